What follows belongs to an exercise in optimizing a design on an open flow for small area, a short achievable clock period and few clock cycles; a production flow would make more cautious choices. The RTL was checked by simulation tests, not by an equivalence proof against the original design. Order is by start time. A run may have started before the one above it ended, and the first run may already hold edits. Not every run is shown, and edits may drop behaviour that the tests do not exercise. Power and IR drop assume default switching activity.

$ cat config.mk
export PLATFORM = sky130hd
export DESIGN_NAME = MAU
export DESIGN_NICKNAME = MAU
export VERILOG_FILES = /design/flow/design.v
export SDC_FILE = /design/flow/constraint.sdc
export NUM_CORES = 4
export LEC_CHECK = 0
export CAP_MARGIN = 20
export CORE_MARGIN = 2
export CORE_UTILIZATION = 40
export SLEW_MARGIN = 20
$ cat constraint.sdc
create_clock -name core_clock -period 10.0 [get_ports {clk}]
set_input_delay 2.0000 -clock core_clock [delete_from_list [all_inputs] [get_ports {clk}]]
set_output_delay 2.0000 -clock core_clock [all_outputs]
set_load 0.01 [all_outputs]
$ cat design.v
module FP_Input_Pipe (output logic [17:0] mantissa,
					output logic [4:0] exponent,
					output logic sign,
					input logic [15:0] FP16);
	always_comb
	begin
		mantissa = {(|FP16[14:10]), FP16[9:0], 7'd0};
		exponent = FP16[14:10];
		sign = FP16[15];
	end
endmodule
module FP_Output_Pipe (output logic [15:0] FP16,
					input logic [17:0] mantissa,
					input logic [4:0] exponent,
					input logic sign);
	logic [10:0] rounded_mantissa;
	logic round_up, overflow;
	always_comb
	begin
		round_up = mantissa[6];  
		rounded_mantissa = mantissa[16:7] + (round_up ? 10'd1 : '0);
		overflow = rounded_mantissa[10];
		FP16[15] = sign;
		FP16[14:10] = exponent + ((overflow && ~&exponent) ? 5'd1 : '0);
		FP16[9:0] = rounded_mantissa[9:0];
	end
endmodule
module IM_Log18 (output logic [4:0] log,
				input logic [17:0] number);
	logic [17:0] streched_number;
	always_comb
	begin
		streched_number[17] = number[17];
		streched_number[16] = |number[17:16];
		streched_number[15] = |number[17:15];
		streched_number[14] = |number[17:14];
		streched_number[13] = |number[17:13];
		streched_number[12] = |number[17:12];
		streched_number[11] = |number[17:11];
		streched_number[10] = |number[17:10];
		streched_number[9] = |number[17:9];
		streched_number[8] = |number[17:8];
		streched_number[7] = |number[17:7];
		streched_number[6] = |number[17:6];
		streched_number[5] = |number[17:5];
		streched_number[4] = |number[17:4];
		streched_number[3] = |number[17:3];
		streched_number[2] = |number[17:2];
		streched_number[1] = |number[17:1];
		streched_number[0] = |number[17:0];
		log[4] = streched_number[15];
		log[3] = ^{streched_number[15],
				   streched_number[7]};
		log[2] = ^{streched_number[15], 
				   streched_number[11], 
				   streched_number[7], 
				   streched_number[3]};
		log[1] = ^{streched_number[17], 
				   streched_number[15], 
				   streched_number[13], 
				   streched_number[11], 
		           streched_number[9], 
				   streched_number[7], 
				   streched_number[5], 
				   streched_number[3], 
				   streched_number[1]};
		log[0] = ^streched_number;
	end
endmodule
module MULT18 (dout, a, b);
	output [35:0] dout;
	input [17:0] a;
	input [17:0] b;
	assign dout = a * b;
endmodule
module MAU_Multiplier (output logic [17:0] c_mantissa,
					output logic [4:0] c_exponent,
					output logic c_sign,
					input logic [17:0] a_mantissa, b_mantissa,
					input logic [4:0] a_exponent, b_exponent,
					input logic a_sign, b_sign);
	logic [35:0] mult_output;
	logic [5:0] reduced_exp, initial_exp;
	logic very_small;
	MULT18 mult0 (
        .dout(mult_output),  
        .a(a_mantissa),  
        .b(b_mantissa)  
    );
	always_comb
	begin
		initial_exp = a_exponent + b_exponent;
		very_small = (initial_exp < 5'd14);
		reduced_exp = initial_exp - 5'd14;
		c_mantissa = mult_output[35:18];
		c_exponent = (reduced_exp[5] || very_small) ? (very_small ? '0 : '1) : reduced_exp[4:0];
		c_sign = a_sign ^ b_sign;
	end
endmodule
module MAU_Adder (output logic [17:0] c_mantissa,
				output logic [4:0] c_exponent,
				output logic c_sign,
				input logic [17:0] a_mantissa, b_mantissa,
				input logic [4:0] a_exponent, b_exponent,
				input logic a_sign, b_sign, clk, reset, start);
	logic [35:0] mult_output;
	logic [17:0] large_m, value, shift, adder_output;
	logic [4:0] large_e, log_output, adjusted_log, shift_value;
	logic large_s, small_s, adder_output_sign, adder_overflow, full_shift;
	enum {load, preshift, add, postshift} state;
	MULT18 mult0 (
        .dout(mult_output),  
        .a(value),  
        .b(shift)  
    );
	MAU_Mantissa_Adder add0 (
		.sum(adder_output),
		.sum_sign(adder_output_sign),
		.overflow(adder_overflow),
		.a(large_m),
		.a_sign(large_s),
		.b(value),
		.b_sign(small_s)
	);
	IM_Log18 log0 (
		.log(log_output),
		.number(adder_output)
	);
	MAU_Shift shift0 (
		.shift(shift),
		.number(shift_value)
	);
	assign adjusted_log = 5'd18 - log_output;
	assign full_shift = (large_e > adjusted_log);
	always_ff @ (posedge clk, posedge reset)
	begin
		if (reset)
		begin
			state <= load;
			large_m <= '0;
			large_e	<= '0;
			large_s <= '0;
			small_s <= '0;
			value <= '0;
			shift_value <= '0;
			c_mantissa <= '0;
			c_exponent <= '0;
			c_sign <= '0;
		end
		else
		begin
			case (state)
				load : begin
					if (start) begin
						state <= preshift;
						if (a_exponent > b_exponent) begin
							large_m <= a_mantissa;
							large_e <= a_exponent;
							large_s <= a_sign;
							small_s <= b_sign;
							shift_value <= (a_exponent - b_exponent);
							value <= b_mantissa;
						end else begin
							large_m <= b_mantissa;
							large_e <= b_exponent;
							large_s <= b_sign;
							small_s <= a_sign;
							shift_value <= (b_exponent - a_exponent);
							value <= a_mantissa;
						end
					end
				end
				preshift : begin
					state <= add;
					value <= mult_output[34:17];
				end
				add : begin
					state <= postshift;
					value <= adder_output;
					c_sign <= adder_output_sign;
					c_exponent <= adder_overflow ? (large_e + 5'd1) : (full_shift ? (large_e - adjusted_log) : '0);
					shift_value <= 5'd17 - (adder_overflow ? '0 : (full_shift ? adjusted_log : large_e));
				end
				postshift : begin
					state <= load;
					c_mantissa <= mult_output[17:0];
				end
			endcase
		end
	end
endmodule
module MAU_Mantissa_Adder (output logic [17:0] sum,
						output logic sum_sign, overflow,
						input logic [17:0] a, b,
						input logic a_sign, b_sign);
	logic [18:0] sum_internal;
	always_comb
	begin
		if (a_sign ^ b_sign)
			if (a > b) 
			begin 
				sum_internal = a - b;
				sum_sign = a_sign;
			end
			else
			begin 
				sum_internal = b - a;
				sum_sign = b_sign;
			end
		else
		begin 
			sum_internal = a + b;
			sum_sign = a_sign;
		end
		overflow = sum_internal[18];
		sum = overflow ? sum_internal[18:1] : sum_internal[17:0];
	end
endmodule
module MAU_Shift (output logic [17:0] shift,
				input logic [4:0] number);
	always_comb
	begin
		shift = (number < 18'd18) ? (18'b100000000000000000 >> number) : '0;
	end
endmodule
module MAU (output logic busy,
			output logic [15:0] dbs_output, dbi_output,
			input logic [15:0] data_bus_supr, data_bus_infr,
			input logic [15:0] matRAM,
			input logic start, mode, clk, reset, add_mode);
	logic [17:0] mult_a_m, mult_b_m, mult_out_m, buffer_m[2], add_out_m, add_in_m;
	logic [15:0] db_input_buffer[2], db_input;
	logic [4:0] mult_a_e, mult_b_e, mult_out_e, buffer_e[2], add_out_e, add_in_e;
	logic [3:0] time_waited;
	logic mult_a_s, mult_b_s, mult_out_s, buffer_s[2], add_out_s, add_in_s;
	logic start_add;
	enum {idle, mult1, mult2, add1, mult3, mult4, add2, add2_result, add3, add3_result, waiting} state;
	FP_Input_Pipe in0 (
		.mantissa(mult_a_m),
		.exponent(mult_a_e),
		.sign(mult_a_s),
		.FP16(db_input)
	);
	FP_Input_Pipe in1 (
		.mantissa(mult_b_m),
		.exponent(mult_b_e),
		.sign(mult_b_s),
		.FP16(matRAM)
	);
	MAU_Multiplier m_mult0 (
		.c_mantissa(mult_out_m),
		.c_exponent(mult_out_e),
		.c_sign(mult_out_s),
		.a_mantissa(mult_a_m),
		.b_mantissa(mult_b_m),
		.a_exponent(mult_a_e),
		.b_exponent(mult_b_e),
		.a_sign(mult_a_s),
		.b_sign(mult_b_s)
	);
	MAU_Adder m_add0 (
		.c_mantissa(add_out_m),
		.c_exponent(add_out_e),
		.c_sign(add_out_s),
		.a_mantissa(buffer_m[0]),
		.b_mantissa(add_in_m),
		.a_exponent(buffer_e[0]),
		.b_exponent(add_in_e),
		.a_sign(buffer_s[0]),
		.b_sign(add_in_s),
		.clk(clk), 
		.reset(reset), 
		.start(start_add)
	);
	FP_Output_Pipe out0 (
		.FP16(dbs_output),
		.mantissa(buffer_m[0]),
		.exponent(buffer_e[0]),
		.sign(buffer_s[0])
	);
	FP_Output_Pipe out1 (
		.FP16(dbi_output),
		.mantissa(buffer_m[1]),
		.exponent(buffer_e[1]),
		.sign(buffer_s[1])
	);
	always_ff @ (posedge clk, posedge reset)
	begin
		if (reset) 
		begin
			state <= idle;
			db_input_buffer[0] <= '0;
			db_input_buffer[1] <= '0;
			time_waited <= '0;
			buffer_m[0] <= '0;
			buffer_e[0] <= '0;
			buffer_s[0] <= '0;
			buffer_m[1] <= '0;
			buffer_e[1] <= '0;
			buffer_s[1] <= '0;
		end
		else
			case (state)
				idle : begin
					if (start) state <= mult1;
					time_waited <= '0;
				end
				mult1 : begin
					state <= mult2;
					db_input_buffer[0] <= data_bus_supr;
					db_input_buffer[1] <= data_bus_infr;
					buffer_m[0] <= mult_out_m;
					buffer_e[0] <= mult_out_e;
					buffer_s[0] <= mult_out_s;
				end
				mult2 : begin
					state <= add1;
					buffer_m[1] <= mult_out_m;
					buffer_e[1] <= mult_out_e;
					buffer_s[1] <= mult_out_s;
				end
				add1 : begin
					state <= mult3;
				end
				mult3 : begin
					state <= mult4;
					if (~mode || add_mode) db_input_buffer[1] <= data_bus_infr;
					buffer_m[0] <= mult_out_m;
					buffer_e[0] <= mult_out_e;
					buffer_s[0] <= mult_out_s;
				end
				mult4 : begin
					state <= waiting;
					buffer_m[1] <= mult_out_m;
					buffer_e[1] <= mult_out_e;
					buffer_s[1] <= mult_out_s;
				end
				add2 : begin
					state <= waiting;
					buffer_m[0] <= add_out_m;  
					buffer_e[0] <= add_out_e;
					buffer_s[0] <= add_out_s;
				end
				add2_result : begin
					state <= idle;
					buffer_m[1] <= add_out_m;  
					buffer_e[1] <= add_out_e;
					buffer_s[1] <= add_out_s;
				end
				add3 : begin
					state <= waiting;
				end
				add3_result : begin
					state <= idle;
					buffer_m[0] <= add_out_m;
					buffer_e[0] <= add_out_e;
					buffer_s[0] <= add_out_s;
				end
				waiting : begin
					time_waited <= time_waited + 4'd1;
					if (time_waited == 4'd0) state <= add2;
					if (time_waited == 4'd3) 
						if (mode) state <= add2_result; 
						else state <= add3;
					if (time_waited == 4'd6) state <= add3_result;
				end
			endcase
	end
	always_comb
	begin
		busy = '1;
		db_input = data_bus_supr;
		add_in_m = buffer_m[1];
		add_in_e = buffer_e[1];
		add_in_s = buffer_s[1];
		start_add = '0;
		case(state)
			idle : busy = '0;
			mult2 : begin
				db_input = db_input_buffer[1];
			end
			add1 : begin
				start_add = '1;
			end
			mult3 : begin
				if (mode && ~add_mode) db_input = db_input_buffer[0];
			end
			mult4 : begin
				db_input = db_input_buffer[1];
			end
			add2 : begin
				start_add = '1;
			end
			add3 : begin
				start_add = '1;
				add_in_m = add_out_m;
				add_in_e = add_out_e;
				add_in_s = add_out_s;
			end
		endcase
	end
endmodule
$ cat run.sh
#!/bin/bash
# synth_recipe.tcl (not shown) runs the flow's synth.tcl, then flattens the netlist and writes it again
# the make line also repeats each setting of config.mk as NAME=value (left out here)
make -C /OpenROAD-flow-scripts/flow DESIGN_CONFIG=/design/flow/config.mk WORK_HOME=/design/flow/orfs CLKGATE_MAP_FILE= SYNTH_SCRIPT=/design/flow/synth_recipe.tcl finish
==> notes.md, run 1 <==
- OpenSTA, run right after detailed placement, puts the worst setup slack at 0.797 ns.
- In this run the power density over the cells is 79.3 nW/um2.
- The cell depth of the worst flop-to-flop path is 30.
- In this run the vertical extent of the chip is 266 um.
- The startpoint identified for the worst register-to-register timing path is m_add0.shift_value[4]$_DFFE_PP0P_.
- TritonCTS built the clock tree.
- The endpoint identified for the worst register-to-register timing path is m_add0.value[17]$_DFFE_PP0P_.
- The number of cells produced by synthesis is 3,319.
- The final layout contains 3,967 nets.
- In the post-route analysis, the smallest setup slack over all paths is 1.16 ns.
- The critical path is of the register to register type.
- The largest incremental delay on the critical path is 0.74 ns.
- The port buffer count is 85.
- In the post-synthesis netlist, the biggest area contributors are sky130_fd_sc_hd__fa_1 (25%), sky130_fd_sc_hd__dfrtp_1 (15%), sky130_fd_sc_hd__ha_1 (12%).
- The clock arrives with 0.0151 ns of skew.
- The internal reg-to-reg setup slack is 1.16 ns.
- The die covers 70,700 um2.
- The maximum clock frequency is 113 MHz.
- STA classifies the critical path startpoint as a register.
- The average footprint of a synthesized cell is 8.27 um2.
- The post-CTS resize count is 0.
- After detailed routing, the average wire length per cell comes to 19.9 um.
- The top-level I/O count is 86.
- The number of max-cap violations is 0.
- The total CTS buffers is 17.
- The number of pins exceeding their max-slew limit in the final report came to 0.
- The layout overhead on the synthesized area is 8.90%.
- The arrival time of data at the critical path endpoint is 9.23 ns.
- The worst setup path is captured at a register.
- The ratio of cells with drive above 1 in the final layout is 6.10%.
- The count of buffers added by post-CTS timing repair for setup is 0.
- The first detailed-routing pass took 7 iterations.
- For this run, design rule violations remaining after detail routing come to 0.
- For this configuration, the core starts out at a cell density of 40.2%.
- The region available for standard cell placement spans 68,200 um2.
- The standard-cell row count is 96.
- In the synthesized netlist the dominant register cell turns out to be sky130_fd_sc_hd__dfrtp_1.
- At the pin with the least slew margin, the transition time is 1.03 ns.
- After the first detailed-routing iteration, the DRC count stood at 1,755.
- The final layout contains routed wiring with a total length of 83,700 um.
- Counting every net in the synthesized netlist gives 3,969.
- The die width is 266 um.
- The worst hold path passes through 2 cells.
- The end point of the most critical hold path is buffer_m[1][5]$_DFFE_PP0P_.
- Once detailed placement completed, the half-perimeter wirelength came to 67,100 um.
- Counting I/O delays and the setup requirement, the final critical path takes 8.84 ns.
- The share of synthesized area in the top cell type comes to 24.9%.
- The beginning of the worst hold path is buffer_m[1][5]$_DFFE_PP0P_.
- The first global-routing pass estimated 133,000 um of wire.
- The overall routing resource usage is 24.0%.
- The congestion estimate from routability-driven global placement came to 0.972.
- At the worst endpoint, the required time is 10.39 ns.
- Setup repair after global routing left no endpoint under its margin.
- The initial antenna violation count is 0.
- Summing over every cut layer, the via total after detailed routing is 23.4k.
- After global routing the overflow that remains totals 0.
- The largest individual stage delay along the critical path comes from the cell sky130_fd_sc_hd__nor3_1.
- Counting every sink on the clock net gives 162.
- The count of antenna-violating nets left after detailed routing is 0.
- The most frequently used cell type in the post-synthesis netlist is sky130_fd_sc_hd__inv_1.
- The H-tree generated during clock tree synthesis spans 4 levels.
- The via count of the first global-routing pass was 23.3k.
- The insertion delay of the later-clocked pin in the worst-skew pair is 0.44 ns.
- The sequential-to-total area share from yosys stat is 14.8%.
- The number of enable flip-flop cells after synthesis is 0.
- In the final timing run, aggregate negative setup slack is 0 ns.
- The total count of hold-check failures in the final report is 0.
- The maximum clock insertion buffer count is 2.
- Entering global routing, the biggest net connects 92 pins.
- The synthesis-stage register bit count is 162.
- Setup violations remaining at the end of the flow were counted as 0.
- The ratio of final minimum period to clock period is 88.4%.
- The peak supply drop is 160 uV.
- The cell taking the most area after synthesis is sky130_fd_sc_hd__fa_1.
- The fill cell total of the finished layout is 6,849.
- After detailed routing, the number of vias per cell comes to 5.56.
- The worst hold path belongs to the class register to register.
- The worst-path maximum fanout is 31.
- The buffer type at the clock tree root is sky130_fd_sc_hd__clkbuf_16.
- The run finished with no timing, DRC or antenna violations.
- The netlist area before placement is 27,400 um2.
- By count the netlist is led by sky130_fd_sc_hd__inv_1 (511), sky130_fd_sc_hd__nand2_1 (485), sky130_fd_sc_hd__fa_1 (342), sky130_fd_sc_hd__ha_1 (255), sky130_fd_sc_hd__o21ai_0 (176).
- The distinct cell type count after synthesis is 86.
- After clock tree synthesis, the clock-pin slew on the worst setup and hold paths is 0.08 ns.
- The reported leakage power is 14.3 nW.
- The hold-fix buffer count after cts is 0.
- The number of warning messages in the yosys log is 16.
- The share of synthesized flip-flops with an asynchronous set or reset is 100%.
- The tightest slew margin relative to the limit is 31.3%.
==> sequential cells by signal, summed over array words and instances (netlist names) <==
signal and flops:
buffer_m 36, db_input_buffer 32, m_add0.c_mantissa 18, m_add0.large_m 18, m_add0.value 18, buffer_e 10
m_add0.c_exponent 5, m_add0.large_e 5, m_add0.shift_value 5, state 4, time_waited 4, buffer_s 2
m_add0.state 2, m_add0.c_sign 1, m_add0.large_s 1, m_add0.small_s 1
==> metrics by stage <==
step	cells	hold slack, ns	util [%]	cell area (um2)	power (mW)
2_1_floorplan	3319	0.461	-	27400	1.49
3_3_place_gp	4180	0.480	43.0	29300	1.72
3_5_place_dp	4180	0.487	43.0	29300	1.72
4_1_cts	4212	0.506	43.8	29900	2.39
5_1_grt	4212	0.523	43.8	29900	2.58
6_report	4213	0.500	43.8	29900	2.37
==> worst max-delay path: cells and delay by family (launching register included) <==
family                   cells  cell delay (ns)
AO/OA/AOI/OAI               12             2.78
AND/OR/NAND/NOR              6             2.10
adder cells (fa/ha/maj)      7             3.11
flip-flops                   1             0.48
buffers and inverters        5             0.29
==> cell families after synthesis <==
logic type | count (synthesis) | synth area share, %
simple gates | 1052 | 17.7
buf+inv | 694 | 9.59
compound gates | 645 | 15.3
fa+ha+maj | 597 | 36.6
flops | 162 | 14.8
mux | 86 | 3.37
xor+xnor | 83 | 2.65
==> worst max path at each step <==
stage / startpoint / end / slack (ns)
floorplan: m_add0.shift_value[1]$_DFFE_PP0P_ / m_add0.value[17]$_DFFE_PP0P_ / 1.87
detailed placement: mode / buffer_m[0][17]$_DFFE_PP0P_ / 0.80
global route: mode / buffer_m[0][17]$_DFFE_PP0P_ / 0.56
finish: m_add0.shift_value[4]$_DFFE_PP0P_ / m_add0.value[17]$_DFFE_PP0P_ / 1.16
global placement: mode / buffer_m[0][17]$_DFFE_PP0P_ / 0.86
CTS: m_add0.shift_value[3]$_DFFE_PP0P_ / m_add0.value[17]$_DFFE_PP0P_ / 1.14
==> final cells by class <==
type                    count  area, um2  share of cell area [%]
well taps                 882       1100                    3.69
multi-input cells        2463      20800                    69.6
diodes                      1       2.50                 0.00837
clock buffers              17        425                    1.42
clock inverters            15        154                   0.515
inverters                 516       1940                    6.50
repair buffers            157       1390                    4.65
flip-flops and latches    162       4050                    13.6
==> power by group <==
| group | switching, mW | internal [mW] | total, mW |
|---|---|---|---|
| Sequential | 0 | 0.655 | 0.655 |
| Combinational | 0.614 | 0.446 | 1.06 |
| Clock | 0.322 | 0.334 | 0.656 |
| Total | 0.936 | 1.44 | 2.37 |
==> cells in the final DEF (no fill, tap or decap), types with 58 or more instances in the layout <==
master                            count
sky130_fd_sc_hd__xnor2_1             58
sky130_fd_sc_hd__inv_1              510
sky130_fd_sc_hd__dfrtp_1            162
sky130_fd_sc_hd__nand2_1            485
sky130_fd_sc_hd__fa_1               342
sky130_fd_sc_hd__ha_1               255
sky130_fd_sc_hd__o21ai_0            175
sky130_fd_sc_hd__a21oi_1            140
sky130_fd_sc_hd__nor3_1              93
sky130_fd_sc_hd__nor2_1             166
sky130_fd_sc_hd__clkdlybuf4s50_1     85
sky130_fd_sc_hd__buf_4               72
==> routing by layer <==
layer	track usage, %	wire (um)	up-vias
li1	-	-	11000
met1	33.3	37300	11500
met2	38.9	38400	789
met3	2.68	4800	142
met4	8.49	3130	0
met5	0	0	-
Testbench counts, summed over its fixed seeds: cycles 44,800.
==> run 2, diff against run 1 <==
==> design.v (replaced) <==
module FP_Input_Pipe (output logic [17:0] mantissa,
					output logic [4:0] exponent,
					output logic sign,
					input logic [15:0] FP16);
	always_comb
	begin
		mantissa = {(|FP16[14:10]), FP16[9:0], 7'd0};
		exponent = FP16[14:10];
		sign = FP16[15];
	end
endmodule
module FP_Output_Pipe (output logic [15:0] FP16,
					input logic [17:0] mantissa,
					input logic [4:0] exponent,
					input logic sign);
	logic [10:0] rounded_mantissa;
	logic round_up, overflow;
	always_comb
	begin
		round_up = mantissa[6];  
		rounded_mantissa = mantissa[16:7] + (round_up ? 10'd1 : '0);
		overflow = rounded_mantissa[10];
		FP16[15] = sign;
		FP16[14:10] = exponent + ((overflow && ~&exponent) ? 5'd1 : '0);
		FP16[9:0] = rounded_mantissa[9:0];
	end
endmodule
module IM_LZC18 (output logic [4:0] lz,
				input logic [17:0] number);
	always_comb
	begin
		lz = 5'd18;
		for (int i = 0; i < 18; i++)
			if (number[i]) lz = 5'(17 - i);
	end
endmodule
module MULT11 (dout, a, b);
	output [21:0] dout;
	input [10:0] a;
	input [10:0] b;
	assign dout = a * b;
endmodule
module MAU_Multiplier (output logic [17:0] c_mantissa,
					output logic [4:0] c_exponent,
					output logic c_sign,
					input logic [15:0] a, b);
	logic [21:0] mult_output;
	logic [5:0] initial_exp;
	MULT11 mult0 (
        .dout(mult_output),
        .a({(|a[14:10]), a[9:0]}),
        .b({(|b[14:10]), b[9:0]})
    );
	always_comb
	begin
		initial_exp = a[14:10] + b[14:10];
		c_mantissa = mult_output[21:4];
		c_exponent = (initial_exp < 6'd14) ? 5'd0 : ((initial_exp >= 6'd46) ? 5'd31 : 5'(initial_exp - 6'd14));
		c_sign = a[15] ^ b[15];
	end
endmodule
module MAU_Adder (output logic [17:0] c_mantissa,
				output logic [4:0] c_exponent,
				output logic c_sign,
				input logic [17:0] a_mantissa, b_mantissa,
				input logic [4:0] a_exponent, b_exponent,
				input logic a_sign, b_sign);
	logic a_large;
	logic [17:0] large_m, small_m, value, sum;
	logic [4:0] large_e, diff, lz, sh;
	logic large_s, small_s, ovf;
	logic [18:0] sum_internal;
	IM_LZC18 lzc0 (
		.lz(lz),
		.number(sum)
	);
	always_comb
	begin
		a_large = a_exponent > b_exponent;
		large_m = a_large ? a_mantissa : b_mantissa;
		small_m = a_large ? b_mantissa : a_mantissa;
		large_e = a_large ? a_exponent : b_exponent;
		large_s = a_large ? a_sign : b_sign;
		small_s = a_large ? b_sign : a_sign;
		diff = a_large ? (a_exponent - b_exponent) : (b_exponent - a_exponent);
		value = small_m >> diff;
		if (large_s ^ small_s)
			if (large_m > value)
			begin
				sum_internal = large_m - value;
				c_sign = large_s;
			end
			else
			begin
				sum_internal = value - large_m;
				c_sign = small_s;
			end
		else
		begin
			sum_internal = large_m + value;
			c_sign = large_s;
		end
		ovf = sum_internal[18];
		sum = ovf ? sum_internal[18:1] : sum_internal[17:0];
		sh = (large_e > lz) ? lz : large_e;
		c_mantissa = sum << sh;
		c_exponent = large_e - sh + {4'd0, ovf};
	end
endmodule
module MAU (output logic busy,
			output logic [15:0] dbs_output, dbi_output,
			input logic [15:0] data_bus_supr, data_bus_infr,
			input logic [15:0] matRAM,
			input logic start, mode, clk, reset, add_mode);
	logic [2:0] step;
	logic [15:0] hold_i, hold_s, mult_a;
	logic [17:0] p_m, q_m, r_m, mult_m, add_m, add_a_m;
	logic [4:0] p_e, q_e, r_e, mult_e, add_e, add_a_e;
	logic p_s, q_s, r_s, mult_s, add_s, add_a_s;
	logic reuse;
	assign reuse = mode && ~add_mode;
	always_comb
	begin
		mult_a = data_bus_supr;
		if (step == 3'd2 || step == 3'd5) mult_a = hold_i;
		else if (step == 3'd4 && reuse) mult_a = hold_s;
	end
	MAU_Multiplier m_mult0 (
		.c_mantissa(mult_m),
		.c_exponent(mult_e),
		.c_sign(mult_s),
		.a(mult_a),
		.b(matRAM)
	);
	assign add_a_m = (step == 3'd6) ? q_m : r_m;
	assign add_a_e = (step == 3'd6) ? q_e : r_e;
	assign add_a_s = (step == 3'd6) ? q_s : r_s;
	MAU_Adder m_add0 (
		.c_mantissa(add_m),
		.c_exponent(add_e),
		.c_sign(add_s),
		.a_mantissa(add_a_m),
		.b_mantissa(p_m),
		.a_exponent(add_a_e),
		.b_exponent(p_e),
		.a_sign(add_a_s),
		.b_sign(p_s)
	);
	FP_Output_Pipe out0 (
		.FP16(dbs_output),
		.mantissa(r_m),
		.exponent(r_e),
		.sign(r_s)
	);
	FP_Output_Pipe out1 (
		.FP16(dbi_output),
		.mantissa(q_m),
		.exponent(q_e),
		.sign(q_s)
	);
	assign busy = (step != 3'd0);
	always_ff @ (posedge clk, posedge reset)
	begin
		if (reset)
			step <= 3'd0;
		else if (step == 3'd0)
		begin
			if (start) step <= 3'd1;
		end
		else if ((step == 3'd6 && mode) || step == 3'd7)
			step <= 3'd0;
		else
			step <= step + 3'd1;
	end
	always_ff @ (posedge clk)
	begin
		case (step)
			3'd1 : begin
				hold_i <= data_bus_infr;
				hold_s <= data_bus_supr;
			end
			3'd4 : if (~reuse) hold_i <= data_bus_infr;
			default : ;
		endcase
		if (step == 3'd1 || step == 3'd2 || step == 3'd4 || step == 3'd5)
			{p_m, p_e, p_s} <= {mult_m, mult_e, mult_s};
		else if (step == 3'd6 && ~mode)
			{p_m, p_e, p_s} <= {add_m, add_e, add_s};
		if (step == 3'd2)
			{r_m, r_e, r_s} <= {p_m, p_e, p_s};
		else if (step == 3'd3 || step == 3'd7)
			{r_m, r_e, r_s} <= {add_m, add_e, add_s};
		if (step == 3'd5)
			{q_m, q_e, q_s} <= {p_m, p_e, p_s};
		else if (step == 3'd6 && mode)
			{q_m, q_e, q_s} <= {add_m, add_e, add_s};
	end
endmodule
==> notes.md, run 2 <==
- The most common cell after layout, fill and taps aside is sky130_fd_sc_hd__buf_4.
- The sink count of the clock tree is 107.
- The post-place instance area is 19,200 um2.
- The count of nets left with antenna violations once routing finished came out at 0.
- The floorplan step set the die height to 204 um.
- The post-route netlist has 21.5% of its cells at a drive strength greater than 1.
- For this design, the slowest cell found on the critical path is sky130_fd_sc_hd__or4b_4.
- The number of pins exceeding their max-slew limit in the final report is 0.
- Averaged over all synthesized cells, the footprint is 8.20 um2.
- The insertion delay of the later-clocked pin in the worst-skew pair is 0.38 ns.
- By area the synthesized netlist is led by sky130_fd_sc_hd__edfxtp_1 (20%), sky130_fd_sc_hd__ha_1 (12%), sky130_fd_sc_hd__fa_1 (11%).
- The total count of hold-check failures in the final report is 0.
- The core region is 39,500 um2.
- The overall routing resource usage is 26.1%.
- Entering global routing, the biggest net connects 40 pins.
- The initial antenna violation count is 1.
- The distinct cell type count after synthesis is 89.
- The flip-flop cell with the highest count after synthesis is sky130_fd_sc_hd__edfxtp_1.
- The worst setup path is of the register to register kind.
- The most common cell in the synthesized netlist is sky130_fd_sc_hd__nand2_1.
- The cell taking the most area after synthesis is sky130_fd_sc_hd__edfxtp_1.
- The number of levels in the clock H-tree is 3.
- The pre-antenna-repair detailed-routing pass consisted of 6 iterations.
- TritonCTS built the clock tree.
- For this run, the post-layout net count is 2,529.
- CTS placed an instance of sky130_fd_sc_hd__clkbuf_16 at the clock tree root.
- The routed via count divided by cell count is 5.67.
- For this configuration, the core starts out at a cell density of 40.4%.
- The maximum clock insertion buffer count is 2.
- STA classifies the critical path startpoint as a register.
- The wire length per cell after detailed routing is 19.9 um.
- The type of the tightest min-delay check is register to register.
- The number of nets handed over by synthesis was 2,239.
- Clock-pin slew was measured on the worst setup and hold paths at 0.08 ns.
- Along the worst path, the maximum fanout reaches 5.
- Measured against its own limit, the worst slew margin works out to 41.4%.
- The tool flagged a number of max-cap violations equal to 0.
- For this run, asynchronously set or reset flops after synthesis account for 2.80%.
- The flow ran to the end, but the layout failed its checks.
- The synthesized netlist occupies a cell area of 16,000 um2.
- The share of the synthesized area in the top cell type is 19.6%.
- After detailed routing, the total wire length is 55,100 um.
- The worst setup path is captured at a register.
- The wire length of the first global-routing pass is 84,700 um.
- The final critical path takes up 102% of the cycle.
- The total congestion overflow after global routing is 0.
- In this run, CTS created clock tree buffers numbering 9.
- The data required time at the worst endpoint is 10.22 ns.
- In the layout the commonest cells are sky130_fd_sc_hd__buf_4 (285), sky130_fd_sc_hd__nand2_1 (231), sky130_fd_sc_hd__inv_1 (172), sky130_fd_sc_hd__ha_1 (141), sky130_fd_sc_hd__nor2_1 (136).
- Detailed routing inserted a total of 15.7k vias.
- From left edge to right edge, the die measures 204 um.
- On the final layout, the worst clock skew is 0.0200 ns.
- In the routed design, unresolved DRC markers number 0.
- The standard-cell row count is 73.
- The area of the die is 41,500 um2.
- The worst path setup slack after routing is -0.162 ns.
- The post-route minimum period is 10.16 ns.
- The Yosys step of the flow raised 5 warnings.
- The layout has 3,698 filler cells.
- For the pin with the worst max-slew slack, the measured transition is 0.877 ns.
- Derived from the worst setup path, the maximum achievable clock frequency is 98.4 MHz.
- The commonest cells after synthesis are sky130_fd_sc_hd__nand2_1 (237), sky130_fd_sc_hd__inv_1 (181), sky130_fd_sc_hd__ha_1 (153), sky130_fd_sc_hd__nor2_1 (139), sky130_fd_sc_hd__a21oi_1 (133).
- The area growth from synthesis to layout is 28.7%.
- The first routing iteration left 1,057 violations.
- Detailed placement finished with a half-perimeter wire length of 44,300 um.
- The port buffer count is 85.
- For this run, the register share of the synthesized area comes to 20.0%.
- The number of cells produced by synthesis is 1,946.
- The summed negative setup slack over all endpoints is -1.67 ns.
- The number of enable flip-flop cells after synthesis is 104.
- Once layout is done, the placed cells without fillers occupy 20,500 um2.
- The setup violation total in the final timing report is 23.
- Setup repair after global routing could not meet its margin everywhere.
- The most repeated library cell on the critical path is sky130_fd_sc_hd__ha_4.
- The synthesis-stage register bit count is 107.
- The top-level I/O count is 86.
- The layout checks failed on negative setup slack.
- The routability-driven placement congestion ratio is 1.02.
- The via count of the first global-routing pass is 15.3k.
- The largest single stage delay on the critical path is 0.52 ns.
- At the worst endpoint, the arrival time is 10.38 ns.
## run 2: cell types whose count changed after synthesis, sizes merged, moves of 35 or more
cell / delta
inv: -332
dfrtp: -159
o21ai: -77
edfxtp: +104
clkbuf: -71
nor4: -35
mux2i: +71
ha: -102
mux2: -46
nor3: -56
nand2: -248
a22oi: -49
fa: -255
## run 2: per-layer routing
metal / routed length [um] / vias up / part of all wire [%] / global-route usage, %
met5: 0 / - / 0 / 0
li1: - / 7446 / - / -
met2: 25300 / 590 / 46 / 42.9
met1: 24100 / 7556 / 44 / 34.9
met4: 2310 / 0 / 4.2 / 9.93
met3: 3320 / 109 / 6.0 / 3.72
## run 2: layout make-up
class | count | area, um2 | share of cell area, %
antenna | 1 | 2.50 | 0.0122
sequential | 107 | 3200 | 15.6
clock buffer | 9 | 225 | 1.10
multi-input combinational | 1551 | 12500 | 60.8
inverter | 183 | 692 | 3.37
timing repair buffer | 384 | 3200 | 15.6
tap | 525 | 657 | 3.20
clock inverter | 7 | 88.8 | 0.433
## run 2: timing repair
action,CTS,global route
setup endpoints to repair,54,64
pin swaps,21,41
hold buffers,0,0
resized for setup,42,114
gates cloned,1,0
setup buffers,14,23
## run 2: cells by family (layout without fill, tap and decap cells)
kind of cell	count (synthesis)	in the layout	synth area share [%]
compound gates	482	482	19.9
xor+xnor	69	69	3.88
fa+ha+maj	241	241	23.0
buf+inv	288	583	7.06
flops	107	107	20.0
mux	111	111	7.01
other cells	0	1	0
simple gates	648	648	19.1
## run 2: final timing paths
| path | cells past startpoint | slack [ns] | from | end |
|---|---|---|---|---|
| max | 54 | -0.16 | step[1]$_DFFE_PP0P_ | p_e[4]$_DFFE_PP_ |
| min | 2 | 0.61 | step[0]$_DFFE_PP0P_ | step[0]$_DFFE_PP0P_ |
| max reg2reg | 54 | -0.16 | step[1]$_DFFE_PP0P_ | p_e[4]$_DFFE_PP_ |
| min reg2reg | 2 | 0.61 | step[0]$_DFFE_PP0P_ | step[0]$_DFFE_PP0P_ |
| max in group asynchronous | 2 | 8.07 | reset | step[1]$_DFFE_PP0P_ |
| min in group asynchronous | 2 | 1.80 | reset | step[2]$_DFFE_PP0P_ |
## run 2: metrics by stage
stage	setup WS [ns]	cells	hold slack [ns]	util (%)
2_1_floorplan	0.0191	1946	0.535	-
6_report	-0.162	2767	0.614	51.9
5_1_grt	-0.559	2766	0.644	51.9
4_1_cts	0.00253	2744	0.612	50.2
3_5_place_dp	-0.382	2713	0.600	48.6
3_3_place_gp	-0.218	2713	0.609	48.6
## run 2: critical path: cells and delay by family, from the launching register on
kind	cells	cell delay, ns
AO/OA/AOI/OAI	22	4.18
XOR/XNOR	2	0.37
adder cells (fa/ha/maj)	7	1.62
buffers and inverters	10	1.09
flip-flops	1	0.43
multiplexers	3	0.82
AND/OR/NAND/NOR	10	1.46
Testbench counts for the RTL of run 2, summed over its fixed seeds: cycles 24,000.
Power of run 2 is left out: the tool's default activity adds up to more than one toggle a clock period on the data nets, which glitch-free logic cannot reach.
==> run 3, diff against run 2 <==
==> design.v (replaced) <==
module FP_Input_Pipe (output logic [17:0] mantissa,
					output logic [4:0] exponent,
					output logic sign,
					input logic [15:0] FP16);
	always_comb
	begin
		mantissa = {(|FP16[14:10]), FP16[9:0], 7'd0};
		exponent = FP16[14:10];
		sign = FP16[15];
	end
endmodule
module FP_Output_Pipe (output logic [15:0] FP16,
					input logic [17:0] mantissa,
					input logic [4:0] exponent,
					input logic sign);
	logic [10:0] rounded_mantissa;
	logic round_up, overflow;
	always_comb
	begin
		round_up = mantissa[6];  
		rounded_mantissa = mantissa[16:7] + (round_up ? 10'd1 : '0);
		overflow = rounded_mantissa[10];
		FP16[15] = sign;
		FP16[14:10] = exponent + ((overflow && ~&exponent) ? 5'd1 : '0);
		FP16[9:0] = rounded_mantissa[9:0];
	end
endmodule
module IM_LZC18 (output logic [4:0] lz,
				input logic [17:0] number);
	always_comb
	begin
		lz = 5'd18;
		for (int i = 0; i < 18; i++)
			if (number[i]) lz = 5'(17 - i);
	end
endmodule
module MULT11 (dout, a, b);
	output [21:0] dout;
	input [10:0] a;
	input [10:0] b;
	assign dout = a * b;
endmodule
module MAU_Multiplier (output logic [17:0] c_mantissa,
					output logic [4:0] c_exponent,
					output logic c_sign,
					input logic [15:0] a, b);
	logic [21:0] mult_output;
	logic [5:0] initial_exp;
	MULT11 mult0 (
        .dout(mult_output),
        .a({(|a[14:10]), a[9:0]}),
        .b({(|b[14:10]), b[9:0]})
    );
	always_comb
	begin
		initial_exp = a[14:10] + b[14:10];
		c_mantissa = mult_output[21:4];
		c_exponent = (initial_exp < 6'd14) ? 5'd0 : ((initial_exp >= 6'd46) ? 5'd31 : 5'(initial_exp - 6'd14));
		c_sign = a[15] ^ b[15];
	end
endmodule
module MAU_Adder_Align (output logic [17:0] sum,
				output logic [4:0] large_e,
				output logic ovf, sign,
				input logic [17:0] q_mantissa, p_mantissa,
				input logic [4:0] q_exponent, p_exponent,
				input logic q_sign, p_sign,
				input logic q_large,
				input logic [4:0] diff);
	logic [17:0] large_m, small_m, value, addend;
	logic large_s, small_s, sub;
	logic [18:0] t;
	logic [17:0] u;
	always_comb
	begin
		large_m = q_large ? q_mantissa : p_mantissa;
		small_m = q_large ? p_mantissa : q_mantissa;
		large_e = q_large ? q_exponent : p_exponent;
		large_s = q_large ? q_sign : p_sign;
		small_s = q_large ? p_sign : q_sign;
		value = small_m >> diff;
		sub = large_s ^ small_s;
		addend = sub ? ~value : value;
		t = {1'b0, large_m} + {1'b0, addend};
		u = large_m + addend + 18'd1;
		ovf = ~sub & t[18];
		if (~sub)
		begin
			sum = t[18] ? t[18:1] : t[17:0];
			sign = large_s;
		end
		else if (t[18])
		begin
			sum = u;                  
			sign = large_s;
		end
		else
		begin
			sum = ~t[17:0];           
			sign = small_s;
		end
	end
endmodule
module MAU_Adder_Norm (output logic [17:0] c_mantissa,
				output logic [4:0] c_exponent,
				input logic [17:0] sum,
				input logic [4:0] large_e,
				input logic ovf);
	logic [17:0] limit;
	logic [4:0] sh;
	assign limit = sum | (18'h20000 >> large_e);
	IM_LZC18 lzc0 (
		.lz(sh),
		.number(limit)
	);
	always_comb
	begin
		c_mantissa = sum << sh;
		c_exponent = large_e - sh + {4'd0, ovf};
	end
endmodule
module MAU (output logic busy,
			output logic [15:0] dbs_output, dbi_output,
			input logic [15:0] data_bus_supr, data_bus_infr,
			input logic [15:0] matRAM,
			input logic start, mode, clk, reset, add_mode);
	logic [3:0] step;
	logic [15:0] hold_s, hold_i, mat;
	logic [17:0] p_m, q_m, sum1_m, mult_m, norm_m;
	logic [4:0] p_e, q_e, sum1_e, mult_e, norm_e;
	logic p_s, q_s, sum1_s, mult_s;
	logic q_large, next_q_large;
	logic [4:0] diff, next_diff;
	logic [17:0] x_sum, align_sum;
	logic [4:0] x_e, align_e;
	logic x_ovf, x_s, align_ovf, align_s;
	logic [15:0] rounded;
	MAU_Multiplier m_mult0 (
		.c_mantissa(mult_m),
		.c_exponent(mult_e),
		.c_sign(mult_s),
		.a((step == 4'd3 || step == 4'd6) ? hold_i : hold_s),
		.b(mat)
	);
	MAU_Adder_Align m_align0 (
		.sum(align_sum),
		.large_e(align_e),
		.ovf(align_ovf),
		.sign(align_s),
		.q_mantissa(q_m),
		.p_mantissa(p_m),
		.q_exponent(q_e),
		.p_exponent(p_e),
		.q_sign(q_s),
		.p_sign(p_s),
		.q_large(q_large),
		.diff(diff)
	);
	MAU_Adder_Norm m_norm0 (
		.c_mantissa(norm_m),
		.c_exponent(norm_e),
		.sum(x_sum),
		.large_e(x_e),
		.ovf(x_ovf)
	);
	FP_Output_Pipe out0 (
		.FP16(rounded),
		.mantissa(norm_m),
		.exponent(norm_e),
		.sign(x_s)
	);
	always_comb
	begin
		if (step == 4'd8)
		begin
			next_q_large = ~(sum1_e > norm_e);
			next_diff = (sum1_e > norm_e) ? (sum1_e - norm_e) : (norm_e - sum1_e);
		end
		else
		begin
			next_q_large = p_e > mult_e;
			next_diff = (p_e > mult_e) ? (p_e - mult_e) : (mult_e - p_e);
		end
	end
	assign busy = (step != 4'd0);
	always_ff @ (posedge clk, posedge reset)
	begin
		if (reset)
			step <= 4'd0;
		else if (step == 4'd0)
		begin
			if (start) step <= 4'd1;
		end
		else if ((step == 4'd8 && mode) || step == 4'd10)
			step <= 4'd0;
		else
			step <= step + 4'd1;
	end
	always_ff @ (posedge clk)
	begin
		mat <= matRAM;
		if (step == 4'd1 || (step == 4'd4 && ~(mode && ~add_mode)))
		begin
			hold_s <= data_bus_supr;
			hold_i <= data_bus_infr;
		end
		if (step == 4'd8)
			{p_m, p_e, p_s} <= {sum1_m, sum1_e, sum1_s};
		else
			{p_m, p_e, p_s} <= {mult_m, mult_e, mult_s};
		if (step == 4'd8)
			{q_m, q_e, q_s} <= {norm_m, norm_e, x_s};
		else
			{q_m, q_e, q_s} <= {p_m, p_e, p_s};
		q_large <= next_q_large;
		diff <= next_diff;
		{x_sum, x_e, x_ovf, x_s} <= {align_sum, align_e, align_ovf, align_s};
		if (step == 4'd5)
			{sum1_m, sum1_e, sum1_s} <= {norm_m, norm_e, x_s};
		if (step == 4'd5 || step == 4'd10)
			dbs_output <= rounded;
		if (step == 4'd8)
			dbi_output <= rounded;
	end
endmodule
==> notes.md, run 3 <==
- The total buffers and inverters traversed by the critical path is 3.
- The smallest clock period supported by the final layout is computed as 7.16 ns.
- The kind of cell with the highest combined delay on the critical path is adder cells.
- The largest net degree at the start of global routing is 70.
- Setup repair after global routing left no endpoint under its margin.
- The wire length per cell after detailed routing is 18.3 um.
- For this run, the detailed router's first-pass iteration total came to 7.
- Leaving out fill and tap cells, the most frequent cell in the layout is sky130_fd_sc_hd__nand2_1.
- During I/O placement, the number of pins put on the boundary was 86.
- The routability-driven placement congestion ratio is 0.902.
- For the final database, setup skew stands at 0.0120 ns.
- The tool flagged a number of max-cap violations equal to 0.
- The cell count after placement is 2,218.
- STA puts the critical path data required time at 10.31 ns.
- The buffer type at the clock tree root is sky130_fd_sc_hd__clkbuf_16.
- The cell taking the most area after synthesis is sky130_fd_sc_hd__edfxtp_1.
- The multi-input gate area in the final layout is 10,100 um2.
- The post-CTS resize count is 0.
- The setup violation total in the final timing report is 0.
- Setup slack on the worst reg-to-reg path comes out at 2.84 ns.
- Counting flops with an async set or reset pin after synthesis yields a share of 2.14%.
- The worst pin sits at a relative slew slack of 34.8%.
- 0 antenna diodes ended up in the layout.
- In the final layout, the share of cells above drive strength 1 is 8.77%.
- The detail route stage leaves a number of antenna-violating nets equal to 0.
- Counting instances in the post-synthesis netlist gives the leading cell types as sky130_fd_sc_hd__nand2_1 (221), sky130_fd_sc_hd__inv_1 (148), sky130_fd_sc_hd__a21oi_1 (128), sky130_fd_sc_hd__ha_1 (114), sky130_fd_sc_hd__nor2_1 (110).
- Wires add up to 41,300 um.
- In the final design database the tool counted 1,975 nets.
- TritonCTS built the clock tree.
- The worst slack after detailed placement is 2.87 ns.
- The summed negative setup slack over all endpoints is 0 ns.
- The die covers 40,800 um2.
- By area the synthesized netlist is led by sky130_fd_sc_hd__edfxtp_1 (17%), sky130_fd_sc_hd__dfxtp_1 (12%), sky130_fd_sc_hd__fa_1 (11%).
- The top cell types in the final layout, fill and taps aside, are sky130_fd_sc_hd__nand2_1 (221), sky130_fd_sc_hd__inv_1 (147), sky130_fd_sc_hd__a21oi_1 (127), sky130_fd_sc_hd__ha_1 (114), sky130_fd_sc_hd__nor2_1 (110).
- Clock-pin slew was measured on the worst setup and hold paths at 0.07 ns.
- The share of the synthesized area in the top cell type is 16.8%.
- The effective utilization at floorplan is 40.6%.
- The wire-length estimate of the detail-placed layout is 32,300 um.
- The number of enable flip-flop cells after synthesis is 88.
- The worst-path maximum fanout is 15.
- The number of pins exceeding their max-slew limit in the final report is 0.
- The critical path starts at step[0]$_DFFE_PP0P_.
- Excluding fillers, the count of instances in the completed layout stands at 2,251.
- The die width is 202 um.
- CTS saw 187 sinks.
- Dividing the detail-routed via count by the number of cells gives 5.35.
- In this run the number of cells on the critical path is 25.
- The distinct cell type count after synthesis is 89.
- The sequential cells in the finished layout cover a total of 4650 um2.
- The worst setup path is launched from a register.
- By instance count, the leading cell after synthesis is sky130_fd_sc_hd__nand2_1.
- The maximum clock insertion buffer count is 2.
- The initial antenna violation count was 1.
- The area of the core region is 38,600 um2.
- The H-tree was split into 4 levels.
- The maximum clock frequency is 140 MHz.
- The total count of hold-check failures in the final report is 0.
- The first routing iteration left 884 violations.
- The average footprint of a synthesized cell is 9.22 um2.
- The arrival time of data at the critical path endpoint is 7.47 ns.
- The critical path class is register to register.
- In this run, CTS created clock tree buffers numbering 17.
- The via count of the first global-routing pass is 12.1k.
- The first global-routing pass estimated 65,700 um of wire.
- The fill cell total of the finished layout is 3,711.
- The routed layout has 12.1k vias.
- For this run the aggregate overflow at the end of global routing stands at 0.
- The type of the tightest min-delay check is register to register.
- The startpoint identified for the worst register-to-register timing path is step[0]$_DFFE_PP0P_.
- In the synthesized netlist the dominant register cell turns out to be sky130_fd_sc_hd__dfxtp_1.
- The port buffer count is 85.
- For the pin with the worst max-slew slack, the measured transition is 0.962 ns.
- The standard-cell row count is 72.
- From bottom edge to top edge, the die measures 202 um.
- During synthesis, Yosys emitted a total of 6 warnings.
- Synthesis handed over a netlist of 1,702 instances.
- The worst setup path is captured at a register.
- The share of the Yosys chip area taken by registers is 29.6%.
- After detailed routing, the number of remaining DRC violations is 0.
- The netlist area before placement is 15,700 um2.
- The ratio of final minimum period to clock period is 71.6%.
- The count of buffers added by post-CTS timing repair for setup is 0.
- The most repeated library cell on the critical path is sky130_fd_sc_hd__fa_1.
- Measured in cells, the most critical reg-to-reg path has a length of 25.
- The flow ran to the end and the layout has no timing, DRC or antenna violations.
- On the worst path, the slowest cell contributes a delay of 0.53 ns.
- The critical path capture point is p_m[17]$_DFF_P_.
- The cell with the largest stage delay on the worst path is sky130_fd_sc_hd__fa_1.
- The layout overhead on the synthesized area is 11.5%.
- The hold-fix buffer count after cts is 0.
- The insertion delay of the later-clocked pin in the worst-skew pair is 0.45 ns.
- The number of nets in the synthesized netlist is 1,957.
- The endpoint identified for the worst register-to-register timing path is p_m[17]$_DFF_P_.
- After synthesis the netlist holds a flip-flop and latch count of 187.
- Setup slack on the critical path of the routed design comes to 2.84 ns.
- Global routing consumed, over all layers together, 20.4% of the routing resources.
run 3: changes by cell type in the layout (fill, tap and decap cells not counted), moves of 25 or more:
cell	before	now
sky130_fd_sc_hd__buf_4	285	13
sky130_fd_sc_hd__mux2_2	5	39
sky130_fd_sc_hd__mux2i_1	84	35
sky130_fd_sc_hd__xnor2_1	39	72
sky130_fd_sc_hd__ha_1	141	114
sky130_fd_sc_hd__inv_1	172	147
sky130_fd_sc_hd__dfxtp_1	0	94
sky130_fd_sc_hd__nor2_1	136	110
sky130_fd_sc_hd__nand3_1	54	18
run 3: worst min path at each step:
stage	to	cells past startpoint	start
2_1_floorplan	x_e[3]$_DFF_P_	2	q_e[3]$_DFF_P_
3_3_place_gp	x_e[3]$_DFF_P_	2	q_e[3]$_DFF_P_
3_5_place_dp	x_e[3]$_DFF_P_	2	q_e[3]$_DFF_P_
4_1_cts	p_s$_DFF_P_	2	sum1_s$_DFFE_PP_
5_1_grt	x_e[4]$_DFF_P_	1	q_e[4]$_DFF_P_
6_report	x_e[3]$_DFF_P_	2	q_e[3]$_DFF_P_
run 3: cell type report:
class | count | share of cell area (%)
clock inverter | 12 | 0.722
timing repair buffer | 99 | 5.53
tap | 518 | 3.70
clock buffer | 20 | 2.67
inverter | 153 | 3.28
multi-input combinational | 1262 | 57.5
sequential | 187 | 26.5
run 3: kinds of logic after synthesis:
group,after synthesis,share of synthesized area (%)
xor+xnor,104,5.81
compound gates,353,14.4
mux,95,7.99
simple gates,507,15.5
flops,187,29.6
fa+ha+maj,203,20.4
buf+inv,253,6.33
run 3: tightest hold or removal path, stage by stage, from the launching register on:
cell,delay (ns)
sky130_fd_sc_hd__dfxtp_1,0.31
sky130_fd_sc_hd__nand2_1,0.04
sky130_fd_sc_hd__o21ai_0,0.07
run 3: per-stage QoR:
step           utilization [%]  area (um2)  hold slack (ns)
3_3_place_gp              43.7       16900            0.413
3_5_place_dp              43.7       16900            0.434
2_1_floorplan                -       15700            0.401
6_report                  45.3       17500            0.448
5_1_grt                   45.3       17500            0.487
4_1_cts                   45.2       17500            0.452
run 3: layer usage:
layer	vias up	part of all wire [%]	GRT usage, %
met2	298	48	33.8
met1	5836	46	27.6
met3	45	4.0	2.95
met4	0	2.4	6.49
met5	-	0	0
li1	5871	-	-
Testbench counts for the RTL of run 3, summed over its fixed seeds: cycles 32,000.
Power of run 3 is left out for the same reason.
==> run 4, diff against run 3 <==
--- a/config.mk
+++ b/config.mk
@@ -10,2 +10,3 @@
 export CORE_UTILIZATION = 40
+export SETUP_SLACK_MARGIN = 5
 export SLEW_MARGIN = 20
==> notes.md, run 4 <==
- Measured in cells, the most critical reg-to-reg path has a length of 24.
- The worst hold margin is 0.432 ns.
- The later pin in the worst-skew pair is clocked with a latency of 0.46 ns.
- The kind of end point of the critical path is a register.
- The die covers 40,800 um2.
- The final wirelength is 44,600 um.
- In this run the deepest clock path goes through 2 buffers.
- TritonCTS built the clock tree.
- At the pin with the least slew margin, the transition time is 1.06 ns.
- Across the run, the number of max-cap violations was 0.
- The core region is 38,600 um2.
- The setup violation total in the final timing report is 0.
- The total overflow left after global routing is 0.
- The top cell types in the final layout, fill and taps aside, are sky130_fd_sc_hd__nand2_1 (206), sky130_fd_sc_hd__inv_1 (131), sky130_fd_sc_hd__a21oi_1 (109), sky130_fd_sc_hd__nor2_1 (105), sky130_fd_sc_hd__buf_4 (97).
- The area of all sequential standard cells is 4670 um2.
- The flow ran to the end and the layout has no timing, DRC or antenna violations.
- In this run the core area contains 72 standard-cell rows.
- The post-layout net count is 2,082.
- The overall routing resource usage is 21.2%.
- For this design the top-level I/O count stands at 86.
- Counting flops and latches in the post-synthesis netlist gives 187.
- In this run the worst setup path begins at step[0]$_DFFE_PP0P_.
- The port buffer count is 85.
- The distinct cell type count after synthesis is 89.
- The slowest stage of the critical path belongs to the cell sky130_fd_sc_hd__fa_1.
- The number of DRC violations after detailed-routing iteration 0 is 731.
- The number of pins exceeding their max-slew limit in the final report came to 0.
- The kind of cell with the highest combined delay on the critical path is adder cells.
- The ratio of cells with drive above 1 in the final layout is 22.9%.
- The number of nets in the synthesized netlist is 1,957.
- The fill cell total of the finished layout is 3,538.
- Entering global routing, the biggest net connects 70 pins.
- The flip-flop cell with the highest count after synthesis is sky130_fd_sc_hd__dfxtp_1.
- In this run the most critical hold path is launched from q_e[1]$_DFF_P_.
- The area of all placed cells without fillers is 19,400 um2.
- The routability-driven placement congestion ratio is 0.914.
- Sorting the synthesized cells by area gives the leading types as sky130_fd_sc_hd__edfxtp_1 (17%), sky130_fd_sc_hd__dfxtp_1 (12%), sky130_fd_sc_hd__fa_1 (11%).
- At the worst endpoint, the arrival time is 6.60 ns.
- Setup repair after global routing could not meet its margin everywhere.
- Once detailed placement completed, the half-perimeter wirelength came to 32,000 um.
- The most repeated library cell on the critical path is sky130_fd_sc_hd__fa_1.
- CTS built an H-tree with a depth of 4.
- The largest total area in the synthesized netlist belongs to sky130_fd_sc_hd__edfxtp_1.
- After routing, the total negative slack on setup checks comes to 0 ns.
- The share of the synthesized area in the top cell type is 16.8%.
- The die width is 202 um.
- Of all nets on the critical path, the largest fanout is 8.
- The via count of the first global-routing pass is 12.5k.
- The initial antenna violation count was 0.
- The detailed router placed 12.7k vias in this run.
- The die is 202 um tall.
- The Yosys step of the flow raised 6 warnings.
- The routed via count divided by cell count is 5.39.
- The category of the worst setup path launch point is a register.
- The number of cells produced by synthesis is 1,702.
- The maximum clock skew at final layout is 0.0174 ns.
- The diode insertion count for antenna repair is 0.
- The critical path class is register to register.
- Traced cell by cell, the critical path runs through inv_2 -> ha_4 -> mux2i_4 -> nor2_4 -> buf_12 -> mux2_4 -> buf_12 -> nand2_1 -> fa_1 -> fa_2 -> fa_1 -> inv_1 -> fa_1 -> fa_1 -> ha_4 -> nor2_4 -> a21oi_2 -> a221o_1 -> o311a_1 -> o21a_1 -> o21a_1 -> o41ai_2 -> xnor2_1 -> a21oi_1.
- The tightest slew margin relative to the limit is 28.3%.
- The multi-input combinational cells in the finished layout cover a total of 11,100 um2.
- Ranked by instance count, the synthesized netlist is headed by sky130_fd_sc_hd__nand2_1 (221), sky130_fd_sc_hd__inv_1 (148), sky130_fd_sc_hd__a21oi_1 (128), sky130_fd_sc_hd__ha_1 (114), sky130_fd_sc_hd__nor2_1 (110).
- For the finished layout, the period the worst path requires is 6.28 ns.
- After clock tree synthesis, the clock-pin slew on the worst setup and hold paths is 0.07 ns.
- In this run the critical register-to-register path is captured at p_m[17]$_DFF_P_.
- The data required time at the worst endpoint is 10.32 ns.
- Of all flip-flops after synthesis, the portion carrying an async set or reset was 2.14%.
- The maximum clock frequency is 159 MHz.
- From synthesis to final layout, the design area changed by 23.9%.
- The most common cell after layout, fill and taps aside is sky130_fd_sc_hd__nand2_1.
- The end point of the most critical hold path is x_e[1]$_DFF_P_.
- The netlist area before placement is 15,700 um2.
- The internal reg-to-reg setup slack is 3.72 ns.
- The type of the tightest min-delay check is register to register.
- The post-route core utilization is 50.3%.
- The count of antenna-violating nets left after detailed routing is 0.
- The average footprint of a synthesized cell is 9.22 um2.
- The detailed-router iteration count before antenna repair is 5.
- The total count of hold-check failures in the final report is 0.
- For this run, the slowest stage of the critical path takes 0.62 ns.
- The buffer type at the clock tree root is sky130_fd_sc_hd__clkbuf_16.
- The worst flop-to-flop path startpoint is step[0]$_DFFE_PP0P_.
- In this run, post-CTS hold repair placed 0 buffers.
- The tree built by TritonCTS fans out to 187 sinks.
- The share of the Yosys chip area taken by registers is 29.6%.
- The wire length of the first global-routing pass is 68,000 um.
- The most frequently used cell type in the post-synthesis netlist is sky130_fd_sc_hd__nand2_1.
- The post-route DRC violation count is 0.
- Yosys mapped a number of flops with a built-in enable equal to 88.
- The depth of the worst hold-timing path is 2.
- The post-place instance area is 17,100 um2.
- The total buffers and inverters traversed by the critical path is 4.
- The total CTS buffers is 17.
- Of the available clock period, the critical path in the final layout requires 62.8%.
- Dividing the detail-routed wire length by the instance count gives 18.9 um.
- The initial utilization of the core area, before any placement, comes to 40.6%.
-- run 4: cell count changes in the layout (fill, tap and decap cells not counted), sizes merged --
cell,previous run,this run
buf,14,116
clkbuf,20,22
mux2,39,41
clkinv,4,6
and2,47,48
inv,158,156
-- run 4: how the worst max path moves through the flow --
stage	end	slack [ns]	depth (start not counted)
after floorplan	p_m[17]$_DFF_P_	3.72	25
after global placement	p_m[17]$_DFF_P_	3.03	24
after detailed placement	p_m[17]$_DFF_P_	2.90	24
after CTS	p_m[17]$_DFF_P_	3.72	25
after global routing	p_m[17]$_DFF_P_	3.47	25
final	p_m[17]$_DFF_P_	3.72	24
-- run 4: kinds of logic (layout without fill, tap and decap cells) --
| logic type | count (synthesis) | after routing | synth area share [%] |
|---|---|---|---|
| buffers and inverters | 253 | 388 | 6.33 |
| XOR/XNOR | 104 | 104 | 5.81 |
| AND/OR/NAND/NOR | 507 | 508 | 15.5 |
| AO/OA/AOI/OAI | 353 | 353 | 14.4 |
| adder cells (fa/ha/maj) | 203 | 203 | 20.4 |
| flip-flops | 187 | 187 | 29.6 |
| multiplexers | 95 | 97 | 7.99 |
-- run 4: final cells by class --
cell class	count	share of cell area (%)
multi-input cells	1265	57.0
clock inverters	12	0.547
flip-flops and latches	187	24.0
clock buffers	20	2.25
inverters	153	3.12
repair buffers	203	9.72
well taps	518	3.34
-- run 4: through the flow --
step / setup WS, ns / instances
2_1_floorplan: 3.72 / 1702
3_3_place_gp: 3.03 / 2216
3_5_place_dp: 2.90 / 2216
4_1_cts: 3.72 / 2311
5_1_grt: 3.47 / 2358
6_report: 3.72 / 2358
-- run 4: what timing repair did --
| item | CTS | global route |
|---|---|---|
| hold endpoints to repair | 0 | 0 |
| buffers inserted | 61 | 42 |
| resized for setup | 100 | 124 |
| pin swaps | 38 | 58 |
| endpoints found under the setup margin | 61 | 46 |
| cloned | 2 | 5 |
-- run 4: routing by layer --
metal	GRT usage, %	vias up	share of wire, %
li1	-	6084	-
met1	28.3	6175	44
met2	34.9	394	49
met3	3.61	62	5.3
met4	6.75	0	2.4
met5	0	-	0
-- run 4: tightest hold or removal path, stage by stage (launching register included) --
cell,delay (ns)
sky130_fd_sc_hd__dfxtp_1,0.31
sky130_fd_sc_hd__nand2_1,0.04
sky130_fd_sc_hd__o21ai_0,0.05
Power of run 4 is left out for the same reason.
==> run 5, diff against run 4 <==
--- a/design.v
+++ b/design.v
@@ -141,3 +141,3 @@
 		.c_sign(mult_s),
-		.a((step == 4'd3 || step == 4'd6) ? hold_i : hold_s),
+		.a(hold_s),
 		.b(mat)
@@ -206,2 +206,7 @@
 		end
+		else if (step == 4'd2 || step == 4'd4 || step == 4'd5)
+		begin
+			hold_s <= hold_i;
+			hold_i <= hold_s;
+		end
 		if (step == 4'd8)
--- a/config.mk
+++ b/config.mk
@@ -10,3 +10,2 @@
 export CORE_UTILIZATION = 40
-export SETUP_SLACK_MARGIN = 5
 export SLEW_MARGIN = 20
==> notes.md, run 5 <==
- The worst-path maximum fanout is 26.
- The total count of hold-check failures in the final report was 0.
- For this run, the top clock speed supported by timing is 159 MHz.
- Once the clock tree was built, the resizer swapped 0 gates to a different size.
- Compared with the post-synthesis result, the final layout area differs by 11.5%.
- Synthesis handed over a netlist of 1,711 instances.
- The type of the tightest min-delay check is register to register.
- STA classifies the critical path startpoint as a register.
- The final route contains 12.4k vias.
- The most common cell after layout, fill and taps aside is sky130_fd_sc_hd__nand2_1.
- The slowest stage of the critical path belongs to the cell sky130_fd_sc_hd__dfxtp_1.
- The setup violation total in the final timing report is 0.
- The critical path class is register to register.
- The detailed placement HPWL is 31,300 um.
- For the pin with the worst max-slew slack, the measured transition is 1.01 ns.
- TritonCTS created 17 clock buffers.
- The count of antenna-violating nets left after detailed routing is 0.
- The cell depth of the worst flop-to-flop path is 18.
- The largest net degree at the start of global routing is 72.
- At the worst endpoint, the required time is 10.18 ns.
- After synthesis, flip-flops and latches occupy 29.3% of the total area.
- The diode insertion count for antenna repair is 0.
- Counting every net in the synthesized netlist gives 1,966.
- Averaged over all synthesized cells, the footprint is 9.25 um2.
- The clock tree from TritonCTS is built.
- The most numerous cell type found on the critical path is sky130_fd_sc_hd__ha_1.
- The run finished with no timing, DRC or antenna violations.
- The netlist area before placement is 15,800 um2.
- The effective utilization at floorplan is 40.8%.
- In the routed design, unresolved DRC markers number 0.
- The ratio of cells with drive above 1 in the final layout is 8.99%.
- The wire length per cell after detailed routing is 17.6 um.
- Walking the worst path, the cells encountered are nor4b_1 -> nor3_1 -> a21oi_1 -> a21boi_1 -> o21a_1 -> inv_1 -> ha_1 -> fa_1 -> a21o_1 -> a21oi_1 -> xnor2_1 -> xnor2_1 -> nor2_1 -> nor4_1 -> ha_1 -> ha_1 -> nand3_1 -> xor2_1.
- The insertion delay of the later-clocked pin in the worst-skew pair is 0.47 ns.
- The most used flip-flop cell after synthesis is sky130_fd_sc_hd__dfxtp_1.
- The most common cell in the synthesized netlist is sky130_fd_sc_hd__nand2_1.
- Sorting the synthesized cells by how often they occur yields sky130_fd_sc_hd__nand2_1 (210), sky130_fd_sc_hd__inv_1 (138), sky130_fd_sc_hd__nor2_1 (118), sky130_fd_sc_hd__a21oi_1 (114), sky130_fd_sc_hd__ha_1 (114).
- The clock-pin transition on the worst setup and hold timing paths is 0.08 ns.
- The synthesis-stage register bit count is 187.
- The number of DRC violations after detailed-routing iteration 0 is 608.
- The ratio of final minimum period to clock period is 62.9%.
- The library cells used most frequently in the layout, excluding fill and tap cells, are sky130_fd_sc_hd__nand2_1 (210), sky130_fd_sc_hd__inv_1 (138), sky130_fd_sc_hd__nor2_1 (117), sky130_fd_sc_hd__ha_1 (114), sky130_fd_sc_hd__a21oi_1 (113).
- For the final routed database, the setup TNS stands at 0 ns.
- The overall routing resource usage is 19.5%.
- The first global-routing pass estimated 64,100 um of wire.
- Yosys attributes the largest share of cell area to sky130_fd_sc_hd__edfxtp_1 (17%), sky130_fd_sc_hd__dfxtp_1 (12%), sky130_fd_sc_hd__fa_1 (11%).
- The number of enable flip-flop cells after synthesis is 88.
- The routed via count divided by cell count is 5.47.
- Across the run, the number of max-cap violations was 0.
- The number of warning messages in the yosys log is 6.
- The hold-fix buffer count after cts is 0.
- In this run the clock root is driven by a sky130_fd_sc_hd__clkbuf_16.
- The area of the die is 41,200 um2.
- The maximum clock skew at final layout is 0.0242 ns.
- The number of levels in the clock H-tree is 4.
- The kind of end point of the critical path is a register.
- The initialized floorplan defines 72 standard-cell rows.
- For this run, the number of standard cells in the final layout without fillers is 2,265.
- The cell taking the most area after synthesis is sky130_fd_sc_hd__edfxtp_1.
- Setup repair after global routing left no endpoint under its margin.
- The sink count of the clock tree is 187.
- The largest incremental delay on the critical path is 0.79 ns.
- The routability-driven placement congestion ratio is 0.914.
- In this run the count of I/O pins placed on the die edge is 86.
- The worst hold path was traced through 2 stages.
- The number of pins exceeding their max-slew limit in the final report came to 0.
- The first TritonRoute pass finished after 4 iterations.
- The post-route minimum period is 6.29 ns.
- The die is 203 um tall.
- At the end of the flow, the number of nets in the layout was 1,989.
- The die width is 203 um.
- The share of synthesized flip-flops with an asynchronous set or reset is 2.14%.
- The number of setup buffers added after CTS is 0.
- The arrival time of data at the critical path endpoint is 6.47 ns.
- The share of the synthesized area in the top cell type is 16.7%.
- The port buffer count is 85.
- The fill cell total of the finished layout is 3,784.
- The initial antenna violation count came to 0.
- After synthesis, the netlist uses 88 different library cells.
- For this block, the routed nets add up to 39,900 um of wire.
- In this run the tightest slew margin relative to its limit is 32.5%.
- No sink is reached through more buffers than the 2 on the longest clock path.
- The total congestion overflow after global routing is 0.
- Including well taps, the total number of placed cells is 2,233.
- The via count of the first global-routing pass was 12.0k.
- The area of the core region is 38,800 um2.
-- run 5: changes by cell type after synthesis, moves of 10 or more --
| cell | delta |
|---|---|
| sky130_fd_sc_hd__nand3_1 | +18 |
| sky130_fd_sc_hd__a21oi_1 | -14 |
| sky130_fd_sc_hd__mux2_2 | +24 |
| sky130_fd_sc_hd__inv_1 | -10 |
| sky130_fd_sc_hd__nand2_1 | -11 |
| sky130_fd_sc_hd__mux2i_1 | -15 |
-- run 5: metal layers --
metal	track usage [%]	wire length [um]
met5	0	0
met4	4.59	610
met3	2.73	1600
met2	32.4	18700
met1	26.9	19000
-- run 5: worst max-delay path, delay by kind of cell (launching register included) --
kind / cells / cell delay, ns
xor gates and xnor gates: 3 / 0.98
buffers and inverters: 1 / 0.68
adders and majority gates: 4 / 1.32
DFF: 1 / 0.79
and+or+nand+nor: 5 / 1.22
AOI/OAI and AO/OA: 5 / 1.01
-- run 5: worst paths after layout --
| kind | from | to | slack, ns |
|---|---|---|---|
| setup reg to reg | x_e[3]$_DFF_P_ | dbs_output[14]$_DFFE_PP_ | 3.71 |
| max in group asynchronous | reset | step[0]$_DFFE_PP0P_ | 8.14 |
| min in group asynchronous | reset | step[3]$_DFFE_PP0P_ | 1.70 |
| hold reg to reg | q_e[0]$_DFF_P_ | x_e[0]$_DFF_P_ | 0.46 |
| setup / recovery | x_e[3]$_DFF_P_ | dbs_output[14]$_DFFE_PP_ | 3.71 |
| hold / removal | q_e[0]$_DFF_P_ | x_e[0]$_DFF_P_ | 0.46 |
-- run 5: stage by stage --
| stage | worst slack [ns] | util (%) | hold slack (ns) | cell area (um2) |
|---|---|---|---|---|
| global placement | 4.13 | 43.9 | 0.433 | 17000 |
| detailed placement | 3.92 | 43.9 | 0.433 | 17000 |
| finish | 3.71 | 45.4 | 0.458 | 17600 |
| floorplan | 4.57 | - | 0.401 | 15800 |
| CTS | 3.89 | 45.4 | 0.457 | 17600 |
| global route | 3.17 | 45.4 | 0.481 | 17600 |
-- run 5: final cells by class --
cell class	count	area [um2]	share of cell area [%]
clock buffers	17	425	2.41
inverters	142	533	3.02
repair buffers	95	926	5.25
flip-flops and latches	187	4650	26.3
multi-input cells	1291	10300	58.3
clock inverters	15	180	1.02
well taps	518	648	3.67
-- run 5: cell families (layout without fill, tap and decap cells) --
family	after synthesis	in the layout	share of synthesized area [%]
AO/OA/AOI/OAI	358	358	14.9
XOR/XNOR	101	101	5.59
adder cells (fa/ha/maj)	203	203	20.2
buffers and inverters	233	269	5.82
flip-flops	187	187	29.3
multiplexers	101	101	8.31
AND/OR/NAND/NOR	528	528	15.8
Testbench counts for the RTL of run 5, summed over its fixed seeds: cycles 32,000.
Power of run 5 is left out for the same reason.
==> run 6, diff against run 5 <==
--- a/design.v
+++ b/design.v
@@ -36,9 +36,279 @@
 endmodule
-module MULT11 (dout, a, b);
-	output [21:0] dout;
-	input [10:0] a;
-	input [10:0] b;
-	assign dout = a * b;
+module MULT11_CS (r0, r1, a, b);
+	output [21:0] r0, r1;
+	input [10:0] a, b;
+	wire w1;
+	wire w2;
+	wire w3;
+	wire w4;
+	wire w5;
+	wire w6;
+	wire w7;
+	wire w8;
+	wire w9;
+	wire w10;
+	wire w11;
+	wire w12;
+	wire w13;
+	wire w14;
+	wire w15;
+	wire w16;
+	wire w17;
+	wire w18;
+	wire w19;
+	wire w20;
+	wire w21;
+	wire w22;
+	wire w23;
+	wire w24;
+	wire w25;
+	wire w26;
+	wire w27;
+	wire w28;
+	wire w29;
+	wire w30;
+	wire w31;
+	wire w32;
+	wire w33;
+	wire w34;
+	wire w35;
+	wire w36;
+	wire w37;
+	wire w38;
+	wire w39;
+	wire w40;
+	wire w41;
+	wire w42;
+	wire w43;
+	wire w44;
+	wire w45;
+	wire w46;
+	wire w47;
+	wire w48;
+	wire w49;
+	wire w50;
+	wire w51;
+	wire w52;
+	wire w53;
+	wire w54;
+	wire w55;
+	wire w56;
+	wire w57;
+	wire w58;
+	wire w59;
+	wire w60;
+	wire w61;
+	wire w62;
+	wire w63;
+	wire w64;
+	wire w65;
+	wire w66;
+	wire w67;
+	wire w68;
+	wire w69;
+	wire w70;
+	wire w71;
+	wire w72;
+	wire w73;
+	wire w74;
+	wire w75;
+	wire w76;
+	wire w77;
+	wire w78;
+	wire w79;
+	wire w80;
+	wire w81;
+	wire w82;
+	wire w83;
+	wire w84;
+	wire w85;
+	wire w86;
+	wire w87;
+	wire w88;
+	wire w89;
+	wire w90;
+	wire w91;
+	wire w92;
+	wire w93;
+	wire w94;
+	wire w95;
+	wire w96;
+	wire w97;
+	wire w98;
+	wire w99;
+	wire w100;
+	wire w101;
+	wire w102;
+	wire w103;
+	wire w104;
+	wire w105;
+	wire w106;
+	wire w107;
+	wire w108;
+	wire w109;
+	wire w110;
+	wire w111;
+	wire w112;
+	wire w113;
+	wire w114;
+	wire w115;
+	wire w116;
+	wire w117;
+	wire w118;
+	wire w119;
+	wire w120;
+	wire w121;
+	wire w122;
+	wire w123;
+	wire w124;
+	wire w125;
+	wire w126;
+	wire w127;
+	wire w128;
+	wire w129;
+	wire w130;
+	wire w131;
+	wire w132;
+	wire w133;
+	wire w134;
+	wire w135;
+	wire w136;
+	wire w137;
+	wire w138;
+	wire w139;
+	wire w140;
+	wire w141;
+	wire w142;
+	wire w143;
+	wire w144;
+	wire w145;
+	wire w146;
+	wire w147;
+	wire w148;
+	wire w149;
+	wire w150;
+	wire w151;
+	wire w152;
+	wire w153;
+	wire w154;
+	wire w155;
+	wire w156;
+	wire w157;
+	wire w158;
+	wire w159;
+	wire w160;
+	wire w161;
+	wire w162;
+	wire w163;
+	wire w164;
+	wire w165;
+	wire w166;
+	wire w167;
+	wire w168;
+	wire w169;
+	wire w170;
+	wire w171;
+	wire w172;
+	wire w173;
+	wire w174;
+	wire w175;
+	wire w176;
+	wire w177;
+	wire w178;
+	wire w179;
+	wire w180;
+	assign {w2, w1} = (a[0] & b[9]) + (a[1] & b[8]);
+	assign {w4, w3} = (a[0] & b[10]) + (a[1] & b[9]) + (a[2] & b[8]);
+	assign {w6, w5} = (a[3] & b[7]) + (a[4] & b[6]);
+	assign {w8, w7} = (a[1] & b[10]) + (a[2] & b[9]) + (a[3] & b[8]);
+	assign {w10, w9} = (a[4] & b[7]) + (a[5] & b[6]);
+	assign {w12, w11} = (a[2] & b[10]) + (a[3] & b[9]) + (a[4] & b[8]);
+	assign {w14, w13} = (a[0] & b[6]) + (a[1] & b[5]);
+	assign {w16, w15} = (a[0] & b[7]) + (a[1] & b[6]) + (a[2] & b[5]);
+	assign {w18, w17} = (a[3] & b[4]) + (a[4] & b[3]);
+	assign {w20, w19} = (a[0] & b[8]) + (a[1] & b[7]) + (a[2] & b[6]);
+	assign {w22, w21} = (a[3] & b[5]) + (a[4] & b[4]) + (a[5] & b[3]);
+	assign {w24, w23} = (a[6] & b[2]) + (a[7] & b[1]);
+	assign {w26, w25} = w1 + (a[2] & b[7]) + (a[3] & b[6]);
+	assign {w28, w27} = (a[4] & b[5]) + (a[5] & b[4]) + (a[6] & b[3]);
+	assign {w30, w29} = (a[7] & b[2]) + (a[8] & b[1]) + (a[9] & b[0]);
+	assign {w32, w31} = w2 + w3 + w5;
+	assign {w34, w33} = (a[5] & b[5]) + (a[6] & b[4]) + (a[7] & b[3]);
+	assign {w36, w35} = (a[8] & b[2]) + (a[9] & b[1]) + (a[10] & b[0]);
+	assign {w38, w37} = w4 + w6 + w7;
+	assign {w40, w39} = w9 + (a[6] & b[5]) + (a[7] & b[4]);
+	assign {w42, w41} = (a[8] & b[3]) + (a[9] & b[2]) + (a[10] & b[1]);
+	assign {w44, w43} = w8 + w10 + w11;
+	assign {w46, w45} = (a[5] & b[7]) + (a[6] & b[6]) + (a[7] & b[5]);
+	assign {w48, w47} = (a[8] & b[4]) + (a[9] & b[3]) + (a[10] & b[2]);
+	assign {w50, w49} = w12 + (a[3] & b[10]) + (a[4] & b[9]);
+	assign {w52, w51} = (a[5] & b[8]) + (a[6] & b[7]) + (a[7] & b[6]);
+	assign {w54, w53} = (a[8] & b[5]) + (a[9] & b[4]) + (a[10] & b[3]);
+	assign {w56, w55} = (a[4] & b[10]) + (a[5] & b[9]) + (a[6] & b[8]);
+	assign {w58, w57} = (a[7] & b[7]) + (a[8] & b[6]) + (a[9] & b[5]);
+	assign {w60, w59} = (a[5] & b[10]) + (a[6] & b[9]) + (a[7] & b[8]);
+	assign {w62, w61} = (a[0] & b[4]) + (a[1] & b[3]);
+	assign {w64, w63} = (a[0] & b[5]) + (a[1] & b[4]) + (a[2] & b[3]);
+	assign {w66, w65} = (a[3] & b[2]) + (a[4] & b[1]);
+	assign {w68, w67} = w13 + (a[2] & b[4]) + (a[3] & b[3]);
+	assign {w70, w69} = (a[4] & b[2]) + (a[5] & b[1]) + (a[6] & b[0]);
+	assign {w72, w71} = w14 + w15 + w17;
+	assign {w74, w73} = (a[5] & b[2]) + (a[6] & b[1]) + (a[7] & b[0]);
+	assign {w76, w75} = w16 + w18 + w19;
+	assign {w78, w77} = w21 + w23 + (a[8] & b[0]);
+	assign {w80, w79} = w20 + w22 + w24;
+	assign {w82, w81} = w25 + w27 + w29;
+	assign {w84, w83} = w26 + w28 + w30;
+	assign {w86, w85} = w31 + w33 + w35;
+	assign {w88, w87} = w32 + w34 + w36;
+	assign {w90, w89} = w37 + w39 + w41;
+	assign {w92, w91} = w38 + w40 + w42;
+	assign {w94, w93} = w43 + w45 + w47;
+	assign {w96, w95} = w44 + w46 + w48;
+	assign {w98, w97} = w49 + w51 + w53;
+	assign {w100, w99} = w50 + w52 + w54;
+	assign {w102, w101} = w55 + w57 + (a[10] & b[4]);
+	assign {w104, w103} = w56 + w58 + w59;
+	assign {w106, w105} = (a[8] & b[7]) + (a[9] & b[6]) + (a[10] & b[5]);
+	assign {w108, w107} = w60 + (a[6] & b[10]) + (a[7] & b[9]);
+	assign {w110, w109} = (a[8] & b[8]) + (a[9] & b[7]) + (a[10] & b[6]);
+	assign {w112, w111} = (a[7] & b[10]) + (a[8] & b[9]) + (a[9] & b[8]);
+	assign {w114, w113} = (a[0] & b[3]) + (a[1] & b[2]);
+	assign {w116, w115} = w61 + (a[2] & b[2]) + (a[3] & b[1]);
+	assign {w118, w117} = w62 + w63 + w65;
+	assign {w120, w119} = w64 + w66 + w67;
+	assign {w122, w121} = w68 + w70 + w71;
+	assign {w124, w123} = w72 + w74 + w75;
+	assign {w126, w125} = w76 + w78 + w79;
+	assign {w128, w127} = w80 + w82 + w83;
+	assign {w130, w129} = w84 + w86 + w87;
+	assign {w132, w131} = w88 + w90 + w91;
+	assign {w134, w133} = w92 + w94 + w95;
+	assign {w136, w135} = w96 + w98 + w99;
+	assign {w138, w137} = w100 + w102 + w103;
+	assign {w140, w139} = w104 + w106 + w107;
+	assign {w142, w141} = w108 + w110 + w111;
+	assign {w144, w143} = w112 + (a[8] & b[10]) + (a[9] & b[9]);
+	assign {w146, w145} = (a[0] & b[2]) + (a[1] & b[1]);
+	assign {w148, w147} = w113 + (a[2] & b[1]) + (a[3] & b[0]);
+	assign {w150, w149} = w114 + w115 + (a[4] & b[0]);
+	assign {w152, w151} = w116 + w117 + (a[5] & b[0]);
+	assign {w154, w153} = w118 + w119 + w69;
+	assign {w156, w155} = w120 + w121 + w73;
+	assign {w158, w157} = w122 + w123 + w77;
+	assign {w160, w159} = w124 + w125 + w81;
+	assign {w162, w161} = w126 + w127 + w85;
+	assign {w164, w163} = w128 + w129 + w89;
+	assign {w166, w165} = w130 + w131 + w93;
+	assign {w168, w167} = w132 + w133 + w97;
+	assign {w170, w169} = w134 + w135 + w101;
+	assign {w172, w171} = w136 + w137 + w105;
+	assign {w174, w173} = w138 + w139 + w109;
+	assign {w176, w175} = w140 + w141 + (a[10] & b[7]);
+	assign {w178, w177} = w142 + w143 + (a[10] & b[8]);
+	assign {w180, w179} = w144 + (a[9] & b[10]) + (a[10] & b[9]);
+	assign r0 = {1'b0, w180, w178, w176, w174, w172, w170, w168, w166, w164, w162, w160, w158, w156, w154, w152, w150, w148, w146, w145, (a[0] & b[1]), (a[0] & b[0])};
+	assign r1 = {1'b0, (a[10] & b[10]), w179, w177, w175, w173, w171, w169, w167, w165, w163, w161, w159, w157, w155, w153, w151, w149, w147, (a[2] & b[0]), (a[1] & b[0]), 1'b0};
 endmodule
-module MAU_Multiplier (output logic [17:0] c_mantissa,
+module MAU_Multiplier (output logic [21:0] c_r0, c_r1,
 					output logic [4:0] c_exponent,
@@ -46,9 +316,9 @@
 					input logic [15:0] a, b);
-	logic [21:0] mult_output;
 	logic [5:0] initial_exp;
-	MULT11 mult0 (
-        .dout(mult_output),
-        .a({(|a[14:10]), a[9:0]}),
-        .b({(|b[14:10]), b[9:0]})
-    );
+	MULT11_CS mult0 (
+		.r0(c_r0),
+		.r1(c_r1),
+		.a({(|a[14:10]), a[9:0]}),
+		.b({(|b[14:10]), b[9:0]})
+	);
 	always_comb
@@ -56,3 +326,2 @@
 		initial_exp = a[14:10] + b[14:10];
-		c_mantissa = mult_output[21:4];
 		c_exponent = (initial_exp < 6'd14) ? 5'd0 : ((initial_exp >= 6'd46) ? 5'd31 : 5'(initial_exp - 6'd14));
@@ -61,5 +330,14 @@
 endmodule
-module MAU_Adder_Align (output logic [17:0] sum,
+module MAU_Multiplier_Sum (output logic [17:0] c_mantissa,
+					input logic [21:0] r0, r1);
+	logic [21:0] product;
+	always_comb
+	begin
+		product = r0 + r1;
+		c_mantissa = product[21:4];
+	end
+endmodule
+module MAU_Adder_Align (output logic [17:0] large_m, addend,
 				output logic [4:0] large_e,
-				output logic ovf, sign,
+				output logic sub, large_s, small_s,
 				input logic [17:0] q_mantissa, p_mantissa,
@@ -69,6 +347,3 @@
 				input logic [4:0] diff);
-	logic [17:0] large_m, small_m, value, addend;
-	logic large_s, small_s, sub;
-	logic [18:0] t;
-	logic [17:0] u;
+	logic [17:0] small_m, value;
 	always_comb
@@ -83,2 +358,14 @@
 		addend = sub ? ~value : value;
+	end
+endmodule
+module MAU_Adder_Add (output logic [17:0] sum,
+				output logic [4:0] sh,
+				output logic ovf, sign,
+				input logic [17:0] large_m, addend,
+				input logic [4:0] large_e,
+				input logic sub, large_s, small_s);
+	logic [18:0] t;
+	logic [17:0] u, limit;
+	always_comb
+	begin
 		t = {1'b0, large_m} + {1'b0, addend};
@@ -102,10 +389,2 @@
 	end
-endmodule
-module MAU_Adder_Norm (output logic [17:0] c_mantissa,
-				output logic [4:0] c_exponent,
-				input logic [17:0] sum,
-				input logic [4:0] large_e,
-				input logic ovf);
-	logic [17:0] limit;
-	logic [4:0] sh;
 	assign limit = sum | (18'h20000 >> large_e);
@@ -115,2 +394,8 @@
 	);
+endmodule
+module MAU_Adder_Norm (output logic [17:0] c_mantissa,
+				output logic [4:0] c_exponent,
+				input logic [17:0] sum,
+				input logic [4:0] large_e, sh,
+				input logic ovf);
 	always_comb
@@ -128,13 +413,24 @@
 	logic [15:0] hold_s, hold_i, mat;
-	logic [17:0] p_m, q_m, sum1_m, mult_m, norm_m;
-	logic [4:0] p_e, q_e, sum1_e, mult_e, norm_e;
-	logic p_s, q_s, sum1_s, mult_s;
+	logic [21:0] mult_r0, mult_r1, m_r0, m_r1;
+	logic [4:0] mult_e, m_e;
+	logic mult_s, m_s;
+	logic [17:0] p_m, q_m, sum1_m, prod_m, norm_m;
+	logic [4:0] p_e, q_e, sum1_e, norm_e;
+	logic p_s, q_s, sum1_s;
 	logic q_large, next_q_large;
 	logic [4:0] diff, next_diff;
-	logic [17:0] x_sum, align_sum;
-	logic [4:0] x_e, align_e;
-	logic x_ovf, x_s, align_ovf, align_s;
+	logic [17:0] align_large_m, align_addend, x_large_m, x_addend;
+	logic [4:0] align_e, x_e;
+	logic align_sub, align_large_s, align_small_s, x_sub, x_large_s, x_small_s;
+	logic [17:0] add_sum, y_sum;
+	logic [4:0] add_sh, y_e, y_sh;
+	logic add_ovf, add_s, y_ovf, y_s;
 	logic [15:0] rounded;
+	logic [6:0] y_d, y_nd, y_d_ovf, d, nd;
+	logic d_pos;
+	logic [4:0] x_e_inc;
+	assign x_e_inc = x_e + 5'd1;
 	MAU_Multiplier m_mult0 (
-		.c_mantissa(mult_m),
+		.c_r0(mult_r0),
+		.c_r1(mult_r1),
 		.c_exponent(mult_e),
@@ -144,7 +440,14 @@
 	);
+	MAU_Multiplier_Sum m_mult1 (
+		.c_mantissa(prod_m),
+		.r0(m_r0),
+		.r1(m_r1)
+	);
 	MAU_Adder_Align m_align0 (
-		.sum(align_sum),
+		.large_m(align_large_m),
+		.addend(align_addend),
 		.large_e(align_e),
-		.ovf(align_ovf),
-		.sign(align_s),
+		.sub(align_sub),
+		.large_s(align_large_s),
+		.small_s(align_small_s),
 		.q_mantissa(q_m),
@@ -158,2 +461,14 @@
 	);
+	MAU_Adder_Add m_add0 (
+		.sum(add_sum),
+		.sh(add_sh),
+		.ovf(add_ovf),
+		.sign(add_s),
+		.large_m(x_large_m),
+		.addend(x_addend),
+		.large_e(x_e),
+		.sub(x_sub),
+		.large_s(x_large_s),
+		.small_s(x_small_s)
+	);
 	MAU_Adder_Norm m_norm0 (
@@ -161,5 +476,6 @@
 		.c_exponent(norm_e),
-		.sum(x_sum),
-		.large_e(x_e),
-		.ovf(x_ovf)
+		.sum(y_sum),
+		.large_e(y_e),
+		.sh(y_sh),
+		.ovf(y_ovf)
 	);
@@ -169,3 +485,3 @@
 		.exponent(norm_e),
-		.sign(x_s)
+		.sign(y_s)
 	);
@@ -173,6 +489,9 @@
 	begin
-		if (step == 4'd8)
+		d = y_ovf ? y_d_ovf : (y_d + {2'd0, y_sh});
+		nd = y_ovf ? -y_d_ovf : (y_nd - {2'd0, y_sh});
+		d_pos = ~d[6] && (d != 7'd0);
+		if (step == 4'd10)
 		begin
-			next_q_large = ~(sum1_e > norm_e);
-			next_diff = (sum1_e > norm_e) ? (sum1_e - norm_e) : (norm_e - sum1_e);
+			next_q_large = ~d_pos;
+			next_diff = d_pos ? d[4:0] : nd[4:0];
 		end
@@ -180,4 +499,4 @@
 		begin
-			next_q_large = p_e > mult_e;
-			next_diff = (p_e > mult_e) ? (p_e - mult_e) : (mult_e - p_e);
+			next_q_large = p_e > m_e;
+			next_diff = (p_e > m_e) ? (p_e - m_e) : (m_e - p_e);
 		end
@@ -193,3 +512,3 @@
 		end
-		else if ((step == 4'd8 && mode) || step == 4'd10)
+		else if ((step == 4'd10 && mode) || step == 4'd13)
 			step <= 4'd0;
@@ -211,8 +530,9 @@
 		end
-		if (step == 4'd8)
+		{m_r0, m_r1, m_e, m_s} <= {mult_r0, mult_r1, mult_e, mult_s};
+		if (step == 4'd10)
 			{p_m, p_e, p_s} <= {sum1_m, sum1_e, sum1_s};
 		else
-			{p_m, p_e, p_s} <= {mult_m, mult_e, mult_s};
-		if (step == 4'd8)
-			{q_m, q_e, q_s} <= {norm_m, norm_e, x_s};
+			{p_m, p_e, p_s} <= {prod_m, m_e, m_s};
+		if (step == 4'd10)
+			{q_m, q_e, q_s} <= {norm_m, norm_e, y_s};
 		else
@@ -221,8 +541,13 @@
 		diff <= next_diff;
-		{x_sum, x_e, x_ovf, x_s} <= {align_sum, align_e, align_ovf, align_s};
-		if (step == 4'd5)
-			{sum1_m, sum1_e, sum1_s} <= {norm_m, norm_e, x_s};
-		if (step == 4'd5 || step == 4'd10)
+		{x_large_m, x_addend, x_e, x_sub, x_large_s, x_small_s} <=
+			{align_large_m, align_addend, align_e, align_sub, align_large_s, align_small_s};
+		{y_sum, y_e, y_sh, y_ovf, y_s} <= {add_sum, x_e, add_sh, add_ovf, add_s};
+		y_d <= {2'd0, sum1_e} - {2'd0, x_e};
+		y_nd <= {2'd0, x_e} - {2'd0, sum1_e};
+		y_d_ovf <= {2'd0, sum1_e} - {2'd0, x_e_inc};
+		if (step == 4'd7)
+			{sum1_m, sum1_e, sum1_s} <= {norm_m, norm_e, y_s};
+		if (step == 4'd7 || step == 4'd13)
 			dbs_output <= rounded;
-		if (step == 4'd8)
+		if (step == 4'd10)
 			dbi_output <= rounded;
==> notes.md, run 6 <==
- The run finished with no timing, DRC or antenna violations.
- The count of buffers added by post-CTS timing repair for setup is 0.
- After synthesis, the share of flip-flops with an asynchronous set or reset is 1.34%.
- The total CTS buffers is 35.
- The tree is rooted in a sky130_fd_sc_hd__clkbuf_16.
- The number of DRC violations after detailed-routing iteration 0 is 699.
- The endpoint of the lowest-slack register-to-register path is dbi_output[14]$_DFFE_PP_.
- The maximum clock insertion buffer count is 3.
- At the later pin of the worst-skew pair, clock insertion delay measures 0.55 ns.
- The area fraction in compound gates after synthesis is 11.6%.
- The kind of end point of the critical path is a register.
- The ratio of final minimum period to clock period is 43.6%.
- The total count of hold-check failures in the final report was 0.
- The tightest slew margin relative to the limit is 27.3%.
- The maximum clock skew at final layout is 0.0309 ns.
- Yosys mapped a number of flops with a built-in enable equal to 88.
- The final wirelength is 45,000 um.
- At the end of routability-driven placement, the weighted congestion stood at 0.898.
- The number of vias in the routed layout is 13.2k.
- The wire length per cell after detailed routing is 17.9 um.
- The worst path setup slack after routing is 5.64 ns.
- Across every metal layer, demand over resource in global routing totals 18.9%.
- In the layout the commonest cells are sky130_fd_sc_hd__dfxtp_1 (205), sky130_fd_sc_hd__inv_1 (173), sky130_fd_sc_hd__nand2_1 (156), sky130_fd_sc_hd__ha_1 (109), sky130_fd_sc_hd__and2_1 (101).
- The initial antenna violation count is 0.
- The top-level I/O count is 86.
- CTS built an H-tree with a depth of 2.
- The most common cell after layout, fill and taps aside is sky130_fd_sc_hd__dfxtp_1.
- The post-route DRC violation count is 0.
- The depth of the worst hold-timing path is 1.
- The total overflow left after global routing is 0.
- The floorplan step defined a die boundary enclosing 48,000 um2.
- Buffers placed on the I/O ports in this run total 85.
- Summing the areas of all and, or, nand and nor instances in the mapped netlist gives 13.3% of the synthesized area.
- The worst-path maximum fanout is 24.
- By count the netlist is led by sky130_fd_sc_hd__dfxtp_1 (206), sky130_fd_sc_hd__inv_1 (174), sky130_fd_sc_hd__nand2_1 (156), sky130_fd_sc_hd__ha_1 (109), sky130_fd_sc_hd__and2_1 (101).
- Once the clock tree was built, the resizer swapped 0 gates to a different size.
- Summing the areas of all xor and xnor instances in the mapped netlist gives 5.30% of the synthesized area.
- The area share of fa/ha/maj cells after synthesis is 17.2%.
- Synthesis inferred 298 register bits.
- The effective utilization at floorplan is 40.7%.
- The pre-antenna-repair detailed-routing pass consisted of 5 iterations.
- The via count of the first global-routing pass came to 13.1k.
- The category of the worst setup path launch point is a register.
- The data required time at the worst endpoint is 10.27 ns.
- The number of warning messages in the yosys log is 8.
- The hold-fix buffer count after cts is 0.
- The combinational family with the most area after synthesis is adder cells.
- Setup violations remaining at the end of the flow were counted as 0.
- OpenSTA, run right after detailed placement, puts the worst setup slack at 5.70 ns.
- In the post-synthesis netlist, the biggest area contributors are sky130_fd_sc_hd__dfxtp_1 (22%), sky130_fd_sc_hd__edfxtp_1 (14%), sky130_fd_sc_hd__fa_1 (9.8%).
- The post-route minimum period is 4.36 ns.
- The critical path ends at dbi_output[14]$_DFFE_PP_.
- Setup repair after global routing left no endpoint under its margin.
- For this run, the leading register cell type out of synthesis is sky130_fd_sc_hd__dfxtp_1.
- The clock-pin transition on the worst setup and hold timing paths is 0.06 ns.
- The layout overhead on the synthesized area is 13.2%.
- The core region is 45,500 um2.
- Yosys mapped the design onto 85 distinct sky130hd cell types.
- The number of nets in the synthesized netlist is 2,099.
- The share of the synthesized area in the top cell type is 22.3%.
- The worst register-to-register path begins at y_sh[0]$_SDFF_PP0_.
- The detailed placement HPWL is 34,400 um.
- The wire length of the first global-routing pass is 71,300 um.
- The netlist area before placement is 18,500 um2.
- The floorplan has 78 rows.
- For this run, the register share of the synthesized area comes to 37.1%.
- The critical path class is register to register.
- The internal reg-to-reg setup slack is 5.64 ns.
- Using the TritonRoute via totals, the vias-per-cell ratio works out to 5.25.
- The average footprint of a synthesized cell is 10.0 um2.
- The cell depth of the worst flop-to-flop path is 14.
- After filler insertion, the fill cell instance count of the layout stands at 4,340.
- The arrival time of data at the critical path endpoint is 4.63 ns.
- The post-layout net count is 2,138.
- The maximum clock frequency is 230 MHz.
- 0 antenna diodes ended up in the layout.
- In the synthesized netlist, the number of instances is 1,846.
- The floorplan step set the die width to 219 um.
- The largest total area in the synthesized netlist belongs to sky130_fd_sc_hd__dfxtp_1.
- The worst hold path belongs to the class register to register.
- The largest net degree at the start of global routing is 72.
- In this run the vertical extent of the chip is 219 um.
- The detail route stage leaves a number of antenna-violating nets equal to 0.
- For the final routed database, the setup TNS stands at 0 ns.
- The sink count of the clock tree is 298.
- Max-cap violations in this run came to 0.
- The number of pins exceeding their max-slew limit in the final report is 0.
- The actual slew at the worst max-slew pin is 1.09 ns.
- TritonCTS built the clock tree.
- The ratio of cells with drive above 1 in the final layout is 10.0%.
- The critical path starts at y_sh[0]$_SDFF_PP0_.
- In the synthesized netlist, mux cells make up 9.57% of the area.
- sky130_fd_sc_hd__dfxtp_1 is the most common cell in the netlist.
[run 6: changes by cell type after synthesis, moves of 10 or more]
cell and change:
sky130_fd_sc_hd__a21oi_1 -17, sky130_fd_sc_hd__nor2_1 -21, sky130_fd_sc_hd__xor2_1 +10, sky130_fd_sc_hd__buf_2 +10, sky130_fd_sc_hd__mux2i_1 +25, sky130_fd_sc_hd__nand2_1 -54, sky130_fd_sc_hd__dfxtp_1 +111, sky130_fd_sc_hd__nand3_1 -14
sky130_fd_sc_hd__clkbuf_1 -13, sky130_fd_sc_hd__and2_1 +49, sky130_fd_sc_hd__nor2b_1 +23, sky130_fd_sc_hd__o21bai_1 -11, sky130_fd_sc_hd__inv_1 +36
[run 6: worst min-delay path by stage]
stage                          from        endpoint  slack [ns]
floorplan            x_e[4]$_DFF_P_  y_e[4]$_DFF_P_        0.33
detailed placement  mat[15]$_DFF_P_     m_s$_DFF_P_        0.42
CTS                 mat[15]$_DFF_P_     m_s$_DFF_P_        0.43
finish              mat[15]$_DFF_P_     m_s$_DFF_P_        0.42
global placement     q_e[1]$_DFF_P_  x_e[1]$_DFF_P_        0.42
global route         q_e[2]$_DFF_P_  x_e[2]$_DFF_P_        0.45
[run 6: area by class of cell]
class                           instances  area, um2  area share [%]
Clock inverter                         16        194           0.926
Timing Repair Buffer                   95        926            4.42
Multi-Input combinational cell       1275      10600            50.5
Clock buffer                           48        965            4.60
Tap cell                              600        751            3.58
Inverter                              180        676            3.22
Sequential cell                       298       6870            32.8
[run 6: cell families (layout without fill, tap and decap cells)]
logic type / Yosys count / in the layout
flip-flops: 298 / 298
adder cells (fa/ha/maj): 200 / 200
XOR/XNOR: 112 / 112
multiplexers: 138 / 138
buffers and inverters: 273 / 339
AND/OR/NAND/NOR: 498 / 498
AO/OA/AOI/OAI: 327 / 327
[run 6: layer usage]
metal  up-vias  wire length, um  GRT usage [%]
li1       6347                -              -
met1      6414            20800           26.1
met2       337            20500           30.2
met3        79             2380           3.09
met4         0             1260           6.15
met5         -                0              0
[run 6: critical path, stage by stage (launching register included)]
cell and delay, ns:
sky130_fd_sc_hd__dfxtp_1 0.98, sky130_fd_sc_hd__inv_1 0.31, sky130_fd_sc_hd__a21oi_1 0.29, sky130_fd_sc_hd__a21oi_1 0.16
sky130_fd_sc_hd__nor2_1 0.19, sky130_fd_sc_hd__ha_1 0.20, sky130_fd_sc_hd__ha_1 0.20, sky130_fd_sc_hd__nand3_1 0.11
sky130_fd_sc_hd__or3_1 0.46, sky130_fd_sc_hd__nor3_2 0.31, sky130_fd_sc_hd__o2111a_1 0.24, sky130_fd_sc_hd__ha_1 0.18
sky130_fd_sc_hd__ha_1 0.19, sky130_fd_sc_hd__nand3_1 0.09, sky130_fd_sc_hd__xnor2_1 0.17
[run 6: stage by stage]
stage / hold WS, ns / util, % / cells / instance area, um2
final: 0.423 / 46.1 / 2512 / 21000
after global routing: 0.449 / 46.1 / 2512 / 21000
after CTS: 0.426 / 46.1 / 2512 / 21000
after detailed placement: 0.417 / 43.5 / 2448 / 19800
after global placement: 0.416 / 43.5 / 2448 / 19800
after floorplan: 0.329 / - / 1846 / 18500
Testbench counts for the RTL of run 6, summed over its fixed seeds: cycles 40,000.
Power of run 6 is left out for the same reason.
==> run 7, diff against run 6 <==
==> design.v (replaced) <==
module FP_Input_Pipe (output logic [17:0] mantissa,
					output logic [4:0] exponent,
					output logic sign,
					input logic [15:0] FP16);
	always_comb
	begin
		mantissa = {(|FP16[14:10]), FP16[9:0], 7'd0};
		exponent = FP16[14:10];
		sign = FP16[15];
	end
endmodule
module FP_Output_Pipe (output logic [15:0] FP16,
					input logic [17:0] mantissa,
					input logic [4:0] exponent,
					input logic sign);
	logic [10:0] rounded_mantissa;
	logic round_up, overflow;
	always_comb
	begin
		round_up = mantissa[6];  
		rounded_mantissa = mantissa[16:7] + (round_up ? 10'd1 : '0);
		overflow = rounded_mantissa[10];
		FP16[15] = sign;
		FP16[14:10] = exponent + ((overflow && ~&exponent) ? 5'd1 : '0);
		FP16[9:0] = rounded_mantissa[9:0];
	end
endmodule
module IM_LZC18 (output logic [4:0] lz,
				input logic [17:0] number);
	always_comb
	begin
		lz = 5'd18;
		for (int i = 0; i < 18; i++)
			if (number[i]) lz = 5'(17 - i);
	end
endmodule
module MULT11 (dout, a, b);
	output [21:0] dout;
	input [10:0] a;
	input [10:0] b;
	assign dout = a * b;
endmodule
module MAU_Multiplier (output logic [17:0] c_mantissa,
					output logic [4:0] c_exponent,
					output logic c_sign,
					input logic [15:0] a, b);
	logic [21:0] mult_output;
	logic [5:0] initial_exp;
	MULT11 mult0 (
        .dout(mult_output),
        .a({(|a[14:10]), a[9:0]}),
        .b({(|b[14:10]), b[9:0]})
    );
	always_comb
	begin
		initial_exp = a[14:10] + b[14:10];
		c_mantissa = mult_output[21:4];
		c_exponent = (initial_exp < 6'd14) ? 5'd0 : ((initial_exp >= 6'd46) ? 5'd31 : 5'(initial_exp - 6'd14));
		c_sign = a[15] ^ b[15];
	end
endmodule
module MAU_Adder_Align (output logic [17:0] sum,
				output logic [4:0] large_e,
				output logic ovf, sign,
				input logic [17:0] q_mantissa, p_mantissa,
				input logic [4:0] q_exponent, p_exponent,
				input logic q_sign, p_sign,
				input logic q_large,
				input logic [4:0] diff);
	logic [17:0] large_m, small_m, value, addend;
	logic large_s, small_s, sub;
	logic [18:0] t;
	logic [17:0] u;
	always_comb
	begin
		large_m = q_large ? q_mantissa : p_mantissa;
		small_m = q_large ? p_mantissa : q_mantissa;
		large_e = q_large ? q_exponent : p_exponent;
		large_s = q_large ? q_sign : p_sign;
		small_s = q_large ? p_sign : q_sign;
		value = small_m >> diff;
		sub = large_s ^ small_s;
		addend = sub ? ~value : value;
		t = {1'b0, large_m} + {1'b0, addend};
		u = large_m + addend + 18'd1;
		ovf = ~sub & t[18];
		if (~sub)
		begin
			sum = t[18] ? t[18:1] : t[17:0];
			sign = large_s;
		end
		else if (t[18])
		begin
			sum = u;                  
			sign = large_s;
		end
		else
		begin
			sum = ~t[17:0];           
			sign = small_s;
		end
	end
endmodule
module MAU_Adder_Norm (output logic [17:0] c_mantissa,
				output logic [4:0] c_exponent, sh,
				input logic [17:0] sum,
				input logic [4:0] large_e,
				input logic ovf);
	logic [17:0] limit;
	assign limit = sum | (18'h20000 >> large_e);
	IM_LZC18 lzc0 (
		.lz(sh),
		.number(limit)
	);
	always_comb
	begin
		c_mantissa = sum << sh;
		c_exponent = large_e - sh + {4'd0, ovf};
	end
endmodule
module MAU (output logic busy,
			output logic [15:0] dbs_output, dbi_output,
			input logic [15:0] data_bus_supr, data_bus_infr,
			input logic [15:0] matRAM,
			input logic start, mode, clk, reset, add_mode);
	logic [3:0] step;
	logic [15:0] hold_s, hold_i, mat;
	logic [17:0] p_m, q_m, r_m, mult_m, norm_m;
	logic [4:0] p_e, q_e, r_e, mult_e, norm_e, norm_sh;
	logic p_s, q_s, r_s, mult_s;
	logic q_large, next_q_large;
	logic [4:0] diff, next_diff;
	logic [17:0] x_sum, align_sum;
	logic [4:0] x_e, align_e, align_e_inc;
	logic x_ovf, x_s, align_ovf, align_s;
	logic [6:0] x_d, x_nd, x_d_ovf, d, nd;
	logic d_pos;
	MAU_Multiplier m_mult0 (
		.c_mantissa(mult_m),
		.c_exponent(mult_e),
		.c_sign(mult_s),
		.a(hold_s),
		.b(mat)
	);
	MAU_Adder_Align m_align0 (
		.sum(align_sum),
		.large_e(align_e),
		.ovf(align_ovf),
		.sign(align_s),
		.q_mantissa(q_m),
		.p_mantissa(p_m),
		.q_exponent(q_e),
		.p_exponent(p_e),
		.q_sign(q_s),
		.p_sign(p_s),
		.q_large(q_large),
		.diff(diff)
	);
	MAU_Adder_Norm m_norm0 (
		.c_mantissa(norm_m),
		.c_exponent(norm_e),
		.sh(norm_sh),
		.sum(x_sum),
		.large_e(x_e),
		.ovf(x_ovf)
	);
	FP_Output_Pipe out0 (
		.FP16(dbs_output),
		.mantissa(r_m),
		.exponent(r_e),
		.sign(r_s)
	);
	FP_Output_Pipe out1 (
		.FP16(dbi_output),
		.mantissa(q_m),
		.exponent(q_e),
		.sign(q_s)
	);
	assign align_e_inc = align_e + 5'd1;
	always_comb
	begin
		d = x_ovf ? x_d_ovf : (x_d + {2'd0, norm_sh});
		nd = x_ovf ? -x_d_ovf : (x_nd - {2'd0, norm_sh});
		d_pos = ~d[6] && (d != 7'd0);
		if (step == 4'd8)
		begin
			next_q_large = ~d_pos;
			next_diff = d_pos ? d[4:0] : nd[4:0];
		end
		else
		begin
			next_q_large = p_e > mult_e;
			next_diff = (p_e > mult_e) ? (p_e - mult_e) : (mult_e - p_e);
		end
	end
	assign busy = (step != 4'd0);
	always_ff @ (posedge clk, posedge reset)
	begin
		if (reset)
			step <= 4'd0;
		else if (step == 4'd0)
		begin
			if (start) step <= 4'd1;
		end
		else if ((step == 4'd8 && mode) || step == 4'd10)
			step <= 4'd0;
		else
			step <= step + 4'd1;
	end
	always_ff @ (posedge clk)
	begin
		mat <= matRAM;
		if (step == 4'd1 || (step == 4'd4 && ~(mode && ~add_mode)))
		begin
			hold_s <= data_bus_supr;
			hold_i <= data_bus_infr;
		end
		else if (step == 4'd2 || step == 4'd4 || step == 4'd5)
		begin
			hold_s <= hold_i;
			hold_i <= hold_s;
		end
		if (step == 4'd8)
			{p_m, p_e, p_s} <= {r_m, r_e, r_s};
		else
			{p_m, p_e, p_s} <= {mult_m, mult_e, mult_s};
		if (step == 4'd8)
			{q_m, q_e, q_s} <= {norm_m, norm_e, x_s};
		else if (step == 4'd3 || step == 4'd6)
			{q_m, q_e, q_s} <= {p_m, p_e, p_s};
		q_large <= next_q_large;
		diff <= next_diff;
		{x_sum, x_e, x_ovf, x_s} <= {align_sum, align_e, align_ovf, align_s};
		x_d <= {2'd0, r_e} - {2'd0, align_e};
		x_nd <= {2'd0, align_e} - {2'd0, r_e};
		x_d_ovf <= {2'd0, r_e} - {2'd0, align_e_inc};
		if (step == 4'd5 || step == 4'd10)
			{r_m, r_e, r_s} <= {norm_m, norm_e, x_s};
	end
endmodule
==> notes.md, run 7 <==
- Cells fill 44.8% of the core in the end.
- The worst setup path is captured at a register.
- The detail route stage leaves a number of antenna-violating nets equal to 0.
- Across all register-to-register paths, the minimum setup slack is 3.87 ns.
- After Yosys synthesis, full adders, half adders and majority gates account for 21.5% of the synthesized area.
- The port buffer count is 85.
- The ratio of cells with drive above 1 in the final layout is 9.58%.
- The total congestion overflow after global routing is 0.
- The count of buffers added by post-CTS timing repair for setup is 0.
- The post-place instance area is 17,600 um2.
- The overall routing resource usage is 21.5%.
- In this run, synthesis inferred 80 flip-flops with an integrated enable.
- Setup repair after global routing left no endpoint under its margin.
- The ratio of final minimum period to clock period is 61.3%.
- For this run, the detailed router's first-pass iteration total came to 6.
- The top-level I/O count is 86.
- The library cell used most frequently in the layout, excluding fill and tap cells, is sky130_fd_sc_hd__nand2_1.
- The standard-cell row count is 74.
- The number of hold buffers added after CTS was 0.
- The area of all placed cells without fillers is 18,200 um2.
- The floorplan die height is 206 um.
- The post-layout net count is 2,062.
- The via count of the first global-routing pass was 12.9k.
- STA classifies the critical path startpoint as a register.
- For this run, design rule violations remaining after detail routing come to 0.
- Sequential cells were found to cover 25.9% of the synthesized design area.
- The initial antenna violation count is 0.
- The critical path class is register to register.
- The worst hold path passes through 2 cells.
- For the final routed database, the setup TNS stands at 0 ns.
- In the synthesized netlist, mux cells make up 10.8% of the area.
- The share of synthesized flip-flops with an asynchronous set or reset is 2.34%.
- Ranked by total cell area, the synthesized netlist is headed by sky130_fd_sc_hd__edfxtp_1 (15%), sky130_fd_sc_hd__fa_1 (11%), sky130_fd_sc_hd__dfxtp_1 (11%).
- Setup violations remaining at the end of the flow were counted as 0.
- For this run, the number of Yosys warnings is 6.
- The most frequently used cell type in the post-synthesis netlist is sky130_fd_sc_hd__nand2_1.
- Post-CTS repair changed the size of 0 cells.
- The average footprint of a synthesized cell is 9.28 um2.
- For the pin with the worst max-slew slack, the measured transition is 0.993 ns.
- The number of DRC violations after detailed-routing iteration 0 is 938.
- The flow ran to the end and the layout has no timing, DRC or antenna violations.
- The library cells used most frequently in the layout, excluding fill and tap cells, are sky130_fd_sc_hd__nand2_1 (172), sky130_fd_sc_hd__inv_1 (151), sky130_fd_sc_hd__ha_1 (136), sky130_fd_sc_hd__a21oi_1 (118), sky130_fd_sc_hd__nor2_1 (109).
- The die covers 42,500 um2.
- The die width is 206 um.
- The tightest slew margin relative to the limit is 33.6%.
- The clock-pin transition on the worst setup and hold timing paths is 0.07 ns.
- The number of cells on the worst reg-to-reg path is 19.
- The type of the tightest min-delay check is register to register.
- The distinct cell type count after synthesis is 96.
- In this run, placement finished with an instance count of 2,295.
- After synthesis, the largest family of logic cells by area is adder cells.
- The arrival time of data at the critical path endpoint is 6.46 ns.
- The share of the synthesized netlist area taken by xor and xnor gates is 7.28%.
- The routability-driven placement congestion ratio is 0.921.
- After the flow finishes, the layout carries non-filler instances totaling 2,327.
- The number of pins exceeding their max-slew limit in the final report is 0.
- In the routed layout, each cell is associated on average with a via count of 5.48.
- Static timing analysis puts the maximum clock frequency at 163 MHz.
- The worst flop-to-flop path startpoint is mat[11]$_DFF_P_.
- The detailed router placed 12.8k vias in this run.
- The most used flip-flop cell after synthesis is sky130_fd_sc_hd__dfxtp_1.
- The largest net degree at the start of global routing is 58.
- The number of max-cap violations is 0.
- The core region is 40,600 um2.
- The wire length per cell after detailed routing is 18.9 um.
- The total count of hold-check failures in the final report is 0.
- 0 antenna diodes ended up in the layout.
- The buffer type at the clock tree root is sky130_fd_sc_hd__clkbuf_16.
- The synthesis-stage register bit count is 171.
- By count the netlist is led by sky130_fd_sc_hd__nand2_1 (172), sky130_fd_sc_hd__inv_1 (151), sky130_fd_sc_hd__ha_1 (136), sky130_fd_sc_hd__a21oi_1 (119), sky130_fd_sc_hd__nor2_1 (110).
- Synthesis produced a netlist with a net count of 2,043.
- The number of levels in the clock H-tree is 4.
- For the worst-skew pair, the clock arrives at the later sink with an insertion delay of 0.48 ns.
- The wire length of the first global-routing pass is 70,900 um.
- The endpoint identified for the worst register-to-register timing path is p_m[16]$_DFF_P_.
- The share of the synthesized area in the top cell type is 14.7%.
- The HPWL after detailed placement is 35,200 um.
- The number of cells produced by synthesis is 1,763.
- The effective utilization at floorplan is 40.3%.
- Between clock sinks in the finished design, the worst skew comes to 0.0195 ns.
- In this run the deepest clock path goes through 2 buffers.
- The area fraction in and, or, nand and nor cells after synthesis is 14.0%.
- The clock tree from TritonCTS is built.
- The end point of the most critical hold path is p_m[17]$_DFF_P_.
- For this block, the routed nets add up to 43,900 um of wire.
- At the worst endpoint, the required time is 10.34 ns.
- Registers take 4250 um2.
- The beginning of the worst hold path is r_m[17]$_DFFE_PP_.
- The sink count of the clock tree is 171.
- The fill cell total of the finished layout is 3,920.
- The mapped netlist covers 16,400 um2.
- Buffers inserted during clock tree synthesis total 17.
- The worst-path maximum fanout is 11.
- The area growth from synthesis to layout is 11.2%.
- The smallest clock period supported by the final layout is computed as 6.13 ns.
- The biggest area contributor in the post-synthesis netlist is sky130_fd_sc_hd__edfxtp_1.
- The area fraction in compound gates after synthesis is 14.3%.
- The multi-input gate area in the final layout is 11,200 um2.
==> run 7: cell types whose count changed in the layout (fill, tap and decap cells not counted), moves of 8 or more <==
cell / delta
sky130_fd_sc_hd__o21ai_0: -10
sky130_fd_sc_hd__clkbuf_16: -18
sky130_fd_sc_hd__nor2_1: +13
sky130_fd_sc_hd__nand2_1: +16
sky130_fd_sc_hd__clkbuf_1: -9
sky130_fd_sc_hd__inv_1: -22
sky130_fd_sc_hd__ha_1: +27
sky130_fd_sc_hd__a21oi_1: +22
sky130_fd_sc_hd__nor2b_1: -21
sky130_fd_sc_hd__and2_1: -43
sky130_fd_sc_hd__edfxtp_1: -8
sky130_fd_sc_hd__xnor2_1: +18
sky130_fd_sc_hd__a21o_1: +9
sky130_fd_sc_hd__dfxtp_1: -119
==> run 7: critical path: stages, from the launching register on <==
cell and delay (ns):
sky130_fd_sc_hd__dfxtp_1 0.39, sky130_fd_sc_hd__nor3_1 0.08, sky130_fd_sc_hd__nand2_1 0.34, sky130_fd_sc_hd__nand2_1 0.15, sky130_fd_sc_hd__fa_1 0.54, sky130_fd_sc_hd__inv_1 0.05
sky130_fd_sc_hd__fa_1 0.50, sky130_fd_sc_hd__fa_1 0.52, sky130_fd_sc_hd__fa_1 0.51, sky130_fd_sc_hd__fa_1 0.50, sky130_fd_sc_hd__ha_1 0.36, sky130_fd_sc_hd__a21o_1 0.22
sky130_fd_sc_hd__a221o_1 0.35, sky130_fd_sc_hd__a21oi_1 0.20, sky130_fd_sc_hd__nor2b_1 0.08, sky130_fd_sc_hd__a2111oi_0 0.57, sky130_fd_sc_hd__o21ai_0 0.20, sky130_fd_sc_hd__a31oi_1 0.22
sky130_fd_sc_hd__xnor2_1 0.13, sky130_fd_sc_hd__o21ai_0 0.07
==> run 7: worst max-delay path by stage <==
stage	startpoint	to	slack (ns)	depth (start not counted)
4_1_cts	mat[11]$_DFF_P_	p_m[16]$_DFF_P_	3.86	19
2_1_floorplan	mat[11]$_DFF_P_	p_m[16]$_DFF_P_	4.36	20
6_report	mat[11]$_DFF_P_	p_m[16]$_DFF_P_	3.87	19
3_5_place_dp	mat[11]$_DFF_P_	p_m[16]$_DFF_P_	3.89	19
3_3_place_gp	mat[11]$_DFF_P_	p_m[16]$_DFF_P_	4.03	19
5_1_grt	mat[11]$_DFF_P_	p_m[16]$_DFF_P_	3.49	19
==> run 7: layout make-up <==
type | instances | share of cell area [%]
Multi-Input combinational cell | 1342 | 61.3
Sequential cell | 171 | 23.3
Timing Repair Buffer | 94 | 5.05
Tap cell | 532 | 3.66
Inverter | 156 | 3.22
Clock buffer | 17 | 2.34
Clock inverter | 15 | 1.06
==> run 7: cells by family (layout without fill, tap and decap cells) <==
kind of cell,after synthesis,count (layout)
adder cells (fa/ha/maj),227,227
AND/OR/NAND/NOR,477,477
XOR/XNOR,136,136
buffers and inverters,250,282
multiplexers,143,143
AO/OA/AOI/OAI,359,359
flip-flops,171,171
==> run 7: metal layers <==
| metal | GRT usage (%) | part of all wire [%] | routed length, um |
|---|---|---|---|
| met5 | 0 | 0 | 0 |
| met4 | 6.28 | 2.4 | 1030 |
| met3 | 3.71 | 5.4 | 2380 |
| met2 | 35.0 | 46 | 20300 |
| met1 | 29.3 | 46 | 20200 |
==> run 7: metrics by stage <==
step / worst slack, ns / hold slack, ns
after floorplan: 4.36 / 0.408
after global placement: 4.03 / 0.456
after detailed placement: 3.89 / 0.436
after CTS: 3.86 / 0.454
after global routing: 3.49 / 0.471
final: 3.87 / 0.453
Testbench counts for the RTL of run 7, summed over its fixed seeds: cycles 32,000.
Power of run 7 is left out for the same reason.
==> run 8, diff against run 7 <==
--- a/config.mk
+++ b/config.mk
@@ -9,3 +9,3 @@
 export CORE_MARGIN = 2
-export CORE_UTILIZATION = 40
+export CORE_UTILIZATION = 65
 export SLEW_MARGIN = 20
==> notes.md, run 8 <==
- The flow ran to the end and the layout has no timing, DRC or antenna violations.
- The summed negative setup slack over all endpoints is 0 ns.
- The average footprint of a synthesized cell is 9.28 um2.
- The tree is rooted in a sky130_fd_sc_hd__clkbuf_16.
- The initial utilization of the core area, before any placement, comes to 65.5%.
- The longest clock path from root to sink contains 2 buffers.
- The hold-fix buffer count after cts is 0.
- For the worst setup path, the data arrival time is 6.52 ns.
- The initial antenna violation count is 0.
- After layout, the worst setup slack is 3.78 ns.
- The floorplan die height is 163 um.
- The die width is 163 um.
- At the later pin of the worst-skew pair, clock insertion delay measures 0.44 ns.
- CTS saw 171 sinks.
- Using the TritonRoute via totals, the vias-per-cell ratio works out to 6.10.
- The critical path class is register to register.
- The clock tree from TritonCTS is built.
- The largest incremental delay on the critical path is 0.64 ns.
- In the layout the commonest cells are sky130_fd_sc_hd__nand2_1 (172), sky130_fd_sc_hd__inv_1 (151), sky130_fd_sc_hd__ha_1 (136), sky130_fd_sc_hd__a21oi_1 (118), sky130_fd_sc_hd__nor2_1 (109).
- In the final layout, the share of cells above drive strength 1 is 9.63%.
- CTS built an H-tree with a depth of 4.
- The count of buffers added on input and output ports is 85.
- The number of gates resized after CTS was 0.
- The detailed placement HPWL is 33,000 um.
- The post-route non-filler standard cell count is 2,127.
- The maximum clock skew at final layout is 0.0162 ns.
- The worst hold path belongs to the class register to register.
- The worst-path maximum fanout is 11.
- The number of pins exceeding their max-slew limit in the final report is 0.
- The netlist area before placement is 16,400 um2.
- The die covers 26,500 um2.
- Ranked by total cell area, the synthesized netlist is headed by sky130_fd_sc_hd__edfxtp_1 (15%), sky130_fd_sc_hd__fa_1 (11%), sky130_fd_sc_hd__dfxtp_1 (11%).
- The wire length of the first global-routing pass is 66,200 um.
- Global routing consumed, over all layers together, 32.1% of the routing resources.
- The maximum clock frequency is 161 MHz.
- Setup violations remaining at the end of the flow were counted as 0.
- The routability-driven placement congestion ratio is 0.955.
- The ratio of final minimum period to clock period is 62.2%.
- 0 antenna diodes ended up in the layout.
- After detailed routing, the number of remaining DRC violations is 0.
- The number of DRC violations after detailed-routing iteration 0 is 1,150.
- Summed over its instances, the top area cell type makes up 14.7% of the synthesized netlist area.
- Setup repair after global routing left no endpoint under its margin.
- The via count of the first global-routing pass is 12.8k.
- In this run, placement finished with an instance count of 2,095.
- The tightest slew margin relative to the limit is 40.5%.
- The multi-input gate area in the final layout is 11,100 um2.
- The total CTS buffers is 17.
- The share of synthesized flip-flops with an asynchronous set or reset is 2.34%.
- Global routing finished with a remaining overflow of 0.
- The number of setup buffers added after CTS is 0.
- The area of the core region is 25,000 um2.
- The largest individual stage delay along the critical path comes from the cell sky130_fd_sc_hd__a2111oi_0.
- The critical path goes through nor3_1 -> nand2_1 -> nand2_1 -> fa_1 -> inv_1 -> fa_1 -> fa_1 -> fa_1 -> fa_1 -> ha_1 -> a21o_1 -> a221o_1 -> a21oi_1 -> nor2b_1 -> a2111oi_0 -> o21ai_0 -> a31oi_1 -> xnor2_1 -> o21ai_0.
- The total count of hold-check failures in the final report is 0.
- The number of warning messages in the yosys log is 6.
- For this run, the leading register cell type out of synthesis is sky130_fd_sc_hd__dfxtp_1.
- The kind of cell with the highest combined delay along the critical path is adder cells.
- Leaving out fill and tap cells, the most frequent cell in the layout is sky130_fd_sc_hd__nand2_1.
- The worst slack after detailed placement is 3.85 ns.
- In this run the remaining antenna-violating nets after routing total 0.
- sky130_fd_sc_hd__edfxtp_1 takes more of the synthesized area than any other cell.
- The layout has 1,972 filler cells.
- The area of all sequential standard cells is 4250 um2.
- The commonest cells after synthesis are sky130_fd_sc_hd__nand2_1 (172), sky130_fd_sc_hd__inv_1 (151), sky130_fd_sc_hd__ha_1 (136), sky130_fd_sc_hd__a21oi_1 (119), sky130_fd_sc_hd__nor2_1 (110).
- The standard-cell row count is 58.
- The most common cell in the synthesized netlist is sky130_fd_sc_hd__nand2_1.
- Counting flops with a built-in enable in the synthesized netlist gives 80.
- The worst setup path is launched from a register.
- The most repeated library cell on the critical path is sky130_fd_sc_hd__fa_1.
- Together, buffers and inverters on the worst path number 1.
- The actual slew at the worst max-slew pin is 0.891 ns.
- The largest net degree at the start of global routing is 58.
- The post-route minimum period is 6.22 ns.
- The final wirelength is 41,800 um.
- When the netlist entered floorplanning its net count stood at 2,043.
- The post-route core utilization is 71.7%.
- The sequential-to-total area share from yosys stat is 25.9%.
- Synthesis produced 1,763 cells.
- The post-layout net count is 2,064.
- In the final routed layout, each cell accounts on average for 19.6 um.
- The layout overhead on the synthesized area is 9.45%.
- The kind of end point of the critical path is a register.
- 86 I/O pins were placed.
- The number of vias in the routed layout is 13.0k.
- The number of max-cap violations is 0.
- The data required time at the worst endpoint is 10.30 ns.
- The synthesis-stage register bit count is 171.
- Clock-pin slew was measured on the worst setup and hold paths at 0.07 ns.
- The detailed-router iteration count before antenna repair is 5.
- The distinct cell type count after synthesis is 96.
[run 8: cell type report]
cell class / instances / area share (%)
clock buffer: 18 / 2.40
clock inverter: 14 / 0.866
inverter: 156 / 3.27
multi-input combinational: 1342 / 62.2
sequential: 171 / 23.7
tap: 330 / 2.31
timing repair buffer: 96 / 5.21
[run 8: kinds of logic after synthesis]
logic type	share of synthesized area, %
AOI/OAI and AO/OA	14.3
xor gates and xnor gates	7.28
adders and majority gates	21.5
buffers and inverters	6.16
DFF	25.9
muxes	10.8
and+or+nand+nor	14.0
[run 8: path summary, 6_finish.rpt]
kind / cells past startpoint / end / start / slack (ns)
setup / recovery: 19 / p_m[16]$_DFF_P_ / mat[11]$_DFF_P_ / 3.78
hold / removal: 2 / p_m[17]$_DFF_P_ / r_m[17]$_DFFE_PP_ / 0.45
setup reg to reg: 19 / p_m[16]$_DFF_P_ / mat[11]$_DFF_P_ / 3.78
hold reg to reg: 2 / p_m[17]$_DFF_P_ / r_m[17]$_DFFE_PP_ / 0.45
max in group asynchronous: 2 / step[2]$_DFFE_PP0P_ / reset / 8.09
min in group asynchronous: 2 / step[0]$_DFFE_PP0P_ / reset / 1.74
[run 8: routing by layer]
| metal | global-route usage, % | up-vias | routed length (um) |
|---|---|---|---|
| met2 | 56.8 | 505 | 20600 |
| met1 | 40.4 | 6217 | 17400 |
| met4 | 11.6 | 0 | 1460 |
| met3 | 4.28 | 101 | 2330 |
| met5 | 0 | - | 0 |
| li1 | - | 6154 | - |
[run 8: worst reg2reg max path, cell delays in order, from the launching register on]
cell and delay, ns:
sky130_fd_sc_hd__dfxtp_1 0.39, sky130_fd_sc_hd__nor3_1 0.08, sky130_fd_sc_hd__nand2_1 0.28, sky130_fd_sc_hd__nand2_1 0.15
sky130_fd_sc_hd__fa_1 0.55, sky130_fd_sc_hd__inv_1 0.05, sky130_fd_sc_hd__fa_1 0.51, sky130_fd_sc_hd__fa_1 0.53
sky130_fd_sc_hd__fa_1 0.53, sky130_fd_sc_hd__fa_1 0.49, sky130_fd_sc_hd__ha_1 0.36, sky130_fd_sc_hd__a21o_1 0.21
sky130_fd_sc_hd__a221o_1 0.34, sky130_fd_sc_hd__a21oi_1 0.22, sky130_fd_sc_hd__nor2b_1 0.09, sky130_fd_sc_hd__a2111oi_0 0.64
sky130_fd_sc_hd__o21ai_0 0.21, sky130_fd_sc_hd__a31oi_1 0.23, sky130_fd_sc_hd__xnor2_1 0.14, sky130_fd_sc_hd__o21ai_0 0.08
[run 8: stage by stage]
stage	instance area, um2	hold WS [ns]
after floorplan	16400	0.408
after global placement	17300	0.434
after detailed placement	17300	0.429
after CTS	17900	0.461
after global routing	17900	0.477
final	17900	0.455
Power of run 8 is left out for the same reason.
==> run 9, diff against run 8 <==
--- a/design.v
+++ b/design.v
@@ -36,7 +36,201 @@
 endmodule
-module MULT11 (dout, a, b);
-	output [21:0] dout;
+module MULT11_Booth (r0, r1, a, neg, one, two);
+	output [21:0] r0, r1;
 	input [10:0] a;
+	input [5:0] neg, one, two;
+	wire w1;
+	wire w2;
+	wire w3;
+	wire w4;
+	wire w5;
+	wire w6;
+	wire w7;
+	wire w8;
+	wire w9;
+	wire w10;
+	wire w11;
+	wire w12;
+	wire w13;
+	wire w14;
+	wire w15;
+	wire w16;
+	wire w17;
+	wire w18;
+	wire w19;
+	wire w20;
+	wire w21;
+	wire w22;
+	wire w23;
+	wire w24;
+	wire w25;
+	wire w26;
+	wire w27;
+	wire w28;
+	wire w29;
+	wire w30;
+	wire w31;
+	wire w32;
+	wire w33;
+	wire w34;
+	wire w35;
+	wire w36;
+	wire w37;
+	wire w38;
+	wire w39;
+	wire w40;
+	wire w41;
+	wire w42;
+	wire w43;
+	wire w44;
+	wire w45;
+	wire w46;
+	wire w47;
+	wire w48;
+	wire w49;
+	wire w50;
+	wire w51;
+	wire w52;
+	wire w53;
+	wire w54;
+	wire w55;
+	wire w56;
+	wire w57;
+	wire w58;
+	wire w59;
+	wire w60;
+	wire w61;
+	wire w62;
+	wire w63;
+	wire w64;
+	wire w65;
+	wire w66;
+	wire w67;
+	wire w68;
+	wire w69;
+	wire w70;
+	wire w71;
+	wire w72;
+	wire w73;
+	wire w74;
+	wire w75;
+	wire w76;
+	wire w77;
+	wire w78;
+	wire w79;
+	wire w80;
+	wire w81;
+	wire w82;
+	wire w83;
+	wire w84;
+	wire w85;
+	wire w86;
+	wire w87;
+	wire w88;
+	wire w89;
+	wire w90;
+	wire w91;
+	wire w92;
+	wire w93;
+	wire w94;
+	wire w95;
+	wire w96;
+	wire w97;
+	wire w98;
+	wire w99;
+	wire w100;
+	wire w101;
+	wire w102;
+	wire w103;
+	wire w104;
+	wire w105;
+	wire w106;
+	wire w107;
+	wire w108;
+	wire w109;
+	wire w110;
+	wire w111;
+	wire w112;
+	wire w113;
+	wire w114;
+	wire w115;
+	wire w116;
+	wire w117;
+	wire w118;
+	wire w119;
+	wire w120;
+	assign {w2, w1} = (((a[10] & one[0]) | (a[9] & two[0])) ^ neg[0]) + (((a[8] & one[1]) | (a[7] & two[1])) ^ neg[1]);
+	assign {w4, w3} = (((a[10] & two[0])) ^ neg[0]) + (((a[9] & one[1]) | (a[8] & two[1])) ^ neg[1]);
+	assign {w6, w5} = (!neg[0]) + (((a[10] & one[1]) | (a[9] & two[1])) ^ neg[1]) + (((a[8] & one[2]) | (a[7] & two[2])) ^ neg[2]);
+	assign {w8, w7} = (((a[10] & two[1])) ^ neg[1]) + (((a[9] & one[2]) | (a[8] & two[2])) ^ neg[2]);
+	assign {w10, w9} = (((a[6] & one[0]) | (a[5] & two[0])) ^ neg[0]) + (((a[4] & one[1]) | (a[3] & two[1])) ^ neg[1]);
+	assign {w12, w11} = (((a[7] & one[0]) | (a[6] & two[0])) ^ neg[0]) + (((a[5] & one[1]) | (a[4] & two[1])) ^ neg[1]);
+	assign {w14, w13} = (((a[8] & one[0]) | (a[7] & two[0])) ^ neg[0]) + (((a[6] & one[1]) | (a[5] & two[1])) ^ neg[1]) + (((a[4] & one[2]) | (a[3] & two[2])) ^ neg[2]);
+	assign {w16, w15} = (((a[2] & one[3]) | (a[1] & two[3])) ^ neg[3]) + (((a[0] & one[4])) ^ neg[4]);
+	assign {w18, w17} = (((a[9] & one[0]) | (a[8] & two[0])) ^ neg[0]) + (((a[7] & one[1]) | (a[6] & two[1])) ^ neg[1]) + (((a[5] & one[2]) | (a[4] & two[2])) ^ neg[2]);
+	assign {w20, w19} = (((a[3] & one[3]) | (a[2] & two[3])) ^ neg[3]) + (((a[1] & one[4]) | (a[0] & two[4])) ^ neg[4]);
+	assign {w22, w21} = w1 + (((a[6] & one[2]) | (a[5] & two[2])) ^ neg[2]) + (((a[4] & one[3]) | (a[3] & two[3])) ^ neg[3]);
+	assign {w24, w23} = (((a[2] & one[4]) | (a[1] & two[4])) ^ neg[4]) + (((a[0] & one[5])) ^ neg[5]) + neg[5];
+	assign {w26, w25} = w2 + w3 + (((a[7] & one[2]) | (a[6] & two[2])) ^ neg[2]);
+	assign {w28, w27} = (((a[5] & one[3]) | (a[4] & two[3])) ^ neg[3]) + (((a[3] & one[4]) | (a[2] & two[4])) ^ neg[4]) + (((a[1] & one[5]) | (a[0] & two[5])) ^ neg[5]);
+	assign {w30, w29} = w4 + w5 + (((a[6] & one[3]) | (a[5] & two[3])) ^ neg[3]);
+	assign {w32, w31} = (((a[4] & one[4]) | (a[3] & two[4])) ^ neg[4]) + (((a[2] & one[5]) | (a[1] & two[5])) ^ neg[5]) + 1'b1;
+	assign {w34, w33} = w6 + w7 + (((a[7] & one[3]) | (a[6] & two[3])) ^ neg[3]);
+	assign {w36, w35} = (((a[5] & one[4]) | (a[4] & two[4])) ^ neg[4]) + (((a[3] & one[5]) | (a[2] & two[5])) ^ neg[5]) + 1'b1;
+	assign {w38, w37} = w8 + (!neg[1]) + (((a[10] & one[2]) | (a[9] & two[2])) ^ neg[2]);
+	assign {w40, w39} = (((a[8] & one[3]) | (a[7] & two[3])) ^ neg[3]) + (((a[6] & one[4]) | (a[5] & two[4])) ^ neg[4]) + (((a[4] & one[5]) | (a[3] & two[5])) ^ neg[5]);
+	assign {w42, w41} = (((a[10] & two[2])) ^ neg[2]) + (((a[9] & one[3]) | (a[8] & two[3])) ^ neg[3]) + (((a[7] & one[4]) | (a[6] & two[4])) ^ neg[4]);
+	assign {w44, w43} = (((a[5] & one[5]) | (a[4] & two[5])) ^ neg[5]) + 1'b1;
+	assign {w46, w45} = (!neg[2]) + (((a[10] & one[3]) | (a[9] & two[3])) ^ neg[3]) + (((a[8] & one[4]) | (a[7] & two[4])) ^ neg[4]);
+	assign {w48, w47} = (((a[10] & two[3])) ^ neg[3]) + (((a[9] & one[4]) | (a[8] & two[4])) ^ neg[4]);
+	assign {w50, w49} = (((a[4] & one[0]) | (a[3] & two[0])) ^ neg[0]) + (((a[2] & one[1]) | (a[1] & two[1])) ^ neg[1]);
+	assign {w52, w51} = (((a[5] & one[0]) | (a[4] & two[0])) ^ neg[0]) + (((a[3] & one[1]) | (a[2] & two[1])) ^ neg[1]);
+	assign {w54, w53} = w9 + (((a[2] & one[2]) | (a[1] & two[2])) ^ neg[2]) + (((a[0] & one[3])) ^ neg[3]);
+	assign {w56, w55} = w10 + w11 + (((a[3] & one[2]) | (a[2] & two[2])) ^ neg[2]);
+	assign {w58, w57} = w12 + w13 + w15;
+	assign {w60, w59} = w14 + w16 + w17;
+	assign {w62, w61} = w18 + w20 + w21;
+	assign {w64, w63} = w22 + w24 + w25;
+	assign {w66, w65} = w26 + w28 + w29;
+	assign {w68, w67} = w30 + w32 + w33;
+	assign {w70, w69} = w34 + w36 + w37;
+	assign {w72, w71} = w38 + w40 + w41;
+	assign {w74, w73} = w42 + w44 + w45;
+	assign {w76, w75} = w46 + w47 + (((a[7] & one[5]) | (a[6] & two[5])) ^ neg[5]);
+	assign {w78, w77} = w48 + (!neg[3]) + (((a[10] & one[4]) | (a[9] & two[4])) ^ neg[4]);
+	assign {w80, w79} = (((a[10] & two[4])) ^ neg[4]) + (((a[9] & one[5]) | (a[8] & two[5])) ^ neg[5]);
+	assign {w82, w81} = (((a[2] & one[0]) | (a[1] & two[0])) ^ neg[0]) + (((a[0] & one[1])) ^ neg[1]);
+	assign {w84, w83} = (((a[3] & one[0]) | (a[2] & two[0])) ^ neg[0]) + (((a[1] & one[1]) | (a[0] & two[1])) ^ neg[1]);
+	assign {w86, w85} = w49 + (((a[0] & one[2])) ^ neg[2]) + neg[2];
+	assign {w88, w87} = w50 + w51 + (((a[1] & one[2]) | (a[0] & two[2])) ^ neg[2]);
+	assign {w90, w89} = w52 + w53 + neg[3];
+	assign {w92, w91} = w54 + w55 + (((a[1] & one[3]) | (a[0] & two[3])) ^ neg[3]);
+	assign {w94, w93} = w56 + w57 + neg[4];
+	assign {w96, w95} = w58 + w59 + w19;
+	assign {w98, w97} = w60 + w61 + w23;
+	assign {w100, w99} = w62 + w63 + w27;
+	assign {w102, w101} = w64 + w65 + w31;
+	assign {w104, w103} = w66 + w67 + w35;
+	assign {w106, w105} = w68 + w69 + w39;
+	assign {w108, w107} = w70 + w71 + w43;
+	assign {w110, w109} = w72 + w73 + (((a[6] & one[5]) | (a[5] & two[5])) ^ neg[5]);
+	assign {w112, w111} = w74 + w75 + 1'b1;
+	assign {w114, w113} = w76 + w77 + (((a[8] & one[5]) | (a[7] & two[5])) ^ neg[5]);
+	assign {w116, w115} = w78 + w79 + 1'b1;
+	assign {w118, w117} = w80 + (!neg[4]) + (((a[10] & one[5]) | (a[9] & two[5])) ^ neg[5]);
+	assign {w120, w119} = (((a[10] & two[5])) ^ neg[5]) + 1'b1;
+	assign r0 = {w118, w116, w114, w112, w110, w108, w106, w104, w102, w100, w98, w96, w94, w92, w90, w88, w86, w84, w82, w81, (((a[1] & one[0]) | (a[0] & two[0])) ^ neg[0]), (((a[0] & one[0])) ^ neg[0])};
+	assign r1 = {w119, w117, w115, w113, w111, w109, w107, w105, w103, w101, w99, w97, w95, w93, w91, w89, w87, w85, w83, neg[1], 1'b0, neg[0]};
+endmodule
+module Booth_Encode11 (neg, one, two, b);
+	output [5:0] neg, one, two;
 	input [10:0] b;
-	assign dout = a * b;
+	wire [12:0] x = {1'b0, b, 1'b0};
+	genvar i;
+	generate
+		for (i = 0; i < 6; i = i + 1) begin : digit
+			assign neg[i] = x[2*i+2] & ~(x[2*i+1] & x[2*i]);
+			assign one[i] = x[2*i+1] ^ x[2*i];
+			assign two[i] = (x[2*i+2] & ~x[2*i+1] & ~x[2*i]) | (~x[2*i+2] & x[2*i+1] & x[2*i]);
+		end
+	endgenerate
 endmodule
@@ -45,16 +239,23 @@
 					output logic c_sign,
-					input logic [15:0] a, b);
-	logic [21:0] mult_output;
+					input logic [10:0] a_mantissa,
+					input logic [4:0] a_exponent, b_exponent,
+					input logic a_sign, b_sign,
+					input logic [5:0] b_neg, b_one, b_two);
+	logic [21:0] r0, r1, product;
 	logic [5:0] initial_exp;
-	MULT11 mult0 (
-        .dout(mult_output),
-        .a({(|a[14:10]), a[9:0]}),
-        .b({(|b[14:10]), b[9:0]})
-    );
+	MULT11_Booth mult0 (
+		.r0(r0),
+		.r1(r1),
+		.a(a_mantissa),
+		.neg(b_neg),
+		.one(b_one),
+		.two(b_two)
+	);
 	always_comb
 	begin
-		initial_exp = a[14:10] + b[14:10];
-		c_mantissa = mult_output[21:4];
+		product = r0 + r1;
+		initial_exp = a_exponent + b_exponent;
+		c_mantissa = product[21:4];
 		c_exponent = (initial_exp < 6'd14) ? 5'd0 : ((initial_exp >= 6'd46) ? 5'd31 : 5'(initial_exp - 6'd14));
-		c_sign = a[15] ^ b[15];
+		c_sign = a_sign ^ b_sign;
 	end
@@ -126,3 +327,6 @@
 	logic [3:0] step;
-	logic [15:0] hold_s, hold_i, mat;
+	logic [16:0] hold_s, hold_i;
+	logic [5:0] mat_neg, mat_one, mat_two, in_neg, in_one, in_two;
+	logic [4:0] mat_e;
+	logic mat_s;
 	logic [17:0] p_m, q_m, r_m, mult_m, norm_m;
@@ -137,2 +341,8 @@
 	logic d_pos;
+	Booth_Encode11 enc0 (
+		.neg(in_neg),
+		.one(in_one),
+		.two(in_two),
+		.b({(|matRAM[14:10]), matRAM[9:0]})
+	);
 	MAU_Multiplier m_mult0 (
@@ -141,4 +351,10 @@
 		.c_sign(mult_s),
-		.a(hold_s),
-		.b(mat)
+		.a_mantissa(hold_s[10:0]),
+		.a_exponent(hold_s[15:11]),
+		.a_sign(hold_s[16]),
+		.b_exponent(mat_e),
+		.b_sign(mat_s),
+		.b_neg(mat_neg),
+		.b_one(mat_one),
+		.b_two(mat_two)
 	);
@@ -211,7 +427,7 @@
 	begin
-		mat <= matRAM;
+		{mat_neg, mat_one, mat_two, mat_e, mat_s} <= {in_neg, in_one, in_two, matRAM[14:10], matRAM[15]};
 		if (step == 4'd1 || (step == 4'd4 && ~(mode && ~add_mode)))
 		begin
-			hold_s <= data_bus_supr;
-			hold_i <= data_bus_infr;
+			hold_s <= {data_bus_supr[15:10], (|data_bus_supr[14:10]), data_bus_supr[9:0]};
+			hold_i <= {data_bus_infr[15:10], (|data_bus_infr[14:10]), data_bus_infr[9:0]};
 		end
--- a/config.mk
+++ b/config.mk
@@ -9,3 +9,3 @@
 export CORE_MARGIN = 2
-export CORE_UTILIZATION = 65
+export CORE_UTILIZATION = 40
 export SLEW_MARGIN = 20
==> notes.md, run 9 <==
- STA classifies the critical path startpoint as a register.
- The detailed-router iteration count before antenna repair is 5.
- Entering global routing, the biggest net connects 55 pins.
- The post-route minimum period is 5.68 ns.
- After layout, the worst path uses 56.8% of the clock period.
- The net count of the finished layout is 1,985.
- The initialized floorplan defines 73 standard-cell rows.
- The arrival time of data at the critical path endpoint is 6.01 ns.
- The distinct cell type count after synthesis is 85.
- The floorplan die height is 203 um.
- The maximum clock frequency is 176 MHz.
- For the worst flop-to-flop path, the logic depth is 18.
- The die width is 203 um.
- In this run the critical register-to-register path is launched from q_large$_DFF_P_.
- The number of levels in the clock H-tree is 4.
- The area of the core region is 39,500 um2.
- Counting flops with a built-in enable in the synthesized netlist gives 82.
- The commonest cells after synthesis are sky130_fd_sc_hd__nand2_1 (148), sky130_fd_sc_hd__inv_1 (136), sky130_fd_sc_hd__xnor2_1 (133), sky130_fd_sc_hd__ha_1 (121), sky130_fd_sc_hd__nor2_1 (114).
- The maximum clock skew at final layout is 0.0168 ns.
- In the synthesized netlist the dominant register cell turns out to be sky130_fd_sc_hd__dfxtp_1.
- The total count of hold-check failures in the final report is 0.
- The end point of the most critical hold path is p_m[1]$_DFF_P_.
- The netlist area before placement is 15,900 um2.
- The layout overhead on the synthesized area is 11.4%.
- The setup violation total in the final timing report is 0.
- The clock passes through at most 2 buffers.
- In the global route stage, met1 resource usage came out at 27.4%.
- In the synthesized netlist the async set-or-reset flop fraction comes to 2.22%.
- After detailed routing, the number of vias per cell comes to 5.60.
- sky130_fd_sc_hd__edfxtp_1 takes more of the synthesized area than any other cell.
- The die covers 41,300 um2.
- The number of pins exceeding their max-slew limit in the final report is 0.
- The routed design has 42,600 um of wire.
- The number of warning messages in the yosys log is 6.
- The via count of the first global-routing pass is 12.5k.
- The first routing iteration left 1,128 violations.
- The depth of the worst hold-timing path is 2.
- The number of nets in the synthesized netlist is 1,970.
- The post-route DRC violation count is 0.
- The average footprint of a synthesized cell is 9.10 um2.
- The detail route stage leaves a number of antenna-violating nets equal to 0.
- In the final routed layout, each cell accounts on average for 18.5 um.
- The detailed placement HPWL is 33,400 um.
- The worst register-to-register path has a setup slack of 4.32 ns.
- The buffer type at the clock tree root is sky130_fd_sc_hd__clkbuf_16.
- The beginning of the worst hold path is r_m[1]$_DFFE_PP_.
- The worst setup path is captured at a register.
- The port buffer count is 85.
- Once placement finished, the instance area stood at 17,100 um2.
- By startpoint and endpoint, the worst setup path is classified as register to register.
- The first global-routing pass estimated 68,100 um of wire.
- The clock tree from TritonCTS is built.
- Measured against its own limit, the worst slew margin works out to 29.5%.
- The initial antenna violation count is 0.
- Setup repair after global routing left no endpoint under its margin.
- Max-cap violations in this run came to 0.
- During I/O placement, the number of pins put on the boundary was 86.
- The share of the synthesized area in the top cell type is 15.5%.
- The number of clock buffers added by TritonCTS is 17.
- The area of all sequential standard cells is 4450 um2.
- The routability-driven placement congestion ratio is 0.953.
- The layer carrying the most global-route usage is met2.
- The flow ran to the end and the layout has no timing, DRC or antenna violations.
- At the worst endpoint, the required time is 10.33 ns.
- The most frequently used cell type in the post-synthesis netlist is sky130_fd_sc_hd__nand2_1.
- In the layout the commonest cells are sky130_fd_sc_hd__nand2_1 (148), sky130_fd_sc_hd__inv_1 (136), sky130_fd_sc_hd__xnor2_1 (132), sky130_fd_sc_hd__ha_1 (121), sky130_fd_sc_hd__nor2_1 (113).
- After filler insertion, the fill cell instance count of the layout stands at 3,872.
- For met2 alone, demand over resource in global routing was 33.9%.
- The multi-input gate area in the final layout is 10,600 um2.
- The actual slew at the worst max-slew pin is 1.05 ns.
- The hold-fix buffer count after cts is 0.
- Global routing consumed, on the met3 layer, 3.93% of the routing resources.
- The post-CTS resize count is 0.
- Yosys attributes the largest share of cell area to sky130_fd_sc_hd__edfxtp_1 (15%), sky130_fd_sc_hd__dfxtp_1 (12%), sky130_fd_sc_hd__ha_1 (9.5%).
- For this configuration, the core starts out at a cell density of 40.3%.
- For this design, the sink count on the clock tree is 180.
- Leaving out fill and tap cells, the most frequent cell in the layout is sky130_fd_sc_hd__nand2_1.
- The endpoint of the lowest-slack register-to-register path is x_s$_DFF_P_.
- The number of cells produced by synthesis is 1,746.
- The synthesized design contains 180 register bits.
- The worst hold margin is 0.468 ns.
- The clock-pin transition on the worst setup and hold timing paths is 0.07 ns.
- The worst-path maximum fanout is 37.
- 0 antenna diodes ended up in the layout.
- In this run the worst hold path is classified as register to register.
- The finished cells cover 17,700 um2.
- Summed over all failing endpoints, the final setup total negative slack is 0 ns.
- The insertion delay of the later-clocked pin in the worst-skew pair is 0.45 ns.
- Detailed routing inserted a total of 12.9k vias.
- The total congestion overflow after global routing is 0.
- Global routing used 20.9% of the available tracks across all layers.
- The ratio of cells with drive above 1 in the final layout is 8.85%.
- The share of the Yosys chip area taken by registers is 28.0%.
- The count of buffers added by post-CTS timing repair for setup is 0.
-- run 9: changes by cell type after synthesis, moves of 10 or more --
cell and delta:
sky130_fd_sc_hd__a21oi_1 -10, sky130_fd_sc_hd__a22oi_1 +55, sky130_fd_sc_hd__a31oi_1 +14, sky130_fd_sc_hd__and2_1 -45, sky130_fd_sc_hd__fa_1 -41, sky130_fd_sc_hd__ha_1 -15
sky130_fd_sc_hd__inv_1 -15, sky130_fd_sc_hd__mux2i_1 -12, sky130_fd_sc_hd__nand2_1 -24, sky130_fd_sc_hd__nand3_1 +19, sky130_fd_sc_hd__xnor2_1 +41, sky130_fd_sc_hd__xor2_1 +14
-- run 9: area by class of cell --
type                    count  area share, %
multi-input cells        1328           59.7
flip-flops and latches    180           25.1
repair buffers             93           5.14
well taps                 525           3.71
inverters                 141           2.99
clock buffers              19           2.56
clock inverters            13          0.756
-- run 9: worst max path at each step --
stage	cells past startpoint	endpoint	startpoint
3_3_place_gp	19	x_sum[16]$_DFF_P_	q_large$_DFF_P_
6_report	18	x_s$_DFF_P_	q_large$_DFF_P_
2_1_floorplan	23	x_sum[16]$_DFF_P_	q_large$_DFF_P_
5_1_grt	18	x_s$_DFF_P_	q_large$_DFF_P_
4_1_cts	18	x_sum[16]$_DFF_P_	q_large$_DFF_P_
3_5_place_dp	18	x_sum[16]$_DFF_P_	q_large$_DFF_P_
-- run 9: logic make-up (layout without fill, tap and decap cells) --
| family | Yosys count | in the layout | share of synthesized area, % |
|---|---|---|---|
| compound gates | 426 | 426 | 17.8 |
| xor+xnor | 191 | 191 | 10.5 |
| fa+ha+maj | 171 | 171 | 15.8 |
| buf+inv | 238 | 266 | 5.84 |
| flops | 180 | 180 | 28.0 |
| mux | 125 | 125 | 9.90 |
| simple gates | 415 | 415 | 12.1 |
-- run 9: metrics by stage --
stage | cells | worst slack, ns | util (%)
final | 2299 | 4.32 | 44.9
after global routing | 2299 | 3.85 | 44.9
after CTS | 2299 | 4.15 | 44.9
after detailed placement | 2267 | 4.23 | 43.4
after global placement | 2267 | 4.41 | 43.4
after floorplan | 1746 | 5.08 | -
-- run 9: metal layers --
layer  vias to the layer above  routed length (um)
met5                         -                   0
met4                         0                1320
met3                        76                2650
met2                       458               19600
met1                      6116               19000
li1                       6227                   -
-- run 9: worst max-delay path, stage by stage, from the launching register on --
cell and delay [ns]:
sky130_fd_sc_hd__dfxtp_2 0.43, sky130_fd_sc_hd__buf_4 0.47, sky130_fd_sc_hd__mux4_2 0.60, sky130_fd_sc_hd__mux2i_1 0.20, sky130_fd_sc_hd__nand2_1 0.07, sky130_fd_sc_hd__o21ai_0 0.13
sky130_fd_sc_hd__or3_1 0.14, sky130_fd_sc_hd__o21ai_0 0.12, sky130_fd_sc_hd__xnor2_1 0.19, sky130_fd_sc_hd__ha_1 0.29, sky130_fd_sc_hd__fa_1 0.42, sky130_fd_sc_hd__a21o_1 0.18
sky130_fd_sc_hd__a21oi_1 0.25, sky130_fd_sc_hd__o21ai_0 0.22, sky130_fd_sc_hd__a311oi_1 0.50, sky130_fd_sc_hd__nor3_1 0.19, sky130_fd_sc_hd__o22a_1 0.50, sky130_fd_sc_hd__xnor2_1 0.29
sky130_fd_sc_hd__mux2_2 0.35
Testbench counts for the RTL of run 9, summed over its fixed seeds: cycles 32,000.
Power of run 9 is left out for the same reason.
==> run 10, diff against run 9 <==
--- a/design.v
+++ b/design.v
@@ -337,5 +337,6 @@
 	logic [17:0] x_sum, align_sum;
-	logic [4:0] x_e, align_e, align_e_inc;
+	logic [4:0] x_e, align_e;
 	logic x_ovf, x_s, align_ovf, align_s;
 	logic [6:0] x_d, x_nd, x_d_ovf, d, nd;
+	logic [4:0] x_e_inc;
 	logic d_pos;
@@ -394,3 +395,6 @@
 	);
-	assign align_e_inc = align_e + 5'd1;
+	assign x_e_inc = x_e + 5'd1;
+	assign x_d = {2'd0, r_e} - {2'd0, x_e};
+	assign x_nd = {2'd0, x_e} - {2'd0, r_e};
+	assign x_d_ovf = {2'd0, r_e} - {2'd0, x_e_inc};
 	always_comb
@@ -449,5 +453,2 @@
 		{x_sum, x_e, x_ovf, x_s} <= {align_sum, align_e, align_ovf, align_s};
-		x_d <= {2'd0, r_e} - {2'd0, align_e};
-		x_nd <= {2'd0, align_e} - {2'd0, r_e};
-		x_d_ovf <= {2'd0, r_e} - {2'd0, align_e_inc};
 		if (step == 4'd5 || step == 4'd10)
==> notes.md, run 10 <==
- The sink count of the clock tree is 164.
- Buffers added to address setup during post-CTS repair amount to 0.
- The floorplan step set the die height to 202 um.
- The layout overhead on the synthesized area is 11.5%.
- The later pin in the worst-skew pair is clocked with a latency of 0.47 ns.
- The synthesized design spends more area on one cell type than any other, namely sky130_fd_sc_hd__edfxtp_1.
- The number of pins exceeding their max-slew limit in the final report was 0.
- The repair_antennas step left the layout with diodes totalling 0.
- The critical path goes through inv_1 -> ha_1 -> nor2b_1 -> a21oi_1 -> o2111a_1 -> or2_1 -> clkinv_2 -> fa_1 -> nor2b_1 -> o21a_1 -> o21a_1 -> nor3_1 -> a2111oi_0 -> o211ai_1 -> nand2_1 -> mux4_2 -> a21oi_1.
- Timing would allow up to 159 MHz.
- In the finished design, the share of the clock period the worst path needs comes to 63.0%.
- The cell depth of the worst flop-to-flop path is 17.
- Across all register-to-register paths, the minimum setup slack is 3.70 ns.
- The clock passes through at most 2 buffers.
- The buffer type at the clock tree root is sky130_fd_sc_hd__clkbuf_16.
- The Yosys step of the flow raised 6 warnings.
- The tool flagged a number of max-cap violations equal to 0.
- The number of DRC violations after detailed-routing iteration 0 is 972.
- The tightest slew margin relative to the limit is 26.6%.
- The total CTS buffers is 17.
- At the pin with the least slew margin, the transition time is 1.10 ns.
- In the final routed layout, each cell accounts on average for 19.4 um.
- The worst register-to-register path ends at diff[1]$_DFF_P_.
- The fill cell total of the finished layout is 3,648.
- The setup path with the least slack is of type register to register.
- In this design, the stage delay of the slowest critical-path cell is 0.92 ns.
- Counting every instance in the synthesized netlist gives 1,722.
- The die width is 202 um.
- The worst hold path begins at r_m[2]$_DFFE_PP_.
- The number of enable flip-flop cells after synthesis is 82.
- Synthesis inferred 164 register bits.
- The end point of the most critical hold path is p_m[2]$_DFF_P_.
- The most frequently used cell type in the post-synthesis netlist is sky130_fd_sc_hd__nand2_1.
- Detailed routing inserted a total of 12.8k vias.
- The post-layout net count is 1,961.
- The type of the tightest min-delay check is register to register.
- Ranked by total cell area, the synthesized netlist is headed by sky130_fd_sc_hd__edfxtp_1 (16%), sky130_fd_sc_hd__dfxtp_1 (10%), sky130_fd_sc_hd__ha_1 (9.7%).
- The hold-fix buffer count after cts is 0.
- The setup violation total in the final timing report is 0.
- The library cell used most frequently in the layout, excluding fill and tap cells, is sky130_fd_sc_hd__nand2_1.
- In this run, distinct cell masters in the synthesized netlist total 86.
- Among all flip-flop cells after synthesis, the most frequent one is sky130_fd_sc_hd__edfxtp_1.
- The summed negative setup slack over all endpoints is 0 ns.
- Clock-pin slew was measured on the worst setup and hold paths at 0.07 ns.
- The H-tree was split into 4 levels.
- STA classifies the critical path endpoint as a register.
- For this block, wires on met1 add up to 20,100 um.
- The post-route minimum period is 6.30 ns.
- In this design, the largest share of critical-path delay is due to compound AO/OA/AOI/OAI gates.
- The worst flop-to-flop path startpoint is x_e[1]$_DFF_P_.
- Once the floorplan was initialized, standard cells occupied 40.6% of the core.
- After detailed routing, the number of remaining DRC violations is 0.
- The total buffers and inverters traversed by the critical path is 2.
- The final wirelength is 43,900 um.
- The total count of hold-check failures in the final report is 0.
- In the layout the commonest cells are sky130_fd_sc_hd__nand2_1 (143), sky130_fd_sc_hd__inv_1 (135), sky130_fd_sc_hd__xnor2_1 (130), sky130_fd_sc_hd__ha_1 (122).
- The initial antenna violation count is 0.
- Setup repair after global routing left no endpoint under its margin.
- The netlist area before placement is 15,700 um2.
- The ratio of cells with drive above 1 in the final layout is 9.44%.
- In this run, post-CTS repair resized a total of 0 instances.
- The overall routing resource usage is 21.6%.
- Clock skew on the completed layout was measured at 0.0145 ns.
- The detailed placement HPWL is 34,200 um.
- The number of nets in the synthesized netlist is 1,949.
- The run finished with no timing, DRC or antenna violations.
- The die covers 40,800 um2.
- After floorplanning, the core was divided into 72 placement rows.
- The count of buffers added on input and output ports is 85.
- The total congestion overflow after global routing is 0.
- Along the worst path, the maximum fanout reaches 27.
- The area of the core region is 38,600 um2.
- TritonCTS built the clock tree.
- Counting flops with an async set or reset pin after synthesis yields a share of 2.44%.
- The data required time at the worst endpoint is 10.40 ns.
- The via count of the first global-routing pass was 12.6k.
- For this run, the register share of the synthesized area comes to 26.3%.
- The post-route core utilization is 45.2%.
- Dividing the detail-routed via count by the number of cells gives 5.66.
- The wire length of the first global-routing pass is 69,400 um.
- The met3 wire length is 2520 um.
- At the end of routability-driven placement, the weighted congestion stood at 0.930.
- For this run, the detailed router's first-pass iteration total came to 5.
- Summed over all nets, wire length on met2 after detailed routing comes to 20,100 um.
- By count the netlist is led by sky130_fd_sc_hd__nand2_1 (143), sky130_fd_sc_hd__inv_1 (135), sky130_fd_sc_hd__xnor2_1 (131), sky130_fd_sc_hd__ha_1 (122), sky130_fd_sc_hd__nor2_1 (111).
- In this run the top signal layer used is met4.
- Counting instances, the worst hold path has a depth of 2.
- The slowest stage of the critical path is the sky130_fd_sc_hd__a21oi_1 cell.
- The count of antenna-violating nets left after detailed routing is 0.
- The arrival time of data at the critical path endpoint is 6.70 ns.
- The worst setup path is launched from a register.
- The share of the synthesized area in the top cell type is 15.7%.
- The largest net degree at the start of global routing is 55.
- The average footprint of a synthesized cell is 9.10 um2.
- 86 I/O pins were placed.
- The number of cells on the critical path is 17.
-- run 10: worst max path at each step --
| stage | slack, ns | from | to |
|---|---|---|---|
| global route | 3.23 | x_e[1]$_DFF_P_ | diff[1]$_DFF_P_ |
| global placement | 3.87 | x_e[1]$_DFF_P_ | diff[1]$_DFF_P_ |
| finish | 3.70 | x_e[1]$_DFF_P_ | diff[1]$_DFF_P_ |
| detailed placement | 3.58 | x_e[1]$_DFF_P_ | diff[1]$_DFF_P_ |
| floorplan | 4.97 | q_large$_DFF_P_ | x_sum[6]$_DFF_P_ |
| CTS | 3.57 | x_e[1]$_DFF_P_ | diff[1]$_DFF_P_ |
-- run 10: kinds of logic (layout without fill, tap and decap cells) --
kind of cell | Yosys count | count (layout) | synth area share, %
buf+inv | 244 | 269 | 6.12
xor+xnor | 187 | 187 | 10.5
mux | 124 | 124 | 10.5
flops | 164 | 164 | 26.3
compound gates | 437 | 437 | 18.6
simple gates | 392 | 392 | 11.7
fa+ha+maj | 174 | 174 | 16.4
-- run 10: per-stage QoR --
| stage | instances | area [um2] | setup WS, ns | hold WS [ns] |
|---|---|---|---|---|
| 6_report | 2265 | 17500 | 3.70 | 0.457 |
| 5_1_grt | 2265 | 17500 | 3.23 | 0.486 |
| 4_1_cts | 2264 | 17500 | 3.57 | 0.464 |
| 3_5_place_dp | 2232 | 16900 | 3.58 | 0.440 |
| 3_3_place_gp | 2232 | 16900 | 3.87 | 0.431 |
| 2_1_floorplan | 1722 | 15700 | 4.97 | 0.408 |
-- run 10: metal layers --
| layer | track usage, % | up-vias |
|---|---|---|
| li1 | - | 6159 |
| met2 | 34.5 | 360 |
| met5 | 0 | - |
| met1 | 29.6 | 6234 |
| met4 | 7.80 | 0 |
| met3 | 3.53 | 58 |
-- run 10: final cells by class --
type,instances,area (um2),area share [%]
flip-flops and latches,164,4130,23.6
well taps,518,648,3.71
multi-input cells,1314,10600,60.9
clock inverters,15,158,0.902
clock buffers,17,425,2.43
inverters,140,527,3.01
repair buffers,97,948,5.43
-- run 10: worst register-to-register path, stage by stage (launching register included) --
cell and delay [ns]:
sky130_fd_sc_hd__dfxtp_1 0.51, sky130_fd_sc_hd__inv_1 0.19, sky130_fd_sc_hd__ha_1 0.27, sky130_fd_sc_hd__nor2b_1 0.22
sky130_fd_sc_hd__a21oi_1 0.93, sky130_fd_sc_hd__o2111a_1 0.30, sky130_fd_sc_hd__or2_1 0.66, sky130_fd_sc_hd__clkinv_2 0.61
sky130_fd_sc_hd__fa_1 0.61, sky130_fd_sc_hd__nor2b_1 0.14, sky130_fd_sc_hd__o21a_1 0.14, sky130_fd_sc_hd__o21a_1 0.13
sky130_fd_sc_hd__nor3_1 0.07, sky130_fd_sc_hd__a2111oi_0 0.43, sky130_fd_sc_hd__o211ai_1 0.14, sky130_fd_sc_hd__nand2_1 0.22
sky130_fd_sc_hd__mux4_2 0.52, sky130_fd_sc_hd__a21oi_1 0.14
Testbench counts for the RTL of run 10, summed over its fixed seeds: cycles 32,000.
Power of run 10 is left out for the same reason.
==> run 11, diff against run 10 <==
--- a/design.v
+++ b/design.v
@@ -253,5 +253,14 @@
 	);
+	logic [21:0] product_inc;
+	logic carry, carry_inc;
+	Add_Compound #(.N(22)) add0 (
+		.s0(product),
+		.s1(product_inc),
+		.c0(carry),
+		.c1(carry_inc),
+		.a(r0),
+		.b(r1)
+	);
 	always_comb
 	begin
-		product = r0 + r1;
 		initial_exp = a_exponent + b_exponent;
@@ -274,2 +283,11 @@
 	logic [17:0] u;
+	logic cout_u;
+	Add_Compound #(.N(18)) add0 (
+		.s0(t[17:0]),
+		.s1(u),
+		.c0(t[18]),
+		.c1(cout_u),
+		.a(large_m),
+		.b(addend)
+	);
 	always_comb
@@ -284,4 +302,2 @@
 		addend = sub ? ~value : value;
-		t = {1'b0, large_m} + {1'b0, addend};
-		u = large_m + addend + 18'd1;
 		ovf = ~sub & t[18];
@@ -320,2 +336,26 @@
 	end
+endmodule
+module Add_Compound #(parameter int N = 18)
+				(output logic [N-1:0] s0, s1,
+				output logic c0, c1,
+				input logic [N-1:0] a, b);
+	logic [N-1:0] g, p, gg, pp;
+	always_comb
+	begin
+		g = a & b;
+		p = a ^ b;
+		gg = g;
+		pp = p;
+		for (int l = 0; l < 5; l++)
+			for (int i = N - 1; i >= 0; i--)
+				if (((i >> l) & 1) && ((1 << l) < N))
+				begin
+					gg[i] = gg[i] | (pp[i] & gg[((i >> l) << l) - 1]);
+					pp[i] = pp[i] & pp[((i >> l) << l) - 1];
+				end
+		s0 = p ^ {gg[N-2:0], 1'b0};
+		s1 = p ^ {gg[N-2:0] | pp[N-2:0], 1'b1};
+		c0 = gg[N-1];
+		c1 = gg[N-1] | pp[N-1];
+	end
 endmodule
==> notes.md, run 11 <==
- The flow ran to the end and the layout has no timing, DRC or antenna violations.
- The first detailed-routing pass ran for 8 iterations.
- The number of nets in the synthesized netlist is 1,882.
- Yosys attributes the largest share of cell area to sky130_fd_sc_hd__edfxtp_1 (16%), sky130_fd_sc_hd__dfxtp_1 (10%), sky130_fd_sc_hd__ha_1 (9.9%).
- The critical path is of the register to register type.
- Multiplexer cells account for 9.91% of the synthesized area.
- The worst slack after detailed placement is 4.12 ns.
- The layout overhead on the synthesized area is 11.9%.
- The total area inside the core boundary comes to 37,800 um2.
- The number of levels in the clock H-tree is 4.
- For the pin with the worst max-slew slack, the measured transition is 0.991 ns.
- The final wirelength is 41,600 um.
- Measured against its own limit, the worst slew margin works out to 33.8%.
- The maximum clock skew at final layout is 0.0105 ns.
- The average footprint of a synthesized cell is 9.36 um2.
- Clock tree synthesis found a total of 164 sinks.
- The number of enable flip-flop cells after synthesis is 82.
- The number of vias in the routed layout is 12.3k.
- After layout, the worst path uses 59.8% of the clock period.
- Leaving out fill and tap cells, the most frequent cell in the layout is sky130_fd_sc_hd__nand2_1.
- Summing the areas of all fa, ha and maj instances in the mapped netlist gives 17.4% of the synthesized area.
- The top-level I/O count is 86.
- The type of the tightest min-delay check is register to register.
- The cell with the largest stage delay on the worst path is sky130_fd_sc_hd__clkinv_1.
- The largest incremental delay on the critical path is 0.88 ns.
- Synthesis instantiated 90 different standard cells from the library.
- In the routed design, unresolved DRC markers number 0.
- Global routing used 20.7% of the available tracks across all layers.
- The area fraction in compound gates after synthesis is 17.5%.
- Of the synthesized area, sequential elements account for 26.7%.
- The insertion delay of the later-clocked pin in the worst-skew pair is 0.45 ns.
- At the end of routability-driven placement, the weighted congestion stood at 0.949.
- Data on the critical path is required at its endpoint by 10.38 ns.
- The initial antenna violation count is 1.
- The post-route minimum period is 5.98 ns.
- The fill cell total of the finished layout is 3,684.
- The kind of cell with the highest combined delay on the critical path is compound AO/OA/AOI/OAI gates.
- The worst hold path was traced through 2 stages.
- The number of DRC violations after detailed-routing iteration 0 is 746.
- The hold-fix buffer count after cts is 0.
- The critical path contains buffers and inverters numbering 2 combined.
- The summed negative setup slack over all endpoints is 0 ns.
- The maximum clock frequency is 167 MHz.
- The die is 200 um tall.
- After synthesis, the largest area contributor takes up 16.0% of total cell area.
- The number of pins exceeding their max-slew limit in the final report is 0.
- The worst setup path is captured at a register.
- For the worst setup path, the data arrival time is 6.36 ns.
- The signal on the critical path passes through inv_1 -> ha_1 -> nor2b_1 -> a2111oi_4 -> nor2b_1 -> a31o_1 -> clkinv_1 -> fa_1 -> nor2b_1 -> o21a_1 -> o21ai_0 -> a21oi_1 -> o211a_1 -> o31ai_1 -> o211ai_1 -> mux4_2 -> a21oi_1.
- In the final routed layout, each cell accounts on average for 18.9 um.
- The placed instances occupy a cell area of 16,600 um2.
- Of all cell types, the one taking the most synthesized area is sky130_fd_sc_hd__edfxtp_1.
- Setup repair after global routing left no endpoint under its margin.
- The total congestion overflow after global routing is 0.
- In the layout the commonest cells are sky130_fd_sc_hd__nand2_1 (130), sky130_fd_sc_hd__xnor2_1 (129), sky130_fd_sc_hd__ha_1 (122), sky130_fd_sc_hd__inv_1 (119), sky130_fd_sc_hd__nor2_1 (107).
- After Yosys synthesis, and, or, nand and nor cells account for 13.1% of the synthesized area.
- The post-route core utilization is 45.6%.
- The total count of hold-check failures in the final report came to 0.
- The setup violation total in the final timing report is 0.
- The total CTS buffers is 17.
- The maximum clock insertion buffer count is 2.
- The cell depth of the worst flop-to-flop path is 17.
- The post-CTS resize count is 0.
- Along the worst path, the maximum fanout reaches 25.
- From left edge to right edge, the die measures 200 um.
- The count of antenna-violating nets left after detailed routing is 0.
- The detailed placement HPWL is 32,500 um.
- Yosys printed 8 warnings.
- In the synthesized netlist the async set-or-reset flop fraction comes to 2.44%.
- Row generation in the floorplan step produced 71 rows.
- By area, the combinational part of the netlist is dominated by compound AO/OA/AOI/OAI gates.
- The effective utilization at floorplan is 40.8%.
- Max-cap violations in this run came to 0.
- The buffer type at the clock tree root is sky130_fd_sc_hd__clkbuf_16.
- The worst setup path is launched from a register.
- The ratio of cells with drive above 1 in the final layout is 10.1%.
- The post-layout net count is 1,906.
- The worst path setup slack after routing is 4.02 ns.
- Counting instances in the post-synthesis netlist gives the leading cell types as sky130_fd_sc_hd__nand2_1 (130), sky130_fd_sc_hd__xnor2_1 (130), sky130_fd_sc_hd__ha_1 (122), sky130_fd_sc_hd__inv_1 (119), sky130_fd_sc_hd__nor2_1 (108).
- The port buffer count is 85.
- The count of buffers added by post-CTS timing repair for setup is 0.
- The critical path runs through a total of 17 cells.
- Dividing the detail-routed via count by the number of cells gives 5.58.
- In the synthesized netlist the dominant register cell turns out to be sky130_fd_sc_hd__edfxtp_1.
- The die covers 40,200 um2.
- The via count of the first global-routing pass is 12.0k.
- In this design, the critical path's most frequently occurring cell is sky130_fd_sc_hd__nor2b_1.
- The area of all placed cells without fillers is 17,300 um2.
- Entering global routing, the biggest net connects 55 pins.
- The wire length of the first global-routing pass is 66,400 um.
- The synthesis-stage register bit count is 164.
- The clock-pin transition on the worst setup and hold timing paths is 0.08 ns.
- The mapped netlist covers 15,400 um2.
- Summing the areas of all xor and xnor instances in the mapped netlist gives 9.76% of the synthesized area.
- The cell count after synthesis came out at 1,649.
- The clock tree from TritonCTS is built.
==> run 11: cell types whose count changed after synthesis, moves of 6 or more <==
cell                       delta
sky130_fd_sc_hd__a21o_1       -8
sky130_fd_sc_hd__a21oi_1     -20
sky130_fd_sc_hd__clkbuf_1    -16
sky130_fd_sc_hd__fa_1         +6
sky130_fd_sc_hd__inv_1       -16
sky130_fd_sc_hd__mux2i_1      +9
sky130_fd_sc_hd__nand2_1     -13
sky130_fd_sc_hd__nand3_1      +9
sky130_fd_sc_hd__o211ai_1    -10
sky130_fd_sc_hd__o21ai_0     -11
sky130_fd_sc_hd__o21bai_1     -9
sky130_fd_sc_hd__xor2_1      -14
==> run 11: worst paths after layout <==
check / start / to / slack, ns
min in group asynchronous: reset / step[2]$_DFFE_PP0P_ / 1.75
worst min-delay path: r_m[2]$_DFFE_PP_ / p_m[2]$_DFF_P_ / 0.45
max in group asynchronous: reset / step[3]$_DFFE_PP0P_ / 8.09
worst max-delay path: x_e[1]$_DFF_P_ / diff[1]$_DFF_P_ / 4.02
worst max register to register: x_e[1]$_DFF_P_ / diff[1]$_DFF_P_ / 4.02
worst min register to register: r_m[2]$_DFFE_PP_ / p_m[2]$_DFF_P_ / 0.45
==> run 11: metrics by stage <==
stage,cells,hold slack [ns]
6_report,2198,0.449
4_1_cts,2196,0.453
5_1_grt,2197,0.472
2_1_floorplan,1649,0.408
3_5_place_dp,2164,0.421
3_3_place_gp,2164,0.422
==> run 11: cell families (layout without fill, tap and decap cells) <==
| family | count (synthesis) | in the layout |
|---|---|---|
| adders and majority gates | 180 | 180 |
| other | 0 | 1 |
| DFF | 164 | 164 |
| AOI/OAI and AO/OA | 387 | 387 |
| and+or+nand+nor | 411 | 411 |
| buffers and inverters | 214 | 251 |
| muxes | 121 | 121 |
| xor gates and xnor gates | 172 | 172 |
==> run 11: worst min-delay path: stages (launching register included) <==
cell,delay (ns)
sky130_fd_sc_hd__edfxtp_1,0.32
sky130_fd_sc_hd__nand2_1,0.04
sky130_fd_sc_hd__o21ai_0,0.06
==> run 11: layer usage <==
metal / global-route usage, % / wire length, um / vias up
li1: - / - / 5969
met1: 27.8 / 19000 / 5909
met2: 33.6 / 19200 / 345
met3: 4.22 / 2470 / 49
met4: 6.35 / 946 / 0
met5: 0 / 0 / -
==> run 11: layout make-up <==
type	count	area [um2]	share of cell area, %
Antenna cell	1	2.50	0.0145
Clock buffer	17	425	2.46
Clock inverter	15	179	1.04
Inverter	126	473	2.74
Multi-Input combinational cell	1271	10500	60.8
Sequential cell	164	4130	23.9
Tap cell	511	639	3.70
Timing Repair Buffer	93	931	5.39
Testbench counts for the RTL of run 11, summed over its fixed seeds: cycles 32,000.
Power of run 11 is left out for the same reason.
==> run 12, diff against run 11 <==
--- a/design.v
+++ b/design.v
@@ -379,4 +379,3 @@
 	logic x_ovf, x_s, align_ovf, align_s;
-	logic [6:0] x_d, x_nd, x_d_ovf, d, nd;
-	logic [4:0] x_e_inc;
+	logic [6:0] x_d, x_nd, k, d, nd;
 	logic d_pos;
@@ -435,10 +434,7 @@
 	);
-	assign x_e_inc = x_e + 5'd1;
-	assign x_d = {2'd0, r_e} - {2'd0, x_e};
-	assign x_nd = {2'd0, x_e} - {2'd0, r_e};
-	assign x_d_ovf = {2'd0, r_e} - {2'd0, x_e_inc};
 	always_comb
 	begin
-		d = x_ovf ? x_d_ovf : (x_d + {2'd0, norm_sh});
-		nd = x_ovf ? -x_d_ovf : (x_nd - {2'd0, norm_sh});
+		k = x_ovf ? ((&x_e) ? 7'd31 : 7'h7f) : {2'd0, norm_sh};
+		d = x_d + k;
+		nd = x_nd - k;
 		d_pos = ~d[6] && (d != 7'd0);
@@ -493,2 +489,4 @@
 		{x_sum, x_e, x_ovf, x_s} <= {align_sum, align_e, align_ovf, align_s};
+		x_d <= {2'd0, r_e} - {2'd0, align_e};
+		x_nd <= {2'd0, align_e} - {2'd0, r_e};
 		if (step == 4'd5 || step == 4'd10)
==> notes.md, run 12 <==
- The run finished with no timing, DRC or antenna violations.
- The die width is 200 um.
- The most critical setup path has its endpoint at x_sum[14]$_DFF_P_.
- Dividing the final minimum period by the clock period gives 59.1%.
- Setup repair after global routing left no endpoint under its margin.
- The post-route minimum period is 5.91 ns.
- The most frequently used cell type in the post-synthesis netlist is sky130_fd_sc_hd__nand2_1.
- The wire length per cell after detailed routing is 18.6 um.
- The worst setup path is captured at a register.
- The share of synthesized area in the top cell type comes to 16.0%.
- The final wirelength is 40,500 um.
- The total count of hold-check failures in the final report is 0.
- The arrival time of data at the critical path endpoint is 6.27 ns.
- The standard-cell row count is 71.
- The number of pins exceeding their max-slew limit in the final report is 0.
- The total congestion overflow after global routing is 0.
- The count of buffers added by post-CTS timing repair for setup is 0.
- The data required time at the worst endpoint is 10.35 ns.
- The via count of the first global-routing pass was 11.8k.
- The summed negative setup slack over all endpoints is 0 ns.
- In this run the mean area of a mapped cell was 9.45 um2.
- The layout has 3,603 filler cells.
- Setup violations remaining at the end of the flow were counted as 0.
- Yosys attributes the largest share of cell area to sky130_fd_sc_hd__edfxtp_1 (16%), sky130_fd_sc_hd__dfxtp_1 (11%), sky130_fd_sc_hd__ha_1 (9.4%).
- Clock-pin slew was measured on the worst setup and hold paths at 0.09 ns.
- After synthesis, the share of flip-flops with an asynchronous set or reset is 2.30%.
- Clock tree synthesis found a total of 174 sinks.
- The cell taking the most area after synthesis is sky130_fd_sc_hd__edfxtp_1.
- The number of DRC violations after detailed-routing iteration 0 is 770.
- The number of vias in the routed layout is 12.0k.
- The worst setup path is launched from a register.
- For the final database, setup skew stands at 0.0237 ns.
- The floorplan die height is 200 um.
- The detailed-router iteration count before antenna repair is 5.
- The number of nets in the synthesized netlist is 1,854.
- For this run, the register share of the synthesized area comes to 28.1%.
- The flip-flop cell with the highest count after synthesis is sky130_fd_sc_hd__dfxtp_1.
- The number of antenna diodes in the final layout is 0.
- The initial antenna violation count is 0.
- The first global-routing pass estimated 64,800 um of wire.
- The cell depth of the worst flop-to-flop path is 21.
- In the synthesized netlist, the cells that appear most often are sky130_fd_sc_hd__nand2_1 (136), sky130_fd_sc_hd__xnor2_1 (126), sky130_fd_sc_hd__inv_1 (122), sky130_fd_sc_hd__ha_1 (116), sky130_fd_sc_hd__nor2_1 (97).
- Synthesis inferred 174 register bits.
- Leaving out fill and tap cells, the most frequent cell in the layout is sky130_fd_sc_hd__nand2_1.
- TritonCTS built the clock tree.
- The setup path with the least slack is of type register to register.
- In this run, post-CTS hold repair placed 0 buffers.
- The tree is rooted in a sky130_fd_sc_hd__clkbuf_16.
- Synthesis instantiated 87 different standard cells from the library.
- The largest net degree at the start of global routing is 49.
- The worst register-to-register path begins at q_large$_DFF_P_.
- The type of the tightest min-delay check is register to register.
- The most critical setup path has its startpoint at q_large$_DFF_P_.
- In this run the tool buffered the top-level ports with 85 buffer cells.
- The worst register-to-register path has a setup slack of 4.09 ns.
- The actual slew at the worst max-slew pin is 1.00 ns.
- In this run the most critical hold path is launched from r_m[4]$_DFFE_PP_.
- The maximum clock insertion buffer count is 2.
- In this run the cell area of the synthesized design comes to 15,400 um2.
- The area of the core region is 37,800 um2.
- The Yosys step of the flow raised 8 warnings.
- 86 I/O pins were placed.
- The number of cells produced by synthesis is 1,630.
- The post-CTS resize count is 0.
- The library cells used most frequently in the layout, excluding fill and tap cells, are sky130_fd_sc_hd__nand2_1 (136), sky130_fd_sc_hd__xnor2_1 (125), sky130_fd_sc_hd__inv_1 (122), sky130_fd_sc_hd__ha_1 (116), sky130_fd_sc_hd__nor2_1 (96).
- The total CTS buffers is 17.
- The area of the die is 40,100 um2.
- The worst-path maximum fanout is 30.
- In the final layout, the share of cells above drive strength 1 is 10.1%.
- The tightest slew margin relative to the limit is 32.6%.
- The maximum clock frequency is 169 MHz.
- The effective utilization at floorplan is 40.8%.
- The count of antenna-violating nets left after detailed routing is 0.
- After detailed routing, the number of vias per cell comes to 5.49.
- In the routed design, unresolved DRC markers number 0.
- The insertion delay of the later-clocked pin in the worst-skew pair is 0.46 ns.
- The number of max-cap violations is 0.
- The clock tree synthesis step divided the H-tree into 4 levels.
- The layout overhead on the synthesized area is 11.9%.
- The routability-driven placement congestion ratio is 0.911.
- The endpoint of the lowest-slack register-to-register path is x_sum[14]$_DFF_P_.
- The number of enable flip-flop cells after synthesis is 82.
- The post-layout net count is 1,878.
- Summed over all nets, the half-perimeter wirelength after detailed placement is 31,700 um.
- For this run, the total global-route usage over all layers was measured as 20.1%.
## run 12: changes by cell type after synthesis, sizes merged, moves of 7 or more
| cell | delta |
|---|---|
| a211oi | -18 |
| buf | +7 |
| mux2i | +18 |
| nor3 | +12 |
| nor2 | -12 |
| nand3 | -9 |
| o21ai | -9 |
| nand2b | +8 |
| dfxtp | +10 |
| nor2b | -8 |
## run 12: how the worst min path moves through the flow
| stage | endpoint | slack, ns | depth (start not counted) |
|---|---|---|---|
| final | p_m[4]$_DFF_P_ | 0.46 | 2 |
| after global routing | p_m[4]$_DFF_P_ | 0.49 | 2 |
| after CTS | p_m[4]$_DFF_P_ | 0.46 | 2 |
| after detailed placement | p_m[4]$_DFF_P_ | 0.42 | 2 |
| after global placement | p_m[4]$_DFF_P_ | 0.42 | 2 |
| after floorplan | r_s$_DFFE_PP_ | 0.41 | 0 |
## run 12: final cells by class
cell class | instances | area, um2 | area share [%]
Multi-Input combinational cell | 1238 | 10200 | 59.3
Sequential cell | 174 | 4330 | 25.1
Timing Repair Buffer | 94 | 938 | 5.45
Tap cell | 511 | 639 | 3.71
Inverter | 129 | 484 | 2.81
Clock buffer | 17 | 425 | 2.47
Clock inverter | 15 | 195 | 1.13
## run 12: logic make-up after synthesis
kind of cell | Yosys count | synth area share (%)
AO/OA/AOI/OAI | 352 | 15.8
XOR/XNOR | 164 | 9.33
adder cells (fa/ha/maj) | 171 | 16.6
buffers and inverters | 218 | 5.81
flip-flops | 174 | 28.1
multiplexers | 145 | 11.6
AND/OR/NAND/NOR | 406 | 12.8
## run 12: routing by layer
metal	track usage (%)	part of all wire, %	vias to the layer above
met5	0	0	-
met4	5.33	2.2	0
met3	3.37	4.2	52
met2	33.9	48	261
met1	26.8	46	5798
li1	-	-	5842
## run 12: stage by stage
stage	hold WS, ns	utilization, %	instance area (um2)	instances	setup WS, ns
floorplan	0.408	-	15400	1630	5.07
global placement	0.422	43.9	16600	2145	4.21
detailed placement	0.424	43.9	16600	2145	4.11
CTS	0.456	45.6	17200	2177	4.10
global route	0.494	45.6	17200	2178	3.61
finish	0.456	45.6	17200	2178	4.09
## run 12: critical path, cell delays in order (launching register included)
cell and delay [ns]:
sky130_fd_sc_hd__dfxtp_2 0.58, sky130_fd_sc_hd__buf_4 0.48, sky130_fd_sc_hd__mux4_2 0.59, sky130_fd_sc_hd__mux2i_1 0.18, sky130_fd_sc_hd__nand2_1 0.07, sky130_fd_sc_hd__o21ai_0 0.15
sky130_fd_sc_hd__or3_1 0.14, sky130_fd_sc_hd__o21ai_0 0.09, sky130_fd_sc_hd__xnor2_1 0.23, sky130_fd_sc_hd__ha_1 0.17, sky130_fd_sc_hd__inv_1 0.05, sky130_fd_sc_hd__fa_1 0.40
sky130_fd_sc_hd__nor2b_1 0.15, sky130_fd_sc_hd__o31ai_1 0.10, sky130_fd_sc_hd__a211o_1 0.31, sky130_fd_sc_hd__o211a_1 0.30, sky130_fd_sc_hd__nor3_2 0.28, sky130_fd_sc_hd__o31a_1 0.56
sky130_fd_sc_hd__nor2_1 0.15, sky130_fd_sc_hd__buf_4 0.25, sky130_fd_sc_hd__mux2_2 0.29, sky130_fd_sc_hd__a211o_1 0.28
Testbench counts for the RTL of run 12, summed over its fixed seeds: cycles 32,000.
Power of run 12 is left out for the same reason.
==> run 13, diff against run 12 <==
--- a/design.v
+++ b/design.v
@@ -253,14 +253,5 @@
 	);
-	logic [21:0] product_inc;
-	logic carry, carry_inc;
-	Add_Compound #(.N(22)) add0 (
-		.s0(product),
-		.s1(product_inc),
-		.c0(carry),
-		.c1(carry_inc),
-		.a(r0),
-		.b(r1)
-	);
 	always_comb
 	begin
+		product = r0 + r1;
 		initial_exp = a_exponent + b_exponent;
@@ -283,11 +274,2 @@
 	logic [17:0] u;
-	logic cout_u;
-	Add_Compound #(.N(18)) add0 (
-		.s0(t[17:0]),
-		.s1(u),
-		.c0(t[18]),
-		.c1(cout_u),
-		.a(large_m),
-		.b(addend)
-	);
 	always_comb
@@ -302,2 +284,4 @@
 		addend = sub ? ~value : value;
+		t = {1'b0, large_m} + {1'b0, addend};
+		u = large_m + addend + 18'd1;
 		ovf = ~sub & t[18];
@@ -337,26 +321,2 @@
 endmodule
-module Add_Compound #(parameter int N = 18)
-				(output logic [N-1:0] s0, s1,
-				output logic c0, c1,
-				input logic [N-1:0] a, b);
-	logic [N-1:0] g, p, gg, pp;
-	always_comb
-	begin
-		g = a & b;
-		p = a ^ b;
-		gg = g;
-		pp = p;
-		for (int l = 0; l < 5; l++)
-			for (int i = N - 1; i >= 0; i--)
-				if (((i >> l) & 1) && ((1 << l) < N))
-				begin
-					gg[i] = gg[i] | (pp[i] & gg[((i >> l) << l) - 1]);
-					pp[i] = pp[i] & pp[((i >> l) << l) - 1];
-				end
-		s0 = p ^ {gg[N-2:0], 1'b0};
-		s1 = p ^ {gg[N-2:0] | pp[N-2:0], 1'b1};
-		c0 = gg[N-1];
-		c1 = gg[N-1] | pp[N-1];
-	end
-endmodule
 module MAU (output logic busy,
@@ -377,5 +337,5 @@
 	logic [17:0] x_sum, align_sum;
-	logic [4:0] x_e, align_e;
+	logic [4:0] x_e, align_e, align_e_inc;
 	logic x_ovf, x_s, align_ovf, align_s;
-	logic [6:0] x_d, x_nd, k, d, nd;
+	logic [6:0] x_d, x_nd, x_d_ovf, d, nd;
 	logic d_pos;
@@ -434,7 +394,7 @@
 	);
+	assign align_e_inc = align_e + 5'd1;
 	always_comb
 	begin
-		k = x_ovf ? ((&x_e) ? 7'd31 : 7'h7f) : {2'd0, norm_sh};
-		d = x_d + k;
-		nd = x_nd - k;
+		d = x_ovf ? x_d_ovf : (x_d + {2'd0, norm_sh});
+		nd = x_ovf ? -x_d_ovf : (x_nd - {2'd0, norm_sh});
 		d_pos = ~d[6] && (d != 7'd0);
@@ -491,2 +451,3 @@
 		x_nd <= {2'd0, align_e} - {2'd0, r_e};
+		x_d_ovf <= {2'd0, r_e} - {2'd0, align_e_inc};
 		if (step == 4'd5 || step == 4'd10)
--- a/config.mk
+++ b/config.mk
@@ -10,2 +10,3 @@
 export CORE_UTILIZATION = 40
+export SETUP_SLACK_MARGIN = 4.6
 export SLEW_MARGIN = 20
==> notes.md, run 13 <==
- The run finished with no timing, DRC or antenna violations.
- For the worst-skew pair, the clock arrives at the later sink with an insertion delay of 0.46 ns.
- The total congestion overflow after global routing is 0.
- The wire length of the first global-routing pass is 68,400 um.
- In this run the biggest area consumer among cell types represents 15.5% of the synthesized area.
- The ratio of cells with drive above 1 in the final layout is 10.7%.
- The synthesized netlist occupies a cell area of 15,900 um2.
- The area of the core region is 39,500 um2.
- The number of DRC violations after detailed-routing iteration 0 is 1,164.
- After detailed routing, the average wire length per cell comes to 18.6 um.
- The H-tree was split into 4 levels.
- The buffer type at the clock tree root is sky130_fd_sc_hd__clkbuf_16.
- Of all flip-flops after synthesis, the portion carrying an async set or reset was 2.22%.
- After clock tree synthesis, the clock-pin slew on the worst setup and hold paths is 0.07 ns.
- The effective utilization at floorplan is 40.3%.
- The post-layout net count is 2,007.
- The floorplan die height is 203 um.
- The largest net degree at the start of global routing is 55.
- Among all flip-flop cells after synthesis, the most frequent one is sky130_fd_sc_hd__dfxtp_1.
- The floorplan step defined a die boundary enclosing 41,300 um2.
- For this block, the routed nets add up to 43,100 um of wire.
- The area growth from synthesis to layout is 13.0%.
- The number of nets handed over by synthesis was 1,970.
- Ranked by total cell area, the synthesized netlist is headed by sky130_fd_sc_hd__edfxtp_1 (15%), sky130_fd_sc_hd__dfxtp_1 (12%), sky130_fd_sc_hd__ha_1 (9.5%).
- Measured against its own limit, the worst slew margin works out to 29.0%.
- The synthesized design contains 82 enable-type register cells.
- In this run, CTS created clock tree buffers numbering 17.
- The distinct cell type count after synthesis is 85.
- The number of vias in the routed layout is 13.0k.
- The count of antenna-violating nets left after detailed routing is 0.
- Each instance of the synthesized netlist takes up on average 9.10 um2.
- The floorplan has 73 rows.
- The type of the tightest min-delay check is register to register.
- After detailed routing, the number of remaining DRC violations is 0.
- The number of warning messages in the yosys log is 6.
- The worst path in the final design needs a cycle of 5.19 ns, including I/O delays and setup.
- On the final layout, the worst hold slack is 0.467 ns.
- No sink is reached through more buffers than the 2 on the longest clock path.
- After layout, the worst path uses 51.9% of the clock period.
- The clock net in this run drives a total of 180 sinks.
- STA classifies the critical path startpoint as a register.
- Sequential elements use 28.0% of the synthesized area.
- Setup repair after global routing could not meet its margin everywhere.
- The routability-driven placement congestion ratio is 0.953.
- Before antenna repair, the detailed router went through 7 iterations.
- In the synthesized netlist, the cells that appear most often are sky130_fd_sc_hd__nand2_1 (148), sky130_fd_sc_hd__inv_1 (136), sky130_fd_sc_hd__xnor2_1 (133), sky130_fd_sc_hd__ha_1 (121), sky130_fd_sc_hd__nor2_1 (114).
- The number of antenna diodes in the final layout is 0.
- The number of cells produced by synthesis is 1,746.
- Hold repair after CTS inserted 0 buffers.
- Summed over all nets, the half-perimeter wirelength after detailed placement is 33,400 um.
- The number of pins exceeding their max-slew limit in the final report is 0.
- Derived from the worst setup path, the maximum achievable clock frequency is 193 MHz.
- The via count of the first global-routing pass is 12.5k.
- Leaving out fill and tap cells, the most frequent cell in the layout is sky130_fd_sc_hd__nand2_1.
- The fill cell total of the finished layout is 3,851.
- The data required time at the worst endpoint is 8.00 ns.
- The library cells used most frequently in the layout, excluding fill and tap cells, are sky130_fd_sc_hd__nand2_1 (148), sky130_fd_sc_hd__inv_1 (136), sky130_fd_sc_hd__xnor2_1 (132), sky130_fd_sc_hd__ha_1 (121), sky130_fd_sc_hd__nor2_1 (111).
- Of all nets on the critical path, the largest fanout is 4.
- In this run the tool buffered the top-level ports with 85 buffer cells.
- The cell taking the most area after synthesis is sky130_fd_sc_hd__edfxtp_1.
- The setup path with the least slack is of type register to primary output.
- The kind of end point of the critical path is a primary output.
- The total count of hold-check failures in the final report is 0.
- Measured along the x axis, the die boundary spans 203 um.
- Setup violations remaining at the end of the flow were counted as 0.
- The summed negative setup slack over all endpoints is 0 ns.
- Between clock sinks in the finished design, the worst skew comes to 0.0169 ns.
- The overall routing resource usage is 20.9%.
- The synthesis-stage register bit count is 180.
- The number of max-cap violations is 0.
- The arrival time of data at the critical path endpoint is 3.19 ns.
- The top-level I/O count is 86.
- At the pin with the least slew margin, the transition time is 1.06 ns.
- The initial antenna violation count is 0.
- The most frequently used cell type in the post-synthesis netlist is sky130_fd_sc_hd__nand2_1.
- The routed via count divided by cell count is 5.58.
- TritonCTS built the clock tree.
## run 13: changes by cell type in the layout (fill, tap and decap cells not counted), moves of 15 or more
cell	previous run	this run
sky130_fd_sc_hd__a21oi_1	84	108
sky130_fd_sc_hd__buf_4	8	27
sky130_fd_sc_hd__xor2_1	38	57
sky130_fd_sc_hd__mux2i_1	55	39
sky130_fd_sc_hd__nor2_1	96	111
## run 13: cell type report
cell class              count  area (um2)  share of cell area [%]
clock buffers              19         454                    2.53
clock inverters            13         134                   0.745
inverters                 141         529                    2.95
multi-input cells        1329       10600                    59.2
flip-flops and latches    180        4450                    24.8
well taps                 525         657                    3.66
repair buffers            114        1090                    6.09
## run 13: what timing repair did
item                                   4_1_cts  5_1_grt
buffers inserted                             0       21
pin swaps                                    1        3
cloned                                       1        0
setup endpoints to repair                   20       23
endpoints found under the hold margin        0        0
gates resized for setup                      6       15
## run 13: path summary, 6_finish.rpt
kind                                startpoint             endpoint  slack [ns]  cells after the start
max                           q_m[6]$_DFFE_PP_       dbi_output[14]        4.81                     10
min                           r_m[1]$_DFFE_PP_       p_m[1]$_DFF_P_        0.47                      2
max reg2reg                hold_s[7]$_DFFE_PP_      p_m[17]$_DFF_P_        4.84                     20
min reg2reg                   r_m[1]$_DFFE_PP_       p_m[1]$_DFF_P_        0.47                      2
max in group asynchronous                reset  step[3]$_DFFE_PP0P_        8.13                      2
min in group asynchronous                reset  step[0]$_DFFE_PP0P_        1.72                      2
## run 13: per-stage QoR
step / setup slack, ns / cells / util (%) / instance area (um2)
2_1_floorplan: 5.08 / 1746 / - / 15900
3_3_place_gp: 4.41 / 2267 / 43.4 / 17100
3_5_place_dp: 4.23 / 2267 / 43.4 / 17100
4_1_cts: 4.67 / 2300 / 45.0 / 17700
5_1_grt: 4.55 / 2321 / 45.5 / 18000
6_report: 4.81 / 2321 / 45.5 / 18000
## run 13: metal layers
layer  part of all wire [%]  GRT usage [%]  up-vias
met5                      0              0        -
met4                    2.9           7.69        0
met3                    6.1           3.42       83
met2                     46           34.2      432
met1                     45           27.9     6176
li1                       -              -     6266
## run 13: cell families (layout without fill, tap and decap cells)
family          Yosys count  count (layout)  share of synthesized area [%]
compound gates          426             427                           17.8
simple gates            415             415                           12.1
buf+inv                 238             287                           5.84
xor+xnor                191             191                           10.5
flops                   180             180                           28.0
fa+ha+maj               171             171                           15.8
mux                     125             125                           9.90
## run 13: critical path, stage by stage (launching register included)
cell	delay, ns
sky130_fd_sc_hd__edfxtp_1	0.42
sky130_fd_sc_hd__ha_1	0.24
sky130_fd_sc_hd__ha_1	0.23
sky130_fd_sc_hd__nand2_1	0.11
sky130_fd_sc_hd__nor2_4	0.19
sky130_fd_sc_hd__o2111a_1	0.23
sky130_fd_sc_hd__ha_1	0.18
sky130_fd_sc_hd__ha_1	0.19
sky130_fd_sc_hd__nand3_1	0.11
sky130_fd_sc_hd__xnor2_1	0.24
sky130_fd_sc_hd__clkdlybuf4s50_1	0.59
Testbench counts for the RTL of run 13, summed over its fixed seeds: cycles 32,000.
Power of run 13 is left out for the same reason.
==> run 14, diff against run 13 <==
--- a/config.mk
+++ b/config.mk
@@ -10,3 +10,3 @@
 export CORE_UTILIZATION = 40
-export SETUP_SLACK_MARGIN = 4.6
+export SETUP_SLACK_MARGIN = 5.0
 export SLEW_MARGIN = 20
==> notes.md, run 14 <==
- The largest total area in the synthesized netlist belongs to sky130_fd_sc_hd__edfxtp_1.
- The tightest slew margin relative to the limit is 29.4%.
- The post-route DRC violation count is 0.
- The overall routing resource usage is 21.3%.
- The HPWL after detailed placement is 33,400 um.
- The top metal layer carrying routed signals is met4.
- Synthesis inferred 180 register bits.
- The flip-flop cell with the highest count after synthesis is sky130_fd_sc_hd__dfxtp_1.
- The number of max-cap violations is 0.
- In the layout the commonest cells are sky130_fd_sc_hd__nand2_1 (148), sky130_fd_sc_hd__inv_1 (132), sky130_fd_sc_hd__xnor2_1 (131), sky130_fd_sc_hd__ha_1 (118), sky130_fd_sc_hd__nor2_1 (111).
- For this run, the detailed router's first-pass iteration total came to 5.
- The number of pins exceeding their max-slew limit in the final report is 0.
- At the pin with the least slew margin, the transition time is 1.06 ns.
- The share of synthesized flip-flops with an asynchronous set or reset is 2.22%.
- The met2 wirelength from detailed routing is 20,500 um.
- The area of the die is 41,300 um2.
- Counting the buffers created by CTS gives 17.
- The sink count of the clock tree is 180.
- In this run the remaining antenna-violating nets after routing total 0.
- The kind of end point of the critical path is a primary output.
- In this run, the number of DRC markers left after iteration 0 of detailed routing was 1,078.
- Synthesis handed over a netlist of 1,746 instances.
- The initial antenna violation count is 0.
- In the final routing, the length of wire on met1 measures 19,500 um.
- In this run, synthesis inferred 82 flip-flops with an integrated enable.
- The most frequently used cell type in the post-synthesis netlist is sky130_fd_sc_hd__nand2_1.
- The ratio of cells with drive above 1 in the final layout is 12.9%.
- By area the synthesized netlist is led by sky130_fd_sc_hd__edfxtp_1 (15%), sky130_fd_sc_hd__dfxtp_1 (12%), sky130_fd_sc_hd__ha_1 (9.5%).
- The type of the tightest min-delay check is register to register.
- A synthesized cell averages 9.10 um2.
- The top cell type by area accounts for 15.5% of the synthesized area.
- The largest net degree at the start of global routing is 55.
- The buffer type at the clock tree root is sky130_fd_sc_hd__clkbuf_16.
- On the final layout, the worst clock skew is 0.0176 ns.
- The routed via count divided by cell count is 5.56.
- The first global-routing pass estimated 69,500 um of wire.
- The total congestion overflow after global routing is 0.
- The hold-fix buffer count after cts is 0.
- By count the netlist is led by sky130_fd_sc_hd__nand2_1 (148), sky130_fd_sc_hd__inv_1 (136), sky130_fd_sc_hd__xnor2_1 (133), sky130_fd_sc_hd__ha_1 (121), sky130_fd_sc_hd__nor2_1 (114).
- The total count of hold-check failures in the final report is 0.
- The floorplan die height is 203 um.
- After floorplanning, the core was divided into 73 placement rows.
- Yosys printed 6 warnings.
- The distinct cell type count after synthesis is 85.
- The worst setup path is of the register to primary output kind.
- The via count of the first global-routing pass is 12.6k.
- The ratio of final minimum period to clock period is 48.9%.
- In this run the number of H-tree levels came out at 4.
- The worst-path maximum fanout is 3.
- During I/O placement, the number of pins put on the boundary was 86.
- The maximum clock frequency is 205 MHz.
- The sequential-to-total area share from yosys stat is 28.0%.
- The layout overhead on the synthesized area is 14.4%.
- The effective utilization at floorplan is 40.3%.
- After detailed routing, the total wire length is 43,800 um.
- 0 antenna diodes ended up in the layout.
- The post-layout net count is 2,016.
- In this run the horizontal extent of the chip is 203 um.
- The most common cell after layout, fill and taps aside is sky130_fd_sc_hd__nand2_1.
- In the final routed layout, each cell accounts on average for 18.8 um.
- The fill cell total of the finished layout is 3,839.
- Port buffering added 85 buffers.
- The maximum clock insertion buffer count is 2.
- Setup repair after global routing could not meet its margin everywhere.
- TritonCTS built the clock tree.
- At the later pin of the worst-skew pair, clock insertion delay measures 0.46 ns.
- The number of nets in the synthesized netlist is 1,970.
- The run finished with no timing, DRC or antenna violations.
- The arrival time of data at the critical path endpoint is 2.89 ns.
- In the final timing run, aggregate negative setup slack is 0 ns.
- Summed over all nets, wire length on met3 after detailed routing comes to 2470 um.
- The core region is 39,500 um2.
- STA classifies the critical path startpoint as a register.
- The data required time at the worst endpoint is 8.00 ns.
- The clock-pin transition on the worst setup and hold timing paths is 0.07 ns.
- The worst path in the final design needs a cycle of 4.89 ns, including I/O delays and setup.
- Setup violations remaining at the end of the flow were counted as 0.
- The congestion estimate from routability-driven global placement came to 0.953.
- The netlist area before placement is 15,900 um2.
- The number of vias in the routed layout is 13.0k.
==> run 14: through the flow <==
step / hold WS, ns / setup slack [ns] / util (%) / cell area [um2] / std cells
after floorplan: 0.408 / 5.08 / - / 15900 / 1746
after global placement: 0.429 / 4.41 / 43.4 / 17100 / 2267
after detailed placement: 0.458 / 4.23 / 43.4 / 17100 / 2267
after CTS: 0.479 / 4.95 / 45.4 / 17900 / 2311
after global routing: 0.533 / 4.92 / 46.1 / 18200 / 2330
final: 0.467 / 5.11 / 46.1 / 18200 / 2330
==> run 14: layer usage <==
metal	global-route usage (%)	up-vias
li1	-	6290
met1	28.2	6156
met2	34.8	425
met3	3.48	84
met4	8.55	0
met5	0	-
==> run 14: final cells by class <==
class	instances	area [um2]	share of cell area [%]
Clock buffer	19	454	2.50
Clock inverter	13	134	0.736
Inverter	141	529	2.91
Multi-Input combinational cell	1329	10700	59.1
Sequential cell	180	4470	24.6
Tap cell	525	657	3.61
Timing Repair Buffer	123	1190	6.55
==> run 14: path summary, 6_finish.rpt <==
path | from | end | slack, ns | depth (start not counted)
max | q_m[7]$_DFFE_PP_ | dbi_output[13] | 5.11 | 9
min | r_m[1]$_DFFE_PP_ | p_m[1]$_DFF_P_ | 0.47 | 2
max reg2reg | hold_s[9]$_DFFE_PP_ | p_m[17]$_DFF_P_ | 5.16 | 21
min reg2reg | r_m[1]$_DFFE_PP_ | p_m[1]$_DFF_P_ | 0.47 | 2
max in group asynchronous | reset | step[3]$_DFFE_PP0P_ | 8.13 | 2
min in group asynchronous | reset | step[0]$_DFFE_PP0P_ | 1.72 | 2
==> run 14: critical path: stages, from the launching register on <==
cell and delay, ns:
sky130_fd_sc_hd__edfxtp_1 0.39, sky130_fd_sc_hd__ha_2 0.22, sky130_fd_sc_hd__ha_2 0.21, sky130_fd_sc_hd__nand2_1 0.09
sky130_fd_sc_hd__nor2_4 0.17, sky130_fd_sc_hd__o2111a_1 0.22, sky130_fd_sc_hd__ha_1 0.18, sky130_fd_sc_hd__nand3_1 0.10
sky130_fd_sc_hd__xnor2_1 0.26, sky130_fd_sc_hd__clkdlybuf4s50_1 0.59
==> run 14: kinds of logic (layout without fill, tap and decap cells) <==
group / after synthesis / count (layout) / share of synthesized area [%]
flip-flops: 180 / 180 / 28.0
adder cells (fa/ha/maj): 171 / 171 / 15.8
buffers and inverters: 238 / 296 / 5.84
XOR/XNOR: 191 / 191 / 10.5
multiplexers: 125 / 125 / 9.90
AO/OA/AOI/OAI: 426 / 427 / 17.8
AND/OR/NAND/NOR: 415 / 415 / 12.1
==> run 14: what timing repair did <==
item	4_1_cts	5_1_grt
cloned	2	0
pin swaps	4	16
setup endpoints to repair	34	33
resized for setup	30	33
buffers inserted	10	19
Power of run 14 is left out for the same reason.
==> run 15, diff against run 14 <==
--- a/design.v
+++ b/design.v
@@ -1,11 +1,255 @@
-module FP_Input_Pipe (output logic [17:0] mantissa,
-					output logic [4:0] exponent,
-					output logic sign,
-					input logic [15:0] FP16);
-	always_comb
-	begin
-		mantissa = {(|FP16[14:10]), FP16[9:0], 7'd0};
-		exponent = FP16[14:10];
-		sign = FP16[15];
-	end
+module Add_Compound18 (s0, s1, c0, c1, a, b);
+	output [17:0] s0, s1;
+	output c0, c1;
+	input [17:0] a, b;
+	wire g0_0;
+	wire p0_0;
+	wire g0_1;
+	wire p0_1;
+	wire g0_2;
+	wire p0_2;
+	wire g0_3;
+	wire p0_3;
+	wire g0_4;
+	wire p0_4;
+	wire g0_5;
+	wire p0_5;
+	wire g0_6;
+	wire p0_6;
+	wire g0_7;
+	wire p0_7;
+	wire g0_8;
+	wire p0_8;
+	wire g0_9;
+	wire p0_9;
+	wire g0_10;
+	wire p0_10;
+	wire g0_11;
+	wire p0_11;
+	wire g0_12;
+	wire p0_12;
+	wire g0_13;
+	wire p0_13;
+	wire g0_14;
+	wire p0_14;
+	wire g0_15;
+	wire p0_15;
+	wire g0_16;
+	wire p0_16;
+	wire g0_17;
+	wire p0_17;
+	wire g1_1;
+	wire p1_1;
+	wire g1_3;
+	wire p1_3;
+	wire g1_5;
+	wire p1_5;
+	wire g1_7;
+	wire p1_7;
+	wire g1_9;
+	wire p1_9;
+	wire g1_11;
+	wire p1_11;
+	wire g1_13;
+	wire p1_13;
+	wire g1_15;
+	wire p1_15;
+	wire g1_17;
+	wire p1_17;
+	wire g2_2;
+	wire p2_2;
+	wire g2_3;
+	wire p2_3;
+	wire g2_6;
+	wire p2_6;
+	wire g2_7;
+	wire p2_7;
+	wire g2_10;
+	wire p2_10;
+	wire g2_11;
+	wire p2_11;
+	wire g2_14;
+	wire p2_14;
+	wire g2_15;
+	wire p2_15;
+	wire g3_4;
+	wire p3_4;
+	wire g3_5;
+	wire p3_5;
+	wire g3_6;
+	wire p3_6;
+	wire g3_7;
+	wire p3_7;
+	wire g3_12;
+	wire p3_12;
+	wire g3_13;
+	wire p3_13;
+	wire g3_14;
+	wire p3_14;
+	wire g3_15;
+	wire p3_15;
+	wire g4_8;
+	wire p4_8;
+	wire g4_9;
+	wire p4_9;
+	wire g4_10;
+	wire p4_10;
+	wire g4_11;
+	wire p4_11;
+	wire g4_12;
+	wire p4_12;
+	wire g4_13;
+	wire p4_13;
+	wire g4_14;
+	wire p4_14;
+	wire g4_15;
+	wire p4_15;
+	wire g5_16;
+	wire p5_16;
+	wire g5_17;
+	wire p5_17;
+	assign g0_0 = a[0] & b[0];
+	assign p0_0 = a[0] ^ b[0];
+	assign g0_1 = a[1] & b[1];
+	assign p0_1 = a[1] ^ b[1];
+	assign g0_2 = a[2] & b[2];
+	assign p0_2 = a[2] ^ b[2];
+	assign g0_3 = a[3] & b[3];
+	assign p0_3 = a[3] ^ b[3];
+	assign g0_4 = a[4] & b[4];
+	assign p0_4 = a[4] ^ b[4];
+	assign g0_5 = a[5] & b[5];
+	assign p0_5 = a[5] ^ b[5];
+	assign g0_6 = a[6] & b[6];
+	assign p0_6 = a[6] ^ b[6];
+	assign g0_7 = a[7] & b[7];
+	assign p0_7 = a[7] ^ b[7];
+	assign g0_8 = a[8] & b[8];
+	assign p0_8 = a[8] ^ b[8];
+	assign g0_9 = a[9] & b[9];
+	assign p0_9 = a[9] ^ b[9];
+	assign g0_10 = a[10] & b[10];
+	assign p0_10 = a[10] ^ b[10];
+	assign g0_11 = a[11] & b[11];
+	assign p0_11 = a[11] ^ b[11];
+	assign g0_12 = a[12] & b[12];
+	assign p0_12 = a[12] ^ b[12];
+	assign g0_13 = a[13] & b[13];
+	assign p0_13 = a[13] ^ b[13];
+	assign g0_14 = a[14] & b[14];
+	assign p0_14 = a[14] ^ b[14];
+	assign g0_15 = a[15] & b[15];
+	assign p0_15 = a[15] ^ b[15];
+	assign g0_16 = a[16] & b[16];
+	assign p0_16 = a[16] ^ b[16];
+	assign g0_17 = a[17] & b[17];
+	assign p0_17 = a[17] ^ b[17];
+	assign g1_1 = g0_1 | (p0_1 & g0_0);
+	assign p1_1 = p0_1 & p0_0;
+	assign g1_3 = g0_3 | (p0_3 & g0_2);
+	assign p1_3 = p0_3 & p0_2;
+	assign g1_5 = g0_5 | (p0_5 & g0_4);
+	assign p1_5 = p0_5 & p0_4;
+	assign g1_7 = g0_7 | (p0_7 & g0_6);
+	assign p1_7 = p0_7 & p0_6;
+	assign g1_9 = g0_9 | (p0_9 & g0_8);
+	assign p1_9 = p0_9 & p0_8;
+	assign g1_11 = g0_11 | (p0_11 & g0_10);
+	assign p1_11 = p0_11 & p0_10;
+	assign g1_13 = g0_13 | (p0_13 & g0_12);
+	assign p1_13 = p0_13 & p0_12;
+	assign g1_15 = g0_15 | (p0_15 & g0_14);
+	assign p1_15 = p0_15 & p0_14;
+	assign g1_17 = g0_17 | (p0_17 & g0_16);
+	assign p1_17 = p0_17 & p0_16;
+	assign g2_2 = g0_2 | (p0_2 & g1_1);
+	assign p2_2 = p0_2 & p1_1;
+	assign g2_3 = g1_3 | (p1_3 & g1_1);
+	assign p2_3 = p1_3 & p1_1;
+	assign g2_6 = g0_6 | (p0_6 & g1_5);
+	assign p2_6 = p0_6 & p1_5;
+	assign g2_7 = g1_7 | (p1_7 & g1_5);
+	assign p2_7 = p1_7 & p1_5;
+	assign g2_10 = g0_10 | (p0_10 & g1_9);
+	assign p2_10 = p0_10 & p1_9;
+	assign g2_11 = g1_11 | (p1_11 & g1_9);
+	assign p2_11 = p1_11 & p1_9;
+	assign g2_14 = g0_14 | (p0_14 & g1_13);
+	assign p2_14 = p0_14 & p1_13;
+	assign g2_15 = g1_15 | (p1_15 & g1_13);
+	assign p2_15 = p1_15 & p1_13;
+	assign g3_4 = g0_4 | (p0_4 & g2_3);
+	assign p3_4 = p0_4 & p2_3;
+	assign g3_5 = g1_5 | (p1_5 & g2_3);
+	assign p3_5 = p1_5 & p2_3;
+	assign g3_6 = g2_6 | (p2_6 & g2_3);
+	assign p3_6 = p2_6 & p2_3;
+	assign g3_7 = g2_7 | (p2_7 & g2_3);
+	assign p3_7 = p2_7 & p2_3;
+	assign g3_12 = g0_12 | (p0_12 & g2_11);
+	assign p3_12 = p0_12 & p2_11;
+	assign g3_13 = g1_13 | (p1_13 & g2_11);
+	assign p3_13 = p1_13 & p2_11;
+	assign g3_14 = g2_14 | (p2_14 & g2_11);
+	assign p3_14 = p2_14 & p2_11;
+	assign g3_15 = g2_15 | (p2_15 & g2_11);
+	assign p3_15 = p2_15 & p2_11;
+	assign g4_8 = g0_8 | (p0_8 & g3_7);
+	assign p4_8 = p0_8 & p3_7;
+	assign g4_9 = g1_9 | (p1_9 & g3_7);
+	assign p4_9 = p1_9 & p3_7;
+	assign g4_10 = g2_10 | (p2_10 & g3_7);
+	assign p4_10 = p2_10 & p3_7;
+	assign g4_11 = g2_11 | (p2_11 & g3_7);
+	assign p4_11 = p2_11 & p3_7;
+	assign g4_12 = g3_12 | (p3_12 & g3_7);
+	assign p4_12 = p3_12 & p3_7;
+	assign g4_13 = g3_13 | (p3_13 & g3_7);
+	assign p4_13 = p3_13 & p3_7;
+	assign g4_14 = g3_14 | (p3_14 & g3_7);
+	assign p4_14 = p3_14 & p3_7;
+	assign g4_15 = g3_15 | (p3_15 & g3_7);
+	assign p4_15 = p3_15 & p3_7;
+	assign g5_16 = g0_16 | (p0_16 & g4_15);
+	assign p5_16 = p0_16 & p4_15;
+	assign g5_17 = g1_17 | (p1_17 & g4_15);
+	assign p5_17 = p1_17 & p4_15;
+	assign s0[0] = p0_0 ^ 1'b0;
+	assign s1[0] = p0_0 ^ 1'b1;
+	assign s0[1] = p0_1 ^ g0_0;
+	assign s1[1] = p0_1 ^ (g0_0 | p0_0);
+	assign s0[2] = p0_2 ^ g1_1;
+	assign s1[2] = p0_2 ^ (g1_1 | p1_1);
+	assign s0[3] = p0_3 ^ g2_2;
+	assign s1[3] = p0_3 ^ (g2_2 | p2_2);
+	assign s0[4] = p0_4 ^ g2_3;
+	assign s1[4] = p0_4 ^ (g2_3 | p2_3);
+	assign s0[5] = p0_5 ^ g3_4;
+	assign s1[5] = p0_5 ^ (g3_4 | p3_4);
+	assign s0[6] = p0_6 ^ g3_5;
+	assign s1[6] = p0_6 ^ (g3_5 | p3_5);
+	assign s0[7] = p0_7 ^ g3_6;
+	assign s1[7] = p0_7 ^ (g3_6 | p3_6);
+	assign s0[8] = p0_8 ^ g3_7;
+	assign s1[8] = p0_8 ^ (g3_7 | p3_7);
+	assign s0[9] = p0_9 ^ g4_8;
+	assign s1[9] = p0_9 ^ (g4_8 | p4_8);
+	assign s0[10] = p0_10 ^ g4_9;
+	assign s1[10] = p0_10 ^ (g4_9 | p4_9);
+	assign s0[11] = p0_11 ^ g4_10;
+	assign s1[11] = p0_11 ^ (g4_10 | p4_10);
+	assign s0[12] = p0_12 ^ g4_11;
+	assign s1[12] = p0_12 ^ (g4_11 | p4_11);
+	assign s0[13] = p0_13 ^ g4_12;
+	assign s1[13] = p0_13 ^ (g4_12 | p4_12);
+	assign s0[14] = p0_14 ^ g4_13;
+	assign s1[14] = p0_14 ^ (g4_13 | p4_13);
+	assign s0[15] = p0_15 ^ g4_14;
+	assign s1[15] = p0_15 ^ (g4_14 | p4_14);
+	assign s0[16] = p0_16 ^ g4_15;
+	assign s1[16] = p0_16 ^ (g4_15 | p4_15);
+	assign s0[17] = p0_17 ^ g5_16;
+	assign s1[17] = p0_17 ^ (g5_16 | p5_16);
+	assign c0 = g5_17;
+	assign c1 = g5_17 | p5_17;
 endmodule
@@ -274,2 +518,11 @@
 	logic [17:0] u;
+	logic cout_u;
+	Add_Compound18 add0 (
+		.s0(t[17:0]),
+		.s1(u),
+		.c0(t[18]),
+		.c1(cout_u),
+		.a(large_m),
+		.b(addend)
+	);
 	always_comb
@@ -284,4 +537,2 @@
 		addend = sub ? ~value : value;
-		t = {1'b0, large_m} + {1'b0, addend};
-		u = large_m + addend + 18'd1;
 		ovf = ~sub & t[18];
@@ -337,5 +588,5 @@
 	logic [17:0] x_sum, align_sum;
-	logic [4:0] x_e, align_e, align_e_inc;
+	logic [4:0] x_e, align_e;
 	logic x_ovf, x_s, align_ovf, align_s;
-	logic [6:0] x_d, x_nd, x_d_ovf, d, nd;
+	logic [6:0] x_d, x_nd, k, d, nd;
 	logic d_pos;
@@ -394,7 +645,7 @@
 	);
-	assign align_e_inc = align_e + 5'd1;
 	always_comb
 	begin
-		d = x_ovf ? x_d_ovf : (x_d + {2'd0, norm_sh});
-		nd = x_ovf ? -x_d_ovf : (x_nd - {2'd0, norm_sh});
+		k = x_ovf ? ((&x_e) ? 7'd31 : 7'h7f) : {2'd0, norm_sh};
+		d = x_d + k;
+		nd = x_nd - k;
 		d_pos = ~d[6] && (d != 7'd0);
@@ -451,3 +702,2 @@
 		x_nd <= {2'd0, align_e} - {2'd0, r_e};
-		x_d_ovf <= {2'd0, r_e} - {2'd0, align_e_inc};
 		if (step == 4'd5 || step == 4'd10)
--- a/config.mk
+++ b/config.mk
@@ -10,3 +10,3 @@
 export CORE_UTILIZATION = 40
-export SETUP_SLACK_MARGIN = 5.0
+export SETUP_SLACK_MARGIN = 4.6
 export SLEW_MARGIN = 20
==> notes.md, run 15 <==
- The setup violation total in the final timing report is 0.
- In the post-synthesis netlist, the biggest area contributors are sky130_fd_sc_hd__edfxtp_1 (16%), sky130_fd_sc_hd__dfxtp_1 (11%), sky130_fd_sc_hd__ha_1 (9.2%).
- The clock period could shrink to 5.08 ns.
- The maximum clock frequency is 197 MHz.
- STA classifies the critical path startpoint as a register.
- The synthesis-stage register bit count is 174.
- The sequential-to-total area share from yosys stat is 27.5%.
- Summed over its instances, the top area cell type makes up 15.7% of the synthesized netlist area.
- By instance count, the leading cell after synthesis is sky130_fd_sc_hd__nand2_1.
- The kind of cell with the highest combined delay on the critical path is adder cells.
- The netlist area before placement is 15,700 um2.
- At the pin with the least slew margin, the transition time is 0.986 ns.
- The insertion delay of the later-clocked pin in the worst-skew pair is 0.46 ns.
- After legalization and detailed placement, the total HPWL measured 31,900 um.
- The number of levels in the clock H-tree is 4.
- The library cells used most frequently in the layout, excluding fill and tap cells, are sky130_fd_sc_hd__nand2_1 (143), sky130_fd_sc_hd__inv_1 (129), sky130_fd_sc_hd__xnor2_1 (121), sky130_fd_sc_hd__ha_1 (116), sky130_fd_sc_hd__nor2_1 (114).
- After synthesis, the mean cell area works out to 9.15 um2.
- The most common cell after layout, fill and taps aside is sky130_fd_sc_hd__nand2_1.
- The critical path is of the register to register type.
- The number of vias in the routed layout is 12.7k.
- The number of nets in the synthesized netlist is 1,939.
- The internal reg-to-reg setup slack is 4.92 ns.
- The worst path setup slack after routing is 4.92 ns.
- In this run the worst hold path is classified as register to register.
- The arrival time of data at the critical path endpoint is 5.39 ns.
- For this run, the number of Yosys warnings is 6.
- Synthesis produced 1,718 cells.
- The sink count of the clock tree is 174.
- The flow ran to the end and the layout has no timing, DRC or antenna violations.
- The effective utilization at floorplan is 40.6%.
- The top-level I/O count is 86.
- The port buffer count is 85.
- The area growth from synthesis to layout is 12.5%.
- The initial antenna violation count is 0.
- Setup repair after global routing left no endpoint under its margin.
- The floorplan die height is 202 um.
- The total buffers and inverters traversed by the critical path is 4.
- The ratio of cells with drive above 1 in the final layout is 11.0%.
- The wire length per cell after detailed routing is 18.5 um.
- The distinct cell type count after synthesis is 93.
- Buffers inserted during clock tree synthesis total 17.
- The maximum clock insertion buffer count is 2.
- The critical path goes through a22oi_1 -> xnor2_1 -> ha_1 -> inv_1 -> fa_1 -> inv_1 -> fa_1 -> inv_1 -> fa_1 -> inv_1 -> ha_1 -> a21o_1 -> a221oi_1 -> o21ai_0 -> o211ai_1 -> o21ai_0 -> o31ai_1 -> xor2_1 -> a21oi_1.
- The total count of hold-check failures in the final report is 0.
- The number of enable flip-flop cells after synthesis is 82.
- The ratio of final minimum period to clock period is 50.8%.
- Wires add up to 42,100 um.
- The standard-cell row count is 72.
- The routed via count divided by cell count is 5.57.
- The detailed-router iteration count before antenna repair is 6.
- The kind of end point of the critical path is a register.
- The fill cell total of the finished layout is 3,796.
- Before CTS, the worst setup slack after placement is 4.43 ns.
- The worst-path maximum fanout is 10.
- Global routing used 3.43% of the available met3 tracks.
- In the final layout, flip-flops and latches occupy 4340 um2.
- The cell with the largest stage delay on the worst path is sky130_fd_sc_hd__edfxtp_1.
- TritonCTS built the clock tree.
- The post-layout net count is 1,969.
- The number of pins exceeding their max-slew limit in the final report is 0.
- Cells fill 45.7% of the core in the end.
- The clock-pin transition on the worst setup and hold timing paths is 0.08 ns.
- After synthesis, the most frequently instantiated cells are sky130_fd_sc_hd__nand2_1 (143), sky130_fd_sc_hd__inv_1 (129), sky130_fd_sc_hd__xnor2_1 (122), sky130_fd_sc_hd__ha_1 (116), sky130_fd_sc_hd__nor2_1 (115).
- The tightest slew margin relative to the limit is 34.1%.
- Summed over all layers, the global routing overflow is 0.
- The wire length of the first global-routing pass is 67,200 um.
- In the final layout, the multi-input gates occupy 10,500 um2.
- The met2 routing resource usage after global routing is 33.6%.
- After detailed routing, the number of remaining DRC violations is 0.
- The maximum clock skew at final layout is 0.0122 ns.
- The share of synthesized flip-flops with an asynchronous set or reset is 2.30%.
- The cell taking the most area after synthesis is sky130_fd_sc_hd__edfxtp_1.
- Buffers inserted to repair hold after CTS numbered 0.
- Among all flip-flop cells after synthesis, the most frequent one is sky130_fd_sc_hd__dfxtp_1.
- Global routing used 28.0% of the available met1 tracks.
- STA puts the critical path data required time at 10.30 ns.
- The die covers 40,900 um2.
- The first routing iteration left 968 violations.
- The congestion estimate from routability-driven global placement came to 0.905.
- The layer carrying the most global-route usage is met2.
- The die width is 202 um.
- The count of antenna-violating nets left after detailed routing is 0.
- The largest net degree at the start of global routing is 59.
- 0 antenna diodes ended up in the layout.
- Across the run, the number of max-cap violations was 0.
- The buffer type at the clock tree root is sky130_fd_sc_hd__clkbuf_16.
- The summed negative setup slack over all endpoints is 0 ns.
- The core region is 38,700 um2.
- The largest single stage delay on the critical path is 0.55 ns.
- The cell that appears most often on the critical path is sky130_fd_sc_hd__inv_1.
- The via count of the first global-routing pass is 12.2k.
- Across every metal layer, demand over resource in global routing totals 20.5%.
[run 15: cell types whose count changed in the layout (fill, tap and decap cells not counted), sizes merged, moves of 8 or more]
| cell | delta |
|---|---|
| o211ai | -8 |
| a31oi | -9 |
| xnor2 | -11 |
| buf | -10 |
| inv | -10 |
| or3 | +8 |
| a21oi | -11 |
[run 15: cell families (layout without fill, tap and decap cells)]
| family | after synthesis | after routing | synth area share (%) |
|---|---|---|---|
| simple gates | 453 | 453 | 14.1 |
| xor+xnor | 173 | 173 | 9.64 |
| buf+inv | 233 | 276 | 5.90 |
| compound gates | 392 | 392 | 17.0 |
| mux | 125 | 125 | 9.97 |
| flops | 174 | 174 | 27.5 |
| fa+ha+maj | 168 | 168 | 15.8 |
[run 15: layout make-up]
type                       instances  area share, %
multi-input combinational       1311           59.6
sequential                       174           24.5
timing repair buffer             112           6.18
tap                              518           3.66
inverter                         132           2.80
clock buffer                      20           2.47
clock inverter                    12          0.722
[run 15: final timing paths]
kind,startpoint,end,cells past startpoint
min in group asynchronous,reset,step[1]$_DFFE_PP0P_,2
hold reg to reg,r_m[1]$_DFFE_PP_,p_m[1]$_DFF_P_,2
setup / recovery,hold_s[9]$_DFFE_PP_,p_m[15]$_DFF_P_,19
hold / removal,r_m[1]$_DFFE_PP_,p_m[1]$_DFF_P_,2
setup reg to reg,hold_s[9]$_DFFE_PP_,p_m[15]$_DFF_P_,19
max in group asynchronous,reset,step[2]$_DFFE_PP0P_,2
[run 15: worst reg2reg max path: cells and delay by family (launching register included)]
| family | cells | cell delay (ns) |
|---|---|---|
| DFF | 1 | 0.55 |
| adders and majority gates | 5 | 2.10 |
| AOI/OAI and AO/OA | 8 | 1.83 |
| xor gates and xnor gates | 2 | 0.28 |
| buffers and inverters | 4 | 0.19 |
[run 15: repair_timing]
action	4_1_cts	5_1_grt
endpoints found under the setup margin	9	26
gates resized for setup	2	10
setup buffers	0	17
pin swaps	0	0
[run 15: through the flow]
step           hold WS [ns]  area, um2  instances
2_1_floorplan         0.408      15700       1718
3_3_place_gp          0.416      16900       2229
3_5_place_dp          0.422      16900       2229
4_1_cts               0.427      17500       2261
5_1_grt               0.448      17700       2279
6_report              0.420      17700       2279
[run 15: per-layer routing]
metal	vias up	part of all wire, %
li1	6180	-
met1	6081	45
met2	391	47
met3	49	5.9
met4	0	1.8
met5	-	0
Testbench counts for the RTL of run 15, summed over its fixed seeds: cycles 32,000.
Power of run 15 is left out for the same reason.
==> run 16, diff against run 15 <==
--- a/config.mk
+++ b/config.mk
@@ -10,3 +10,3 @@
 export CORE_UTILIZATION = 40
-export SETUP_SLACK_MARGIN = 4.6
+export SETUP_SLACK_MARGIN = 5.0
 export SLEW_MARGIN = 20
==> notes.md, run 16 <==
- The run finished with no timing, DRC or antenna violations.
- The number of vias in the routed layout is 12.7k.
- After synthesis, the netlist uses 93 different library cells.
- The effective utilization at floorplan is 40.6%.
- The number of DRC violations after detailed-routing iteration 0 is 926.
- The post-layout net count is 1,976.
- At the pin with the least slew margin, the transition time is 0.974 ns.
- The repair_antennas step left the layout with diodes totalling 0.
- The most common cell after layout, fill and taps aside is sky130_fd_sc_hd__nand2_1.
- The post-route minimum period is 4.87 ns.
- Setup repair after global routing could not meet its margin everywhere.
- The critical path class is register to primary output.
- In the synthesized netlist the async set-or-reset flop fraction comes to 2.30%.
- The via count of the first global-routing pass is 12.4k.
- The number of cells produced by synthesis is 1,718.
- The clock net in this run drives a total of 174 sinks.
- By count the netlist is led by sky130_fd_sc_hd__nand2_1 (143), sky130_fd_sc_hd__inv_1 (129), sky130_fd_sc_hd__xnor2_1 (122), sky130_fd_sc_hd__ha_1 (116), sky130_fd_sc_hd__nor2_1 (115).
- In the post-synthesis netlist, the biggest area contributors are sky130_fd_sc_hd__edfxtp_1 (16%), sky130_fd_sc_hd__dfxtp_1 (11%), sky130_fd_sc_hd__ha_1 (9.2%).
- The sequential-to-total area share from yosys stat is 27.5%.
- STA classifies the critical path startpoint as a register.
- Summed over all layers, the global routing overflow is 0.
- The total CTS buffers is 17.
- Dividing the detail-routed via count by the number of cells gives 5.57.
- The wire length per cell after detailed routing is 18.5 um.
- The buffer type at the clock tree root is sky130_fd_sc_hd__clkbuf_16.
- Compared with the post-synthesis result, the final layout area differs by 13.8%.
- For this run, design rule violations remaining after detail routing come to 0.
- The port buffer count is 85.
- The share of the synthesized area in the top cell type is 15.7%.
- Data arrives at the worst endpoint at 2.87 ns.
- The number of pins exceeding their max-slew limit in the final report is 0.
- Across the run, the number of max-cap violations was 0.
- For this run, the leading register cell type out of synthesis is sky130_fd_sc_hd__dfxtp_1.
- Wires add up to 42,300 um.
- Setup violations remaining at the end of the flow were counted as 0.
- The detailed placement HPWL is 31,900 um.
- At the worst endpoint, the required time is 8.00 ns.
- The count of antenna-violating nets left after detailed routing is 0.
- The number of enable flip-flop cells after synthesis is 82.
- The average footprint of a synthesized cell is 9.15 um2.
- Entering global routing, the biggest net connects 59 pins.
- In this run the horizontal extent of the chip is 202 um.
- The total count of hold-check failures in the final report came to 0.
- The routability-driven placement congestion ratio is 0.905.
- Cells with a size suffix above 1 make up 12.6% of the layout.
- The maximum clock frequency is 205 MHz.
- The initial antenna violation count is 0.
- The cell area that synthesis handed to floorplanning was 15,700 um2.
- The later pin in the worst-skew pair is clocked with a latency of 0.46 ns.
- The path class of the tightest hold or removal check is register to register.
- The worst-path maximum fanout is 3.
- The first global-routing pass estimated 68,100 um of wire.
- In the final timing run, aggregate negative setup slack is 0 ns.
- The die is 202 um tall.
- The clock tree synthesis step divided the H-tree into 4 levels.
- The cell count after placement is 2,229.
- The die covers 40,900 um2.
- The worst path uses 48.7% of the clock period.
- The standard-cell row count is 72.
- The tightest slew margin relative to the limit is 35.0%.
- The most frequently used cell type in the post-synthesis netlist is sky130_fd_sc_hd__nand2_1.
- In this run, synthesis produced a sequential element count of 174.
- The post-route core utilization is 46.2%.
- The library cells used most frequently in the layout, excluding fill and tap cells, are sky130_fd_sc_hd__nand2_1 (143), sky130_fd_sc_hd__inv_1 (129), sky130_fd_sc_hd__xnor2_1 (120), sky130_fd_sc_hd__nor2_1 (113), sky130_fd_sc_hd__ha_1 (112).
- Yosys printed 6 warnings.
- The clock passes through at most 2 buffers.
- Clock-pin slew was measured on the worst setup and hold paths at 0.08 ns.
- When the netlist entered floorplanning its net count stood at 1,939.
- The post-route non-filler standard cell count is 2,286.
- The overall routing resource usage is 20.8%.
- The detailed-router iteration count before antenna repair is 7.
- The clock tree from TritonCTS is built.
- In this run the standard cell core region covers 38,700 um2.
- The kind of end point of the critical path is a primary output.
- Across the routed clock network, the largest skew measured is 0.0151 ns.
- The cell taking the most area after synthesis is sky130_fd_sc_hd__edfxtp_1.
- The top-level I/O count is 86.
-- run 16: per-stage QoR --
stage / hold slack [ns] / cell area, um2 / setup slack, ns
after floorplan: 0.408 / 15700 / 5.01
after global placement: 0.416 / 16900 / 4.52
after detailed placement: 0.422 / 16900 / 4.43
after CTS: 0.427 / 17700 / 4.99
after global routing: 0.448 / 17900 / 4.98
final: 0.423 / 17900 / 5.13
-- run 16: final timing paths --
check,startpoint,to,slack [ns],depth (start not counted)
worst max register to register,q_m[15]$_DFFE_PP_,x_sum[17]$_DFF_P_,5.23,20
min in group asynchronous,reset,step[1]$_DFFE_PP0P_,1.72,2
max in group asynchronous,reset,step[2]$_DFFE_PP0P_,8.13,2
worst min-delay path,r_m[1]$_DFFE_PP_,p_m[1]$_DFF_P_,0.42,2
worst max-delay path,q_m[7]$_DFFE_PP_,dbi_output[12],5.13,8
worst min register to register,r_m[1]$_DFFE_PP_,p_m[1]$_DFF_P_,0.42,2
-- run 16: worst max-delay path, stage by stage (launching register included) --
cell                              delay, ns
sky130_fd_sc_hd__edfxtp_1              0.40
sky130_fd_sc_hd__ha_1                  0.25
sky130_fd_sc_hd__ha_1                  0.23
sky130_fd_sc_hd__and3_2                0.26
sky130_fd_sc_hd__o2111a_1              0.19
sky130_fd_sc_hd__ha_1                  0.21
sky130_fd_sc_hd__ha_1                  0.20
sky130_fd_sc_hd__xor2_1                0.13
sky130_fd_sc_hd__clkdlybuf4s50_1       0.55
-- run 16: cell families after synthesis --
| group | share of synthesized area [%] |
|---|---|
| compound gates | 17.0 |
| fa+ha+maj | 15.8 |
| simple gates | 14.1 |
| buf+inv | 5.90 |
| xor+xnor | 9.64 |
| flops | 27.5 |
| mux | 9.97 |
-- run 16: layer usage --
layer | global-route usage (%) | vias up | wire length [um]
met1 | 28.1 | 6087 | 19100
met2 | 34.0 | 399 | 19800
met3 | 3.32 | 62 | 2350
met4 | 6.62 | 0 | 1030
met5 | 0 | - | 0
li1 | - | 6176 | -
-- run 16: layout make-up --
cell class,count,area (um2)
Clock buffer,20,437
Sequential cell,174,4360
Multi-Input combinational cell,1311,10700
Fill cell,3772,20800
Inverter,132,495
Clock inverter,12,128
Tap cell,518,648
Timing Repair Buffer,119,1180
-- run 16: timing repair --
item                                    CTS  global route
cloned                                    0             0
buffers inserted                         12            12
endpoints found under the setup margin   35            27
hold buffers                              0             0
gates resized for setup                  20            28
pin swaps                                 0             6
Power of run 16 is left out for the same reason.
==> run 17, diff against run 16 <==
--- a/config.mk
+++ b/config.mk
@@ -7,2 +7,3 @@
 export LEC_CHECK = 0
+export ABC_AREA = 1
 export CAP_MARGIN = 20
==> notes.md, run 17 <==
- The combinational family with the most area after synthesis is simple AND/OR/NAND/NOR gates.
- The area fraction in and, or, nand and nor cells after synthesis is 21.7%.
- Walking the worst path, the cells encountered are ha_2 -> ha_2 -> nand3_2 -> nor3_4 -> nand3_2 -> nor4_4 -> ha_2 -> ha_1 -> clkdlybuf4s50_1.
- The worst flop-to-flop path startpoint is hold_s[8]$_DFFE_PP_.
- In this run the most critical hold path is launched from r_m[3]$_DFFE_PP_.
- The most used flip-flop cell after synthesis is sky130_fd_sc_hd__dfxtp_1.
- The detailed placement HPWL is 35,600 um.
- The number of max-cap violations is 0.
- Summing over every cut layer, the via total after detailed routing is 14.0k.
- The number of antenna diodes in the final layout is 0.
- For this run, design rule violations remaining after detail routing come to 0.
- The netlist area before placement is 15,400 um2.
- In this run, post-CTS hold repair placed 0 buffers.
- The overall routing resource usage is 22.0%.
- Of the cells placed in the final design, the portion with a size suffix greater than 1 is 10.6%.
- The maximum clock frequency is 207 MHz.
- The area of the core region is 37,800 um2.
- The depth of the worst hold-timing path is 2.
- The final wirelength is 45,400 um.
- The tightest slew margin relative to the limit is 44.9%.
- The initial antenna violation count is 0.
- Clock-pin slew was measured on the worst setup and hold paths at 0.07 ns.
- The number of DRC violations after detailed-routing iteration 0 is 1,101.
- In this run the critical register-to-register path is captured at p_m[17]$_DFF_P_.
- The clock tree from TritonCTS is built.
- The final layout contains 2,376 nets.
- Leaving out fill and tap cells, the most frequent cell in the layout is sky130_fd_sc_hd__nand2_1.
- The critical path class is register to primary output.
- For the worst flop-to-flop path, the logic depth is 18.
- The arrival time of data at the critical path endpoint is 2.83 ns.
- The post-route minimum period is 4.83 ns.
- The number of warning messages in the yosys log is 6.
- The number of nets in the synthesized netlist is 2,281.
- The most frequently used cell type in the post-synthesis netlist is sky130_fd_sc_hd__nand2_1.
- The commonest cells after synthesis are sky130_fd_sc_hd__nand2_1 (465), sky130_fd_sc_hd__inv_1 (292), sky130_fd_sc_hd__o21ai_0 (149), sky130_fd_sc_hd__nand3_1 (129), sky130_fd_sc_hd__xor2_1 (125).
- The routed via count divided by cell count is 5.23.
- The routability-driven placement congestion ratio is 0.945.
- The via count of the first global-routing pass is 13.1k.
- In this run the worst hold path is classified as register to register.
- The port buffer count is 85.
- The clock drives 174 sinks.
- The end point of the most critical hold path is p_m[3]$_DFF_P_.
- The effective utilization at floorplan is 40.8%.
- In the finished design, the share of the clock period the worst path needs comes to 48.3%.
- The synthesized design contains 82 enable-type register cells.
- The library cells used most frequently in the layout, excluding fill and tap cells, are sky130_fd_sc_hd__nand2_1 (462), sky130_fd_sc_hd__inv_1 (281), sky130_fd_sc_hd__o21ai_0 (126), sky130_fd_sc_hd__nand3_1 (126), sky130_fd_sc_hd__xor2_1 (125).
- The insertion delay of the later-clocked pin in the worst-skew pair is 0.45 ns.
- The top-level I/O count is 86.
- The category of the worst setup path launch point is a register.
- The area of the die is 40,100 um2.
- The layout overhead on the synthesized area is 16.9%.
- The synthesized design spends more area on one cell type than any other, namely sky130_fd_sc_hd__edfxtp_1.
- Synthesis inferred 174 register bits.
- The share of the synthesized area in the top cell type is 16.0%.
- The floorplan has 71 rows.
- The share of the synthesized netlist area taken by xor and xnor gates is 8.82%.
- By area the synthesized netlist is led by sky130_fd_sc_hd__edfxtp_1 (16%), sky130_fd_sc_hd__dfxtp_1 (11%), sky130_fd_sc_hd__nand2_1 (11%).
- The area fraction in compound gates after synthesis is 14.2%.
- The post-synthesis mux area share is 0.910%.
- The number of pins exceeding their max-slew limit in the final report came to 0.
- The first global-routing pass estimated 70,100 um of wire.
- The most repeated library cell on the critical path is sky130_fd_sc_hd__ha_2.
- The worst-path maximum fanout is 2.
- The kind of end point of the critical path is a primary output.
- The count of nets left with antenna violations once routing finished came out at 0.
- The internal reg-to-reg setup slack is 5.22 ns.
- For the final database, setup skew stands at 0.0131 ns.
- The average footprint of a synthesized cell is 7.48 um2.
- The summed negative setup slack over all endpoints is 0 ns.
- The total congestion overflow after global routing is 0.
- The share of synthesized flip-flops with an asynchronous set or reset is 2.30%.
- The total count of hold-check failures in the final report is 0.
- The largest net degree at the start of global routing is 72.
- The fill cell total of the finished layout is 3,696.
- Setup repair after global routing could not meet its margin everywhere.
- The number of cells produced by synthesis is 2,060.
- The area share of fa/ha/maj cells after synthesis is 16.2%.
- The actual slew at the worst max-slew pin is 0.825 ns.
- The flow ran to the end and the layout has no timing, DRC or antenna violations.
- The slowest stage of the critical path is the sky130_fd_sc_hd__clkdlybuf4s50_1 cell.
- Broken down by cell family, the worst path's largest delay share belongs to adder cells.
- The setup violation total in the final timing report is 0.
- The total buffers and inverters traversed by the critical path is 1.
- No sink is reached through more buffers than the 2 on the longest clock path.
- The number of clock buffers added by TritonCTS is 17.
- The detailed-router iteration count before antenna repair is 5.
- After detailed routing, the average wire length per cell comes to 16.9 um.
- The buffer type at the clock tree root is sky130_fd_sc_hd__clkbuf_16.
- The floorplan die height is 200 um.
- The data required time at the worst endpoint is 8.00 ns.
- The H-tree generated during clock tree synthesis spans 4 levels.
- The distinct cell type count after synthesis is 59.
- The largest incremental delay on the critical path is 0.47 ns.
- The sequential-to-total area share from yosys stat is 28.1%.
- The floorplan step set the die width to 200 um.
run 17: kinds of logic (layout without fill, tap and decap cells):
family | Yosys count | count (layout)
muxes | 14 | 14
buffers and inverters | 388 | 495
adders and majority gates | 168 | 168
and+or+nand+nor | 775 | 776
AOI/OAI and AO/OA | 386 | 386
DFF | 174 | 174
xor gates and xnor gates | 155 | 155
run 17: area by class of cell:
cell class	instances	area (um2)	share of cell area, %
well taps	511	639	3.55
multi-input cells	1499	9800	54.4
clock buffers	17	425	2.36
repair buffers	147	1400	7.78
repair inverters	2	10.0	0.0556
inverters	314	1240	6.88
clock inverters	15	148	0.820
flip-flops and latches	174	4340	24.1
run 17: per-stage QoR:
step | hold slack [ns] | utilization, % | area (um2) | cells | worst slack [ns]
after floorplan | 0.409 | - | 15400 | 2060 | 5.20
after global placement | 0.434 | 44.0 | 16600 | 2592 | 4.65
after detailed placement | 0.432 | 44.0 | 16600 | 2592 | 4.41
after CTS | 0.450 | 46.1 | 17400 | 2633 | 5.00
after global routing | 0.476 | 47.7 | 18000 | 2679 | 4.91
final | 0.448 | 47.7 | 18000 | 2679 | 5.17
run 17: how the worst max path moves through the flow:
stage / from / depth (start not counted) / endpoint / slack, ns
2_1_floorplan: mat_neg[1]$_DFF_P_ / 18 / p_m[17]$_DFF_P_ / 5.20
3_3_place_gp: q_large$_DFF_P_ / 44 / x_sum[10]$_DFF_P_ / 4.65
3_5_place_dp: q_large$_DFF_P_ / 44 / x_sum[2]$_DFF_P_ / 4.41
4_1_cts: r_m[6]$_DFFE_PP_ / 9 / dbs_output[11] / 5.00
5_1_grt: q_large$_DFF_P_ / 42 / x_sum[16]$_DFF_P_ / 4.91
6_report: r_m[6]$_DFFE_PP_ / 9 / dbs_output[11] / 5.17
run 17: worst min-delay path, cell delays in order (launching register included):
cell,delay [ns]
sky130_fd_sc_hd__edfxtp_1,0.32
sky130_fd_sc_hd__nand2_1,0.05
sky130_fd_sc_hd__nand2_1,0.05
run 17: layer usage:
layer	part of all wire, %	routed length, um	vias to the layer above	global-route usage (%)
li1	-	-	6943	-
met1	44	20000	6585	28.9
met2	48	21700	407	37.2
met3	5.1	2310	63	3.04
met4	3.0	1360	0	7.25
met5	0	0	-	0
run 17: repair_timing:
item                       CTS  global route
resized for setup           42            78
setup buffers                7            42
pin swaps                    7            17
setup endpoints to repair   32            33
gates cloned                 2             4
Power of run 17 is left out for the same reason.
==> run 18, diff against run 17 <==
--- a/config.mk
+++ b/config.mk
@@ -7,6 +7,5 @@
 export LEC_CHECK = 0
-export ABC_AREA = 1
 export CAP_MARGIN = 20
 export CORE_MARGIN = 2
-export CORE_UTILIZATION = 40
+export CORE_UTILIZATION = 55
 export SETUP_SLACK_MARGIN = 5.0
==> notes.md, run 18 <==
- The run finished with no timing, DRC or antenna violations.
- The sequential-to-total area share from yosys stat is 27.5%.
- The detailed placement HPWL is 31,600 um.
- The worst flop-to-flop path startpoint is hold_s[8]$_DFFE_PP_.
- The distinct cell type count after synthesis is 93.
- The hold-fix buffer count after cts is 0.
- The actual slew at the worst max-slew pin is 1.04 ns.
- After the first detailed-routing iteration, the DRC count stood at 1,015.
- The number of pins exceeding their max-slew limit in the final report is 0.
- The library cells used most frequently in the layout, excluding fill and tap cells, are sky130_fd_sc_hd__nand2_1 (143), sky130_fd_sc_hd__inv_1 (128), sky130_fd_sc_hd__xnor2_1 (119), sky130_fd_sc_hd__ha_1 (114), sky130_fd_sc_hd__nor2_1 (113).
- Summed over all layers, the routed wires come to 42,400 um.
- After synthesis, the largest family of logic cells by area is compound AO/OA/AOI/OAI gates.
- The total count of hold-check failures in the final report is 0.
- In this run, synthesis inferred 82 flip-flops with an integrated enable.
- The number of cells on the worst reg-to-reg path is 18.
- The port buffer count is 85.
- STA classifies the critical path endpoint as a register.
- The largest incremental delay on the critical path is 0.51 ns.
- The clock-pin transition on the worst setup and hold timing paths is 0.07 ns.
- Summed over all failing endpoints, the final setup total negative slack is 0 ns.
- In this run the tightest slew margin relative to its limit is 30.3%.
- In the final routed layout, each cell accounts on average for 19.7 um.
- The routed via count divided by cell count is 5.95.
- The endpoint of the lowest-slack register-to-register path is p_m[15]$_DFF_P_.
- The clock tree from TritonCTS is built.
- The share of synthesized flip-flops with an asynchronous set or reset is 2.30%.
- Traced cell by cell, the critical path runs through buf_4 -> a22oi_2 -> xnor2_1 -> ha_1 -> fa_1 -> fa_1 -> inv_1 -> fa_1 -> inv_1 -> ha_1 -> and3_4 -> a221oi_2 -> o21ai_1 -> o211ai_1 -> o21ai_1 -> o31ai_1 -> xor2_1 -> a21oi_1.
- The buffer type at the clock tree root is sky130_fd_sc_hd__clkbuf_16.
- When the netlist entered floorplanning its net count stood at 1,939.
- The number of cells produced by synthesis is 1,718.
- The total congestion overflow after global routing is 0.
- After synthesis the cells add up to 15,700 um2.
- The worst-path maximum fanout is 3.
- The routed layout has 12.8k vias.
- The number of max-cap violations is 0.
- The insertion delay of the later-clocked pin in the worst-skew pair is 0.46 ns.
- Summing the areas of all compound-gate instances in the mapped netlist gives 17.0% of the synthesized area.
- Based on the critical path, the design can be clocked at up to 207 MHz.
- The routability-driven placement congestion ratio is 0.930.
- By count the netlist is led by sky130_fd_sc_hd__nand2_1 (143), sky130_fd_sc_hd__inv_1 (129), sky130_fd_sc_hd__xnor2_1 (122), sky130_fd_sc_hd__ha_1 (116), sky130_fd_sc_hd__nor2_1 (115).
- The internal reg-to-reg setup slack is 5.16 ns.
- The die width is 173 um.
- The cell taking the most area after synthesis is sky130_fd_sc_hd__edfxtp_1.
- The post-layout net count is 1,986.
- The area of all placed cells without fillers is 17,900 um2.
- Compared with the post-synthesis result, the final layout area differs by 14.0%.
- In this run the remaining antenna-violating nets after routing total 0.
- The initial antenna violation count is 0.
- Following the worst setup path forward leads to its endpoint at p_m[15]$_DFF_P_.
- Of the total synthesized cell area, the portion taken by full adders, half adders and majority gates is 15.8%.
- The core region is 27,900 um2.
- The ratio of final minimum period to clock period is 48.4%.
- Counting the buffers created by CTS gives 17.
- The sink count of the clock tree is 174.
- The share of synthesized area in the top cell type comes to 15.7%.
- The initial utilization of the core area, before any placement, comes to 56.3%.
- By area the synthesized netlist is led by sky130_fd_sc_hd__edfxtp_1 (16%), sky130_fd_sc_hd__dfxtp_1 (11%), sky130_fd_sc_hd__ha_1 (9.2%).
- Entering global routing, the biggest net connects 59 pins.
- STA puts the critical path data arrival time at 5.17 ns.
- The diode insertion count for antenna repair is 0.
- Setup violations remaining at the end of the flow were counted as 0.
- The data required time at the worst endpoint is 10.33 ns.
- The library cell used most frequently in the layout, excluding fill and tap cells, is sky130_fd_sc_hd__nand2_1.
- The critical path class is register to register.
- Final hold analysis gives a worst-case slack of 0.436 ns.
- In this run the count of I/O pins placed on the die edge is 86.
- Synthesis inferred 174 register bits.
- The kind of cell with the highest combined delay along the critical path is adder cells.
- The startpoint of the most critical setup path is hold_s[8]$_DFFE_PP_.
- The number of cells on the critical path is 18.
- The maximum clock insertion buffer count is 2.
- For this design, the slowest cell found on the critical path is sky130_fd_sc_hd__fa_1.
- A synthesized cell averages 9.15 um2.
- CTS built an H-tree with a depth of 4.
- Clock skew on the completed layout was measured at 0.0115 ns.
- In the synthesized netlist, mux cells make up 9.97% of the area.
- Setup repair after global routing could not meet its margin everywhere.
- In the final layout, the share of cells above drive strength 1 is 13.4%.
- The placed instances occupy a cell area of 16,800 um2.
- After detailed routing, the number of remaining DRC violations is 0.
- The most frequently used cell type in the post-synthesis netlist is sky130_fd_sc_hd__nand2_1.
- Summing the areas of all xor and xnor instances in the mapped netlist gives 9.64% of the synthesized area.
- The first detailed-routing pass ran for 6 iterations.
- Counting both buffers and inverters, the worst setup path holds a total of 3.
- The first global-routing pass estimated 66,400 um of wire.
- The type of the tightest min-delay check is register to register.
- The area fraction in and, or, nand and nor cells after synthesis is 14.1%.
- The via count of the first global-routing pass is 12.1k.
- The worst setup path is launched from a register.
- Row generation in the floorplan step produced 61 rows.
- Global routing consumed, over all layers together, 28.0% of the routing resources.
- The die is 173 um tall.
- The cell that appears most often on the critical path is sky130_fd_sc_hd__fa_1.
- The area of the die is 30,000 um2.
- The flip-flop cell with the highest count after synthesis is sky130_fd_sc_hd__dfxtp_1.
- The layout has 2,395 filler cells.
- Yosys printed 6 warnings.
- The worst path in the final design needs a cycle of 4.84 ns, including I/O delays and setup.
==> run 18: changes by cell type in the layout (fill, tap and decap cells not counted), sizes merged, moves of 27 or more <==
cell,previous run,this run
a21oi,72,99
xor2,125,51
xnor2,30,122
inv,300,139
o22ai,65,14
nand2,493,145
o21ai,201,62
a22oi,1,60
mux2,0,67
nand3,131,46
==> run 18: layout make-up <==
class                           count  area, um2  area share [%]
Tap cell                          378        473            2.64
Sequential cell                   174       4360            24.3
Clock inverter                     15        219            1.22
Timing Repair Buffer              128       1260            7.04
Clock buffer                       17        425            2.37
Inverter                          132        495            2.76
Multi-Input combinational cell   1312      10700            59.7
==> run 18: cells by family after synthesis <==
| kind of cell | Yosys count |
|---|---|
| compound gates | 392 |
| buf+inv | 233 |
| flops | 174 |
| fa+ha+maj | 168 |
| mux | 125 |
| xor+xnor | 173 |
| simple gates | 453 |
==> run 18: how the worst min path moves through the flow <==
stage | start | end | slack (ns) | cells past startpoint
after floorplan | x_s$_DFF_P_ | r_s$_DFFE_PP_ | 0.41 | 0
after global placement | r_m[1]$_DFFE_PP_ | p_m[1]$_DFF_P_ | 0.41 | 2
after detailed placement | r_m[0]$_DFFE_PP_ | p_m[0]$_DFF_P_ | 0.43 | 2
after CTS | r_m[0]$_DFFE_PP_ | p_m[0]$_DFF_P_ | 0.44 | 2
after global routing | r_m[0]$_DFFE_PP_ | p_m[0]$_DFF_P_ | 0.48 | 2
final | r_m[0]$_DFFE_PP_ | p_m[0]$_DFF_P_ | 0.44 | 2
==> run 18: worst reg2reg max path: stages (launching register included) <==
cell and delay (ns):
sky130_fd_sc_hd__edfxtp_1 0.41, sky130_fd_sc_hd__buf_4 0.18, sky130_fd_sc_hd__a22oi_2 0.18, sky130_fd_sc_hd__xnor2_1 0.14, sky130_fd_sc_hd__ha_1 0.26, sky130_fd_sc_hd__fa_1 0.48
sky130_fd_sc_hd__fa_1 0.52, sky130_fd_sc_hd__inv_1 0.05, sky130_fd_sc_hd__fa_1 0.47, sky130_fd_sc_hd__inv_1 0.04, sky130_fd_sc_hd__ha_1 0.35, sky130_fd_sc_hd__and3_4 0.21
sky130_fd_sc_hd__a221oi_2 0.28, sky130_fd_sc_hd__o21ai_1 0.11, sky130_fd_sc_hd__o211ai_1 0.30, sky130_fd_sc_hd__o21ai_1 0.15, sky130_fd_sc_hd__o31ai_1 0.30, sky130_fd_sc_hd__xor2_1 0.21
sky130_fd_sc_hd__a21oi_1 0.08
==> run 18: stage by stage <==
| stage | util [%] | setup WS [ns] | instances |
|---|---|---|---|
| finish | 64.2 | 5.16 | 2156 |
| floorplan | - | 5.01 | 1718 |
| detailed placement | 60.0 | 4.56 | 2090 |
| global route | 64.2 | 4.91 | 2156 |
| global placement | 60.0 | 4.63 | 2090 |
| CTS | 62.7 | 5.00 | 2132 |
==> run 18: routing by layer <==
layer	up-vias	GRT usage [%]	share of wire, %
met2	419	44.0	46
li1	6213	-	-
met3	79	4.46	5.0
met1	6125	38.1	45
met4	0	12.4	3.9
met5	-	0	0
==> run 18: timing repair <==
| item | 4_1_cts | 5_1_grt |
|---|---|---|
| endpoints found under the setup margin | 28 | 34 |
| gates resized for setup | 18 | 40 |
| gates cloned | 1 | 2 |
| hold endpoints to repair | 0 | 0 |
| pin swaps | 2 | 15 |
| setup buffers | 9 | 21 |
Power of run 18 is left out for the same reason.
==> run 19, diff against run 18 <==
--- a/design.v
+++ b/design.v
@@ -396,72 +396,60 @@
 	wire w112;
-	wire w113;
-	wire w114;
-	wire w115;
-	wire w116;
-	wire w117;
-	wire w118;
-	wire w119;
-	wire w120;
-	assign {w2, w1} = (((a[10] & one[0]) | (a[9] & two[0])) ^ neg[0]) + (((a[8] & one[1]) | (a[7] & two[1])) ^ neg[1]);
-	assign {w4, w3} = (((a[10] & two[0])) ^ neg[0]) + (((a[9] & one[1]) | (a[8] & two[1])) ^ neg[1]);
-	assign {w6, w5} = (!neg[0]) + (((a[10] & one[1]) | (a[9] & two[1])) ^ neg[1]) + (((a[8] & one[2]) | (a[7] & two[2])) ^ neg[2]);
-	assign {w8, w7} = (((a[10] & two[1])) ^ neg[1]) + (((a[9] & one[2]) | (a[8] & two[2])) ^ neg[2]);
-	assign {w10, w9} = (((a[6] & one[0]) | (a[5] & two[0])) ^ neg[0]) + (((a[4] & one[1]) | (a[3] & two[1])) ^ neg[1]);
-	assign {w12, w11} = (((a[7] & one[0]) | (a[6] & two[0])) ^ neg[0]) + (((a[5] & one[1]) | (a[4] & two[1])) ^ neg[1]);
-	assign {w14, w13} = (((a[8] & one[0]) | (a[7] & two[0])) ^ neg[0]) + (((a[6] & one[1]) | (a[5] & two[1])) ^ neg[1]) + (((a[4] & one[2]) | (a[3] & two[2])) ^ neg[2]);
-	assign {w16, w15} = (((a[2] & one[3]) | (a[1] & two[3])) ^ neg[3]) + (((a[0] & one[4])) ^ neg[4]);
-	assign {w18, w17} = (((a[9] & one[0]) | (a[8] & two[0])) ^ neg[0]) + (((a[7] & one[1]) | (a[6] & two[1])) ^ neg[1]) + (((a[5] & one[2]) | (a[4] & two[2])) ^ neg[2]);
-	assign {w20, w19} = (((a[3] & one[3]) | (a[2] & two[3])) ^ neg[3]) + (((a[1] & one[4]) | (a[0] & two[4])) ^ neg[4]);
-	assign {w22, w21} = w1 + (((a[6] & one[2]) | (a[5] & two[2])) ^ neg[2]) + (((a[4] & one[3]) | (a[3] & two[3])) ^ neg[3]);
-	assign {w24, w23} = (((a[2] & one[4]) | (a[1] & two[4])) ^ neg[4]) + (((a[0] & one[5])) ^ neg[5]) + neg[5];
-	assign {w26, w25} = w2 + w3 + (((a[7] & one[2]) | (a[6] & two[2])) ^ neg[2]);
-	assign {w28, w27} = (((a[5] & one[3]) | (a[4] & two[3])) ^ neg[3]) + (((a[3] & one[4]) | (a[2] & two[4])) ^ neg[4]) + (((a[1] & one[5]) | (a[0] & two[5])) ^ neg[5]);
-	assign {w30, w29} = w4 + w5 + (((a[6] & one[3]) | (a[5] & two[3])) ^ neg[3]);
-	assign {w32, w31} = (((a[4] & one[4]) | (a[3] & two[4])) ^ neg[4]) + (((a[2] & one[5]) | (a[1] & two[5])) ^ neg[5]) + 1'b1;
-	assign {w34, w33} = w6 + w7 + (((a[7] & one[3]) | (a[6] & two[3])) ^ neg[3]);
-	assign {w36, w35} = (((a[5] & one[4]) | (a[4] & two[4])) ^ neg[4]) + (((a[3] & one[5]) | (a[2] & two[5])) ^ neg[5]) + 1'b1;
-	assign {w38, w37} = w8 + (!neg[1]) + (((a[10] & one[2]) | (a[9] & two[2])) ^ neg[2]);
-	assign {w40, w39} = (((a[8] & one[3]) | (a[7] & two[3])) ^ neg[3]) + (((a[6] & one[4]) | (a[5] & two[4])) ^ neg[4]) + (((a[4] & one[5]) | (a[3] & two[5])) ^ neg[5]);
-	assign {w42, w41} = (((a[10] & two[2])) ^ neg[2]) + (((a[9] & one[3]) | (a[8] & two[3])) ^ neg[3]) + (((a[7] & one[4]) | (a[6] & two[4])) ^ neg[4]);
-	assign {w44, w43} = (((a[5] & one[5]) | (a[4] & two[5])) ^ neg[5]) + 1'b1;
-	assign {w46, w45} = (!neg[2]) + (((a[10] & one[3]) | (a[9] & two[3])) ^ neg[3]) + (((a[8] & one[4]) | (a[7] & two[4])) ^ neg[4]);
-	assign {w48, w47} = (((a[10] & two[3])) ^ neg[3]) + (((a[9] & one[4]) | (a[8] & two[4])) ^ neg[4]);
-	assign {w50, w49} = (((a[4] & one[0]) | (a[3] & two[0])) ^ neg[0]) + (((a[2] & one[1]) | (a[1] & two[1])) ^ neg[1]);
-	assign {w52, w51} = (((a[5] & one[0]) | (a[4] & two[0])) ^ neg[0]) + (((a[3] & one[1]) | (a[2] & two[1])) ^ neg[1]);
-	assign {w54, w53} = w9 + (((a[2] & one[2]) | (a[1] & two[2])) ^ neg[2]) + (((a[0] & one[3])) ^ neg[3]);
-	assign {w56, w55} = w10 + w11 + (((a[3] & one[2]) | (a[2] & two[2])) ^ neg[2]);
-	assign {w58, w57} = w12 + w13 + w15;
-	assign {w60, w59} = w14 + w16 + w17;
-	assign {w62, w61} = w18 + w20 + w21;
-	assign {w64, w63} = w22 + w24 + w25;
-	assign {w66, w65} = w26 + w28 + w29;
-	assign {w68, w67} = w30 + w32 + w33;
-	assign {w70, w69} = w34 + w36 + w37;
-	assign {w72, w71} = w38 + w40 + w41;
-	assign {w74, w73} = w42 + w44 + w45;
-	assign {w76, w75} = w46 + w47 + (((a[7] & one[5]) | (a[6] & two[5])) ^ neg[5]);
-	assign {w78, w77} = w48 + (!neg[3]) + (((a[10] & one[4]) | (a[9] & two[4])) ^ neg[4]);
-	assign {w80, w79} = (((a[10] & two[4])) ^ neg[4]) + (((a[9] & one[5]) | (a[8] & two[5])) ^ neg[5]);
-	assign {w82, w81} = (((a[2] & one[0]) | (a[1] & two[0])) ^ neg[0]) + (((a[0] & one[1])) ^ neg[1]);
-	assign {w84, w83} = (((a[3] & one[0]) | (a[2] & two[0])) ^ neg[0]) + (((a[1] & one[1]) | (a[0] & two[1])) ^ neg[1]);
-	assign {w86, w85} = w49 + (((a[0] & one[2])) ^ neg[2]) + neg[2];
-	assign {w88, w87} = w50 + w51 + (((a[1] & one[2]) | (a[0] & two[2])) ^ neg[2]);
-	assign {w90, w89} = w52 + w53 + neg[3];
-	assign {w92, w91} = w54 + w55 + (((a[1] & one[3]) | (a[0] & two[3])) ^ neg[3]);
-	assign {w94, w93} = w56 + w57 + neg[4];
-	assign {w96, w95} = w58 + w59 + w19;
-	assign {w98, w97} = w60 + w61 + w23;
-	assign {w100, w99} = w62 + w63 + w27;
-	assign {w102, w101} = w64 + w65 + w31;
-	assign {w104, w103} = w66 + w67 + w35;
-	assign {w106, w105} = w68 + w69 + w39;
-	assign {w108, w107} = w70 + w71 + w43;
-	assign {w110, w109} = w72 + w73 + (((a[6] & one[5]) | (a[5] & two[5])) ^ neg[5]);
-	assign {w112, w111} = w74 + w75 + 1'b1;
-	assign {w114, w113} = w76 + w77 + (((a[8] & one[5]) | (a[7] & two[5])) ^ neg[5]);
-	assign {w116, w115} = w78 + w79 + 1'b1;
-	assign {w118, w117} = w80 + (!neg[4]) + (((a[10] & one[5]) | (a[9] & two[5])) ^ neg[5]);
-	assign {w120, w119} = (((a[10] & two[5])) ^ neg[5]) + 1'b1;
-	assign r0 = {w118, w116, w114, w112, w110, w108, w106, w104, w102, w100, w98, w96, w94, w92, w90, w88, w86, w84, w82, w81, (((a[1] & one[0]) | (a[0] & two[0])) ^ neg[0]), (((a[0] & one[0])) ^ neg[0])};
-	assign r1 = {w119, w117, w115, w113, w111, w109, w107, w105, w103, w101, w99, w97, w95, w93, w91, w89, w87, w85, w83, neg[1], 1'b0, neg[0]};
+	assign {w2, w1} = (((a[6] & one[0]) | (a[5] & two[0])) ^ neg[0]) + (((a[4] & one[1]) | (a[3] & two[1])) ^ neg[1]);
+	assign {w4, w3} = (((a[7] & one[0]) | (a[6] & two[0])) ^ neg[0]) + (((a[5] & one[1]) | (a[4] & two[1])) ^ neg[1]);
+	assign {w6, w5} = (((a[8] & one[0]) | (a[7] & two[0])) ^ neg[0]) + (((a[6] & one[1]) | (a[5] & two[1])) ^ neg[1]) + (((a[4] & one[2]) | (a[3] & two[2])) ^ neg[2]);
+	assign {w8, w7} = (((a[2] & one[3]) | (a[1] & two[3])) ^ neg[3]) + (((a[0] & one[4])) ^ neg[4]);
+	assign {w10, w9} = (((a[9] & one[0]) | (a[8] & two[0])) ^ neg[0]) + (((a[7] & one[1]) | (a[6] & two[1])) ^ neg[1]) + (((a[5] & one[2]) | (a[4] & two[2])) ^ neg[2]);
+	assign {w12, w11} = (((a[3] & one[3]) | (a[2] & two[3])) ^ neg[3]) + (((a[1] & one[4]) | (a[0] & two[4])) ^ neg[4]);
+	assign {w14, w13} = (((a[10] & one[0]) | (a[9] & two[0])) ^ neg[0]) + (((a[8] & one[1]) | (a[7] & two[1])) ^ neg[1]) + (((a[6] & one[2]) | (a[5] & two[2])) ^ neg[2]);
+	assign {w16, w15} = (((a[4] & one[3]) | (a[3] & two[3])) ^ neg[3]) + (((a[2] & one[4]) | (a[1] & two[4])) ^ neg[4]) + ((a[0] & one[5]));
+	assign {w18, w17} = (((a[10] & two[0])) ^ neg[0]) + (((a[9] & one[1]) | (a[8] & two[1])) ^ neg[1]) + (((a[7] & one[2]) | (a[6] & two[2])) ^ neg[2]);
+	assign {w20, w19} = (((a[5] & one[3]) | (a[4] & two[3])) ^ neg[3]) + (((a[3] & one[4]) | (a[2] & two[4])) ^ neg[4]) + ((a[1] & one[5]) | (a[0] & two[5]));
+	assign {w22, w21} = (((a[10] & one[1]) | (a[9] & two[1])) ^ neg[1]) + (((a[8] & one[2]) | (a[7] & two[2])) ^ neg[2]) + (((a[6] & one[3]) | (a[5] & two[3])) ^ neg[3]);
+	assign {w24, w23} = (((a[4] & one[4]) | (a[3] & two[4])) ^ neg[4]) + ((a[2] & one[5]) | (a[1] & two[5])) + neg[0];
+	assign {w26, w25} = (((a[10] & two[1])) ^ neg[1]) + (((a[9] & one[2]) | (a[8] & two[2])) ^ neg[2]) + (((a[7] & one[3]) | (a[6] & two[3])) ^ neg[3]);
+	assign {w28, w27} = (((a[5] & one[4]) | (a[4] & two[4])) ^ neg[4]) + ((a[3] & one[5]) | (a[2] & two[5])) + neg[0];
+	assign {w30, w29} = (((a[10] & one[2]) | (a[9] & two[2])) ^ neg[2]) + (((a[8] & one[3]) | (a[7] & two[3])) ^ neg[3]) + (((a[6] & one[4]) | (a[5] & two[4])) ^ neg[4]);
+	assign {w32, w31} = ((a[4] & one[5]) | (a[3] & two[5])) + (!neg[0]) + (!neg[1]);
+	assign {w34, w33} = (((a[10] & two[2])) ^ neg[2]) + (((a[9] & one[3]) | (a[8] & two[3])) ^ neg[3]) + (((a[7] & one[4]) | (a[6] & two[4])) ^ neg[4]);
+	assign {w36, w35} = ((a[5] & one[5]) | (a[4] & two[5])) + 1'b1;
+	assign {w38, w37} = (((a[10] & one[3]) | (a[9] & two[3])) ^ neg[3]) + (((a[8] & one[4]) | (a[7] & two[4])) ^ neg[4]) + ((a[6] & one[5]) | (a[5] & two[5]));
+	assign {w40, w39} = (((a[10] & two[3])) ^ neg[3]) + (((a[9] & one[4]) | (a[8] & two[4])) ^ neg[4]);
+	assign {w42, w41} = (((a[4] & one[0]) | (a[3] & two[0])) ^ neg[0]) + (((a[2] & one[1]) | (a[1] & two[1])) ^ neg[1]);
+	assign {w44, w43} = (((a[5] & one[0]) | (a[4] & two[0])) ^ neg[0]) + (((a[3] & one[1]) | (a[2] & two[1])) ^ neg[1]);
+	assign {w46, w45} = w1 + (((a[2] & one[2]) | (a[1] & two[2])) ^ neg[2]) + (((a[0] & one[3])) ^ neg[3]);
+	assign {w48, w47} = w2 + w3 + (((a[3] & one[2]) | (a[2] & two[2])) ^ neg[2]);
+	assign {w50, w49} = w4 + w5 + w7;
+	assign {w52, w51} = w6 + w8 + w9;
+	assign {w54, w53} = w10 + w12 + w13;
+	assign {w56, w55} = w14 + w16 + w17;
+	assign {w58, w57} = w18 + w20 + w21;
+	assign {w60, w59} = w22 + w24 + w25;
+	assign {w62, w61} = w26 + w28 + w29;
+	assign {w64, w63} = w30 + w32 + w33;
+	assign {w66, w65} = w34 + w36 + w37;
+	assign {w68, w67} = w38 + w39 + ((a[7] & one[5]) | (a[6] & two[5]));
+	assign {w70, w69} = w40 + (((a[10] & one[4]) | (a[9] & two[4])) ^ neg[4]) + ((a[8] & one[5]) | (a[7] & two[5]));
+	assign {w72, w71} = (((a[10] & two[4])) ^ neg[4]) + ((a[9] & one[5]) | (a[8] & two[5]));
+	assign {w74, w73} = (((a[2] & one[0]) | (a[1] & two[0])) ^ neg[0]) + (((a[0] & one[1])) ^ neg[1]);
+	assign {w76, w75} = (((a[3] & one[0]) | (a[2] & two[0])) ^ neg[0]) + (((a[1] & one[1]) | (a[0] & two[1])) ^ neg[1]);
+	assign {w78, w77} = w41 + (((a[0] & one[2])) ^ neg[2]) + neg[2];
+	assign {w80, w79} = w42 + w43 + (((a[1] & one[2]) | (a[0] & two[2])) ^ neg[2]);
+	assign {w82, w81} = w44 + w45 + neg[3];
+	assign {w84, w83} = w46 + w47 + (((a[1] & one[3]) | (a[0] & two[3])) ^ neg[3]);
+	assign {w86, w85} = w48 + w49 + neg[4];
+	assign {w88, w87} = w50 + w51 + w11;
+	assign {w90, w89} = w52 + w53 + w15;
+	assign {w92, w91} = w54 + w55 + w19;
+	assign {w94, w93} = w56 + w57 + w23;
+	assign {w96, w95} = w58 + w59 + w27;
+	assign {w98, w97} = w60 + w61 + w31;
+	assign {w100, w99} = w62 + w63 + w35;
+	assign {w102, w101} = w64 + w65 + (!neg[2]);
+	assign {w104, w103} = w66 + w67 + 1'b1;
+	assign {w106, w105} = w68 + w69 + (!neg[3]);
+	assign {w108, w107} = w70 + w71 + 1'b1;
+	assign {w110, w109} = w72 + ((a[10] & one[5]) | (a[9] & two[5])) + (!neg[4]);
+	assign {w112, w111} = ((a[10] & two[5])) + 1'b1;
+	assign r0 = {w110, w108, w106, w104, w102, w100, w98, w96, w94, w92, w90, w88, w86, w84, w82, w80, w78, w76, w74, w73, (((a[1] & one[0]) | (a[0] & two[0])) ^ neg[0]), (((a[0] & one[0])) ^ neg[0])};
+	assign r1 = {w111, w109, w107, w105, w103, w101, w99, w97, w95, w93, w91, w89, w87, w85, w83, w81, w79, w77, w75, neg[1], 1'b0, neg[0]};
 endmodule
--- a/config.mk
+++ b/config.mk
@@ -9,3 +9,3 @@
 export CORE_MARGIN = 2
-export CORE_UTILIZATION = 55
+export CORE_UTILIZATION = 40
 export SETUP_SLACK_MARGIN = 5.0
==> notes.md, run 19 <==
- Counting I/O delays and the setup requirement, the final critical path takes 4.90 ns.
- The total congestion overflow after global routing is 0.
- The number of pins exceeding their max-slew limit in the final report came to 0.
- The summed negative setup slack over all endpoints is 0 ns.
- The count of antenna-violating nets left after detailed routing is 0.
- The insertion delay of the later-clocked pin in the worst-skew pair is 0.45 ns.
- 0 antenna diodes ended up in the layout.
- Data arrives at the worst endpoint at 5.24 ns.
- The cell sitting at the root of the clock tree is a sky130_fd_sc_hd__clkbuf_16.
- The number of cells produced by synthesis is 1,703.
- The via count of the first global-routing pass is 12.4k.
- The clock drives 174 sinks.
- The distinct cell type count after synthesis is 90.
- The tightest min-delay check is of the register to register type.
- In this run, the number of DRC markers left after iteration 0 of detailed routing was 1,152.
- Counting instances in the post-synthesis netlist gives the leading cell types as sky130_fd_sc_hd__nand2_1 (133), sky130_fd_sc_hd__xnor2_1 (133), sky130_fd_sc_hd__inv_1 (126), sky130_fd_sc_hd__nor2_1 (113), sky130_fd_sc_hd__ha_1 (111).
- The clock tree from TritonCTS is built.
- The Yosys step of the flow raised 6 warnings.
- Relative to the synthesized area, the layout overhead comes to 15.3%.
- Summing the areas of all fa, ha and maj instances in the mapped netlist gives 15.6% of the synthesized area.
- The data required time at the worst endpoint is 10.33 ns.
- Leaving out fill and tap cells, the most frequent cell in the layout is sky130_fd_sc_hd__nand2_1.
- Leaving out fill and tap cells, the most frequent cells in the layout are sky130_fd_sc_hd__nand2_1 (133), sky130_fd_sc_hd__xnor2_1 (129), sky130_fd_sc_hd__inv_1 (126), sky130_fd_sc_hd__nor2_1 (111), sky130_fd_sc_hd__ha_1 (106).
- The total count of hold-check failures in the final report came to 0.
- Headroom to the max-slew limit came out at 34.9%.
- The effective utilization at floorplan is 40.6%.
- Routability-driven placement finished with a final weighted congestion of 0.926.
- Dividing the detail-routed via count by the number of cells gives 5.64.
- The critical path in this run is classified as register to register.
- The portion of synthesized area spent on multiplexers is 10.7%.
- Counting flops and latches in the post-synthesis netlist gives 174.
- The hold-fix buffer count after cts is 0.
- The ratio of cells with drive above 1 in the final layout is 14.2%.
- The area fraction in and, or, nand and nor cells after synthesis is 13.1%.
- Averaged over all synthesized cells, the footprint is 9.21 um2.
- The total CTS buffers is 17.
- Entering global routing, the biggest net connects 48 pins.
- For this run, the post-layout net count is 1,973.
- The category of the worst setup path launch point is a register.
- The flip-flop cell with the highest count after synthesis is sky130_fd_sc_hd__dfxtp_1.
- At the pin with the least slew margin, the transition time is 0.973 ns.
- The overall routing resource usage is 21.0%.
- The detailed-router iteration count before antenna repair is 5.
- The wire length per cell after detailed routing is 19.3 um.
- The worst path uses 49.0% of the clock period.
- The clock passes through at most 2 buffers.
- Global routing consumed, on the met1 layer, 27.7% of the routing resources.
- The detailed placement HPWL is 32,800 um.
- The floorplan die height is 202 um.
- The die width is 202 um.
- The floorplan has 72 rows.
- The cell taking the most area after synthesis is sky130_fd_sc_hd__edfxtp_1.
- Counting flops with a built-in enable in the synthesized netlist gives 82.
- Along the worst path, the maximum fanout reaches 6.
- In the routed design, unresolved DRC markers number 0.
- For the final database, setup skew stands at 0.0149 ns.
- The number of nets in the synthesized netlist is 1,920.
- The first global-routing pass estimated 67,800 um of wire.
- The worst slack after detailed placement is 3.97 ns.
- The count of buffers added on input and output ports is 85.
- Setup repair after global routing could not meet its margin everywhere.
- The final route contains 12.9k vias.
- The H-tree was split into 4 levels.
- The initial antenna violation count is 0.
- Of the total synthesized cell area, the portion taken by XOR and XNOR cells is 9.54%.
- The kind of end point of the critical path is a register.
- The number of max-cap violations is 0.
- Summing the areas of all compound-gate instances in the mapped netlist gives 17.4% of the synthesized area.
- The area of the core region is 38,600 um2.
- Global routing consumed, on the met3 layer, 3.97% of the routing resources.
- After detailed placement, the total cell area comes to 16,900 um2.
- The routed design has 44,100 um of wire.
- After clock tree synthesis, the clock-pin slew on the worst setup and hold paths is 0.08 ns.
- Of the synthesized area, sequential elements account for 27.6%.
- The area of all placed cells without fillers is 18,100 um2.
- For this run, global-route usage on met2 was measured as 35.2%.
- The area of the die is 40,800 um2.
- The setup violation total in the final timing report is 0.
- The netlist area before placement is 15,700 um2.
- The layer carrying the most global-route usage is met2.
- The combinational family with the most area after synthesis is compound AO/OA/AOI/OAI gates.
- The run finished with no timing, DRC or antenna violations.
- Counting flops with an async set or reset pin after synthesis yields a share of 2.30%.
- 86 I/O pins were placed.
- Timing would allow up to 204 MHz.
- By area the synthesized netlist is led by sky130_fd_sc_hd__edfxtp_1 (16%), sky130_fd_sc_hd__dfxtp_1 (11%), sky130_fd_sc_hd__ha_1 (8.9%).
- Across all setup checks in the final design, the least slack found is 5.10 ns.
- The share of the synthesized area in the top cell type is 15.7%.
[run 19: cell count changes after synthesis, sizes merged, moves of 6 or more]
| cell | change |
|---|---|
| a211oi | +13 |
| a22o | +6 |
| mux2i | +10 |
| nand2 | -12 |
| nand3 | -11 |
| nand4 | -6 |
| nor4 | +6 |
| o221ai | +6 |
| o22ai | -10 |
| o31ai | -13 |
| xnor2 | +11 |
| xor2 | -13 |
[run 19: area by class of cell]
| class | instances | area [um2] |
|---|---|---|
| Fill cell | 3672 | 20600 |
| Tap cell | 518 | 648 |
| Clock inverter | 15 | 165 |
| Sequential cell | 174 | 4360 |
| Multi-Input combinational cell | 1294 | 10600 |
| Timing Repair Buffer | 135 | 1380 |
| Clock buffer | 17 | 425 |
| Inverter | 134 | 509 |
[run 19: critical path, cell delays in order (launching register included)]
cell,delay (ns)
sky130_fd_sc_hd__dfxtp_4,0.41
sky130_fd_sc_hd__buf_12,0.15
sky130_fd_sc_hd__mux4_2,0.52
sky130_fd_sc_hd__nand2_1,0.08
sky130_fd_sc_hd__a21oi_1,0.06
sky130_fd_sc_hd__a21oi_1,0.15
sky130_fd_sc_hd__nor2_1,0.05
sky130_fd_sc_hd__a21oi_1,0.14
sky130_fd_sc_hd__o21ai_1,0.09
sky130_fd_sc_hd__xnor2_1,0.28
sky130_fd_sc_hd__ha_2,0.22
sky130_fd_sc_hd__inv_1,0.06
sky130_fd_sc_hd__fa_2,0.40
sky130_fd_sc_hd__nor2b_4,0.18
sky130_fd_sc_hd__o2111ai_4,0.16
sky130_fd_sc_hd__a311oi_2,0.23
sky130_fd_sc_hd__buf_4,0.17
sky130_fd_sc_hd__o221a_4,0.20
sky130_fd_sc_hd__o22a_1,0.20
sky130_fd_sc_hd__a221o_2,0.28
sky130_fd_sc_hd__buf_12,0.15
sky130_fd_sc_hd__buf_4,0.10
sky130_fd_sc_hd__nor3_1,0.04
sky130_fd_sc_hd__or4_1,0.49
[run 19: per-layer routing]
metal | vias to the layer above | routed length (um)
met5 | - | 0
met1 | 6215 | 19300
met4 | 0 | 884
met3 | 57 | 2800
li1 | 6186 | -
met2 | 430 | 21100
[run 19: worst paths after layout]
| check | start | to | slack (ns) | cells after the start |
|---|---|---|---|---|
| setup / recovery | q_large$_DFF_P_ | x_sum[5]$_DFF_P_ | 5.10 | 23 |
| hold / removal | r_m[5]$_DFFE_PP_ | p_m[5]$_DFF_P_ | 0.45 | 2 |
| setup reg to reg | q_large$_DFF_P_ | x_sum[5]$_DFF_P_ | 5.10 | 23 |
| hold reg to reg | r_m[5]$_DFFE_PP_ | p_m[5]$_DFF_P_ | 0.45 | 2 |
| max in group asynchronous | reset | step[1]$_DFFE_PP0P_ | 8.07 | 2 |
| min in group asynchronous | reset | step[0]$_DFFE_PP0P_ | 1.76 | 2 |
[run 19: cells by family after synthesis]
family	after synthesis
buffers and inverters	235
muxes	137
DFF	174
AOI/OAI and AO/OA	396
and+or+nand+nor	426
xor gates and xnor gates	171
adders and majority gates	164
[run 19: stage by stage]
stage,cells,hold slack [ns],util [%]
after floorplan,1703,0.408,-
after global placement,2215,0.431,43.7
after detailed placement,2215,0.436,43.7
after CTS,2257,0.453,45.6
after global routing,2287,0.484,46.8
final,2287,0.451,46.8
[run 19: repair_timing]
| action | 4_1_cts | 5_1_grt |
|---|---|---|
| gates cloned | 0 | 5 |
| setup buffers | 10 | 24 |
| endpoints found under the setup margin | 32 | 30 |
| pin swaps | 3 | 11 |
| hold endpoints to repair | 0 | 0 |
| resized for setup | 24 | 44 |
Testbench counts for the RTL of run 19, summed over its fixed seeds: cycles 32,000.
Power of run 19 is left out for the same reason.
==> run 20, diff against run 19 <==
--- a/design.v
+++ b/design.v
@@ -258,13 +258,10 @@
 					input logic [4:0] exponent,
-					input logic sign);
-	logic [10:0] rounded_mantissa;
-	logic round_up, overflow;
+					input logic sign, all_ones);
+	logic overflow;
 	always_comb
 	begin
-		round_up = mantissa[6];  
-		rounded_mantissa = mantissa[16:7] + (round_up ? 10'd1 : '0);
-		overflow = rounded_mantissa[10];
+		overflow = mantissa[6] & all_ones;
 		FP16[15] = sign;
 		FP16[14:10] = exponent + ((overflow && ~&exponent) ? 5'd1 : '0);
-		FP16[9:0] = rounded_mantissa[9:0];
+		FP16[9:0] = mantissa[16:7] + {9'd0, mantissa[6]};
 	end
@@ -573,2 +570,3 @@
 	logic p_s, q_s, r_s, mult_s;
+	logic q_ao, r_ao;
 	logic q_large, next_q_large;
@@ -625,3 +623,4 @@
 		.exponent(r_e),
-		.sign(r_s)
+		.sign(r_s),
+		.all_ones(r_ao)
 	);
@@ -631,3 +630,4 @@
 		.exponent(q_e),
-		.sign(q_s)
+		.sign(q_s),
+		.all_ones(q_ao)
 	);
@@ -682,5 +682,5 @@
 		if (step == 4'd8)
-			{q_m, q_e, q_s} <= {norm_m, norm_e, x_s};
+			{q_m, q_e, q_s, q_ao} <= {norm_m, norm_e, x_s, (&norm_m[16:7])};
 		else if (step == 4'd3 || step == 4'd6)
-			{q_m, q_e, q_s} <= {p_m, p_e, p_s};
+			{q_m, q_e, q_s, q_ao} <= {p_m, p_e, p_s, (&p_m[16:7])};
 		q_large <= next_q_large;
@@ -691,3 +691,3 @@
 		if (step == 4'd5 || step == 4'd10)
-			{r_m, r_e, r_s} <= {norm_m, norm_e, x_s};
+			{r_m, r_e, r_s, r_ao} <= {norm_m, norm_e, x_s, (&norm_m[16:7])};
 	end
==> notes.md, run 20 <==
- The diode insertion count for antenna repair is 0.
- The commonest cells after synthesis are sky130_fd_sc_hd__nand2_1 (153), sky130_fd_sc_hd__nor2_1 (136), sky130_fd_sc_hd__xnor2_1 (133), sky130_fd_sc_hd__inv_1 (120), sky130_fd_sc_hd__a21oi_1 (116).
- In this run the most used layer during global routing was met2.
- The critical path crosses 21 cells after its start point.
- Once layout is complete, the utilization of the core stands at 46.6%.
- The detailed placement HPWL is 32,700 um.
- The post-route non-filler standard cell count is 2,310.
- In the finished design, the share of the clock period the worst path needs comes to 48.1%.
- The count of antenna-violating nets left after detailed routing is 0.
- The arrival time of data at the critical path endpoint is 5.16 ns.
- The layout overhead on the synthesized area is 15.4%.
- Of all nets on the critical path, the largest fanout is 15.
- The number of max-cap violations is 0.
- The H-tree was split into 4 levels.
- In the final layout, the multi-input gates occupy 10,500 um2.
- The routed design has 43,500 um of wire.
- Before CTS, the worst setup slack after placement is 3.93 ns.
- The top-level I/O count is 86.
- The die width is 201 um.
- The insertion delay of the later-clocked pin in the worst-skew pair is 0.45 ns.
- Setup repair after global routing left no endpoint under its margin.
- The met1 demand-to-capacity share in global routing is 27.4%.
- The library cell used most frequently in the layout, excluding fill and tap cells, is sky130_fd_sc_hd__nand2_1.
- Setup violations remaining at the end of the flow were counted as 0.
- In this run, placement finished with an instance count of 2,230.
- Among all stages on the critical path, the largest delay is contributed by sky130_fd_sc_hd__dfxtp_2.
- The most common cell in the synthesized netlist is sky130_fd_sc_hd__nand2_1.
- The cell taking the most area after synthesis is sky130_fd_sc_hd__edfxtp_1.
- The total buffers and inverters traversed by the critical path is 2.
- The share of the synthesized area in the top cell type is 16.2%.
- By area the synthesized netlist is led by sky130_fd_sc_hd__edfxtp_1 (16%), sky130_fd_sc_hd__dfxtp_1 (11%), sky130_fd_sc_hd__ha_1 (8.9%).
- Across all setup checks in the final design, the least slack found is 5.19 ns.
- Counting along the longest clock path gives a buffer depth of 2.
- Timing would allow up to 208 MHz.
- The via count of the first global-routing pass is 12.5k.
- Entering global routing, the biggest net connects 63 pins.
- The number of warning messages in the yosys log is 6.
- The hold-fix buffer count after cts is 0.
- The flip-flop cell with the highest count after synthesis is sky130_fd_sc_hd__dfxtp_1.
- The total CTS buffers is 17.
- The worst setup path is captured at a register.
- The number of enable flip-flop cells after synthesis is 84.
- At the end of routability-driven placement, the weighted congestion stood at 0.896.
- Buffers placed on the I/O ports in this run total 85.
- After filler insertion, the fill cell instance count of the layout stands at 3,767.
- After global routing the overflow that remains totals 0.
- The routed via count divided by cell count is 5.58.
- The buffer type at the clock tree root is sky130_fd_sc_hd__clkbuf_16.
- The critical path goes through and4bb_4 -> mux2i_1 -> o21ai_0 -> a211o_2 -> a21oi_4 -> nor2_4 -> inv_6 -> ha_1 -> inv_1 -> ha_1 -> fa_1 -> a21oi_1 -> nor2_1 -> nor2_1 -> xnor2_1 -> nor4_1 -> o21ai_0 -> o21ai_2 -> mux2i_1 -> nor2_1 -> a21oi_1.
- The top cell types in the final layout, fill and taps aside, are sky130_fd_sc_hd__nand2_1 (153), sky130_fd_sc_hd__nor2_1 (134), sky130_fd_sc_hd__xnor2_1 (130), sky130_fd_sc_hd__inv_1 (120), sky130_fd_sc_hd__a21oi_1 (112).
- The tightest slew margin relative to the limit is 29.2%.
- The wire length per cell after detailed routing is 18.9 um.
- After layout, the minimum clock period comes to 4.81 ns.
- The floorplan die height is 201 um.
- The number of pins exceeding their max-slew limit in the final report is 0.
- The die covers 40,500 um2.
- The sink count of the clock tree is 176.
- After the last flow step, the layout net total stands at 1,996.
- The overall routing resource usage is 21.3%.
- The number of cells produced by synthesis is 1,721.
- The actual slew at the worst max-slew pin is 1.06 ns.
- For the worst flop-to-flop path, the logic depth is 21.
- The share of synthesized flip-flops with an asynchronous set or reset is 2.27%.
- The category of the worst setup path launch point is a register.
- In this design, the stage delay of the slowest critical-path cell is 0.59 ns.
- The total count of hold-check failures in the final report is 0.
- The type of the tightest min-delay check is register to register.
- The depth of the worst hold-timing path is 2.
- For this configuration, the core starts out at a cell density of 40.4%.
- The flow ran to the end and the layout has no timing, DRC or antenna violations.
- Synthesis instantiated 93 different standard cells from the library.
- The sequential-to-total area share from yosys stat is 28.2%.
- The detailed-router iteration count before antenna repair is 8.
- The cell that appears most often on the critical path is sky130_fd_sc_hd__nor2_1.
- For this run, global-route usage on met3 was measured as 3.17%.
- The synthesis-stage register bit count is 176.
- TritonCTS built the clock tree.
- The initial antenna violation count is 0.
- The number of nets in the synthesized netlist is 1,938.
- The area of the core region is 38,600 um2.
- The netlist area before placement is 15,600 um2.
- Cells with a size suffix above 1 make up 13.7% of the layout.
- The critical path is of the register to register type.
- The average footprint of a synthesized cell is 9.04 um2.
- The final route contains 12.9k vias.
- The wire length of the first global-routing pass is 68,400 um.
- The floorplan has 72 rows.
- The summed negative setup slack over all endpoints is 0 ns.
- After clock tree synthesis, the clock-pin slew on the worst setup and hold paths is 0.08 ns.
- The kind of cell with the highest combined delay on the critical path is compound AO/OA/AOI/OAI gates.
- The area of all sequential standard cells is 4420 um2.
- For this run, design rule violations remaining after detail routing come to 0.
- The met2 routing resource usage after global routing is 35.8%.
- Across the routed clock network, the largest skew measured is 0.0109 ns.
- The data required time at the worst endpoint is 10.35 ns.
- The detailed router finished its first iteration with 924 violations.
==> run 20: cell types whose count changed in the layout (fill, tap and decap cells not counted), moves of 7 or more <==
cell and change:
sky130_fd_sc_hd__o21ai_0 +11, sky130_fd_sc_hd__nor3_1 +7, sky130_fd_sc_hd__nor2_1 +23, sky130_fd_sc_hd__mux2_2 -10, sky130_fd_sc_hd__nand3_1 -9, sky130_fd_sc_hd__buf_4 +14, sky130_fd_sc_hd__nand2_1 +20, sky130_fd_sc_hd__a21oi_1 +21
sky130_fd_sc_hd__a211oi_1 -7, sky130_fd_sc_hd__a31oi_1 -9
==> run 20: worst paths after layout <==
kind                                  endpoint        startpoint  slack (ns)
max                            diff[2]$_DFF_P_    x_e[3]$_DFF_P_        5.19
min                             p_m[0]$_DFF_P_  r_m[0]$_DFFE_PP_        0.47
max reg2reg                    diff[2]$_DFF_P_    x_e[3]$_DFF_P_        5.19
min reg2reg                     p_m[0]$_DFF_P_  r_m[0]$_DFFE_PP_        0.47
max in group asynchronous  step[0]$_DFFE_PP0P_             reset        8.11
min in group asynchronous  step[1]$_DFFE_PP0P_             reset        1.73
==> run 20: kinds of logic (layout without fill, tap and decap cells) <==
kind of cell	after synthesis	in the layout	share of synthesized area, %
fa+ha+maj	164	164	15.7
buf+inv	232	302	5.82
simple gates	468	468	14.4
compound gates	388	389	16.5
mux	123	123	9.84
xor+xnor	170	170	9.57
flops	176	176	28.2
==> run 20: area by class of cell <==
cell class                 count  area share [%]
multi-input combinational   1314            58.3
sequential                   176            24.6
timing repair buffer         142            7.45
tap                          518            3.61
inverter                     128            2.71
clock buffer                  18            2.45
clock inverter                14           0.892
==> run 20: timing repair <==
action	4_1_cts	5_1_grt
gates resized for setup	32	26
setup buffers	22	23
pin swaps	4	5
setup endpoints to repair	29	20
cloned	2	1
==> run 20: worst reg2reg max path, cell delays in order, from the launching register on <==
cell                       delay, ns
sky130_fd_sc_hd__dfxtp_2        0.59
sky130_fd_sc_hd__and4bb_4       0.31
sky130_fd_sc_hd__mux2i_1        0.19
sky130_fd_sc_hd__o21ai_0        0.11
sky130_fd_sc_hd__a211o_2        0.42
sky130_fd_sc_hd__a21oi_4        0.28
sky130_fd_sc_hd__nor2_4         0.10
sky130_fd_sc_hd__inv_6          0.14
sky130_fd_sc_hd__ha_1           0.15
sky130_fd_sc_hd__inv_1          0.06
sky130_fd_sc_hd__ha_1           0.21
sky130_fd_sc_hd__fa_1           0.41
sky130_fd_sc_hd__a21oi_1        0.16
sky130_fd_sc_hd__nor2_1         0.05
sky130_fd_sc_hd__nor2_1         0.16
sky130_fd_sc_hd__xnor2_1        0.13
sky130_fd_sc_hd__nor4_1         0.29
sky130_fd_sc_hd__o21ai_0        0.17
sky130_fd_sc_hd__o21ai_2        0.18
sky130_fd_sc_hd__mux2i_1        0.29
sky130_fd_sc_hd__nor2_1         0.07
sky130_fd_sc_hd__a21oi_1        0.25
==> run 20: through the flow <==
step	cell area (um2)	hold WS, ns
final	18000	0.471
after global routing	18000	0.489
after CTS	17700	0.468
after detailed placement	16800	0.449
after global placement	16800	0.439
after floorplan	15600	0.408
==> run 20: per-layer routing <==
metal / share of wire, % / vias to the layer above
met5: 0 / -
met4: 3.4 / 0
met3: 5.0 / 95
met2: 48 / 430
met1: 44 / 6162
li1: - / 6208
Testbench counts for the RTL of run 20, summed over its fixed seeds: cycles 32,000.
Power of run 20 is left out for the same reason.
==> run 21, diff against run 20 <==
==> design.v: back to that of run 15 <==
--- a/config.mk
+++ b/config.mk
@@ -10,2 +10,3 @@
 export CORE_UTILIZATION = 40
+export PLACE_DENSITY = 0.8
 export SETUP_SLACK_MARGIN = 5.0
==> notes.md, run 21 <==
- The run finished with no timing, DRC or antenna violations.
- The total CTS buffers is 17.
- The number of cells produced by synthesis is 1,718.
- The largest net degree at the start of global routing is 59.
- The number of max-cap violations is 0.
- The maximum clock insertion buffer count is 2.
- The maximum clock skew at final layout is 0.0140 ns.
- The number of nets in the synthesized netlist is 1,939.
- In this run the remaining antenna-violating nets after routing total 0.
- The distinct cell type count after synthesis is 93.
- In this run the worst hold path is classified as register to register.
- For this design the top-level I/O count stands at 86.
- Summed over its instances, the top area cell type makes up 15.7% of the synthesized netlist area.
- The actual slew at the worst max-slew pin is 0.995 ns.
- For this run, the slowest stage of the critical path takes 0.56 ns.
- The number of DRC violations after detailed-routing iteration 0 is 1,329.
- The number of pins exceeding their max-slew limit in the final report came to 0.
- The share of synthesized flip-flops with an asynchronous set or reset is 2.30%.
- The via count of the first global-routing pass is 12.9k.
- For this run, design rule violations remaining after detail routing come to 0.
- After clock tree synthesis, the clock-pin slew on the worst setup and hold paths is 0.07 ns.
- The category of the worst setup path launch point is a register.
- After floorplanning, the core was divided into 72 placement rows.
- During placement, the flow inserted port buffers numbering 85.
- The H-tree generated during clock tree synthesis spans 4 levels.
- Timing would allow up to 208 MHz.
- In the post-synthesis netlist, the biggest area contributors are sky130_fd_sc_hd__edfxtp_1 (16%), sky130_fd_sc_hd__dfxtp_1 (11%), sky130_fd_sc_hd__ha_1 (9.2%).
- The effective utilization at floorplan is 40.6%.
- The diode insertion count for antenna repair is 0.
- Data arrives at the worst endpoint at 2.80 ns.
- The hold-fix buffer count after cts is 0.
- The cell with the largest stage delay on the worst path is sky130_fd_sc_hd__clkdlybuf4s50_1.
- The critical path class is register to primary output.
- The ratio of cells with drive above 1 in the final layout is 13.6%.
- The number of warning messages in the yosys log is 6.
- Wires add up to 42,500 um.
- After detailed routing, the number of vias per cell comes to 5.79.
- Global routing used 20.4% of the available tracks.
- In the synthesized netlist the dominant register cell turns out to be sky130_fd_sc_hd__dfxtp_1.
- In the layout the commonest cells are sky130_fd_sc_hd__nand2_1 (143), sky130_fd_sc_hd__inv_1 (129), sky130_fd_sc_hd__xnor2_1 (119), sky130_fd_sc_hd__nor2_1 (113), sky130_fd_sc_hd__ha_1 (110).
- The synthesis-stage register bit count is 174.
- The die width is 202 um.
- The most common cell after layout, fill and taps aside is sky130_fd_sc_hd__nand2_1.
- The die covers 40,900 um2.
- Routability-driven placement finished with a final weighted congestion of 0.954.
- The initial antenna violation count is 0.
- The data required time at the worst endpoint is 8.00 ns.
- The first detailed-routing pass ran for 8 iterations.
- The buffer type at the clock tree root is sky130_fd_sc_hd__clkbuf_16.
- Headroom to the max-slew limit came out at 33.6%.
- The detailed placement HPWL is 31,600 um.
- For the finished layout, the period the worst path requires is 4.80 ns.
- The floorplan die height is 202 um.
- Dividing the detail-routed wire length by the instance count gives 18.5 um.
- TritonCTS built the clock tree.
- For the worst-skew pair, the clock arrives at the later sink with an insertion delay of 0.45 ns.
- In this run the cell area of the synthesized design comes to 15,700 um2.
- The signal on the critical path passes through ha_2 -> ha_2 -> and3_2 -> o2111a_1 -> ha_1 -> ha_1 -> xor2_1 -> clkdlybuf4s50_1.
- The setup violation total in the final timing report is 0.
- Dividing the final minimum period by the clock period gives 48.0%.
- Setup repair after global routing could not meet its margin everywhere.
- The total area inside the core boundary comes to 38,700 um2.
- The worst-path maximum fanout is 3.
- The average footprint of a synthesized cell is 9.15 um2.
- By instance count, the leading cell after synthesis is sky130_fd_sc_hd__nand2_1.
- The sink count of the clock tree is 174.
- The wire length of the first global-routing pass is 67,400 um.
- The layout overhead on the synthesized area is 14.8%.
- The total count of hold-check failures in the final report is 0.
- The summed negative setup slack over all endpoints is 0 ns.
- The cell taking the most area after synthesis is sky130_fd_sc_hd__edfxtp_1.
- After the last flow step, the layout net total stands at 1,983.
- Sequential cells were found to cover 27.5% of the synthesized design area.
- After synthesis, the most frequently instantiated cells are sky130_fd_sc_hd__nand2_1 (143), sky130_fd_sc_hd__inv_1 (129), sky130_fd_sc_hd__xnor2_1 (122), sky130_fd_sc_hd__ha_1 (116), sky130_fd_sc_hd__nor2_1 (115).
- The number of vias in the routed layout is 13.3k.
- The kind of end point of the critical path is a primary output.
- The total congestion overflow after global routing is 0.
- The number of enable flip-flop cells after synthesis is 82.
## run 21: area by class of cell
class | instances | area [um2]
sequential | 174 | 4360
multi-input combinational | 1311 | 10700
tap | 518 | 648
clock inverter | 14 | 148
inverter | 132 | 495
timing repair buffer | 126 | 1270
clock buffer | 18 | 429
fill | 3559 | 20700
## run 21: cells by family after synthesis
kind of cell             count (synthesis)  share of synthesized area [%]
AO/OA/AOI/OAI                          392                           17.0
XOR/XNOR                               173                           9.64
adder cells (fa/ha/maj)                168                           15.8
buffers and inverters                  233                           5.90
flip-flops                             174                           27.5
multiplexers                           125                           9.97
AND/OR/NAND/NOR                        453                           14.1
## run 21: per-layer routing
metal  GRT usage, %  wire length (um)  vias up
met5              0                 0        -
met1           26.4             17700     6393
met4           7.61              1360        0
met2           33.9             20300      612
met3           3.66              3100       91
li1               -                 -     6188
## run 21: timing repair
action	CTS	global route
pin swaps	0	11
setup buffers	7	20
setup endpoints to repair	33	35
resized for setup	20	48
gates cloned	0	3
## run 21: per-stage QoR
| step | area, um2 | hold WS (ns) | setup WS [ns] | util [%] | std cells |
|---|---|---|---|---|---|
| 2_1_floorplan | 15700 | 0.408 | 5.01 | - | 1718 |
| 3_3_place_gp | 16900 | 0.415 | 4.75 | 43.7 | 2230 |
| 3_5_place_dp | 16900 | 0.430 | 4.65 | 43.7 | 2230 |
| 4_1_cts | 17600 | 0.447 | 5.01 | 45.5 | 2269 |
| 5_1_grt | 18100 | 0.461 | 4.90 | 46.6 | 2293 |
| 6_report | 18100 | 0.446 | 5.20 | 46.6 | 2293 |
## run 21: worst max-delay path: cells and delay by family (launching register included)
family | cells | cell delay [ns]
adders and majority gates | 4 | 0.78
buffers and inverters | 1 | 0.56
xor gates and xnor gates | 1 | 0.15
and+or+nand+nor | 1 | 0.25
AOI/OAI and AO/OA | 1 | 0.23
DFF | 1 | 0.38
## run 21: worst paths after layout
check	startpoint	end	slack, ns	cells after the start
setup reg to reg	hold_s[9]$_DFFE_PP_	p_m[15]$_DFF_P_	5.24	19
hold reg to reg	r_m[0]$_DFFE_PP_	p_m[0]$_DFF_P_	0.45	2
max in group asynchronous	reset	step[1]$_DFFE_PP0P_	8.12	2
hold / removal	r_m[0]$_DFFE_PP_	p_m[0]$_DFF_P_	0.45	2
min in group asynchronous	reset	step[2]$_DFFE_PP0P_	1.72	2
setup / recovery	q_m[6]$_DFFE_PP_	dbi_output[12]	5.20	8
Testbench counts for the RTL of run 21, summed over its fixed seeds: cycles 32,000.
Power of run 21 is left out for the same reason.

==> port drivers added, routing unchanged <==
The flow's constraints put no driver on any port. The routed layouts listed below were extracted and timed again, unchanged, in two steps. Step 1 assumes that a clkbuf_16 drives the clock port and a buf_2 every other input. Step 2, shift: input delay + t, output delay - t, t = (earliest + latest rising clock arrival at the registers) / 2. This alone moves slack from input paths to output paths. a / b / c = no drivers / after step 1 / after step 2; a / b = the first two.
run	t (ns)	setup WS [ns]	latest minus earliest clock arrival (ns)	worst register clock-pin slew, ns	worst data-port slew with drivers (ns)
run 1	0.483	1.155 / 1.155 / 0.781	0.015 / 0.015	0.08 / 0.08	0.07
run 2	0.417	-0.162 / -0.162 / -0.162	0.020 / 0.020	0.10 / 0.10	0.04
run 3	0.492	2.841 / 2.841 / 2.841	0.015 / 0.015	0.08 / 0.08	0.05
run 4	0.511	3.717 / 3.717 / 3.717	0.018 / 0.018	0.08 / 0.08	0.05
run 5	0.508	3.708 / 3.708 / 3.708	0.025 / 0.024	0.08 / 0.08	0.05
run 6	0.585	5.644 / 5.644 / 5.644	0.033 / 0.033	0.06 / 0.06	0.05
run 7	0.516	3.871 / 3.871 / 3.871	0.025 / 0.025	0.09 / 0.09	0.05
run 8	0.487	3.783 / 3.783 / 3.783	0.020 / 0.020	0.08 / 0.08	0.07
run 9	0.503	4.316 / 4.316 / 4.316	0.018 / 0.018	0.08 / 0.08	0.05
run 10	0.519	3.702 / 3.702 / 3.702	0.015 / 0.016	0.08 / 0.08	0.04
run 11	0.494	4.016 / 4.016 / 4.016	0.010 / 0.011	0.08 / 0.08	0.05
run 12	0.497	4.087 / 4.087 / 4.087	0.024 / 0.024	0.09 / 0.09	0.04
run 13	0.506	4.809 / 4.753 / 4.845	0.020 / 0.020	0.08 / 0.08	0.05
run 14	0.503	5.112 / 5.057 / 5.156	0.020 / 0.020	0.08 / 0.08	0.05
run 15	0.500	4.919 / 4.880 / 4.919	0.012 / 0.013	0.08 / 0.08	0.05
run 16	0.504	5.131 / 5.081 / 5.231	0.016 / 0.015	0.08 / 0.08	0.05
run 17	0.495	5.174 / 5.123 / 5.224	0.013 / 0.013	0.08 / 0.08	0.05
run 18	0.510	5.162 / 5.144 / 5.162	0.015 / 0.015	0.08 / 0.08	0.04
run 19	0.491	5.096 / 5.096 / 5.096	0.017 / 0.017	0.08 / 0.08	0.04
run 20	0.499	5.191 / 5.191 / 5.191	0.012 / 0.011	0.08 / 0.08	0.05
run 21	0.490	5.204 / 5.156 / 5.237	0.016 / 0.015	0.08 / 0.08	0.05
The setup slack of run 1, which loses most, moves by 0.000 ns with the drivers and by -0.374 ns with both steps.
